This design comes from an exercise in tuning for small area on the open sky130 flow, not from production work.
At most, simulation tests tie the RTL to the original design; equivalence was not proved.
Runs are listed by start time; runs that overlapped did not see each other's results, and the first one shown may already differ from the original design.
Some runs may be left out. An edit can pass the tests and still lose a function that they never use.
The RTL of runs 11, 12, 26 and 27 was laid out without a check of its function.

$ cat flow/design.v
module  cordic_amplitude_angle
#(    
    parameter PIPELINE  = 16                         
)
(
    input                               clk         ,
    input                               rst_n       ,
    input       signed  [31:0]          x           ,    
    input       signed  [31:0]          y           ,
    input                               pre_vaild   ,
    output  reg signed  [31:0]          amplitude   ,   
    output  reg signed  [31:0]          angle       ,   
    output  reg                         post_vaild
); 
wire signed [31:0]  angle_array[15:0];
assign angle_array[0]  = 32'sd2949120;     
assign angle_array[1]  = 32'sd1740992;     
assign angle_array[2]  = 32'sd919872;      
assign angle_array[3]  = 32'sd466944;      
assign angle_array[4]  = 32'sd234368;      
assign angle_array[5]  = 32'sd117312;      
assign angle_array[6]  = 32'sd58688;       
assign angle_array[7]  = 32'sd29312;       
assign angle_array[8]  = 32'sd14656;       
assign angle_array[9]  = 32'sd7360;        
assign angle_array[10] = 32'sd3648;        
assign angle_array[11] = 32'sd1856;	      
assign angle_array[12] = 32'sd896;         
assign angle_array[13] = 32'sd448;         
assign angle_array[14] = 32'sd256;         
assign angle_array[15] = 32'sd128;         
localparam K        = 32'sh09b74;	   
reg signed  [31:0]  x_map;
reg signed  [31:0]  y_map;
reg         [1:0]   site ;
always@(posedge clk or negedge rst_n)begin 
    if(!rst_n)begin
        x_map   <=  0;
        y_map   <=  0;
        site    <=  2'd1;
    end
    else    if(x >= 0)begin
        x_map   <=  x;  
        y_map   <=  y;
        site    <=  2'd1;
    end
    else    if(x < 0 && y >= 0)begin
        x_map   <=  -x;  
        y_map   <=  y;
        site    <=  2'd2;
    end
    else    begin
        x_map   <=  -x;  
        y_map   <=  y;
        site    <=  2'd3;
    end
end
reg signed 	[31:0] 		currentX[PIPELINE:0];
reg signed 	[31:0] 		currentY[PIPELINE:0];
reg signed 	[31:0] 		currentZ[PIPELINE:0];
always@(posedge clk or negedge rst_n)begin
   if(!rst_n)begin
       currentX[0]    <=  32'sd0;
       currentY[0]    <=  32'sd0;
       currentZ[0]    <=  32'sd0;
   end
   else    begin
       currentX[0]    <=   x_map;
       currentY[0]    <=   y_map;
       currentZ[0]    <=   32'sd0;
   end
end
genvar i;
generate
    for(i = 1;i < PIPELINE + 1;i = i + 1)begin:cal_xyz
        always@(posedge clk or negedge rst_n)begin
            if(!rst_n)begin
                currentX[i]    <=  32'sd0;
                currentY[i]    <=  32'sd0;
                currentZ[i]    <=  32'sd0;
            end
            else    if(currentY[i-1][31])begin
                currentX[i]    <=  currentX[i-1] - (currentY[i-1] >>> (i-1));
                currentY[i]    <=  currentY[i-1] + (currentX[i-1] >>> (i-1));
                currentZ[i]    <=  currentZ[i-1] - angle_array[i-1];
            end
            else    begin
                currentX[i]    <=  currentX[i-1] + (currentY[i-1] >>> (i-1));
                currentY[i]    <=  currentY[i-1] - (currentX[i-1] >>> (i-1));
                currentZ[i]    <=  currentZ[i-1] + angle_array[i-1];
            end
        end 
    end
endgenerate
reg     [PIPELINE+2:0]      vaild_r;
reg     [2*PIPELINE+3:0]    site_r;
always@(posedge clk or negedge rst_n)begin
    if(!rst_n)
        vaild_r <=  {(PIPELINE+3){1'b0}};
    else
        vaild_r <=  {vaild_r[PIPELINE+1:0],pre_vaild};
end
always@(posedge clk )begin
    site_r  <=  {site_r[2*PIPELINE+1:0],site};   
end
always@(posedge clk or negedge rst_n)begin
    if(!rst_n)
        post_vaild  <=  0;
    else
        post_vaild  <=  vaild_r[PIPELINE+2];
end
reg signed [47:0]  K_mult_currentX;
reg signed [31:0]  currentZ_r;
always@(posedge clk)begin
    K_mult_currentX <=  K*currentX[PIPELINE];
    currentZ_r      <=  currentZ[PIPELINE];
end
always@(posedge clk or negedge rst_n)begin
    if(!rst_n)begin
        amplitude <=  0;
        angle     <=  0;
    end
    else    if(~vaild_r[PIPELINE+2])begin
        amplitude <=  0;
        angle     <=  0;
    end
    else    begin
        case(site_r[2*PIPELINE+3:2*PIPELINE+2])
            2'd1:begin
                amplitude <=  K_mult_currentX >>> 16;
                angle     <=  currentZ_r;
            end
            2'd2:begin
                amplitude <=  K_mult_currentX >>> 16;
                angle     <=  32'sd11796480 - currentZ_r;
            end
            2'd3:begin
                amplitude <=  K_mult_currentX >>> 16;
                angle     <=  -32'sd11796480 - currentZ_r;
            end      
            default:begin
                amplitude <=  K_mult_currentX >>> 16;
                angle     <=  currentZ_r;
            end
        endcase  
    end
end
endmodule
$ cat flow/run.sh
#!/bin/bash
# synth_recipe.tcl (not shown) runs the flow's synth.tcl, then flattens the netlist and writes it again
# the make line also repeats each setting of config.mk as NAME=value (left out here)
make -C /OpenROAD-flow-scripts/flow DESIGN_CONFIG=/design/flow/config.mk WORK_HOME=/design/flow/orfs CLKGATE_MAP_FILE= SYNTH_SCRIPT=/design/flow/synth_recipe.tcl finish
$ cat flow/config.mk
export PLATFORM = sky130hd
export DESIGN_NAME = cordic_amplitude_angle
export DESIGN_NICKNAME = cordic_amplitude_angle
export VERILOG_FILES = /design/flow/design.v
export SDC_FILE = /design/flow/constraint.sdc
export NUM_CORES = 4
export LEC_CHECK = 0
export CAP_MARGIN = 20
export CORE_MARGIN = 2
export CORE_UTILIZATION = 40
export SLEW_MARGIN = 20
$ cat flow/constraint.sdc
create_clock -name core_clock -period 7.5 [get_ports {clk}]
set_input_delay 1.5000 -clock core_clock [delete_from_list [all_inputs] [get_ports {clk}]]
set_output_delay 1.5000 -clock core_clock [all_outputs]
set_load 0.01 [all_outputs]
==> flow_summary.json, run 1 <==
{
  "synth_edf_count": 0,
  "worst-endpoint-required_ns": 8.32,
  "grt_util_met1": 0.261,
  "dp.cells": 18700,
  "status": "no timing/DRC/antenna violations",
  "slew_viol_final": 0,
  "synth_ff_type": "dfrtp_1",
  "hold_viol_final": 0,
  "root_buffer": "clkbuf_16",
  "critPathLaunchType": "flip-flop",
  "clock_skew_ns": 0.105,
  "slowest_delay_ns": 0.52,
  "crit_fanout": 7,
  "synthTopCellsByCount": "dfrtp_1 (1568), ha_1 (1560), a21oi_1 (1335), nor2_1 (1264), xnor2_1 (1241)",
  "timing.final.crit_share": 0.858,
  "rsz0062_at_grt": "no",
  "drc": 0,
  "dieArea_um2": 332000,
  "die_x_um": 577,
  "cts.clk_slew.worst_paths_ns": 0.06,
  "crit_path_end_kind": "flip-flop",
  "busiest_layer": "met2",
  "area_delta_synth_final_pct": 9.91,
  "avgSynthCellArea_um2": 9.09,
  "drt_iter0_drc": 6221,
  "instances_no_fill": 19100,
  "drive_above_1_share": 0.0383,
  "rows": 210,
  "synth_seq_area_share": 0.314,
  "ctsResizeCount": 0,
  "globalRouteMet3Util": 0.0201,
  "postRouteAntennaNets": 0,
  "synth_cells": 14400,
  "yosys_warnings": 4,
  "critPathSlowestCell": "dfrtp_1",
  "fin_area_um2": 144000,
  "vias_per_cell": 5.40,
  "yosysTopAreaCellShare": 0.299,
  "cts_num_sinks": 1663,
  "cts_buffers": 195,
  "grt_pass1_vias": 100000,
  "grtUsageMet2": 0.359,
  "hold_ws_ns": 0.324,
  "cp_data_arrival_time_ns": 7.26,
  "synth_cell_types": 104,
  "grt_usage": 0.204,
  "dieHeight_um": 577,
  "ioPinCount": 132,
  "antenna_found_initial": 8,
  "start_util": 0.401,
  "seq_area_um2": 41200,
  "async_reset_ff_frac": 0.943,
  "vias": 103000,
  "first_pass_iters": 7,
  "wl_per_cell_um": 18.1,
  "synthTopCellsByArea": "dfrtp_1 (30%), ha_1 (15%), xnor2_1 (8.3%), a21oi_1 (5.1%), xor2_1 (4.3%)",
  "mappedNetlistArea_um2": 131000,
  "core_area_um2": 327000,
  "max_clock_freq_mhz": 155,
  "ctsHoldBuffers": 0,
  "relSlewSlack": 0.255,
  "port_buffers": 125,
  "ys_ff_latch": 1663,
  "place_hpwl_um": 279000,
  "postCtsSetupBuffers": 0,
  "setup_viol": 0,
  "min_period_ns": 6.44,
  "multi_input_area_um2": 85400,
  "placed_area_um2": 137000,
  "layout.nets": 16400,
  "cp_common_cell": "fa_1",
  "max-clock-path-buffers": 4,
  "grt_first_pass_wirelength_um": 549000,
  "insertion_delay_ns": 0.94,
  "crit_type": "reg -> reg",
  "grt_overflow": 0,
  "gp_congestion": 0.924,
  "drv_cap": 0,
  "fillers": 31800,
  "path_cells": "ha_1 -> xor2_1 -> ha_1 -> a21o_1 -> fa_1 -> fa_1 -> fa_1 -> inv_1 -> fa_1 -> inv_1 -> ha_1 -> a21o_1 -> a21o_1 -> and3_1 -> a2111oi_0 -> o21ai_1 -> a21oi_2 -> o21bai_1 -> a31o_2 -> a21oi_1 -> xnor2_1",
  "hold_class": "reg -> reg",
  "synth_area_leader_cell": "dfrtp_1",
  "worst_slew_pin_slew_ns": 1.10,
  "grt_max_degree": 161,
  "routed_wl_um": 346000,
  "cts_tree": "yes",
  "tns_ns": 0,
  "synth.most_common_cell": "dfrtp_1",
  "h-tree-depth": 4
}
[final cells by class]
| class | instances | area share |
|---|---|---|
| Tap cell | 4346 | 0.0377 |
| Timing Repair Buffer | 184 | 0.0126 |
| Clock inverter | 98 | 0.00826 |
| Inverter | 967 | 0.0252 |
| Antenna cell | 2 | 0.0000347 |
| Multi-Input combinational cell | 11500 | 0.593 |
| Sequential cell | 1663 | 0.286 |
| Clock buffer | 262 | 0.0381 |
[worst max-delay path: cells and delay by family (launching register included)]
kind / cells / cell delay (ns)
DFF: 1 / 0.52
xor gates and xnor gates: 2 / 0.34
adders and majority gates: 7 / 2.98
AOI/OAI and AO/OA: 9 / 2.24
and+or+nand+nor: 1 / 0.19
buffers and inverters: 2 / 0.09
[cell usage in the layout, fill, tap and decap left out, types with 124 or more instances in the layout]
cell / instances
and2_1: 131
nand3_1: 237
fa_1: 231
nor2_1: 1264
o21bai_1: 211
xor2_1: 637
clkdlybuf4s50_1: 124
nor3_1: 411
a21oi_1: 1335
o21a_1: 155
a31oi_1: 145
nand2b_1: 196
xnor2_1: 1241
nand2_1: 695
inv_1: 965
o21ai_0: 642
and3_1: 150
nor2b_1: 254
ha_1: 1560
clkbuf_16: 200
dfrtp_1: 1551
a21o_1: 613
[routing by layer]
metal,wire (µm),part of all wire
met1,152000,0.44
met4,11000,0.032
met3,13400,0.039
met2,169000,0.49
met5,12,0.000035
[metrics by stage]
| step | util | setup WS [ns] |
|---|---|---|
| after floorplan | - | 1.76 |
| after global routing | 0.441 | 0.576 |
| final | 0.441 | 1.06 |
| after detailed placement | 0.421 | 1.08 |
| after global placement | 0.421 | 1.18 |
| after CTS | 0.441 | 1.03 |
[worst paths after layout]
kind,from,endpoint,slack [ns],cells past startpoint
worst min-delay path,site_r[12]$_DFF_P_,site_r[14]$_DFF_P_,0.32,0
worst max-delay path,currentX[16][12]$_DFF_PN0_,K_mult_currentX[41]$_DFF_P_,1.06,21
worst max register to register,currentX[16][12]$_DFF_PN0_,K_mult_currentX[41]$_DFF_P_,1.06,21
min in group asynchronous,rst_n,currentX[16][7]$_DFF_PN0_,0.51,1
worst min register to register,site_r[12]$_DFF_P_,site_r[14]$_DFF_P_,0.32,0
max in group asynchronous,rst_n,currentZ[1][21]$_DFF_PN0_,5.26,3
[kinds of logic (layout without fill, tap and decap cells)]
| kind of cell | count (synthesis) | count (layout) | synth area share |
|---|---|---|---|
| muxes | 78 | 78 | 0.00629 |
| other | 2 | 9 | 0.0000573 |
| DFF | 1663 | 1663 | 0.314 |
| buffers and inverters | 1221 | 1511 | 0.0351 |
| and+or+nand+nor | 3886 | 3886 | 0.145 |
| AOI/OAI and AO/OA | 3902 | 3902 | 0.190 |
| xor gates and xnor gates | 1878 | 1878 | 0.125 |
| adders and majority gates | 1791 | 1791 | 0.184 |
[state kept, by name, indices dropped and copies added, names as in the netlist]
register	cells
currentX	543
x_map	32
angle	26
site	2
currentZ_r	26
amplitude	32
y_map	32
currentY	497
vaild_r	19
currentZ	385
site_r	36
post_vaild	1
K_mult_currentX	32
Power of run 1 is not shown: default switching activity piles up to over one toggle a cycle in this logic, so the estimate is an artifact.
==> run 2: changes to the inputs <==
==> flow/design.v (replaced) <==
module cordic_amplitude_angle (
    input clk, input rst_n,
    input signed [31:0] x, input signed [31:0] y, input pre_vaild,
    output signed [31:0] amplitude, output signed [31:0] angle, output reg post_vaild);
wire sx_i = x[31];
wire [28:0] ax_i = sx_i ? (~x[28:0] + 29'd1) : x[28:0];
reg [28:0] X_s0;
always @(posedge clk) X_s0 <= ax_i;
reg [29:0] Y_s0;
always @(posedge clk) Y_s0 <= y[29:0];
reg [0:0] sx_s0;
always @(posedge clk) sx_s0 <= sx_i;
wire d0 = Y_s0[29];
wire nd0 = ~d0;
wire e0 = d0 ^ ~sx_s0;
wire [28:0] xo0 = Y_s0[28:0] ^ {29{d0}};
wire [29:0] Xn0 = X_s0 + xo0 + d0;
wire [29:0] yo0 = {{1{1'b0}}, X_s0[28:0]} ^ {30{~d0}};
wire [29:0] Yn0 = Y_s0[29:0] + yo0 + nd0;
wire d1 = Yn0[29];
wire nd1 = ~d1;
wire e1 = d1 ^ ~sx_s0;
wire [27:0] xo1 = Yn0[28:1] ^ {28{d1}};
wire [30:0] Xn1 = Xn0 + xo1 + d1;
wire [29:0] yo1 = {{1{1'b0}}, Xn0[29:1]} ^ {30{~d1}};
wire [29:0] Yn1 = Yn0[29:0] + yo1 + nd1;
reg [30:0] X_s2;
always @(posedge clk) X_s2 <= Xn1;
reg [29:0] Y_s2;
always @(posedge clk) Y_s2 <= Yn1;
reg [0:0] e0_s2;
always @(posedge clk) e0_s2 <= e0;
reg [0:0] e1_s2;
always @(posedge clk) e1_s2 <= e1;
reg [0:0] sx_s2;
always @(posedge clk) sx_s2 <= sx_s0;
wire d2 = Y_s2[29];
wire nd2 = ~d2;
wire e2 = d2 ^ ~sx_s2;
wire [26:0] xo2 = Y_s2[28:2] ^ {27{d2}};
wire [30:0] Xn2 = X_s2 + xo2 + d2;
wire [29:0] yo2 = {{1{1'b0}}, X_s2[30:2]} ^ {30{~d2}};
wire [29:0] Yn2 = Y_s2[29:0] + yo2 + nd2;
wire d3 = Yn2[29];
wire nd3 = ~d3;
wire e3 = d3 ^ ~sx_s2;
wire [25:0] xo3 = Yn2[28:3] ^ {26{d3}};
wire [30:0] Xn3 = Xn2 + xo3 + d3;
wire [28:0] yo3 = {{1{1'b0}}, Xn2[30:3]} ^ {29{~d3}};
wire [28:0] Yn3 = Yn2[28:0] + yo3 + nd3;
reg [30:0] X_s4;
always @(posedge clk) X_s4 <= Xn3;
reg [28:0] Y_s4;
always @(posedge clk) Y_s4 <= Yn3;
reg [0:0] e0_s4;
always @(posedge clk) e0_s4 <= e0_s2;
reg [0:0] e1_s4;
always @(posedge clk) e1_s4 <= e1_s2;
reg [0:0] e2_s4;
always @(posedge clk) e2_s4 <= e2;
reg [0:0] e3_s4;
always @(posedge clk) e3_s4 <= e3;
reg [0:0] sx_s4;
always @(posedge clk) sx_s4 <= sx_s2;
wire d4 = Y_s4[28];
wire nd4 = ~d4;
wire e4 = d4 ^ ~sx_s4;
wire [23:0] xo4 = Y_s4[27:4] ^ {24{d4}};
wire [30:0] Xn4 = X_s4 + xo4 + d4;
wire [27:0] yo4 = {{1{1'b0}}, X_s4[30:4]} ^ {28{~d4}};
wire [27:0] Yn4 = Y_s4[27:0] + yo4 + nd4;
wire d5 = Yn4[27];
wire nd5 = ~d5;
wire e5 = d5 ^ ~sx_s4;
wire [21:0] xo5 = Yn4[26:5] ^ {22{d5}};
wire [30:0] Xn5 = Xn4 + xo5 + d5;
wire [26:0] yo5 = {{1{1'b0}}, Xn4[30:5]} ^ {27{~d5}};
wire [26:0] Yn5 = Yn4[26:0] + yo5 + nd5;
reg [30:0] X_s6;
always @(posedge clk) X_s6 <= Xn5;
reg [26:0] Y_s6;
always @(posedge clk) Y_s6 <= Yn5;
reg [0:0] e0_s6;
always @(posedge clk) e0_s6 <= e0_s4;
reg [0:0] e1_s6;
always @(posedge clk) e1_s6 <= e1_s4;
reg [0:0] e2_s6;
always @(posedge clk) e2_s6 <= e2_s4;
reg [0:0] e3_s6;
always @(posedge clk) e3_s6 <= e3_s4;
reg [0:0] e4_s6;
always @(posedge clk) e4_s6 <= e4;
reg [0:0] e5_s6;
always @(posedge clk) e5_s6 <= e5;
reg [0:0] sx_s6;
always @(posedge clk) sx_s6 <= sx_s4;
wire d6 = Y_s6[26];
wire nd6 = ~d6;
wire e6 = d6 ^ ~sx_s6;
wire [19:0] xo6 = Y_s6[25:6] ^ {20{d6}};
wire [30:0] Xn6 = X_s6 + xo6 + d6;
wire [25:0] yo6 = {{1{1'b0}}, X_s6[30:6]} ^ {26{~d6}};
wire [25:0] Yn6 = Y_s6[25:0] + yo6 + nd6;
wire d7 = Yn6[25];
wire nd7 = ~d7;
wire e7 = d7 ^ ~sx_s6;
wire [17:0] xo7 = Yn6[24:7] ^ {18{d7}};
wire [30:0] Xn7 = Xn6 + xo7 + d7;
wire [24:0] yo7 = {{1{1'b0}}, Xn6[30:7]} ^ {25{~d7}};
wire [24:0] Yn7 = Yn6[24:0] + yo7 + nd7;
reg [30:0] X_s8;
always @(posedge clk) X_s8 <= Xn7;
reg [24:0] Y_s8;
always @(posedge clk) Y_s8 <= Yn7;
reg [0:0] e0_s8;
always @(posedge clk) e0_s8 <= e0_s6;
reg [0:0] e1_s8;
always @(posedge clk) e1_s8 <= e1_s6;
reg [0:0] e2_s8;
always @(posedge clk) e2_s8 <= e2_s6;
reg [0:0] e3_s8;
always @(posedge clk) e3_s8 <= e3_s6;
reg [0:0] e4_s8;
always @(posedge clk) e4_s8 <= e4_s6;
reg [0:0] e5_s8;
always @(posedge clk) e5_s8 <= e5_s6;
reg [0:0] e6_s8;
always @(posedge clk) e6_s8 <= e6;
reg [0:0] e7_s8;
always @(posedge clk) e7_s8 <= e7;
reg [0:0] sx_s8;
always @(posedge clk) sx_s8 <= sx_s6;
wire d8 = Y_s8[24];
wire nd8 = ~d8;
wire e8 = d8 ^ ~sx_s8;
wire [15:0] xo8 = Y_s8[23:8] ^ {16{d8}};
wire [30:0] Xn8 = X_s8 + xo8 + d8;
wire [23:0] yo8 = {{1{1'b0}}, X_s8[30:8]} ^ {24{~d8}};
wire [23:0] Yn8 = Y_s8[23:0] + yo8 + nd8;
wire d9 = Yn8[23];
wire nd9 = ~d9;
wire e9 = d9 ^ ~sx_s8;
wire [13:0] xo9 = Yn8[22:9] ^ {14{d9}};
wire [30:0] Xn9 = Xn8 + xo9 + d9;
wire [22:0] yo9 = {{1{1'b0}}, Xn8[30:9]} ^ {23{~d9}};
wire [22:0] Yn9 = Yn8[22:0] + yo9 + nd9;
reg [30:0] X_s10;
always @(posedge clk) X_s10 <= Xn9;
reg [22:0] Y_s10;
always @(posedge clk) Y_s10 <= Yn9;
reg [0:0] e0_s10;
always @(posedge clk) e0_s10 <= e0_s8;
reg [0:0] e1_s10;
always @(posedge clk) e1_s10 <= e1_s8;
reg [0:0] e2_s10;
always @(posedge clk) e2_s10 <= e2_s8;
reg [0:0] e3_s10;
always @(posedge clk) e3_s10 <= e3_s8;
reg [0:0] e4_s10;
always @(posedge clk) e4_s10 <= e4_s8;
reg [0:0] e5_s10;
always @(posedge clk) e5_s10 <= e5_s8;
reg [0:0] e6_s10;
always @(posedge clk) e6_s10 <= e6_s8;
reg [0:0] e7_s10;
always @(posedge clk) e7_s10 <= e7_s8;
reg [0:0] e8_s10;
always @(posedge clk) e8_s10 <= e8;
reg [0:0] e9_s10;
always @(posedge clk) e9_s10 <= e9;
reg [0:0] sx_s10;
always @(posedge clk) sx_s10 <= sx_s8;
wire d10 = Y_s10[22];
wire nd10 = ~d10;
wire e10 = d10 ^ ~sx_s10;
wire [11:0] xo10 = Y_s10[21:10] ^ {12{d10}};
wire [30:0] Xn10 = X_s10 + xo10 + d10;
wire [21:0] yo10 = {{1{1'b0}}, X_s10[30:10]} ^ {22{~d10}};
wire [21:0] Yn10 = Y_s10[21:0] + yo10 + nd10;
wire d11 = Yn10[21];
wire nd11 = ~d11;
wire e11 = d11 ^ ~sx_s10;
wire [9:0] xo11 = Yn10[20:11] ^ {10{d11}};
wire [30:0] Xn11 = Xn10 + xo11 + d11;
wire [20:0] yo11 = {{1{1'b0}}, Xn10[30:11]} ^ {21{~d11}};
wire [20:0] Yn11 = Yn10[20:0] + yo11 + nd11;
reg [30:0] X_s12;
always @(posedge clk) X_s12 <= Xn11;
reg [20:0] Y_s12;
always @(posedge clk) Y_s12 <= Yn11;
reg [0:0] e0_s12;
always @(posedge clk) e0_s12 <= e0_s10;
reg [0:0] e1_s12;
always @(posedge clk) e1_s12 <= e1_s10;
reg [0:0] e2_s12;
always @(posedge clk) e2_s12 <= e2_s10;
reg [0:0] e3_s12;
always @(posedge clk) e3_s12 <= e3_s10;
reg [0:0] e4_s12;
always @(posedge clk) e4_s12 <= e4_s10;
reg [0:0] e5_s12;
always @(posedge clk) e5_s12 <= e5_s10;
reg [0:0] e6_s12;
always @(posedge clk) e6_s12 <= e6_s10;
reg [0:0] e7_s12;
always @(posedge clk) e7_s12 <= e7_s10;
reg [0:0] e8_s12;
always @(posedge clk) e8_s12 <= e8_s10;
reg [0:0] e9_s12;
always @(posedge clk) e9_s12 <= e9_s10;
reg [0:0] e10_s12;
always @(posedge clk) e10_s12 <= e10;
reg [0:0] e11_s12;
always @(posedge clk) e11_s12 <= e11;
reg [0:0] sx_s12;
always @(posedge clk) sx_s12 <= sx_s10;
wire d12 = Y_s12[20];
wire nd12 = ~d12;
wire e12 = d12 ^ ~sx_s12;
wire [7:0] xo12 = Y_s12[19:12] ^ {8{d12}};
wire [30:0] Xn12 = X_s12 + xo12 + d12;
wire [19:0] yo12 = {{1{1'b0}}, X_s12[30:12]} ^ {20{~d12}};
wire [19:0] Yn12 = Y_s12[19:0] + yo12 + nd12;
wire d13 = Yn12[19];
wire nd13 = ~d13;
wire e13 = d13 ^ ~sx_s12;
wire [5:0] xo13 = Yn12[18:13] ^ {6{d13}};
wire [30:0] Xn13 = Xn12 + xo13 + d13;
wire [18:0] yo13 = {{1{1'b0}}, Xn12[30:13]} ^ {19{~d13}};
wire [18:0] Yn13 = Yn12[18:0] + yo13 + nd13;
reg [30:0] X_s14;
always @(posedge clk) X_s14 <= Xn13;
reg [18:0] Y_s14;
always @(posedge clk) Y_s14 <= Yn13;
reg [0:0] e0_s14;
always @(posedge clk) e0_s14 <= e0_s12;
reg [0:0] e1_s14;
always @(posedge clk) e1_s14 <= e1_s12;
reg [0:0] e2_s14;
always @(posedge clk) e2_s14 <= e2_s12;
reg [0:0] e3_s14;
always @(posedge clk) e3_s14 <= e3_s12;
reg [0:0] e4_s14;
always @(posedge clk) e4_s14 <= e4_s12;
reg [0:0] e5_s14;
always @(posedge clk) e5_s14 <= e5_s12;
reg [0:0] e6_s14;
always @(posedge clk) e6_s14 <= e6_s12;
reg [0:0] e7_s14;
always @(posedge clk) e7_s14 <= e7_s12;
reg [0:0] e8_s14;
always @(posedge clk) e8_s14 <= e8_s12;
reg [0:0] e9_s14;
always @(posedge clk) e9_s14 <= e9_s12;
reg [0:0] e10_s14;
always @(posedge clk) e10_s14 <= e10_s12;
reg [0:0] e11_s14;
always @(posedge clk) e11_s14 <= e11_s12;
reg [0:0] e12_s14;
always @(posedge clk) e12_s14 <= e12;
reg [0:0] e13_s14;
always @(posedge clk) e13_s14 <= e13;
reg [0:0] sx_s14;
always @(posedge clk) sx_s14 <= sx_s12;
wire d14 = Y_s14[18];
wire nd14 = ~d14;
wire e14 = d14 ^ ~sx_s14;
wire [3:0] xo14 = Y_s14[17:14] ^ {4{d14}};
wire [30:0] Xn14 = X_s14 + xo14 + d14;
wire [17:0] yo14 = {{1{1'b0}}, X_s14[30:14]} ^ {18{~d14}};
wire [17:0] Yn14 = Y_s14[17:0] + yo14 + nd14;
wire d15 = Yn14[17];
wire nd15 = ~d15;
wire e15 = d15 ^ ~sx_s14;
wire [1:0] xo15 = Yn14[16:15] ^ {2{d15}};
wire [30:0] Xn15 = Xn14 + xo15 + d15;
reg [30:0] X_s16;
always @(posedge clk) X_s16 <= Xn15;
reg [0:0] e0_s16;
always @(posedge clk) e0_s16 <= e0_s14;
reg [0:0] e1_s16;
always @(posedge clk) e1_s16 <= e1_s14;
reg [0:0] e2_s16;
always @(posedge clk) e2_s16 <= e2_s14;
reg [0:0] e3_s16;
always @(posedge clk) e3_s16 <= e3_s14;
reg [0:0] e4_s16;
always @(posedge clk) e4_s16 <= e4_s14;
reg [0:0] e5_s16;
always @(posedge clk) e5_s16 <= e5_s14;
reg [0:0] e6_s16;
always @(posedge clk) e6_s16 <= e6_s14;
reg [0:0] e7_s16;
always @(posedge clk) e7_s16 <= e7_s14;
reg [0:0] e8_s16;
always @(posedge clk) e8_s16 <= e8_s14;
reg [0:0] e9_s16;
always @(posedge clk) e9_s16 <= e9_s14;
reg [0:0] e10_s16;
always @(posedge clk) e10_s16 <= e10_s14;
reg [0:0] e11_s16;
always @(posedge clk) e11_s16 <= e11_s14;
reg [0:0] e12_s16;
always @(posedge clk) e12_s16 <= e12_s14;
reg [0:0] e13_s16;
always @(posedge clk) e13_s16 <= e13_s14;
reg [0:0] e14_s16;
always @(posedge clk) e14_s16 <= e14;
reg [0:0] e15_s16;
always @(posedge clk) e15_s16 <= e15;
reg [0:0] sx_s16;
always @(posedge clk) sx_s16 <= sx_s14;
wire [46:0] prod = ({16'd0, X_s16} << 15) + ({16'd0, X_s16} << 13) - ({16'd0, X_s16} << 10) - ({16'd0, X_s16} << 7) - ({16'd0, X_s16} << 4) + ({16'd0, X_s16} << 2);
wire [16:0] tsum = (e1_s16 ? 17'd27203 : 17'd0) + (e2_s16 ? 17'd14373 : 17'd0) + (e3_s16 ? 17'd7296 : 17'd0) + (e4_s16 ? 17'd3662 : 17'd0) + (e5_s16 ? 17'd1833 : 17'd0) + (e6_s16 ? 17'd917 : 17'd0) + (e7_s16 ? 17'd458 : 17'd0) + (e8_s16 ? 17'd229 : 17'd0) + (e9_s16 ? 17'd115 : 17'd0) + (e10_s16 ? 17'd57 : 17'd0) + (e11_s16 ? 17'd29 : 17'd0) + (e12_s16 ? 17'd14 : 17'd0) + (e13_s16 ? 17'd7 : 17'd0) + (e14_s16 ? 17'd4 : 17'd0) + (e15_s16 ? 17'd2 : 17'd0);
wire d0f = e0_s16 ^ ~sx_s16;
wire [17:0] base = ~sx_s16 ? (d0f ? -18'sd51140 : -18'sd5060) : (d0f ? -18'sd97220 : 18'sd41020);
wire [17:0] ahi = base + {1'b0, tsum};
wire [31:0] amp_w = {2'b00, prod[45:16]};
wire [31:0] ang_w = {{7{ahi[17]}}, ahi, 7'b1000000};
assign amplitude = amp_w; assign angle = ang_w;
reg [7:0] vr;
always @(posedge clk or negedge rst_n)
  if (!rst_n) begin vr <= 0; post_vaild <= 1'b0; end
  else begin vr <= {vr[6:0], pre_vaild}; post_vaild <= vr[7]; end
endmodule
==> flow_summary.json, run 2 <==
{
  "synth_xor_area_frac": 0.208,
  "hold_class": "reg -> reg",
  "grt_pass1_vias": 46700,
  "synthSimpleGateAreaFrac": 0.139,
  "drc": 0,
  "cts_tree": "yes",
  "dp.cells": 8800,
  "setup_viol": 0,
  "timing.final.crit_share": 0.976,
  "port_buffers": 118,
  "root_buffer": "clkbuf_16",
  "grt_max_degree": 47,
  "worst-endpoint-required_ns": 6.00,
  "crit_fanout": 4,
  "regToRegSetupSlack_ns": 0.46,
  "grt_first_pass_wirelength_um": 244000,
  "synth_top_family_by_area": "adder cells",
  "r2r-end": "X_s4[28]$_DFF_P_",
  "yosysTopAreaCellShare": 0.194,
  "drv_cap": 0,
  "critPathLaunchType": "flip-flop",
  "min_period_ns": 7.32,
  "vias_per_cell": 5.31,
  "vias": 47400,
  "core_area_um2": 144000,
  "gp_congestion": 0.909,
  "rsz0062_at_grt": "yes",
  "max-clock-path-buffers": 3,
  "relSlewSlack": 0.293,
  "start_util": 0.403,
  "max_clock_freq_mhz": 137,
  "dieArea_um2": 148000,
  "synth.most_common_cell": "xnor2_1",
  "grtUsageMet2": 0.361,
  "cts_num_sinks": 571,
  "cts_buffers": 70,
  "ioPinCount": 132,
  "crit_type": "reg -> out",
  "synth_compound_area_frac": 0.191,
  "crit_path_end_kind": "output pin",
  "synthAdderAreaFrac": 0.219,
  "fin_ws_ns": 0.182,
  "synthTopCellsByCount": "xnor2_1 (920), ha_1 (731), dfxtp_1 (562), a21oi_1 (509), inv_1 (471)",
  "antenna_found_initial": 0,
  "first_pass_iters": 26,
  "die_x_um": 385,
  "mappedNetlistArea_um2": 57900,
  "routed_wl_um": 152000,
  "avgSynthCellArea_um2": 8.50,
  "wl_per_cell_um": 17.0,
  "muxShareOfSynthArea": 0.00326,
  "cp_data_arrival_time_ns": 5.82,
  "cts.clk_slew.worst_paths_ns": 0.06,
  "yosys_warnings": 1,
  "ys_ff_latch": 571,
  "grt_usage": 0.203,
  "fillers": 14200,
  "rows": 139,
  "r2r_start": "Y_s2[29]$_DFF_P_",
  "synth_cells": 6816,
  "cp-startpoint": "e7_s16$_DFF_P_",
  "mostFrequentLayoutCells": "xnor2_1 (920), ha_1 (729), dfxtp_1 (546)",
  "status": "no timing/DRC/antenna violations",
  "grt_util_met1": 0.257,
  "globalRouteMet3Util": 0.0210,
  "hold_viol_final": 0,
  "synth_area_leader_cell": "dfxtp_1",
  "postRouteAntennaNets": 0,
  "antenna_cells": 0,
  "synthTopCellsByArea": "dfxtp_1 (19%), ha_1 (16%), xnor2_1 (14%), xor2_1 (6.7%), fa_1 (6.1%)",
  "worst_slew_pin_slew_ns": 1.05,
  "place_hpwl_um": 127000,
  "clock_skew_ns": 0.0327,
  "rr_worst_depth": 24,
  "slew_viol_final": 0,
  "synth_seq_area_share": 0.198,
  "h-tree-depth": 3,
  "grt_overflow": 0,
  "insertion_delay_ns": 0.68,
  "layout.nets": 7954,
  "crit_end": "angle[24]",
  "synth_edf_count": 0,
  "post-place-ws_ns": -0.0822,
  "dieHeight_um": 385,
  "drive_above_1_share": 0.0542,
  "area_delta_synth_final_pct": 11.2,
  "instances_no_fill": 8935,
  "drt_iter0_drc": 2713,
  "ctsHoldBuffers": 0,
  "synth_cell_types": 109,
  "busiest_layer": "met2",
  "tns_ns": 0,
  "synth_ff_type": "dfxtp_1",
  "async_reset_ff_frac": 0.0158,
  "final_common_cell": "xnor2_1"
}
[run 2: cell count changes after synthesis, moves of 276 or more]
cell,change
xnor2_1,-321
dfrtp_1,-1559
dfxtp_1,+468
nor3_1,-276
nand2_1,-344
nor2_1,-830
a21oi_1,-826
a21o_1,-351
o21ai_0,-340
inv_1,-494
ha_1,-829
[run 2: how the worst min path moves through the flow]
stage / startpoint / end / slack [ns] / depth (start not counted)
detailed placement: e0_s6$_DFF_P_ / e0_s8$_DFF_P_ / 0.31 / 0
global route: e5_s8$_DFF_P_ / e5_s10$_DFF_P_ / 0.33 / 0
floorplan: e0_s8$_DFF_P_ / e0_s10$_DFF_P_ / 0.31 / 0
finish: e1_s12$_DFF_P_ / e1_s14$_DFF_P_ / 0.32 / 0
CTS: e1_s6$_DFF_P_ / e1_s8$_DFF_P_ / 0.32 / 0
global placement: e0_s4$_DFF_P_ / e0_s6$_DFF_P_ / 0.31 / 0
[run 2: kinds of logic after synthesis]
group,after synthesis
other,2
DFF,571
and+or+nand+nor,1621
buffers and inverters,621
adders and majority gates,907
AOI/OAI and AO/OA,1708
xor gates and xnor gates,1368
muxes,18
[run 2: area by class of cell]
type                            count  area, µm²  share of cell area
Sequential cell                   571      11500               0.178
Multi-Input combinational cell   5631      44300               0.687
Inverter                          471       1770              0.0274
Tap cell                         1903       2380              0.0369
Timing Repair Buffer              235       2140              0.0332
Clock buffer                       86       1910              0.0297
Clock inverter                     38        483             0.00749
[run 2: critical path: stages, from the launching register on]
cell and delay [ns]:
dfxtp_2 0.32, buf_4 0.14, fa_1 0.53, inv_1 0.05
fa_1 0.48, inv_1 0.06, fa_1 0.53, inv_1 0.05
fa_1 0.52, inv_1 0.04, ha_1 0.28, nor2b_2 0.14
o21ai_2 0.07, a21boi_2 0.18, o21ai_2 0.08, a21boi_2 0.18
o21ai_2 0.08, a21boi_2 0.18, o21ai_2 0.08, a21o_1 0.17
a21o_1 0.17, and3_1 0.16, a311oi_2 0.27, buf_4 0.18
buf_6 0.11, buf_2 0.12
[run 2: repair_timing]
action                     CTS  global route
gates cloned                 0             0
gates resized for setup     74            64
setup endpoints to repair   31            30
setup buffers                8             3
pin swaps                   19            26
[run 2: metal layers]
metal,vias up,part of all wire
li1,24100,-
met1,22300,0.46
met2,795,0.48
met3,197,0.029
met4,0,0.028
met5,-,0
[run 2: stage by stage]
step | utilization | instance area [µm²] | hold slack, ns
after CTS | 0.447 | 64200 | 0.325
after global routing | 0.449 | 64400 | 0.327
after detailed placement | 0.430 | 61800 | 0.312
after floorplan | - | 58000 | 0.310
final | 0.449 | 64400 | 0.317
after global placement | 0.430 | 61800 | 0.310
Power of run 2 is left out for the same reason.
==> run 3: too many edits to list; what changed since run 2 <==
flow/design.v: 325 -> 4566 lines; modules unchanged: 0
  cordic_amplitude_angle: edited, 325 -> 4566 lines, shown in part
==> module cordic_amplitude_angle, changes in run 3, first 36 of 4842 lines <==
@@ -1,322 +1,4563 @@
 module cordic_amplitude_angle (
-    input clk, input rst_n,
-    input signed [31:0] x, input signed [31:0] y, input pre_vaild,
-    output signed [31:0] amplitude, output signed [31:0] angle, output reg post_vaild);
+    input                clk,
+    input                rst_n,
+    input  signed [31:0] x,
+    input  signed [31:0] y,
+    input                pre_vaild,
+    output signed [31:0] amplitude,
+    output signed [31:0] angle,
+    output reg           post_vaild
+);
 wire sx_i = x[31];
 wire [28:0] ax_i = sx_i ? (~x[28:0] + 29'd1) : x[28:0];
-reg [28:0] X_s0;
-always @(posedge clk) X_s0 <= ax_i;
-reg [29:0] Y_s0;
-always @(posedge clk) Y_s0 <= y[29:0];
-reg [0:0] sx_s0;
-always @(posedge clk) sx_s0 <= sx_i;
-wire d0 = Y_s0[29];
+wire d0 = y[29:0][29];
 wire nd0 = ~d0;
-wire e0 = d0 ^ ~sx_s0;
-wire [28:0] xo0 = Y_s0[28:0] ^ {29{d0}};
-wire [29:0] Xn0 = X_s0 + xo0 + d0;
-wire [29:0] yo0 = {{1{1'b0}}, X_s0[28:0]} ^ {30{~d0}};
-wire [29:0] Yn0 = Y_s0[29:0] + yo0 + nd0;
-wire d1 = Yn0[29];
+wire e0 = d0 ^ ~sx_i;
+wire [28:0] xo0 = y[29:0][28:0] ^ {29{d0}};
+wire [29:0] Xn0_p, Xn0_g;
+assign Xn0_p[0] = ax_i[0] ^ xo0[0]; assign Xn0_g[0] = ax_i[0] & xo0[0];
+assign Xn0_p[1] = ax_i[1] ^ xo0[1]; assign Xn0_g[1] = ax_i[1] & xo0[1];
==> flow_summary.json, run 3 <==
{
  "drt_iter0_drc": 1641,
  "synth_area_leader_cell": "dfxtp_1",
  "synth_edf_count": 0,
  "cts_tree": "yes",
  "relSlewSlack": 0.355,
  "layout.nets": 6861,
  "ctsHoldBuffers": 0,
  "vias_per_cell": 5.03,
  "cts_buffers": 61,
  "mostFrequentLayoutCells": "ha_1 (833), xnor2_1 (692), dfxtp_1 (528)",
  "root_buffer": "clkbuf_16",
  "hold_class": "reg -> reg",
  "critPathLaunchType": "flip-flop",
  "vias": 37300,
  "insertion_delay_ns": 0.69,
  "first_pass_iters": 5,
  "fin_area_um2": 58800,
  "synth_cell_types": 87,
  "clock_skew_ns": 0.0302,
  "grt_first_pass_wirelength_um": 198000,
  "hold_viol_final": 0,
  "tns_ns": 0,
  "ioPinCount": 132,
  "max_clock_freq_mhz": 134,
  "cts_num_sinks": 559,
  "postRouteAntennaNets": 0,
  "synthTopCellsByArea": "dfxtp_1 (21%), ha_1 (20%), fa_1 (13%), xnor2_1 (12%), xor2_1 (8.1%)",
  "grt_pass1_vias": 38200,
  "fillers": 12500,
  "synthTopCellsByCount": "ha_1 (835), xnor2_1 (697), dfxtp_1 (550), xor2_1 (484), inv_1 (471)",
  "wl_per_cell_um": 16.4,
  "timing.final.crit_share": 0.992,
  "port_buffers": 118,
  "antenna_found_initial": 5,
  "worst_slew_pin_slew_ns": 0.967,
  "start_util": 0.404,
  "die_x_um": 366,
  "crit_path_end_kind": "output pin",
  "ys_ff_latch": 559,
  "crit_fanout": 6,
  "synth_ff_type": "dfxtp_1",
  "grt_overflow": 0,
  "dp.cells": 7254,
  "gp_congestion": 0.895,
  "dieHeight_um": 366,
  "synth_seq_area_share": 0.214,
  "min_period_ns": 7.44,
  "placed_area_um2": 55900,
  "cts.clk_slew.worst_paths_ns": 0.07,
  "worst-endpoint-required_ns": 6.00,
  "mappedNetlistArea_um2": 52400,
  "async_reset_ff_frac": 0.0161,
  "dieArea_um2": 134000,
  "slew_viol_final": 0,
  "routed_wl_um": 122000,
  "status": "no timing/DRC/antenna violations",
  "final_core_util": 0.453,
  "max-clock-path-buffers": 3,
  "crit_type": "reg -> out",
  "drv_cap": 0,
  "h-tree-depth": 2,
  "rsz0062_at_grt": "yes",
  "drc": 0,
  "avgSynthCellArea_um2": 9.69,
  "rows": 132,
  "grt_usage": 0.181,
  "instances_no_fill": 7420,
  "yosys_warnings": 1,
  "area_delta_synth_final_pct": 12.2,
  "yosysTopAreaCellShare": 0.210,
  "setup_viol": 0,
  "cp_data_arrival_time_ns": 5.94,
  "synth.most_common_cell": "ha_1",
  "drive_above_1_share": 0.0650,
  "final_common_cell": "ha_1",
  "grt_max_degree": 60,
  "place_hpwl_um": 103000,
  "core_area_um2": 130000,
  "synth_cells": 5409
}
## run 3: repair_timing
item                                   4_1_cts  5_1_grt
pin swaps                                   27       33
setup buffers                               44        7
resized for setup                           96       63
endpoints found under the hold margin        0        0
setup endpoints to repair                   25       31
## run 3: cell type report
| type | instances | area (µm²) | area share |
|---|---|---|---|
| Tap cell | 1742 | 2180 | 0.0371 |
| Timing Repair Buffer | 235 | 2070 | 0.0351 |
| Clock inverter | 38 | 542 | 0.00922 |
| Clock buffer | 77 | 1680 | 0.0285 |
| Inverter | 471 | 1770 | 0.0301 |
| Multi-Input combinational cell | 4297 | 39300 | 0.668 |
| Antenna cell | 1 | 2.50 | 0.0000426 |
| Sequential cell | 559 | 11300 | 0.192 |
## run 3: path summary, 6_finish.rpt
kind,to,slack [ns],cells after the start,startpoint
worst max-delay path,angle[26],0.06,26,e8_s16$_DFF_P_
worst min-delay path,e5_s15$_DFF_P_,0.30,0,e5_s13$_DFF_P_
worst max register to register,Y_s5[27]$_DFF_P_,0.77,24,Y_s3[29]$_DFF_P_
worst min register to register,e5_s15$_DFF_P_,0.30,0,e5_s13$_DFF_P_
max in group asynchronous,vr[7]$_DFF_PN0_,6.11,1,rst_n
min in group asynchronous,vr[4]$_DFF_PN0_,1.11,1,rst_n
## run 3: kinds of logic (layout without fill, tap and decap cells)
| logic type | count (synthesis) | count (layout) | synth area share |
|---|---|---|---|
| AO/OA/AOI/OAI | 950 | 950 | 0.120 |
| multiplexers | 18 | 18 | 0.00361 |
| XOR/XNOR | 1183 | 1183 | 0.198 |
| AND/OR/NAND/NOR | 968 | 968 | 0.0947 |
| flip-flops | 559 | 559 | 0.214 |
| adder cells (fa/ha/maj) | 1169 | 1169 | 0.327 |
| buffers and inverters | 560 | 821 | 0.0415 |
| other | 2 | 10 | 0.000143 |
## run 3: critical path, cell delays in order (launching register included)
cell       delay, ns
dfxtp_2         0.33
buf_6           0.12
fa_1            0.49
inv_1           0.05
fa_1            0.46
fa_2            0.53
inv_1           0.05
fa_2            0.54
inv_2           0.04
fa_2            0.39
nor2b_2         0.13
o21ai_2         0.07
a21boi_2        0.18
o21ai_2         0.09
nand2_2         0.10
a21oi_2         0.06
o21ai_2         0.16
a21o_4          0.18
a21o_1          0.19
a31oi_4         0.11
o2111ai_2       0.24
a21oi_2         0.09
xnor2_1         0.12
buf_4           0.16
buf_6           0.13
buf_6           0.11
buf_6           0.11
## run 3: routing by layer
| layer | GRT usage | up-vias | wire length, µm |
|---|---|---|---|
| met5 | 0 | - | 0 |
| met4 | 0.0378 | 0 | 2360 |
| met3 | 0.0222 | 132 | 4120 |
| met2 | 0.318 | 546 | 59500 |
| met1 | 0.237 | 17800 | 55900 |
| li1 | - | 18800 | - |
## run 3: through the flow
stage | hold slack [ns] | worst slack [ns]
2_1_floorplan | 0.310 | 0.575
3_3_place_gp | 0.310 | 0.0419
3_5_place_dp | 0.312 | -0.0711
4_1_cts | 0.309 | -0.189
5_1_grt | 0.322 | -0.229
6_report | 0.298 | 0.0629
Power of run 3 is left out for the same reason.
==> run 4: changes to the inputs <==
--- a/flow/design.v
+++ b/flow/design.v
@@ -4338,76 +4338,40 @@
 assign Yn14[16] = Yn14_p[16] ^ Yn14_G34;
 assign Yn14[17] = Yn14_p[17] ^ Yn14_G35;
-reg [30:0] X_s15;
-always @(posedge clk) X_s15 <= Xn14;
-reg [17:0] Y_s15;
-always @(posedge clk) Y_s15 <= Yn14;
-reg [0:0] sx_s15;
-always @(posedge clk) sx_s15 <= sx_s13;
-reg [0:0] e0_s15;
-always @(posedge clk) e0_s15 <= e0_s13;
-reg [0:0] e1_s15;
-always @(posedge clk) e1_s15 <= e1_s13;
-reg [0:0] e2_s15;
-always @(posedge clk) e2_s15 <= e2_s13;
-reg [0:0] e3_s15;
-always @(posedge clk) e3_s15 <= e3_s13;
-reg [0:0] e4_s15;
-always @(posedge clk) e4_s15 <= e4_s13;
-reg [0:0] e5_s15;
-always @(posedge clk) e5_s15 <= e5_s13;
-reg [0:0] e6_s15;
-always @(posedge clk) e6_s15 <= e6_s13;
-reg [0:0] e7_s15;
-always @(posedge clk) e7_s15 <= e7_s13;
-reg [0:0] e8_s15;
-always @(posedge clk) e8_s15 <= e8_s13;
-reg [0:0] e9_s15;
-always @(posedge clk) e9_s15 <= e9_s13;
-reg [0:0] e10_s15;
-always @(posedge clk) e10_s15 <= e10_s13;
-reg [0:0] e11_s15;
-always @(posedge clk) e11_s15 <= e11_s13;
-reg [0:0] e12_s15;
-always @(posedge clk) e12_s15 <= e12_s13;
-reg [0:0] e13_s15;
-always @(posedge clk) e13_s15 <= e13;
-reg [0:0] e14_s15;
-always @(posedge clk) e14_s15 <= e14;
-wire d15 = Y_s15[17];
+wire d15 = Yn14[17];
 wire nd15 = ~d15;
-wire e15 = d15 ^ ~sx_s15;
-wire [1:0] xo15 = Y_s15[16:15] ^ {2{d15}};
+wire e15 = d15 ^ ~sx_s13;
+wire [1:0] xo15 = Yn14[16:15] ^ {2{d15}};
 wire [30:0] Xn15_p, Xn15_g;
-assign Xn15_p[0] = X_s15[0] ^ xo15[0]; assign Xn15_g[0] = X_s15[0] & xo15[0];
-assign Xn15_p[1] = X_s15[1] ^ xo15[1]; assign Xn15_g[1] = X_s15[1] & xo15[1];
-assign Xn15_p[2] = X_s15[2] ^ 1'b0; assign Xn15_g[2] = X_s15[2] & 1'b0;
-assign Xn15_p[3] = X_s15[3] ^ 1'b0; assign Xn15_g[3] = X_s15[3] & 1'b0;
-assign Xn15_p[4] = X_s15[4] ^ 1'b0; assign Xn15_g[4] = X_s15[4] & 1'b0;
-assign Xn15_p[5] = X_s15[5] ^ 1'b0; assign Xn15_g[5] = X_s15[5] & 1'b0;
-assign Xn15_p[6] = X_s15[6] ^ 1'b0; assign Xn15_g[6] = X_s15[6] & 1'b0;
-assign Xn15_p[7] = X_s15[7] ^ 1'b0; assign Xn15_g[7] = X_s15[7] & 1'b0;
-assign Xn15_p[8] = X_s15[8] ^ 1'b0; assign Xn15_g[8] = X_s15[8] & 1'b0;
-assign Xn15_p[9] = X_s15[9] ^ 1'b0; assign Xn15_g[9] = X_s15[9] & 1'b0;
-assign Xn15_p[10] = X_s15[10] ^ 1'b0; assign Xn15_g[10] = X_s15[10] & 1'b0;
-assign Xn15_p[11] = X_s15[11] ^ 1'b0; assign Xn15_g[11] = X_s15[11] & 1'b0;
-assign Xn15_p[12] = X_s15[12] ^ 1'b0; assign Xn15_g[12] = X_s15[12] & 1'b0;
-assign Xn15_p[13] = X_s15[13] ^ 1'b0; assign Xn15_g[13] = X_s15[13] & 1'b0;
-assign Xn15_p[14] = X_s15[14] ^ 1'b0; assign Xn15_g[14] = X_s15[14] & 1'b0;
-assign Xn15_p[15] = X_s15[15] ^ 1'b0; assign Xn15_g[15] = X_s15[15] & 1'b0;
-assign Xn15_p[16] = X_s15[16] ^ 1'b0; assign Xn15_g[16] = X_s15[16] & 1'b0;
-assign Xn15_p[17] = X_s15[17] ^ 1'b0; assign Xn15_g[17] = X_s15[17] & 1'b0;
-assign Xn15_p[18] = X_s15[18] ^ 1'b0; assign Xn15_g[18] = X_s15[18] & 1'b0;
-assign Xn15_p[19] = X_s15[19] ^ 1'b0; assign Xn15_g[19] = X_s15[19] & 1'b0;
-assign Xn15_p[20] = X_s15[20] ^ 1'b0; assign Xn15_g[20] = X_s15[20] & 1'b0;
-assign Xn15_p[21] = X_s15[21] ^ 1'b0; assign Xn15_g[21] = X_s15[21] & 1'b0;
-assign Xn15_p[22] = X_s15[22] ^ 1'b0; assign Xn15_g[22] = X_s15[22] & 1'b0;
-assign Xn15_p[23] = X_s15[23] ^ 1'b0; assign Xn15_g[23] = X_s15[23] & 1'b0;
-assign Xn15_p[24] = X_s15[24] ^ 1'b0; assign Xn15_g[24] = X_s15[24] & 1'b0;
-assign Xn15_p[25] = X_s15[25] ^ 1'b0; assign Xn15_g[25] = X_s15[25] & 1'b0;
-assign Xn15_p[26] = X_s15[26] ^ 1'b0; assign Xn15_g[26] = X_s15[26] & 1'b0;
-assign Xn15_p[27] = X_s15[27] ^ 1'b0; assign Xn15_g[27] = X_s15[27] & 1'b0;
-assign Xn15_p[28] = X_s15[28] ^ 1'b0; assign Xn15_g[28] = X_s15[28] & 1'b0;
-assign Xn15_p[29] = X_s15[29] ^ 1'b0; assign Xn15_g[29] = X_s15[29] & 1'b0;
-assign Xn15_p[30] = X_s15[30] ^ 1'b0; assign Xn15_g[30] = X_s15[30] & 1'b0;
+assign Xn15_p[0] = Xn14[0] ^ xo15[0]; assign Xn15_g[0] = Xn14[0] & xo15[0];
+assign Xn15_p[1] = Xn14[1] ^ xo15[1]; assign Xn15_g[1] = Xn14[1] & xo15[1];
+assign Xn15_p[2] = Xn14[2] ^ 1'b0; assign Xn15_g[2] = Xn14[2] & 1'b0;
+assign Xn15_p[3] = Xn14[3] ^ 1'b0; assign Xn15_g[3] = Xn14[3] & 1'b0;
+assign Xn15_p[4] = Xn14[4] ^ 1'b0; assign Xn15_g[4] = Xn14[4] & 1'b0;
+assign Xn15_p[5] = Xn14[5] ^ 1'b0; assign Xn15_g[5] = Xn14[5] & 1'b0;
+assign Xn15_p[6] = Xn14[6] ^ 1'b0; assign Xn15_g[6] = Xn14[6] & 1'b0;
+assign Xn15_p[7] = Xn14[7] ^ 1'b0; assign Xn15_g[7] = Xn14[7] & 1'b0;
+assign Xn15_p[8] = Xn14[8] ^ 1'b0; assign Xn15_g[8] = Xn14[8] & 1'b0;
+assign Xn15_p[9] = Xn14[9] ^ 1'b0; assign Xn15_g[9] = Xn14[9] & 1'b0;
+assign Xn15_p[10] = Xn14[10] ^ 1'b0; assign Xn15_g[10] = Xn14[10] & 1'b0;
+assign Xn15_p[11] = Xn14[11] ^ 1'b0; assign Xn15_g[11] = Xn14[11] & 1'b0;
+assign Xn15_p[12] = Xn14[12] ^ 1'b0; assign Xn15_g[12] = Xn14[12] & 1'b0;
+assign Xn15_p[13] = Xn14[13] ^ 1'b0; assign Xn15_g[13] = Xn14[13] & 1'b0;
+assign Xn15_p[14] = Xn14[14] ^ 1'b0; assign Xn15_g[14] = Xn14[14] & 1'b0;
+assign Xn15_p[15] = Xn14[15] ^ 1'b0; assign Xn15_g[15] = Xn14[15] & 1'b0;
+assign Xn15_p[16] = Xn14[16] ^ 1'b0; assign Xn15_g[16] = Xn14[16] & 1'b0;
+assign Xn15_p[17] = Xn14[17] ^ 1'b0; assign Xn15_g[17] = Xn14[17] & 1'b0;
+assign Xn15_p[18] = Xn14[18] ^ 1'b0; assign Xn15_g[18] = Xn14[18] & 1'b0;
+assign Xn15_p[19] = Xn14[19] ^ 1'b0; assign Xn15_g[19] = Xn14[19] & 1'b0;
+assign Xn15_p[20] = Xn14[20] ^ 1'b0; assign Xn15_g[20] = Xn14[20] & 1'b0;
+assign Xn15_p[21] = Xn14[21] ^ 1'b0; assign Xn15_g[21] = Xn14[21] & 1'b0;
+assign Xn15_p[22] = Xn14[22] ^ 1'b0; assign Xn15_g[22] = Xn14[22] & 1'b0;
+assign Xn15_p[23] = Xn14[23] ^ 1'b0; assign Xn15_g[23] = Xn14[23] & 1'b0;
+assign Xn15_p[24] = Xn14[24] ^ 1'b0; assign Xn15_g[24] = Xn14[24] & 1'b0;
+assign Xn15_p[25] = Xn14[25] ^ 1'b0; assign Xn15_g[25] = Xn14[25] & 1'b0;
+assign Xn15_p[26] = Xn14[26] ^ 1'b0; assign Xn15_g[26] = Xn14[26] & 1'b0;
+assign Xn15_p[27] = Xn14[27] ^ 1'b0; assign Xn15_g[27] = Xn14[27] & 1'b0;
+assign Xn15_p[28] = Xn14[28] ^ 1'b0; assign Xn15_g[28] = Xn14[28] & 1'b0;
+assign Xn15_p[29] = Xn14[29] ^ 1'b0; assign Xn15_g[29] = Xn14[29] & 1'b0;
+assign Xn15_p[30] = Xn14[30] ^ 1'b0; assign Xn15_g[30] = Xn14[30] & 1'b0;
 wire Xn15_G1 = Xn15_g[0] | (Xn15_p[0] & d15);
 wire Xn15_G2 = Xn15_g[2] | (Xn15_p[2] & Xn15_g[1]);
@@ -4519,35 +4483,35 @@
 always @(posedge clk) X_s16 <= Xn15;
 reg [0:0] sx_s16;
-always @(posedge clk) sx_s16 <= sx_s15;
+always @(posedge clk) sx_s16 <= sx_s13;
 reg [0:0] e0_s16;
-always @(posedge clk) e0_s16 <= e0_s15;
+always @(posedge clk) e0_s16 <= e0_s13;
 reg [0:0] e1_s16;
-always @(posedge clk) e1_s16 <= e1_s15;
+always @(posedge clk) e1_s16 <= e1_s13;
 reg [0:0] e2_s16;
-always @(posedge clk) e2_s16 <= e2_s15;
+always @(posedge clk) e2_s16 <= e2_s13;
 reg [0:0] e3_s16;
-always @(posedge clk) e3_s16 <= e3_s15;
+always @(posedge clk) e3_s16 <= e3_s13;
 reg [0:0] e4_s16;
-always @(posedge clk) e4_s16 <= e4_s15;
+always @(posedge clk) e4_s16 <= e4_s13;
 reg [0:0] e5_s16;
-always @(posedge clk) e5_s16 <= e5_s15;
+always @(posedge clk) e5_s16 <= e5_s13;
 reg [0:0] e6_s16;
-always @(posedge clk) e6_s16 <= e6_s15;
+always @(posedge clk) e6_s16 <= e6_s13;
 reg [0:0] e7_s16;
-always @(posedge clk) e7_s16 <= e7_s15;
+always @(posedge clk) e7_s16 <= e7_s13;
 reg [0:0] e8_s16;
-always @(posedge clk) e8_s16 <= e8_s15;
+always @(posedge clk) e8_s16 <= e8_s13;
 reg [0:0] e9_s16;
-always @(posedge clk) e9_s16 <= e9_s15;
+always @(posedge clk) e9_s16 <= e9_s13;
 reg [0:0] e10_s16;
-always @(posedge clk) e10_s16 <= e10_s15;
+always @(posedge clk) e10_s16 <= e10_s13;
 reg [0:0] e11_s16;
-always @(posedge clk) e11_s16 <= e11_s15;
+always @(posedge clk) e11_s16 <= e11_s13;
 reg [0:0] e12_s16;
-always @(posedge clk) e12_s16 <= e12_s15;
+always @(posedge clk) e12_s16 <= e12_s13;
 reg [0:0] e13_s16;
-always @(posedge clk) e13_s16 <= e13_s15;
+always @(posedge clk) e13_s16 <= e13;
 reg [0:0] e14_s16;
-always @(posedge clk) e14_s16 <= e14_s15;
+always @(posedge clk) e14_s16 <= e14;
 reg [0:0] e15_s16;
 always @(posedge clk) e15_s16 <= e15;
@@ -4560,7 +4524,7 @@
 assign amplitude = {2'b00, prod[45:16]};
 assign angle = {{7{ahi[17]}}, ahi, 7'b1000000};
-reg [7:0] vr;
+reg [6:0] vr;
 always @(posedge clk or negedge rst_n)
   if (!rst_n) begin vr <= 0; post_vaild <= 1'b0; end
-  else begin vr <= {vr[6:0], pre_vaild}; post_vaild <= vr[7]; end
+  else begin vr <= {vr[5:0], pre_vaild}; post_vaild <= vr[6]; end
 endmodule
==> flow_summary.json, run 4 <==
{
  "status": "no timing/DRC/antenna violations",
  "antenna_cells": 0,
  "synth_ff_type": "dfxtp_1",
  "synth_xor_area_frac": 0.199,
  "hold_viol_final": 0,
  "grt_pass1_vias": 38600,
  "yosys_warnings": 1,
  "grt_max_degree": 54,
  "cp-startpoint": "e9_s16$_DFF_P_",
  "postRouteAntennaNets": 0,
  "crit_fanout": 6,
  "rows": 132,
  "drv_cap": 0,
  "start_util": 0.402,
  "multi_input_area_um2": 39700,
  "clock_skew_ns": 0.0469,
  "mostFrequentLayoutCells": "ha_1 (832), xnor2_1 (689), inv_1 (532)",
  "critPathLaunchType": "flip-flop",
  "ioPinCount": 132,
  "max-clock-path-buffers": 3,
  "routed_wl_um": 117000,
  "synth_compound_area_frac": 0.128,
  "cts_num_sinks": 508,
  "fillers": 12400,
  "rr_worst_depth": 34,
  "gp_congestion": 0.870,
  "avgSynthCellArea_um2": 9.52,
  "placed_area_um2": 55600,
  "cts.clk_slew.worst_paths_ns": 0.06,
  "drive_above_1_share": 0.0605,
  "ys_ff_latch": 508,
  "dieHeight_um": 365,
  "timing.final.crit_share": 0.966,
  "r2r_start": "Y_s13[19]$_DFF_P_",
  "vias": 36800,
  "first_pass_iters": 7,
  "worst_slew_pin_slew_ns": 0.880,
  "slew_viol_final": 0,
  "cp_data_arrival_time_ns": 5.75,
  "core_area_um2": 129000,
  "synth_seq_area_share": 0.196,
  "muxShareOfSynthArea": 0.00337,
  "die_x_um": 365,
  "seq_area_um2": 10300,
  "grt_first_pass_wirelength_um": 194000,
  "synth_top_family_by_area": "adder cells",
  "cts_tree": "yes",
  "synthTopCellsByArea": "ha_1 (20%), dfxtp_1 (19%), fa_1 (13%), xnor2_1 (12%), xor2_1 (8.1%)",
  "worst-endpoint-required_ns": 6.00,
  "wl_per_cell_um": 15.8,
  "ctsHoldBuffers": 0,
  "dp.cells": 7313,
  "hold_depth": 0,
  "drc": 0,
  "mappedNetlistArea_um2": 52000,
  "synthAdderAreaFrac": 0.329,
  "vias_per_cell": 4.95,
  "crit_path_end_kind": "output pin",
  "port_buffers": 118,
  "drt_iter0_drc": 1334,
  "synthTopCellsByCount": "ha_1 (835), xnor2_1 (692), inv_1 (533), dfxtp_1 (500), xor2_1 (483)",
  "crit_type": "reg -> out",
  "yosysTopAreaCellShare": 0.201,
  "fin_area_um2": 57900,
  "min_period_ns": 7.25,
  "grt_overflow": 0,
  "synth_area_leader_cell": "ha_1",
  "worstHoldStart": "e1_s3$_DFF_P_",
  "max_clock_freq_mhz": 138,
  "setup_viol": 0,
  "relSlewSlack": 0.413,
  "synth_cell_types": 102,
  "root_buffer": "clkbuf_16",
  "hold_class": "reg -> reg",
  "async_reset_ff_frac": 0.0157,
  "rsz0062_at_grt": "yes",
  "layout.nets": 6878,
  "synth.most_common_cell": "ha_1",
  "synth_edf_count": 0,
  "final_common_cell": "ha_1",
  "place_hpwl_um": 101000,
  "dieArea_um2": 133000,
  "instances_no_fill": 7430,
  "synthSimpleGateAreaFrac": 0.0974,
  "grt_usage": 0.179,
  "synth_cells": 5466,
  "h-tree-depth": 2,
  "insertion_delay_ns": 0.68,
  "area_delta_synth_final_pct": 11.4,
  "cts_buffers": 61,
  "antenna_found_initial": 0
}
## run 4: cell count changes after synthesis, sizes merged, moves of 10 or more
cell | previous run | this run
a21o | 215 | 245
nor2 | 234 | 265
nand3 | 68 | 78
a211oi | 15 | 30
buf | 52 | 64
clkbuf | 37 | 26
inv | 471 | 533
and3 | 59 | 39
nand2b | 90 | 69
dfxtp | 550 | 500
nor3 | 84 | 94
o21ai | 157 | 137
## run 4: worst max-delay path, stage by stage, from the launching register on
cell and delay (ns):
dfxtp_2 0.34, fa_1 0.52, inv_1 0.06, fa_1 0.55, fa_1 0.43, fa_1 0.49
inv_1 0.06, ha_4 0.16, inv_2 0.05, fa_2 0.22, nor2b_2 0.05, o21ai_1 0.17
a21boi_1 0.10, o21ai_1 0.14, nand2_1 0.10, a21oi_2 0.15, o21ai_1 0.09, a21o_1 0.18
a21o_1 0.19, a31oi_4 0.19, o2111ai_1 0.14, a21oi_1 0.19, xnor2_1 0.14, buf_4 0.15
buf_4 0.11, clkbuf_2 0.12
## run 4: cell type report
type / count / area share
Inverter: 533 / 0.0345
Clock buffer: 73 / 0.0287
Tap cell: 1742 / 0.0376
Timing Repair Buffer: 196 / 0.0300
Clock inverter: 36 / 0.00724
Multi-Input combinational cell: 4342 / 0.685
Sequential cell: 508 / 0.177
## run 4: kinds of logic (layout without fill, tap and decap cells)
logic type               Yosys count  count (layout)
multiplexers                      16              16
XOR/XNOR                        1178            1178
buffers and inverters            623             838
AND/OR/NAND/NOR                  991             991
adder cells (fa/ha/maj)         1169            1169
AO/OA/AOI/OAI                    979             979
other                              2               9
flip-flops                       508             508
## run 4: layer usage
| layer | global-route usage | wire length (µm) |
|---|---|---|
| met5 | 0 | 0 |
| met2 | 0.341 | 60600 |
| met3 | 0.0184 | 2870 |
| met1 | 0.205 | 49700 |
| met4 | 0.0665 | 4340 |
## run 4: final timing paths
check | end | slack (ns)
setup / recovery | angle[30] | 0.25
hold / removal | e1_s5$_DFF_P_ | 0.32
setup reg to reg | X_s16[30]$_DFF_P_ | 0.36
hold reg to reg | e1_s5$_DFF_P_ | 0.32
max in group asynchronous | vr[1]$_DFF_PN0_ | 6.15
min in group asynchronous | vr[6]$_DFF_PN0_ | 1.09
## run 4: per-stage QoR
step	hold slack, ns	utilization	worst slack [ns]	setup TNS, ns
2_1_floorplan	0.310	-	0.165	0
3_3_place_gp	0.312	0.430	0.190	0
3_5_place_dp	0.312	0.430	0.177	0
4_1_cts	0.324	0.446	0.00128	0
5_1_grt	0.328	0.448	-0.0862	-0.307
6_report	0.322	0.448	0.252	0
## run 4: what timing repair did
action,in CTS,in global routing
endpoints found under the setup margin,17,49
buffers inserted,2,6
pin swaps,6,18
gates resized for setup,39,70
Power of run 4 is left out for the same reason.
==> run 5: changes to the inputs <==
--- a/flow/config.mk
+++ b/flow/config.mk
@@ -8,4 +8,5 @@
 export CAP_MARGIN = 20
 export CORE_MARGIN = 2
-export CORE_UTILIZATION = 40
+export CORE_UTILIZATION = 65
+export PLACE_DENSITY = 0.75
 export SLEW_MARGIN = 20
==> flow_summary.json, run 5 <==
{
  "status": "no timing/DRC/antenna violations",
  "synthTopCellsByCount": "ha_1 (835), xnor2_1 (692), inv_1 (533), dfxtp_1 (500), xor2_1 (483)",
  "setup_viol": 0,
  "start_util": 0.657,
  "max_clock_freq_mhz": 137,
  "ioPinCount": 132,
  "synth_edf_count": 0,
  "yosysTopAreaCellShare": 0.201,
  "slew_viol_final": 0,
  "mostFrequentLayoutCells": "ha_1 (834), xnor2_1 (687), inv_1 (533)",
  "layout.nets": 6883,
  "grt_first_pass_wirelength_um": 191000,
  "vias_per_cell": 5.59,
  "crit_path_end_kind": "output pin",
  "port_buffers": 118,
  "root_buffer": "clkbuf_16",
  "core_area_um2": 79100,
  "final_core_util": 0.723,
  "synth_cells": 5466,
  "cts_tree": "yes",
  "clock_skew_ns": 0.0506,
  "final_common_cell": "ha_1",
  "slowest_delay_ns": 0.55,
  "timing.final.crit_share": 0.971,
  "min_period_ns": 7.28,
  "die_x_um": 287,
  "hold_viol_final": 0,
  "area_delta_synth_final_pct": 10.0,
  "fin_ws_ns": 0.217,
  "drive_above_1_share": 0.0597,
  "critPathLaunchType": "flip-flop",
  "drv_cap": 0,
  "routed_wl_um": 116000,
  "cts_num_sinks": 508,
  "grt_overflow": 0,
  "synth_seq_area_share": 0.196,
  "max-clock-path-buffers": 3,
  "async_reset_ff_frac": 0.0157,
  "antenna_found_initial": 0,
  "synth_cell_types": 102,
  "insertion_delay_ns": 0.67,
  "wl_per_cell_um": 17.1,
  "relSlewSlack": 0.438,
  "fin_area_um2": 57200,
  "h-tree-depth": 2,
  "path_cells": "buf_4 -> fa_1 -> inv_1 -> fa_1 -> fa_1 -> inv_1 -> fa_1 -> ha_1 -> a21o_1 -> a21oi_2 -> o21ai_0 -> a21oi_1 -> o21ai_0 -> a21oi_1 -> o21ai_0 -> a21oi_2 -> buf_4 -> buf_4 -> xnor2_1 -> clkdlybuf4s50_1",
  "synth_ff_type": "dfxtp_1",
  "dieArea_um2": 82300,
  "cts_buffers": 57,
  "postRouteAntennaNets": 0,
  "cp_common_cell": "fa_1",
  "synthTopCellsByArea": "ha_1 (20%), dfxtp_1 (19%), fa_1 (13%), xnor2_1 (12%), xor2_1 (8.1%)",
  "gp_congestion": 0.922,
  "grt_usage": 0.283,
  "rows": 103,
  "crit_type": "reg -> out",
  "yosys_warnings": 1,
  "first_pass_iters": 7,
  "ys_ff_latch": 508,
  "hold_class": "reg -> reg",
  "worst-endpoint-required_ns": 6.00,
  "hold_ws_ns": 0.323,
  "antenna_cells": 0,
  "placed_area_um2": 54800,
  "drt_iter0_drc": 1768,
  "synth.most_common_cell": "ha_1",
  "mappedNetlistArea_um2": 52000,
  "avgSynthCellArea_um2": 9.52,
  "synth_area_leader_cell": "ha_1",
  "crit_fanout": 4,
  "ctsHoldBuffers": 0,
  "worst_slew_pin_slew_ns": 0.838,
  "post-place-ws_ns": 0.0531,
  "grt_max_degree": 59,
  "grt_pass1_vias": 38700,
  "critPathSlowestCell": "clkdlybuf4s50_1",
  "vias": 37700,
  "dieHeight_um": 287,
  "place_hpwl_um": 95700,
  "cp_data_arrival_time_ns": 5.78,
  "drc": 0,
  "cts.clk_slew.worst_paths_ns": 0.07
}
## run 5: final timing paths
kind	cells after the start	startpoint	slack [ns]	end
max in group asynchronous	1	rst_n	6.09	vr[6]$_DFF_PN0_
worst min-delay path	0	e2_s7$_DFF_P_	0.32	e2_s9$_DFF_P_
worst max-delay path	20	e6_s16$_DFF_P_	0.22	angle[17]
worst max register to register	32	Y_s13[19]$_DFF_P_	0.44	X_s16[30]$_DFF_P_
min in group asynchronous	1	rst_n	1.14	vr[4]$_DFF_PN0_
worst min register to register	0	e2_s7$_DFF_P_	0.32	e2_s9$_DFF_P_
## run 5: critical path: cells and delay by family, from the launching register on
| family | cells | cell delay, ns |
|---|---|---|
| xor gates and xnor gates | 1 | 0.10 |
| buffers and inverters | 6 | 1.05 |
| adders and majority gates | 5 | 2.23 |
| AOI/OAI and AO/OA | 8 | 1.47 |
| DFF | 1 | 0.33 |
## run 5: final cells by class
type | count | area [µm²]
Multi-Input combinational cell | 4342 | 39700
Tap cell | 1050 | 1310
Inverter | 533 | 2000
Sequential cell | 508 | 10200
Clock buffer | 68 | 1560
Timing Repair Buffer | 205 | 1850
Fill cell | 6045 | 21900
Clock inverter | 38 | 588
## run 5: cell families (layout without fill, tap and decap cells)
group	after synthesis	in the layout	synth area share
AOI/OAI and AO/OA	979	979	0.128
xor gates and xnor gates	1178	1178	0.199
adders and majority gates	1169	1169	0.329
buffers and inverters	623	844	0.0464
DFF	508	508	0.196
muxes	16	16	0.00337
other	2	9	0.000144
and+or+nand+nor	991	991	0.0974
## run 5: per-stage QoR
step,setup TNS [ns],cells
after floorplan,0,5473
after global placement,0,6625
after detailed placement,0,6625
after CTS,0,6735
after global routing,-0.611,6744
final,0,6744
## run 5: per-layer routing
metal  routed length (µm)  GRT usage  vias up
met5                    0          0        -
met4                 4420      0.105        0
met3                 3830     0.0309      223
met2                53800      0.478      655
met1                53600      0.374    17900
li1                     -          -    18900
## run 5: what timing repair did
item	4_1_cts	5_1_grt
resized for setup	55	45
buffers inserted	4	9
hold endpoints to repair	0	0
pin swaps	7	19
setup endpoints to repair	17	49
Power of run 5 is left out for the same reason.
==> run 6: changes to the inputs <==
--- a/flow/config.mk
+++ b/flow/config.mk
@@ -8,5 +8,6 @@
 export CAP_MARGIN = 20
 export CORE_MARGIN = 2
-export CORE_UTILIZATION = 65
-export PLACE_DENSITY = 0.75
+export CORE_UTILIZATION = 55
+export CTS_CLUSTER_SIZE = 50
+export PLACE_DENSITY = 0.65
 export SLEW_MARGIN = 20
==> flow_summary.json, run 6 <==
{
  "antenna_cells": 0,
  "root_buffer": "clkbuf_16",
  "synth_seq_area_share": 0.196,
  "yosysTopAreaCellShare": 0.201,
  "synthTopCellsByCount": "ha_1 (835), xnor2_1 (692), inv_1 (533), dfxtp_1 (500), xor2_1 (483)",
  "gp_congestion": 0.926,
  "insertion_delay_ns": 0.69,
  "drt_iter0_drc": 1476,
  "ctsHoldBuffers": 0,
  "postRouteAntennaNets": 0,
  "dieHeight_um": 312,
  "avgSynthCellArea_um2": 9.52,
  "dieArea_um2": 97100,
  "critPathLaunchType": "flip-flop",
  "mappedNetlistArea_um2": 52000,
  "status": "no timing/DRC/antenna violations",
  "min_period_ns": 7.24,
  "grt_pass1_vias": 38000,
  "synth_cells": 5466,
  "max-clock-path-buffers": 3,
  "setup_viol": 0,
  "hold_viol_final": 0,
  "multi_input_area_um2": 39700,
  "cts_buffers": 58,
  "grt_first_pass_wirelength_um": 190000,
  "seq_area_um2": 10200,
  "synth_ff_type": "dfxtp_1",
  "cts.clk_slew.worst_paths_ns": 0.06,
  "drv_cap": 0,
  "drc": 0,
  "grt_usage": 0.240,
  "place_hpwl_um": 98800,
  "synth_cell_types": 102,
  "port_buffers": 118,
  "synthTopCellsByArea": "ha_1 (20%), dfxtp_1 (19%), fa_1 (13%), xnor2_1 (12%), xor2_1 (8.1%)",
  "start_util": 0.557,
  "crit_fanout": 8,
  "cp_data_arrival_time_ns": 5.74,
  "yosys_warnings": 1,
  "cts_num_sinks": 508,
  "slew_viol_final": 0,
  "layout.nets": 6876,
  "fillers": 8299,
  "timing.final.crit_share": 0.965,
  "h-tree-depth": 2,
  "die_x_um": 312,
  "synth_area_leader_cell": "ha_1",
  "ioPinCount": 132,
  "mostFrequentLayoutCells": "ha_1 (832), xnor2_1 (685), inv_1 (531)",
  "vias": 37400,
  "synth.most_common_cell": "ha_1",
  "ys_ff_latch": 508,
  "crit_type": "reg -> out",
  "grt_max_degree": 59,
  "rows": 112,
  "hold_ws_ns": 0.320,
  "vias_per_cell": 5.38,
  "hold_class": "reg -> reg",
  "drive_above_1_share": 0.0627,
  "max_clock_freq_mhz": 138,
  "relSlewSlack": 0.248,
  "antenna_found_initial": 0,
  "async_reset_ff_frac": 0.0157,
  "grt_overflow": 0,
  "routed_wl_um": 116000,
  "rsz0062_at_grt": "yes",
  "worst_slew_pin_slew_ns": 1.12,
  "synth_edf_count": 0,
  "final_common_cell": "ha_1",
  "wl_per_cell_um": 16.7,
  "core_area_um2": 93500,
  "clock_skew_ns": 0.0513,
  "first_pass_iters": 5,
  "area_delta_synth_final_pct": 10.3,
  "cts_tree": "yes",
  "worst-endpoint-required_ns": 6.00,
  "crit_path_end_kind": "output pin"
}
==> run 6: cell counts after synthesis <==
Identical to the previous run, type by type.
==> run 6: layer usage <==
layer,track usage,part of all wire
met4,0.0833,0.038
met2,0.438,0.50
met1,0.289,0.43
met3,0.0295,0.031
met5,0,0
==> run 6: cell type report <==
cell class                 count  share of cell area
clock buffer                  68              0.0266
timing repair buffer         197              0.0312
clock inverter                42             0.00883
tap                         1254              0.0273
multi-input combinational   4342               0.693
sequential                   508               0.179
inverter                     533              0.0349
==> run 6: metrics by stage <==
step | TNS [ns] | cell area (µm²) | setup WS (ns) | cells | utilization
3_5_place_dp | -0.0231 | 55000 | -0.0231 | 6824 | 0.589
6_report | 0 | 57400 | 0.262 | 6944 | 0.614
3_3_place_gp | 0 | 55000 | 0.166 | 6824 | 0.589
2_1_floorplan | 0 | 52000 | 0.165 | 5473 | -
4_1_cts | 0 | 57100 | 0.000482 | 6938 | 0.611
5_1_grt | -0.673 | 57400 | -0.119 | 6944 | 0.614
==> run 6: kinds of logic after synthesis <==
group | share of synthesized area
xor gates and xnor gates | 0.199
adders and majority gates | 0.329
and+or+nand+nor | 0.0974
AOI/OAI and AO/OA | 0.128
buffers and inverters | 0.0464
DFF | 0.196
muxes | 0.00337
other | 0.000144
==> run 6: worst paths after layout <==
path                                   start                 to  slack [ns]  cells past startpoint
min in group asynchronous              rst_n    vr[0]$_DFF_PN0_        1.10                      1
max in group asynchronous              rst_n    vr[2]$_DFF_PN0_        6.14                      1
hold / removal                e1_s11$_DFF_P_     e1_s13$_DFF_P_        0.32                      0
hold reg to reg               e1_s11$_DFF_P_     e1_s13$_DFF_P_        0.32                      0
setup / recovery              e6_s16$_DFF_P_          angle[29]        0.26                     24
setup reg to reg           Y_s13[19]$_DFF_P_  X_s16[16]$_DFF_P_        0.35                     34
==> run 6: timing repair <==
action,in CTS,in global routing
cloned,0,1
resized for setup,54,79
buffers inserted,4,5
pin swaps,6,23
setup endpoints to repair,21,53
==> run 6: worst max-delay path, stage by stage, from the launching register on <==
cell and delay, ns:
dfxtp_1 0.31, buf_4 0.16, fa_1 0.53, inv_1 0.05, fa_1 0.46, fa_2 0.53, inv_1 0.05, fa_1 0.56
inv_2 0.05, fa_2 0.39, nor2b_1 0.15, o21ai_2 0.09, a21boi_2 0.17, o21ai_1 0.07, nand2_1 0.11, a21oi_2 0.07
o21ai_2 0.14, a21o_1 0.13, a21o_1 0.16, a31oi_4 0.11, o2111ai_2 0.20, a21oi_2 0.09, xnor2_1 0.16, buf_4 0.16
clkbuf_2 0.13
Power of run 6 is left out for the same reason.
==> run 7: changes to the inputs <==
--- a/flow/design.v
+++ b/flow/design.v
@@ -4516,10 +4516,774 @@
 reg [0:0] e15_s16;
 always @(posedge clk) e15_s16 <= e15;
-wire [46:0] xf0 = {16'd0, X_s16};
-wire [46:0] prod = (xf0 << 15) + (xf0 << 13) - (xf0 << 10) - (xf0 << 7) - (xf0 << 4) + (xf0 << 2);
-wire [16:0] tsum = (e1_s16 ? 17'd27203 : 17'd0) + (e2_s16 ? 17'd14373 : 17'd0) + (e3_s16 ? 17'd7296 : 17'd0) + (e4_s16 ? 17'd3662 : 17'd0) + (e5_s16 ? 17'd1833 : 17'd0) + (e6_s16 ? 17'd917 : 17'd0) + (e7_s16 ? 17'd458 : 17'd0) + (e8_s16 ? 17'd229 : 17'd0) + (e9_s16 ? 17'd115 : 17'd0) + (e10_s16 ? 17'd57 : 17'd0) + (e11_s16 ? 17'd29 : 17'd0) + (e12_s16 ? 17'd14 : 17'd0) + (e13_s16 ? 17'd7 : 17'd0) + (e14_s16 ? 17'd4 : 17'd0) + (e15_s16 ? 17'd2 : 17'd0);
+wire prod_s1 = ~X_s16[0] ^ ~X_s16[3];
+wire prod_c1 = ~X_s16[0] & ~X_s16[3];
+wire prod_s2 = ~X_s16[1] ^ ~X_s16[4];
+wire prod_c2 = ~X_s16[1] & ~X_s16[4];
+wire prod_s3 = ~X_s16[2] ^ ~X_s16[5];
+wire prod_c3 = ~X_s16[2] & ~X_s16[5];
+wire prod_s4 = X_s16[0] ^ ~X_s16[3] ^ ~X_s16[6];
+wire prod_c4 = (X_s16[0] & ~X_s16[3]) | (X_s16[0] & ~X_s16[6]) | (~X_s16[3] & ~X_s16[6]);
+wire prod_s5 = X_s16[1] ^ ~X_s16[4] ^ ~X_s16[7];
+wire prod_c5 = (X_s16[1] & ~X_s16[4]) | (X_s16[1] & ~X_s16[7]) | (~X_s16[4] & ~X_s16[7]);
+wire prod_s6 = X_s16[0] ^ X_s16[2] ^ ~X_s16[5];
+wire prod_c6 = (X_s16[0] & X_s16[2]) | (X_s16[0] & ~X_s16[5]) | (X_s16[2] & ~X_s16[5]);
+wire prod_s7 = ~X_s16[8] ^ ~X_s16[11];
+wire prod_c7 = ~X_s16[8] & ~X_s16[11];
+wire prod_s8 = X_s16[1] ^ X_s16[3] ^ ~X_s16[6];
+wire prod_c8 = (X_s16[1] & X_s16[3]) | (X_s16[1] & ~X_s16[6]) | (X_s16[3] & ~X_s16[6]);
+wire prod_s9 = ~X_s16[9] ^ ~X_s16[12] ^ X_s16[14];
+wire prod_c9 = (~X_s16[9] & ~X_s16[12]) | (~X_s16[9] & X_s16[14]) | (~X_s16[12] & X_s16[14]);
+wire prod_s10 = X_s16[2] ^ X_s16[4] ^ ~X_s16[7];
+wire prod_c10 = (X_s16[2] & X_s16[4]) | (X_s16[2] & ~X_s16[7]) | (X_s16[4] & ~X_s16[7]);
+wire prod_s11 = ~X_s16[10] ^ ~X_s16[13] ^ X_s16[15];
+wire prod_c11 = (~X_s16[10] & ~X_s16[13]) | (~X_s16[10] & X_s16[15]) | (~X_s16[13] & X_s16[15]);
+wire prod_s12 = X_s16[3] ^ X_s16[5] ^ ~X_s16[8];
+wire prod_c12 = (X_s16[3] & X_s16[5]) | (X_s16[3] & ~X_s16[8]) | (X_s16[5] & ~X_s16[8]);
+wire prod_s13 = ~X_s16[11] ^ ~X_s16[14] ^ X_s16[16];
+wire prod_c13 = (~X_s16[11] & ~X_s16[14]) | (~X_s16[11] & X_s16[16]) | (~X_s16[14] & X_s16[16]);
+wire prod_s14 = X_s16[4] ^ X_s16[6] ^ ~X_s16[9];
+wire prod_c14 = (X_s16[4] & X_s16[6]) | (X_s16[4] & ~X_s16[9]) | (X_s16[6] & ~X_s16[9]);
+wire prod_s15 = ~X_s16[12] ^ ~X_s16[15] ^ X_s16[17];
+wire prod_c15 = (~X_s16[12] & ~X_s16[15]) | (~X_s16[12] & X_s16[17]) | (~X_s16[15] & X_s16[17]);
+wire prod_s16 = X_s16[5] ^ X_s16[7] ^ ~X_s16[10];
+wire prod_c16 = (X_s16[5] & X_s16[7]) | (X_s16[5] & ~X_s16[10]) | (X_s16[7] & ~X_s16[10]);
+wire prod_s17 = ~X_s16[13] ^ ~X_s16[16] ^ X_s16[18];
+wire prod_c17 = (~X_s16[13] & ~X_s16[16]) | (~X_s16[13] & X_s16[18]) | (~X_s16[16] & X_s16[18]);
+wire prod_s18 = X_s16[6] ^ X_s16[8] ^ ~X_s16[11];
+wire prod_c18 = (X_s16[6] & X_s16[8]) | (X_s16[6] & ~X_s16[11]) | (X_s16[8] & ~X_s16[11]);
+wire prod_s19 = ~X_s16[14] ^ ~X_s16[17] ^ X_s16[19];
+wire prod_c19 = (~X_s16[14] & ~X_s16[17]) | (~X_s16[14] & X_s16[19]) | (~X_s16[17] & X_s16[19]);
+wire prod_s20 = X_s16[7] ^ X_s16[9] ^ ~X_s16[12];
+wire prod_c20 = (X_s16[7] & X_s16[9]) | (X_s16[7] & ~X_s16[12]) | (X_s16[9] & ~X_s16[12]);
+wire prod_s21 = ~X_s16[15] ^ ~X_s16[18] ^ X_s16[20];
+wire prod_c21 = (~X_s16[15] & ~X_s16[18]) | (~X_s16[15] & X_s16[20]) | (~X_s16[18] & X_s16[20]);
+wire prod_s22 = X_s16[8] ^ X_s16[10] ^ ~X_s16[13];
+wire prod_c22 = (X_s16[8] & X_s16[10]) | (X_s16[8] & ~X_s16[13]) | (X_s16[10] & ~X_s16[13]);
+wire prod_s23 = ~X_s16[16] ^ ~X_s16[19] ^ X_s16[21];
+wire prod_c23 = (~X_s16[16] & ~X_s16[19]) | (~X_s16[16] & X_s16[21]) | (~X_s16[19] & X_s16[21]);
+wire prod_s24 = X_s16[9] ^ X_s16[11] ^ ~X_s16[14];
+wire prod_c24 = (X_s16[9] & X_s16[11]) | (X_s16[9] & ~X_s16[14]) | (X_s16[11] & ~X_s16[14]);
+wire prod_s25 = ~X_s16[17] ^ ~X_s16[20] ^ X_s16[22];
+wire prod_c25 = (~X_s16[17] & ~X_s16[20]) | (~X_s16[17] & X_s16[22]) | (~X_s16[20] & X_s16[22]);
+wire prod_s26 = X_s16[10] ^ X_s16[12] ^ ~X_s16[15];
+wire prod_c26 = (X_s16[10] & X_s16[12]) | (X_s16[10] & ~X_s16[15]) | (X_s16[12] & ~X_s16[15]);
+wire prod_s27 = ~X_s16[18] ^ ~X_s16[21] ^ X_s16[23];
+wire prod_c27 = (~X_s16[18] & ~X_s16[21]) | (~X_s16[18] & X_s16[23]) | (~X_s16[21] & X_s16[23]);
+wire prod_s28 = X_s16[11] ^ X_s16[13] ^ ~X_s16[16];
+wire prod_c28 = (X_s16[11] & X_s16[13]) | (X_s16[11] & ~X_s16[16]) | (X_s16[13] & ~X_s16[16]);
+wire prod_s29 = ~X_s16[19] ^ ~X_s16[22] ^ X_s16[24];
+wire prod_c29 = (~X_s16[19] & ~X_s16[22]) | (~X_s16[19] & X_s16[24]) | (~X_s16[22] & X_s16[24]);
+wire prod_s30 = X_s16[12] ^ X_s16[14] ^ ~X_s16[17];
+wire prod_c30 = (X_s16[12] & X_s16[14]) | (X_s16[12] & ~X_s16[17]) | (X_s16[14] & ~X_s16[17]);
+wire prod_s31 = ~X_s16[20] ^ ~X_s16[23] ^ X_s16[25];
+wire prod_c31 = (~X_s16[20] & ~X_s16[23]) | (~X_s16[20] & X_s16[25]) | (~X_s16[23] & X_s16[25]);
+wire prod_s32 = X_s16[13] ^ X_s16[15] ^ ~X_s16[18];
+wire prod_c32 = (X_s16[13] & X_s16[15]) | (X_s16[13] & ~X_s16[18]) | (X_s16[15] & ~X_s16[18]);
+wire prod_s33 = ~X_s16[21] ^ ~X_s16[24] ^ X_s16[26];
+wire prod_c33 = (~X_s16[21] & ~X_s16[24]) | (~X_s16[21] & X_s16[26]) | (~X_s16[24] & X_s16[26]);
+wire prod_s34 = X_s16[14] ^ X_s16[16] ^ ~X_s16[19];
+wire prod_c34 = (X_s16[14] & X_s16[16]) | (X_s16[14] & ~X_s16[19]) | (X_s16[16] & ~X_s16[19]);
+wire prod_s35 = ~X_s16[22] ^ ~X_s16[25] ^ X_s16[27];
+wire prod_c35 = (~X_s16[22] & ~X_s16[25]) | (~X_s16[22] & X_s16[27]) | (~X_s16[25] & X_s16[27]);
+wire prod_s36 = X_s16[15] ^ X_s16[17] ^ ~X_s16[20];
+wire prod_c36 = (X_s16[15] & X_s16[17]) | (X_s16[15] & ~X_s16[20]) | (X_s16[17] & ~X_s16[20]);
+wire prod_s37 = ~X_s16[23] ^ ~X_s16[26] ^ X_s16[28];
+wire prod_c37 = (~X_s16[23] & ~X_s16[26]) | (~X_s16[23] & X_s16[28]) | (~X_s16[26] & X_s16[28]);
+wire prod_s38 = X_s16[16] ^ X_s16[18] ^ ~X_s16[21];
+wire prod_c38 = (X_s16[16] & X_s16[18]) | (X_s16[16] & ~X_s16[21]) | (X_s16[18] & ~X_s16[21]);
+wire prod_s39 = ~X_s16[24] ^ ~X_s16[27] ^ X_s16[29];
+wire prod_c39 = (~X_s16[24] & ~X_s16[27]) | (~X_s16[24] & X_s16[29]) | (~X_s16[27] & X_s16[29]);
+wire prod_s40 = X_s16[17] ^ X_s16[19] ^ ~X_s16[22];
+wire prod_c40 = (X_s16[17] & X_s16[19]) | (X_s16[17] & ~X_s16[22]) | (X_s16[19] & ~X_s16[22]);
+wire prod_s41 = ~X_s16[25] ^ ~X_s16[28] ^ X_s16[30];
+wire prod_c41 = (~X_s16[25] & ~X_s16[28]) | (~X_s16[25] & X_s16[30]) | (~X_s16[28] & X_s16[30]);
+wire prod_s42 = X_s16[18] ^ X_s16[20] ^ ~X_s16[23];
+wire prod_c42 = (X_s16[18] & X_s16[20]) | (X_s16[18] & ~X_s16[23]) | (X_s16[20] & ~X_s16[23]);
+wire prod_s43 = ~X_s16[26] ^ ~X_s16[29];
+wire prod_c43 = ~X_s16[26] & ~X_s16[29];
+wire prod_s44 = X_s16[19] ^ X_s16[21] ^ ~X_s16[24];
+wire prod_c44 = (X_s16[19] & X_s16[21]) | (X_s16[19] & ~X_s16[24]) | (X_s16[21] & ~X_s16[24]);
+wire prod_s45 = ~X_s16[27] ^ ~X_s16[30];
+wire prod_c45 = ~X_s16[27] & ~X_s16[30];
+wire prod_s46 = X_s16[20] ^ X_s16[22] ^ ~X_s16[25];
+wire prod_c46 = (X_s16[20] & X_s16[22]) | (X_s16[20] & ~X_s16[25]) | (X_s16[22] & ~X_s16[25]);
+wire prod_s47 = ~X_s16[28] ^ 1'b1;
+wire prod_c47 = ~X_s16[28] & 1'b1;
+wire prod_s48 = X_s16[21] ^ X_s16[23] ^ ~X_s16[26];
+wire prod_c48 = (X_s16[21] & X_s16[23]) | (X_s16[21] & ~X_s16[26]) | (X_s16[23] & ~X_s16[26]);
+wire prod_s49 = ~X_s16[29] ^ 1'b1;
+wire prod_c49 = ~X_s16[29] & 1'b1;
+wire prod_s50 = X_s16[22] ^ X_s16[24] ^ ~X_s16[27];
+wire prod_c50 = (X_s16[22] & X_s16[24]) | (X_s16[22] & ~X_s16[27]) | (X_s16[24] & ~X_s16[27]);
+wire prod_s51 = ~X_s16[30] ^ 1'b1;
+wire prod_c51 = ~X_s16[30] & 1'b1;
+wire prod_s52 = X_s16[23] ^ X_s16[25];
+wire prod_c52 = X_s16[23] & X_s16[25];
+wire prod_s53 = X_s16[24] ^ X_s16[26];
+wire prod_c53 = X_s16[24] & X_s16[26];
+wire prod_s54 = X_s16[25] ^ X_s16[27];
+wire prod_c54 = X_s16[25] & X_s16[27];
+wire prod_s55 = ~X_s16[0] ^ ~X_s16[3];
+wire prod_c55 = ~X_s16[0] & ~X_s16[3];
+wire prod_s56 = ~X_s16[1] ^ ~X_s16[4];
+wire prod_c56 = ~X_s16[1] & ~X_s16[4];
+wire prod_s57 = ~X_s16[2] ^ ~X_s16[5];
+wire prod_c57 = ~X_s16[2] & ~X_s16[5];
+wire prod_s58 = prod_s1 ^ ~X_s16[6] ^ X_s16[8];
+wire prod_c58 = (prod_s1 & ~X_s16[6]) | (prod_s1 & X_s16[8]) | (~X_s16[6] & X_s16[8]);
+wire prod_s59 = prod_c1 ^ prod_s2 ^ ~X_s16[7];
+wire prod_c59 = (prod_c1 & prod_s2) | (prod_c1 & ~X_s16[7]) | (prod_s2 & ~X_s16[7]);
+wire prod_s60 = prod_c2 ^ prod_s3 ^ ~X_s16[8];
+wire prod_c60 = (prod_c2 & prod_s3) | (prod_c2 & ~X_s16[8]) | (prod_s3 & ~X_s16[8]);
+wire prod_s61 = prod_c3 ^ prod_s4 ^ ~X_s16[9];
+wire prod_c61 = (prod_c3 & prod_s4) | (prod_c3 & ~X_s16[9]) | (prod_s4 & ~X_s16[9]);
+wire prod_s62 = prod_c4 ^ prod_s5 ^ ~X_s16[10];
+wire prod_c62 = (prod_c4 & prod_s5) | (prod_c4 & ~X_s16[10]) | (prod_s5 & ~X_s16[10]);
+wire prod_s63 = prod_c5 ^ prod_s6 ^ prod_s7;
+wire prod_c63 = (prod_c5 & prod_s6) | (prod_c5 & prod_s7) | (prod_s6 & prod_s7);
+wire prod_s64 = prod_c6 ^ prod_c7 ^ prod_s8;
+wire prod_c64 = (prod_c6 & prod_c7) | (prod_c6 & prod_s8) | (prod_c7 & prod_s8);
+wire prod_s65 = prod_c8 ^ prod_c9 ^ prod_s10;
+wire prod_c65 = (prod_c8 & prod_c9) | (prod_c8 & prod_s10) | (prod_c9 & prod_s10);
+wire prod_s66 = prod_c10 ^ prod_c11 ^ prod_s12;
+wire prod_c66 = (prod_c10 & prod_c11) | (prod_c10 & prod_s12) | (prod_c11 & prod_s12);
+wire prod_s67 = prod_c12 ^ prod_c13 ^ prod_s14;
+wire prod_c67 = (prod_c12 & prod_c13) | (prod_c12 & prod_s14) | (prod_c13 & prod_s14);
+wire prod_s68 = prod_c14 ^ prod_c15 ^ prod_s16;
+wire prod_c68 = (prod_c14 & prod_c15) | (prod_c14 & prod_s16) | (prod_c15 & prod_s16);
+wire prod_s69 = prod_c16 ^ prod_c17 ^ prod_s18;
+wire prod_c69 = (prod_c16 & prod_c17) | (prod_c16 & prod_s18) | (prod_c17 & prod_s18);
+wire prod_s70 = prod_c18 ^ prod_c19 ^ prod_s20;
+wire prod_c70 = (prod_c18 & prod_c19) | (prod_c18 & prod_s20) | (prod_c19 & prod_s20);
+wire prod_s71 = prod_c20 ^ prod_c21 ^ prod_s22;
+wire prod_c71 = (prod_c20 & prod_c21) | (prod_c20 & prod_s22) | (prod_c21 & prod_s22);
+wire prod_s72 = prod_c22 ^ prod_c23 ^ prod_s24;
+wire prod_c72 = (prod_c22 & prod_c23) | (prod_c22 & prod_s24) | (prod_c23 & prod_s24);
+wire prod_s73 = prod_c24 ^ prod_c25 ^ prod_s26;
+wire prod_c73 = (prod_c24 & prod_c25) | (prod_c24 & prod_s26) | (prod_c25 & prod_s26);
+wire prod_s74 = prod_c26 ^ prod_c27 ^ prod_s28;
+wire prod_c74 = (prod_c26 & prod_c27) | (prod_c26 & prod_s28) | (prod_c27 & prod_s28);
+wire prod_s75 = prod_c28 ^ prod_c29 ^ prod_s30;
+wire prod_c75 = (prod_c28 & prod_c29) | (prod_c28 & prod_s30) | (prod_c29 & prod_s30);
+wire prod_s76 = prod_c30 ^ prod_c31 ^ prod_s32;
+wire prod_c76 = (prod_c30 & prod_c31) | (prod_c30 & prod_s32) | (prod_c31 & prod_s32);
+wire prod_s77 = prod_c32 ^ prod_c33 ^ prod_s34;
+wire prod_c77 = (prod_c32 & prod_c33) | (prod_c32 & prod_s34) | (prod_c33 & prod_s34);
+wire prod_s78 = prod_c34 ^ prod_c35 ^ prod_s36;
+wire prod_c78 = (prod_c34 & prod_c35) | (prod_c34 & prod_s36) | (prod_c35 & prod_s36);
+wire prod_s79 = prod_c36 ^ prod_c37 ^ prod_s38;
+wire prod_c79 = (prod_c36 & prod_c37) | (prod_c36 & prod_s38) | (prod_c37 & prod_s38);
+wire prod_s80 = prod_c38 ^ prod_c39 ^ prod_s40;
+wire prod_c80 = (prod_c38 & prod_c39) | (prod_c38 & prod_s40) | (prod_c39 & prod_s40);
+wire prod_s81 = prod_c40 ^ prod_c41 ^ prod_s42;
+wire prod_c81 = (prod_c40 & prod_c41) | (prod_c40 & prod_s42) | (prod_c41 & prod_s42);
+wire prod_s82 = prod_c42 ^ prod_c43 ^ prod_s44;
+wire prod_c82 = (prod_c42 & prod_c43) | (prod_c42 & prod_s44) | (prod_c43 & prod_s44);
+wire prod_s83 = prod_c44 ^ prod_c45 ^ prod_s46;
+wire prod_c83 = (prod_c44 & prod_c45) | (prod_c44 & prod_s46) | (prod_c45 & prod_s46);
+wire prod_s84 = prod_c46 ^ prod_c47 ^ prod_s48;
+wire prod_c84 = (prod_c46 & prod_c47) | (prod_c46 & prod_s48) | (prod_c47 & prod_s48);
+wire prod_s85 = prod_c48 ^ prod_c49 ^ prod_s50;
+wire prod_c85 = (prod_c48 & prod_c49) | (prod_c48 & prod_s50) | (prod_c49 & prod_s50);
+wire prod_s86 = prod_c50 ^ prod_c51 ^ prod_s52;
+wire prod_c86 = (prod_c50 & prod_c51) | (prod_c50 & prod_s52) | (prod_c51 & prod_s52);
+wire prod_s87 = prod_c52 ^ prod_s53 ^ ~X_s16[29];
+wire prod_c87 = (prod_c52 & prod_s53) | (prod_c52 & ~X_s16[29]) | (prod_s53 & ~X_s16[29]);
+wire prod_s88 = prod_c53 ^ prod_s54 ^ ~X_s16[30];
+wire prod_c88 = (prod_c53 & prod_s54) | (prod_c53 & ~X_s16[30]) | (prod_s54 & ~X_s16[30]);
+wire prod_s89 = prod_c54 ^ X_s16[26];
+wire prod_c89 = prod_c54 & X_s16[26];
+wire prod_s90 = X_s16[27] ^ X_s16[29];
+wire prod_c90 = X_s16[27] & X_s16[29];
+wire prod_s91 = X_s16[28] ^ X_s16[30];
+wire prod_c91 = X_s16[28] & X_s16[30];
+wire prod_s92 = ~X_s16[0] ^ X_s16[2];
+wire prod_c92 = ~X_s16[0] & X_s16[2];
+wire prod_s93 = ~X_s16[1] ^ X_s16[3];
+wire prod_c93 = ~X_s16[1] & X_s16[3];
+wire prod_s94 = ~X_s16[2] ^ X_s16[4];
+wire prod_c94 = ~X_s16[2] & X_s16[4];
+wire prod_s95 = prod_s55 ^ X_s16[5] ^ 1'b1;
+wire prod_c95 = (prod_s55 & X_s16[5]) | (prod_s55 & 1'b1) | (X_s16[5] & 1'b1);
+wire prod_s96 = prod_c55 ^ prod_s56 ^ X_s16[6];
+wire prod_c96 = (prod_c55 & prod_s56) | (prod_c55 & X_s16[6]) | (prod_s56 & X_s16[6]);
+wire prod_s97 = prod_c56 ^ prod_s57 ^ X_s16[7];
+wire prod_c97 = (prod_c56 & prod_s57) | (prod_c56 & X_s16[7]) | (prod_s57 & X_s16[7]);
+wire prod_s98 = prod_c57 ^ prod_s58 ^ 1'b1;
+wire prod_c98 = (prod_c57 & prod_s58) | (prod_c57 & 1'b1) | (prod_s58 & 1'b1);
+wire prod_s99 = prod_c58 ^ prod_s59 ^ X_s16[9];
+wire prod_c99 = (prod_c58 & prod_s59) | (prod_c58 & X_s16[9]) | (prod_s59 & X_s16[9]);
+wire prod_s100 = prod_c59 ^ prod_s60 ^ X_s16[10];
+wire prod_c100 = (prod_c59 & prod_s60) | (prod_c59 & X_s16[10]) | (prod_s60 & X_s16[10]);
+wire prod_s101 = prod_c60 ^ prod_s61 ^ X_s16[11];
+wire prod_c101 = (prod_c60 & prod_s61) | (prod_c60 & X_s16[11]) | (prod_s61 & X_s16[11]);
+wire prod_s102 = prod_c61 ^ prod_s62 ^ X_s16[12];
+wire prod_c102 = (prod_c61 & prod_s62) | (prod_c61 & X_s16[12]) | (prod_s62 & X_s16[12]);
+wire prod_s103 = prod_c62 ^ prod_s63 ^ X_s16[13];
+wire prod_c103 = (prod_c62 & prod_s63) | (prod_c62 & X_s16[13]) | (prod_s63 & X_s16[13]);
+wire prod_s104 = prod_c63 ^ prod_s64 ^ prod_s9;
+wire prod_c104 = (prod_c63 & prod_s64) | (prod_c63 & prod_s9) | (prod_s64 & prod_s9);
+wire prod_s105 = prod_c64 ^ prod_s65 ^ prod_s11;
+wire prod_c105 = (prod_c64 & prod_s65) | (prod_c64 & prod_s11) | (prod_s65 & prod_s11);
+wire prod_s106 = prod_c65 ^ prod_s66 ^ prod_s13;
+wire prod_c106 = (prod_c65 & prod_s66) | (prod_c65 & prod_s13) | (prod_s66 & prod_s13);
+wire prod_s107 = prod_c66 ^ prod_s67 ^ prod_s15;
+wire prod_c107 = (prod_c66 & prod_s67) | (prod_c66 & prod_s15) | (prod_s67 & prod_s15);
+wire prod_s108 = prod_c67 ^ prod_s68 ^ prod_s17;
+wire prod_c108 = (prod_c67 & prod_s68) | (prod_c67 & prod_s17) | (prod_s68 & prod_s17);
+wire prod_s109 = prod_c68 ^ prod_s69 ^ prod_s19;
+wire prod_c109 = (prod_c68 & prod_s69) | (prod_c68 & prod_s19) | (prod_s69 & prod_s19);
+wire prod_s110 = prod_c69 ^ prod_s70 ^ prod_s21;
+wire prod_c110 = (prod_c69 & prod_s70) | (prod_c69 & prod_s21) | (prod_s70 & prod_s21);
+wire prod_s111 = prod_c70 ^ prod_s71 ^ prod_s23;
+wire prod_c111 = (prod_c70 & prod_s71) | (prod_c70 & prod_s23) | (prod_s71 & prod_s23);
+wire prod_s112 = prod_c71 ^ prod_s72 ^ prod_s25;
+wire prod_c112 = (prod_c71 & prod_s72) | (prod_c71 & prod_s25) | (prod_s72 & prod_s25);
+wire prod_s113 = prod_c72 ^ prod_s73 ^ prod_s27;
+wire prod_c113 = (prod_c72 & prod_s73) | (prod_c72 & prod_s27) | (prod_s73 & prod_s27);
+wire prod_s114 = prod_c73 ^ prod_s74 ^ prod_s29;
+wire prod_c114 = (prod_c73 & prod_s74) | (prod_c73 & prod_s29) | (prod_s74 & prod_s29);
+wire prod_s115 = prod_c74 ^ prod_s75 ^ prod_s31;
+wire prod_c115 = (prod_c74 & prod_s75) | (prod_c74 & prod_s31) | (prod_s75 & prod_s31);
+wire prod_s116 = prod_c75 ^ prod_s76 ^ prod_s33;
+wire prod_c116 = (prod_c75 & prod_s76) | (prod_c75 & prod_s33) | (prod_s76 & prod_s33);
+wire prod_s117 = prod_c76 ^ prod_s77 ^ prod_s35;
+wire prod_c117 = (prod_c76 & prod_s77) | (prod_c76 & prod_s35) | (prod_s77 & prod_s35);
+wire prod_s118 = prod_c77 ^ prod_s78 ^ prod_s37;
+wire prod_c118 = (prod_c77 & prod_s78) | (prod_c77 & prod_s37) | (prod_s78 & prod_s37);
+wire prod_s119 = prod_c78 ^ prod_s79 ^ prod_s39;
+wire prod_c119 = (prod_c78 & prod_s79) | (prod_c78 & prod_s39) | (prod_s79 & prod_s39);
+wire prod_s120 = prod_c79 ^ prod_s80 ^ prod_s41;
+wire prod_c120 = (prod_c79 & prod_s80) | (prod_c79 & prod_s41) | (prod_s80 & prod_s41);
+wire prod_s121 = prod_c80 ^ prod_s81 ^ prod_s43;
+wire prod_c121 = (prod_c80 & prod_s81) | (prod_c80 & prod_s43) | (prod_s81 & prod_s43);
+wire prod_s122 = prod_c81 ^ prod_s82 ^ prod_s45;
+wire prod_c122 = (prod_c81 & prod_s82) | (prod_c81 & prod_s45) | (prod_s82 & prod_s45);
+wire prod_s123 = prod_c82 ^ prod_s83 ^ prod_s47;
+wire prod_c123 = (prod_c82 & prod_s83) | (prod_c82 & prod_s47) | (prod_s83 & prod_s47);
+wire prod_s124 = prod_c83 ^ prod_s84 ^ prod_s49;
+wire prod_c124 = (prod_c83 & prod_s84) | (prod_c83 & prod_s49) | (prod_s84 & prod_s49);
+wire prod_s125 = prod_c84 ^ prod_s85 ^ prod_s51;
+wire prod_c125 = (prod_c84 & prod_s85) | (prod_c84 & prod_s51) | (prod_s85 & prod_s51);
+wire prod_s126 = prod_c85 ^ prod_s86 ^ ~X_s16[28];
+wire prod_c126 = (prod_c85 & prod_s86) | (prod_c85 & ~X_s16[28]) | (prod_s86 & ~X_s16[28]);
+wire prod_s127 = prod_c86 ^ prod_s87 ^ 1'b1;
+wire prod_c127 = (prod_c86 & prod_s87) | (prod_c86 & 1'b1) | (prod_s87 & 1'b1);
+wire prod_s128 = prod_c87 ^ prod_s88 ^ 1'b1;
+wire prod_c128 = (prod_c87 & prod_s88) | (prod_c87 & 1'b1) | (prod_s88 & 1'b1);
+wire prod_s129 = prod_c88 ^ prod_s89 ^ X_s16[28];
+wire prod_c129 = (prod_c88 & prod_s89) | (prod_c88 & X_s16[28]) | (prod_s89 & X_s16[28]);
+wire prod_s130 = prod_c89 ^ prod_s90 ^ 1'b1;
+wire prod_c130 = (prod_c89 & prod_s90) | (prod_c89 & 1'b1) | (prod_s90 & 1'b1);
+wire prod_s131 = prod_c90 ^ prod_s91 ^ 1'b1;
+wire prod_c131 = (prod_c90 & prod_s91) | (prod_c90 & 1'b1) | (prod_s91 & 1'b1);
+wire prod_s132 = prod_c91 ^ X_s16[29] ^ 1'b1;
+wire prod_c132 = (prod_c91 & X_s16[29]) | (prod_c91 & 1'b1) | (X_s16[29] & 1'b1);
+wire prod_s133 = X_s16[30] ^ 1'b1;
+wire prod_c133 = X_s16[30] & 1'b1;
+wire [45:0] prod_p, prod_g;
+assign prod_p[0] = 1'b0 ^ 1'b0; assign prod_g[0] = 1'b0 & 1'b0;
+assign prod_p[1] = 1'b0 ^ 1'b0; assign prod_g[1] = 1'b0 & 1'b0;
+assign prod_p[2] = X_s16[0] ^ 1'b0; assign prod_g[2] = X_s16[0] & 1'b0;
+assign prod_p[3] = X_s16[1] ^ 1'b0; assign prod_g[3] = X_s16[1] & 1'b0;
+assign prod_p[4] = prod_s92 ^ 1'b1; assign prod_g[4] = prod_s92 & 1'b1;
+assign prod_p[5] = prod_c92 ^ prod_s93; assign prod_g[5] = prod_c92 & prod_s93;
+assign prod_p[6] = prod_c93 ^ prod_s94; assign prod_g[6] = prod_c93 & prod_s94;
+assign prod_p[7] = prod_c94 ^ prod_s95; assign prod_g[7] = prod_c94 & prod_s95;
+assign prod_p[8] = prod_c95 ^ prod_s96; assign prod_g[8] = prod_c95 & prod_s96;
+assign prod_p[9] = prod_c96 ^ prod_s97; assign prod_g[9] = prod_c96 & prod_s97;
+assign prod_p[10] = prod_c97 ^ prod_s98; assign prod_g[10] = prod_c97 & prod_s98;
+assign prod_p[11] = prod_c98 ^ prod_s99; assign prod_g[11] = prod_c98 & prod_s99;
+assign prod_p[12] = prod_c99 ^ prod_s100; assign prod_g[12] = prod_c99 & prod_s100;
+assign prod_p[13] = prod_c100 ^ prod_s101; assign prod_g[13] = prod_c100 & prod_s101;
+assign prod_p[14] = prod_c101 ^ prod_s102; assign prod_g[14] = prod_c101 & prod_s102;
+assign prod_p[15] = prod_c102 ^ prod_s103; assign prod_g[15] = prod_c102 & prod_s103;
+assign prod_p[16] = prod_c103 ^ prod_s104; assign prod_g[16] = prod_c103 & prod_s104;
+assign prod_p[17] = prod_c104 ^ prod_s105; assign prod_g[17] = prod_c104 & prod_s105;
+assign prod_p[18] = prod_c105 ^ prod_s106; assign prod_g[18] = prod_c105 & prod_s106;
+assign prod_p[19] = prod_c106 ^ prod_s107; assign prod_g[19] = prod_c106 & prod_s107;
+assign prod_p[20] = prod_c107 ^ prod_s108; assign prod_g[20] = prod_c107 & prod_s108;
+assign prod_p[21] = prod_c108 ^ prod_s109; assign prod_g[21] = prod_c108 & prod_s109;
+assign prod_p[22] = prod_c109 ^ prod_s110; assign prod_g[22] = prod_c109 & prod_s110;
+assign prod_p[23] = prod_c110 ^ prod_s111; assign prod_g[23] = prod_c110 & prod_s111;
+assign prod_p[24] = prod_c111 ^ prod_s112; assign prod_g[24] = prod_c111 & prod_s112;
+assign prod_p[25] = prod_c112 ^ prod_s113; assign prod_g[25] = prod_c112 & prod_s113;
+assign prod_p[26] = prod_c113 ^ prod_s114; assign prod_g[26] = prod_c113 & prod_s114;
+assign prod_p[27] = prod_c114 ^ prod_s115; assign prod_g[27] = prod_c114 & prod_s115;
+assign prod_p[28] = prod_c115 ^ prod_s116; assign prod_g[28] = prod_c115 & prod_s116;
+assign prod_p[29] = prod_c116 ^ prod_s117; assign prod_g[29] = prod_c116 & prod_s117;
+assign prod_p[30] = prod_c117 ^ prod_s118; assign prod_g[30] = prod_c117 & prod_s118;
+assign prod_p[31] = prod_c118 ^ prod_s119; assign prod_g[31] = prod_c118 & prod_s119;
+assign prod_p[32] = prod_c119 ^ prod_s120; assign prod_g[32] = prod_c119 & prod_s120;
+assign prod_p[33] = prod_c120 ^ prod_s121; assign prod_g[33] = prod_c120 & prod_s121;
+assign prod_p[34] = prod_c121 ^ prod_s122; assign prod_g[34] = prod_c121 & prod_s122;
+assign prod_p[35] = prod_c122 ^ prod_s123; assign prod_g[35] = prod_c122 & prod_s123;
+assign prod_p[36] = prod_c123 ^ prod_s124; assign prod_g[36] = prod_c123 & prod_s124;
+assign prod_p[37] = prod_c124 ^ prod_s125; assign prod_g[37] = prod_c124 & prod_s125;
+assign prod_p[38] = prod_c125 ^ prod_s126; assign prod_g[38] = prod_c125 & prod_s126;
+assign prod_p[39] = prod_c126 ^ prod_s127; assign prod_g[39] = prod_c126 & prod_s127;
+assign prod_p[40] = prod_c127 ^ prod_s128; assign prod_g[40] = prod_c127 & prod_s128;
+assign prod_p[41] = prod_c128 ^ prod_s129; assign prod_g[41] = prod_c128 & prod_s129;
+assign prod_p[42] = prod_c129 ^ prod_s130; assign prod_g[42] = prod_c129 & prod_s130;
+assign prod_p[43] = prod_c130 ^ prod_s131; assign prod_g[43] = prod_c130 & prod_s131;
+assign prod_p[44] = prod_c131 ^ prod_s132; assign prod_g[44] = prod_c131 & prod_s132;
+assign prod_p[45] = prod_c132 ^ prod_s133; assign prod_g[45] = prod_c132 & prod_s133;
+wire prod_G1 = prod_g[0] | (prod_p[0] & 1'b0);
+wire prod_G2 = prod_g[2] | (prod_p[2] & prod_g[1]);
+wire prod_P2 = prod_p[2] & prod_p[1];
+wire prod_G3 = prod_g[4] | (prod_p[4] & prod_g[3]);
+wire prod_P3 = prod_p[4] & prod_p[3];
+wire prod_G4 = prod_g[6] | (prod_p[6] & prod_g[5]);
+wire prod_P4 = prod_p[6] & prod_p[5];
+wire prod_G5 = prod_g[8] | (prod_p[8] & prod_g[7]);
+wire prod_P5 = prod_p[8] & prod_p[7];
+wire prod_G6 = prod_g[10] | (prod_p[10] & prod_g[9]);
+wire prod_P6 = prod_p[10] & prod_p[9];
+wire prod_G7 = prod_g[12] | (prod_p[12] & prod_g[11]);
+wire prod_P7 = prod_p[12] & prod_p[11];
+wire prod_G8 = prod_g[14] | (prod_p[14] & prod_g[13]);
+wire prod_P8 = prod_p[14] & prod_p[13];
+wire prod_G9 = prod_g[16] | (prod_p[16] & prod_g[15]);
+wire prod_P9 = prod_p[16] & prod_p[15];
+wire prod_G10 = prod_g[18] | (prod_p[18] & prod_g[17]);
+wire prod_P10 = prod_p[18] & prod_p[17];
+wire prod_G11 = prod_g[20] | (prod_p[20] & prod_g[19]);
+wire prod_P11 = prod_p[20] & prod_p[19];
+wire prod_G12 = prod_g[22] | (prod_p[22] & prod_g[21]);
+wire prod_P12 = prod_p[22] & prod_p[21];
+wire prod_G13 = prod_g[24] | (prod_p[24] & prod_g[23]);
+wire prod_P13 = prod_p[24] & prod_p[23];
+wire prod_G14 = prod_g[26] | (prod_p[26] & prod_g[25]);
+wire prod_P14 = prod_p[26] & prod_p[25];
+wire prod_G15 = prod_g[28] | (prod_p[28] & prod_g[27]);
+wire prod_P15 = prod_p[28] & prod_p[27];
+wire prod_G16 = prod_g[30] | (prod_p[30] & prod_g[29]);
+wire prod_P16 = prod_p[30] & prod_p[29];
+wire prod_G17 = prod_g[32] | (prod_p[32] & prod_g[31]);
+wire prod_P17 = prod_p[32] & prod_p[31];
+wire prod_G18 = prod_g[34] | (prod_p[34] & prod_g[33]);
+wire prod_P18 = prod_p[34] & prod_p[33];
+wire prod_G19 = prod_g[36] | (prod_p[36] & prod_g[35]);
+wire prod_P19 = prod_p[36] & prod_p[35];
+wire prod_G20 = prod_g[38] | (prod_p[38] & prod_g[37]);
+wire prod_P20 = prod_p[38] & prod_p[37];
+wire prod_G21 = prod_g[40] | (prod_p[40] & prod_g[39]);
+wire prod_P21 = prod_p[40] & prod_p[39];
+wire prod_G22 = prod_g[42] | (prod_p[42] & prod_g[41]);
+wire prod_P22 = prod_p[42] & prod_p[41];
+wire prod_G23 = prod_g[44] | (prod_p[44] & prod_g[43]);
+wire prod_P23 = prod_p[44] & prod_p[43];
+wire prod_G24 = prod_g[1] | (prod_p[1] & prod_G1);
+wire prod_G25 = prod_G2 | (prod_P2 & prod_G1);
+wire prod_G26 = prod_g[5] | (prod_p[5] & prod_G3);
+wire prod_P26 = prod_p[5] & prod_P3;
+wire prod_G27 = prod_G4 | (prod_P4 & prod_G3);
+wire prod_P27 = prod_P4 & prod_P3;
+wire prod_G28 = prod_g[9] | (prod_p[9] & prod_G5);
+wire prod_P28 = prod_p[9] & prod_P5;
+wire prod_G29 = prod_G6 | (prod_P6 & prod_G5);
+wire prod_P29 = prod_P6 & prod_P5;
+wire prod_G30 = prod_g[13] | (prod_p[13] & prod_G7);
+wire prod_P30 = prod_p[13] & prod_P7;
+wire prod_G31 = prod_G8 | (prod_P8 & prod_G7);
+wire prod_P31 = prod_P8 & prod_P7;
+wire prod_G32 = prod_g[17] | (prod_p[17] & prod_G9);
+wire prod_P32 = prod_p[17] & prod_P9;
+wire prod_G33 = prod_G10 | (prod_P10 & prod_G9);
+wire prod_P33 = prod_P10 & prod_P9;
+wire prod_G34 = prod_g[21] | (prod_p[21] & prod_G11);
+wire prod_P34 = prod_p[21] & prod_P11;
+wire prod_G35 = prod_G12 | (prod_P12 & prod_G11);
+wire prod_P35 = prod_P12 & prod_P11;
+wire prod_G36 = prod_g[25] | (prod_p[25] & prod_G13);
+wire prod_P36 = prod_p[25] & prod_P13;
+wire prod_G37 = prod_G14 | (prod_P14 & prod_G13);
+wire prod_P37 = prod_P14 & prod_P13;
+wire prod_G38 = prod_g[29] | (prod_p[29] & prod_G15);
+wire prod_P38 = prod_p[29] & prod_P15;
+wire prod_G39 = prod_G16 | (prod_P16 & prod_G15);
+wire prod_P39 = prod_P16 & prod_P15;
+wire prod_G40 = prod_g[33] | (prod_p[33] & prod_G17);
+wire prod_P40 = prod_p[33] & prod_P17;
+wire prod_G41 = prod_G18 | (prod_P18 & prod_G17);
+wire prod_P41 = prod_P18 & prod_P17;
+wire prod_G42 = prod_g[37] | (prod_p[37] & prod_G19);
+wire prod_P42 = prod_p[37] & prod_P19;
+wire prod_G43 = prod_G20 | (prod_P20 & prod_G19);
+wire prod_P43 = prod_P20 & prod_P19;
+wire prod_G44 = prod_g[41] | (prod_p[41] & prod_G21);
+wire prod_P44 = prod_p[41] & prod_P21;
+wire prod_G45 = prod_G22 | (prod_P22 & prod_G21);
+wire prod_P45 = prod_P22 & prod_P21;
+wire prod_G46 = prod_g[3] | (prod_p[3] & prod_G25);
+wire prod_G47 = prod_G3 | (prod_P3 & prod_G25);
+wire prod_G48 = prod_G26 | (prod_P26 & prod_G25);
+wire prod_G49 = prod_G27 | (prod_P27 & prod_G25);
+wire prod_G50 = prod_g[11] | (prod_p[11] & prod_G29);
+wire prod_P50 = prod_p[11] & prod_P29;
+wire prod_G51 = prod_G7 | (prod_P7 & prod_G29);
+wire prod_P51 = prod_P7 & prod_P29;
+wire prod_G52 = prod_G30 | (prod_P30 & prod_G29);
+wire prod_P52 = prod_P30 & prod_P29;
+wire prod_G53 = prod_G31 | (prod_P31 & prod_G29);
+wire prod_P53 = prod_P31 & prod_P29;
+wire prod_G54 = prod_g[19] | (prod_p[19] & prod_G33);
+wire prod_P54 = prod_p[19] & prod_P33;
+wire prod_G55 = prod_G11 | (prod_P11 & prod_G33);
+wire prod_P55 = prod_P11 & prod_P33;
+wire prod_G56 = prod_G34 | (prod_P34 & prod_G33);
+wire prod_P56 = prod_P34 & prod_P33;
+wire prod_G57 = prod_G35 | (prod_P35 & prod_G33);
+wire prod_P57 = prod_P35 & prod_P33;
+wire prod_G58 = prod_g[27] | (prod_p[27] & prod_G37);
+wire prod_P58 = prod_p[27] & prod_P37;
+wire prod_G59 = prod_G15 | (prod_P15 & prod_G37);
+wire prod_P59 = prod_P15 & prod_P37;
+wire prod_G60 = prod_G38 | (prod_P38 & prod_G37);
+wire prod_P60 = prod_P38 & prod_P37;
+wire prod_G61 = prod_G39 | (prod_P39 & prod_G37);
+wire prod_P61 = prod_P39 & prod_P37;
+wire prod_G62 = prod_g[35] | (prod_p[35] & prod_G41);
+wire prod_P62 = prod_p[35] & prod_P41;
+wire prod_G63 = prod_G19 | (prod_P19 & prod_G41);
+wire prod_P63 = prod_P19 & prod_P41;
+wire prod_G64 = prod_G42 | (prod_P42 & prod_G41);
+wire prod_P64 = prod_P42 & prod_P41;
+wire prod_G65 = prod_G43 | (prod_P43 & prod_G41);
+wire prod_P65 = prod_P43 & prod_P41;
+wire prod_G66 = prod_g[43] | (prod_p[43] & prod_G45);
+wire prod_P66 = prod_p[43] & prod_P45;
+wire prod_G67 = prod_G23 | (prod_P23 & prod_G45);
+wire prod_P67 = prod_P23 & prod_P45;
+wire prod_G68 = prod_g[7] | (prod_p[7] & prod_G49);
+wire prod_G69 = prod_G5 | (prod_P5 & prod_G49);
+wire prod_G70 = prod_G28 | (prod_P28 & prod_G49);
+wire prod_G71 = prod_G29 | (prod_P29 & prod_G49);
+wire prod_G72 = prod_G50 | (prod_P50 & prod_G49);
+wire prod_G73 = prod_G51 | (prod_P51 & prod_G49);
+wire prod_G74 = prod_G52 | (prod_P52 & prod_G49);
+wire prod_G75 = prod_G53 | (prod_P53 & prod_G49);
+wire prod_G76 = prod_g[23] | (prod_p[23] & prod_G57);
+wire prod_P76 = prod_p[23] & prod_P57;
+wire prod_G77 = prod_G13 | (prod_P13 & prod_G57);
+wire prod_P77 = prod_P13 & prod_P57;
+wire prod_G78 = prod_G36 | (prod_P36 & prod_G57);
+wire prod_P78 = prod_P36 & prod_P57;
+wire prod_G79 = prod_G37 | (prod_P37 & prod_G57);
+wire prod_P79 = prod_P37 & prod_P57;
+wire prod_G80 = prod_G58 | (prod_P58 & prod_G57);
+wire prod_P80 = prod_P58 & prod_P57;
+wire prod_G81 = prod_G59 | (prod_P59 & prod_G57);
+wire prod_P81 = prod_P59 & prod_P57;
+wire prod_G82 = prod_G60 | (prod_P60 & prod_G57);
+wire prod_P82 = prod_P60 & prod_P57;
+wire prod_G83 = prod_G61 | (prod_P61 & prod_G57);
+wire prod_P83 = prod_P61 & prod_P57;
+wire prod_G84 = prod_g[39] | (prod_p[39] & prod_G65);
+wire prod_P84 = prod_p[39] & prod_P65;
+wire prod_G85 = prod_G21 | (prod_P21 & prod_G65);
+wire prod_P85 = prod_P21 & prod_P65;
+wire prod_G86 = prod_G44 | (prod_P44 & prod_G65);
+wire prod_P86 = prod_P44 & prod_P65;
+wire prod_G87 = prod_G45 | (prod_P45 & prod_G65);
+wire prod_P87 = prod_P45 & prod_P65;
+wire prod_G88 = prod_G66 | (prod_P66 & prod_G65);
+wire prod_P88 = prod_P66 & prod_P65;
+wire prod_G89 = prod_G67 | (prod_P67 & prod_G65);
+wire prod_P89 = prod_P67 & prod_P65;
+wire prod_G90 = prod_g[15] | (prod_p[15] & prod_G75);
+wire prod_G91 = prod_G9 | (prod_P9 & prod_G75);
+wire prod_G92 = prod_G32 | (prod_P32 & prod_G75);
+wire prod_G93 = prod_G33 | (prod_P33 & prod_G75);
+wire prod_G94 = prod_G54 | (prod_P54 & prod_G75);
+wire prod_G95 = prod_G55 | (prod_P55 & prod_G75);
+wire prod_G96 = prod_G56 | (prod_P56 & prod_G75);
+wire prod_G97 = prod_G57 | (prod_P57 & prod_G75);
+wire prod_G98 = prod_G76 | (prod_P76 & prod_G75);
+wire prod_G99 = prod_G77 | (prod_P77 & prod_G75);
+wire prod_G100 = prod_G78 | (prod_P78 & prod_G75);
+wire prod_G101 = prod_G79 | (prod_P79 & prod_G75);
+wire prod_G102 = prod_G80 | (prod_P80 & prod_G75);
+wire prod_G103 = prod_G81 | (prod_P81 & prod_G75);
+wire prod_G104 = prod_G82 | (prod_P82 & prod_G75);
+wire prod_G105 = prod_G83 | (prod_P83 & prod_G75);
+wire prod_G106 = prod_g[31] | (prod_p[31] & prod_G105);
+wire prod_G107 = prod_G17 | (prod_P17 & prod_G105);
+wire prod_G108 = prod_G40 | (prod_P40 & prod_G105);
+wire prod_G109 = prod_G41 | (prod_P41 & prod_G105);
+wire prod_G110 = prod_G62 | (prod_P62 & prod_G105);
+wire prod_G111 = prod_G63 | (prod_P63 & prod_G105);
+wire prod_G112 = prod_G64 | (prod_P64 & prod_G105);
+wire prod_G113 = prod_G65 | (prod_P65 & prod_G105);
+wire prod_G114 = prod_G84 | (prod_P84 & prod_G105);
+wire prod_G115 = prod_G85 | (prod_P85 & prod_G105);
+wire prod_G116 = prod_G86 | (prod_P86 & prod_G105);
+wire prod_G117 = prod_G87 | (prod_P87 & prod_G105);
+wire prod_G118 = prod_G88 | (prod_P88 & prod_G105);
+wire prod_G119 = prod_G89 | (prod_P89 & prod_G105);
+wire [45:0] prod;
+assign prod[0] = prod_p[0] ^ 1'b0;
+assign prod[1] = prod_p[1] ^ prod_G1;
+assign prod[2] = prod_p[2] ^ prod_G24;
+assign prod[3] = prod_p[3] ^ prod_G25;
+assign prod[4] = prod_p[4] ^ prod_G46;
+assign prod[5] = prod_p[5] ^ prod_G47;
+assign prod[6] = prod_p[6] ^ prod_G48;
+assign prod[7] = prod_p[7] ^ prod_G49;
+assign prod[8] = prod_p[8] ^ prod_G68;
+assign prod[9] = prod_p[9] ^ prod_G69;
+assign prod[10] = prod_p[10] ^ prod_G70;
+assign prod[11] = prod_p[11] ^ prod_G71;
+assign prod[12] = prod_p[12] ^ prod_G72;
+assign prod[13] = prod_p[13] ^ prod_G73;
+assign prod[14] = prod_p[14] ^ prod_G74;
+assign prod[15] = prod_p[15] ^ prod_G75;
+assign prod[16] = prod_p[16] ^ prod_G90;
+assign prod[17] = prod_p[17] ^ prod_G91;
+assign prod[18] = prod_p[18] ^ prod_G92;
+assign prod[19] = prod_p[19] ^ prod_G93;
+assign prod[20] = prod_p[20] ^ prod_G94;
+assign prod[21] = prod_p[21] ^ prod_G95;
+assign prod[22] = prod_p[22] ^ prod_G96;
+assign prod[23] = prod_p[23] ^ prod_G97;
+assign prod[24] = prod_p[24] ^ prod_G98;
+assign prod[25] = prod_p[25] ^ prod_G99;
+assign prod[26] = prod_p[26] ^ prod_G100;
+assign prod[27] = prod_p[27] ^ prod_G101;
+assign prod[28] = prod_p[28] ^ prod_G102;
+assign prod[29] = prod_p[29] ^ prod_G103;
+assign prod[30] = prod_p[30] ^ prod_G104;
+assign prod[31] = prod_p[31] ^ prod_G105;
+assign prod[32] = prod_p[32] ^ prod_G106;
+assign prod[33] = prod_p[33] ^ prod_G107;
+assign prod[34] = prod_p[34] ^ prod_G108;
+assign prod[35] = prod_p[35] ^ prod_G109;
+assign prod[36] = prod_p[36] ^ prod_G110;
+assign prod[37] = prod_p[37] ^ prod_G111;
+assign prod[38] = prod_p[38] ^ prod_G112;
+assign prod[39] = prod_p[39] ^ prod_G113;
+assign prod[40] = prod_p[40] ^ prod_G114;
+assign prod[41] = prod_p[41] ^ prod_G115;
+assign prod[42] = prod_p[42] ^ prod_G116;
+assign prod[43] = prod_p[43] ^ prod_G117;
+assign prod[44] = prod_p[44] ^ prod_G118;
+assign prod[45] = prod_p[45] ^ prod_G119;
 wire d0f = e0_s16 ^ ~sx_s16;
 wire [17:0] base = ~sx_s16 ? (d0f ? -18'sd51140 : -18'sd5060) : (d0f ? -18'sd97220 : 18'sd41020);
-wire [17:0] ahi = base + {1'b0, tsum};
+wire ahi_s1 = e1_s16 ^ e2_s16;
+wire ahi_c1 = e1_s16 & e2_s16;
+wire ahi_s2 = ahi_s1 ^ e5_s16 ^ e6_s16;
+wire ahi_c2 = (ahi_s1 & e5_s16) | (ahi_s1 & e6_s16) | (e5_s16 & e6_s16);
+wire ahi_s3 = e8_s16 ^ e9_s16;
+wire ahi_c3 = e8_s16 & e9_s16;
+wire ahi_s4 = ahi_c1 ^ e1_s16 ^ e4_s16;
+wire ahi_c4 = (ahi_c1 & e1_s16) | (ahi_c1 & e4_s16) | (e1_s16 & e4_s16);
+wire ahi_s5 = e7_s16 ^ e9_s16 ^ e12_s16;
+wire ahi_c5 = (e7_s16 & e9_s16) | (e7_s16 & e12_s16) | (e9_s16 & e12_s16);
+wire ahi_s6 = e13_s16 ^ e15_s16;
+wire ahi_c6 = e13_s16 & e15_s16;
+wire ahi_s7 = e2_s16 ^ e4_s16 ^ e6_s16;
+wire ahi_c7 = (e2_s16 & e4_s16) | (e2_s16 & e6_s16) | (e4_s16 & e6_s16);
+wire ahi_s8 = e8_s16 ^ e11_s16 ^ e12_s16;
+wire ahi_c8 = (e8_s16 & e11_s16) | (e8_s16 & e12_s16) | (e11_s16 & e12_s16);
+wire ahi_s9 = e13_s16 ^ e14_s16 ^ base[2];
+wire ahi_c9 = (e13_s16 & e14_s16) | (e13_s16 & base[2]) | (e14_s16 & base[2]);
+wire ahi_s10 = e4_s16 ^ e5_s16 ^ e7_s16;
+wire ahi_c10 = (e4_s16 & e5_s16) | (e4_s16 & e7_s16) | (e5_s16 & e7_s16);
+wire ahi_s11 = e10_s16 ^ e11_s16 ^ e12_s16;
+wire ahi_c11 = (e10_s16 & e11_s16) | (e10_s16 & e12_s16) | (e11_s16 & e12_s16);
+wire ahi_s12 = e6_s16 ^ e9_s16;
+wire ahi_c12 = e6_s16 & e9_s16;
+wire ahi_s13 = e2_s16 ^ e5_s16;
+wire ahi_c13 = e2_s16 & e5_s16;
+wire ahi_s14 = e1_s16 ^ e4_s16;
+wire ahi_c14 = e1_s16 & e4_s16;
+wire ahi_s15 = ahi_s2 ^ ahi_s3 ^ e10_s16;
+wire ahi_c15 = (ahi_s2 & ahi_s3) | (ahi_s2 & e10_s16) | (ahi_s3 & e10_s16);
+wire ahi_s16 = ahi_c2 ^ ahi_c3 ^ ahi_s4;
+wire ahi_c16 = (ahi_c2 & ahi_c3) | (ahi_c2 & ahi_s4) | (ahi_c3 & ahi_s4);
+wire ahi_s17 = ahi_s5 ^ ahi_s6;
+wire ahi_c17 = ahi_s5 & ahi_s6;
+wire ahi_s18 = ahi_c4 ^ ahi_c5 ^ ahi_c6;
+wire ahi_c18 = (ahi_c4 & ahi_c5) | (ahi_c4 & ahi_c6) | (ahi_c5 & ahi_c6);
+wire ahi_s19 = ahi_s7 ^ ahi_s8 ^ ahi_s9;
+wire ahi_c19 = (ahi_s7 & ahi_s8) | (ahi_s7 & ahi_s9) | (ahi_s8 & ahi_s9);
+wire ahi_s20 = ahi_c7 ^ ahi_c8 ^ ahi_c9;
+wire ahi_c20 = (ahi_c7 & ahi_c8) | (ahi_c7 & ahi_c9) | (ahi_c8 & ahi_c9);
+wire ahi_s21 = ahi_s10 ^ ahi_s11 ^ base[3];
+wire ahi_c21 = (ahi_s10 & ahi_s11) | (ahi_s10 & base[3]) | (ahi_s11 & base[3]);
+wire ahi_s22 = ahi_c10 ^ ahi_c11 ^ ahi_s12;
+wire ahi_c22 = (ahi_c10 & ahi_c11) | (ahi_c10 & ahi_s12) | (ahi_c11 & ahi_s12);
+wire ahi_s23 = e10_s16 ^ e11_s16 ^ base[4];
+wire ahi_c23 = (e10_s16 & e11_s16) | (e10_s16 & base[4]) | (e11_s16 & base[4]);
+wire ahi_s24 = ahi_c12 ^ ahi_s13 ^ e8_s16;
+wire ahi_c24 = (ahi_c12 & ahi_s13) | (ahi_c12 & e8_s16) | (ahi_s13 & e8_s16);
+wire ahi_s25 = e9_s16 ^ e10_s16 ^ base[5];
+wire ahi_c25 = (e9_s16 & e10_s16) | (e9_s16 & base[5]) | (e10_s16 & base[5]);
+wire ahi_s26 = ahi_c13 ^ ahi_s14 ^ e7_s16;
+wire ahi_c26 = (ahi_c13 & ahi_s14) | (ahi_c13 & e7_s16) | (ahi_s14 & e7_s16);
+wire ahi_s27 = e8_s16 ^ e9_s16 ^ base[6];
+wire ahi_c27 = (e8_s16 & e9_s16) | (e8_s16 & base[6]) | (e9_s16 & base[6]);
+wire ahi_s28 = ahi_c14 ^ e3_s16 ^ e6_s16;
+wire ahi_c28 = (ahi_c14 & e3_s16) | (ahi_c14 & e6_s16) | (e3_s16 & e6_s16);
+wire ahi_s29 = e7_s16 ^ e8_s16 ^ base[7];
+wire ahi_c29 = (e7_s16 & e8_s16) | (e7_s16 & base[7]) | (e8_s16 & base[7]);
+wire ahi_s30 = e5_s16 ^ e6_s16 ^ e7_s16;
+wire ahi_c30 = (e5_s16 & e6_s16) | (e5_s16 & e7_s16) | (e6_s16 & e7_s16);
+wire ahi_s31 = e1_s16 ^ e4_s16 ^ e5_s16;
+wire ahi_c31 = (e1_s16 & e4_s16) | (e1_s16 & e5_s16) | (e4_s16 & e5_s16);
+wire ahi_s32 = e3_s16 ^ e4_s16;
+wire ahi_c32 = e3_s16 & e4_s16;
+wire ahi_s33 = e1_s16 ^ e2_s16 ^ e3_s16;
+wire ahi_c33 = (e1_s16 & e2_s16) | (e1_s16 & e3_s16) | (e2_s16 & e3_s16);
+wire ahi_s34 = ahi_s15 ^ e11_s16;
+wire ahi_c34 = ahi_s15 & e11_s16;
+wire ahi_s35 = ahi_c15 ^ ahi_s16 ^ ahi_s17;
+wire ahi_c35 = (ahi_c15 & ahi_s16) | (ahi_c15 & ahi_s17) | (ahi_s16 & ahi_s17);
+wire ahi_s36 = ahi_c16 ^ ahi_c17 ^ ahi_s18;
+wire ahi_c36 = (ahi_c16 & ahi_c17) | (ahi_c16 & ahi_s18) | (ahi_c17 & ahi_s18);
+wire ahi_s37 = ahi_c18 ^ ahi_c19 ^ ahi_s20;
+wire ahi_c37 = (ahi_c18 & ahi_c19) | (ahi_c18 & ahi_s20) | (ahi_c19 & ahi_s20);
+wire ahi_s38 = ahi_c20 ^ ahi_c21 ^ ahi_s22;
+wire ahi_c38 = (ahi_c20 & ahi_c21) | (ahi_c20 & ahi_s22) | (ahi_c21 & ahi_s22);
+wire ahi_s39 = ahi_c22 ^ ahi_c23 ^ ahi_s24;
+wire ahi_c39 = (ahi_c22 & ahi_c23) | (ahi_c22 & ahi_s24) | (ahi_c23 & ahi_s24);
+wire ahi_s40 = ahi_c24 ^ ahi_c25 ^ ahi_s26;
+wire ahi_c40 = (ahi_c24 & ahi_c25) | (ahi_c24 & ahi_s26) | (ahi_c25 & ahi_s26);
+wire ahi_s41 = ahi_c26 ^ ahi_c27 ^ ahi_s28;
+wire ahi_c41 = (ahi_c26 & ahi_c27) | (ahi_c26 & ahi_s28) | (ahi_c27 & ahi_s28);
+wire ahi_s42 = ahi_c28 ^ ahi_c29 ^ ahi_s30;
+wire ahi_c42 = (ahi_c28 & ahi_c29) | (ahi_c28 & ahi_s30) | (ahi_c29 & ahi_s30);
+wire ahi_s43 = ahi_c30 ^ ahi_s31 ^ e6_s16;
+wire ahi_c43 = (ahi_c30 & ahi_s31) | (ahi_c30 & e6_s16) | (ahi_s31 & e6_s16);
+wire ahi_s44 = ahi_c31 ^ ahi_s32 ^ e5_s16;
+wire ahi_c44 = (ahi_c31 & ahi_s32) | (ahi_c31 & e5_s16) | (ahi_s32 & e5_s16);
+wire ahi_s45 = ahi_c32 ^ ahi_s33 ^ e4_s16;
+wire ahi_c45 = (ahi_c32 & ahi_s33) | (ahi_c32 & e4_s16) | (ahi_s33 & e4_s16);
+wire ahi_s46 = ahi_c33 ^ e2_s16 ^ e3_s16;
+wire ahi_c46 = (ahi_c33 & e2_s16) | (ahi_c33 & e3_s16) | (e2_s16 & e3_s16);
+wire ahi_s47 = e1_s16 ^ e2_s16;
+wire ahi_c47 = e1_s16 & e2_s16;
+wire ahi_s48 = ahi_s34 ^ e13_s16;
+wire ahi_c48 = ahi_s34 & e13_s16;
+wire ahi_s49 = ahi_c34 ^ ahi_s35 ^ base[1];
+wire ahi_c49 = (ahi_c34 & ahi_s35) | (ahi_c34 & base[1]) | (ahi_s35 & base[1]);
+wire ahi_s50 = ahi_c35 ^ ahi_s36 ^ ahi_s19;
+wire ahi_c50 = (ahi_c35 & ahi_s36) | (ahi_c35 & ahi_s19) | (ahi_s36 & ahi_s19);
+wire ahi_s51 = ahi_c36 ^ ahi_s37 ^ ahi_s21;
+wire ahi_c51 = (ahi_c36 & ahi_s37) | (ahi_c36 & ahi_s21) | (ahi_s37 & ahi_s21);
+wire ahi_s52 = ahi_c37 ^ ahi_s38 ^ ahi_s23;
+wire ahi_c52 = (ahi_c37 & ahi_s38) | (ahi_c37 & ahi_s23) | (ahi_s38 & ahi_s23);
+wire ahi_s53 = ahi_c38 ^ ahi_s39 ^ ahi_s25;
+wire ahi_c53 = (ahi_c38 & ahi_s39) | (ahi_c38 & ahi_s25) | (ahi_s39 & ahi_s25);
+wire ahi_s54 = ahi_c39 ^ ahi_s40 ^ ahi_s27;
+wire ahi_c54 = (ahi_c39 & ahi_s40) | (ahi_c39 & ahi_s27) | (ahi_s40 & ahi_s27);
+wire ahi_s55 = ahi_c40 ^ ahi_s41 ^ ahi_s29;
+wire ahi_c55 = (ahi_c40 & ahi_s41) | (ahi_c40 & ahi_s29) | (ahi_s41 & ahi_s29);
+wire ahi_s56 = ahi_c41 ^ ahi_s42 ^ base[8];
+wire ahi_c56 = (ahi_c41 & ahi_s42) | (ahi_c41 & base[8]) | (ahi_s42 & base[8]);
+wire ahi_s57 = ahi_c42 ^ ahi_s43 ^ base[9];
+wire ahi_c57 = (ahi_c42 & ahi_s43) | (ahi_c42 & base[9]) | (ahi_s43 & base[9]);
+wire ahi_s58 = ahi_c43 ^ ahi_s44 ^ base[10];
+wire ahi_c58 = (ahi_c43 & ahi_s44) | (ahi_c43 & base[10]) | (ahi_s44 & base[10]);
+wire ahi_s59 = ahi_c44 ^ ahi_s45 ^ base[11];
+wire ahi_c59 = (ahi_c44 & ahi_s45) | (ahi_c44 & base[11]) | (ahi_s45 & base[11]);
+wire ahi_s60 = ahi_c45 ^ ahi_s46 ^ base[12];
+wire ahi_c60 = (ahi_c45 & ahi_s46) | (ahi_c45 & base[12]) | (ahi_s46 & base[12]);
+wire ahi_s61 = ahi_c46 ^ ahi_s47 ^ base[13];
+wire ahi_c61 = (ahi_c46 & ahi_s47) | (ahi_c46 & base[13]) | (ahi_s47 & base[13]);
+wire ahi_s62 = ahi_c47 ^ e1_s16 ^ base[14];
+wire ahi_c62 = (ahi_c47 & e1_s16) | (ahi_c47 & base[14]) | (e1_s16 & base[14]);
+wire [17:0] ahi_p, ahi_g;
+assign ahi_p[0] = ahi_s48 ^ base[0]; assign ahi_g[0] = ahi_s48 & base[0];
+assign ahi_p[1] = ahi_c48 ^ ahi_s49; assign ahi_g[1] = ahi_c48 & ahi_s49;
+assign ahi_p[2] = ahi_c49 ^ ahi_s50; assign ahi_g[2] = ahi_c49 & ahi_s50;
+assign ahi_p[3] = ahi_c50 ^ ahi_s51; assign ahi_g[3] = ahi_c50 & ahi_s51;
+assign ahi_p[4] = ahi_c51 ^ ahi_s52; assign ahi_g[4] = ahi_c51 & ahi_s52;
+assign ahi_p[5] = ahi_c52 ^ ahi_s53; assign ahi_g[5] = ahi_c52 & ahi_s53;
+assign ahi_p[6] = ahi_c53 ^ ahi_s54; assign ahi_g[6] = ahi_c53 & ahi_s54;
+assign ahi_p[7] = ahi_c54 ^ ahi_s55; assign ahi_g[7] = ahi_c54 & ahi_s55;
+assign ahi_p[8] = ahi_c55 ^ ahi_s56; assign ahi_g[8] = ahi_c55 & ahi_s56;
+assign ahi_p[9] = ahi_c56 ^ ahi_s57; assign ahi_g[9] = ahi_c56 & ahi_s57;
+assign ahi_p[10] = ahi_c57 ^ ahi_s58; assign ahi_g[10] = ahi_c57 & ahi_s58;
+assign ahi_p[11] = ahi_c58 ^ ahi_s59; assign ahi_g[11] = ahi_c58 & ahi_s59;
+assign ahi_p[12] = ahi_c59 ^ ahi_s60; assign ahi_g[12] = ahi_c59 & ahi_s60;
+assign ahi_p[13] = ahi_c60 ^ ahi_s61; assign ahi_g[13] = ahi_c60 & ahi_s61;
+assign ahi_p[14] = ahi_c61 ^ ahi_s62; assign ahi_g[14] = ahi_c61 & ahi_s62;
+assign ahi_p[15] = ahi_c62 ^ base[15]; assign ahi_g[15] = ahi_c62 & base[15];
+assign ahi_p[16] = base[16] ^ 1'b0; assign ahi_g[16] = base[16] & 1'b0;
+assign ahi_p[17] = base[17] ^ 1'b0; assign ahi_g[17] = base[17] & 1'b0;
+wire ahi_G1 = ahi_g[0] | (ahi_p[0] & 1'b0);
+wire ahi_G2 = ahi_g[2] | (ahi_p[2] & ahi_g[1]);
+wire ahi_P2 = ahi_p[2] & ahi_p[1];
+wire ahi_G3 = ahi_g[4] | (ahi_p[4] & ahi_g[3]);
+wire ahi_P3 = ahi_p[4] & ahi_p[3];
+wire ahi_G4 = ahi_g[6] | (ahi_p[6] & ahi_g[5]);
+wire ahi_P4 = ahi_p[6] & ahi_p[5];
+wire ahi_G5 = ahi_g[8] | (ahi_p[8] & ahi_g[7]);
+wire ahi_P5 = ahi_p[8] & ahi_p[7];
+wire ahi_G6 = ahi_g[10] | (ahi_p[10] & ahi_g[9]);
+wire ahi_P6 = ahi_p[10] & ahi_p[9];
+wire ahi_G7 = ahi_g[12] | (ahi_p[12] & ahi_g[11]);
+wire ahi_P7 = ahi_p[12] & ahi_p[11];
+wire ahi_G8 = ahi_g[14] | (ahi_p[14] & ahi_g[13]);
+wire ahi_P8 = ahi_p[14] & ahi_p[13];
+wire ahi_G9 = ahi_g[16] | (ahi_p[16] & ahi_g[15]);
+wire ahi_P9 = ahi_p[16] & ahi_p[15];
+wire ahi_G10 = ahi_g[1] | (ahi_p[1] & ahi_G1);
+wire ahi_G11 = ahi_G2 | (ahi_P2 & ahi_G1);
+wire ahi_G12 = ahi_g[5] | (ahi_p[5] & ahi_G3);
+wire ahi_P12 = ahi_p[5] & ahi_P3;
+wire ahi_G13 = ahi_G4 | (ahi_P4 & ahi_G3);
+wire ahi_P13 = ahi_P4 & ahi_P3;
+wire ahi_G14 = ahi_g[9] | (ahi_p[9] & ahi_G5);
+wire ahi_P14 = ahi_p[9] & ahi_P5;
+wire ahi_G15 = ahi_G6 | (ahi_P6 & ahi_G5);
+wire ahi_P15 = ahi_P6 & ahi_P5;
+wire ahi_G16 = ahi_g[13] | (ahi_p[13] & ahi_G7);
+wire ahi_P16 = ahi_p[13] & ahi_P7;
+wire ahi_G17 = ahi_G8 | (ahi_P8 & ahi_G7);
+wire ahi_P17 = ahi_P8 & ahi_P7;
+wire ahi_G18 = ahi_g[3] | (ahi_p[3] & ahi_G11);
+wire ahi_G19 = ahi_G3 | (ahi_P3 & ahi_G11);
+wire ahi_G20 = ahi_G12 | (ahi_P12 & ahi_G11);
+wire ahi_G21 = ahi_G13 | (ahi_P13 & ahi_G11);
+wire ahi_G22 = ahi_g[11] | (ahi_p[11] & ahi_G15);
+wire ahi_P22 = ahi_p[11] & ahi_P15;
+wire ahi_G23 = ahi_G7 | (ahi_P7 & ahi_G15);
+wire ahi_P23 = ahi_P7 & ahi_P15;
+wire ahi_G24 = ahi_G16 | (ahi_P16 & ahi_G15);
+wire ahi_P24 = ahi_P16 & ahi_P15;
+wire ahi_G25 = ahi_G17 | (ahi_P17 & ahi_G15);
+wire ahi_P25 = ahi_P17 & ahi_P15;
+wire ahi_G26 = ahi_g[7] | (ahi_p[7] & ahi_G21);
+wire ahi_G27 = ahi_G5 | (ahi_P5 & ahi_G21);
+wire ahi_G28 = ahi_G14 | (ahi_P14 & ahi_G21);
+wire ahi_G29 = ahi_G15 | (ahi_P15 & ahi_G21);
+wire ahi_G30 = ahi_G22 | (ahi_P22 & ahi_G21);
+wire ahi_G31 = ahi_G23 | (ahi_P23 & ahi_G21);
+wire ahi_G32 = ahi_G24 | (ahi_P24 & ahi_G21);
+wire ahi_G33 = ahi_G25 | (ahi_P25 & ahi_G21);
+wire ahi_G34 = ahi_g[15] | (ahi_p[15] & ahi_G33);
+wire ahi_G35 = ahi_G9 | (ahi_P9 & ahi_G33);
+wire [17:0] ahi;
+assign ahi[0] = ahi_p[0] ^ 1'b0;
+assign ahi[1] = ahi_p[1] ^ ahi_G1;
+assign ahi[2] = ahi_p[2] ^ ahi_G10;
+assign ahi[3] = ahi_p[3] ^ ahi_G11;
+assign ahi[4] = ahi_p[4] ^ ahi_G18;
+assign ahi[5] = ahi_p[5] ^ ahi_G19;
+assign ahi[6] = ahi_p[6] ^ ahi_G20;
+assign ahi[7] = ahi_p[7] ^ ahi_G21;
+assign ahi[8] = ahi_p[8] ^ ahi_G26;
+assign ahi[9] = ahi_p[9] ^ ahi_G27;
+assign ahi[10] = ahi_p[10] ^ ahi_G28;
+assign ahi[11] = ahi_p[11] ^ ahi_G29;
+assign ahi[12] = ahi_p[12] ^ ahi_G30;
+assign ahi[13] = ahi_p[13] ^ ahi_G31;
+assign ahi[14] = ahi_p[14] ^ ahi_G32;
+assign ahi[15] = ahi_p[15] ^ ahi_G33;
+assign ahi[16] = ahi_p[16] ^ ahi_G34;
+assign ahi[17] = ahi_p[17] ^ ahi_G35;
 assign amplitude = {2'b00, prod[45:16]};
 assign angle = {{7{ahi[17]}}, ahi, 7'b1000000};
--- a/flow/config.mk
+++ b/flow/config.mk
@@ -8,6 +8,4 @@
 export CAP_MARGIN = 20
 export CORE_MARGIN = 2
-export CORE_UTILIZATION = 55
-export CTS_CLUSTER_SIZE = 50
-export PLACE_DENSITY = 0.65
+export CORE_UTILIZATION = 40
 export SLEW_MARGIN = 20
==> flow_summary.json, run 7 <==
{
  "max-clock-path-buffers": 3,
  "status": "no timing/DRC/antenna violations",
  "cts_buffers": 55,
  "ctsHoldBuffers": 0,
  "synth.most_common_cell": "ha_1",
  "ys_ff_latch": 508,
  "async_reset_ff_frac": 0.0157,
  "cp_data_arrival_time_ns": 5.76,
  "drc": 0,
  "min_period_ns": 7.26,
  "avgSynthCellArea_um2": 9.49,
  "drt_iter0_drc": 1472,
  "wl_per_cell_um": 15.8,
  "area_delta_synth_final_pct": 11.4,
  "dp.cells": 7292,
  "port_buffers": 118,
  "crit_fanout": 2,
  "hold_viol_final": 0,
  "yosys_warnings": 1,
  "grt_usage": 0.177,
  "cts.clk_slew.worst_paths_ns": 0.07,
  "max_clock_freq_mhz": 138,
  "hold_class": "reg -> reg",
  "h-tree-depth": 2,
  "cts_tree": "yes",
  "vias_per_cell": 4.97,
  "place_hpwl_um": 101000,
  "root_buffer": "clkbuf_16",
  "cts_num_sinks": 508,
  "worst_slew_pin_slew_ns": 1.01,
  "yosysTopAreaCellShare": 0.194,
  "synthTopCellsByCount": "ha_1 (801), xnor2_1 (714), inv_1 (575), dfxtp_1 (500), xor2_1 (460)",
  "grt_max_degree": 48,
  "antenna_cells": 0,
  "ioPinCount": 132,
  "antenna_found_initial": 0,
  "instances_no_fill": 7400,
  "final_common_cell": "ha_1",
  "slew_viol_final": 0,
  "die_x_um": 364,
  "synth_cells": 5454,
  "synth_area_leader_cell": "ha_1",
  "synth_cell_types": 105,
  "post-place-ws_ns": -0.155,
  "drive_above_1_share": 0.0582,
  "crit_type": "reg -> out",
  "final_core_util": 0.450,
  "rsz0062_at_grt": "yes",
  "core_area_um2": 128000,
  "synth_edf_count": 0,
  "dieArea_um2": 132000,
  "critPathLaunchType": "flip-flop",
  "insertion_delay_ns": 0.65,
  "synth_ff_type": "dfxtp_1",
  "layout.nets": 6831,
  "start_util": 0.404,
  "postRouteAntennaNets": 0,
  "drv_cap": 0,
  "mostFrequentLayoutCells": "ha_1 (796), xnor2_1 (713), inv_1 (567)",
  "synthTopCellsByArea": "ha_1 (19%), dfxtp_1 (19%), fa_1 (13%), xnor2_1 (12%), xor2_1 (7.8%)",
  "grt_overflow": 0,
  "timing.final.crit_share": 0.967,
  "crit_path_end_kind": "output pin",
  "setup_viol": 0,
  "first_pass_iters": 5,
  "grt_pass1_vias": 37100,
  "grt_first_pass_wirelength_um": 190000,
  "relSlewSlack": 0.321,
  "dieHeight_um": 364,
  "gp_congestion": 0.883,
  "clock_skew_ns": 0.0411,
  "fin_ws_ns": 0.244,
  "fillers": 12400,
  "rows": 131,
  "routed_wl_um": 117000,
  "worst-endpoint-required_ns": 6.00,
  "vias": 36800,
  "synth_seq_area_share": 0.197,
  "mappedNetlistArea_um2": 51800
}
[run 7: final timing paths]
| path | from | to | slack, ns | depth (start not counted) |
|---|---|---|---|---|
| setup / recovery | e2_s16$_DFF_P_ | angle[23] | 0.24 | 24 |
| hold / removal | e0_s5$_DFF_P_ | e0_s7$_DFF_P_ | 0.32 | 0 |
| setup reg to reg | Y_s13[19]$_DFF_P_ | X_s16[30]$_DFF_P_ | 0.64 | 33 |
| hold reg to reg | e0_s5$_DFF_P_ | e0_s7$_DFF_P_ | 0.32 | 0 |
| max in group asynchronous | rst_n | vr[2]$_DFF_PN0_ | 6.13 | 1 |
| min in group asynchronous | rst_n | vr[1]$_DFF_PN0_ | 1.13 | 1 |
[run 7: critical path, cell delays in order, from the launching register on]
cell      delay, ns
dfxtp_2        0.34
inv_2          0.04
ha_4           0.22
fa_2           0.40
fa_1           0.51
fa_2           0.55
inv_2          0.04
ha_4           0.22
ha_4           0.16
fa_2           0.36
a21o_1         0.16
a21o_1         0.17
a21oi_2        0.19
o21bai_2       0.08
a21oi_1        0.12
inv_1          0.06
a21oi_2        0.17
o21ba_4        0.19
nor2b_4        0.05
o21ai_4        0.14
a21oi_2        0.08
a21o_1         0.19
fa_2           0.40
xnor2_2        0.15
buf_2          0.15
[run 7: layout make-up]
class / instances / area [µm²] / area share
Tap cell: 1729 / 2160 / 0.0375
Inverter: 581 / 2180 / 0.0378
Multi-Input combinational cell: 4277 / 39200 / 0.680
Sequential cell: 508 / 10200 / 0.178
Clock inverter: 32 / 433 / 0.00751
Timing Repair Buffer: 202 / 1890 / 0.0327
Clock buffer: 71 / 1550 / 0.0268
[run 7: cells by family (layout without fill, tap and decap cells)]
kind of cell	count (synthesis)	in the layout	synth area share
XOR/XNOR	1177	1177	0.200
adder cells (fa/ha/maj)	1139	1139	0.324
AND/OR/NAND/NOR	973	973	0.0968
AO/OA/AOI/OAI	963	963	0.128
buffers and inverters	676	886	0.0506
flip-flops	508	508	0.197
multiplexers	16	16	0.00353
other	2	9	0.000145
[run 7: per-stage QoR]
step | TNS [ns] | instance area, µm² | hold slack [ns]
finish | 0 | 57700 | 0.324
detailed placement | -0.233 | 55400 | 0.312
global placement | -0.142 | 55400 | 0.311
floorplan | 0 | 51800 | 0.310
CTS | 0 | 57400 | 0.325
global route | -0.178 | 57700 | 0.331
[run 7: timing repair]
action	CTS	global route
endpoints found under the setup margin	20	28
pin swaps	7	29
resized for setup	40	54
setup buffers	0	5
[run 7: per-layer routing]
metal  global-route usage  vias to the layer above  wire length, µm  part of all wire
li1                     -                    18800                -                 -
met1                0.233                    17400            54800              0.47
met4               0.0371                        0             2230             0.019
met5                    0                        -                0                 0
met2                0.313                      476            55700              0.48
met3               0.0190                      133             3870             0.033
Power of run 7 is left out for the same reason.
## Run 8: large edit since run 7, in outline
flow/design.v: 5294 -> 6000 lines; modules unchanged: 0
  cordic_amplitude_angle: edited, 5294 -> 6000 lines, not shown
==> flow_summary.json, run 8 <==
{
  "status": "finished with violations",
  "so_faults": "negative setup slack",
  "hold_class": "reg -> reg",
  "critPathSlowestCell": "or4_4",
  "grt_first_pass_wirelength_um": 210000,
  "max_clock_freq_mhz": 123,
  "synth_xor_area_frac": 0.229,
  "fillers": 11600,
  "mostFrequentLayoutCells": "buf_4 (868), xnor2_1 (780), ha_1 (696)",
  "regToRegSetupSlack_ns": -0.60,
  "drc": 0,
  "r2r_start": "Y_s5[27]$_DFF_P_",
  "synth_top_family_by_area": "adder cells",
  "crit_fanout": 6,
  "clock_skew_ns": 0.0361,
  "drv_cap": 0,
  "antenna_cells": 0,
  "area_delta_synth_final_pct": 26.8,
  "post-place-ws_ns": -0.913,
  "cts.clk_slew.worst_paths_ns": 0.07,
  "port_buffers": 118,
  "insertion_delay_ns": 0.63,
  "rsz0062_at_grt": "yes",
  "cts_tree": "yes",
  "mappedNetlistArea_um2": 50100,
  "synth_area_leader_cell": "ha_1",
  "timing.final.crit_share": 1.08,
  "crit_end": "X_s8[30]$_DFF_P_",
  "worst-endpoint-required_ns": 8.01,
  "grt_max_degree": 53,
  "cp-startpoint": "Y_s5[27]$_DFF_P_",
  "grt_overflow": 0,
  "rows": 129,
  "ys_ff_latch": 442,
  "final_core_util": 0.513,
  "synth_cell_types": 108,
  "root_buffer": "clkbuf_16",
  "routed_wl_um": 130000,
  "cts_buffers": 49,
  "min_period_ns": 8.10,
  "multi_input_area_um2": 40400,
  "vias": 41200,
  "setup_viol": 51,
  "drt_iter0_drc": 1775,
  "muxShareOfSynthArea": 0.00402,
  "ioPinCount": 132,
  "critPathBufInv": 6,
  "fin_ws_ns": -0.598,
  "yosys_warnings": 1,
  "avgSynthCellArea_um2": 8.93,
  "start_util": 0.404,
  "wl_per_cell_um": 15.7,
  "ctsHoldBuffers": 0,
  "synth_ff_type": "dfxtp_1",
  "hold_viol_final": 0,
  "drive_above_1_share": 0.206,
  "synth_seq_area_share": 0.177,
  "die_x_um": 358,
  "synthTopCellsByCount": "xnor2_1 (819), ha_1 (706), inv_1 (501), xor2_1 (490), dfxtp_1 (435)",
  "synth_edf_count": 0,
  "worst_slew_pin_slew_ns": 1.00,
  "max-clock-path-buffers": 3,
  "synthTopCellsByArea": "ha_1 (18%), dfxtp_1 (17%), xnor2_1 (14%), fa_1 (10%), xor2_1 (8.6%)",
  "final_common_cell": "buf_4",
  "tns_ns": -13.61,
  "rr_worst_depth": 40,
  "synth_cells": 5616,
  "slew_viol_final": 0,
  "grt_usage": 0.200,
  "synthSimpleGateAreaFrac": 0.118,
  "hold_ws_ns": 0.315,
  "place_hpwl_um": 110000,
  "antenna_found_initial": 0,
  "first_pass_iters": 6,
  "h-tree-depth": 2,
  "yosysTopAreaCellShare": 0.176,
  "synth_compound_area_frac": 0.142,
  "path_delay_family": "compound AO/OA/AOI/OAI gates",
  "synth.most_common_cell": "xnor2_1",
  "grt_pass1_vias": 41500,
  "crit_type": "reg -> reg",
  "r2r-end": "X_s8[30]$_DFF_P_",
  "core_area_um2": 124000,
  "layout.nets": 7606,
  "critPathLaunchType": "flip-flop",
  "crit_path_end_kind": "flip-flop",
  "vias_per_cell": 5.00,
  "cts_num_sinks": 442,
  "relSlewSlack": 0.329,
  "async_reset_ff_frac": 0.0158,
  "dieHeight_um": 358,
  "seq_area_um2": 8930,
  "synthAdderAreaFrac": 0.280,
  "cp_common_cell": "a21o_1",
  "gp_congestion": 0.904,
  "dieArea_um2": 128000,
  "slowest_delay_ns": 0.52,
  "cp.depth": 40,
  "cp_data_arrival_time_ns": 8.61,
  "postRouteAntennaNets": 0
}
run 8: routing by layer:
layer / global-route usage / vias up / share of wire
met4: 0.0453 / 0 / 0.023
met2: 0.347 / 497 / 0.47
met5: 0 / - / 0
li1: - / 21000 / -
met3: 0.0178 / 143 / 0.027
met1: 0.269 / 19600 / 0.48
run 8: worst min path at each step:
stage / startpoint / to / slack, ns / cells past startpoint
floorplan: e1_s13$_DFF_P_ / e1_s16$_DFF_P_ / 0.31 / 0
global placement: e3_s5$_DFF_P_ / e3_s8$_DFF_P_ / 0.31 / 0
detailed placement: e3_s13$_DFF_P_ / e3_s16$_DFF_P_ / 0.31 / 0
CTS: e2_s8$_DFF_P_ / e2_s10$_DFF_P_ / 0.32 / 0
global route: e2_s8$_DFF_P_ / e2_s10$_DFF_P_ / 0.32 / 0
finish: e2_s8$_DFF_P_ / e2_s10$_DFF_P_ / 0.32 / 0
run 8: stage by stage:
step	std cells	cell area [µm²]
detailed placement	8054	59300
CTS	8197	62200
finish	8250	63600
floorplan	5623	50600
global placement	8054	59300
global route	8250	63600
run 8: cell type report:
type	count	share of cell area
clock buffers	57	0.0205
clock inverters	32	0.00693
inverters	502	0.0297
multi-input cells	4535	0.636
flip-flops and latches	442	0.140
well taps	1637	0.0322
repair buffers	1045	0.135
run 8: cells by family (layout without fill, tap and decap cells):
kind of cell             after synthesis  count (layout)
XOR/XNOR                            1310            1310
adder cells (fa/ha/maj)              967             967
buffers and inverters                646            1636
AO/OA/AOI/OAI                       1049            1049
flip-flops                           442             442
AND/OR/NAND/NOR                     1183            1183
other                                  2               9
multiplexers                          17              17
run 8: timing repair:
action / 4_1_cts / 5_1_grt
gates resized for setup: 203 / 199
setup buffers: 52 / 56
cloned: 3 / 0
pin swaps: 96 / 98
endpoints found under the setup margin: 96 / 123
run 8: worst register-to-register path, delay by kind of cell (launching register included):
family,cells,cell delay [ns]
AND/OR/NAND/NOR,8,1.57
adder cells (fa/ha/maj),3,0.99
flip-flops,1,0.38
buffers and inverters,6,0.82
AO/OA/AOI/OAI,18,3.47
XOR/XNOR,5,0.76
Power of run 8 is left out for the same reason.
==> run 9: changes to the inputs <==
==> flow/design.v: back to that of run 4 <==
--- a/flow/config.mk
+++ b/flow/config.mk
@@ -9,3 +9,4 @@
 export CORE_MARGIN = 2
 export CORE_UTILIZATION = 40
+export CTS_BUF_LIST = sky130_fd_sc_hd__clkbuf_4 sky130_fd_sc_hd__clkbuf_8
 export SLEW_MARGIN = 20
==> flow_summary.json, run 9 <==
{
  "status": "no timing/DRC/antenna violations",
  "crit_path_end_kind": "output pin",
  "fillers": 12400,
  "grt_pass1_vias": 38800,
  "dieArea_um2": 133000,
  "synth.most_common_cell": "ha_1",
  "synthTopCellsByCount": "ha_1 (835), xnor2_1 (692), inv_1 (533), dfxtp_1 (500), xor2_1 (483)",
  "yosys_warnings": 1,
  "root_buffer": "clkbuf_8",
  "grt_overflow": 0,
  "critPathLaunchType": "flip-flop",
  "avgSynthCellArea_um2": 9.52,
  "worst-endpoint-required_ns": 6.00,
  "path_delay_family": "adder cells",
  "seq_area_um2": 10300,
  "drive_above_1_share": 0.0728,
  "rr_worst_depth": 34,
  "multi_input_area_um2": 39700,
  "ioPinCount": 132,
  "ys_ff_latch": 508,
  "die_x_um": 365,
  "cts_num_sinks": 508,
  "insertion_delay_ns": 0.76,
  "layout.nets": 6915,
  "core_area_um2": 129000,
  "cp_data_arrival_time_ns": 5.76,
  "mappedNetlistArea_um2": 52000,
  "antenna_found_initial": 1,
  "dieHeight_um": 365,
  "slew_viol_final": 0,
  "wl_per_cell_um": 15.8,
  "async_reset_ff_frac": 0.0157,
  "hold_ws_ns": 0.325,
  "tns_ns": 0,
  "synth_area_leader_cell": "ha_1",
  "max_clock_freq_mhz": 138,
  "final_core_util": 0.450,
  "start_util": 0.402,
  "hold_class": "reg -> reg",
  "synth_cells": 5466,
  "regToRegSetupSlack_ns": 0.33,
  "r2r-end": "X_s16[30]$_DFF_P_",
  "drt_iter0_drc": 1291,
  "synth_cell_types": 102,
  "min_period_ns": 7.26,
  "first_pass_iters": 5,
  "critPathSlowestCell": "fa_1",
  "h-tree-depth": 3,
  "rsz0062_at_grt": "yes",
  "drc": 0,
  "gp_congestion": 0.870,
  "crit_type": "reg -> out",
  "hold_viol_final": 0,
  "yosysTopAreaCellShare": 0.201,
  "final_common_cell": "ha_1",
  "ctsHoldBuffers": 0,
  "area_delta_synth_final_pct": 11.8,
  "cts_tree": "yes",
  "post-place-ws_ns": 0.177,
  "synth_seq_area_share": 0.196,
  "relSlewSlack": 0.415,
  "worstHoldStart": "e2_s13$_DFF_P_",
  "grt_max_degree": 54,
  "postRouteAntennaNets": 0,
  "drv_cap": 0,
  "max-clock-path-buffers": 3,
  "mostFrequentLayoutCells": "ha_1 (832), xnor2_1 (689), inv_1 (529)",
  "port_buffers": 118,
  "crit_fanout": 6,
  "routed_wl_um": 118000,
  "critPathBufInv": 6,
  "timing.final.crit_share": 0.968,
  "clock_skew_ns": 0.0417,
  "slowest_delay_ns": 0.53,
  "synth_ff_type": "dfxtp_1",
  "r2r_start": "Y_s13[19]$_DFF_P_",
  "vias": 37000,
  "synth_edf_count": 0,
  "worst_slew_pin_slew_ns": 0.877,
  "cp_common_cell": "fa_1",
  "hold_depth": 0,
  "rows": 132,
  "grt_first_pass_wirelength_um": 194000,
  "vias_per_cell": 4.93,
  "setup_viol": 0,
  "synthTopCellsByArea": "ha_1 (20%), dfxtp_1 (19%), fa_1 (13%), xnor2_1 (12%), xor2_1 (8.1%)",
  "grt_usage": 0.181,
  "hold_end": "e2_s16$_DFF_P_",
  "place_hpwl_um": 101000,
  "fin_ws_ns": 0.240,
  "cts.clk_slew.worst_paths_ns": 0.06,
  "cts_buffers": 93
}
==> run 9: metal layers <==
metal,up-vias,global-route usage,part of all wire
met1,17400,0.205,0.42
met3,200,0.0209,0.025
li1,19000,-,-
met2,422,0.342,0.52
met4,0,0.0685,0.035
met5,-,0,0
==> run 9: worst max path at each step <==
stage	start	to	slack [ns]	cells after the start
4_1_cts	e6_s16$_DFF_P_	angle[30]	0.01	24
6_report	e9_s16$_DFF_P_	angle[27]	0.24	25
3_5_place_dp	Y_s13[19]$_DFF_P_	X_s16[30]$_DFF_P_	0.18	34
5_1_grt	e9_s16$_DFF_P_	angle[27]	-0.11	25
2_1_floorplan	Y_s13[19]$_DFF_P_	X_s16[30]$_DFF_P_	0.16	34
3_3_place_gp	Y_s13[19]$_DFF_P_	X_s16[30]$_DFF_P_	0.19	33
==> run 9: cell families (layout without fill, tap and decap cells) <==
logic type,after synthesis,count (layout),synth area share
other,2,10,0.000144
XOR/XNOR,1178,1178,0.199
buffers and inverters,623,904,0.0464
AND/OR/NAND/NOR,991,991,0.0974
adder cells (fa/ha/maj),1169,1169,0.329
multiplexers,16,16,0.00337
AO/OA/AOI/OAI,979,979,0.128
flip-flops,508,508,0.196
==> run 9: worst register-to-register path: cells and delay by family (launching register included) <==
kind            cells  cell delay, ns
simple gates       11            2.54
fa+ha+maj           6            1.63
xor+xnor            7            1.16
compound gates      9            1.14
flops               1            0.36
buf+inv             1            0.21
==> run 9: cell type report <==
| class | instances | area share |
|---|---|---|
| clock inverter | 46 | 0.0102 |
| antenna | 1 | 0.0000430 |
| clock buffer | 124 | 0.0275 |
| multi-input combinational | 4342 | 0.682 |
| inverter | 533 | 0.0344 |
| tap | 1742 | 0.0375 |
| timing repair buffer | 201 | 0.0317 |
| sequential | 508 | 0.176 |
==> run 9: per-stage QoR <==
| stage | cells | cell area (µm²) |
|---|---|---|
| finish | 7497 | 58200 |
| global route | 7497 | 58200 |
| CTS | 7488 | 57900 |
| detailed placement | 7313 | 55600 |
| global placement | 7312 | 55600 |
| floorplan | 5473 | 52000 |
==> run 9: timing repair <==
| item | 4_1_cts | 5_1_grt |
|---|---|---|
| resized for setup | 65 | 67 |
| hold endpoints to repair | 0 | 0 |
| setup endpoints to repair | 19 | 49 |
| pin swaps | 10 | 23 |
| setup buffers | 5 | 8 |
Power of run 9 is left out for the same reason.
==> run 10: changes to the inputs <==
--- a/flow/config.mk
+++ b/flow/config.mk
@@ -9,4 +9,5 @@
 export CORE_MARGIN = 2
 export CORE_UTILIZATION = 40
-export CTS_BUF_LIST = sky130_fd_sc_hd__clkbuf_4 sky130_fd_sc_hd__clkbuf_8
+export CTS_BUF_LIST = sky130_fd_sc_hd__clkbuf_2 sky130_fd_sc_hd__clkbuf_4
+export CTS_CLUSTER_SIZE = 16
 export SLEW_MARGIN = 20
==> flow_summary.json, run 10 <==
{
  "insertion_delay_ns": 1.06,
  "drive_above_1_share": 0.0937,
  "synthTopCellsByArea": "ha_1 (20%), dfxtp_1 (19%), fa_1 (13%), xnor2_1 (12%), xor2_1 (8.1%)",
  "area_delta_synth_final_pct": 12.0,
  "cts_num_sinks": 508,
  "cp_data_arrival_time_ns": 5.95,
  "fin_ws_ns": 0.0544,
  "cts.clk_slew.worst_paths_ns": 0.07,
  "post-place-ws_ns": 0.177,
  "ioPinCount": 132,
  "min_period_ns": 7.45,
  "grt_overflow": 0,
  "synth_edf_count": 0,
  "cts_buffers": 143,
  "root_buffer": "clkbuf_4",
  "core_area_um2": 129000,
  "async_reset_ff_frac": 0.0157,
  "status": "no timing/DRC/antenna violations",
  "ys_ff_latch": 508,
  "postRouteAntennaNets": 0,
  "mostFrequentLayoutCells": "ha_1 (821), xnor2_1 (688), inv_1 (528)",
  "synth_ff_type": "dfxtp_1",
  "relSlewSlack": 0.415,
  "drt_iter0_drc": 1292,
  "grt_first_pass_wirelength_um": 195000,
  "fin_area_um2": 58300,
  "mappedNetlistArea_um2": 52000,
  "worstHoldStart": "e2_s3$_DFF_P_",
  "vias": 37600,
  "grt_max_degree": 54,
  "synth.most_common_cell": "ha_1",
  "hold_end": "e2_s5$_DFF_P_",
  "grt_pass1_vias": 39400,
  "ctsHoldBuffers": 0,
  "yosysTopAreaCellShare": 0.201,
  "grt_usage": 0.182,
  "rows": 132,
  "hold_ws_ns": 0.318,
  "crit_path_end_kind": "output pin",
  "wl_per_cell_um": 15.6,
  "synth_cells": 5466,
  "die_x_um": 365,
  "cts_tree": "yes",
  "synth_seq_area_share": 0.196,
  "start_util": 0.402,
  "worst_slew_pin_slew_ns": 0.877,
  "rsz0062_at_grt": "yes",
  "hold_depth": 0,
  "worst-endpoint-required_ns": 6.00,
  "first_pass_iters": 6,
  "drc": 0,
  "place_hpwl_um": 101000,
  "synthTopCellsByCount": "ha_1 (835), xnor2_1 (692), inv_1 (533), dfxtp_1 (500), xor2_1 (483)",
  "synth_area_leader_cell": "ha_1",
  "clock_skew_ns": 0.0637,
  "layout.nets": 6991,
  "antenna_found_initial": 3,
  "slew_viol_final": 0,
  "h-tree-depth": 4,
  "crit_fanout": 5,
  "r2r-end": "X_s16[30]$_DFF_P_",
  "rr_worst_depth": 34,
  "dieHeight_um": 365,
  "r2r_start": "Y_s13[19]$_DFF_P_",
  "setup_viol": 0,
  "max_clock_freq_mhz": 134,
  "port_buffers": 118,
  "final_core_util": 0.450,
  "crit_type": "reg -> out",
  "synth_cell_types": 102,
  "critPathLaunchType": "flip-flop",
  "hold_class": "reg -> reg",
  "gp_congestion": 0.870,
  "vias_per_cell": 4.94,
  "yosys_warnings": 1,
  "hold_viol_final": 0,
  "final_common_cell": "ha_1",
  "placed_area_um2": 55600,
  "timing.final.crit_share": 0.993,
  "avgSynthCellArea_um2": 9.52,
  "max-clock-path-buffers": 3,
  "drv_cap": 0,
  "regToRegSetupSlack_ns": 0.35,
  "dieArea_um2": 133000,
  "routed_wl_um": 119000
}
[run 10: cell counts after synthesis]
No cell type changed its count.
[run 10: layout make-up]
class	count	area (µm²)
fillers	12500	71100
clock buffers	198	1490
flip-flops and latches	508	10300
repair buffers	227	2030
well taps	1742	2180
inverters	533	2000
multi-input cells	4342	39900
clock inverters	59	372
diodes	4	10.0
[run 10: how the worst max path moves through the flow]
stage | start | endpoint | cells past startpoint
floorplan | Y_s13[19]$_DFF_P_ | X_s16[30]$_DFF_P_ | 34
global placement | Y_s13[19]$_DFF_P_ | X_s16[30]$_DFF_P_ | 33
detailed placement | Y_s13[19]$_DFF_P_ | X_s16[30]$_DFF_P_ | 34
CTS | e4_s16$_DFF_P_ | angle[31] | 25
global route | e1_s16$_DFF_P_ | angle[25] | 25
finish | e1_s16$_DFF_P_ | angle[28] | 25
[run 10: through the flow]
step,TNS (ns),instances
after floorplan,0,5473
after global placement,0,7312
final,0,7613
after CTS,-0.997,7595
after detailed placement,0,7313
after global routing,-2.90,7613
[run 10: repair_timing]
action                     CTS  global route
resized for setup          135            91
pin swaps                   34            44
setup buffers               25            13
gates cloned                 0             1
setup endpoints to repair   30            58
[run 10: critical path: stages (launching register included)]
cell and delay [ns]:
dfxtp_4 0.36, fa_1 0.52, inv_2 0.06, fa_1 0.52, fa_1 0.43, fa_1 0.49, inv_1 0.04, ha_2 0.18
inv_2 0.05, fa_2 0.19, nor2b_2 0.05, o21ai_2 0.15, a21boi_2 0.08, o21ai_1 0.11, nand2_1 0.10, a21oi_2 0.15
o21ai_2 0.07, a21o_1 0.15, a21o_1 0.19, a31oi_4 0.19, o2111ai_1 0.13, a21oi_1 0.19, xnor2_1 0.14, buf_4 0.18
buf_12 0.12, buf_6 0.09
[run 10: logic make-up after synthesis]
group,Yosys count,synth area share
AOI/OAI and AO/OA,979,0.128
xor gates and xnor gates,1178,0.199
adders and majority gates,1169,0.329
buffers and inverters,623,0.0464
DFF,508,0.196
muxes,16,0.00337
other,2,0.000144
and+or+nand+nor,991,0.0974
[run 10: routing by layer]
layer	global-route usage	vias to the layer above	share of wire
met4	0.0755	0	0.039
met2	0.341	513	0.51
met1	0.204	17600	0.42
li1	-	19200	-
met5	0	-	0
met3	0.0268	231	0.028
Power of run 10 is left out for the same reason.
--- run 11: outline of the changes from run 10 ---
flow/design.v: 4530 -> 4974 lines; modules unchanged: 0
  cordic_amplitude_angle: edited, 4530 -> 4974 lines, not shown
--- a/flow/config.mk
+++ b/flow/config.mk
@@ -9,5 +9,3 @@
 export CORE_MARGIN = 2
 export CORE_UTILIZATION = 40
-export CTS_BUF_LIST = sky130_fd_sc_hd__clkbuf_2 sky130_fd_sc_hd__clkbuf_4
-export CTS_CLUSTER_SIZE = 16
 export SLEW_MARGIN = 20
==> flow_summary.json, run 11 <==
{
  "cts.clk_slew.worst_paths_ns": 0.06,
  "mappedNetlistArea_um2": 48900,
  "hold_viol_final": 0,
  "synth_edf_count": 0,
  "mostFrequentLayoutCells": "ha_1 (748), xnor2_1 (703), buf_4 (681)",
  "dieArea_um2": 125000,
  "drive_above_1_share": 0.192,
  "setup_viol": 70,
  "min_period_ns": 8.15,
  "start_util": 0.402,
  "crit_fanout": 6,
  "drv_cap": 0,
  "drc": 0,
  "ctsHoldBuffers": 0,
  "max_clock_freq_mhz": 123,
  "r2r_start": "Y_s7[8]$_DFF_P_",
  "crit_type": "reg -> reg",
  "yosys_warnings": 1,
  "h-tree-depth": 2,
  "slowest_delay_ns": 0.36,
  "vias_per_cell": 4.87,
  "grt_max_degree": 40,
  "tns_ns": -28.27,
  "core_area_um2": 122000,
  "fin_ws_ns": -0.647,
  "rows": 128,
  "die_x_um": 354,
  "max-clock-path-buffers": 3,
  "routed_wl_um": 119000,
  "layout.nets": 7190,
  "vias": 37300,
  "dieHeight_um": 354,
  "cts_num_sinks": 444,
  "ioPinCount": 132,
  "yosysTopAreaCellShare": 0.200,
  "root_buffer": "clkbuf_16",
  "r2r-end": "X_s10[22]$_DFF_P_",
  "synth_area_leader_cell": "ha_1",
  "rr_worst_depth": 43,
  "timing.final.crit_share": 1.09,
  "so_faults": "negative setup slack",
  "worst-endpoint-required_ns": 8.02,
  "place_hpwl_um": 102000,
  "hold_end": "e12_s16$_DFF_P_",
  "worstHoldStart": "e12_s13$_DFF_P_",
  "synthTopCellsByArea": "ha_1 (20%), dfxtp_1 (18%), fa_1 (14%), xnor2_1 (13%), xor2_1 (6.9%)",
  "area_delta_synth_final_pct": 24.5,
  "synthTopCellsByCount": "ha_1 (782), xnor2_1 (738), inv_1 (584), dfxtp_1 (437), xor2_1 (388)",
  "async_reset_ff_frac": 0.0158,
  "cp_data_arrival_time_ns": 8.66,
  "first_pass_iters": 7,
  "grt_pass1_vias": 38400,
  "gp_congestion": 0.905,
  "avgSynthCellArea_um2": 9.45,
  "grt_usage": 0.188,
  "synth.most_common_cell": "ha_1",
  "cp_common_cell": "a21o_1",
  "insertion_delay_ns": 0.65,
  "cts_tree": "yes",
  "synth_cells": 5178,
  "hold_depth": 0,
  "hold_class": "reg -> reg",
  "antenna_found_initial": 3,
  "grt_overflow": 0,
  "fillers": 11200,
  "crit_path_end_kind": "flip-flop",
  "hold_ws_ns": 0.326,
  "rsz0062_at_grt": "yes",
  "postRouteAntennaNets": 0,
  "worst_slew_pin_slew_ns": 0.935,
  "clock_skew_ns": 0.0493,
  "regToRegSetupSlack_ns": -0.65,
  "drt_iter0_drc": 1568,
  "synth_cell_types": 91,
  "relSlewSlack": 0.372,
  "grt_first_pass_wirelength_um": 193000,
  "cts_buffers": 52,
  "synth_ff_type": "dfxtp_1",
  "status": "finished with violations",
  "critPathSlowestCell": "dfxtp_4",
  "ys_ff_latch": 444,
  "critPathLaunchType": "flip-flop",
  "synth_seq_area_share": 0.182,
  "port_buffers": 118,
  "final_common_cell": "ha_1",
  "slew_viol_final": 0,
  "wl_per_cell_um": 15.5
}
run 11: cell count changes in the layout (fill, tap and decap cells not counted), sizes merged, moves of 22 or more:
cell and delta:
xnor2 +47, dfxtp -63, xor2 -95, clkinv -31, clkbuf -143, inv +55, nand2 -35, nand3 -22
a21oi -35, ha -53, buf +627
run 11: critical path: cells and delay by family (launching register included):
kind	cells	cell delay [ns]
AO/OA/AOI/OAI	26	4.73
XOR/XNOR	6	0.86
adder cells (fa/ha/maj)	5	1.27
buffers and inverters	3	0.44
flip-flops	1	0.36
AND/OR/NAND/NOR	3	0.39
run 11: cell type report:
class / count / area (µm²) / share of cell area
tap: 1625 / 2030 / 0.0334
clock buffer: 59 / 1400 / 0.0230
sequential: 444 / 8960 / 0.147
inverter: 585 / 2200 / 0.0361
multi-input combinational: 4066 / 39000 / 0.640
clock inverter: 37 / 519 / 0.00852
antenna: 1 / 2.50 / 0.0000411
timing repair buffer: 845 / 6820 / 0.112
run 11: timing repair:
action | in CTS | in global routing
pin swaps | 125 | 111
endpoints found under the setup margin | 95 | 127
gates resized for setup | 223 | 200
endpoints found under the hold margin | 0 | 0
setup buffers | 60 | 42
run 11: cell families after synthesis:
logic type / share of synthesized area
AO/OA/AOI/OAI: 0.125
XOR/XNOR: 0.203
adder cells (fa/ha/maj): 0.342
buffers and inverters: 0.0533
flip-flops: 0.182
multiplexers: 0.00307
other: 0.000154
AND/OR/NAND/NOR: 0.0911
run 11: how the worst max path moves through the flow:
stage                                  from                 to  slack (ns)  cells after the start
final                       Y_s7[8]$_DFF_P_  X_s10[22]$_DFF_P_       -0.65                     43
after global routing      Y_s10[22]$_DFF_P_  Y_s13[19]$_DFF_P_       -1.07                     43
after detailed placement    Y_s7[8]$_DFF_P_  Y_s10[22]$_DFF_P_       -0.94                     41
after global placement    Y_s10[22]$_DFF_P_  Y_s13[19]$_DFF_P_       -0.89                     43
after floorplan            Y_s7[25]$_DFF_P_  Y_s10[16]$_DFF_P_       -0.92                     44
after CTS                 Y_s10[22]$_DFF_P_  Y_s13[19]$_DFF_P_       -0.66                     43
run 11: per-layer routing:
layer	global-route usage	vias up	share of wire
met4	0.0442	2	0.022
met5	0	-	0.00011
met2	0.340	483	0.50
met1	0.239	17600	0.45
li1	-	19000	-
met3	0.0201	143	0.032
run 11: per-stage QoR:
stage | cells | setup slack [ns] | util | instance area, µm²
2_1_floorplan | 5185 | -0.918 | - | 49400
3_3_place_gp | 7487 | -0.892 | 0.469 | 57000
3_5_place_dp | 7487 | -0.936 | 0.469 | 57000
4_1_cts | 7636 | -0.657 | 0.493 | 60000
5_1_grt | 7661 | -1.07 | 0.501 | 60900
6_report | 7662 | -0.647 | 0.501 | 60900
Power of run 11 is left out for the same reason.
--- run 12: outline of the changes from run 11 ---
flow/design.v: 4974 -> 5524 lines; modules unchanged: 0
  cordic_amplitude_angle: edited, 4974 -> 5524 lines, not shown
==> flow_summary.json, run 12 <==
{
  "insertion_delay_ns": 0.61,
  "crit_path_end_kind": "flip-flop",
  "routed_wl_um": 122000,
  "vias_per_cell": 4.93,
  "core_area_um2": 120000,
  "clock_skew_ns": 0.0328,
  "synth_edf_count": 0,
  "relSlewSlack": 0.360,
  "mostFrequentLayoutCells": "xnor2_1 (721), ha_1 (708), buf_4 (659)",
  "slowest_delay_ns": 0.41,
  "dieHeight_um": 352,
  "crit_fanout": 6,
  "min_period_ns": 7.94,
  "hold_class": "reg -> reg",
  "critPathBufInv": 3,
  "first_pass_iters": 7,
  "crit_type": "reg -> reg",
  "timing.final.crit_share": 1.06,
  "rr_worst_depth": 44,
  "tns_ns": -8.04,
  "fin_ws_ns": -0.439,
  "drc": 0,
  "grt_usage": 0.193,
  "wl_per_cell_um": 15.7,
  "critPathSlowestCell": "a2111oi_4",
  "grt_overflow": 0,
  "layout.nets": 7180,
  "worst_slew_pin_slew_ns": 0.953,
  "antenna_found_initial": 0,
  "port_buffers": 118,
  "setup_viol": 41,
  "async_reset_ff_frac": 0.0158,
  "synthTopCellsByCount": "xnor2_1 (766), ha_1 (726), inv_1 (514), xor2_1 (465), dfxtp_1 (437)",
  "synth_cells": 5333,
  "grt_pass1_vias": 39000,
  "cts.clk_slew.worst_paths_ns": 0.06,
  "slew_viol_final": 0,
  "synth_seq_area_share": 0.184,
  "postRouteAntennaNets": 0,
  "hold_depth": 0,
  "ys_ff_latch": 444,
  "cts_buffers": 51,
  "post-place-ws_ns": -0.632,
  "mappedNetlistArea_um2": 48500,
  "final_core_util": 0.503,
  "final_common_cell": "xnor2_1",
  "cp_data_arrival_time_ns": 8.43,
  "area_delta_synth_final_pct": 24.7,
  "avgSynthCellArea_um2": 9.09,
  "grt_first_pass_wirelength_um": 196000,
  "max_clock_freq_mhz": 126,
  "antenna_cells": 0,
  "start_util": 0.404,
  "synth.most_common_cell": "xnor2_1",
  "ioPinCount": 132,
  "place_hpwl_um": 105000,
  "so_faults": "negative setup slack",
  "h-tree-depth": 2,
  "path_delay_family": "compound AO/OA/AOI/OAI gates",
  "placed_area_um2": 56300,
  "synth_area_leader_cell": "ha_1",
  "vias": 38300,
  "dieArea_um2": 124000,
  "root_buffer": "clkbuf_16",
  "yosysTopAreaCellShare": 0.187,
  "rows": 127,
  "drive_above_1_share": 0.193,
  "die_x_um": 352,
  "gp_congestion": 0.885,
  "worst-endpoint-required_ns": 7.99,
  "status": "finished with violations",
  "drt_iter0_drc": 1601,
  "fin_area_um2": 60500,
  "synth_cell_types": 111,
  "rsz0062_at_grt": "yes",
  "synth_ff_type": "dfxtp_1",
  "critPathLaunchType": "flip-flop",
  "drv_cap": 0,
  "cts_tree": "yes",
  "grt_max_degree": 60,
  "hold_viol_final": 0,
  "yosys_warnings": 1,
  "cts_num_sinks": 444,
  "max-clock-path-buffers": 3,
  "synthTopCellsByArea": "ha_1 (19%), dfxtp_1 (18%), xnor2_1 (14%), fa_1 (11%), xor2_1 (8.4%)",
  "cp.depth": 44
}
## run 12: changes by cell type after synthesis, sizes merged, moves of 40 or more
cell / before / now
nand2: 145 / 193
xor2: 389 / 466
fa: 347 / 266
o21ai: 124 / 164
inv: 585 / 515
nand3: 56 / 105
ha: 782 / 726
a21oi: 227 / 288
a21o: 237 / 182
## run 12: final cells by class
| cell class | count | area [µm²] |
|---|---|---|
| Multi-Input combinational cell | 4267 | 38800 |
| Sequential cell | 444 | 8970 |
| Clock buffer | 69 | 1470 |
| Inverter | 515 | 1930 |
| Clock inverter | 19 | 289 |
| Timing Repair Buffer | 842 | 7000 |
| Tap cell | 1612 | 2020 |
| Fill cell | 11300 | 59700 |
## run 12: cell families after synthesis
kind of cell               Yosys count  synth area share
AOI/OAI and AO/OA                  969             0.132
xor gates and xnor gates          1234             0.224
adders and majority gates          995             0.298
buffers and inverters              629            0.0504
DFF                                444             0.184
muxes                               15           0.00330
other                                2          0.000155
and+or+nand+nor                   1045             0.109
## run 12: timing repair
action	4_1_cts	5_1_grt
setup endpoints to repair	70	103
pin swaps	70	124
gates cloned	2	0
gates resized for setup	173	263
setup buffers	31	71
hold buffers	0	0
## run 12: worst paths after layout
kind | end | from | slack, ns
max in group asynchronous | vr[2]$_DFF_PN0_ | rst_n | 6.12
setup / recovery | Y_s13[19]$_DFF_P_ | Y_s10[22]$_DFF_P_ | -0.44
hold reg to reg | e3_s16$_DFF_P_ | e3_s13$_DFF_P_ | 0.32
hold / removal | e3_s16$_DFF_P_ | e3_s13$_DFF_P_ | 0.32
setup reg to reg | Y_s13[19]$_DFF_P_ | Y_s10[22]$_DFF_P_ | -0.44
min in group asynchronous | post_vaild$_DFF_PN0_ | rst_n | 1.16
## run 12: worst reg2reg max path, delay by kind of cell, from the launching register on
| kind | cells | cell delay (ns) |
|---|---|---|
| AOI/OAI and AO/OA | 22 | 3.85 |
| and+or+nand+nor | 10 | 1.43 |
| adders and majority gates | 3 | 0.91 |
| xor gates and xnor gates | 6 | 0.90 |
| buffers and inverters | 3 | 0.38 |
| DFF | 1 | 0.37 |
## run 12: per-stage QoR
stage,hold slack [ns],cells
after floorplan,0.310,5340
after global placement,0.310,7587
after detailed placement,0.312,7587
after CTS,0.322,7708
after global routing,0.322,7768
final,0.321,7768
## run 12: layer usage
| layer | track usage | part of all wire | wire [µm] | vias to the layer above |
|---|---|---|---|---|
| li1 | - | - | - | 19500 |
| met1 | 0.239 | 0.44 | 54400 | 18100 |
| met2 | 0.351 | 0.50 | 60800 | 473 |
| met3 | 0.0173 | 0.027 | 3340 | 173 |
| met4 | 0.0591 | 0.031 | 3760 | 0 |
| met5 | 0 | 0 | 0 | - |
Power of run 12 is left out for the same reason.
## Run 13: large edit since run 12, in outline
flow/design.v: 5524 -> 5000 lines; modules unchanged: 0
  cordic_amplitude_angle: edited, 5524 -> 5000 lines, not shown
--- a/flow/config.mk
+++ b/flow/config.mk
@@ -9,3 +9,4 @@
 export CORE_MARGIN = 2
 export CORE_UTILIZATION = 40
+export SETUP_SLACK_MARGIN = 0.1
 export SLEW_MARGIN = 20
==> flow_summary.json, run 13 <==
{
  "status": "no timing/DRC/antenna violations",
  "multi_input_area_um2": 37800,
  "start_util": 0.402,
  "muxShareOfSynthArea": 0.00321,
  "synthTopCellsByArea": "dfxtp_1 (20%), ha_1 (19%), fa_1 (14%), xnor2_1 (12%), xor2_1 (7.6%)",
  "crit_path_end_kind": "output pin",
  "port_buffers": 118,
  "drc": 0,
  "grt_first_pass_wirelength_um": 184000,
  "routed_wl_um": 113000,
  "instances_no_fill": 7161,
  "max_clock_freq_mhz": 134,
  "clock_skew_ns": 0.0384,
  "crit_fanout": 2,
  "slew_viol_final": 0,
  "vias": 35400,
  "cp-startpoint": "e2_s16$_DFF_P_",
  "area_delta_synth_final_pct": 12.0,
  "root_buffer": "clkbuf_16",
  "synth_ff_type": "dfxtp_1",
  "timing.final.crit_share": 0.992,
  "postRouteAntennaNets": 0,
  "dp.cells": 7028,
  "gp_congestion": 0.877,
  "drt_iter0_drc": 1378,
  "yosys_warnings": 1,
  "hold_class": "reg -> reg",
  "cts_num_sinks": 510,
  "place_hpwl_um": 97500,
  "synthTopCellsByCount": "ha_1 (782), xnor2_1 (708), inv_1 (597), dfxtp_1 (502), xor2_1 (436)",
  "avgSynthCellArea_um2": 9.55,
  "tns_ns": 0,
  "core_area_um2": 125000,
  "ioPinCount": 132,
  "crit_type": "reg -> out",
  "seq_area_um2": 10300,
  "worstHoldStart": "e7_s9$_DFF_P_",
  "synth_cell_types": 81,
  "mappedNetlistArea_um2": 50300,
  "layout.nets": 6661,
  "synth_area_leader_cell": "dfxtp_1",
  "cts.clk_slew.worst_paths_ns": 0.06,
  "synthAdderAreaFrac": 0.333,
  "cts_tree": "yes",
  "synth_xor_area_frac": 0.199,
  "placed_area_um2": 53800,
  "cts_buffers": 57,
  "grt_max_degree": 46,
  "synthSimpleGateAreaFrac": 0.0836,
  "dieHeight_um": 359,
  "final_common_cell": "ha_1",
  "drive_above_1_share": 0.0631,
  "antenna_cells": 0,
  "ys_ff_latch": 510,
  "rows": 130,
  "grt_pass1_vias": 36000,
  "worst_slew_pin_slew_ns": 0.825,
  "setup_viol": 0,
  "synth_seq_area_share": 0.204,
  "synth.most_common_cell": "ha_1",
  "vias_per_cell": 4.94,
  "grt_usage": 0.177,
  "grt_overflow": 0,
  "h-tree-depth": 2,
  "fillers": 12100,
  "critPathLaunchType": "flip-flop",
  "r2r_start": "Y_s13[19]$_DFF_P_",
  "rsz0062_at_grt": "yes",
  "mostFrequentLayoutCells": "ha_1 (769), xnor2_1 (706), inv_1 (582)",
  "die_x_um": 359,
  "fin_area_um2": 56300,
  "relSlewSlack": 0.450,
  "synth_edf_count": 0,
  "synth_top_family_by_area": "adder cells",
  "synth_compound_area_frac": 0.125,
  "insertion_delay_ns": 0.66,
  "dieArea_um2": 129000,
  "max-clock-path-buffers": 3,
  "final_core_util": 0.450,
  "yosysTopAreaCellShare": 0.200,
  "min_period_ns": 7.44,
  "async_reset_ff_frac": 0.0157,
  "hold_viol_final": 0,
  "cp_data_arrival_time_ns": 5.94,
  "synth_cells": 5270,
  "first_pass_iters": 4,
  "worst-endpoint-required_ns": 6.00,
  "wl_per_cell_um": 15.8,
  "drv_cap": 0,
  "antenna_found_initial": 3
}
## run 13: cells by family after synthesis
kind of cell             Yosys count
flip-flops                       510
buffers and inverters            686
AND/OR/NAND/NOR                  842
AO/OA/AOI/OAI                    942
other                              2
XOR/XNOR                        1144
multiplexers                      15
adder cells (fa/ha/maj)         1129
## run 13: critical path, cell delays in order (launching register included)
cell,delay [ns]
dfxtp_2,0.34
inv_2,0.05
ha_4,0.24
fa_2,0.56
inv_2,0.04
fa_2,0.33
inv_2,0.07
fa_2,0.42
inv_2,0.08
ha_4,0.20
ha_4,0.16
fa_2,0.37
a21o_1,0.17
a21o_1,0.17
a21oi_2,0.15
o21bai_1,0.10
a21o_1,0.17
a21o_1,0.17
a21oi_2,0.13
o21bai_1,0.10
a21oi_1,0.20
o21bai_1,0.10
a21o_1,0.17
a21o_1,0.18
fa_2,0.53
buf_6,0.10
## run 13: stage by stage
step	setup slack (ns)	hold WS (ns)
after floorplan	0.123	0.310
after global placement	-0.146	0.310
after detailed placement	-0.189	0.312
after CTS	-0.0359	0.324
after global routing	-0.137	0.324
final	0.0594	0.324
## run 13: metal layers
metal	part of all wire	GRT usage	routed length, µm
met5	0	0	0
met4	0.027	0.0510	3050
met3	0.028	0.0149	3210
met1	0.46	0.228	52200
met2	0.48	0.315	54600
## run 13: area by class of cell
type                       count  area share
clock buffer                  74      0.0284
timing repair buffer         218      0.0350
sequential                   510       0.183
tap                         1650      0.0366
inverter                     597      0.0398
clock inverter                31     0.00742
multi-input combinational   4081       0.670
## run 13: worst paths after layout
path,cells past startpoint,slack (ns),to
setup / recovery,25,0.06,angle[22]
hold / removal,0,0.32,e7_s11$_DFF_P_
setup reg to reg,28,0.59,L_s16[15]$_DFF_P_
hold reg to reg,0,0.32,e7_s11$_DFF_P_
max in group asynchronous,1,6.05,vr[1]$_DFF_PN0_
min in group asynchronous,1,1.15,post_vaild$_DFF_PN0_
## run 13: what timing repair did
action	CTS	global route
hold buffers	0	0
pin swaps	38	22
endpoints found under the hold margin	0	0
buffers inserted	22	6
gates resized for setup	122	48
endpoints found under the setup margin	27	29
Power of run 13 is left out for the same reason.
==> run 14: changes to the inputs <==
--- a/flow/design.v
+++ b/flow/design.v
@@ -4124,42 +4124,304 @@
 assign Ln15[16] = Ln15_p[16] ^ Ln15_G27;
 wire [14:0] Un15 = Un14[15:1];
-reg [0:0] sx_s16;
-always @(posedge clk) sx_s16 <= sx_s13;
-reg [0:0] e0_s16;
-always @(posedge clk) e0_s16 <= e0_s13;
-reg [0:0] e1_s16;
-always @(posedge clk) e1_s16 <= e1_s13;
-reg [0:0] e2_s16;
-always @(posedge clk) e2_s16 <= e2_s13;
-reg [0:0] e3_s16;
-always @(posedge clk) e3_s16 <= e3_s13;
-reg [0:0] e4_s16;
-always @(posedge clk) e4_s16 <= e4_s13;
-reg [0:0] e5_s16;
-always @(posedge clk) e5_s16 <= e5_s13;
-reg [0:0] e6_s16;
-always @(posedge clk) e6_s16 <= e6_s13;
-reg [0:0] e7_s16;
-always @(posedge clk) e7_s16 <= e7_s13;
-reg [0:0] e8_s16;
-always @(posedge clk) e8_s16 <= e8_s13;
-reg [0:0] e9_s16;
-always @(posedge clk) e9_s16 <= e9_s13;
-reg [0:0] e10_s16;
-always @(posedge clk) e10_s16 <= e10_s13;
-reg [0:0] e11_s16;
-always @(posedge clk) e11_s16 <= e11_s13;
+wire d0f = e0_s13 ^ ~sx_s13;
+wire [17:0] base = ~sx_s13 ? (d0f ? -18'sd51140 : -18'sd5060) : (d0f ? -18'sd97220 : 18'sd41020);
+wire aearly_s1 = base[0] ^ e1_s13 ^ e2_s13;
+wire aearly_c1 = (base[0] & e1_s13) | (base[0] & e2_s13) | (e1_s13 & e2_s13);
+wire aearly_s2 = e5_s13 ^ e6_s13;
+wire aearly_c2 = e5_s13 & e6_s13;
+wire aearly_s3 = base[1] ^ e1_s13 ^ e4_s13;
+wire aearly_c3 = (base[1] & e1_s13) | (base[1] & e4_s13) | (e1_s13 & e4_s13);
+wire aearly_s4 = base[2] ^ e2_s13 ^ e4_s13;
+wire aearly_c4 = (base[2] & e2_s13) | (base[2] & e4_s13) | (e2_s13 & e4_s13);
+wire aearly_s5 = base[3] ^ e4_s13 ^ e5_s13;
+wire aearly_c5 = (base[3] & e4_s13) | (base[3] & e5_s13) | (e4_s13 & e5_s13);
+wire aearly_s6 = aearly_s1 ^ aearly_s2 ^ e8_s13;
+wire aearly_c6 = (aearly_s1 & aearly_s2) | (aearly_s1 & e8_s13) | (aearly_s2 & e8_s13);
+wire aearly_s7 = aearly_c1 ^ aearly_c2 ^ aearly_s3;
+wire aearly_c7 = (aearly_c1 & aearly_c2) | (aearly_c1 & aearly_s3) | (aearly_c2 & aearly_s3);
+wire aearly_s8 = e7_s13 ^ e9_s13;
+wire aearly_c8 = e7_s13 & e9_s13;
+wire aearly_s9 = aearly_c3 ^ aearly_s4 ^ e6_s13;
+wire aearly_c9 = (aearly_c3 & aearly_s4) | (aearly_c3 & e6_s13) | (aearly_s4 & e6_s13);
+wire aearly_s10 = e8_s13 ^ e11_s13 ^ e12_s13;
+wire aearly_c10 = (e8_s13 & e11_s13) | (e8_s13 & e12_s13) | (e11_s13 & e12_s13);
+wire aearly_s11 = aearly_c4 ^ aearly_s5 ^ e7_s13;
+wire aearly_c11 = (aearly_c4 & aearly_s5) | (aearly_c4 & e7_s13) | (aearly_s5 & e7_s13);
+wire aearly_s12 = e10_s13 ^ e11_s13 ^ e12_s13;
+wire aearly_c12 = (e10_s13 & e11_s13) | (e10_s13 & e12_s13) | (e11_s13 & e12_s13);
+wire aearly_s13 = aearly_c5 ^ base[4] ^ e6_s13;
+wire aearly_c13 = (aearly_c5 & base[4]) | (aearly_c5 & e6_s13) | (base[4] & e6_s13);
+wire aearly_s14 = e9_s13 ^ e10_s13 ^ e11_s13;
+wire aearly_c14 = (e9_s13 & e10_s13) | (e9_s13 & e11_s13) | (e10_s13 & e11_s13);
+wire aearly_s15 = base[5] ^ e2_s13 ^ e5_s13;
+wire aearly_c15 = (base[5] & e2_s13) | (base[5] & e5_s13) | (e2_s13 & e5_s13);
+wire aearly_s16 = e8_s13 ^ e9_s13 ^ e10_s13;
+wire aearly_c16 = (e8_s13 & e9_s13) | (e8_s13 & e10_s13) | (e9_s13 & e10_s13);
+wire aearly_s17 = base[6] ^ e1_s13 ^ e4_s13;
+wire aearly_c17 = (base[6] & e1_s13) | (base[6] & e4_s13) | (e1_s13 & e4_s13);
+wire aearly_s18 = e7_s13 ^ e8_s13 ^ e9_s13;
+wire aearly_c18 = (e7_s13 & e8_s13) | (e7_s13 & e9_s13) | (e8_s13 & e9_s13);
+wire aearly_s19 = base[7] ^ e3_s13 ^ e6_s13;
+wire aearly_c19 = (base[7] & e3_s13) | (base[7] & e6_s13) | (e3_s13 & e6_s13);
+wire aearly_s20 = e7_s13 ^ e8_s13;
+wire aearly_c20 = e7_s13 & e8_s13;
+wire aearly_s21 = base[8] ^ e5_s13 ^ e6_s13;
+wire aearly_c21 = (base[8] & e5_s13) | (base[8] & e6_s13) | (e5_s13 & e6_s13);
+wire aearly_s22 = base[9] ^ e1_s13 ^ e4_s13;
+wire aearly_c22 = (base[9] & e1_s13) | (base[9] & e4_s13) | (e1_s13 & e4_s13);
+wire aearly_s23 = base[10] ^ e3_s13;
+wire aearly_c23 = base[10] & e3_s13;
+wire aearly_s24 = base[11] ^ e1_s13 ^ e2_s13;
+wire aearly_c24 = (base[11] & e1_s13) | (base[11] & e2_s13) | (e1_s13 & e2_s13);
+wire aearly_s25 = aearly_s6 ^ e9_s13;
+wire aearly_c25 = aearly_s6 & e9_s13;
+wire aearly_s26 = aearly_c6 ^ aearly_s7 ^ aearly_s8;
+wire aearly_c26 = (aearly_c6 & aearly_s7) | (aearly_c6 & aearly_s8) | (aearly_s7 & aearly_s8);
+wire aearly_s27 = aearly_c7 ^ aearly_c8 ^ aearly_s9;
+wire aearly_c27 = (aearly_c7 & aearly_c8) | (aearly_c7 & aearly_s9) | (aearly_c8 & aearly_s9);
+wire aearly_s28 = aearly_c9 ^ aearly_c10 ^ aearly_s11;
+wire aearly_c28 = (aearly_c9 & aearly_c10) | (aearly_c9 & aearly_s11) | (aearly_c10 & aearly_s11);
+wire aearly_s29 = aearly_c11 ^ aearly_c12 ^ aearly_s13;
+wire aearly_c29 = (aearly_c11 & aearly_c12) | (aearly_c11 & aearly_s13) | (aearly_c12 & aearly_s13);
+wire aearly_s30 = aearly_c13 ^ aearly_c14 ^ aearly_s15;
+wire aearly_c30 = (aearly_c13 & aearly_c14) | (aearly_c13 & aearly_s15) | (aearly_c14 & aearly_s15);
+wire aearly_s31 = aearly_c15 ^ aearly_c16 ^ aearly_s17;
+wire aearly_c31 = (aearly_c15 & aearly_c16) | (aearly_c15 & aearly_s17) | (aearly_c16 & aearly_s17);
+wire aearly_s32 = aearly_c17 ^ aearly_c18 ^ aearly_s19;
+wire aearly_c32 = (aearly_c17 & aearly_c18) | (aearly_c17 & aearly_s19) | (aearly_c18 & aearly_s19);
+wire aearly_s33 = aearly_c19 ^ aearly_c20 ^ aearly_s21;
+wire aearly_c33 = (aearly_c19 & aearly_c20) | (aearly_c19 & aearly_s21) | (aearly_c20 & aearly_s21);
+wire aearly_s34 = aearly_c21 ^ aearly_s22 ^ e5_s13;
+wire aearly_c34 = (aearly_c21 & aearly_s22) | (aearly_c21 & e5_s13) | (aearly_s22 & e5_s13);
+wire aearly_s35 = aearly_c22 ^ aearly_s23 ^ e4_s13;
+wire aearly_c35 = (aearly_c22 & aearly_s23) | (aearly_c22 & e4_s13) | (aearly_s23 & e4_s13);
+wire aearly_s36 = aearly_c23 ^ aearly_s24 ^ e3_s13;
+wire aearly_c36 = (aearly_c23 & aearly_s24) | (aearly_c23 & e3_s13) | (aearly_s24 & e3_s13);
+wire aearly_s37 = aearly_c24 ^ base[12] ^ e2_s13;
+wire aearly_c37 = (aearly_c24 & base[12]) | (aearly_c24 & e2_s13) | (base[12] & e2_s13);
+wire aearly_s38 = base[13] ^ e1_s13;
+wire aearly_c38 = base[13] & e1_s13;
+wire aearly_s39 = aearly_s25 ^ e10_s13;
+wire aearly_c39 = aearly_s25 & e10_s13;
+wire aearly_s40 = aearly_c25 ^ aearly_s26 ^ e12_s13;
+wire aearly_c40 = (aearly_c25 & aearly_s26) | (aearly_c25 & e12_s13) | (aearly_s26 & e12_s13);
+wire aearly_s41 = aearly_c26 ^ aearly_s27 ^ aearly_s10;
+wire aearly_c41 = (aearly_c26 & aearly_s27) | (aearly_c26 & aearly_s10) | (aearly_s27 & aearly_s10);
+wire aearly_s42 = aearly_c27 ^ aearly_s28 ^ aearly_s12;
+wire aearly_c42 = (aearly_c27 & aearly_s28) | (aearly_c27 & aearly_s12) | (aearly_s28 & aearly_s12);
+wire aearly_s43 = aearly_c28 ^ aearly_s29 ^ aearly_s14;
+wire aearly_c43 = (aearly_c28 & aearly_s29) | (aearly_c28 & aearly_s14) | (aearly_s29 & aearly_s14);
+wire aearly_s44 = aearly_c29 ^ aearly_s30 ^ aearly_s16;
+wire aearly_c44 = (aearly_c29 & aearly_s30) | (aearly_c29 & aearly_s16) | (aearly_s30 & aearly_s16);
+wire aearly_s45 = aearly_c30 ^ aearly_s31 ^ aearly_s18;
+wire aearly_c45 = (aearly_c30 & aearly_s31) | (aearly_c30 & aearly_s18) | (aearly_s31 & aearly_s18);
+wire aearly_s46 = aearly_c31 ^ aearly_s32 ^ aearly_s20;
+wire aearly_c46 = (aearly_c31 & aearly_s32) | (aearly_c31 & aearly_s20) | (aearly_s32 & aearly_s20);
+wire aearly_s47 = aearly_c32 ^ aearly_s33 ^ e7_s13;
+wire aearly_c47 = (aearly_c32 & aearly_s33) | (aearly_c32 & e7_s13) | (aearly_s33 & e7_s13);
+wire aearly_s48 = aearly_c33 ^ aearly_s34 ^ e6_s13;
+wire aearly_c48 = (aearly_c33 & aearly_s34) | (aearly_c33 & e6_s13) | (aearly_s34 & e6_s13);
+wire aearly_s49 = aearly_c34 ^ aearly_s35 ^ e5_s13;
+wire aearly_c49 = (aearly_c34 & aearly_s35) | (aearly_c34 & e5_s13) | (aearly_s35 & e5_s13);
+wire aearly_s50 = aearly_c35 ^ aearly_s36 ^ e4_s13;
+wire aearly_c50 = (aearly_c35 & aearly_s36) | (aearly_c35 & e4_s13) | (aearly_s36 & e4_s13);
+wire aearly_s51 = aearly_c36 ^ aearly_s37 ^ e3_s13;
+wire aearly_c51 = (aearly_c36 & aearly_s37) | (aearly_c36 & e3_s13) | (aearly_s37 & e3_s13);
+wire aearly_s52 = aearly_c37 ^ aearly_s38 ^ e2_s13;
+wire aearly_c52 = (aearly_c37 & aearly_s38) | (aearly_c37 & e2_s13) | (aearly_s38 & e2_s13);
+wire aearly_s53 = aearly_c38 ^ base[14] ^ e1_s13;
+wire aearly_c53 = (aearly_c38 & base[14]) | (aearly_c38 & e1_s13) | (base[14] & e1_s13);
+wire [17:0] aearly_p, aearly_g;
+assign aearly_p[0] = aearly_s39 ^ e11_s13; assign aearly_g[0] = aearly_s39 & e11_s13;
+assign aearly_p[1] = aearly_c39 ^ aearly_s40; assign aearly_g[1] = aearly_c39 & aearly_s40;
+assign aearly_p[2] = aearly_c40 ^ aearly_s41; assign aearly_g[2] = aearly_c40 & aearly_s41;
+assign aearly_p[3] = aearly_c41 ^ aearly_s42; assign aearly_g[3] = aearly_c41 & aearly_s42;
+assign aearly_p[4] = aearly_c42 ^ aearly_s43; assign aearly_g[4] = aearly_c42 & aearly_s43;
+assign aearly_p[5] = aearly_c43 ^ aearly_s44; assign aearly_g[5] = aearly_c43 & aearly_s44;
+assign aearly_p[6] = aearly_c44 ^ aearly_s45; assign aearly_g[6] = aearly_c44 & aearly_s45;
+assign aearly_p[7] = aearly_c45 ^ aearly_s46; assign aearly_g[7] = aearly_c45 & aearly_s46;
+assign aearly_p[8] = aearly_c46 ^ aearly_s47; assign aearly_g[8] = aearly_c46 & aearly_s47;
+assign aearly_p[9] = aearly_c47 ^ aearly_s48; assign aearly_g[9] = aearly_c47 & aearly_s48;
+assign aearly_p[10] = aearly_c48 ^ aearly_s49; assign aearly_g[10] = aearly_c48 & aearly_s49;
+assign aearly_p[11] = aearly_c49 ^ aearly_s50; assign aearly_g[11] = aearly_c49 & aearly_s50;
+assign aearly_p[12] = aearly_c50 ^ aearly_s51; assign aearly_g[12] = aearly_c50 & aearly_s51;
+assign aearly_p[13] = aearly_c51 ^ aearly_s52; assign aearly_g[13] = aearly_c51 & aearly_s52;
+assign aearly_p[14] = aearly_c52 ^ aearly_s53; assign aearly_g[14] = aearly_c52 & aearly_s53;
+assign aearly_p[15] = aearly_c53 ^ base[15]; assign aearly_g[15] = aearly_c53 & base[15];
+assign aearly_p[16] = base[16] ^ 1'b0; assign aearly_g[16] = base[16] & 1'b0;
+assign aearly_p[17] = base[17] ^ 1'b0; assign aearly_g[17] = base[17] & 1'b0;
+wire aearly_G1 = aearly_g[0] | (aearly_p[0] & 1'b0);
+wire aearly_G2 = aearly_g[2] | (aearly_p[2] & aearly_g[1]);
+wire aearly_P2 = aearly_p[2] & aearly_p[1];
+wire aearly_G3 = aearly_g[4] | (aearly_p[4] & aearly_g[3]);
+wire aearly_P3 = aearly_p[4] & aearly_p[3];
+wire aearly_G4 = aearly_g[6] | (aearly_p[6] & aearly_g[5]);
+wire aearly_P4 = aearly_p[6] & aearly_p[5];
+wire aearly_G5 = aearly_g[8] | (aearly_p[8] & aearly_g[7]);
+wire aearly_P5 = aearly_p[8] & aearly_p[7];
+wire aearly_G6 = aearly_g[10] | (aearly_p[10] & aearly_g[9]);
+wire aearly_P6 = aearly_p[10] & aearly_p[9];
+wire aearly_G7 = aearly_g[12] | (aearly_p[12] & aearly_g[11]);
+wire aearly_P7 = aearly_p[12] & aearly_p[11];
+wire aearly_G8 = aearly_g[14] | (aearly_p[14] & aearly_g[13]);
+wire aearly_P8 = aearly_p[14] & aearly_p[13];
+wire aearly_G9 = aearly_g[16] | (aearly_p[16] & aearly_g[15]);
+wire aearly_P9 = aearly_p[16] & aearly_p[15];
+wire aearly_G10 = aearly_g[1] | (aearly_p[1] & aearly_G1);
+wire aearly_G11 = aearly_G2 | (aearly_P2 & aearly_G1);
+wire aearly_G12 = aearly_g[5] | (aearly_p[5] & aearly_G3);
+wire aearly_P12 = aearly_p[5] & aearly_P3;
+wire aearly_G13 = aearly_G4 | (aearly_P4 & aearly_G3);
+wire aearly_P13 = aearly_P4 & aearly_P3;
+wire aearly_G14 = aearly_g[9] | (aearly_p[9] & aearly_G5);
+wire aearly_P14 = aearly_p[9] & aearly_P5;
+wire aearly_G15 = aearly_G6 | (aearly_P6 & aearly_G5);
+wire aearly_P15 = aearly_P6 & aearly_P5;
+wire aearly_G16 = aearly_g[13] | (aearly_p[13] & aearly_G7);
+wire aearly_P16 = aearly_p[13] & aearly_P7;
+wire aearly_G17 = aearly_G8 | (aearly_P8 & aearly_G7);
+wire aearly_P17 = aearly_P8 & aearly_P7;
+wire aearly_G18 = aearly_g[3] | (aearly_p[3] & aearly_G11);
+wire aearly_G19 = aearly_G3 | (aearly_P3 & aearly_G11);
+wire aearly_G20 = aearly_G12 | (aearly_P12 & aearly_G11);
+wire aearly_G21 = aearly_G13 | (aearly_P13 & aearly_G11);
+wire aearly_G22 = aearly_g[11] | (aearly_p[11] & aearly_G15);
+wire aearly_P22 = aearly_p[11] & aearly_P15;
+wire aearly_G23 = aearly_G7 | (aearly_P7 & aearly_G15);
+wire aearly_P23 = aearly_P7 & aearly_P15;
+wire aearly_G24 = aearly_G16 | (aearly_P16 & aearly_G15);
+wire aearly_P24 = aearly_P16 & aearly_P15;
+wire aearly_G25 = aearly_G17 | (aearly_P17 & aearly_G15);
+wire aearly_P25 = aearly_P17 & aearly_P15;
+wire aearly_G26 = aearly_g[7] | (aearly_p[7] & aearly_G21);
+wire aearly_G27 = aearly_G5 | (aearly_P5 & aearly_G21);
+wire aearly_G28 = aearly_G14 | (aearly_P14 & aearly_G21);
+wire aearly_G29 = aearly_G15 | (aearly_P15 & aearly_G21);
+wire aearly_G30 = aearly_G22 | (aearly_P22 & aearly_G21);
+wire aearly_G31 = aearly_G23 | (aearly_P23 & aearly_G21);
+wire aearly_G32 = aearly_G24 | (aearly_P24 & aearly_G21);
+wire aearly_G33 = aearly_G25 | (aearly_P25 & aearly_G21);
+wire aearly_G34 = aearly_g[15] | (aearly_p[15] & aearly_G33);
+wire aearly_G35 = aearly_G9 | (aearly_P9 & aearly_G33);
+wire [17:0] aearly;
+assign aearly[0] = aearly_p[0] ^ 1'b0;
+assign aearly[1] = aearly_p[1] ^ aearly_G1;
+assign aearly[2] = aearly_p[2] ^ aearly_G10;
+assign aearly[3] = aearly_p[3] ^ aearly_G11;
+assign aearly[4] = aearly_p[4] ^ aearly_G18;
+assign aearly[5] = aearly_p[5] ^ aearly_G19;
+assign aearly[6] = aearly_p[6] ^ aearly_G20;
+assign aearly[7] = aearly_p[7] ^ aearly_G21;
+assign aearly[8] = aearly_p[8] ^ aearly_G26;
+assign aearly[9] = aearly_p[9] ^ aearly_G27;
+assign aearly[10] = aearly_p[10] ^ aearly_G28;
+assign aearly[11] = aearly_p[11] ^ aearly_G29;
+assign aearly[12] = aearly_p[12] ^ aearly_G30;
+assign aearly[13] = aearly_p[13] ^ aearly_G31;
+assign aearly[14] = aearly_p[14] ^ aearly_G32;
+assign aearly[15] = aearly_p[15] ^ aearly_G33;
+assign aearly[16] = aearly_p[16] ^ aearly_G34;
+assign aearly[17] = aearly_p[17] ^ aearly_G35;
+wire ahi_s1 = aearly[1] ^ e13;
+wire ahi_c1 = aearly[1] & e13;
+wire ahi_s2 = aearly[2] ^ e13 ^ e14;
+wire ahi_c2 = (aearly[2] & e13) | (aearly[2] & e14) | (e13 & e14);
+wire [17:0] ahi_p, ahi_g;
+assign ahi_p[0] = aearly[0] ^ e13; assign ahi_g[0] = aearly[0] & e13;
+assign ahi_p[1] = ahi_s1 ^ e15; assign ahi_g[1] = ahi_s1 & e15;
+assign ahi_p[2] = ahi_c1 ^ ahi_s2; assign ahi_g[2] = ahi_c1 & ahi_s2;
+assign ahi_p[3] = ahi_c2 ^ aearly[3]; assign ahi_g[3] = ahi_c2 & aearly[3];
+assign ahi_p[4] = aearly[4] ^ 1'b0; assign ahi_g[4] = aearly[4] & 1'b0;
+assign ahi_p[5] = aearly[5] ^ 1'b0; assign ahi_g[5] = aearly[5] & 1'b0;
+assign ahi_p[6] = aearly[6] ^ 1'b0; assign ahi_g[6] = aearly[6] & 1'b0;
+assign ahi_p[7] = aearly[7] ^ 1'b0; assign ahi_g[7] = aearly[7] & 1'b0;
+assign ahi_p[8] = aearly[8] ^ 1'b0; assign ahi_g[8] = aearly[8] & 1'b0;
+assign ahi_p[9] = aearly[9] ^ 1'b0; assign ahi_g[9] = aearly[9] & 1'b0;
+assign ahi_p[10] = aearly[10] ^ 1'b0; assign ahi_g[10] = aearly[10] & 1'b0;
+assign ahi_p[11] = aearly[11] ^ 1'b0; assign ahi_g[11] = aearly[11] & 1'b0;
+assign ahi_p[12] = aearly[12] ^ 1'b0; assign ahi_g[12] = aearly[12] & 1'b0;
+assign ahi_p[13] = aearly[13] ^ 1'b0; assign ahi_g[13] = aearly[13] & 1'b0;
+assign ahi_p[14] = aearly[14] ^ 1'b0; assign ahi_g[14] = aearly[14] & 1'b0;
+assign ahi_p[15] = aearly[15] ^ 1'b0; assign ahi_g[15] = aearly[15] & 1'b0;
+assign ahi_p[16] = aearly[16] ^ 1'b0; assign ahi_g[16] = aearly[16] & 1'b0;
+assign ahi_p[17] = aearly[17] ^ 1'b0; assign ahi_g[17] = aearly[17] & 1'b0;
+wire ahi_G1 = ahi_g[0] | (ahi_p[0] & 1'b0);
+wire ahi_G2 = ahi_g[2] | (ahi_p[2] & ahi_g[1]);
+wire ahi_P2 = ahi_p[2] & ahi_p[1];
+wire ahi_G3 = ahi_g[4] | (ahi_p[4] & ahi_g[3]);
+wire ahi_P3 = ahi_p[4] & ahi_p[3];
+wire ahi_G4 = ahi_g[6] | (ahi_p[6] & ahi_g[5]);
+wire ahi_P4 = ahi_p[6] & ahi_p[5];
+wire ahi_G5 = ahi_g[8] | (ahi_p[8] & ahi_g[7]);
+wire ahi_P5 = ahi_p[8] & ahi_p[7];
+wire ahi_G6 = ahi_g[10] | (ahi_p[10] & ahi_g[9]);
+wire ahi_P6 = ahi_p[10] & ahi_p[9];
+wire ahi_G7 = ahi_g[12] | (ahi_p[12] & ahi_g[11]);
+wire ahi_P7 = ahi_p[12] & ahi_p[11];
+wire ahi_G8 = ahi_g[14] | (ahi_p[14] & ahi_g[13]);
+wire ahi_P8 = ahi_p[14] & ahi_p[13];
+wire ahi_G9 = ahi_g[16] | (ahi_p[16] & ahi_g[15]);
+wire ahi_P9 = ahi_p[16] & ahi_p[15];
+wire ahi_G10 = ahi_g[1] | (ahi_p[1] & ahi_G1);
+wire ahi_G11 = ahi_G2 | (ahi_P2 & ahi_G1);
+wire ahi_G12 = ahi_g[5] | (ahi_p[5] & ahi_G3);
+wire ahi_P12 = ahi_p[5] & ahi_P3;
+wire ahi_G13 = ahi_G4 | (ahi_P4 & ahi_G3);
+wire ahi_P13 = ahi_P4 & ahi_P3;
+wire ahi_G14 = ahi_g[9] | (ahi_p[9] & ahi_G5);
+wire ahi_P14 = ahi_p[9] & ahi_P5;
+wire ahi_G15 = ahi_G6 | (ahi_P6 & ahi_G5);
+wire ahi_P15 = ahi_P6 & ahi_P5;
+wire ahi_G16 = ahi_g[13] | (ahi_p[13] & ahi_G7);
+wire ahi_P16 = ahi_p[13] & ahi_P7;
+wire ahi_G17 = ahi_G8 | (ahi_P8 & ahi_G7);
+wire ahi_P17 = ahi_P8 & ahi_P7;
+wire ahi_G18 = ahi_g[3] | (ahi_p[3] & ahi_G11);
+wire ahi_G19 = ahi_G3 | (ahi_P3 & ahi_G11);
+wire ahi_G20 = ahi_G12 | (ahi_P12 & ahi_G11);
+wire ahi_G21 = ahi_G13 | (ahi_P13 & ahi_G11);
+wire ahi_G22 = ahi_g[11] | (ahi_p[11] & ahi_G15);
+wire ahi_P22 = ahi_p[11] & ahi_P15;
+wire ahi_G23 = ahi_G7 | (ahi_P7 & ahi_G15);
+wire ahi_P23 = ahi_P7 & ahi_P15;
+wire ahi_G24 = ahi_G16 | (ahi_P16 & ahi_G15);
+wire ahi_P24 = ahi_P16 & ahi_P15;
+wire ahi_G25 = ahi_G17 | (ahi_P17 & ahi_G15);
+wire ahi_P25 = ahi_P17 & ahi_P15;
+wire ahi_G26 = ahi_g[7] | (ahi_p[7] & ahi_G21);
+wire ahi_G27 = ahi_G5 | (ahi_P5 & ahi_G21);
+wire ahi_G28 = ahi_G14 | (ahi_P14 & ahi_G21);
+wire ahi_G29 = ahi_G15 | (ahi_P15 & ahi_G21);
+wire ahi_G30 = ahi_G22 | (ahi_P22 & ahi_G21);
+wire ahi_G31 = ahi_G23 | (ahi_P23 & ahi_G21);
+wire ahi_G32 = ahi_G24 | (ahi_P24 & ahi_G21);
+wire ahi_G33 = ahi_G25 | (ahi_P25 & ahi_G21);
+wire ahi_G34 = ahi_g[15] | (ahi_p[15] & ahi_G33);
+wire ahi_G35 = ahi_G9 | (ahi_P9 & ahi_G33);
+wire [17:0] ahi;
+assign ahi[0] = ahi_p[0] ^ 1'b0;
+assign ahi[1] = ahi_p[1] ^ ahi_G1;
+assign ahi[2] = ahi_p[2] ^ ahi_G10;
+assign ahi[3] = ahi_p[3] ^ ahi_G11;
+assign ahi[4] = ahi_p[4] ^ ahi_G18;
+assign ahi[5] = ahi_p[5] ^ ahi_G19;
+assign ahi[6] = ahi_p[6] ^ ahi_G20;
+assign ahi[7] = ahi_p[7] ^ ahi_G21;
+assign ahi[8] = ahi_p[8] ^ ahi_G26;
+assign ahi[9] = ahi_p[9] ^ ahi_G27;
+assign ahi[10] = ahi_p[10] ^ ahi_G28;
+assign ahi[11] = ahi_p[11] ^ ahi_G29;
+assign ahi[12] = ahi_p[12] ^ ahi_G30;
+assign ahi[13] = ahi_p[13] ^ ahi_G31;
+assign ahi[14] = ahi_p[14] ^ ahi_G32;
+assign ahi[15] = ahi_p[15] ^ ahi_G33;
+assign ahi[16] = ahi_p[16] ^ ahi_G34;
+assign ahi[17] = ahi_p[17] ^ ahi_G35;
 reg [14:0] U_s16;
 always @(posedge clk) U_s16 <= Un15;
 reg [16:0] L_s16;
 always @(posedge clk) L_s16 <= Ln15;
-reg [0:0] e12_s16;
-always @(posedge clk) e12_s16 <= e12_s13;
-reg [0:0] e13_s16;
-always @(posedge clk) e13_s16 <= e13;
-reg [0:0] e14_s16;
-always @(posedge clk) e14_s16 <= e14;
-reg [0:0] e15_s16;
-always @(posedge clk) e15_s16 <= e15;
+reg [17:0] ahi_s16;
+always @(posedge clk) ahi_s16 <= ahi;
 wire prod_s1 = L_s16[3] ^ L_s16[5];
 wire prod_c1 = L_s16[3] & L_s16[5];
@@ -4775,223 +5037,6 @@
 assign prod[44] = prod_p[44] ^ prod_G118;
 assign prod[45] = prod_p[45] ^ prod_G119;
-wire d0f = e0_s16 ^ ~sx_s16;
-wire [17:0] base = ~sx_s16 ? (d0f ? -18'sd51140 : -18'sd5060) : (d0f ? -18'sd97220 : 18'sd41020);
-wire ahi_s1 = e1_s16 ^ e2_s16;
-wire ahi_c1 = e1_s16 & e2_s16;
-wire ahi_s2 = ahi_s1 ^ e5_s16 ^ e6_s16;
-wire ahi_c2 = (ahi_s1 & e5_s16) | (ahi_s1 & e6_s16) | (e5_s16 & e6_s16);
-wire ahi_s3 = e8_s16 ^ e9_s16;
-wire ahi_c3 = e8_s16 & e9_s16;
-wire ahi_s4 = ahi_c1 ^ e1_s16 ^ e4_s16;
-wire ahi_c4 = (ahi_c1 & e1_s16) | (ahi_c1 & e4_s16) | (e1_s16 & e4_s16);
-wire ahi_s5 = e7_s16 ^ e9_s16 ^ e12_s16;
-wire ahi_c5 = (e7_s16 & e9_s16) | (e7_s16 & e12_s16) | (e9_s16 & e12_s16);
-wire ahi_s6 = e13_s16 ^ e15_s16;
-wire ahi_c6 = e13_s16 & e15_s16;
-wire ahi_s7 = e2_s16 ^ e4_s16 ^ e6_s16;
-wire ahi_c7 = (e2_s16 & e4_s16) | (e2_s16 & e6_s16) | (e4_s16 & e6_s16);
-wire ahi_s8 = e8_s16 ^ e11_s16 ^ e12_s16;
-wire ahi_c8 = (e8_s16 & e11_s16) | (e8_s16 & e12_s16) | (e11_s16 & e12_s16);
-wire ahi_s9 = e13_s16 ^ e14_s16 ^ base[2];
-wire ahi_c9 = (e13_s16 & e14_s16) | (e13_s16 & base[2]) | (e14_s16 & base[2]);
-wire ahi_s10 = e4_s16 ^ e5_s16 ^ e7_s16;
-wire ahi_c10 = (e4_s16 & e5_s16) | (e4_s16 & e7_s16) | (e5_s16 & e7_s16);
-wire ahi_s11 = e10_s16 ^ e11_s16 ^ e12_s16;
-wire ahi_c11 = (e10_s16 & e11_s16) | (e10_s16 & e12_s16) | (e11_s16 & e12_s16);
-wire ahi_s12 = e6_s16 ^ e9_s16;
-wire ahi_c12 = e6_s16 & e9_s16;
-wire ahi_s13 = e2_s16 ^ e5_s16;
-wire ahi_c13 = e2_s16 & e5_s16;
-wire ahi_s14 = e1_s16 ^ e4_s16;
-wire ahi_c14 = e1_s16 & e4_s16;
-wire ahi_s15 = ahi_s2 ^ ahi_s3 ^ e10_s16;
-wire ahi_c15 = (ahi_s2 & ahi_s3) | (ahi_s2 & e10_s16) | (ahi_s3 & e10_s16);
-wire ahi_s16 = ahi_c2 ^ ahi_c3 ^ ahi_s4;
-wire ahi_c16 = (ahi_c2 & ahi_c3) | (ahi_c2 & ahi_s4) | (ahi_c3 & ahi_s4);
-wire ahi_s17 = ahi_s5 ^ ahi_s6;
-wire ahi_c17 = ahi_s5 & ahi_s6;
-wire ahi_s18 = ahi_c4 ^ ahi_c5 ^ ahi_c6;
-wire ahi_c18 = (ahi_c4 & ahi_c5) | (ahi_c4 & ahi_c6) | (ahi_c5 & ahi_c6);
-wire ahi_s19 = ahi_s7 ^ ahi_s8 ^ ahi_s9;
-wire ahi_c19 = (ahi_s7 & ahi_s8) | (ahi_s7 & ahi_s9) | (ahi_s8 & ahi_s9);
-wire ahi_s20 = ahi_c7 ^ ahi_c8 ^ ahi_c9;
-wire ahi_c20 = (ahi_c7 & ahi_c8) | (ahi_c7 & ahi_c9) | (ahi_c8 & ahi_c9);
-wire ahi_s21 = ahi_s10 ^ ahi_s11 ^ base[3];
-wire ahi_c21 = (ahi_s10 & ahi_s11) | (ahi_s10 & base[3]) | (ahi_s11 & base[3]);
-wire ahi_s22 = ahi_c10 ^ ahi_c11 ^ ahi_s12;
-wire ahi_c22 = (ahi_c10 & ahi_c11) | (ahi_c10 & ahi_s12) | (ahi_c11 & ahi_s12);
-wire ahi_s23 = e10_s16 ^ e11_s16 ^ base[4];
-wire ahi_c23 = (e10_s16 & e11_s16) | (e10_s16 & base[4]) | (e11_s16 & base[4]);
-wire ahi_s24 = ahi_c12 ^ ahi_s13 ^ e8_s16;
-wire ahi_c24 = (ahi_c12 & ahi_s13) | (ahi_c12 & e8_s16) | (ahi_s13 & e8_s16);
-wire ahi_s25 = e9_s16 ^ e10_s16 ^ base[5];
-wire ahi_c25 = (e9_s16 & e10_s16) | (e9_s16 & base[5]) | (e10_s16 & base[5]);
-wire ahi_s26 = ahi_c13 ^ ahi_s14 ^ e7_s16;
-wire ahi_c26 = (ahi_c13 & ahi_s14) | (ahi_c13 & e7_s16) | (ahi_s14 & e7_s16);
-wire ahi_s27 = e8_s16 ^ e9_s16 ^ base[6];
-wire ahi_c27 = (e8_s16 & e9_s16) | (e8_s16 & base[6]) | (e9_s16 & base[6]);
-wire ahi_s28 = ahi_c14 ^ e3_s16 ^ e6_s16;
-wire ahi_c28 = (ahi_c14 & e3_s16) | (ahi_c14 & e6_s16) | (e3_s16 & e6_s16);
-wire ahi_s29 = e7_s16 ^ e8_s16 ^ base[7];
-wire ahi_c29 = (e7_s16 & e8_s16) | (e7_s16 & base[7]) | (e8_s16 & base[7]);
-wire ahi_s30 = e5_s16 ^ e6_s16 ^ e7_s16;
-wire ahi_c30 = (e5_s16 & e6_s16) | (e5_s16 & e7_s16) | (e6_s16 & e7_s16);
-wire ahi_s31 = e1_s16 ^ e4_s16 ^ e5_s16;
-wire ahi_c31 = (e1_s16 & e4_s16) | (e1_s16 & e5_s16) | (e4_s16 & e5_s16);
-wire ahi_s32 = e3_s16 ^ e4_s16;
-wire ahi_c32 = e3_s16 & e4_s16;
-wire ahi_s33 = e1_s16 ^ e2_s16 ^ e3_s16;
-wire ahi_c33 = (e1_s16 & e2_s16) | (e1_s16 & e3_s16) | (e2_s16 & e3_s16);
-wire ahi_s34 = ahi_s15 ^ e11_s16;
-wire ahi_c34 = ahi_s15 & e11_s16;
-wire ahi_s35 = ahi_c15 ^ ahi_s16 ^ ahi_s17;
-wire ahi_c35 = (ahi_c15 & ahi_s16) | (ahi_c15 & ahi_s17) | (ahi_s16 & ahi_s17);
-wire ahi_s36 = ahi_c16 ^ ahi_c17 ^ ahi_s18;
-wire ahi_c36 = (ahi_c16 & ahi_c17) | (ahi_c16 & ahi_s18) | (ahi_c17 & ahi_s18);
-wire ahi_s37 = ahi_c18 ^ ahi_c19 ^ ahi_s20;
-wire ahi_c37 = (ahi_c18 & ahi_c19) | (ahi_c18 & ahi_s20) | (ahi_c19 & ahi_s20);
-wire ahi_s38 = ahi_c20 ^ ahi_c21 ^ ahi_s22;
-wire ahi_c38 = (ahi_c20 & ahi_c21) | (ahi_c20 & ahi_s22) | (ahi_c21 & ahi_s22);
-wire ahi_s39 = ahi_c22 ^ ahi_c23 ^ ahi_s24;
-wire ahi_c39 = (ahi_c22 & ahi_c23) | (ahi_c22 & ahi_s24) | (ahi_c23 & ahi_s24);
-wire ahi_s40 = ahi_c24 ^ ahi_c25 ^ ahi_s26;
-wire ahi_c40 = (ahi_c24 & ahi_c25) | (ahi_c24 & ahi_s26) | (ahi_c25 & ahi_s26);
-wire ahi_s41 = ahi_c26 ^ ahi_c27 ^ ahi_s28;
-wire ahi_c41 = (ahi_c26 & ahi_c27) | (ahi_c26 & ahi_s28) | (ahi_c27 & ahi_s28);
-wire ahi_s42 = ahi_c28 ^ ahi_c29 ^ ahi_s30;
-wire ahi_c42 = (ahi_c28 & ahi_c29) | (ahi_c28 & ahi_s30) | (ahi_c29 & ahi_s30);
-wire ahi_s43 = ahi_c30 ^ ahi_s31 ^ e6_s16;
-wire ahi_c43 = (ahi_c30 & ahi_s31) | (ahi_c30 & e6_s16) | (ahi_s31 & e6_s16);
-wire ahi_s44 = ahi_c31 ^ ahi_s32 ^ e5_s16;
-wire ahi_c44 = (ahi_c31 & ahi_s32) | (ahi_c31 & e5_s16) | (ahi_s32 & e5_s16);
-wire ahi_s45 = ahi_c32 ^ ahi_s33 ^ e4_s16;
-wire ahi_c45 = (ahi_c32 & ahi_s33) | (ahi_c32 & e4_s16) | (ahi_s33 & e4_s16);
-wire ahi_s46 = ahi_c33 ^ e2_s16 ^ e3_s16;
-wire ahi_c46 = (ahi_c33 & e2_s16) | (ahi_c33 & e3_s16) | (e2_s16 & e3_s16);
-wire ahi_s47 = e1_s16 ^ e2_s16;
-wire ahi_c47 = e1_s16 & e2_s16;
-wire ahi_s48 = ahi_s34 ^ e13_s16;
-wire ahi_c48 = ahi_s34 & e13_s16;
-wire ahi_s49 = ahi_c34 ^ ahi_s35 ^ base[1];
-wire ahi_c49 = (ahi_c34 & ahi_s35) | (ahi_c34 & base[1]) | (ahi_s35 & base[1]);
-wire ahi_s50 = ahi_c35 ^ ahi_s36 ^ ahi_s19;
-wire ahi_c50 = (ahi_c35 & ahi_s36) | (ahi_c35 & ahi_s19) | (ahi_s36 & ahi_s19);
-wire ahi_s51 = ahi_c36 ^ ahi_s37 ^ ahi_s21;
-wire ahi_c51 = (ahi_c36 & ahi_s37) | (ahi_c36 & ahi_s21) | (ahi_s37 & ahi_s21);
-wire ahi_s52 = ahi_c37 ^ ahi_s38 ^ ahi_s23;
-wire ahi_c52 = (ahi_c37 & ahi_s38) | (ahi_c37 & ahi_s23) | (ahi_s38 & ahi_s23);
-wire ahi_s53 = ahi_c38 ^ ahi_s39 ^ ahi_s25;
-wire ahi_c53 = (ahi_c38 & ahi_s39) | (ahi_c38 & ahi_s25) | (ahi_s39 & ahi_s25);
-wire ahi_s54 = ahi_c39 ^ ahi_s40 ^ ahi_s27;
-wire ahi_c54 = (ahi_c39 & ahi_s40) | (ahi_c39 & ahi_s27) | (ahi_s40 & ahi_s27);
-wire ahi_s55 = ahi_c40 ^ ahi_s41 ^ ahi_s29;
-wire ahi_c55 = (ahi_c40 & ahi_s41) | (ahi_c40 & ahi_s29) | (ahi_s41 & ahi_s29);
-wire ahi_s56 = ahi_c41 ^ ahi_s42 ^ base[8];
-wire ahi_c56 = (ahi_c41 & ahi_s42) | (ahi_c41 & base[8]) | (ahi_s42 & base[8]);
-wire ahi_s57 = ahi_c42 ^ ahi_s43 ^ base[9];
-wire ahi_c57 = (ahi_c42 & ahi_s43) | (ahi_c42 & base[9]) | (ahi_s43 & base[9]);
-wire ahi_s58 = ahi_c43 ^ ahi_s44 ^ base[10];
-wire ahi_c58 = (ahi_c43 & ahi_s44) | (ahi_c43 & base[10]) | (ahi_s44 & base[10]);
-wire ahi_s59 = ahi_c44 ^ ahi_s45 ^ base[11];
-wire ahi_c59 = (ahi_c44 & ahi_s45) | (ahi_c44 & base[11]) | (ahi_s45 & base[11]);
-wire ahi_s60 = ahi_c45 ^ ahi_s46 ^ base[12];
-wire ahi_c60 = (ahi_c45 & ahi_s46) | (ahi_c45 & base[12]) | (ahi_s46 & base[12]);
-wire ahi_s61 = ahi_c46 ^ ahi_s47 ^ base[13];
-wire ahi_c61 = (ahi_c46 & ahi_s47) | (ahi_c46 & base[13]) | (ahi_s47 & base[13]);
-wire ahi_s62 = ahi_c47 ^ e1_s16 ^ base[14];
-wire ahi_c62 = (ahi_c47 & e1_s16) | (ahi_c47 & base[14]) | (e1_s16 & base[14]);
-wire [17:0] ahi_p, ahi_g;
-assign ahi_p[0] = ahi_s48 ^ base[0]; assign ahi_g[0] = ahi_s48 & base[0];
-assign ahi_p[1] = ahi_c48 ^ ahi_s49; assign ahi_g[1] = ahi_c48 & ahi_s49;
-assign ahi_p[2] = ahi_c49 ^ ahi_s50; assign ahi_g[2] = ahi_c49 & ahi_s50;
-assign ahi_p[3] = ahi_c50 ^ ahi_s51; assign ahi_g[3] = ahi_c50 & ahi_s51;
-assign ahi_p[4] = ahi_c51 ^ ahi_s52; assign ahi_g[4] = ahi_c51 & ahi_s52;
-assign ahi_p[5] = ahi_c52 ^ ahi_s53; assign ahi_g[5] = ahi_c52 & ahi_s53;
-assign ahi_p[6] = ahi_c53 ^ ahi_s54; assign ahi_g[6] = ahi_c53 & ahi_s54;
-assign ahi_p[7] = ahi_c54 ^ ahi_s55; assign ahi_g[7] = ahi_c54 & ahi_s55;
-assign ahi_p[8] = ahi_c55 ^ ahi_s56; assign ahi_g[8] = ahi_c55 & ahi_s56;
-assign ahi_p[9] = ahi_c56 ^ ahi_s57; assign ahi_g[9] = ahi_c56 & ahi_s57;
-assign ahi_p[10] = ahi_c57 ^ ahi_s58; assign ahi_g[10] = ahi_c57 & ahi_s58;
-assign ahi_p[11] = ahi_c58 ^ ahi_s59; assign ahi_g[11] = ahi_c58 & ahi_s59;
-assign ahi_p[12] = ahi_c59 ^ ahi_s60; assign ahi_g[12] = ahi_c59 & ahi_s60;
-assign ahi_p[13] = ahi_c60 ^ ahi_s61; assign ahi_g[13] = ahi_c60 & ahi_s61;
-assign ahi_p[14] = ahi_c61 ^ ahi_s62; assign ahi_g[14] = ahi_c61 & ahi_s62;
-assign ahi_p[15] = ahi_c62 ^ base[15]; assign ahi_g[15] = ahi_c62 & base[15];
-assign ahi_p[16] = base[16] ^ 1'b0; assign ahi_g[16] = base[16] & 1'b0;
-assign ahi_p[17] = base[17] ^ 1'b0; assign ahi_g[17] = base[17] & 1'b0;
-wire ahi_G1 = ahi_g[0] | (ahi_p[0] & 1'b0);
-wire ahi_G2 = ahi_g[2] | (ahi_p[2] & ahi_g[1]);
-wire ahi_P2 = ahi_p[2] & ahi_p[1];
-wire ahi_G3 = ahi_g[4] | (ahi_p[4] & ahi_g[3]);
-wire ahi_P3 = ahi_p[4] & ahi_p[3];
-wire ahi_G4 = ahi_g[6] | (ahi_p[6] & ahi_g[5]);
-wire ahi_P4 = ahi_p[6] & ahi_p[5];
-wire ahi_G5 = ahi_g[8] | (ahi_p[8] & ahi_g[7]);
-wire ahi_P5 = ahi_p[8] & ahi_p[7];
-wire ahi_G6 = ahi_g[10] | (ahi_p[10] & ahi_g[9]);
-wire ahi_P6 = ahi_p[10] & ahi_p[9];
-wire ahi_G7 = ahi_g[12] | (ahi_p[12] & ahi_g[11]);
-wire ahi_P7 = ahi_p[12] & ahi_p[11];
-wire ahi_G8 = ahi_g[14] | (ahi_p[14] & ahi_g[13]);
-wire ahi_P8 = ahi_p[14] & ahi_p[13];
-wire ahi_G9 = ahi_g[16] | (ahi_p[16] & ahi_g[15]);
-wire ahi_P9 = ahi_p[16] & ahi_p[15];
-wire ahi_G10 = ahi_g[1] | (ahi_p[1] & ahi_G1);
-wire ahi_G11 = ahi_G2 | (ahi_P2 & ahi_G1);
-wire ahi_G12 = ahi_g[5] | (ahi_p[5] & ahi_G3);
-wire ahi_P12 = ahi_p[5] & ahi_P3;
-wire ahi_G13 = ahi_G4 | (ahi_P4 & ahi_G3);
-wire ahi_P13 = ahi_P4 & ahi_P3;
-wire ahi_G14 = ahi_g[9] | (ahi_p[9] & ahi_G5);
-wire ahi_P14 = ahi_p[9] & ahi_P5;
-wire ahi_G15 = ahi_G6 | (ahi_P6 & ahi_G5);
-wire ahi_P15 = ahi_P6 & ahi_P5;
-wire ahi_G16 = ahi_g[13] | (ahi_p[13] & ahi_G7);
-wire ahi_P16 = ahi_p[13] & ahi_P7;
-wire ahi_G17 = ahi_G8 | (ahi_P8 & ahi_G7);
-wire ahi_P17 = ahi_P8 & ahi_P7;
-wire ahi_G18 = ahi_g[3] | (ahi_p[3] & ahi_G11);
-wire ahi_G19 = ahi_G3 | (ahi_P3 & ahi_G11);
-wire ahi_G20 = ahi_G12 | (ahi_P12 & ahi_G11);
-wire ahi_G21 = ahi_G13 | (ahi_P13 & ahi_G11);
-wire ahi_G22 = ahi_g[11] | (ahi_p[11] & ahi_G15);
-wire ahi_P22 = ahi_p[11] & ahi_P15;
-wire ahi_G23 = ahi_G7 | (ahi_P7 & ahi_G15);
-wire ahi_P23 = ahi_P7 & ahi_P15;
-wire ahi_G24 = ahi_G16 | (ahi_P16 & ahi_G15);
-wire ahi_P24 = ahi_P16 & ahi_P15;
-wire ahi_G25 = ahi_G17 | (ahi_P17 & ahi_G15);
-wire ahi_P25 = ahi_P17 & ahi_P15;
-wire ahi_G26 = ahi_g[7] | (ahi_p[7] & ahi_G21);
-wire ahi_G27 = ahi_G5 | (ahi_P5 & ahi_G21);
-wire ahi_G28 = ahi_G14 | (ahi_P14 & ahi_G21);
-wire ahi_G29 = ahi_G15 | (ahi_P15 & ahi_G21);
-wire ahi_G30 = ahi_G22 | (ahi_P22 & ahi_G21);
-wire ahi_G31 = ahi_G23 | (ahi_P23 & ahi_G21);
-wire ahi_G32 = ahi_G24 | (ahi_P24 & ahi_G21);
-wire ahi_G33 = ahi_G25 | (ahi_P25 & ahi_G21);
-wire ahi_G34 = ahi_g[15] | (ahi_p[15] & ahi_G33);
-wire ahi_G35 = ahi_G9 | (ahi_P9 & ahi_G33);
-wire [17:0] ahi;
-assign ahi[0] = ahi_p[0] ^ 1'b0;
-assign ahi[1] = ahi_p[1] ^ ahi_G1;
-assign ahi[2] = ahi_p[2] ^ ahi_G10;
-assign ahi[3] = ahi_p[3] ^ ahi_G11;
-assign ahi[4] = ahi_p[4] ^ ahi_G18;
-assign ahi[5] = ahi_p[5] ^ ahi_G19;
-assign ahi[6] = ahi_p[6] ^ ahi_G20;
-assign ahi[7] = ahi_p[7] ^ ahi_G21;
-assign ahi[8] = ahi_p[8] ^ ahi_G26;
-assign ahi[9] = ahi_p[9] ^ ahi_G27;
-assign ahi[10] = ahi_p[10] ^ ahi_G28;
-assign ahi[11] = ahi_p[11] ^ ahi_G29;
-assign ahi[12] = ahi_p[12] ^ ahi_G30;
-assign ahi[13] = ahi_p[13] ^ ahi_G31;
-assign ahi[14] = ahi_p[14] ^ ahi_G32;
-assign ahi[15] = ahi_p[15] ^ ahi_G33;
-assign ahi[16] = ahi_p[16] ^ ahi_G34;
-assign ahi[17] = ahi_p[17] ^ ahi_G35;
 assign amplitude = {2'b00, prod[45:16]};
-assign angle = {{7{ahi[17]}}, ahi, 7'b1000000};
+assign angle = {{7{ahi_s16[17]}}, ahi_s16, 7'b1000000};
 reg [6:0] vr;
 always @(posedge clk or negedge rst_n)
--- a/flow/config.mk
+++ b/flow/config.mk
@@ -9,4 +9,3 @@
 export CORE_MARGIN = 2
 export CORE_UTILIZATION = 40
-export SETUP_SLACK_MARGIN = 0.1
 export SLEW_MARGIN = 20
==> flow_summary.json, run 14 <==
{
  "status": "no timing/DRC/antenna violations",
  "final_common_cell": "ha_1",
  "cts.clk_slew.worst_paths_ns": 0.06,
  "worst_slew_pin_slew_ns": 0.911,
  "grt_max_degree": 45,
  "grt_usage": 0.174,
  "r2r-end": "Y_s13[19]$_DFF_P_",
  "ctsHoldBuffers": 0,
  "synthTopCellsByArea": "dfxtp_1 (20%), ha_1 (20%), fa_1 (14%), xnor2_1 (11%), xor2_1 (8.6%)",
  "h-tree-depth": 2,
  "core_area_um2": 125000,
  "vias": 35500,
  "grt_overflow": 0,
  "async_reset_ff_frac": 0.0157,
  "synth_area_leader_cell": "dfxtp_1",
  "synth_cells": 5291,
  "crit_path_end_kind": "output pin",
  "drive_above_1_share": 0.0594,
  "mappedNetlistArea_um2": 50400,
  "postRouteAntennaNets": 0,
  "yosysTopAreaCellShare": 0.200,
  "fin_ws_ns": 0.216,
  "slew_viol_final": 0,
  "start_util": 0.402,
  "port_buffers": 118,
  "avgSynthCellArea_um2": 9.53,
  "rr_worst_depth": 26,
  "antenna_found_initial": 2,
  "relSlewSlack": 0.388,
  "synth_ff_type": "dfxtp_1",
  "setup_viol": 0,
  "instances_no_fill": 7171,
  "vias_per_cell": 4.96,
  "path_cells": "inv_2 -> fa_2 -> inv_1 -> fa_1 -> fa_2 -> fa_1 -> inv_1 -> ha_4 -> nand4_1 -> a31oi_1 -> a211oi_2 -> nand2b_4 -> nand3_4 -> o31a_1 -> o21ai_2 -> o211ai_1 -> o211ai_1 -> a21boi_1 -> o21a_1 -> nor2_2 -> xnor2_2 -> buf_2",
  "antenna_cells": 0,
  "cts_tree": "yes",
  "min_period_ns": 7.28,
  "critPathBufInv": 4,
  "timing.final.crit_share": 0.971,
  "die_x_um": 359,
  "rsz0062_at_grt": "yes",
  "rows": 130,
  "wl_per_cell_um": 15.6,
  "root_buffer": "clkbuf_16",
  "critPathSlowestCell": "fa_2",
  "clock_skew_ns": 0.0405,
  "slowest_delay_ns": 0.52,
  "dieArea_um2": 129000,
  "r2r_start": "X_s11[13]$_DFF_P_",
  "hold_end": "e3_s7$_DFF_P_",
  "drv_cap": 0,
  "synthTopCellsByCount": "ha_1 (789), xnor2_1 (645), inv_1 (555), dfxtp_1 (503), xor2_1 (495)",
  "worst-endpoint-required_ns": 6.00,
  "ys_ff_latch": 511,
  "routed_wl_um": 112000,
  "layout.nets": 6677,
  "dp.cells": 7052,
  "cts_num_sinks": 511,
  "gp_congestion": 0.868,
  "regToRegSetupSlack_ns": 0.55,
  "crit_fanout": 4,
  "grt_pass1_vias": 35800,
  "synth_cell_types": 85,
  "place_hpwl_um": 96200,
  "critPathLaunchType": "flip-flop",
  "crit_type": "reg -> out",
  "first_pass_iters": 8,
  "cp_data_arrival_time_ns": 5.78,
  "hold_viol_final": 0,
  "placed_area_um2": 53900,
  "max_clock_freq_mhz": 137,
  "drt_iter0_drc": 1349,
  "post-place-ws_ns": -0.110,
  "fin_area_um2": 56400,
  "hold_ws_ns": 0.305,
  "worstHoldStart": "e3_s5$_DFF_P_",
  "path_delay_family": "adder cells",
  "synth.most_common_cell": "ha_1",
  "dieHeight_um": 359,
  "mostFrequentLayoutCells": "ha_1 (780), xnor2_1 (639), inv_1 (543)",
  "ioPinCount": 132,
  "hold_class": "reg -> reg",
  "yosys_warnings": 1,
  "drc": 0,
  "insertion_delay_ns": 0.67,
  "grt_first_pass_wirelength_um": 184000,
  "hold_depth": 0,
  "max-clock-path-buffers": 3,
  "area_delta_synth_final_pct": 11.8,
  "synth_seq_area_share": 0.204,
  "synth_edf_count": 0,
  "cts_buffers": 58
}
-- run 14: logic make-up after synthesis --
logic type	share of synthesized area
other	0.000149
adder cells (fa/ha/maj)	0.332
buffers and inverters	0.0497
flip-flops	0.204
multiplexers	0.00342
AO/OA/AOI/OAI	0.122
AND/OR/NAND/NOR	0.0912
XOR/XNOR	0.198
-- run 14: worst max-delay path by stage --
stage	cells after the start	endpoint	slack (ns)	start
2_1_floorplan	39	ahi_s16[14]$_DFF_P_	0.02	Y_s13[19]$_DFF_P_
6_report	22	amplitude[29]	0.22	L_s16[10]$_DFF_P_
5_1_grt	24	amplitude[27]	-0.12	U_s16[0]$_DFF_P_
3_5_place_dp	36	ahi_s16[14]$_DFF_P_	-0.11	Y_s13[19]$_DFF_P_
4_1_cts	22	amplitude[25]	0.01	L_s16[12]$_DFF_P_
3_3_place_gp	22	amplitude[29]	-0.05	L_s16[11]$_DFF_P_
-- run 14: worst register-to-register path, cell delays in order (launching register included) --
cell      delay (ns)
dfxtp_1         0.46
xnor2_1         0.16
ha_1            0.28
a21o_1          0.17
a41oi_1         0.32
nand3b_1        0.18
a31oi_1         0.19
a41oi_1         0.44
a21oi_1         0.17
a21o_1          0.23
or2_2           0.31
xnor2_2         0.32
xnor2_1         0.15
fa_1            0.46
a21o_1          0.18
a21o_1          0.20
a21o_1          0.19
a2111o_1        0.42
a41oi_1         0.33
nor2b_1         0.12
o211ai_1        0.26
a21boi_0        0.20
o21ai_0         0.31
a211oi_1        0.18
o21a_1          0.22
nor2_1          0.11
xor2_1          0.28
-- run 14: cell type report --
| cell class | count | area (µm²) |
|---|---|---|
| inverter | 556 | 2090 |
| clock buffer | 75 | 1660 |
| multi-input combinational | 4137 | 38000 |
| sequential | 511 | 10300 |
| timing repair buffer | 214 | 1920 |
| fill | 12100 | 69000 |
| tap | 1650 | 2060 |
| clock inverter | 28 | 342 |
-- run 14: per-layer routing --
layer  wire (µm)  GRT usage  vias to the layer above
li1            -          -                    18200
met1       51700      0.224                    16700
met2       53800      0.306                      481
met3        3270     0.0189                      159
met4        3040     0.0493                        0
met5           0          0                        -
-- run 14: repair_timing --
item / 4_1_cts / 5_1_grt
pin swaps: 7 / 29
gates resized for setup: 52 / 45
buffers inserted: 7 / 9
gates cloned: 0 / 0
setup endpoints to repair: 16 / 15
-- run 14: per-stage QoR --
stage | utilization | TNS, ns
6_report | 0.450 | 0
3_5_place_dp | 0.430 | -0.230
5_1_grt | 0.450 | -0.226
4_1_cts | 0.447 | 0
2_1_floorplan | - | 0
3_3_place_gp | 0.430 | -0.0775
Power of run 14 is left out for the same reason.
==> run 15: changes to the inputs <==
==> flow/flow/run.sh (new file) <==
#!/bin/bash
# The standard layout flow (standard.sh), with the port buffers that global
# placement inserts on every input and output made of sky130_fd_sc_hd__buf_1
# cells instead of the default choice; the resizer may still upsize them.
export BUFFER_PORTS_ARGS="-buffer_cell sky130_fd_sc_hd__buf_1"
bash standard.sh > standard_flow.log 2>&1
status=$?
cp standard.sh standard_copy.sh.txt 2>/dev/null
exit $status
==> flow/standard.sh (new file) <==
#!/bin/bash
# synth_recipe.tcl (not shown) runs the flow's synth.tcl, then flattens the netlist and writes it again
# the make line also repeats each setting of config.mk as NAME=value (left out here)
make -C /OpenROAD-flow-scripts/flow DESIGN_CONFIG=/design/flow/config.mk WORK_HOME=/design/flow/orfs CLKGATE_MAP_FILE= SYNTH_SCRIPT=/design/flow/synth_recipe.tcl "${@:-finish}"
removed: flow/run.sh
==> flow_summary.json, run 15 <==
{
  "rr_worst_depth": 39,
  "fillers": 12200,
  "antenna_found_initial": 1,
  "setup_viol": 0,
  "crit_fanout": 3,
  "mostFrequentLayoutCells": "ha_1 (780), xnor2_1 (641), inv_1 (545)",
  "grt_max_degree": 46,
  "hold_depth": 0,
  "grt_overflow": 0,
  "synth_seq_area_share": 0.204,
  "r2r_start": "Y_s13[19]$_DFF_P_",
  "seq_area_um2": 10300,
  "slowest_delay_ns": 0.53,
  "hold_end": "e5_s11$_DFF_P_",
  "final_common_cell": "ha_1",
  "timing.final.crit_share": 0.980,
  "postRouteAntennaNets": 0,
  "path_delay_family": "adder cells",
  "dieArea_um2": 129000,
  "vias_per_cell": 4.97,
  "h-tree-depth": 2,
  "area_delta_synth_final_pct": 10.3,
  "start_util": 0.402,
  "grt_pass1_vias": 36500,
  "critPathLaunchType": "flip-flop",
  "async_reset_ff_frac": 0.0157,
  "min_period_ns": 7.35,
  "gp_congestion": 0.870,
  "clock_skew_ns": 0.0536,
  "synth_area_leader_cell": "dfxtp_1",
  "relSlewSlack": 0.346,
  "cts.clk_slew.worst_paths_ns": 0.07,
  "synthTopCellsByArea": "dfxtp_1 (20%), ha_1 (20%), fa_1 (14%), xnor2_1 (11%), xor2_1 (8.6%)",
  "path_cells": "buf_6 -> fa_1 -> fa_1 -> inv_2 -> fa_1 -> fa_1 -> inv_2 -> ha_4 -> a21o_1 -> a21oi_2 -> o211ai_1 -> a21oi_2 -> nand3_2 -> o31a_1 -> o21ai_2 -> o211ai_1 -> o211ai_1 -> a21boi_1 -> o21a_1 -> nor2_2 -> xnor2_1 -> buf_2",
  "cp_data_arrival_time_ns": 5.85,
  "regToRegSetupSlack_ns": 0.40,
  "routed_wl_um": 112000,
  "cts_num_sinks": 511,
  "drv_cap": 0,
  "avgSynthCellArea_um2": 9.53,
  "antenna_cells": 0,
  "worst-endpoint-required_ns": 6.00,
  "die_x_um": 359,
  "status": "no timing/DRC/antenna violations",
  "ioPinCount": 132,
  "synth_ff_type": "dfxtp_1",
  "cts_buffers": 59,
  "ys_ff_latch": 511,
  "root_buffer": "clkbuf_16",
  "yosysTopAreaCellShare": 0.200,
  "hold_viol_final": 0,
  "r2r-end": "ahi_s16[14]$_DFF_P_",
  "ctsHoldBuffers": 0,
  "drt_iter0_drc": 1311,
  "dieHeight_um": 359,
  "max_clock_freq_mhz": 136,
  "yosys_warnings": 1,
  "drc": 0,
  "synth_edf_count": 0,
  "worstHoldStart": "e5_s9$_DFF_P_",
  "synth_cells": 5291,
  "synthTopCellsByCount": "ha_1 (789), xnor2_1 (645), inv_1 (555), dfxtp_1 (503), xor2_1 (495)",
  "drive_above_1_share": 0.0548,
  "wl_per_cell_um": 15.7,
  "instances_no_fill": 7156,
  "insertion_delay_ns": 0.68,
  "synth_cell_types": 85,
  "hold_ws_ns": 0.319,
  "layout.nets": 6658,
  "hold_class": "reg -> reg",
  "critPathSlowestCell": "fa_1",
  "crit_path_end_kind": "output pin",
  "synth.most_common_cell": "ha_1",
  "critPathBufInv": 4,
  "port_buffers": 118,
  "cts_tree": "yes",
  "slew_viol_final": 0,
  "vias": 35600,
  "first_pass_iters": 5,
  "rsz0062_at_grt": "yes",
  "max-clock-path-buffers": 3,
  "place_hpwl_um": 96600,
  "grt_first_pass_wirelength_um": 187000,
  "rows": 130,
  "mappedNetlistArea_um2": 50400,
  "core_area_um2": 125000,
  "multi_input_area_um2": 37900,
  "worst_slew_pin_slew_ns": 0.974,
  "grt_usage": 0.176,
  "cp_common_cell": "fa_1",
  "crit_type": "reg -> out",
  "dp.cells": 7035
}
==> run 15: metrics by stage <==
step | TNS (ns) | worst slack (ns) | area (µm²) | utilization
after CTS | -0.0149 | -0.0149 | 55400 | 0.441
after global routing | -0.254 | -0.107 | 55600 | 0.443
after global placement | -0.445 | -0.178 | 53100 | 0.423
after floorplan | 0 | 0.0158 | 50400 | -
final | 0 | 0.146 | 55600 | 0.443
after detailed placement | -0.843 | -0.286 | 53100 | 0.423
==> run 15: cells by family (layout without fill, tap and decap cells) <==
logic type               after synthesis  after routing  share of synthesized area
adder cells (fa/ha/maj)             1132           1132                      0.332
XOR/XNOR                            1140           1140                      0.198
multiplexers                          16             16                    0.00342
AO/OA/AOI/OAI                        914            914                      0.122
AND/OR/NAND/NOR                      926            926                     0.0912
flip-flops                           511            511                      0.204
other                                  2              9                   0.000149
buffers and inverters                650            858                     0.0497
==> run 15: timing repair <==
| item | 4_1_cts | 5_1_grt |
|---|---|---|
| resized for setup | 28 | 45 |
| buffers inserted | 3 | 10 |
| endpoints found under the setup margin | 10 | 15 |
| pin swaps | 11 | 29 |
==> run 15: cell type report <==
| type | instances | area share |
|---|---|---|
| clock buffers | 74 | 0.0290 |
| clock inverters | 34 | 0.00985 |
| inverters | 556 | 0.0375 |
| multi-input cells | 4137 | 0.682 |
| flip-flops and latches | 511 | 0.185 |
| well taps | 1650 | 0.0371 |
| repair buffers | 194 | 0.0191 |
==> run 15: per-layer routing <==
layer,vias up,track usage,routed length [µm]
li1,18200,-,-
met1,16800,0.224,51700
met2,441,0.313,54600
met3,151,0.0213,3150
met4,0,0.0442,2900
met5,-,0,0
==> run 15: worst max-delay path by stage <==
stage / from / endpoint / cells after the start / slack, ns
3_5_place_dp: Y_s13[19]$_DFF_P_ / ahi_s16[14]$_DFF_P_ / 36 / -0.29
6_report: L_s16[11]$_DFF_P_ / amplitude[29] / 22 / 0.15
3_3_place_gp: Y_s13[19]$_DFF_P_ / ahi_s16[14]$_DFF_P_ / 36 / -0.18
4_1_cts: L_s16[11]$_DFF_P_ / amplitude[29] / 22 / -0.01
2_1_floorplan: Y_s13[19]$_DFF_P_ / ahi_s16[14]$_DFF_P_ / 39 / 0.02
5_1_grt: L_s16[11]$_DFF_P_ / amplitude[29] / 22 / -0.11
Power of run 15 is left out for the same reason.
==> run 16: too many edits to list; what changed since run 15 <==
flow/design.v: 5045 -> 5595 lines; modules unchanged: 0
  cordic_amplitude_angle: edited, 5045 -> 5595 lines, not shown
removed: flow/flow/run.sh
removed: flow/standard.sh
==> flow/run.sh (new file) <==
#!/bin/bash
# synth_recipe.tcl (not shown) runs the flow's synth.tcl, then flattens the netlist and writes it again
# the make line also repeats each setting of config.mk as NAME=value (left out here)
make -C /OpenROAD-flow-scripts/flow DESIGN_CONFIG=/design/flow/config.mk WORK_HOME=/design/flow/orfs CLKGATE_MAP_FILE= SYNTH_SCRIPT=/design/flow/synth_recipe.tcl finish
==> flow_summary.json, run 16 <==
{
  "synthTopCellsByCount": "xnor2_1 (778), ha_1 (733), inv_1 (518), dfxtp_1 (503), xor2_1 (474)",
  "start_util": 0.404,
  "critPathLaunchType": "flip-flop",
  "rows": 130,
  "antenna_cells": 0,
  "globalRouteMet3Util": 0.0182,
  "h-tree-depth": 2,
  "ctsHoldBuffers": 0,
  "yosysTopAreaCellShare": 0.198,
  "vias_per_cell": 5.01,
  "final_common_cell": "xnor2_1",
  "cts_tree": "yes",
  "max-clock-path-buffers": 3,
  "cts_num_sinks": 511,
  "core_area_um2": 126000,
  "gp_congestion": 0.889,
  "ioPinCount": 132,
  "post-place-ws_ns": 0.0300,
  "layout.nets": 6717,
  "async_reset_ff_frac": 0.0157,
  "grt_util_met1": 0.253,
  "synth_seq_area_share": 0.202,
  "vias": 36900,
  "busiest_layer": "met2",
  "synthTopCellsByArea": "dfxtp_1 (20%), ha_1 (18%), xnor2_1 (13%), fa_1 (10%), xor2_1 (8.2%)",
  "grt_pass1_vias": 36900,
  "die_x_um": 360,
  "insertion_delay_ns": 0.68,
  "first_pass_iters": 5,
  "yosys_warnings": 1,
  "cts_buffers": 60,
  "crit_fanout": 3,
  "synth_ff_type": "dfxtp_1",
  "avgSynthCellArea_um2": 9.22,
  "antenna_found_initial": 0,
  "grt_first_pass_wirelength_um": 193000,
  "min_period_ns": 7.45,
  "drv_cap": 0,
  "routed_wl_um": 117000,
  "instances_no_fill": 7354,
  "fin_area_um2": 56400,
  "worst_slew_pin_slew_ns": 0.937,
  "port_buffers": 118,
  "mostFrequentLayoutCells": "xnor2_1 (773), ha_1 (731), inv_1 (514)",
  "placed_area_um2": 54100,
  "rsz0062_at_grt": "yes",
  "area_delta_synth_final_pct": 11.1,
  "dp.cells": 7233,
  "ys_ff_latch": 511,
  "grtUsageMet2": 0.302,
  "max_clock_freq_mhz": 134,
  "cp_data_arrival_time_ns": 5.95,
  "drive_above_1_share": 0.0566,
  "dieHeight_um": 360,
  "clock_skew_ns": 0.0312,
  "r2r_start": "Y_s13[19]$_DFF_P_",
  "crit_type": "reg -> out",
  "crit_path_end_kind": "output pin",
  "grt_max_degree": 60,
  "root_buffer": "clkbuf_16",
  "grt_usage": 0.181,
  "synth.most_common_cell": "xnor2_1",
  "worstHoldStart": "e8_s11$_DFF_P_",
  "synth_edf_count": 0,
  "relSlewSlack": 0.375,
  "place_hpwl_um": 101000,
  "fillers": 12100,
  "cts.clk_slew.worst_paths_ns": 0.06,
  "mappedNetlistArea_um2": 50700,
  "synth_cells": 5506,
  "drc": 0,
  "hold_viol_final": 0,
  "hold_class": "reg -> reg",
  "slew_viol_final": 0,
  "timing.final.crit_share": 0.993,
  "wl_per_cell_um": 15.9,
  "dieArea_um2": 130000,
  "worst-endpoint-required_ns": 6.00,
  "synth_cell_types": 108,
  "drt_iter0_drc": 1718,
  "postRouteAntennaNets": 0,
  "fin_ws_ns": 0.0538,
  "status": "no timing/DRC/antenna violations",
  "cp-startpoint": "L_s16[12]$_DFF_P_",
  "setup_viol": 0,
  "grt_overflow": 0,
  "synth_area_leader_cell": "dfxtp_1"
}
run 16: cell types whose count changed in the layout (fill, tap and decap cells not counted), moves of 26 or more:
| cell | before | now |
|---|---|---|
| nor2_1 | 255 | 294 |
| o21ai_0 | 105 | 142 |
| a21o_1 | 233 | 207 |
| a21oi_1 | 234 | 283 |
| fa_1 | 339 | 259 |
| nor2b_1 | 48 | 75 |
| buf_1 | 114 | 0 |
| nor3_1 | 77 | 104 |
| clkdlybuf4s50_1 | 0 | 104 |
| xnor2_1 | 641 | 773 |
| ha_1 | 780 | 731 |
| inv_1 | 545 | 514 |
run 16: path summary, 6_finish.rpt:
path	end	slack (ns)	depth (start not counted)
min	e8_s13$_DFF_P_	0.32	0
max reg2reg	L_s16[15]$_DFF_P_	0.46	31
max	amplitude[29]	0.05	22
max in group asynchronous	post_vaild$_DFF_PN0_	6.02	1
min reg2reg	e8_s13$_DFF_P_	0.32	0
min in group asynchronous	vr[4]$_DFF_PN0_	1.14	1
run 16: per-stage QoR:
stage / setup TNS (ns) / utilization / hold WS [ns]
after floorplan: 0 / - / 0.310
after global placement: 0 / 0.430 / 0.310
after detailed placement: 0 / 0.430 / 0.312
after CTS: -0.0597 / 0.447 / 0.321
after global routing: -0.586 / 0.448 / 0.330
final: 0 / 0.448 / 0.323
run 16: final cells by class:
cell class / count / area (µm²) / share of cell area
sequential: 511 / 10300 / 0.183
multi-input combinational: 4368 / 38300 / 0.679
clock buffer: 86 / 1730 / 0.0307
timing repair buffer: 195 / 1800 / 0.0319
clock inverter: 25 / 264 / 0.00468
inverter: 519 / 1950 / 0.0346
tap: 1650 / 2060 / 0.0366
run 16: layer usage:
layer,vias up,share of wire
li1,19000,-
met1,17200,0.50
met4,0,0.018
met3,130,0.033
met2,519,0.45
met5,-,0
run 16: what timing repair did:
action / 4_1_cts / 5_1_grt
gates resized for setup: 42 / 40
endpoints found under the setup margin: 15 / 28
buffers inserted: 5 / 5
pin swaps: 14 / 21
run 16: cells by family (layout without fill, tap and decap cells):
group / after synthesis / in the layout / synth area share
multiplexers: 17 / 17 / 0.00363
AO/OA/AOI/OAI: 1059 / 1059 / 0.143
adder cells (fa/ha/maj): 997 / 997 / 0.285
AND/OR/NAND/NOR: 1031 / 1031 / 0.101
XOR/XNOR: 1255 / 1255 / 0.217
flip-flops: 511 / 511 / 0.202
other: 2 / 9 / 0.000148
buffers and inverters: 634 / 825 / 0.0486
run 16: critical path: stages (launching register included):
cell,delay (ns)
dfxtp_1,0.31
buf_4,0.16
fa_1,0.56
fa_1,0.43
fa_1,0.49
inv_1,0.05
fa_1,0.49
inv_1,0.04
ha_1,0.28
a21o_1,0.21
a21oi_2,0.12
o21bai_1,0.09
a2111oi_1,0.39
buf_4,0.18
o21ai_2,0.07
o2111ai_2,0.22
a31oi_2,0.13
and4_1,0.18
o31a_1,0.25
o21a_1,0.20
nor2_1,0.13
xnor2_1,0.13
buf_2,0.15
Power of run 16 is left out for the same reason.
==> run 17: changes to the inputs <==
==> flow/design.v: back to that of run 14 <==
==> flow/flow/run.sh (new file) <==
#!/bin/bash
# The standard layout flow (standard.sh), with the port buffers that global
# placement inserts on every input and output made of sky130_fd_sc_hd__buf_1
# cells instead of the default choice; the resizer may still upsize them.
export BUFFER_PORTS_ARGS="-buffer_cell sky130_fd_sc_hd__buf_1"
# Remove the buffers ABC inserted and let the resizer buffer the design instead.
export REMOVE_ABC_BUFFERS=1
bash standard.sh > standard_flow.log 2>&1
status=$?
cp standard.sh standard_copy.sh.txt 2>/dev/null
exit $status
==> flow/standard.sh (new file) <==
#!/bin/bash
# synth_recipe.tcl (not shown) runs the flow's synth.tcl, then flattens the netlist and writes it again
# the make line also repeats each setting of config.mk as NAME=value (left out here)
make -C /OpenROAD-flow-scripts/flow DESIGN_CONFIG=/design/flow/config.mk WORK_HOME=/design/flow/orfs CLKGATE_MAP_FILE= SYNTH_SCRIPT=/design/flow/synth_recipe.tcl "${@:-finish}"
removed: flow/run.sh
==> flow_summary.json, run 17 <==
{
  "status": "no timing/DRC/antenna violations",
  "synth_edf_count": 0,
  "critPathBufInv": 4,
  "min_period_ns": 7.26,
  "area_delta_synth_final_pct": 10.5,
  "timing.final.crit_share": 0.968,
  "async_reset_ff_frac": 0.0157,
  "worst_slew_pin_slew_ns": 0.999,
  "synth_area_leader_cell": "dfxtp_1",
  "grt_pass1_vias": 35900,
  "avgSynthCellArea_um2": 9.53,
  "path_delay_family": "adder cells",
  "mappedNetlistArea_um2": 50400,
  "hold_class": "reg -> reg",
  "crit_type": "reg -> out",
  "h-tree-depth": 2,
  "dieHeight_um": 359,
  "setup_viol": 0,
  "ioPinCount": 132,
  "max-clock-path-buffers": 3,
  "slowest_delay_ns": 0.57,
  "ys_ff_latch": 511,
  "yosysTopAreaCellShare": 0.200,
  "yosys_warnings": 1,
  "drt_iter0_drc": 1362,
  "crit_fanout": 4,
  "port_buffers": 118,
  "start_util": 0.402,
  "place_hpwl_um": 94700,
  "cts_buffers": 58,
  "worst-endpoint-required_ns": 6.00,
  "tns_ns": 0,
  "clock_skew_ns": 0.0167,
  "routed_wl_um": 110000,
  "antenna_found_initial": 1,
  "grt_usage": 0.171,
  "fillers": 12200,
  "root_buffer": "clkbuf_16",
  "mostFrequentLayoutCells": "ha_1 (780), xnor2_1 (641), inv_1 (543)",
  "cts_num_sinks": 511,
  "synth_cell_types": 85,
  "hold_viol_final": 0,
  "crit_path_end_kind": "output pin",
  "drive_above_1_share": 0.0572,
  "final_core_util": 0.444,
  "layout.nets": 6665,
  "max_clock_freq_mhz": 138,
  "synth_ff_type": "dfxtp_1",
  "insertion_delay_ns": 0.66,
  "gp_congestion": 0.880,
  "cts_tree": "yes",
  "grt_max_degree": 36,
  "slew_viol_final": 0,
  "path_cells": "buf_4 -> fa_2 -> fa_1 -> inv_2 -> fa_1 -> fa_1 -> inv_1 -> ha_4 -> a21oi_1 -> o211ai_1 -> a21oi_2 -> nand3_4 -> o31a_1 -> o21ai_2 -> o211ai_1 -> o211ai_1 -> a21boi_1 -> o21a_1 -> nor2_2 -> xnor2_1 -> buf_2",
  "rows": 130,
  "drv_cap": 0,
  "cts.clk_slew.worst_paths_ns": 0.06,
  "synth.most_common_cell": "ha_1",
  "synth_cells": 5291,
  "critPathLaunchType": "flip-flop",
  "die_x_um": 359,
  "postRouteAntennaNets": 0,
  "relSlewSlack": 0.329,
  "cp_data_arrival_time_ns": 5.76,
  "vias_per_cell": 4.93,
  "vias": 35300,
  "synthTopCellsByArea": "dfxtp_1 (20%), ha_1 (20%), fa_1 (14%), xnor2_1 (11%), xor2_1 (8.6%)",
  "synthTopCellsByCount": "ha_1 (789), xnor2_1 (645), inv_1 (555), dfxtp_1 (503), xor2_1 (495)",
  "grt_overflow": 0,
  "core_area_um2": 125000,
  "dieArea_um2": 129000,
  "wl_per_cell_um": 15.3,
  "synth_seq_area_share": 0.204,
  "critPathSlowestCell": "fa_1",
  "drc": 0,
  "rsz0062_at_grt": "yes",
  "first_pass_iters": 5,
  "antenna_cells": 0,
  "grt_first_pass_wirelength_um": 181000,
  "final_common_cell": "ha_1"
}
-- run 17: cell count changes after synthesis, moves of 21 or more --
cell	change
xnor2_1	-133
fa_1	+81
ha_1	+56
a21oi_1	-51
o21ai_0	-38
inv_1	+37
nor2_1	-37
nor2b_1	-28
nor3_1	-28
a21o_1	+26
nand3_1	-21
xor2_1	+21
-- run 17: cell type report --
cell class | count | area (µm²) | share of cell area
sequential | 511 | 10300 | 0.185
inverter | 556 | 2090 | 0.0375
multi-input combinational | 4137 | 38000 | 0.682
clock inverter | 24 | 413 | 0.00741
tap | 1650 | 2060 | 0.0371
clock buffer | 79 | 1670 | 0.0300
timing repair buffer | 202 | 1150 | 0.0207
-- run 17: worst reg2reg max path: cells and delay by family, from the launching register on --
family / cells / cell delay (ns)
flip-flops: 1 / 0.36
XOR/XNOR: 5 / 0.79
AO/OA/AOI/OAI: 18 / 2.87
adder cells (fa/ha/maj): 4 / 1.40
AND/OR/NAND/NOR: 10 / 1.46
-- run 17: timing repair --
action / 4_1_cts / 5_1_grt
hold buffers: 0 / 0
pin swaps: 12 / 29
setup buffers: 8 / 11
endpoints found under the setup margin: 9 / 13
gates resized for setup: 39 / 51
-- run 17: worst paths after layout --
| path | startpoint | endpoint | slack (ns) | depth (start not counted) |
|---|---|---|---|---|
| setup / recovery | L_s16[12]$_DFF_P_ | amplitude[29] | 0.24 | 21 |
| hold / removal | e0_s1$_DFF_P_ | e0_s3$_DFF_P_ | 0.32 | 0 |
| setup reg to reg | Y_s13[19]$_DFF_P_ | ahi_s16[14]$_DFF_P_ | 0.55 | 37 |
| hold reg to reg | e0_s1$_DFF_P_ | e0_s3$_DFF_P_ | 0.32 | 0 |
| max in group asynchronous | rst_n | vr[6]$_DFF_PN0_ | 6.48 | 1 |
| min in group asynchronous | rst_n | vr[0]$_DFF_PN0_ | 0.74 | 1 |
-- run 17: metrics by stage --
step | worst slack, ns | cells | instance area, µm² | hold WS, ns
final | 0.241 | 7159 | 55700 | 0.321
after detailed placement | -0.0711 | 7038 | 53100 | 0.312
after global routing | -0.133 | 7159 | 55700 | 0.331
after floorplan | -2.71 | 5204 | 50000 | 0.310
after CTS | 0.00159 | 7149 | 55400 | 0.319
after global placement | 0.0147 | 7038 | 53100 | 0.312
-- run 17: kinds of logic after synthesis --
kind of cell | after synthesis | synth area share
other | 2 | 0.000149
XOR/XNOR | 1140 | 0.198
flip-flops | 511 | 0.204
multiplexers | 16 | 0.00342
AO/OA/AOI/OAI | 914 | 0.122
AND/OR/NAND/NOR | 926 | 0.0912
buffers and inverters | 650 | 0.0497
adder cells (fa/ha/maj) | 1132 | 0.332
-- run 17: per-layer routing --
| layer | GRT usage | up-vias | wire, µm | share of wire |
|---|---|---|---|---|
| met2 | 0.307 | 470 | 53100 | 0.49 |
| met5 | 0 | - | 0 | 0 |
| li1 | - | 18200 | - | - |
| met1 | 0.216 | 16500 | 50200 | 0.46 |
| met4 | 0.0451 | 0 | 2830 | 0.026 |
| met3 | 0.0203 | 160 | 3380 | 0.031 |
Power of run 17 is left out for the same reason.
--- run 18: outline of the changes from run 17 ---
flow/design.v: 5045 -> 4968 lines; modules unchanged: 0
  cordic_amplitude_angle: edited, 5045 -> 4968 lines, not shown
==> flow/flow/run.sh (replaced) <==
#!/bin/bash
# The standard layout flow (standard.sh) with one change: the buffers that
# global placement puts on every input and output port are
# sky130_fd_sc_hd__buf_1 cells instead of the default choice (the resizer may
# still upsize them). standard.sh's own output goes to standard_flow.log; each
# ORFS step keeps its full log under orfs/logs/.
export BUFFER_PORTS_ARGS="-buffer_cell sky130_fd_sc_hd__buf_1"
bash standard.sh > standard_flow.log 2>&1
==> flow_summary.json, run 18 <==
{
  "fin_ws_ns": -0.843,
  "hold_viol_final": 0,
  "grt_usage": 0.179,
  "cp_common_cell": "a21o_1",
  "antenna_found_initial": 1,
  "so_faults": "negative setup slack",
  "crit_type": "reg -> reg",
  "insertion_delay_ns": 0.68,
  "vias": 35800,
  "cts_num_sinks": 511,
  "hold_ws_ns": 0.319,
  "synthTopCellsByCount": "ha_1 (780), xnor2_1 (672), inv_1 (571), dfxtp_1 (503), xor2_1 (456)",
  "cts_buffers": 59,
  "postRouteAntennaNets": 0,
  "yosysTopAreaCellShare": 0.200,
  "clock_skew_ns": 0.0334,
  "path_delay_family": "compound AO/OA/AOI/OAI gates",
  "dieArea_um2": 129000,
  "ys_ff_latch": 511,
  "rows": 130,
  "drc": 0,
  "drv_cap": 0,
  "drt_iter0_drc": 1415,
  "area_delta_synth_final_pct": 11.4,
  "synth_cell_types": 87,
  "first_pass_iters": 5,
  "relSlewSlack": 0.295,
  "synth_ff_type": "dfxtp_1",
  "crit_fanout": 5,
  "wl_per_cell_um": 15.7,
  "critPathLaunchType": "flip-flop",
  "synth_edf_count": 0,
  "gp_congestion": 0.883,
  "grt_max_degree": 46,
  "grt_overflow": 0,
  "grt_first_pass_wirelength_um": 186000,
  "root_buffer": "clkbuf_16",
  "core_area_um2": 125000,
  "max_clock_freq_mhz": 120,
  "slew_viol_final": 0,
  "ioPinCount": 132,
  "critPathBufInv": 3,
  "cts_tree": "yes",
  "synth_area_leader_cell": "dfxtp_1",
  "min_period_ns": 8.34,
  "worst_slew_pin_slew_ns": 1.05,
  "final_common_cell": "ha_1",
  "mappedNetlistArea_um2": 50300,
  "grt_pass1_vias": 36500,
  "cp_data_arrival_time_ns": 8.88,
  "critPathSlowestCell": "fa_1",
  "dieHeight_um": 359,
  "routed_wl_um": 114000,
  "start_util": 0.402,
  "worst-endpoint-required_ns": 8.03,
  "drive_above_1_share": 0.0663,
  "rsz0062_at_grt": "yes",
  "synth.most_common_cell": "ha_1",
  "synth_cells": 5268,
  "slowest_delay_ns": 0.51,
  "crit_path_end_kind": "flip-flop",
  "max-clock-path-buffers": 3,
  "avgSynthCellArea_um2": 9.55,
  "cts.clk_slew.worst_paths_ns": 0.06,
  "mostFrequentLayoutCells": "ha_1 (776), xnor2_1 (665), inv_1 (567)",
  "timing.final.crit_share": 1.11,
  "status": "finished with violations",
  "hold_class": "reg -> reg",
  "async_reset_ff_frac": 0.0157,
  "vias_per_cell": 4.96,
  "layout.nets": 6710,
  "die_x_um": 359,
  "h-tree-depth": 2,
  "yosys_warnings": 1,
  "place_hpwl_um": 98300,
  "synthTopCellsByArea": "dfxtp_1 (20%), ha_1 (19%), fa_1 (14%), xnor2_1 (12%), xor2_1 (7.9%)",
  "synth_seq_area_share": 0.204,
  "setup_viol": 8,
  "post-place-ws_ns": -1.30,
  "port_buffers": 118
}
run 18: logic make-up after synthesis:
group	after synthesis	share of synthesized area
DFF	511	0.204
muxes	15	0.00318
and+or+nand+nor	902	0.0897
buffers and inverters	659	0.0507
other	2	0.000149
xor gates and xnor gates	1129	0.197
adders and majority gates	1127	0.332
AOI/OAI and AO/OA	923	0.123
run 18: per-layer routing:
metal	routed length [µm]	vias to the layer above	GRT usage
li1	-	18200	-
met1	51200	16900	0.222
met2	55300	473	0.322
met3	3900	148	0.0243
met4	3120	0	0.0494
met5	0	-	0
run 18: worst register-to-register path: cells and delay by family (launching register included):
family          cells  cell delay (ns)
flops               1             0.38
simple gates        7             1.10
fa+ha+maj           6             2.10
compound gates     22             3.71
xor+xnor            4             0.60
buf+inv             3             0.32
run 18: what timing repair did:
item	4_1_cts	5_1_grt
pin swaps	36	15
setup endpoints to repair	18	24
gates resized for setup	30	15
setup buffers	13	9
hold buffers	0	0
gates cloned	0	0
run 18: final timing paths:
kind,startpoint,to,slack (ns),depth (start not counted)
max,Y_s13[19]$_DFF_P_,ahi_s16[16]$_DFF_P_,-0.84,42
min in group asynchronous,rst_n,vr[0]$_DFF_PN0_,0.71,1
max in group asynchronous,rst_n,vr[6]$_DFF_PN0_,6.52,1
min,e7_s11$_DFF_P_,e7_s13$_DFF_P_,0.32,0
max reg2reg,Y_s13[19]$_DFF_P_,ahi_s16[16]$_DFF_P_,-0.84,42
min reg2reg,e7_s11$_DFF_P_,e7_s13$_DFF_P_,0.32,0
run 18: final cells by class:
type                    instances  area, µm²
multi-input cells            4105      37800
inverters                     572       2150
fillers                     12100      69200
repair buffers                267       1660
clock inverters                33        402
diodes                          1       2.50
well taps                    1650       2060
clock buffers                  78       1640
flip-flops and latches        511      10300
run 18: stage by stage:
stage          cells   util  setup TNS (ns)  area, µm²
2_1_floorplan   5275      -           -4.35      50500
3_3_place_gp    7083  0.429           -6.88      53700
3_5_place_dp    7083  0.429           -7.32      53700
4_1_cts         7207  0.446           -4.94      55900
5_1_grt         7216  0.447           -8.37      56000
6_report        7217  0.447           -3.85      56000
Power of run 18 is left out for the same reason.
==> run 19: changes to the inputs <==
--- a/flow/flow/run.sh
+++ b/flow/flow/run.sh
@@ -6,3 +6,4 @@
 # ORFS step keeps its full log under orfs/logs/.
 export BUFFER_PORTS_ARGS="-buffer_cell sky130_fd_sc_hd__buf_1"
+export RECOVER_POWER=100
 bash standard.sh > standard_flow.log 2>&1
==> flow_summary.json, run 19 <==
{
  "insertion_delay_ns": 0.69,
  "port_buffers": 118,
  "h-tree-depth": 2,
  "placed_area_um2": 53700,
  "layout.nets": 6710,
  "yosysTopAreaCellShare": 0.200,
  "worst_slew_pin_slew_ns": 1.50,
  "routed_wl_um": 114000,
  "grtUsageMet2": 0.322,
  "dieArea_um2": 129000,
  "path_delay_family": "compound AO/OA/AOI/OAI gates",
  "vias_per_cell": 4.96,
  "hold_class": "reg -> reg",
  "clock_skew_ns": 0.0339,
  "worst-endpoint-required_ns": 8.03,
  "cts.clk_slew.worst_paths_ns": 0.06,
  "so_faults": "max-capacitance violations, max-slew violations, negative setup slack",
  "cts_buffers": 59,
  "synth_area_leader_cell": "dfxtp_1",
  "slowest_delay_ns": 0.52,
  "yosys_warnings": 1,
  "synthTopCellsByCount": "ha_1 (780), xnor2_1 (672), inv_1 (571), dfxtp_1 (503), xor2_1 (456)",
  "mostFrequentLayoutCells": "ha_1 (776), xnor2_1 (668), inv_1 (567)",
  "dieHeight_um": 359,
  "critPathLaunchType": "flip-flop",
  "drv_cap": 1,
  "ioPinCount": 132,
  "postRouteAntennaNets": 0,
  "crit_path_end_kind": "flip-flop",
  "max_clock_freq_mhz": 120,
  "relSlewSlack": -0.00407,
  "synth_ff_type": "dfxtp_1",
  "synthTopCellsByArea": "dfxtp_1 (20%), ha_1 (19%), fa_1 (14%), xnor2_1 (12%), xor2_1 (7.9%)",
  "synth_cell_types": 87,
  "worstHoldStart": "e7_s11$_DFF_P_",
  "globalRouteMet3Util": 0.0243,
  "dp.cells": 7083,
  "cts_num_sinks": 511,
  "drive_above_1_share": 0.0596,
  "mappedNetlistArea_um2": 50300,
  "core_area_um2": 125000,
  "rsz0062_at_grt": "yes",
  "synth_cells": 5268,
  "die_x_um": 359,
  "rr_worst_depth": 42,
  "ctsHoldBuffers": 0,
  "regToRegSetupSlack_ns": -0.84,
  "wl_per_cell_um": 15.7,
  "hold_end": "e7_s13$_DFF_P_",
  "grt_usage": 0.179,
  "max-clock-path-buffers": 3,
  "hold_depth": 0,
  "final_core_util": 0.446,
  "async_reset_ff_frac": 0.0157,
  "busiest_layer": "met2",
  "fin_area_um2": 55900,
  "instances_no_fill": 7217,
  "drt_iter0_drc": 1381,
  "grt_max_degree": 46,
  "vias": 35800,
  "synth.most_common_cell": "ha_1",
  "hold_ws_ns": 0.319,
  "r2r-end": "ahi_s16[16]$_DFF_P_",
  "setup_viol": 95,
  "grt_first_pass_wirelength_um": 186000,
  "synth_seq_area_share": 0.204,
  "ys_ff_latch": 511,
  "fin_ws_ns": -0.840,
  "final_common_cell": "ha_1",
  "min_period_ns": 8.34,
  "place_hpwl_um": 98300,
  "cp_data_arrival_time_ns": 8.88,
  "crit_type": "reg -> reg",
  "grt_pass1_vias": 36500,
  "critPathBufInv": 3,
  "cts_tree": "yes",
  "antenna_found_initial": 1,
  "avgSynthCellArea_um2": 9.55,
  "fillers": 12200,
  "grt_overflow": 0,
  "drc": 0,
  "slew_viol_final": 25,
  "cp_common_cell": "a21o_1",
  "grt_util_met1": 0.222,
  "critPathSlowestCell": "fa_1",
  "synth_edf_count": 0,
  "r2r_start": "Y_s13[19]$_DFF_P_",
  "first_pass_iters": 5,
  "area_delta_synth_final_pct": 11.1,
  "gp_congestion": 0.883,
  "rows": 130,
  "status": "finished with violations",
  "start_util": 0.402,
  "root_buffer": "clkbuf_16",
  "hold_viol_final": 0,
  "crit_fanout": 5,
  "timing.final.crit_share": 1.11
}
run 19: cell counts after synthesis:
Identical to the previous run, type by type.
run 19: metal layers:
layer  wire length [µm]  up-vias
li1                   -    18200
met1              51200    17000
met2              55300      482
met3               4010      146
met4               3110        0
met5                  0        -
run 19: kinds of logic (layout without fill, tap and decap cells):
logic type | Yosys count | after routing | synth area share
buffers and inverters | 659 | 950 | 0.0507
muxes | 15 | 15 | 0.00318
other | 2 | 10 | 0.000149
and+or+nand+nor | 902 | 902 | 0.0897
adders and majority gates | 1127 | 1127 | 0.332
DFF | 511 | 511 | 0.204
xor gates and xnor gates | 1129 | 1129 | 0.197
AOI/OAI and AO/OA | 923 | 923 | 0.123
run 19: timing repair:
action,CTS,global route
setup endpoints to repair,18,24
gates resized for setup,30,15
setup buffers,13,9
pin swaps,36,15
run 19: how the worst max path moves through the flow:
stage                 startpoint             endpoint  slack (ns)  depth (start not counted)
2_1_floorplan  Y_s13[19]$_DFF_P_  ahi_s16[16]$_DFF_P_       -1.06                         45
3_3_place_gp   Y_s13[19]$_DFF_P_  ahi_s16[16]$_DFF_P_       -1.26                         42
3_5_place_dp   Y_s13[19]$_DFF_P_  ahi_s16[16]$_DFF_P_       -1.30                         42
4_1_cts        L_s13[13]$_DFF_P_  ahi_s16[16]$_DFF_P_       -1.01                         43
5_1_grt        L_s13[13]$_DFF_P_  ahi_s16[16]$_DFF_P_       -1.28                         44
6_report       Y_s13[19]$_DFF_P_  ahi_s16[16]$_DFF_P_       -0.84                         42
run 19: layout make-up:
cell class                      count  area [µm²]  share of cell area
Timing Repair Buffer              267        1550              0.0278
Inverter                          572        2150              0.0385
Multi-Input combinational cell   4105       37800               0.676
Antenna cell                        1        2.50           0.0000448
Sequential cell                   511       10300               0.184
Clock inverter                     33         402             0.00719
Clock buffer                       78        1640              0.0293
Tap cell                         1650        2060              0.0370
run 19: through the flow:
step / setup WS (ns) / TNS [ns]
6_report: -0.840 / -24.91
5_1_grt: -1.28 / -107.84
4_1_cts: -1.01 / -4.94
3_5_place_dp: -1.30 / -7.32
3_3_place_gp: -1.26 / -6.88
2_1_floorplan: -1.06 / -4.35
Power of run 19 is left out for the same reason.
==> run 20: changes to the inputs <==
==> flow/design.v: back to that of run 14 <==
--- a/flow/flow/run.sh
+++ b/flow/flow/run.sh
@@ -6,4 +6,3 @@
 # ORFS step keeps its full log under orfs/logs/.
 export BUFFER_PORTS_ARGS="-buffer_cell sky130_fd_sc_hd__buf_1"
-export RECOVER_POWER=100
 bash standard.sh > standard_flow.log 2>&1
==> flow_summary.json, run 20 <==
{
  "insertion_delay_ns": 0.68,
  "layout.nets": 6658,
  "hold_viol_final": 0,
  "gp_congestion": 0.870,
  "cts.clk_slew.worst_paths_ns": 0.07,
  "start_util": 0.402,
  "core_area_um2": 125000,
  "synth_ff_type": "dfxtp_1",
  "place_hpwl_um": 96600,
  "crit_type": "reg -> out",
  "synth_seq_area_share": 0.204,
  "cp_common_cell": "fa_1",
  "avgSynthCellArea_um2": 9.53,
  "hold_ws_ns": 0.319,
  "dieArea_um2": 129000,
  "grt_overflow": 0,
  "max-clock-path-buffers": 3,
  "area_delta_synth_final_pct": 10.3,
  "grt_usage": 0.176,
  "antenna_found_initial": 1,
  "ioPinCount": 132,
  "cts_buffers": 59,
  "critPathBufInv": 4,
  "status": "no timing/DRC/antenna violations",
  "cts_num_sinks": 511,
  "cts_tree": "yes",
  "synth_cell_types": 85,
  "fillers": 12200,
  "port_buffers": 118,
  "rows": 130,
  "relSlewSlack": 0.346,
  "final_common_cell": "ha_1",
  "die_x_um": 359,
  "hold_class": "reg -> reg",
  "synth_area_leader_cell": "dfxtp_1",
  "worst_slew_pin_slew_ns": 0.974,
  "critPathSlowestCell": "fa_1",
  "postRouteAntennaNets": 0,
  "mappedNetlistArea_um2": 50400,
  "synth_cells": 5291,
  "vias_per_cell": 4.97,
  "h-tree-depth": 2,
  "root_buffer": "clkbuf_16",
  "ctsHoldBuffers": 0,
  "async_reset_ff_frac": 0.0157,
  "crit_path_end_kind": "output pin",
  "synthTopCellsByArea": "dfxtp_1 (20%), ha_1 (20%), fa_1 (14%), xnor2_1 (11%), xor2_1 (8.6%)",
  "drt_iter0_drc": 1311,
  "ys_ff_latch": 511,
  "drv_cap": 0,
  "first_pass_iters": 5,
  "min_period_ns": 7.35,
  "antenna_cells": 0,
  "setup_viol": 0,
  "synthTopCellsByCount": "ha_1 (789), xnor2_1 (645), inv_1 (555), dfxtp_1 (503), xor2_1 (495)",
  "crit_fanout": 3,
  "slowest_delay_ns": 0.53,
  "worst-endpoint-required_ns": 6.00,
  "clock_skew_ns": 0.0536,
  "yosys_warnings": 1,
  "wl_per_cell_um": 15.7,
  "synth_edf_count": 0,
  "synth.most_common_cell": "ha_1",
  "path_delay_family": "adder cells",
  "grt_first_pass_wirelength_um": 187000,
  "max_clock_freq_mhz": 136,
  "grt_pass1_vias": 36500,
  "post-place-ws_ns": -0.286,
  "timing.final.crit_share": 0.980,
  "vias": 35600,
  "yosysTopAreaCellShare": 0.200,
  "cp_data_arrival_time_ns": 5.85,
  "routed_wl_um": 112000,
  "mostFrequentLayoutCells": "ha_1 (780), xnor2_1 (641), inv_1 (545)",
  "path_cells": "buf_6 -> fa_1 -> fa_1 -> inv_2 -> fa_1 -> fa_1 -> inv_2 -> ha_4 -> a21o_1 -> a21oi_2 -> o211ai_1 -> a21oi_2 -> nand3_2 -> o31a_1 -> o21ai_2 -> o211ai_1 -> o211ai_1 -> a21boi_1 -> o21a_1 -> nor2_2 -> xnor2_1 -> buf_2",
  "dieHeight_um": 359,
  "critPathLaunchType": "flip-flop",
  "regToRegSetupSlack_ns": 0.40,
  "drive_above_1_share": 0.0548,
  "grt_max_degree": 46,
  "slew_viol_final": 0,
  "fin_ws_ns": 0.146,
  "rsz0062_at_grt": "yes",
  "tns_ns": 0,
  "drc": 0
}
==> run 20: worst paths after layout <==
kind / startpoint / to / cells past startpoint
max: L_s16[11]$_DFF_P_ / amplitude[29] / 22
min: e5_s9$_DFF_P_ / e5_s11$_DFF_P_ / 0
max reg2reg: Y_s13[19]$_DFF_P_ / ahi_s16[14]$_DFF_P_ / 39
min reg2reg: e5_s9$_DFF_P_ / e5_s11$_DFF_P_ / 0
max in group asynchronous: rst_n / vr[5]$_DFF_PN0_ / 1
min in group asynchronous: rst_n / vr[1]$_DFF_PN0_ / 1
==> run 20: metal layers <==
layer,track usage,wire [µm]
met1,0.224,51700
met2,0.313,54600
met3,0.0213,3150
met4,0.0442,2900
met5,0,0
==> run 20: layout make-up <==
class	count	area, µm²	share of cell area
Inverter	556	2090	0.0375
Multi-Input combinational cell	4137	37900	0.682
Sequential cell	511	10300	0.185
Timing Repair Buffer	194	1060	0.0191
Clock buffer	74	1610	0.0290
Clock inverter	34	548	0.00985
Tap cell	1650	2060	0.0371
==> run 20: cells by family (layout without fill, tap and decap cells) <==
kind of cell,count (synthesis),after routing,share of synthesized area
mux,16,16,0.00342
compound gates,914,914,0.122
simple gates,926,926,0.0912
fa+ha+maj,1132,1132,0.332
other cells,2,9,0.000149
flops,511,511,0.204
buf+inv,650,858,0.0497
xor+xnor,1140,1140,0.198
==> run 20: metrics by stage <==
stage	utilization	area [µm²]	cells
2_1_floorplan	-	50400	5298
3_3_place_gp	0.423	53100	7035
3_5_place_dp	0.423	53100	7035
4_1_cts	0.441	55400	7146
5_1_grt	0.443	55600	7156
6_report	0.443	55600	7156
==> run 20: what timing repair did <==
action | 4_1_cts | 5_1_grt
endpoints found under the setup margin | 10 | 15
resized for setup | 28 | 45
pin swaps | 11 | 29
setup buffers | 3 | 10
hold endpoints to repair | 0 | 0
Power of run 20 is left out for the same reason.
==> run 21: too many edits to list; what changed since run 20 <==
flow/design.v: 5045 -> 5055 lines; modules unchanged: 0
  cordic_amplitude_angle: edited, 5045 -> 5055 lines, not shown
==> flow_summary.json, run 21 <==
{
  "synthTopCellsByCount": "ha_1 (784), xnor2_1 (661), inv_1 (562), dfxtp_1 (503), xor2_1 (499)",
  "final_core_util": 0.440,
  "cp_data_arrival_time_ns": 5.62,
  "synth_cells": 5358,
  "place_hpwl_um": 99000,
  "layout.nets": 6698,
  "crit_type": "reg -> out",
  "postRouteAntennaNets": 0,
  "grt_max_degree": 59,
  "gp_congestion": 0.878,
  "crit_path_end_kind": "output pin",
  "async_reset_ff_frac": 0.0157,
  "slew_viol_final": 0,
  "first_pass_iters": 5,
  "worst-endpoint-required_ns": 6.00,
  "drv_cap": 0,
  "max-clock-path-buffers": 3,
  "root_buffer": "clkbuf_16",
  "mostFrequentLayoutCells": "ha_1 (783), xnor2_1 (660), inv_1 (561)",
  "fin_ws_ns": 0.375,
  "antenna_cells": 0,
  "grt_usage": 0.177,
  "hold_ws_ns": 0.310,
  "ioPinCount": 132,
  "synth_seq_area_share": 0.201,
  "cts_tree": "yes",
  "worst_slew_pin_slew_ns": 0.981,
  "antenna_found_initial": 2,
  "routed_wl_um": 115000,
  "path_cells": "inv_1 -> fa_1 -> fa_1 -> fa_1 -> ha_1 -> or3_1 -> a211oi_1 -> nor3_1 -> o21a_2 -> a221oi_2 -> buf_4 -> o21bai_2 -> a211oi_2 -> o21ai_2 -> a2111o_1 -> o211a_1 -> buf_1",
  "h-tree-depth": 2,
  "cts.clk_slew.worst_paths_ns": 0.07,
  "grt_pass1_vias": 36600,
  "hold_class": "reg -> reg",
  "synth_area_leader_cell": "dfxtp_1",
  "tns_ns": 0,
  "grt_overflow": 0,
  "drc": 0,
  "synth.most_common_cell": "ha_1",
  "synthTopCellsByArea": "dfxtp_1 (20%), ha_1 (19%), fa_1 (14%), xnor2_1 (11%), xor2_1 (8.6%)",
  "synth_cell_types": 98,
  "critPathLaunchType": "flip-flop",
  "dieHeight_um": 361,
  "slowest_delay_ns": 0.54,
  "max_clock_freq_mhz": 140,
  "drt_iter0_drc": 1561,
  "post-place-ws_ns": 0.197,
  "ctsHoldBuffers": 0,
  "port_buffers": 118,
  "ys_ff_latch": 511,
  "start_util": 0.402,
  "cts_num_sinks": 511,
  "rsz0062_at_grt": "no",
  "relSlewSlack": 0.341,
  "min_period_ns": 7.12,
  "dieArea_um2": 131000,
  "insertion_delay_ns": 0.66,
  "grt_first_pass_wirelength_um": 188000,
  "cts_buffers": 59,
  "rows": 131,
  "avgSynthCellArea_um2": 9.54,
  "yosysTopAreaCellShare": 0.197,
  "final_common_cell": "ha_1",
  "wl_per_cell_um": 15.9,
  "synth_edf_count": 0,
  "mappedNetlistArea_um2": 51100,
  "status": "no timing/DRC/antenna violations",
  "area_delta_synth_final_pct": 9.41,
  "drive_above_1_share": 0.0497,
  "vias": 36100,
  "cp_common_cell": "fa_1",
  "die_x_um": 361,
  "synth_ff_type": "dfxtp_1",
  "clock_skew_ns": 0.0338,
  "timing.final.crit_share": 0.950,
  "yosys_warnings": 1,
  "crit_fanout": 6,
  "vias_per_cell": 5.01,
  "hold_viol_final": 0,
  "core_area_um2": 127000,
  "setup_viol": 0,
  "critPathSlowestCell": "fa_1"
}
## run 21: cell types whose count changed after synthesis, moves of 8 or more
| cell | previous run | this run |
|---|---|---|
| o21ai_0 | 108 | 130 |
| o21a_1 | 84 | 59 |
| nor2b_1 | 48 | 74 |
| xnor2_1 | 645 | 661 |
| nor4_1 | 12 | 20 |
| buf_1 | 38 | 29 |
| buf_2 | 6 | 17 |
| nand2b_1 | 60 | 44 |
| a31o_2 | 10 | 18 |
| a21oi_1 | 239 | 267 |
| nor2_1 | 260 | 225 |
## run 21: final cells by class
| cell class | instances | area, µm² |
|---|---|---|
| multi-input combinational | 4200 | 38500 |
| inverter | 563 | 2120 |
| timing repair buffer | 166 | 823 |
| sequential | 511 | 10300 |
| fill | 12300 | 71300 |
| clock buffer | 72 | 1640 |
| tap | 1662 | 2080 |
| clock inverter | 37 | 504 |
## run 21: per-stage QoR
step                      instances  cell area (µm²)
after global routing           7211            55900
final                          7211            55900
after CTS                      7209            55800
after floorplan                5365            51100
after detailed placement       7100            53700
after global placement         7100            53700
## run 21: final timing paths
check | start | endpoint | slack [ns] | cells after the start
setup / recovery | L_s16[4]$_DFF_P_ | amplitude[29] | 0.38 | 17
hold / removal | e8_s11$_DFF_P_ | e8_s13$_DFF_P_ | 0.31 | 0
setup reg to reg | Y_s13[19]$_DFF_P_ | ahi_s16[17]$_DFF_P_ | 0.54 | 31
hold reg to reg | e8_s11$_DFF_P_ | e8_s13$_DFF_P_ | 0.31 | 0
max in group asynchronous | rst_n | vr[6]$_DFF_PN0_ | 6.48 | 1
min in group asynchronous | rst_n | vr[0]$_DFF_PN0_ | 0.75 | 1
## run 21: what timing repair did
action,4_1_cts,5_1_grt
endpoints found under the setup margin,2,15
pin swaps,0,4
setup buffers,0,2
gates resized for setup,3,23
## run 21: routing by layer
metal  routed length, µm  vias up  share of wire  GRT usage
met5                   0        -              0          0
met4                2970        0          0.026     0.0475
met3                3920      160          0.034     0.0178
met2               55700      503           0.49      0.315
met1               52100    17000           0.45      0.226
li1                    -    18400              -          -
## run 21: worst max-delay path, delay by kind of cell (launching register included)
| family | cells | cell delay, ns |
|---|---|---|
| flops | 1 | 0.45 |
| buf+inv | 3 | 0.44 |
| compound gates | 8 | 1.97 |
| fa+ha+maj | 4 | 1.69 |
| simple gates | 2 | 0.42 |
## run 21: cells by family after synthesis
| kind of cell | Yosys count | synth area share |
|---|---|---|
| xor+xnor | 1162 | 0.200 |
| fa+ha+maj | 1130 | 0.327 |
| compound gates | 979 | 0.130 |
| simple gates | 903 | 0.0891 |
| buf+inv | 654 | 0.0496 |
| flops | 511 | 0.201 |
| mux | 17 | 0.00355 |
| other cells | 2 | 0.000147 |
Power of run 21 is left out for the same reason.
==> run 22: changes to the inputs <==
--- a/flow/config.mk
+++ b/flow/config.mk
@@ -9,3 +9,5 @@
 export CORE_MARGIN = 2
 export CORE_UTILIZATION = 40
+export CTS_CLUSTER_DIAMETER = 70
+export CTS_CLUSTER_SIZE = 25
 export SLEW_MARGIN = 20
==> flow_summary.json, run 22 <==
{
  "crit_type": "reg -> out",
  "drc": 0,
  "drive_above_1_share": 0.0465,
  "area_delta_synth_final_pct": 8.77,
  "setup_viol": 0,
  "synth_ff_type": "dfxtp_1",
  "start_util": 0.402,
  "synth_cells": 5358,
  "busiest_layer": "met2",
  "mostFrequentLayoutCells": "ha_1 (783), xnor2_1 (660), inv_1 (561)",
  "ioPinCount": 132,
  "synth.most_common_cell": "ha_1",
  "ctsHoldBuffers": 0,
  "wl_per_cell_um": 15.9,
  "h-tree-depth": 2,
  "slew_viol_final": 0,
  "cts.clk_slew.worst_paths_ns": 0.09,
  "grt_pass1_vias": 36500,
  "grtUsageMet2": 0.315,
  "timing.final.crit_share": 0.950,
  "synth_cell_types": 98,
  "synthTopCellsByCount": "ha_1 (784), xnor2_1 (661), inv_1 (562), dfxtp_1 (503), xor2_1 (499)",
  "antenna_found_initial": 1,
  "layout.nets": 6686,
  "rows": 131,
  "grt_first_pass_wirelength_um": 188000,
  "cts_buffers": 47,
  "hold_viol_final": 0,
  "core_area_um2": 127000,
  "status": "no timing/DRC/antenna violations",
  "hold_class": "reg -> reg",
  "cp_data_arrival_time_ns": 5.63,
  "drv_cap": 0,
  "max-clock-path-buffers": 3,
  "ys_ff_latch": 511,
  "async_reset_ff_frac": 0.0157,
  "dieHeight_um": 361,
  "synth_area_leader_cell": "dfxtp_1",
  "instances_no_fill": 7191,
  "insertion_delay_ns": 0.65,
  "final_common_cell": "ha_1",
  "max_clock_freq_mhz": 140,
  "yosysTopAreaCellShare": 0.197,
  "cts_num_sinks": 511,
  "root_buffer": "clkbuf_16",
  "postRouteAntennaNets": 0,
  "grt_usage": 0.176,
  "synthTopCellsByArea": "dfxtp_1 (20%), ha_1 (19%), fa_1 (14%), xnor2_1 (11%), xor2_1 (8.6%)",
  "avgSynthCellArea_um2": 9.54,
  "port_buffers": 118,
  "synth_seq_area_share": 0.201,
  "first_pass_iters": 5,
  "dp.cells": 7100,
  "drt_iter0_drc": 1543,
  "grt_util_met1": 0.225,
  "tns_ns": 0,
  "min_period_ns": 7.13,
  "mappedNetlistArea_um2": 51100,
  "crit_path_end_kind": "output pin",
  "dieArea_um2": 131000,
  "routed_wl_um": 114000,
  "gp_congestion": 0.878,
  "worst_slew_pin_slew_ns": 0.978,
  "vias_per_cell": 5.01,
  "cts_tree": "yes",
  "yosys_warnings": 1,
  "crit_fanout": 6,
  "vias": 36000,
  "grt_max_degree": 59,
  "relSlewSlack": 0.343,
  "critPathLaunchType": "flip-flop",
  "rsz0062_at_grt": "no",
  "synth_edf_count": 0,
  "place_hpwl_um": 99000,
  "die_x_um": 361,
  "clock_skew_ns": 0.0255,
  "globalRouteMet3Util": 0.0194,
  "grt_overflow": 0,
  "worst-endpoint-required_ns": 6.00
}
-- run 22: changes by cell type in the layout (fill, tap and decap cells not counted), moves of 2 or more --
cell and delta:
clkbuf_16 -12, clkinv_2 -8, clkinv_8 +2, bufinv_16 -6, clkinv_16 +4, clkinvlp_4 -6
clkbuf_8 -8, inv_8 +5, inv_12 +5, inv_16 +2
-- run 22: routing by layer --
metal | routed length (µm) | share of wire | up-vias
li1 | - | - | 18400
met1 | 51800 | 0.45 | 17000
met2 | 55700 | 0.49 | 497
met3 | 4050 | 0.035 | 142
met4 | 2820 | 0.025 | 0
met5 | 0 | 0 | -
-- run 22: logic make-up (layout without fill, tap and decap cells) --
family,after synthesis,count (layout),synth area share
buf+inv,654,817,0.0496
mux,17,17,0.00355
other cells,2,10,0.000147
compound gates,979,979,0.130
simple gates,903,903,0.0891
xor+xnor,1162,1162,0.200
fa+ha+maj,1130,1130,0.327
flops,511,511,0.201
-- run 22: worst max-delay path, stage by stage (launching register included) --
cell	delay, ns
dfxtp_1	0.45
inv_1	0.12
fa_1	0.50
fa_1	0.54
fa_1	0.43
ha_1	0.22
or3_1	0.33
a211oi_1	0.36
nor3_1	0.09
o21a_2	0.28
a221oi_2	0.26
buf_4	0.19
o21bai_2	0.11
a211oi_2	0.30
o21ai_2	0.13
a2111o_1	0.38
o211a_1	0.15
buf_1	0.13
-- run 22: final timing paths --
path | start | to | slack [ns] | cells past startpoint
worst max-delay path | L_s16[4]$_DFF_P_ | amplitude[29] | 0.37 | 17
worst min-delay path | e6_s9$_DFF_P_ | e6_s11$_DFF_P_ | 0.31 | 0
max in group asynchronous | rst_n | vr[3]$_DFF_PN0_ | 6.47 | 1
worst max register to register | Y_s13[19]$_DFF_P_ | ahi_s16[17]$_DFF_P_ | 0.54 | 31
min in group asynchronous | rst_n | vr[0]$_DFF_PN0_ | 0.76 | 1
worst min register to register | e6_s9$_DFF_P_ | e6_s11$_DFF_P_ | 0.31 | 0
-- run 22: layout make-up --
type                    count  area (µm²)
diodes                      1        2.50
clock inverters            37         587
well taps                1662        2080
clock buffers              51        1220
inverters                 563        2120
multi-input cells        4200       38500
fillers                 12400       71600
flip-flops and latches    511       10300
repair buffers            166         823
-- run 22: per-stage QoR --
| stage | instance area, µm² | setup slack [ns] | utilization | hold slack, ns |
|---|---|---|---|---|
| floorplan | 51100 | 0.0951 | - | 0.310 |
| global route | 55600 | 0.0152 | 0.437 | 0.326 |
| CTS | 55500 | 0.0681 | 0.436 | 0.323 |
| finish | 55600 | 0.372 | 0.437 | 0.313 |
| detailed placement | 53700 | 0.197 | 0.422 | 0.312 |
| global placement | 53700 | 0.268 | 0.422 | 0.310 |
-- run 22: what timing repair did --
item / in CTS / in global routing
buffers inserted: 0 / 2
gates resized for setup: 3 / 25
endpoints found under the setup margin: 2 / 15
pin swaps: 0 / 4
cloned: 0 / 0
Power of run 22 is left out for the same reason.
==> run 23: changes to the inputs <==
==> flow/design.v: back to that of run 14 <==
==> flow_summary.json, run 23 <==
{
  "grt_usage": 0.175,
  "rsz0062_at_grt": "yes",
  "mostFrequentLayoutCells": "ha_1 (780), xnor2_1 (641), inv_1 (544)",
  "critPathBufInv": 4,
  "crit_path_end_kind": "output pin",
  "setup_viol": 0,
  "r2r-end": "ahi_s16[14]$_DFF_P_",
  "ctsHoldBuffers": 0,
  "ys_ff_latch": 511,
  "max-clock-path-buffers": 3,
  "ioPinCount": 132,
  "place_hpwl_um": 96600,
  "cp_common_cell": "fa_1",
  "hold_ws_ns": 0.325,
  "avgSynthCellArea_um2": 9.53,
  "critPathLaunchType": "flip-flop",
  "mappedNetlistArea_um2": 50400,
  "grt_max_degree": 46,
  "worst-endpoint-required_ns": 6.00,
  "rows": 130,
  "antenna_found_initial": 1,
  "area_delta_synth_final_pct": 9.56,
  "slowest_delay_ns": 0.53,
  "insertion_delay_ns": 0.67,
  "first_pass_iters": 5,
  "synthSimpleGateAreaFrac": 0.0912,
  "cts.clk_slew.worst_paths_ns": 0.09,
  "regToRegSetupSlack_ns": 0.43,
  "cts_num_sinks": 511,
  "status": "no timing/DRC/antenna violations",
  "die_x_um": 359,
  "synth_edf_count": 0,
  "wl_per_cell_um": 15.6,
  "synth_cells": 5291,
  "async_reset_ff_frac": 0.0157,
  "gp_congestion": 0.870,
  "synth_ff_type": "dfxtp_1",
  "drt_iter0_drc": 1305,
  "clock_skew_ns": 0.0608,
  "grt_first_pass_wirelength_um": 185000,
  "cp_data_arrival_time_ns": 5.86,
  "drv_cap": 0,
  "root_buffer": "clkbuf_16",
  "cts_buffers": 47,
  "rr_worst_depth": 38,
  "synth_seq_area_share": 0.204,
  "muxShareOfSynthArea": 0.00342,
  "yosys_warnings": 1,
  "worst_slew_pin_slew_ns": 0.984,
  "max_clock_freq_mhz": 136,
  "r2r_start": "Y_s13[19]$_DFF_P_",
  "h-tree-depth": 2,
  "vias_per_cell": 4.97,
  "hold_end": "e6_s11$_DFF_P_",
  "final_common_cell": "ha_1",
  "post-place-ws_ns": -0.286,
  "dieArea_um2": 129000,
  "synth.most_common_cell": "ha_1",
  "path_delay_family": "adder cells",
  "min_period_ns": 7.36,
  "postRouteAntennaNets": 0,
  "timing.final.crit_share": 0.982,
  "worstHoldStart": "e6_s9$_DFF_P_",
  "path_cells": "buf_6 -> fa_1 -> fa_1 -> inv_2 -> fa_1 -> fa_1 -> inv_2 -> ha_4 -> a21o_1 -> a21oi_2 -> o211ai_1 -> a21oi_2 -> nand3_4 -> o31a_1 -> o21ai_2 -> o211ai_1 -> o211ai_1 -> a21boi_1 -> o21a_1 -> nor2_2 -> xnor2_1 -> buf_2",
  "hold_viol_final": 0,
  "synth_top_family_by_area": "adder cells",
  "drc": 0,
  "routed_wl_um": 112000,
  "vias": 35500,
  "synth_xor_area_frac": 0.198,
  "crit_type": "reg -> out",
  "slew_viol_final": 0,
  "synthTopCellsByCount": "ha_1 (789), xnor2_1 (645), inv_1 (555), dfxtp_1 (503), xor2_1 (495)",
  "synthAdderAreaFrac": 0.332,
  "hold_class": "reg -> reg",
  "relSlewSlack": 0.339,
  "critPathSlowestCell": "fa_1",
  "synth_compound_area_frac": 0.122,
  "fin_ws_ns": 0.139,
  "hold_depth": 0,
  "port_buffers": 118,
  "start_util": 0.402,
  "grt_pass1_vias": 36400,
  "layout.nets": 6646,
  "crit_fanout": 3,
  "dieHeight_um": 359,
  "synthTopCellsByArea": "dfxtp_1 (20%), ha_1 (20%), fa_1 (14%), xnor2_1 (11%), xor2_1 (8.6%)",
  "synth_cell_types": 85,
  "cts_tree": "yes",
  "yosysTopAreaCellShare": 0.200,
  "final_core_util": 0.440,
  "grt_overflow": 0,
  "drive_above_1_share": 0.0527,
  "core_area_um2": 125000,
  "synth_area_leader_cell": "dfxtp_1"
}
-- run 23: cell types whose count changed after synthesis, sizes merged, moves of 17 or more --
cell | previous run | this run
o21ai | 141 | 121
a21oi | 270 | 241
nor2b | 74 | 48
nor2 | 226 | 260
xnor2 | 662 | 645
o21a | 59 | 84
-- run 23: cells by family after synthesis --
logic type	after synthesis
adder cells (fa/ha/maj)	1132
other	2
AO/OA/AOI/OAI	914
buffers and inverters	650
flip-flops	511
XOR/XNOR	1140
AND/OR/NAND/NOR	926
multiplexers	16
-- run 23: cell type report --
type | count | area [µm²]
inverter | 556 | 2090
timing repair buffer | 194 | 1060
clock inverter | 39 | 592
multi-input combinational | 4137 | 38000
tap | 1650 | 2060
antenna | 1 | 2.50
clock buffer | 48 | 1180
sequential | 511 | 10300
fill | 12200 | 70200
-- run 23: worst max path at each step --
stage | depth (start not counted) | slack [ns] | start | end
floorplan | 39 | 0.02 | Y_s13[19]$_DFF_P_ | ahi_s16[14]$_DFF_P_
global placement | 36 | -0.18 | Y_s13[19]$_DFF_P_ | ahi_s16[14]$_DFF_P_
detailed placement | 36 | -0.29 | Y_s13[19]$_DFF_P_ | ahi_s16[14]$_DFF_P_
CTS | 23 | -0.01 | L_s16[14]$_DFF_P_ | amplitude[29]
global route | 38 | -0.09 | Y_s13[19]$_DFF_P_ | ahi_s16[14]$_DFF_P_
finish | 22 | 0.14 | L_s16[11]$_DFF_P_ | amplitude[29]
-- run 23: per-layer routing --
metal	wire (µm)	up-vias	part of all wire	GRT usage
met5	0	-	0	0
met2	54600	422	0.49	0.314
met1	51500	16800	0.46	0.223
met3	2940	132	0.026	0.0172
met4	2620	0	0.023	0.0438
li1	-	18100	-	-
-- run 23: what timing repair did --
action	in CTS	in global routing
pin swaps	9	28
buffers inserted	3	10
resized for setup	23	52
endpoints found under the setup margin	10	17
-- run 23: per-stage QoR --
stage / instance area (µm²) / std cells / setup TNS, ns
3_3_place_gp: 53100 / 7035 / -0.445
6_report: 55200 / 7136 / 0
5_1_grt: 55200 / 7135 / -0.222
3_5_place_dp: 53100 / 7035 / -0.843
4_1_cts: 55000 / 7125 / -0.0138
2_1_floorplan: 50400 / 5298 / 0
Power of run 23 is left out for the same reason.
==> run 24: changes to the inputs <==
==> flow/design.v: back to that of run 21 <==
--- a/flow/config.mk
+++ b/flow/config.mk
@@ -9,5 +9,5 @@
 export CORE_MARGIN = 2
 export CORE_UTILIZATION = 40
-export CTS_CLUSTER_DIAMETER = 70
-export CTS_CLUSTER_SIZE = 25
+export CTS_CLUSTER_DIAMETER = 85
+export CTS_CLUSTER_SIZE = 32
 export SLEW_MARGIN = 20
==> flow_summary.json, run 24 <==
{
  "status": "no timing/DRC/antenna violations",
  "start_util": 0.402,
  "synthTopCellsByArea": "dfxtp_1 (20%), ha_1 (19%), fa_1 (14%), xnor2_1 (11%), xor2_1 (8.6%)",
  "yosysTopAreaCellShare": 0.197,
  "grt_overflow": 0,
  "timing.final.crit_share": 0.952,
  "drive_above_1_share": 0.0430,
  "postRouteAntennaNets": 0,
  "rows": 131,
  "cts_buffers": 37,
  "async_reset_ff_frac": 0.0157,
  "grt_first_pass_wirelength_um": 187000,
  "crit_type": "reg -> out",
  "drt_iter0_drc": 1550,
  "cts_num_sinks": 511,
  "drc": 0,
  "grt_pass1_vias": 36300,
  "place_hpwl_um": 99000,
  "vias_per_cell": 5.01,
  "layout.nets": 6676,
  "multi_input_area_um2": 38500,
  "cts_tree": "yes",
  "ioPinCount": 132,
  "synth_cells": 5358,
  "mappedNetlistArea_um2": 51100,
  "max-clock-path-buffers": 3,
  "synth_area_leader_cell": "dfxtp_1",
  "synth.most_common_cell": "ha_1",
  "cp-startpoint": "L_s16[4]$_DFF_P_",
  "avgSynthCellArea_um2": 9.54,
  "relSlewSlack": 0.316,
  "slew_viol_final": 0,
  "hold_class": "reg -> reg",
  "root_buffer": "clkbuf_16",
  "worst-endpoint-required_ns": 6.00,
  "setup_viol": 0,
  "synth_cell_types": 98,
  "max_clock_freq_mhz": 140,
  "cts.clk_slew.worst_paths_ns": 0.11,
  "ctsHoldBuffers": 0,
  "core_area_um2": 127000,
  "port_buffers": 118,
  "synth_seq_area_share": 0.201,
  "crit_path_end_kind": "output pin",
  "dieHeight_um": 361,
  "synthTopCellsByCount": "ha_1 (784), xnor2_1 (661), inv_1 (562), dfxtp_1 (503), xor2_1 (499)",
  "die_x_um": 361,
  "synth_ff_type": "dfxtp_1",
  "yosys_warnings": 1,
  "first_pass_iters": 5,
  "h-tree-depth": 2,
  "drv_cap": 0,
  "min_period_ns": 7.14,
  "critPathLaunchType": "flip-flop",
  "fillers": 12400,
  "fin_ws_ns": 0.361,
  "mostFrequentLayoutCells": "ha_1 (783), xnor2_1 (660), inv_1 (561)",
  "hold_ws_ns": 0.303,
  "crit_fanout": 6,
  "vias": 36000,
  "worstHoldStart": "e3_s7$_DFF_P_",
  "ys_ff_latch": 511,
  "wl_per_cell_um": 15.9,
  "post-place-ws_ns": 0.197,
  "fin_area_um2": 55300,
  "hold_viol_final": 0,
  "final_common_cell": "ha_1",
  "grt_max_degree": 59,
  "seq_area_um2": 10300,
  "worst_slew_pin_slew_ns": 1.02,
  "placed_area_um2": 53700,
  "clock_skew_ns": 0.0439,
  "r2r_start": "Y_s13[19]$_DFF_P_",
  "area_delta_synth_final_pct": 8.13,
  "routed_wl_um": 114000,
  "gp_congestion": 0.878,
  "antenna_found_initial": 1,
  "grt_usage": 0.176,
  "synth_edf_count": 0,
  "insertion_delay_ns": 0.62,
  "dieArea_um2": 131000,
  "cp_data_arrival_time_ns": 5.64
}
==> run 24: worst paths after layout <==
check	cells past startpoint	slack, ns	endpoint
worst max-delay path	17	0.36	amplitude[29]
max in group asynchronous	1	6.46	vr[3]$_DFF_PN0_
min in group asynchronous	1	0.77	vr[0]$_DFF_PN0_
worst min-delay path	0	0.30	e3_s9$_DFF_P_
worst min register to register	0	0.30	e3_s9$_DFF_P_
worst max register to register	31	0.51	ahi_s16[17]$_DFF_P_
==> run 24: final cells by class <==
type | instances | area share
Inverter | 563 | 0.0383
Tap cell | 1662 | 0.0376
Multi-Input combinational cell | 4200 | 0.696
Antenna cell | 1 | 0.0000453
Sequential cell | 511 | 0.186
Clock buffer | 40 | 0.0177
Timing Repair Buffer | 166 | 0.0149
Clock inverter | 27 | 0.00910
==> run 24: kinds of logic (layout without fill, tap and decap cells) <==
logic type	after synthesis	count (layout)	synth area share
buffers and inverters	654	796	0.0496
other	2	10	0.000147
AO/OA/AOI/OAI	979	979	0.130
AND/OR/NAND/NOR	903	903	0.0891
XOR/XNOR	1162	1162	0.200
adder cells (fa/ha/maj)	1130	1130	0.327
flip-flops	511	511	0.201
multiplexers	17	17	0.00355
==> run 24: stage by stage <==
stage,util,setup TNS (ns),instances
global placement,0.422,0,7100
floorplan,-,0,5365
detailed placement,0.422,0,7100
CTS,0.434,0,7167
finish,0.434,0,7170
global route,0.434,-0.00921,7169
==> run 24: worst max-delay path, cell delays in order, from the launching register on <==
cell and delay (ns):
dfxtp_1 0.47, inv_1 0.12, fa_1 0.50, fa_1 0.54, fa_1 0.42, ha_1 0.22
or3_1 0.33, a211oi_1 0.36, nor3_1 0.09, o21a_1 0.29, a221oi_2 0.28, buf_4 0.19
o21bai_2 0.11, a211oi_2 0.30, o21ai_2 0.13, a2111o_1 0.38, o211a_1 0.15, buf_1 0.13
==> run 24: what timing repair did <==
item | in CTS | in global routing
setup buffers | 0 | 2
endpoints found under the setup margin | 2 | 16
pin swaps | 0 | 4
gates resized for setup | 3 | 24
==> run 24: routing by layer <==
metal / global-route usage / up-vias / wire length (µm)
met2: 0.313 / 476 / 55300
met1: 0.226 / 17000 / 52300
met4: 0.0458 / 0 / 2880
met5: 0 / - / 0
li1: - / 18300 / -
met3: 0.0164 / 133 / 3420
Power of run 24 is left out for the same reason.
==> run 25: changes to the inputs <==
==> flow/flow/run.sh (replaced) <==
#!/bin/bash
# The standard layout flow (standard.sh) with two changes:
# - the buffers that global placement puts on every input and output port are
#   sky130_fd_sc_hd__buf_1 cells instead of the default choice (the resizer may
#   still upsize them);
# - clock tree synthesis clusters up to 25 flip-flops within 70 um per leaf
#   buffer and inserts no dummy loads.
# standard.sh's own output goes to standard_flow.log; each ORFS step keeps its
# full log under orfs/logs/.
export BUFFER_PORTS_ARGS="-buffer_cell sky130_fd_sc_hd__buf_1"
export CTS_ARGS="-sink_clustering_enable -repair_clock_nets -sink_clustering_size 25 -sink_clustering_max_diameter 70 -dont_use_dummy_load"
bash standard.sh > standard_flow.log 2>&1
--- a/flow/config.mk
+++ b/flow/config.mk
@@ -9,5 +9,3 @@
 export CORE_MARGIN = 2
 export CORE_UTILIZATION = 40
-export CTS_CLUSTER_DIAMETER = 85
-export CTS_CLUSTER_SIZE = 32
 export SLEW_MARGIN = 20
==> flow_summary.json, run 25 <==
{
  "synthAdderAreaFrac": 0.327,
  "min_period_ns": 7.12,
  "drt_iter0_drc": 1528,
  "core_area_um2": 127000,
  "grt_first_pass_wirelength_um": 187000,
  "critPathLaunchType": "flip-flop",
  "mappedNetlistArea_um2": 51100,
  "drv_cap": 0,
  "insertion_delay_ns": 0.64,
  "relSlewSlack": 0.346,
  "rsz0062_at_grt": "no",
  "hold_ws_ns": 0.276,
  "timing.final.crit_share": 0.950,
  "synthSimpleGateAreaFrac": 0.0891,
  "max-clock-path-buffers": 3,
  "rows": 131,
  "worst_slew_pin_slew_ns": 0.974,
  "root_buffer": "clkbuf_16",
  "post-place-ws_ns": 0.197,
  "routed_wl_um": 114000,
  "crit_type": "reg -> out",
  "slew_viol_final": 0,
  "antenna_found_initial": 1,
  "synth_compound_area_frac": 0.130,
  "synth_seq_area_share": 0.201,
  "wl_per_cell_um": 15.9,
  "synth_edf_count": 0,
  "synth_cell_types": 98,
  "crit_path_end_kind": "output pin",
  "grt_usage": 0.176,
  "final_core_util": 0.432,
  "die_x_um": 361,
  "crit_fanout": 6,
  "start_util": 0.402,
  "grt_pass1_vias": 36400,
  "synth_ff_type": "dfxtp_1",
  "async_reset_ff_frac": 0.0157,
  "cts.clk_slew.worst_paths_ns": 0.09,
  "yosysTopAreaCellShare": 0.197,
  "grt_max_degree": 59,
  "layout.nets": 6686,
  "hold_viol_final": 0,
  "worst-endpoint-required_ns": 6.00,
  "postRouteAntennaNets": 0,
  "vias_per_cell": 5.02,
  "ys_ff_latch": 511,
  "avgSynthCellArea_um2": 9.54,
  "synth_top_family_by_area": "adder cells",
  "tns_ns": 0,
  "mostFrequentLayoutCells": "ha_1 (783), xnor2_1 (660), inv_1 (561)",
  "clock_skew_ns": 0.0675,
  "synthTopCellsByArea": "dfxtp_1 (20%), ha_1 (19%), fa_1 (14%), xnor2_1 (11%), xor2_1 (8.6%)",
  "synth.most_common_cell": "ha_1",
  "drive_above_1_share": 0.0395,
  "synth_area_leader_cell": "dfxtp_1",
  "area_delta_synth_final_pct": 7.53,
  "status": "no timing/DRC/antenna violations",
  "dieHeight_um": 361,
  "cts_num_sinks": 511,
  "synthTopCellsByCount": "ha_1 (784), xnor2_1 (661), inv_1 (562), dfxtp_1 (503), xor2_1 (499)",
  "fillers": 12400,
  "muxShareOfSynthArea": 0.00355,
  "drc": 0,
  "ioPinCount": 132,
  "first_pass_iters": 5,
  "cp_data_arrival_time_ns": 5.62,
  "place_hpwl_um": 99000,
  "grt_overflow": 0,
  "gp_congestion": 0.878,
  "dieArea_um2": 131000,
  "synth_cells": 5358,
  "h-tree-depth": 2,
  "max_clock_freq_mhz": 140,
  "port_buffers": 118,
  "yosys_warnings": 1,
  "setup_viol": 0,
  "cts_tree": "yes",
  "final_common_cell": "ha_1",
  "fin_ws_ns": 0.375,
  "hold_class": "reg -> reg",
  "cts_buffers": 47,
  "ctsHoldBuffers": 0,
  "synth_xor_area_frac": 0.200,
  "vias": 35900
}
==> run 25: cell counts after synthesis <==
Identical to the previous run, type by type.
==> run 25: per-stage QoR <==
step                std cells  cell area (µm²)
floorplan                5365            51100
global placement         7100            53700
detailed placement       7100            53700
CTS                      7147            54900
global route             7149            55000
finish                   7150            55000
==> run 25: path summary, 6_finish.rpt <==
check	end	cells past startpoint	slack [ns]	from
min reg2reg	e6_s11$_DFF_P_	0	0.28	e6_s9$_DFF_P_
max in group asynchronous	vr[3]$_DFF_PN0_	1	6.45	rst_n
min	e6_s11$_DFF_P_	0	0.28	e6_s9$_DFF_P_
max reg2reg	ahi_s16[17]$_DFF_P_	31	0.54	Y_s13[19]$_DFF_P_
max	amplitude[29]	17	0.38	L_s16[4]$_DFF_P_
min in group asynchronous	vr[0]$_DFF_PN0_	1	0.78	rst_n
==> run 25: area by class of cell <==
class,instances,area (µm²),area share
sequential,511,10300,0.187
antenna,1,2.50,0.0000455
tap,1662,2080,0.0378
clock buffer,47,1180,0.0214
timing repair buffer,166,823,0.0150
inverter,563,2120,0.0385
multi-input combinational,4200,38500,0.700
==> run 25: what timing repair did <==
action / 4_1_cts / 5_1_grt
gates cloned: 0 / 0
buffers inserted: 0 / 2
pin swaps: 0 / 4
endpoints found under the setup margin: 2 / 15
gates resized for setup: 3 / 24
==> run 25: worst max-delay path: stages, from the launching register on <==
cell and delay, ns:
dfxtp_1 0.45, inv_1 0.12, fa_1 0.51, fa_1 0.54
fa_1 0.42, ha_1 0.22, or3_1 0.33, a211oi_1 0.36
nor3_1 0.09, o21a_1 0.29, a221oi_2 0.28, buf_4 0.19
o21bai_2 0.11, a211oi_2 0.30, o21ai_2 0.13, a2111o_1 0.38
o211a_1 0.15, buf_1 0.13
==> run 25: per-layer routing <==
metal / up-vias / wire (µm) / global-route usage
li1: 18300 / - / -
met1: 17000 / 51900 / 0.225
met2: 486 / 55500 / 0.314
met3: 142 / 3760 / 0.0194
met4: 0 / 2770 / 0.0441
met5: - / 0 / 0
==> run 25: kinds of logic after synthesis <==
| family | Yosys count |
|---|---|
| simple gates | 903 |
| flops | 511 |
| buf+inv | 654 |
| compound gates | 979 |
| fa+ha+maj | 1130 |
| mux | 17 |
| other cells | 2 |
| xor+xnor | 1162 |
Power of run 25 is left out for the same reason.
==> run 26: changes to the inputs <==
--- a/flow/design.v
+++ b/flow/design.v
@@ -538,119 +538,79 @@
 wire Yn1_G15 = Yn1_g[28] | (Yn1_p[28] & Yn1_g[27]);
 wire Yn1_P15 = Yn1_p[28] & Yn1_p[27];
-wire Yn1_G16 = Yn1_g[1] | (Yn1_p[1] & Yn1_G1);
-wire Yn1_G17 = Yn1_G2 | (Yn1_P2 & Yn1_G1);
-wire Yn1_G18 = Yn1_g[5] | (Yn1_p[5] & Yn1_G3);
-wire Yn1_P18 = Yn1_p[5] & Yn1_P3;
-wire Yn1_G19 = Yn1_G4 | (Yn1_P4 & Yn1_G3);
-wire Yn1_P19 = Yn1_P4 & Yn1_P3;
-wire Yn1_G20 = Yn1_g[9] | (Yn1_p[9] & Yn1_G5);
-wire Yn1_P20 = Yn1_p[9] & Yn1_P5;
-wire Yn1_G21 = Yn1_G6 | (Yn1_P6 & Yn1_G5);
-wire Yn1_P21 = Yn1_P6 & Yn1_P5;
-wire Yn1_G22 = Yn1_g[13] | (Yn1_p[13] & Yn1_G7);
-wire Yn1_P22 = Yn1_p[13] & Yn1_P7;
-wire Yn1_G23 = Yn1_G8 | (Yn1_P8 & Yn1_G7);
-wire Yn1_P23 = Yn1_P8 & Yn1_P7;
-wire Yn1_G24 = Yn1_g[17] | (Yn1_p[17] & Yn1_G9);
-wire Yn1_P24 = Yn1_p[17] & Yn1_P9;
-wire Yn1_G25 = Yn1_G10 | (Yn1_P10 & Yn1_G9);
-wire Yn1_P25 = Yn1_P10 & Yn1_P9;
-wire Yn1_G26 = Yn1_g[21] | (Yn1_p[21] & Yn1_G11);
-wire Yn1_P26 = Yn1_p[21] & Yn1_P11;
-wire Yn1_G27 = Yn1_G12 | (Yn1_P12 & Yn1_G11);
-wire Yn1_P27 = Yn1_P12 & Yn1_P11;
-wire Yn1_G28 = Yn1_g[25] | (Yn1_p[25] & Yn1_G13);
-wire Yn1_P28 = Yn1_p[25] & Yn1_P13;
-wire Yn1_G29 = Yn1_G14 | (Yn1_P14 & Yn1_G13);
-wire Yn1_P29 = Yn1_P14 & Yn1_P13;
-wire Yn1_G30 = Yn1_g[3] | (Yn1_p[3] & Yn1_G17);
-wire Yn1_G31 = Yn1_G3 | (Yn1_P3 & Yn1_G17);
-wire Yn1_G32 = Yn1_G18 | (Yn1_P18 & Yn1_G17);
-wire Yn1_G33 = Yn1_G19 | (Yn1_P19 & Yn1_G17);
-wire Yn1_G34 = Yn1_g[11] | (Yn1_p[11] & Yn1_G21);
-wire Yn1_P34 = Yn1_p[11] & Yn1_P21;
-wire Yn1_G35 = Yn1_G7 | (Yn1_P7 & Yn1_G21);
-wire Yn1_P35 = Yn1_P7 & Yn1_P21;
-wire Yn1_G36 = Yn1_G22 | (Yn1_P22 & Yn1_G21);
-wire Yn1_P36 = Yn1_P22 & Yn1_P21;
-wire Yn1_G37 = Yn1_G23 | (Yn1_P23 & Yn1_G21);
-wire Yn1_P37 = Yn1_P23 & Yn1_P21;
-wire Yn1_G38 = Yn1_g[19] | (Yn1_p[19] & Yn1_G25);
-wire Yn1_P38 = Yn1_p[19] & Yn1_P25;
-wire Yn1_G39 = Yn1_G11 | (Yn1_P11 & Yn1_G25);
-wire Yn1_P39 = Yn1_P11 & Yn1_P25;
-wire Yn1_G40 = Yn1_G26 | (Yn1_P26 & Yn1_G25);
-wire Yn1_P40 = Yn1_P26 & Yn1_P25;
-wire Yn1_G41 = Yn1_G27 | (Yn1_P27 & Yn1_G25);
-wire Yn1_P41 = Yn1_P27 & Yn1_P25;
-wire Yn1_G42 = Yn1_g[27] | (Yn1_p[27] & Yn1_G29);
-wire Yn1_P42 = Yn1_p[27] & Yn1_P29;
-wire Yn1_G43 = Yn1_G15 | (Yn1_P15 & Yn1_G29);
-wire Yn1_P43 = Yn1_P15 & Yn1_P29;
-wire Yn1_G44 = Yn1_g[7] | (Yn1_p[7] & Yn1_G33);
-wire Yn1_G45 = Yn1_G5 | (Yn1_P5 & Yn1_G33);
-wire Yn1_G46 = Yn1_G20 | (Yn1_P20 & Yn1_G33);
-wire Yn1_G47 = Yn1_G21 | (Yn1_P21 & Yn1_G33);
-wire Yn1_G48 = Yn1_G34 | (Yn1_P34 & Yn1_G33);
-wire Yn1_G49 = Yn1_G35 | (Yn1_P35 & Yn1_G33);
-wire Yn1_G50 = Yn1_G36 | (Yn1_P36 & Yn1_G33);
-wire Yn1_G51 = Yn1_G37 | (Yn1_P37 & Yn1_G33);
-wire Yn1_G52 = Yn1_g[23] | (Yn1_p[23] & Yn1_G41);
-wire Yn1_P52 = Yn1_p[23] & Yn1_P41;
-wire Yn1_G53 = Yn1_G13 | (Yn1_P13 & Yn1_G41);
-wire Yn1_P53 = Yn1_P13 & Yn1_P41;
-wire Yn1_G54 = Yn1_G28 | (Yn1_P28 & Yn1_G41);
-wire Yn1_P54 = Yn1_P28 & Yn1_P41;
-wire Yn1_G55 = Yn1_G29 | (Yn1_P29 & Yn1_G41);
-wire Yn1_P55 = Yn1_P29 & Yn1_P41;
-wire Yn1_G56 = Yn1_G42 | (Yn1_P42 & Yn1_G41);
-wire Yn1_P56 = Yn1_P42 & Yn1_P41;
-wire Yn1_G57 = Yn1_G43 | (Yn1_P43 & Yn1_G41);
-wire Yn1_P57 = Yn1_P43 & Yn1_P41;
-wire Yn1_G58 = Yn1_g[15] | (Yn1_p[15] & Yn1_G51);
-wire Yn1_G59 = Yn1_G9 | (Yn1_P9 & Yn1_G51);
-wire Yn1_G60 = Yn1_G24 | (Yn1_P24 & Yn1_G51);
-wire Yn1_G61 = Yn1_G25 | (Yn1_P25 & Yn1_G51);
-wire Yn1_G62 = Yn1_G38 | (Yn1_P38 & Yn1_G51);
-wire Yn1_G63 = Yn1_G39 | (Yn1_P39 & Yn1_G51);
-wire Yn1_G64 = Yn1_G40 | (Yn1_P40 & Yn1_G51);
-wire Yn1_G65 = Yn1_G41 | (Yn1_P41 & Yn1_G51);
-wire Yn1_G66 = Yn1_G52 | (Yn1_P52 & Yn1_G51);
-wire Yn1_G67 = Yn1_G53 | (Yn1_P53 & Yn1_G51);
-wire Yn1_G68 = Yn1_G54 | (Yn1_P54 & Yn1_G51);
-wire Yn1_G69 = Yn1_G55 | (Yn1_P55 & Yn1_G51);
-wire Yn1_G70 = Yn1_G56 | (Yn1_P56 & Yn1_G51);
-wire Yn1_G71 = Yn1_G57 | (Yn1_P57 & Yn1_G51);
+wire Yn1_G16 = Yn1_G2 | (Yn1_P2 & Yn1_G1);
+wire Yn1_G17 = Yn1_G4 | (Yn1_P4 & Yn1_G3);
+wire Yn1_P17 = Yn1_P4 & Yn1_P3;
+wire Yn1_G18 = Yn1_G6 | (Yn1_P6 & Yn1_G5);
+wire Yn1_P18 = Yn1_P6 & Yn1_P5;
+wire Yn1_G19 = Yn1_G8 | (Yn1_P8 & Yn1_G7);
+wire Yn1_P19 = Yn1_P8 & Yn1_P7;
+wire Yn1_G20 = Yn1_G10 | (Yn1_P10 & Yn1_G9);
+wire Yn1_P20 = Yn1_P10 & Yn1_P9;
+wire Yn1_G21 = Yn1_G12 | (Yn1_P12 & Yn1_G11);
+wire Yn1_P21 = Yn1_P12 & Yn1_P11;
+wire Yn1_G22 = Yn1_G14 | (Yn1_P14 & Yn1_G13);
+wire Yn1_P22 = Yn1_P14 & Yn1_P13;
+wire Yn1_G23 = Yn1_G17 | (Yn1_P17 & Yn1_G16);
+wire Yn1_G24 = Yn1_G19 | (Yn1_P19 & Yn1_G18);
+wire Yn1_P24 = Yn1_P19 & Yn1_P18;
+wire Yn1_G25 = Yn1_G21 | (Yn1_P21 & Yn1_G20);
+wire Yn1_P25 = Yn1_P21 & Yn1_P20;
+wire Yn1_G26 = Yn1_G24 | (Yn1_P24 & Yn1_G23);
+wire Yn1_G27 = Yn1_G25 | (Yn1_P25 & Yn1_G26);
+wire Yn1_G28 = Yn1_G18 | (Yn1_P18 & Yn1_G23);
+wire Yn1_G29 = Yn1_G20 | (Yn1_P20 & Yn1_G26);
+wire Yn1_G30 = Yn1_G22 | (Yn1_P22 & Yn1_G27);
+wire Yn1_G31 = Yn1_G3 | (Yn1_P3 & Yn1_G16);
+wire Yn1_G32 = Yn1_G5 | (Yn1_P5 & Yn1_G23);
+wire Yn1_G33 = Yn1_G7 | (Yn1_P7 & Yn1_G28);
+wire Yn1_G34 = Yn1_G9 | (Yn1_P9 & Yn1_G26);
+wire Yn1_G35 = Yn1_G11 | (Yn1_P11 & Yn1_G29);
+wire Yn1_G36 = Yn1_G13 | (Yn1_P13 & Yn1_G27);
+wire Yn1_G37 = Yn1_G15 | (Yn1_P15 & Yn1_G30);
+wire Yn1_G38 = Yn1_g[1] | (Yn1_p[1] & Yn1_G1);
+wire Yn1_G39 = Yn1_g[3] | (Yn1_p[3] & Yn1_G16);
+wire Yn1_G40 = Yn1_g[5] | (Yn1_p[5] & Yn1_G31);
+wire Yn1_G41 = Yn1_g[7] | (Yn1_p[7] & Yn1_G23);
+wire Yn1_G42 = Yn1_g[9] | (Yn1_p[9] & Yn1_G32);
+wire Yn1_G43 = Yn1_g[11] | (Yn1_p[11] & Yn1_G28);
+wire Yn1_G44 = Yn1_g[13] | (Yn1_p[13] & Yn1_G33);
+wire Yn1_G45 = Yn1_g[15] | (Yn1_p[15] & Yn1_G26);
+wire Yn1_G46 = Yn1_g[17] | (Yn1_p[17] & Yn1_G34);
+wire Yn1_G47 = Yn1_g[19] | (Yn1_p[19] & Yn1_G29);
+wire Yn1_G48 = Yn1_g[21] | (Yn1_p[21] & Yn1_G35);
+wire Yn1_G49 = Yn1_g[23] | (Yn1_p[23] & Yn1_G27);
+wire Yn1_G50 = Yn1_g[25] | (Yn1_p[25] & Yn1_G36);
+wire Yn1_G51 = Yn1_g[27] | (Yn1_p[27] & Yn1_G30);
 wire [29:0] Yn1;
 assign Yn1[0] = Yn1_p[0] ^ nd1;
 assign Yn1[1] = Yn1_p[1] ^ Yn1_G1;
-assign Yn1[2] = Yn1_p[2] ^ Yn1_G16;
-assign Yn1[3] = Yn1_p[3] ^ Yn1_G17;
-assign Yn1[4] = Yn1_p[4] ^ Yn1_G30;
+assign Yn1[2] = Yn1_p[2] ^ Yn1_G38;
+assign Yn1[3] = Yn1_p[3] ^ Yn1_G16;
+assign Yn1[4] = Yn1_p[4] ^ Yn1_G39;
 assign Yn1[5] = Yn1_p[5] ^ Yn1_G31;
-assign Yn1[6] = Yn1_p[6] ^ Yn1_G32;
-assign Yn1[7] = Yn1_p[7] ^ Yn1_G33;
-assign Yn1[8] = Yn1_p[8] ^ Yn1_G44;
-assign Yn1[9] = Yn1_p[9] ^ Yn1_G45;
-assign Yn1[10] = Yn1_p[10] ^ Yn1_G46;
-assign Yn1[11] = Yn1_p[11] ^ Yn1_G47;
-assign Yn1[12] = Yn1_p[12] ^ Yn1_G48;
-assign Yn1[13] = Yn1_p[13] ^ Yn1_G49;
-assign Yn1[14] = Yn1_p[14] ^ Yn1_G50;
-assign Yn1[15] = Yn1_p[15] ^ Yn1_G51;
-assign Yn1[16] = Yn1_p[16] ^ Yn1_G58;
-assign Yn1[17] = Yn1_p[17] ^ Yn1_G59;
-assign Yn1[18] = Yn1_p[18] ^ Yn1_G60;
-assign Yn1[19] = Yn1_p[19] ^ Yn1_G61;
-assign Yn1[20] = Yn1_p[20] ^ Yn1_G62;
-assign Yn1[21] = Yn1_p[21] ^ Yn1_G63;
-assign Yn1[22] = Yn1_p[22] ^ Yn1_G64;
-assign Yn1[23] = Yn1_p[23] ^ Yn1_G65;
-assign Yn1[24] = Yn1_p[24] ^ Yn1_G66;
-assign Yn1[25] = Yn1_p[25] ^ Yn1_G67;
-assign Yn1[26] = Yn1_p[26] ^ Yn1_G68;
-assign Yn1[27] = Yn1_p[27] ^ Yn1_G69;
-assign Yn1[28] = Yn1_p[28] ^ Yn1_G70;
-assign Yn1[29] = Yn1_p[29] ^ Yn1_G71;
+assign Yn1[6] = Yn1_p[6] ^ Yn1_G40;
+assign Yn1[7] = Yn1_p[7] ^ Yn1_G23;
+assign Yn1[8] = Yn1_p[8] ^ Yn1_G41;
+assign Yn1[9] = Yn1_p[9] ^ Yn1_G32;
+assign Yn1[10] = Yn1_p[10] ^ Yn1_G42;
+assign Yn1[11] = Yn1_p[11] ^ Yn1_G28;
+assign Yn1[12] = Yn1_p[12] ^ Yn1_G43;
+assign Yn1[13] = Yn1_p[13] ^ Yn1_G33;
+assign Yn1[14] = Yn1_p[14] ^ Yn1_G44;
+assign Yn1[15] = Yn1_p[15] ^ Yn1_G26;
+assign Yn1[16] = Yn1_p[16] ^ Yn1_G45;
+assign Yn1[17] = Yn1_p[17] ^ Yn1_G34;
+assign Yn1[18] = Yn1_p[18] ^ Yn1_G46;
+assign Yn1[19] = Yn1_p[19] ^ Yn1_G29;
+assign Yn1[20] = Yn1_p[20] ^ Yn1_G47;
+assign Yn1[21] = Yn1_p[21] ^ Yn1_G35;
+assign Yn1[22] = Yn1_p[22] ^ Yn1_G48;
+assign Yn1[23] = Yn1_p[23] ^ Yn1_G27;
+assign Yn1[24] = Yn1_p[24] ^ Yn1_G49;
+assign Yn1[25] = Yn1_p[25] ^ Yn1_G36;
+assign Yn1[26] = Yn1_p[26] ^ Yn1_G50;
+assign Yn1[27] = Yn1_p[27] ^ Yn1_G30;
+assign Yn1[28] = Yn1_p[28] ^ Yn1_G51;
+assign Yn1[29] = Yn1_p[29] ^ Yn1_G37;
 wire d2 = Yn1[29];
 wire nd2 = ~d2;
@@ -1183,113 +1143,77 @@
 wire Yn3_G14 = Yn3_g[26] | (Yn3_p[26] & Yn3_g[25]);
 wire Yn3_P14 = Yn3_p[26] & Yn3_p[25];
-wire Yn3_G15 = Yn3_g[1] | (Yn3_p[1] & Yn3_G1);
-wire Yn3_G16 = Yn3_G2 | (Yn3_P2 & Yn3_G1);
-wire Yn3_G17 = Yn3_g[5] | (Yn3_p[5] & Yn3_G3);
-wire Yn3_P17 = Yn3_p[5] & Yn3_P3;
-wire Yn3_G18 = Yn3_G4 | (Yn3_P4 & Yn3_G3);
-wire Yn3_P18 = Yn3_P4 & Yn3_P3;
-wire Yn3_G19 = Yn3_g[9] | (Yn3_p[9] & Yn3_G5);
-wire Yn3_P19 = Yn3_p[9] & Yn3_P5;
-wire Yn3_G20 = Yn3_G6 | (Yn3_P6 & Yn3_G5);
-wire Yn3_P20 = Yn3_P6 & Yn3_P5;
-wire Yn3_G21 = Yn3_g[13] | (Yn3_p[13] & Yn3_G7);
-wire Yn3_P21 = Yn3_p[13] & Yn3_P7;
-wire Yn3_G22 = Yn3_G8 | (Yn3_P8 & Yn3_G7);
-wire Yn3_P22 = Yn3_P8 & Yn3_P7;
-wire Yn3_G23 = Yn3_g[17] | (Yn3_p[17] & Yn3_G9);
-wire Yn3_P23 = Yn3_p[17] & Yn3_P9;
-wire Yn3_G24 = Yn3_G10 | (Yn3_P10 & Yn3_G9);
-wire Yn3_P24 = Yn3_P10 & Yn3_P9;
-wire Yn3_G25 = Yn3_g[21] | (Yn3_p[21] & Yn3_G11);
-wire Yn3_P25 = Yn3_p[21] & Yn3_P11;
-wire Yn3_G26 = Yn3_G12 | (Yn3_P12 & Yn3_G11);
-wire Yn3_P26 = Yn3_P12 & Yn3_P11;
-wire Yn3_G27 = Yn3_g[25] | (Yn3_p[25] & Yn3_G13);
-wire Yn3_P27 = Yn3_p[25] & Yn3_P13;
-wire Yn3_G28 = Yn3_G14 | (Yn3_P14 & Yn3_G13);
-wire Yn3_P28 = Yn3_P14 & Yn3_P13;
-wire Yn3_G29 = Yn3_g[3] | (Yn3_p[3] & Yn3_G16);
-wire Yn3_G30 = Yn3_G3 | (Yn3_P3 & Yn3_G16);
-wire Yn3_G31 = Yn3_G17 | (Yn3_P17 & Yn3_G16);
-wire Yn3_G32 = Yn3_G18 | (Yn3_P18 & Yn3_G16);
-wire Yn3_G33 = Yn3_g[11] | (Yn3_p[11] & Yn3_G20);
-wire Yn3_P33 = Yn3_p[11] & Yn3_P20;
-wire Yn3_G34 = Yn3_G7 | (Yn3_P7 & Yn3_G20);
-wire Yn3_P34 = Yn3_P7 & Yn3_P20;
-wire Yn3_G35 = Yn3_G21 | (Yn3_P21 & Yn3_G20);
-wire Yn3_P35 = Yn3_P21 & Yn3_P20;
-wire Yn3_G36 = Yn3_G22 | (Yn3_P22 & Yn3_G20);
-wire Yn3_P36 = Yn3_P22 & Yn3_P20;
-wire Yn3_G37 = Yn3_g[19] | (Yn3_p[19] & Yn3_G24);
-wire Yn3_P37 = Yn3_p[19] & Yn3_P24;
-wire Yn3_G38 = Yn3_G11 | (Yn3_P11 & Yn3_G24);
-wire Yn3_P38 = Yn3_P11 & Yn3_P24;
-wire Yn3_G39 = Yn3_G25 | (Yn3_P25 & Yn3_G24);
-wire Yn3_P39 = Yn3_P25 & Yn3_P24;
-wire Yn3_G40 = Yn3_G26 | (Yn3_P26 & Yn3_G24);
-wire Yn3_P40 = Yn3_P26 & Yn3_P24;
-wire Yn3_G41 = Yn3_g[27] | (Yn3_p[27] & Yn3_G28);
-wire Yn3_P41 = Yn3_p[27] & Yn3_P28;
-wire Yn3_G42 = Yn3_g[7] | (Yn3_p[7] & Yn3_G32);
-wire Yn3_G43 = Yn3_G5 | (Yn3_P5 & Yn3_G32);
-wire Yn3_G44 = Yn3_G19 | (Yn3_P19 & Yn3_G32);
-wire Yn3_G45 = Yn3_G20 | (Yn3_P20 & Yn3_G32);
-wire Yn3_G46 = Yn3_G33 | (Yn3_P33 & Yn3_G32);
-wire Yn3_G47 = Yn3_G34 | (Yn3_P34 & Yn3_G32);
-wire Yn3_G48 = Yn3_G35 | (Yn3_P35 & Yn3_G32);
-wire Yn3_G49 = Yn3_G36 | (Yn3_P36 & Yn3_G32);
-wire Yn3_G50 = Yn3_g[23] | (Yn3_p[23] & Yn3_G40);
-wire Yn3_P50 = Yn3_p[23] & Yn3_P40;
-wire Yn3_G51 = Yn3_G13 | (Yn3_P13 & Yn3_G40);
-wire Yn3_P51 = Yn3_P13 & Yn3_P40;
-wire Yn3_G52 = Yn3_G27 | (Yn3_P27 & Yn3_G40);
-wire Yn3_P52 = Yn3_P27 & Yn3_P40;
-wire Yn3_G53 = Yn3_G28 | (Yn3_P28 & Yn3_G40);
-wire Yn3_P53 = Yn3_P28 & Yn3_P40;
-wire Yn3_G54 = Yn3_G41 | (Yn3_P41 & Yn3_G40);
-wire Yn3_P54 = Yn3_P41 & Yn3_P40;
-wire Yn3_G55 = Yn3_g[15] | (Yn3_p[15] & Yn3_G49);
-wire Yn3_G56 = Yn3_G9 | (Yn3_P9 & Yn3_G49);
-wire Yn3_G57 = Yn3_G23 | (Yn3_P23 & Yn3_G49);
-wire Yn3_G58 = Yn3_G24 | (Yn3_P24 & Yn3_G49);
-wire Yn3_G59 = Yn3_G37 | (Yn3_P37 & Yn3_G49);
-wire Yn3_G60 = Yn3_G38 | (Yn3_P38 & Yn3_G49);
-wire Yn3_G61 = Yn3_G39 | (Yn3_P39 & Yn3_G49);
-wire Yn3_G62 = Yn3_G40 | (Yn3_P40 & Yn3_G49);
-wire Yn3_G63 = Yn3_G50 | (Yn3_P50 & Yn3_G49);
-wire Yn3_G64 = Yn3_G51 | (Yn3_P51 & Yn3_G49);
-wire Yn3_G65 = Yn3_G52 | (Yn3_P52 & Yn3_G49);
-wire Yn3_G66 = Yn3_G53 | (Yn3_P53 & Yn3_G49);
-wire Yn3_G67 = Yn3_G54 | (Yn3_P54 & Yn3_G49);
+wire Yn3_G15 = Yn3_G2 | (Yn3_P2 & Yn3_G1);
+wire Yn3_G16 = Yn3_G4 | (Yn3_P4 & Yn3_G3);
+wire Yn3_P16 = Yn3_P4 & Yn3_P3;
+wire Yn3_G17 = Yn3_G6 | (Yn3_P6 & Yn3_G5);
+wire Yn3_P17 = Yn3_P6 & Yn3_P5;
+wire Yn3_G18 = Yn3_G8 | (Yn3_P8 & Yn3_G7);
+wire Yn3_P18 = Yn3_P8 & Yn3_P7;
+wire Yn3_G19 = Yn3_G10 | (Yn3_P10 & Yn3_G9);
+wire Yn3_P19 = Yn3_P10 & Yn3_P9;
+wire Yn3_G20 = Yn3_G12 | (Yn3_P12 & Yn3_G11);
+wire Yn3_P20 = Yn3_P12 & Yn3_P11;
+wire Yn3_G21 = Yn3_G14 | (Yn3_P14 & Yn3_G13);
+wire Yn3_P21 = Yn3_P14 & Yn3_P13;
+wire Yn3_G22 = Yn3_G16 | (Yn3_P16 & Yn3_G15);
+wire Yn3_G23 = Yn3_G18 | (Yn3_P18 & Yn3_G17);
+wire Yn3_P23 = Yn3_P18 & Yn3_P17;
+wire Yn3_G24 = Yn3_G20 | (Yn3_P20 & Yn3_G19);
+wire Yn3_P24 = Yn3_P20 & Yn3_P19;
+wire Yn3_G25 = Yn3_G23 | (Yn3_P23 & Yn3_G22);
+wire Yn3_G26 = Yn3_G24 | (Yn3_P24 & Yn3_G25);
+wire Yn3_G27 = Yn3_G17 | (Yn3_P17 & Yn3_G22);
+wire Yn3_G28 = Yn3_G19 | (Yn3_P19 & Yn3_G25);
+wire Yn3_G29 = Yn3_G21 | (Yn3_P21 & Yn3_G26);
+wire Yn3_G30 = Yn3_G3 | (Yn3_P3 & Yn3_G15);
+wire Yn3_G31 = Yn3_G5 | (Yn3_P5 & Yn3_G22);
+wire Yn3_G32 = Yn3_G7 | (Yn3_P7 & Yn3_G27);
+wire Yn3_G33 = Yn3_G9 | (Yn3_P9 & Yn3_G25);
+wire Yn3_G34 = Yn3_G11 | (Yn3_P11 & Yn3_G28);
+wire Yn3_G35 = Yn3_G13 | (Yn3_P13 & Yn3_G26);
+wire Yn3_G36 = Yn3_g[1] | (Yn3_p[1] & Yn3_G1);
+wire Yn3_G37 = Yn3_g[3] | (Yn3_p[3] & Yn3_G15);
+wire Yn3_G38 = Yn3_g[5] | (Yn3_p[5] & Yn3_G30);
+wire Yn3_G39 = Yn3_g[7] | (Yn3_p[7] & Yn3_G22);
+wire Yn3_G40 = Yn3_g[9] | (Yn3_p[9] & Yn3_G31);
+wire Yn3_G41 = Yn3_g[11] | (Yn3_p[11] & Yn3_G27);
+wire Yn3_G42 = Yn3_g[13] | (Yn3_p[13] & Yn3_G32);
+wire Yn3_G43 = Yn3_g[15] | (Yn3_p[15] & Yn3_G25);
+wire Yn3_G44 = Yn3_g[17] | (Yn3_p[17] & Yn3_G33);
+wire Yn3_G45 = Yn3_g[19] | (Yn3_p[19] & Yn3_G28);
+wire Yn3_G46 = Yn3_g[21] | (Yn3_p[21] & Yn3_G34);
+wire Yn3_G47 = Yn3_g[23] | (Yn3_p[23] & Yn3_G26);
+wire Yn3_G48 = Yn3_g[25] | (Yn3_p[25] & Yn3_G35);
+wire Yn3_G49 = Yn3_g[27] | (Yn3_p[27] & Yn3_G29);
 wire [28:0] Yn3;
 assign Yn3[0] = Yn3_p[0] ^ nd3;
 assign Yn3[1] = Yn3_p[1] ^ Yn3_G1;
-assign Yn3[2] = Yn3_p[2] ^ Yn3_G15;
-assign Yn3[3] = Yn3_p[3] ^ Yn3_G16;
-assign Yn3[4] = Yn3_p[4] ^ Yn3_G29;
+assign Yn3[2] = Yn3_p[2] ^ Yn3_G36;
+assign Yn3[3] = Yn3_p[3] ^ Yn3_G15;
+assign Yn3[4] = Yn3_p[4] ^ Yn3_G37;
 assign Yn3[5] = Yn3_p[5] ^ Yn3_G30;
-assign Yn3[6] = Yn3_p[6] ^ Yn3_G31;
-assign Yn3[7] = Yn3_p[7] ^ Yn3_G32;
-assign Yn3[8] = Yn3_p[8] ^ Yn3_G42;
-assign Yn3[9] = Yn3_p[9] ^ Yn3_G43;
-assign Yn3[10] = Yn3_p[10] ^ Yn3_G44;
-assign Yn3[11] = Yn3_p[11] ^ Yn3_G45;
-assign Yn3[12] = Yn3_p[12] ^ Yn3_G46;
-assign Yn3[13] = Yn3_p[13] ^ Yn3_G47;
-assign Yn3[14] = Yn3_p[14] ^ Yn3_G48;
-assign Yn3[15] = Yn3_p[15] ^ Yn3_G49;
-assign Yn3[16] = Yn3_p[16] ^ Yn3_G55;
-assign Yn3[17] = Yn3_p[17] ^ Yn3_G56;
-assign Yn3[18] = Yn3_p[18] ^ Yn3_G57;
-assign Yn3[19] = Yn3_p[19] ^ Yn3_G58;
-assign Yn3[20] = Yn3_p[20] ^ Yn3_G59;
-assign Yn3[21] = Yn3_p[21] ^ Yn3_G60;
-assign Yn3[22] = Yn3_p[22] ^ Yn3_G61;
-assign Yn3[23] = Yn3_p[23] ^ Yn3_G62;
-assign Yn3[24] = Yn3_p[24] ^ Yn3_G63;
-assign Yn3[25] = Yn3_p[25] ^ Yn3_G64;
-assign Yn3[26] = Yn3_p[26] ^ Yn3_G65;
-assign Yn3[27] = Yn3_p[27] ^ Yn3_G66;
-assign Yn3[28] = Yn3_p[28] ^ Yn3_G67;
+assign Yn3[6] = Yn3_p[6] ^ Yn3_G38;
+assign Yn3[7] = Yn3_p[7] ^ Yn3_G22;
+assign Yn3[8] = Yn3_p[8] ^ Yn3_G39;
+assign Yn3[9] = Yn3_p[9] ^ Yn3_G31;
+assign Yn3[10] = Yn3_p[10] ^ Yn3_G40;
+assign Yn3[11] = Yn3_p[11] ^ Yn3_G27;
+assign Yn3[12] = Yn3_p[12] ^ Yn3_G41;
+assign Yn3[13] = Yn3_p[13] ^ Yn3_G32;
+assign Yn3[14] = Yn3_p[14] ^ Yn3_G42;
+assign Yn3[15] = Yn3_p[15] ^ Yn3_G25;
+assign Yn3[16] = Yn3_p[16] ^ Yn3_G43;
+assign Yn3[17] = Yn3_p[17] ^ Yn3_G33;
+assign Yn3[18] = Yn3_p[18] ^ Yn3_G44;
+assign Yn3[19] = Yn3_p[19] ^ Yn3_G28;
+assign Yn3[20] = Yn3_p[20] ^ Yn3_G45;
+assign Yn3[21] = Yn3_p[21] ^ Yn3_G34;
+assign Yn3[22] = Yn3_p[22] ^ Yn3_G46;
+assign Yn3[23] = Yn3_p[23] ^ Yn3_G26;
+assign Yn3[24] = Yn3_p[24] ^ Yn3_G47;
+assign Yn3[25] = Yn3_p[25] ^ Yn3_G35;
+assign Yn3[26] = Yn3_p[26] ^ Yn3_G48;
+assign Yn3[27] = Yn3_p[27] ^ Yn3_G29;
+assign Yn3[28] = Yn3_p[28] ^ Yn3_G49;
 wire d4 = Yn3[28];
 wire nd4 = ~d4;
@@ -1806,101 +1730,71 @@
 wire Yn5_G13 = Yn5_g[24] | (Yn5_p[24] & Yn5_g[23]);
 wire Yn5_P13 = Yn5_p[24] & Yn5_p[23];
-wire Yn5_G14 = Yn5_g[1] | (Yn5_p[1] & Yn5_G1);
-wire Yn5_G15 = Yn5_G2 | (Yn5_P2 & Yn5_G1);
-wire Yn5_G16 = Yn5_g[5] | (Yn5_p[5] & Yn5_G3);
-wire Yn5_P16 = Yn5_p[5] & Yn5_P3;
-wire Yn5_G17 = Yn5_G4 | (Yn5_P4 & Yn5_G3);
-wire Yn5_P17 = Yn5_P4 & Yn5_P3;
-wire Yn5_G18 = Yn5_g[9] | (Yn5_p[9] & Yn5_G5);
-wire Yn5_P18 = Yn5_p[9] & Yn5_P5;
-wire Yn5_G19 = Yn5_G6 | (Yn5_P6 & Yn5_G5);
-wire Yn5_P19 = Yn5_P6 & Yn5_P5;
-wire Yn5_G20 = Yn5_g[13] | (Yn5_p[13] & Yn5_G7);
-wire Yn5_P20 = Yn5_p[13] & Yn5_P7;
-wire Yn5_G21 = Yn5_G8 | (Yn5_P8 & Yn5_G7);
-wire Yn5_P21 = Yn5_P8 & Yn5_P7;
-wire Yn5_G22 = Yn5_g[17] | (Yn5_p[17] & Yn5_G9);
-wire Yn5_P22 = Yn5_p[17] & Yn5_P9;
-wire Yn5_G23 = Yn5_G10 | (Yn5_P10 & Yn5_G9);
-wire Yn5_P23 = Yn5_P10 & Yn5_P9;
-wire Yn5_G24 = Yn5_g[21] | (Yn5_p[21] & Yn5_G11);
-wire Yn5_P24 = Yn5_p[21] & Yn5_P11;
-wire Yn5_G25 = Yn5_G12 | (Yn5_P12 & Yn5_G11);
-wire Yn5_P25 = Yn5_P12 & Yn5_P11;
-wire Yn5_G26 = Yn5_g[25] | (Yn5_p[25] & Yn5_G13);
-wire Yn5_P26 = Yn5_p[25] & Yn5_P13;
-wire Yn5_G27 = Yn5_g[3] | (Yn5_p[3] & Yn5_G15);
-wire Yn5_G28 = Yn5_G3 | (Yn5_P3 & Yn5_G15);
-wire Yn5_G29 = Yn5_G16 | (Yn5_P16 & Yn5_G15);
-wire Yn5_G30 = Yn5_G17 | (Yn5_P17 & Yn5_G15);
-wire Yn5_G31 = Yn5_g[11] | (Yn5_p[11] & Yn5_G19);
-wire Yn5_P31 = Yn5_p[11] & Yn5_P19;
-wire Yn5_G32 = Yn5_G7 | (Yn5_P7 & Yn5_G19);
-wire Yn5_P32 = Yn5_P7 & Yn5_P19;
-wire Yn5_G33 = Yn5_G20 | (Yn5_P20 & Yn5_G19);
-wire Yn5_P33 = Yn5_P20 & Yn5_P19;
-wire Yn5_G34 = Yn5_G21 | (Yn5_P21 & Yn5_G19);
-wire Yn5_P34 = Yn5_P21 & Yn5_P19;
-wire Yn5_G35 = Yn5_g[19] | (Yn5_p[19] & Yn5_G23);
-wire Yn5_P35 = Yn5_p[19] & Yn5_P23;
-wire Yn5_G36 = Yn5_G11 | (Yn5_P11 & Yn5_G23);
-wire Yn5_P36 = Yn5_P11 & Yn5_P23;
-wire Yn5_G37 = Yn5_G24 | (Yn5_P24 & Yn5_G23);
-wire Yn5_P37 = Yn5_P24 & Yn5_P23;
-wire Yn5_G38 = Yn5_G25 | (Yn5_P25 & Yn5_G23);
-wire Yn5_P38 = Yn5_P25 & Yn5_P23;
-wire Yn5_G39 = Yn5_g[7] | (Yn5_p[7] & Yn5_G30);
-wire Yn5_G40 = Yn5_G5 | (Yn5_P5 & Yn5_G30);
-wire Yn5_G41 = Yn5_G18 | (Yn5_P18 & Yn5_G30);
-wire Yn5_G42 = Yn5_G19 | (Yn5_P19 & Yn5_G30);
-wire Yn5_G43 = Yn5_G31 | (Yn5_P31 & Yn5_G30);
-wire Yn5_G44 = Yn5_G32 | (Yn5_P32 & Yn5_G30);
-wire Yn5_G45 = Yn5_G33 | (Yn5_P33 & Yn5_G30);
-wire Yn5_G46 = Yn5_G34 | (Yn5_P34 & Yn5_G30);
-wire Yn5_G47 = Yn5_g[23] | (Yn5_p[23] & Yn5_G38);
-wire Yn5_P47 = Yn5_p[23] & Yn5_P38;
-wire Yn5_G48 = Yn5_G13 | (Yn5_P13 & Yn5_G38);
-wire Yn5_P48 = Yn5_P13 & Yn5_P38;
-wire Yn5_G49 = Yn5_G26 | (Yn5_P26 & Yn5_G38);
-wire Yn5_P49 = Yn5_P26 & Yn5_P38;
-wire Yn5_G50 = Yn5_g[15] | (Yn5_p[15] & Yn5_G46);
-wire Yn5_G51 = Yn5_G9 | (Yn5_P9 & Yn5_G46);
-wire Yn5_G52 = Yn5_G22 | (Yn5_P22 & Yn5_G46);
-wire Yn5_G53 = Yn5_G23 | (Yn5_P23 & Yn5_G46);
-wire Yn5_G54 = Yn5_G35 | (Yn5_P35 & Yn5_G46);
-wire Yn5_G55 = Yn5_G36 | (Yn5_P36 & Yn5_G46);
-wire Yn5_G56 = Yn5_G37 | (Yn5_P37 & Yn5_G46);
-wire Yn5_G57 = Yn5_G38 | (Yn5_P38 & Yn5_G46);
-wire Yn5_G58 = Yn5_G47 | (Yn5_P47 & Yn5_G46);
-wire Yn5_G59 = Yn5_G48 | (Yn5_P48 & Yn5_G46);
-wire Yn5_G60 = Yn5_G49 | (Yn5_P49 & Yn5_G46);
+wire Yn5_G14 = Yn5_G2 | (Yn5_P2 & Yn5_G1);
+wire Yn5_G15 = Yn5_G4 | (Yn5_P4 & Yn5_G3);
+wire Yn5_P15 = Yn5_P4 & Yn5_P3;
+wire Yn5_G16 = Yn5_G6 | (Yn5_P6 & Yn5_G5);
+wire Yn5_P16 = Yn5_P6 & Yn5_P5;
+wire Yn5_G17 = Yn5_G8 | (Yn5_P8 & Yn5_G7);
+wire Yn5_P17 = Yn5_P8 & Yn5_P7;
+wire Yn5_G18 = Yn5_G10 | (Yn5_P10 & Yn5_G9);
+wire Yn5_P18 = Yn5_P10 & Yn5_P9;
+wire Yn5_G19 = Yn5_G12 | (Yn5_P12 & Yn5_G11);
+wire Yn5_P19 = Yn5_P12 & Yn5_P11;
+wire Yn5_G20 = Yn5_G15 | (Yn5_P15 & Yn5_G14);
+wire Yn5_G21 = Yn5_G17 | (Yn5_P17 & Yn5_G16);
+wire Yn5_P21 = Yn5_P17 & Yn5_P16;
+wire Yn5_G22 = Yn5_G19 | (Yn5_P19 & Yn5_G18);
+wire Yn5_P22 = Yn5_P19 & Yn5_P18;
+wire Yn5_G23 = Yn5_G21 | (Yn5_P21 & Yn5_G20);
+wire Yn5_G24 = Yn5_G22 | (Yn5_P22 & Yn5_G23);
+wire Yn5_G25 = Yn5_G16 | (Yn5_P16 & Yn5_G20);
+wire Yn5_G26 = Yn5_G18 | (Yn5_P18 & Yn5_G23);
+wire Yn5_G27 = Yn5_G3 | (Yn5_P3 & Yn5_G14);
+wire Yn5_G28 = Yn5_G5 | (Yn5_P5 & Yn5_G20);
+wire Yn5_G29 = Yn5_G7 | (Yn5_P7 & Yn5_G25);
+wire Yn5_G30 = Yn5_G9 | (Yn5_P9 & Yn5_G23);
+wire Yn5_G31 = Yn5_G11 | (Yn5_P11 & Yn5_G26);
+wire Yn5_G32 = Yn5_G13 | (Yn5_P13 & Yn5_G24);
+wire Yn5_G33 = Yn5_g[1] | (Yn5_p[1] & Yn5_G1);
+wire Yn5_G34 = Yn5_g[3] | (Yn5_p[3] & Yn5_G14);
+wire Yn5_G35 = Yn5_g[5] | (Yn5_p[5] & Yn5_G27);
+wire Yn5_G36 = Yn5_g[7] | (Yn5_p[7] & Yn5_G20);
+wire Yn5_G37 = Yn5_g[9] | (Yn5_p[9] & Yn5_G28);
+wire Yn5_G38 = Yn5_g[11] | (Yn5_p[11] & Yn5_G25);
+wire Yn5_G39 = Yn5_g[13] | (Yn5_p[13] & Yn5_G29);
+wire Yn5_G40 = Yn5_g[15] | (Yn5_p[15] & Yn5_G23);
+wire Yn5_G41 = Yn5_g[17] | (Yn5_p[17] & Yn5_G30);
+wire Yn5_G42 = Yn5_g[19] | (Yn5_p[19] & Yn5_G26);
+wire Yn5_G43 = Yn5_g[21] | (Yn5_p[21] & Yn5_G31);
+wire Yn5_G44 = Yn5_g[23] | (Yn5_p[23] & Yn5_G24);
+wire Yn5_G45 = Yn5_g[25] | (Yn5_p[25] & Yn5_G32);
 wire [26:0] Yn5;
 assign Yn5[0] = Yn5_p[0] ^ nd5;
 assign Yn5[1] = Yn5_p[1] ^ Yn5_G1;
-assign Yn5[2] = Yn5_p[2] ^ Yn5_G14;
-assign Yn5[3] = Yn5_p[3] ^ Yn5_G15;
-assign Yn5[4] = Yn5_p[4] ^ Yn5_G27;
-assign Yn5[5] = Yn5_p[5] ^ Yn5_G28;
-assign Yn5[6] = Yn5_p[6] ^ Yn5_G29;
-assign Yn5[7] = Yn5_p[7] ^ Yn5_G30;
-assign Yn5[8] = Yn5_p[8] ^ Yn5_G39;
-assign Yn5[9] = Yn5_p[9] ^ Yn5_G40;
-assign Yn5[10] = Yn5_p[10] ^ Yn5_G41;
-assign Yn5[11] = Yn5_p[11] ^ Yn5_G42;
-assign Yn5[12] = Yn5_p[12] ^ Yn5_G43;
-assign Yn5[13] = Yn5_p[13] ^ Yn5_G44;
-assign Yn5[14] = Yn5_p[14] ^ Yn5_G45;
-assign Yn5[15] = Yn5_p[15] ^ Yn5_G46;
-assign Yn5[16] = Yn5_p[16] ^ Yn5_G50;
-assign Yn5[17] = Yn5_p[17] ^ Yn5_G51;
-assign Yn5[18] = Yn5_p[18] ^ Yn5_G52;
-assign Yn5[19] = Yn5_p[19] ^ Yn5_G53;
-assign Yn5[20] = Yn5_p[20] ^ Yn5_G54;
-assign Yn5[21] = Yn5_p[21] ^ Yn5_G55;
-assign Yn5[22] = Yn5_p[22] ^ Yn5_G56;
-assign Yn5[23] = Yn5_p[23] ^ Yn5_G57;
-assign Yn5[24] = Yn5_p[24] ^ Yn5_G58;
-assign Yn5[25] = Yn5_p[25] ^ Yn5_G59;
-assign Yn5[26] = Yn5_p[26] ^ Yn5_G60;
+assign Yn5[2] = Yn5_p[2] ^ Yn5_G33;
+assign Yn5[3] = Yn5_p[3] ^ Yn5_G14;
+assign Yn5[4] = Yn5_p[4] ^ Yn5_G34;
+assign Yn5[5] = Yn5_p[5] ^ Yn5_G27;
+assign Yn5[6] = Yn5_p[6] ^ Yn5_G35;
+assign Yn5[7] = Yn5_p[7] ^ Yn5_G20;
+assign Yn5[8] = Yn5_p[8] ^ Yn5_G36;
+assign Yn5[9] = Yn5_p[9] ^ Yn5_G28;
+assign Yn5[10] = Yn5_p[10] ^ Yn5_G37;
+assign Yn5[11] = Yn5_p[11] ^ Yn5_G25;
+assign Yn5[12] = Yn5_p[12] ^ Yn5_G38;
+assign Yn5[13] = Yn5_p[13] ^ Yn5_G29;
+assign Yn5[14] = Yn5_p[14] ^ Yn5_G39;
+assign Yn5[15] = Yn5_p[15] ^ Yn5_G23;
+assign Yn5[16] = Yn5_p[16] ^ Yn5_G40;
+assign Yn5[17] = Yn5_p[17] ^ Yn5_G30;
+assign Yn5[18] = Yn5_p[18] ^ Yn5_G41;
+assign Yn5[19] = Yn5_p[19] ^ Yn5_G26;
+assign Yn5[20] = Yn5_p[20] ^ Yn5_G42;
+assign Yn5[21] = Yn5_p[21] ^ Yn5_G31;
+assign Yn5[22] = Yn5_p[22] ^ Yn5_G43;
+assign Yn5[23] = Yn5_p[23] ^ Yn5_G24;
+assign Yn5[24] = Yn5_p[24] ^ Yn5_G44;
+assign Yn5[25] = Yn5_p[25] ^ Yn5_G32;
+assign Yn5[26] = Yn5_p[26] ^ Yn5_G45;
 wire d6 = Yn5[26];
 wire nd6 = ~d6;
@@ -2401,91 +2295,67 @@
 wire Yn7_G12 = Yn7_g[22] | (Yn7_p[22] & Yn7_g[21]);
 wire Yn7_P12 = Yn7_p[22] & Yn7_p[21];
-wire Yn7_G13 = Yn7_g[1] | (Yn7_p[1] & Yn7_G1);
-wire Yn7_G14 = Yn7_G2 | (Yn7_P2 & Yn7_G1);
-wire Yn7_G15 = Yn7_g[5] | (Yn7_p[5] & Yn7_G3);
-wire Yn7_P15 = Yn7_p[5] & Yn7_P3;
-wire Yn7_G16 = Yn7_G4 | (Yn7_P4 & Yn7_G3);
-wire Yn7_P16 = Yn7_P4 & Yn7_P3;
-wire Yn7_G17 = Yn7_g[9] | (Yn7_p[9] & Yn7_G5);
-wire Yn7_P17 = Yn7_p[9] & Yn7_P5;
-wire Yn7_G18 = Yn7_G6 | (Yn7_P6 & Yn7_G5);
-wire Yn7_P18 = Yn7_P6 & Yn7_P5;
-wire Yn7_G19 = Yn7_g[13] | (Yn7_p[13] & Yn7_G7);
-wire Yn7_P19 = Yn7_p[13] & Yn7_P7;
-wire Yn7_G20 = Yn7_G8 | (Yn7_P8 & Yn7_G7);
-wire Yn7_P20 = Yn7_P8 & Yn7_P7;
-wire Yn7_G21 = Yn7_g[17] | (Yn7_p[17] & Yn7_G9);
-wire Yn7_P21 = Yn7_p[17] & Yn7_P9;
-wire Yn7_G22 = Yn7_G10 | (Yn7_P10 & Yn7_G9);
-wire Yn7_P22 = Yn7_P10 & Yn7_P9;
-wire Yn7_G23 = Yn7_g[21] | (Yn7_p[21] & Yn7_G11);
-wire Yn7_P23 = Yn7_p[21] & Yn7_P11;
-wire Yn7_G24 = Yn7_G12 | (Yn7_P12 & Yn7_G11);
-wire Yn7_P24 = Yn7_P12 & Yn7_P11;
-wire Yn7_G25 = Yn7_g[3] | (Yn7_p[3] & Yn7_G14);
-wire Yn7_G26 = Yn7_G3 | (Yn7_P3 & Yn7_G14);
-wire Yn7_G27 = Yn7_G15 | (Yn7_P15 & Yn7_G14);
-wire Yn7_G28 = Yn7_G16 | (Yn7_P16 & Yn7_G14);
-wire Yn7_G29 = Yn7_g[11] | (Yn7_p[11] & Yn7_G18);
-wire Yn7_P29 = Yn7_p[11] & Yn7_P18;
-wire Yn7_G30 = Yn7_G7 | (Yn7_P7 & Yn7_G18);
-wire Yn7_P30 = Yn7_P7 & Yn7_P18;
-wire Yn7_G31 = Yn7_G19 | (Yn7_P19 & Yn7_G18);
-wire Yn7_P31 = Yn7_P19 & Yn7_P18;
-wire Yn7_G32 = Yn7_G20 | (Yn7_P20 & Yn7_G18);
-wire Yn7_P32 = Yn7_P20 & Yn7_P18;
-wire Yn7_G33 = Yn7_g[19] | (Yn7_p[19] & Yn7_G22);
-wire Yn7_P33 = Yn7_p[19] & Yn7_P22;
-wire Yn7_G34 = Yn7_G11 | (Yn7_P11 & Yn7_G22);
-wire Yn7_P34 = Yn7_P11 & Yn7_P22;
-wire Yn7_G35 = Yn7_G23 | (Yn7_P23 & Yn7_G22);
-wire Yn7_P35 = Yn7_P23 & Yn7_P22;
-wire Yn7_G36 = Yn7_G24 | (Yn7_P24 & Yn7_G22);
-wire Yn7_P36 = Yn7_P24 & Yn7_P22;
-wire Yn7_G37 = Yn7_g[7] | (Yn7_p[7] & Yn7_G28);
-wire Yn7_G38 = Yn7_G5 | (Yn7_P5 & Yn7_G28);
-wire Yn7_G39 = Yn7_G17 | (Yn7_P17 & Yn7_G28);
-wire Yn7_G40 = Yn7_G18 | (Yn7_P18 & Yn7_G28);
-wire Yn7_G41 = Yn7_G29 | (Yn7_P29 & Yn7_G28);
-wire Yn7_G42 = Yn7_G30 | (Yn7_P30 & Yn7_G28);
-wire Yn7_G43 = Yn7_G31 | (Yn7_P31 & Yn7_G28);
-wire Yn7_G44 = Yn7_G32 | (Yn7_P32 & Yn7_G28);
-wire Yn7_G45 = Yn7_g[23] | (Yn7_p[23] & Yn7_G36);
-wire Yn7_P45 = Yn7_p[23] & Yn7_P36;
-wire Yn7_G46 = Yn7_g[15] | (Yn7_p[15] & Yn7_G44);
-wire Yn7_G47 = Yn7_G9 | (Yn7_P9 & Yn7_G44);
-wire Yn7_G48 = Yn7_G21 | (Yn7_P21 & Yn7_G44);
-wire Yn7_G49 = Yn7_G22 | (Yn7_P22 & Yn7_G44);
-wire Yn7_G50 = Yn7_G33 | (Yn7_P33 & Yn7_G44);
-wire Yn7_G51 = Yn7_G34 | (Yn7_P34 & Yn7_G44);
-wire Yn7_G52 = Yn7_G35 | (Yn7_P35 & Yn7_G44);
-wire Yn7_G53 = Yn7_G36 | (Yn7_P36 & Yn7_G44);
-wire Yn7_G54 = Yn7_G45 | (Yn7_P45 & Yn7_G44);
+wire Yn7_G13 = Yn7_G2 | (Yn7_P2 & Yn7_G1);
+wire Yn7_G14 = Yn7_G4 | (Yn7_P4 & Yn7_G3);
+wire Yn7_P14 = Yn7_P4 & Yn7_P3;
+wire Yn7_G15 = Yn7_G6 | (Yn7_P6 & Yn7_G5);
+wire Yn7_P15 = Yn7_P6 & Yn7_P5;
+wire Yn7_G16 = Yn7_G8 | (Yn7_P8 & Yn7_G7);
+wire Yn7_P16 = Yn7_P8 & Yn7_P7;
+wire Yn7_G17 = Yn7_G10 | (Yn7_P10 & Yn7_G9);
+wire Yn7_P17 = Yn7_P10 & Yn7_P9;
+wire Yn7_G18 = Yn7_G12 | (Yn7_P12 & Yn7_G11);
+wire Yn7_P18 = Yn7_P12 & Yn7_P11;
+wire Yn7_G19 = Yn7_G14 | (Yn7_P14 & Yn7_G13);
+wire Yn7_G20 = Yn7_G16 | (Yn7_P16 & Yn7_G15);
+wire Yn7_P20 = Yn7_P16 & Yn7_P15;
+wire Yn7_G21 = Yn7_G18 | (Yn7_P18 & Yn7_G17);
+wire Yn7_P21 = Yn7_P18 & Yn7_P17;
+wire Yn7_G22 = Yn7_G20 | (Yn7_P20 & Yn7_G19);
+wire Yn7_G23 = Yn7_G21 | (Yn7_P21 & Yn7_G22);
+wire Yn7_G24 = Yn7_G15 | (Yn7_P15 & Yn7_G19);
+wire Yn7_G25 = Yn7_G17 | (Yn7_P17 & Yn7_G22);
+wire Yn7_G26 = Yn7_G3 | (Yn7_P3 & Yn7_G13);
+wire Yn7_G27 = Yn7_G5 | (Yn7_P5 & Yn7_G19);
+wire Yn7_G28 = Yn7_G7 | (Yn7_P7 & Yn7_G24);
+wire Yn7_G29 = Yn7_G9 | (Yn7_P9 & Yn7_G22);
+wire Yn7_G30 = Yn7_G11 | (Yn7_P11 & Yn7_G25);
+wire Yn7_G31 = Yn7_g[1] | (Yn7_p[1] & Yn7_G1);
+wire Yn7_G32 = Yn7_g[3] | (Yn7_p[3] & Yn7_G13);
+wire Yn7_G33 = Yn7_g[5] | (Yn7_p[5] & Yn7_G26);
+wire Yn7_G34 = Yn7_g[7] | (Yn7_p[7] & Yn7_G19);
+wire Yn7_G35 = Yn7_g[9] | (Yn7_p[9] & Yn7_G27);
+wire Yn7_G36 = Yn7_g[11] | (Yn7_p[11] & Yn7_G24);
+wire Yn7_G37 = Yn7_g[13] | (Yn7_p[13] & Yn7_G28);
+wire Yn7_G38 = Yn7_g[15] | (Yn7_p[15] & Yn7_G22);
+wire Yn7_G39 = Yn7_g[17] | (Yn7_p[17] & Yn7_G29);
+wire Yn7_G40 = Yn7_g[19] | (Yn7_p[19] & Yn7_G25);
+wire Yn7_G41 = Yn7_g[21] | (Yn7_p[21] & Yn7_G30);
+wire Yn7_G42 = Yn7_g[23] | (Yn7_p[23] & Yn7_G23);
 wire [24:0] Yn7;
 assign Yn7[0] = Yn7_p[0] ^ nd7;
 assign Yn7[1] = Yn7_p[1] ^ Yn7_G1;
-assign Yn7[2] = Yn7_p[2] ^ Yn7_G13;
-assign Yn7[3] = Yn7_p[3] ^ Yn7_G14;
-assign Yn7[4] = Yn7_p[4] ^ Yn7_G25;
+assign Yn7[2] = Yn7_p[2] ^ Yn7_G31;
+assign Yn7[3] = Yn7_p[3] ^ Yn7_G13;
+assign Yn7[4] = Yn7_p[4] ^ Yn7_G32;
 assign Yn7[5] = Yn7_p[5] ^ Yn7_G26;
-assign Yn7[6] = Yn7_p[6] ^ Yn7_G27;
-assign Yn7[7] = Yn7_p[7] ^ Yn7_G28;
-assign Yn7[8] = Yn7_p[8] ^ Yn7_G37;
-assign Yn7[9] = Yn7_p[9] ^ Yn7_G38;
-assign Yn7[10] = Yn7_p[10] ^ Yn7_G39;
-assign Yn7[11] = Yn7_p[11] ^ Yn7_G40;
-assign Yn7[12] = Yn7_p[12] ^ Yn7_G41;
-assign Yn7[13] = Yn7_p[13] ^ Yn7_G42;
-assign Yn7[14] = Yn7_p[14] ^ Yn7_G43;
-assign Yn7[15] = Yn7_p[15] ^ Yn7_G44;
-assign Yn7[16] = Yn7_p[16] ^ Yn7_G46;
-assign Yn7[17] = Yn7_p[17] ^ Yn7_G47;
-assign Yn7[18] = Yn7_p[18] ^ Yn7_G48;
-assign Yn7[19] = Yn7_p[19] ^ Yn7_G49;
-assign Yn7[20] = Yn7_p[20] ^ Yn7_G50;
-assign Yn7[21] = Yn7_p[21] ^ Yn7_G51;
-assign Yn7[22] = Yn7_p[22] ^ Yn7_G52;
-assign Yn7[23] = Yn7_p[23] ^ Yn7_G53;
-assign Yn7[24] = Yn7_p[24] ^ Yn7_G54;
+assign Yn7[6] = Yn7_p[6] ^ Yn7_G33;
+assign Yn7[7] = Yn7_p[7] ^ Yn7_G19;
+assign Yn7[8] = Yn7_p[8] ^ Yn7_G34;
+assign Yn7[9] = Yn7_p[9] ^ Yn7_G27;
+assign Yn7[10] = Yn7_p[10] ^ Yn7_G35;
+assign Yn7[11] = Yn7_p[11] ^ Yn7_G24;
+assign Yn7[12] = Yn7_p[12] ^ Yn7_G36;
+assign Yn7[13] = Yn7_p[13] ^ Yn7_G28;
+assign Yn7[14] = Yn7_p[14] ^ Yn7_G37;
+assign Yn7[15] = Yn7_p[15] ^ Yn7_G22;
+assign Yn7[16] = Yn7_p[16] ^ Yn7_G38;
+assign Yn7[17] = Yn7_p[17] ^ Yn7_G29;
+assign Yn7[18] = Yn7_p[18] ^ Yn7_G39;
+assign Yn7[19] = Yn7_p[19] ^ Yn7_G25;
+assign Yn7[20] = Yn7_p[20] ^ Yn7_G40;
+assign Yn7[21] = Yn7_p[21] ^ Yn7_G30;
+assign Yn7[22] = Yn7_p[22] ^ Yn7_G41;
+assign Yn7[23] = Yn7_p[23] ^ Yn7_G23;
+assign Yn7[24] = Yn7_p[24] ^ Yn7_G42;
 wire d8 = Yn7[24];
 wire nd8 = ~d8;
@@ -2974,81 +2844,59 @@
 wire Yn9_G11 = Yn9_g[20] | (Yn9_p[20] & Yn9_g[19]);
 wire Yn9_P11 = Yn9_p[20] & Yn9_p[19];
-wire Yn9_G12 = Yn9_g[1] | (Yn9_p[1] & Yn9_G1);
-wire Yn9_G13 = Yn9_G2 | (Yn9_P2 & Yn9_G1);
-wire Yn9_G14 = Yn9_g[5] | (Yn9_p[5] & Yn9_G3);
-wire Yn9_P14 = Yn9_p[5] & Yn9_P3;
-wire Yn9_G15 = Yn9_G4 | (Yn9_P4 & Yn9_G3);
-wire Yn9_P15 = Yn9_P4 & Yn9_P3;
-wire Yn9_G16 = Yn9_g[9] | (Yn9_p[9] & Yn9_G5);
-wire Yn9_P16 = Yn9_p[9] & Yn9_P5;
-wire Yn9_G17 = Yn9_G6 | (Yn9_P6 & Yn9_G5);
-wire Yn9_P17 = Yn9_P6 & Yn9_P5;
-wire Yn9_G18 = Yn9_g[13] | (Yn9_p[13] & Yn9_G7);
-wire Yn9_P18 = Yn9_p[13] & Yn9_P7;
-wire Yn9_G19 = Yn9_G8 | (Yn9_P8 & Yn9_G7);
-wire Yn9_P19 = Yn9_P8 & Yn9_P7;
-wire Yn9_G20 = Yn9_g[17] | (Yn9_p[17] & Yn9_G9);
-wire Yn9_P20 = Yn9_p[17] & Yn9_P9;
-wire Yn9_G21 = Yn9_G10 | (Yn9_P10 & Yn9_G9);
-wire Yn9_P21 = Yn9_P10 & Yn9_P9;
-wire Yn9_G22 = Yn9_g[21] | (Yn9_p[21] & Yn9_G11);
-wire Yn9_P22 = Yn9_p[21] & Yn9_P11;
-wire Yn9_G23 = Yn9_g[3] | (Yn9_p[3] & Yn9_G13);
-wire Yn9_G24 = Yn9_G3 | (Yn9_P3 & Yn9_G13);
-wire Yn9_G25 = Yn9_G14 | (Yn9_P14 & Yn9_G13);
-wire Yn9_G26 = Yn9_G15 | (Yn9_P15 & Yn9_G13);
-wire Yn9_G27 = Yn9_g[11] | (Yn9_p[11] & Yn9_G17);
-wire Yn9_P27 = Yn9_p[11] & Yn9_P17;
-wire Yn9_G28 = Yn9_G7 | (Yn9_P7 & Yn9_G17);
-wire Yn9_P28 = Yn9_P7 & Yn9_P17;
-wire Yn9_G29 = Yn9_G18 | (Yn9_P18 & Yn9_G17);
-wire Yn9_P29 = Yn9_P18 & Yn9_P17;
-wire Yn9_G30 = Yn9_G19 | (Yn9_P19 & Yn9_G17);
-wire Yn9_P30 = Yn9_P19 & Yn9_P17;
-wire Yn9_G31 = Yn9_g[19] | (Yn9_p[19] & Yn9_G21);
-wire Yn9_P31 = Yn9_p[19] & Yn9_P21;
-wire Yn9_G32 = Yn9_G11 | (Yn9_P11 & Yn9_G21);
-wire Yn9_P32 = Yn9_P11 & Yn9_P21;
-wire Yn9_G33 = Yn9_G22 | (Yn9_P22 & Yn9_G21);
-wire Yn9_P33 = Yn9_P22 & Yn9_P21;
-wire Yn9_G34 = Yn9_g[7] | (Yn9_p[7] & Yn9_G26);
-wire Yn9_G35 = Yn9_G5 | (Yn9_P5 & Yn9_G26);
-wire Yn9_G36 = Yn9_G16 | (Yn9_P16 & Yn9_G26);
-wire Yn9_G37 = Yn9_G17 | (Yn9_P17 & Yn9_G26);
-wire Yn9_G38 = Yn9_G27 | (Yn9_P27 & Yn9_G26);
-wire Yn9_G39 = Yn9_G28 | (Yn9_P28 & Yn9_G26);
-wire Yn9_G40 = Yn9_G29 | (Yn9_P29 & Yn9_G26);
-wire Yn9_G41 = Yn9_G30 | (Yn9_P30 & Yn9_G26);
-wire Yn9_G42 = Yn9_g[15] | (Yn9_p[15] & Yn9_G41);
-wire Yn9_G43 = Yn9_G9 | (Yn9_P9 & Yn9_G41);
-wire Yn9_G44 = Yn9_G20 | (Yn9_P20 & Yn9_G41);
-wire Yn9_G45 = Yn9_G21 | (Yn9_P21 & Yn9_G41);
-wire Yn9_G46 = Yn9_G31 | (Yn9_P31 & Yn9_G41);
-wire Yn9_G47 = Yn9_G32 | (Yn9_P32 & Yn9_G41);
-wire Yn9_G48 = Yn9_G33 | (Yn9_P33 & Yn9_G41);
+wire Yn9_G12 = Yn9_G2 | (Yn9_P2 & Yn9_G1);
+wire Yn9_G13 = Yn9_G4 | (Yn9_P4 & Yn9_G3);
+wire Yn9_P13 = Yn9_P4 & Yn9_P3;
+wire Yn9_G14 = Yn9_G6 | (Yn9_P6 & Yn9_G5);
+wire Yn9_P14 = Yn9_P6 & Yn9_P5;
+wire Yn9_G15 = Yn9_G8 | (Yn9_P8 & Yn9_G7);
+wire Yn9_P15 = Yn9_P8 & Yn9_P7;
+wire Yn9_G16 = Yn9_G10 | (Yn9_P10 & Yn9_G9);
+wire Yn9_P16 = Yn9_P10 & Yn9_P9;
+wire Yn9_G17 = Yn9_G13 | (Yn9_P13 & Yn9_G12);
+wire Yn9_G18 = Yn9_G15 | (Yn9_P15 & Yn9_G14);
+wire Yn9_P18 = Yn9_P15 & Yn9_P14;
+wire Yn9_G19 = Yn9_G18 | (Yn9_P18 & Yn9_G17);
+wire Yn9_G20 = Yn9_G14 | (Yn9_P14 & Yn9_G17);
+wire Yn9_G21 = Yn9_G16 | (Yn9_P16 & Yn9_G19);
+wire Yn9_G22 = Yn9_G3 | (Yn9_P3 & Yn9_G12);
+wire Yn9_G23 = Yn9_G5 | (Yn9_P5 & Yn9_G17);
+wire Yn9_G24 = Yn9_G7 | (Yn9_P7 & Yn9_G20);
+wire Yn9_G25 = Yn9_G9 | (Yn9_P9 & Yn9_G19);
+wire Yn9_G26 = Yn9_G11 | (Yn9_P11 & Yn9_G21);
+wire Yn9_G27 = Yn9_g[1] | (Yn9_p[1] & Yn9_G1);
+wire Yn9_G28 = Yn9_g[3] | (Yn9_p[3] & Yn9_G12);
+wire Yn9_G29 = Yn9_g[5] | (Yn9_p[5] & Yn9_G22);
+wire Yn9_G30 = Yn9_g[7] | (Yn9_p[7] & Yn9_G17);
+wire Yn9_G31 = Yn9_g[9] | (Yn9_p[9] & Yn9_G23);
+wire Yn9_G32 = Yn9_g[11] | (Yn9_p[11] & Yn9_G20);
+wire Yn9_G33 = Yn9_g[13] | (Yn9_p[13] & Yn9_G24);
+wire Yn9_G34 = Yn9_g[15] | (Yn9_p[15] & Yn9_G19);
+wire Yn9_G35 = Yn9_g[17] | (Yn9_p[17] & Yn9_G25);
+wire Yn9_G36 = Yn9_g[19] | (Yn9_p[19] & Yn9_G21);
+wire Yn9_G37 = Yn9_g[21] | (Yn9_p[21] & Yn9_G26);
 wire [22:0] Yn9;
 assign Yn9[0] = Yn9_p[0] ^ nd9;
 assign Yn9[1] = Yn9_p[1] ^ Yn9_G1;
-assign Yn9[2] = Yn9_p[2] ^ Yn9_G12;
-assign Yn9[3] = Yn9_p[3] ^ Yn9_G13;
-assign Yn9[4] = Yn9_p[4] ^ Yn9_G23;
-assign Yn9[5] = Yn9_p[5] ^ Yn9_G24;
-assign Yn9[6] = Yn9_p[6] ^ Yn9_G25;
-assign Yn9[7] = Yn9_p[7] ^ Yn9_G26;
-assign Yn9[8] = Yn9_p[8] ^ Yn9_G34;
-assign Yn9[9] = Yn9_p[9] ^ Yn9_G35;
-assign Yn9[10] = Yn9_p[10] ^ Yn9_G36;
-assign Yn9[11] = Yn9_p[11] ^ Yn9_G37;
-assign Yn9[12] = Yn9_p[12] ^ Yn9_G38;
-assign Yn9[13] = Yn9_p[13] ^ Yn9_G39;
-assign Yn9[14] = Yn9_p[14] ^ Yn9_G40;
-assign Yn9[15] = Yn9_p[15] ^ Yn9_G41;
-assign Yn9[16] = Yn9_p[16] ^ Yn9_G42;
-assign Yn9[17] = Yn9_p[17] ^ Yn9_G43;
-assign Yn9[18] = Yn9_p[18] ^ Yn9_G44;
-assign Yn9[19] = Yn9_p[19] ^ Yn9_G45;
-assign Yn9[20] = Yn9_p[20] ^ Yn9_G46;
-assign Yn9[21] = Yn9_p[21] ^ Yn9_G47;
-assign Yn9[22] = Yn9_p[22] ^ Yn9_G48;
+assign Yn9[2] = Yn9_p[2] ^ Yn9_G27;
+assign Yn9[3] = Yn9_p[3] ^ Yn9_G12;
+assign Yn9[4] = Yn9_p[4] ^ Yn9_G28;
+assign Yn9[5] = Yn9_p[5] ^ Yn9_G22;
+assign Yn9[6] = Yn9_p[6] ^ Yn9_G29;
+assign Yn9[7] = Yn9_p[7] ^ Yn9_G17;
+assign Yn9[8] = Yn9_p[8] ^ Yn9_G30;
+assign Yn9[9] = Yn9_p[9] ^ Yn9_G23;
+assign Yn9[10] = Yn9_p[10] ^ Yn9_G31;
+assign Yn9[11] = Yn9_p[11] ^ Yn9_G20;
+assign Yn9[12] = Yn9_p[12] ^ Yn9_G32;
+assign Yn9[13] = Yn9_p[13] ^ Yn9_G24;
+assign Yn9[14] = Yn9_p[14] ^ Yn9_G33;
+assign Yn9[15] = Yn9_p[15] ^ Yn9_G19;
+assign Yn9[16] = Yn9_p[16] ^ Yn9_G34;
+assign Yn9[17] = Yn9_p[17] ^ Yn9_G25;
+assign Yn9[18] = Yn9_p[18] ^ Yn9_G35;
+assign Yn9[19] = Yn9_p[19] ^ Yn9_G21;
+assign Yn9[20] = Yn9_p[20] ^ Yn9_G36;
+assign Yn9[21] = Yn9_p[21] ^ Yn9_G26;
+assign Yn9[22] = Yn9_p[22] ^ Yn9_G37;
 wire d10 = Yn9[22];
 wire nd10 = ~d10;
@@ -3440,71 +3288,55 @@
 wire Yn11_G10 = Yn11_g[18] | (Yn11_p[18] & Yn11_g[17]);
 wire Yn11_P10 = Yn11_p[18] & Yn11_p[17];
-wire Yn11_G11 = Yn11_g[1] | (Yn11_p[1] & Yn11_G1);
-wire Yn11_G12 = Yn11_G2 | (Yn11_P2 & Yn11_G1);
-wire Yn11_G13 = Yn11_g[5] | (Yn11_p[5] & Yn11_G3);
-wire Yn11_P13 = Yn11_p[5] & Yn11_P3;
-wire Yn11_G14 = Yn11_G4 | (Yn11_P4 & Yn11_G3);
-wire Yn11_P14 = Yn11_P4 & Yn11_P3;
-wire Yn11_G15 = Yn11_g[9] | (Yn11_p[9] & Yn11_G5);
-wire Yn11_P15 = Yn11_p[9] & Yn11_P5;
-wire Yn11_G16 = Yn11_G6 | (Yn11_P6 & Yn11_G5);
-wire Yn11_P16 = Yn11_P6 & Yn11_P5;
-wire Yn11_G17 = Yn11_g[13] | (Yn11_p[13] & Yn11_G7);
-wire Yn11_P17 = Yn11_p[13] & Yn11_P7;
-wire Yn11_G18 = Yn11_G8 | (Yn11_P8 & Yn11_G7);
-wire Yn11_P18 = Yn11_P8 & Yn11_P7;
-wire Yn11_G19 = Yn11_g[17] | (Yn11_p[17] & Yn11_G9);
-wire Yn11_P19 = Yn11_p[17] & Yn11_P9;
-wire Yn11_G20 = Yn11_G10 | (Yn11_P10 & Yn11_G9);
-wire Yn11_P20 = Yn11_P10 & Yn11_P9;
-wire Yn11_G21 = Yn11_g[3] | (Yn11_p[3] & Yn11_G12);
-wire Yn11_G22 = Yn11_G3 | (Yn11_P3 & Yn11_G12);
-wire Yn11_G23 = Yn11_G13 | (Yn11_P13 & Yn11_G12);
-wire Yn11_G24 = Yn11_G14 | (Yn11_P14 & Yn11_G12);
-wire Yn11_G25 = Yn11_g[11] | (Yn11_p[11] & Yn11_G16);
-wire Yn11_P25 = Yn11_p[11] & Yn11_P16;
-wire Yn11_G26 = Yn11_G7 | (Yn11_P7 & Yn11_G16);
-wire Yn11_P26 = Yn11_P7 & Yn11_P16;
-wire Yn11_G27 = Yn11_G17 | (Yn11_P17 & Yn11_G16);
-wire Yn11_P27 = Yn11_P17 & Yn11_P16;
-wire Yn11_G28 = Yn11_G18 | (Yn11_P18 & Yn11_G16);
-wire Yn11_P28 = Yn11_P18 & Yn11_P16;
-wire Yn11_G29 = Yn11_g[19] | (Yn11_p[19] & Yn11_G20);
-wire Yn11_P29 = Yn11_p[19] & Yn11_P20;
-wire Yn11_G30 = Yn11_g[7] | (Yn11_p[7] & Yn11_G24);
-wire Yn11_G31 = Yn11_G5 | (Yn11_P5 & Yn11_G24);
-wire Yn11_G32 = Yn11_G15 | (Yn11_P15 & Yn11_G24);
-wire Yn11_G33 = Yn11_G16 | (Yn11_P16 & Yn11_G24);
-wire Yn11_G34 = Yn11_G25 | (Yn11_P25 & Yn11_G24);
-wire Yn11_G35 = Yn11_G26 | (Yn11_P26 & Yn11_G24);
-wire Yn11_G36 = Yn11_G27 | (Yn11_P27 & Yn11_G24);
-wire Yn11_G37 = Yn11_G28 | (Yn11_P28 & Yn11_G24);
-wire Yn11_G38 = Yn11_g[15] | (Yn11_p[15] & Yn11_G37);
-wire Yn11_G39 = Yn11_G9 | (Yn11_P9 & Yn11_G37);
-wire Yn11_G40 = Yn11_G19 | (Yn11_P19 & Yn11_G37);
-wire Yn11_G41 = Yn11_G20 | (Yn11_P20 & Yn11_G37);
-wire Yn11_G42 = Yn11_G29 | (Yn11_P29 & Yn11_G37);
+wire Yn11_G11 = Yn11_G2 | (Yn11_P2 & Yn11_G1);
+wire Yn11_G12 = Yn11_G4 | (Yn11_P4 & Yn11_G3);
+wire Yn11_P12 = Yn11_P4 & Yn11_P3;
+wire Yn11_G13 = Yn11_G6 | (Yn11_P6 & Yn11_G5);
+wire Yn11_P13 = Yn11_P6 & Yn11_P5;
+wire Yn11_G14 = Yn11_G8 | (Yn11_P8 & Yn11_G7);
+wire Yn11_P14 = Yn11_P8 & Yn11_P7;
+wire Yn11_G15 = Yn11_G10 | (Yn11_P10 & Yn11_G9);
+wire Yn11_P15 = Yn11_P10 & Yn11_P9;
+wire Yn11_G16 = Yn11_G12 | (Yn11_P12 & Yn11_G11);
+wire Yn11_G17 = Yn11_G14 | (Yn11_P14 & Yn11_G13);
+wire Yn11_P17 = Yn11_P14 & Yn11_P13;
+wire Yn11_G18 = Yn11_G17 | (Yn11_P17 & Yn11_G16);
+wire Yn11_G19 = Yn11_G13 | (Yn11_P13 & Yn11_G16);
+wire Yn11_G20 = Yn11_G15 | (Yn11_P15 & Yn11_G18);
+wire Yn11_G21 = Yn11_G3 | (Yn11_P3 & Yn11_G11);
+wire Yn11_G22 = Yn11_G5 | (Yn11_P5 & Yn11_G16);
+wire Yn11_G23 = Yn11_G7 | (Yn11_P7 & Yn11_G19);
+wire Yn11_G24 = Yn11_G9 | (Yn11_P9 & Yn11_G18);
+wire Yn11_G25 = Yn11_g[1] | (Yn11_p[1] & Yn11_G1);
+wire Yn11_G26 = Yn11_g[3] | (Yn11_p[3] & Yn11_G11);
+wire Yn11_G27 = Yn11_g[5] | (Yn11_p[5] & Yn11_G21);
+wire Yn11_G28 = Yn11_g[7] | (Yn11_p[7] & Yn11_G16);
+wire Yn11_G29 = Yn11_g[9] | (Yn11_p[9] & Yn11_G22);
+wire Yn11_G30 = Yn11_g[11] | (Yn11_p[11] & Yn11_G19);
+wire Yn11_G31 = Yn11_g[13] | (Yn11_p[13] & Yn11_G23);
+wire Yn11_G32 = Yn11_g[15] | (Yn11_p[15] & Yn11_G18);
+wire Yn11_G33 = Yn11_g[17] | (Yn11_p[17] & Yn11_G24);
+wire Yn11_G34 = Yn11_g[19] | (Yn11_p[19] & Yn11_G20);
 wire [20:0] Yn11;
 assign Yn11[0] = Yn11_p[0] ^ yc11;
 assign Yn11[1] = Yn11_p[1] ^ Yn11_G1;
-assign Yn11[2] = Yn11_p[2] ^ Yn11_G11;
-assign Yn11[3] = Yn11_p[3] ^ Yn11_G12;
-assign Yn11[4] = Yn11_p[4] ^ Yn11_G21;
-assign Yn11[5] = Yn11_p[5] ^ Yn11_G22;
-assign Yn11[6] = Yn11_p[6] ^ Yn11_G23;
-assign Yn11[7] = Yn11_p[7] ^ Yn11_G24;
-assign Yn11[8] = Yn11_p[8] ^ Yn11_G30;
-assign Yn11[9] = Yn11_p[9] ^ Yn11_G31;
-assign Yn11[10] = Yn11_p[10] ^ Yn11_G32;
-assign Yn11[11] = Yn11_p[11] ^ Yn11_G33;
-assign Yn11[12] = Yn11_p[12] ^ Yn11_G34;
-assign Yn11[13] = Yn11_p[13] ^ Yn11_G35;
-assign Yn11[14] = Yn11_p[14] ^ Yn11_G36;
-assign Yn11[15] = Yn11_p[15] ^ Yn11_G37;
-assign Yn11[16] = Yn11_p[16] ^ Yn11_G38;
-assign Yn11[17] = Yn11_p[17] ^ Yn11_G39;
-assign Yn11[18] = Yn11_p[18] ^ Yn11_G40;
-assign Yn11[19] = Yn11_p[19] ^ Yn11_G41;
-assign Yn11[20] = Yn11_p[20] ^ Yn11_G42;
+assign Yn11[2] = Yn11_p[2] ^ Yn11_G25;
+assign Yn11[3] = Yn11_p[3] ^ Yn11_G11;
+assign Yn11[4] = Yn11_p[4] ^ Yn11_G26;
+assign Yn11[5] = Yn11_p[5] ^ Yn11_G21;
+assign Yn11[6] = Yn11_p[6] ^ Yn11_G27;
+assign Yn11[7] = Yn11_p[7] ^ Yn11_G16;
+assign Yn11[8] = Yn11_p[8] ^ Yn11_G28;
+assign Yn11[9] = Yn11_p[9] ^ Yn11_G22;
+assign Yn11[10] = Yn11_p[10] ^ Yn11_G29;
+assign Yn11[11] = Yn11_p[11] ^ Yn11_G19;
+assign Yn11[12] = Yn11_p[12] ^ Yn11_G30;
+assign Yn11[13] = Yn11_p[13] ^ Yn11_G23;
+assign Yn11[14] = Yn11_p[14] ^ Yn11_G31;
+assign Yn11[15] = Yn11_p[15] ^ Yn11_G18;
+assign Yn11[16] = Yn11_p[16] ^ Yn11_G32;
+assign Yn11[17] = Yn11_p[17] ^ Yn11_G24;
+assign Yn11[18] = Yn11_p[18] ^ Yn11_G33;
+assign Yn11[19] = Yn11_p[19] ^ Yn11_G20;
+assign Yn11[20] = Yn11_p[20] ^ Yn11_G34;
 wire [18:0] Un11 = Us11[19:1];
 wire d12 = Yn11[20];
@@ -3816,63 +3648,49 @@
 wire Yn13_G9 = Yn13_g[16] | (Yn13_p[16] & Yn13_g[15]);
 wire Yn13_P9 = Yn13_p[16] & Yn13_p[15];
-wire Yn13_G10 = Yn13_g[1] | (Yn13_p[1] & Yn13_G1);
-wire Yn13_G11 = Yn13_G2 | (Yn13_P2 & Yn13_G1);
-wire Yn13_G12 = Yn13_g[5] | (Yn13_p[5] & Yn13_G3);
-wire Yn13_P12 = Yn13_p[5] & Yn13_P3;
-wire Yn13_G13 = Yn13_G4 | (Yn13_P4 & Yn13_G3);
-wire Yn13_P13 = Yn13_P4 & Yn13_P3;
-wire Yn13_G14 = Yn13_g[9] | (Yn13_p[9] & Yn13_G5);
-wire Yn13_P14 = Yn13_p[9] & Yn13_P5;
-wire Yn13_G15 = Yn13_G6 | (Yn13_P6 & Yn13_G5);
-wire Yn13_P15 = Yn13_P6 & Yn13_P5;
-wire Yn13_G16 = Yn13_g[13] | (Yn13_p[13] & Yn13_G7);
-wire Yn13_P16 = Yn13_p[13] & Yn13_P7;
-wire Yn13_G17 = Yn13_G8 | (Yn13_P8 & Yn13_G7);
-wire Yn13_P17 = Yn13_P8 & Yn13_P7;
-wire Yn13_G18 = Yn13_g[17] | (Yn13_p[17] & Yn13_G9);
-wire Yn13_P18 = Yn13_p[17] & Yn13_P9;
-wire Yn13_G19 = Yn13_g[3] | (Yn13_p[3] & Yn13_G11);
-wire Yn13_G20 = Yn13_G3 | (Yn13_P3 & Yn13_G11);
-wire Yn13_G21 = Yn13_G12 | (Yn13_P12 & Yn13_G11);
-wire Yn13_G22 = Yn13_G13 | (Yn13_P13 & Yn13_G11);
-wire Yn13_G23 = Yn13_g[11] | (Yn13_p[11] & Yn13_G15);
-wire Yn13_P23 = Yn13_p[11] & Yn13_P15;
-wire Yn13_G24 = Yn13_G7 | (Yn13_P7 & Yn13_G15);
-wire Yn13_P24 = Yn13_P7 & Yn13_P15;
-wire Yn13_G25 = Yn13_G16 | (Yn13_P16 & Yn13_G15);
-wire Yn13_P25 = Yn13_P16 & Yn13_P15;
-wire Yn13_G26 = Yn13_G17 | (Yn13_P17 & Yn13_G15);
-wire Yn13_P26 = Yn13_P17 & Yn13_P15;
-wire Yn13_G27 = Yn13_g[7] | (Yn13_p[7] & Yn13_G22);
-wire Yn13_G28 = Yn13_G5 | (Yn13_P5 & Yn13_G22);
-wire Yn13_G29 = Yn13_G14 | (Yn13_P14 & Yn13_G22);
-wire Yn13_G30 = Yn13_G15 | (Yn13_P15 & Yn13_G22);
-wire Yn13_G31 = Yn13_G23 | (Yn13_P23 & Yn13_G22);
-wire Yn13_G32 = Yn13_G24 | (Yn13_P24 & Yn13_G22);
-wire Yn13_G33 = Yn13_G25 | (Yn13_P25 & Yn13_G22);
-wire Yn13_G34 = Yn13_G26 | (Yn13_P26 & Yn13_G22);
-wire Yn13_G35 = Yn13_g[15] | (Yn13_p[15] & Yn13_G34);
-wire Yn13_G36 = Yn13_G9 | (Yn13_P9 & Yn13_G34);
-wire Yn13_G37 = Yn13_G18 | (Yn13_P18 & Yn13_G34);
+wire Yn13_G10 = Yn13_G2 | (Yn13_P2 & Yn13_G1);
+wire Yn13_G11 = Yn13_G4 | (Yn13_P4 & Yn13_G3);
+wire Yn13_P11 = Yn13_P4 & Yn13_P3;
+wire Yn13_G12 = Yn13_G6 | (Yn13_P6 & Yn13_G5);
+wire Yn13_P12 = Yn13_P6 & Yn13_P5;
+wire Yn13_G13 = Yn13_G8 | (Yn13_P8 & Yn13_G7);
+wire Yn13_P13 = Yn13_P8 & Yn13_P7;
+wire Yn13_G14 = Yn13_G11 | (Yn13_P11 & Yn13_G10);
+wire Yn13_G15 = Yn13_G13 | (Yn13_P13 & Yn13_G12);
+wire Yn13_P15 = Yn13_P13 & Yn13_P12;
+wire Yn13_G16 = Yn13_G15 | (Yn13_P15 & Yn13_G14);
+wire Yn13_G17 = Yn13_G12 | (Yn13_P12 & Yn13_G14);
+wire Yn13_G18 = Yn13_G3 | (Yn13_P3 & Yn13_G10);
+wire Yn13_G19 = Yn13_G5 | (Yn13_P5 & Yn13_G14);
+wire Yn13_G20 = Yn13_G7 | (Yn13_P7 & Yn13_G17);
+wire Yn13_G21 = Yn13_G9 | (Yn13_P9 & Yn13_G16);
+wire Yn13_G22 = Yn13_g[1] | (Yn13_p[1] & Yn13_G1);
+wire Yn13_G23 = Yn13_g[3] | (Yn13_p[3] & Yn13_G10);
+wire Yn13_G24 = Yn13_g[5] | (Yn13_p[5] & Yn13_G18);
+wire Yn13_G25 = Yn13_g[7] | (Yn13_p[7] & Yn13_G14);
+wire Yn13_G26 = Yn13_g[9] | (Yn13_p[9] & Yn13_G19);
+wire Yn13_G27 = Yn13_g[11] | (Yn13_p[11] & Yn13_G17);
+wire Yn13_G28 = Yn13_g[13] | (Yn13_p[13] & Yn13_G20);
+wire Yn13_G29 = Yn13_g[15] | (Yn13_p[15] & Yn13_G16);
+wire Yn13_G30 = Yn13_g[17] | (Yn13_p[17] & Yn13_G21);
 wire [18:0] Yn13;
 assign Yn13[0] = Yn13_p[0] ^ yc13;
 assign Yn13[1] = Yn13_p[1] ^ Yn13_G1;
-assign Yn13[2] = Yn13_p[2] ^ Yn13_G10;
-assign Yn13[3] = Yn13_p[3] ^ Yn13_G11;
-assign Yn13[4] = Yn13_p[4] ^ Yn13_G19;
-assign Yn13[5] = Yn13_p[5] ^ Yn13_G20;
-assign Yn13[6] = Yn13_p[6] ^ Yn13_G21;
-assign Yn13[7] = Yn13_p[7] ^ Yn13_G22;
-assign Yn13[8] = Yn13_p[8] ^ Yn13_G27;
-assign Yn13[9] = Yn13_p[9] ^ Yn13_G28;
-assign Yn13[10] = Yn13_p[10] ^ Yn13_G29;
-assign Yn13[11] = Yn13_p[11] ^ Yn13_G30;
-assign Yn13[12] = Yn13_p[12] ^ Yn13_G31;
-assign Yn13[13] = Yn13_p[13] ^ Yn13_G32;
-assign Yn13[14] = Yn13_p[14] ^ Yn13_G33;
-assign Yn13[15] = Yn13_p[15] ^ Yn13_G34;
-assign Yn13[16] = Yn13_p[16] ^ Yn13_G35;
-assign Yn13[17] = Yn13_p[17] ^ Yn13_G36;
-assign Yn13[18] = Yn13_p[18] ^ Yn13_G37;
+assign Yn13[2] = Yn13_p[2] ^ Yn13_G22;
+assign Yn13[3] = Yn13_p[3] ^ Yn13_G10;
+assign Yn13[4] = Yn13_p[4] ^ Yn13_G23;
+assign Yn13[5] = Yn13_p[5] ^ Yn13_G18;
+assign Yn13[6] = Yn13_p[6] ^ Yn13_G24;
+assign Yn13[7] = Yn13_p[7] ^ Yn13_G14;
+assign Yn13[8] = Yn13_p[8] ^ Yn13_G25;
+assign Yn13[9] = Yn13_p[9] ^ Yn13_G19;
+assign Yn13[10] = Yn13_p[10] ^ Yn13_G26;
+assign Yn13[11] = Yn13_p[11] ^ Yn13_G17;
+assign Yn13[12] = Yn13_p[12] ^ Yn13_G27;
+assign Yn13[13] = Yn13_p[13] ^ Yn13_G20;
+assign Yn13[14] = Yn13_p[14] ^ Yn13_G28;
+assign Yn13[15] = Yn13_p[15] ^ Yn13_G16;
+assign Yn13[16] = Yn13_p[16] ^ Yn13_G29;
+assign Yn13[17] = Yn13_p[17] ^ Yn13_G21;
+assign Yn13[18] = Yn13_p[18] ^ Yn13_G30;
 wire [16:0] Un13 = U_s13[17:1];
 wire d14 = Yn13[18];
==> flow_summary.json, run 26 <==
{
  "hold_class": "reg -> reg",
  "vias": 34100,
  "grt_first_pass_wirelength_um": 179000,
  "crit_fanout": 6,
  "rsz0062_at_grt": "yes",
  "final_core_util": 0.448,
  "first_pass_iters": 5,
  "synth_edf_count": 0,
  "synth_area_leader_cell": "dfxtp_1",
  "setup_viol": 2,
  "vias_per_cell": 4.94,
  "synth_cell_types": 87,
  "drt_iter0_drc": 1206,
  "status": "finished with violations",
  "async_reset_ff_frac": 0.0157,
  "gp_congestion": 0.874,
  "start_util": 0.403,
  "core_area_um2": 124000,
  "synthTopCellsByArea": "dfxtp_1 (20%), ha_1 (20%), fa_1 (16%), xor2_1 (9.9%), xnor2_1 (9.7%)",
  "cts_buffers": 39,
  "place_hpwl_um": 95400,
  "rows": 129,
  "crit_path_end_kind": "flip-flop",
  "ioPinCount": 132,
  "fin_ws_ns": -0.0172,
  "slew_viol_final": 0,
  "drc": 0,
  "critPathBufInv": 3,
  "crit_type": "reg -> reg",
  "drv_cap": 0,
  "synth_ff_type": "dfxtp_1",
  "synth.most_common_cell": "ha_1",
  "synth_seq_area_share": 0.206,
  "cts_tree": "yes",
  "die_x_um": 357,
  "path_delay_family": "compound AO/OA/AOI/OAI gates",
  "mostFrequentLayoutCells": "ha_1 (777), xor2_1 (562), xnor2_1 (540)",
  "wl_per_cell_um": 15.9,
  "worst-endpoint-required_ns": 8.02,
  "routed_wl_um": 110000,
  "insertion_delay_ns": 0.62,
  "hold_viol_final": 0,
  "critPathLaunchType": "flip-flop",
  "worst_slew_pin_slew_ns": 0.849,
  "layout.nets": 6516,
  "so_faults": "negative setup slack",
  "avgSynthCellArea_um2": 10.0,
  "root_buffer": "clkbuf_16",
  "dieHeight_um": 357,
  "h-tree-depth": 2,
  "synth_cells": 4967,
  "timing.final.crit_share": 1.00,
  "ctsHoldBuffers": 0,
  "port_buffers": 118,
  "dieArea_um2": 127000,
  "synthTopCellsByCount": "ha_1 (778), xor2_1 (563), xnor2_1 (552), dfxtp_1 (503), inv_1 (486)",
  "yosysTopAreaCellShare": 0.202,
  "critPathSlowestCell": "fa_1",
  "slowest_delay_ns": 0.50,
  "cts.clk_slew.worst_paths_ns": 0.10,
  "yosys_warnings": 1,
  "area_delta_synth_final_pct": 11.1,
  "clock_skew_ns": 0.0604,
  "drive_above_1_share": 0.0828,
  "grt_pass1_vias": 35200,
  "antenna_found_initial": 0,
  "relSlewSlack": 0.434,
  "min_period_ns": 7.52,
  "mappedNetlistArea_um2": 49800,
  "max_clock_freq_mhz": 133,
  "max-clock-path-buffers": 3,
  "ys_ff_latch": 511,
  "cts_num_sinks": 511,
  "grt_overflow": 0,
  "cp_data_arrival_time_ns": 8.04,
  "grt_max_degree": 54,
  "postRouteAntennaNets": 0,
  "grt_usage": 0.174,
  "cp_common_cell": "a21o_1",
  "final_common_cell": "ha_1"
}
[run 26: cell type report]
| type | count | area (µm²) |
|---|---|---|
| diodes | 1 | 2.50 |
| clock buffers | 39 | 976 |
| fillers | 12000 | 68300 |
| inverters | 487 | 1830 |
| multi-input cells | 3884 | 37900 |
| flip-flops and latches | 511 | 10300 |
| well taps | 1637 | 2050 |
| repair buffers | 347 | 2270 |
[run 26: per-stage QoR]
stage	cell area, µm²	setup TNS, ns	worst slack [ns]	cells	hold WS (ns)
floorplan	50000	-0.0613	-0.0613	4974	0.310
global placement	53700	-3.42	-0.538	6848	0.310
detailed placement	53700	-3.46	-0.473	6848	0.312
CTS	54800	-0.274	-0.0943	6894	0.284
global route	55300	-3.08	-0.369	6905	0.277
finish	55300	-0.0262	-0.0172	6906	0.276
[run 26: path summary, 6_finish.rpt]
path / endpoint / slack (ns) / cells past startpoint / from
worst max-delay path: L_s16[15]$_DFF_P_ / -0.02 / 35 / Y_s13[19]$_DFF_P_
worst min-delay path: e1_s11$_DFF_P_ / 0.28 / 0 / e1_s9$_DFF_P_
worst max register to register: L_s16[15]$_DFF_P_ / -0.02 / 35 / Y_s13[19]$_DFF_P_
worst min register to register: e1_s11$_DFF_P_ / 0.28 / 0 / e1_s9$_DFF_P_
max in group asynchronous: post_vaild$_DFF_PN0_ / 6.41 / 1 / rst_n
min in group asynchronous: vr[6]$_DFF_PN0_ / 0.76 / 1 / rst_n
[run 26: worst reg2reg max path: cells and delay by family (launching register included)]
kind	cells	cell delay [ns]
adder cells (fa/ha/maj)	5	1.74
AO/OA/AOI/OAI	16	3.06
buffers and inverters	3	0.32
XOR/XNOR	5	0.96
AND/OR/NAND/NOR	6	0.96
flip-flops	1	0.38
[run 26: what timing repair did]
item | 4_1_cts | 5_1_grt
pin swaps | 14 | 19
resized for setup | 27 | 71
setup endpoints to repair | 36 | 86
buffers inserted | 7 | 10
gates cloned | 0 | 1
[run 26: logic make-up (layout without fill, tap and decap cells)]
logic type	Yosys count	after routing	synth area share
adder cells (fa/ha/maj)	1180	1180	0.357
flip-flops	511	511	0.206
AND/OR/NAND/NOR	726	726	0.0733
buffers and inverters	579	873	0.0451
XOR/XNOR	1122	1122	0.199
other	2	10	0.000151
AO/OA/AOI/OAI	830	830	0.115
multiplexers	17	17	0.00377
[run 26: metal layers]
layer,global-route usage,share of wire,vias up
met5,0,0,-
met4,0.0438,0.024,0
met3,0.0145,0.028,107
met2,0.317,0.50,408
met1,0.221,0.45,16300
li1,-,-,17300
Power of run 26 is left out for the same reason.
==> run 27: changes to the inputs <==
--- a/flow/design.v
+++ b/flow/design.v
@@ -3648,49 +3648,63 @@
 wire Yn13_G9 = Yn13_g[16] | (Yn13_p[16] & Yn13_g[15]);
 wire Yn13_P9 = Yn13_p[16] & Yn13_p[15];
-wire Yn13_G10 = Yn13_G2 | (Yn13_P2 & Yn13_G1);
-wire Yn13_G11 = Yn13_G4 | (Yn13_P4 & Yn13_G3);
-wire Yn13_P11 = Yn13_P4 & Yn13_P3;
-wire Yn13_G12 = Yn13_G6 | (Yn13_P6 & Yn13_G5);
-wire Yn13_P12 = Yn13_P6 & Yn13_P5;
-wire Yn13_G13 = Yn13_G8 | (Yn13_P8 & Yn13_G7);
-wire Yn13_P13 = Yn13_P8 & Yn13_P7;
-wire Yn13_G14 = Yn13_G11 | (Yn13_P11 & Yn13_G10);
-wire Yn13_G15 = Yn13_G13 | (Yn13_P13 & Yn13_G12);
-wire Yn13_P15 = Yn13_P13 & Yn13_P12;
-wire Yn13_G16 = Yn13_G15 | (Yn13_P15 & Yn13_G14);
-wire Yn13_G17 = Yn13_G12 | (Yn13_P12 & Yn13_G14);
-wire Yn13_G18 = Yn13_G3 | (Yn13_P3 & Yn13_G10);
-wire Yn13_G19 = Yn13_G5 | (Yn13_P5 & Yn13_G14);
-wire Yn13_G20 = Yn13_G7 | (Yn13_P7 & Yn13_G17);
-wire Yn13_G21 = Yn13_G9 | (Yn13_P9 & Yn13_G16);
-wire Yn13_G22 = Yn13_g[1] | (Yn13_p[1] & Yn13_G1);
-wire Yn13_G23 = Yn13_g[3] | (Yn13_p[3] & Yn13_G10);
-wire Yn13_G24 = Yn13_g[5] | (Yn13_p[5] & Yn13_G18);
-wire Yn13_G25 = Yn13_g[7] | (Yn13_p[7] & Yn13_G14);
-wire Yn13_G26 = Yn13_g[9] | (Yn13_p[9] & Yn13_G19);
-wire Yn13_G27 = Yn13_g[11] | (Yn13_p[11] & Yn13_G17);
-wire Yn13_G28 = Yn13_g[13] | (Yn13_p[13] & Yn13_G20);
-wire Yn13_G29 = Yn13_g[15] | (Yn13_p[15] & Yn13_G16);
-wire Yn13_G30 = Yn13_g[17] | (Yn13_p[17] & Yn13_G21);
+wire Yn13_G10 = Yn13_g[1] | (Yn13_p[1] & Yn13_G1);
+wire Yn13_G11 = Yn13_G2 | (Yn13_P2 & Yn13_G1);
+wire Yn13_G12 = Yn13_g[5] | (Yn13_p[5] & Yn13_G3);
+wire Yn13_P12 = Yn13_p[5] & Yn13_P3;
+wire Yn13_G13 = Yn13_G4 | (Yn13_P4 & Yn13_G3);
+wire Yn13_P13 = Yn13_P4 & Yn13_P3;
+wire Yn13_G14 = Yn13_g[9] | (Yn13_p[9] & Yn13_G5);
+wire Yn13_P14 = Yn13_p[9] & Yn13_P5;
+wire Yn13_G15 = Yn13_G6 | (Yn13_P6 & Yn13_G5);
+wire Yn13_P15 = Yn13_P6 & Yn13_P5;
+wire Yn13_G16 = Yn13_g[13] | (Yn13_p[13] & Yn13_G7);
+wire Yn13_P16 = Yn13_p[13] & Yn13_P7;
+wire Yn13_G17 = Yn13_G8 | (Yn13_P8 & Yn13_G7);
+wire Yn13_P17 = Yn13_P8 & Yn13_P7;
+wire Yn13_G18 = Yn13_g[17] | (Yn13_p[17] & Yn13_G9);
+wire Yn13_P18 = Yn13_p[17] & Yn13_P9;
+wire Yn13_G19 = Yn13_g[3] | (Yn13_p[3] & Yn13_G11);
+wire Yn13_G20 = Yn13_G3 | (Yn13_P3 & Yn13_G11);
+wire Yn13_G21 = Yn13_G12 | (Yn13_P12 & Yn13_G11);
+wire Yn13_G22 = Yn13_G13 | (Yn13_P13 & Yn13_G11);
+wire Yn13_G23 = Yn13_g[11] | (Yn13_p[11] & Yn13_G15);
+wire Yn13_P23 = Yn13_p[11] & Yn13_P15;
+wire Yn13_G24 = Yn13_G7 | (Yn13_P7 & Yn13_G15);
+wire Yn13_P24 = Yn13_P7 & Yn13_P15;
+wire Yn13_G25 = Yn13_G16 | (Yn13_P16 & Yn13_G15);
+wire Yn13_P25 = Yn13_P16 & Yn13_P15;
+wire Yn13_G26 = Yn13_G17 | (Yn13_P17 & Yn13_G15);
+wire Yn13_P26 = Yn13_P17 & Yn13_P15;
+wire Yn13_G27 = Yn13_g[7] | (Yn13_p[7] & Yn13_G22);
+wire Yn13_G28 = Yn13_G5 | (Yn13_P5 & Yn13_G22);
+wire Yn13_G29 = Yn13_G14 | (Yn13_P14 & Yn13_G22);
+wire Yn13_G30 = Yn13_G15 | (Yn13_P15 & Yn13_G22);
+wire Yn13_G31 = Yn13_G23 | (Yn13_P23 & Yn13_G22);
+wire Yn13_G32 = Yn13_G24 | (Yn13_P24 & Yn13_G22);
+wire Yn13_G33 = Yn13_G25 | (Yn13_P25 & Yn13_G22);
+wire Yn13_G34 = Yn13_G26 | (Yn13_P26 & Yn13_G22);
+wire Yn13_G35 = Yn13_g[15] | (Yn13_p[15] & Yn13_G34);
+wire Yn13_G36 = Yn13_G9 | (Yn13_P9 & Yn13_G34);
+wire Yn13_G37 = Yn13_G18 | (Yn13_P18 & Yn13_G34);
 wire [18:0] Yn13;
 assign Yn13[0] = Yn13_p[0] ^ yc13;
 assign Yn13[1] = Yn13_p[1] ^ Yn13_G1;
-assign Yn13[2] = Yn13_p[2] ^ Yn13_G22;
-assign Yn13[3] = Yn13_p[3] ^ Yn13_G10;
-assign Yn13[4] = Yn13_p[4] ^ Yn13_G23;
-assign Yn13[5] = Yn13_p[5] ^ Yn13_G18;
-assign Yn13[6] = Yn13_p[6] ^ Yn13_G24;
-assign Yn13[7] = Yn13_p[7] ^ Yn13_G14;
-assign Yn13[8] = Yn13_p[8] ^ Yn13_G25;
-assign Yn13[9] = Yn13_p[9] ^ Yn13_G19;
-assign Yn13[10] = Yn13_p[10] ^ Yn13_G26;
-assign Yn13[11] = Yn13_p[11] ^ Yn13_G17;
-assign Yn13[12] = Yn13_p[12] ^ Yn13_G27;
-assign Yn13[13] = Yn13_p[13] ^ Yn13_G20;
-assign Yn13[14] = Yn13_p[14] ^ Yn13_G28;
-assign Yn13[15] = Yn13_p[15] ^ Yn13_G16;
-assign Yn13[16] = Yn13_p[16] ^ Yn13_G29;
-assign Yn13[17] = Yn13_p[17] ^ Yn13_G21;
-assign Yn13[18] = Yn13_p[18] ^ Yn13_G30;
+assign Yn13[2] = Yn13_p[2] ^ Yn13_G10;
+assign Yn13[3] = Yn13_p[3] ^ Yn13_G11;
+assign Yn13[4] = Yn13_p[4] ^ Yn13_G19;
+assign Yn13[5] = Yn13_p[5] ^ Yn13_G20;
+assign Yn13[6] = Yn13_p[6] ^ Yn13_G21;
+assign Yn13[7] = Yn13_p[7] ^ Yn13_G22;
+assign Yn13[8] = Yn13_p[8] ^ Yn13_G27;
+assign Yn13[9] = Yn13_p[9] ^ Yn13_G28;
+assign Yn13[10] = Yn13_p[10] ^ Yn13_G29;
+assign Yn13[11] = Yn13_p[11] ^ Yn13_G30;
+assign Yn13[12] = Yn13_p[12] ^ Yn13_G31;
+assign Yn13[13] = Yn13_p[13] ^ Yn13_G32;
+assign Yn13[14] = Yn13_p[14] ^ Yn13_G33;
+assign Yn13[15] = Yn13_p[15] ^ Yn13_G34;
+assign Yn13[16] = Yn13_p[16] ^ Yn13_G35;
+assign Yn13[17] = Yn13_p[17] ^ Yn13_G36;
+assign Yn13[18] = Yn13_p[18] ^ Yn13_G37;
 wire [16:0] Un13 = U_s13[17:1];
 wire d14 = Yn13[18];
==> flow_summary.json, run 27 <==
{
  "status": "no timing/DRC/antenna violations",
  "rows": 129,
  "first_pass_iters": 5,
  "worst_slew_pin_slew_ns": 1.14,
  "final_common_cell": "ha_1",
  "tns_ns": 0,
  "synth_seq_area_share": 0.205,
  "max-clock-path-buffers": 3,
  "vias_per_cell": 4.90,
  "grt_pass1_vias": 35600,
  "cts_tree": "yes",
  "setup_viol": 0,
  "critPathSlowestCell": "o41a_1",
  "slowest_delay_ns": 0.42,
  "critPathBufInv": 2,
  "hold_class": "reg -> reg",
  "grt_first_pass_wirelength_um": 181000,
  "cts_num_sinks": 511,
  "min_period_ns": 7.32,
  "synthTopCellsByCount": "ha_1 (779), xnor2_1 (567), xor2_1 (541), inv_1 (526), dfxtp_1 (503)",
  "area_delta_synth_final_pct": 11.2,
  "drive_above_1_share": 0.0786,
  "r2r-end": "X_s7[28]$_DFF_P_",
  "synth_edf_count": 0,
  "timing.final.crit_share": 0.976,
  "cts_buffers": 40,
  "drc": 0,
  "clock_skew_ns": 0.0524,
  "wl_per_cell_um": 15.7,
  "drt_iter0_drc": 1386,
  "rr_worst_depth": 33,
  "slew_viol_final": 0,
  "path_delay_family": "compound AO/OA/AOI/OAI gates",
  "r2r_start": "Y_s5[27]$_DFF_P_",
  "routed_wl_um": 110000,
  "port_buffers": 118,
  "hold_end": "e0_s7$_DFF_P_",
  "insertion_delay_ns": 0.60,
  "cp_data_arrival_time_ns": 7.80,
  "gp_congestion": 0.855,
  "async_reset_ff_frac": 0.0157,
  "die_x_um": 357,
  "synth_cells": 5073,
  "postRouteAntennaNets": 0,
  "h-tree-depth": 2,
  "worstHoldStart": "e0_s5$_DFF_P_",
  "multi_input_area_um2": 38000,
  "relSlewSlack": 0.239,
  "crit_fanout": 8,
  "mostFrequentLayoutCells": "ha_1 (769), xnor2_1 (551), xor2_1 (539)",
  "yosysTopAreaCellShare": 0.201,
  "mappedNetlistArea_um2": 50000,
  "seq_area_um2": 10300,
  "critPathLaunchType": "flip-flop",
  "avgSynthCellArea_um2": 9.85,
  "place_hpwl_um": 95600,
  "ctsHoldBuffers": 0,
  "grt_max_degree": 59,
  "dieHeight_um": 357,
  "core_area_um2": 124000,
  "root_buffer": "clkbuf_16",
  "ioPinCount": 132,
  "hold_viol_final": 0,
  "start_util": 0.404,
  "layout.nets": 6601,
  "grt_overflow": 0,
  "synth_cell_types": 84,
  "worst-endpoint-required_ns": 7.98,
  "cts.clk_slew.worst_paths_ns": 0.10,
  "rsz0062_at_grt": "yes",
  "yosys_warnings": 1,
  "synth_ff_type": "dfxtp_1",
  "synthTopCellsByArea": "dfxtp_1 (20%), ha_1 (20%), fa_1 (16%), xnor2_1 (9.9%), xor2_1 (9.5%)",
  "hold_depth": 0,
  "regToRegSetupSlack_ns": 0.18,
  "crit_path_end_kind": "flip-flop",
  "ys_ff_latch": 511,
  "vias": 34300,
  "max_clock_freq_mhz": 137,
  "crit_type": "reg -> reg",
  "drv_cap": 0,
  "antenna_found_initial": 2,
  "grt_usage": 0.175,
  "synth.most_common_cell": "ha_1",
  "synth_area_leader_cell": "dfxtp_1",
  "dieArea_um2": 128000,
  "fillers": 11900
}
run 27: worst max path at each step:
stage                                  from                to  slack [ns]  depth (start not counted)
final                      Y_s5[27]$_DFF_P_  X_s7[28]$_DFF_P_        0.18                         33
after global routing       Y_s5[27]$_DFF_P_  X_s7[28]$_DFF_P_       -0.04                         33
after CTS                 L_s16[10]$_DFF_P_     amplitude[29]      -0.009                         21
after detailed placement   Y_s3[29]$_DFF_P_  X_s5[30]$_DFF_P_       -0.23                         34
after global placement     Y_s3[29]$_DFF_P_  X_s5[30]$_DFF_P_       -0.28                         34
after floorplan            Y_s5[27]$_DFF_P_  X_s7[28]$_DFF_P_     0.00007                         35
run 27: layout make-up:
| class | instances | share of cell area |
|---|---|---|
| Tap cell | 1637 | 0.0368 |
| Inverter | 530 | 0.0358 |
| Antenna cell | 1 | 0.0000450 |
| Sequential cell | 511 | 0.185 |
| Clock buffer | 40 | 0.0180 |
| Multi-Input combinational cell | 3946 | 0.684 |
| Timing Repair Buffer | 330 | 0.0395 |
run 27: kinds of logic (layout without fill, tap and decap cells):
kind of cell / count (synthesis) / count (layout) / synth area share
other cells: 2 / 10 / 0.000150
mux: 16 / 16 / 0.00348
flops: 511 / 511 / 0.205
simple gates: 800 / 800 / 0.0795
compound gates: 831 / 831 / 0.113
buf+inv: 623 / 900 / 0.0483
fa+ha+maj: 1176 / 1176 / 0.354
xor+xnor: 1114 / 1114 / 0.197
run 27: through the flow:
step	hold slack (ns)	worst slack (ns)	area, µm²	cells	util
floorplan	0.310	0.0000657	50200	5080	-
detailed placement	0.312	-0.229	53700	6932	0.434
finish	0.298	0.181	55600	6995	0.449
global route	0.314	-0.0431	55600	6994	0.449
global placement	0.311	-0.277	53700	6932	0.434
CTS	0.306	-0.00860	54900	6977	0.444
run 27: repair_timing:
| action | CTS | global route |
|---|---|---|
| resized for setup | 47 | 98 |
| gates cloned | 0 | 0 |
| buffers inserted | 5 | 18 |
| setup endpoints to repair | 41 | 77 |
| pin swaps | 25 | 56 |
run 27: routing by layer:
layer / routed length, µm / vias up / track usage
li1: - / 17600 / -
met1: 50800 / 16200 / 0.225
met2: 53600 / 347 / 0.314
met3: 3050 / 121 / 0.0171
met4: 2590 / 0 / 0.0432
met5: 0 / - / 0
Power of run 27 is left out for the same reason.
==> run 28: changes to the inputs <==
==> flow/design.v: back to that of run 21 <==
--- a/flow/config.mk
+++ b/flow/config.mk
@@ -9,3 +9,4 @@
 export CORE_MARGIN = 2
 export CORE_UTILIZATION = 40
+export GPL_TIMING_DRIVEN = 0
 export SLEW_MARGIN = 20
==> flow_summary.json, run 28 <==
{
  "area_delta_synth_final_pct": 8.21,
  "tns_ns": 0,
  "cts_buffers": 46,
  "routed_wl_um": 120000,
  "synth_area_leader_cell": "dfxtp_1",
  "min_period_ns": 7.15,
  "setup_viol": 0,
  "rr_worst_depth": 20,
  "max-clock-path-buffers": 3,
  "crit_path_end_kind": "flip-flop",
  "gp_congestion": 0.898,
  "regToRegSetupSlack_ns": 0.35,
  "crit_fanout": 10,
  "dieHeight_um": 361,
  "drive_above_1_share": 0.0456,
  "slew_viol_final": 0,
  "synthTopCellsByCount": "ha_1 (784), xnor2_1 (661), inv_1 (562), dfxtp_1 (503), xor2_1 (499)",
  "drv_cap": 0,
  "synth_edf_count": 0,
  "fillers": 12400,
  "grt_max_degree": 26,
  "first_pass_iters": 5,
  "dieArea_um2": 131000,
  "grt_overflow": 0,
  "cts.clk_slew.worst_paths_ns": 0.09,
  "cp_data_arrival_time_ns": 7.58,
  "drt_iter0_drc": 1786,
  "r2r_start": "Y_s7[25]$_DFF_P_",
  "synth.most_common_cell": "ha_1",
  "avgSynthCellArea_um2": 9.54,
  "cts_tree": "yes",
  "layout.nets": 6742,
  "synth_cell_types": 98,
  "hold_end": "e2_s9$_DFF_P_",
  "ioPinCount": 132,
  "vias": 36700,
  "clock_skew_ns": 0.111,
  "worst-endpoint-required_ns": 7.93,
  "final_common_cell": "ha_1",
  "worst_slew_pin_slew_ns": 0.950,
  "hold_viol_final": 0,
  "postRouteAntennaNets": 0,
  "critPathLaunchType": "flip-flop",
  "max_clock_freq_mhz": 140,
  "mostFrequentLayoutCells": "ha_1 (783), xnor2_1 (660), inv_1 (561)",
  "mappedNetlistArea_um2": 51100,
  "status": "no timing/DRC/antenna violations",
  "place_hpwl_um": 105000,
  "r2r-end": "X_s9[29]$_DFF_P_",
  "hold_depth": 0,
  "crit_type": "reg -> reg",
  "vias_per_cell": 5.10,
  "grt_first_pass_wirelength_um": 193000,
  "async_reset_ff_frac": 0.0157,
  "seq_area_um2": 10300,
  "wl_per_cell_um": 16.7,
  "synth_cells": 5358,
  "yosys_warnings": 1,
  "ys_ff_latch": 511,
  "multi_input_area_um2": 38600,
  "rows": 131,
  "synthTopCellsByArea": "dfxtp_1 (20%), ha_1 (19%), fa_1 (14%), xnor2_1 (11%), xor2_1 (8.6%)",
  "grt_pass1_vias": 37100,
  "h-tree-depth": 2,
  "yosysTopAreaCellShare": 0.197,
  "synth_ff_type": "dfxtp_1",
  "synth_seq_area_share": 0.201,
  "timing.final.crit_share": 0.953,
  "insertion_delay_ns": 0.66,
  "grt_usage": 0.183,
  "cts_num_sinks": 511,
  "relSlewSlack": 0.361,
  "antenna_cells": 0,
  "root_buffer": "clkbuf_16",
  "core_area_um2": 127000,
  "die_x_um": 361,
  "port_buffers": 117,
  "antenna_found_initial": 0,
  "hold_class": "reg -> reg",
  "drc": 0,
  "start_util": 0.402,
  "worstHoldStart": "e2_s7$_DFF_P_"
}
==> run 28: cell types whose count changed in the layout (fill, tap and decap cells not counted), sizes merged, moves of 24 or more <==
cell,previous run,this run
clkbuf,41,87
nor2,202,226
nor2b,43,74
buf,329,180
xnor2,568,662
a21oi,217,270
a21o,202,229
nand2,152,181
xor2,541,499
nand4,26,54
fa,396,346
inv,530,563
==> run 28: worst max-delay path by stage <==
stage / slack, ns / endpoint / start
3_5_place_dp: -2.02 / ahi_s16[17]$_DFF_P_ / Y_s13[19]$_DFF_P_
3_3_place_gp: -1.87 / ahi_s16[17]$_DFF_P_ / Y_s13[19]$_DFF_P_
5_1_grt: -0.007 / ahi_s16[17]$_DFF_P_ / Y_s13[19]$_DFF_P_
2_1_floorplan: 0.1 / ahi_s16[16]$_DFF_P_ / Y_s13[19]$_DFF_P_
6_report: 0.35 / X_s9[29]$_DFF_P_ / Y_s7[25]$_DFF_P_
4_1_cts: 0.004 / Y_s13[19]$_DFF_P_ / Y_s11[21]$_DFF_P_
==> run 28: metrics by stage <==
| stage | instances | utilization | setup slack [ns] | area, µm² | hold slack (ns) |
|---|---|---|---|---|---|
| finish | 7205 | 0.435 | 0.350 | 55300 | 0.247 |
| global route | 7205 | 0.435 | -0.00726 | 55300 | 0.266 |
| CTS | 7201 | 0.433 | 0.00429 | 55000 | 0.250 |
| detailed placement | 7144 | 0.422 | -2.02 | 53700 | 0.312 |
| global placement | 7144 | 0.422 | -1.87 | 53700 | 0.310 |
| floorplan | 5365 | - | 0.0951 | 51100 | 0.310 |
==> run 28: what timing repair did <==
action                                  in CTS  in global routing
hold buffers                                 0                  0
buffers inserted                            12                  4
endpoints found under the setup margin     121                 99
pin swaps                                    6                 11
resized for setup                           49                 80
==> run 28: final cells by class <==
| class | count | area share |
|---|---|---|
| inverter | 563 | 0.0382 |
| clock buffer | 46 | 0.0208 |
| tap | 1662 | 0.0376 |
| timing repair buffer | 133 | 0.0101 |
| sequential | 511 | 0.186 |
| multi-input combinational | 4200 | 0.697 |
| buffer | 90 | 0.00982 |
==> run 28: cells by family (layout without fill, tap and decap cells) <==
family / count (synthesis) / after routing / share of synthesized area
xor+xnor: 1162 / 1162 / 0.200
fa+ha+maj: 1130 / 1130 / 0.327
compound gates: 979 / 979 / 0.130
simple gates: 903 / 903 / 0.0891
buf+inv: 654 / 832 / 0.0496
flops: 511 / 511 / 0.201
mux: 17 / 17 / 0.00355
other cells: 2 / 9 / 0.000147
==> run 28: critical path, cell delays in order (launching register included) <==
cell and delay, ns:
dfxtp_1 0.30, buf_2 0.23, clkdlybuf4s15_1 0.83, xnor2_1 0.20
ha_1 0.33, a21oi_1 0.15, o21ai_0 0.13, a221o_1 0.35
a21oi_2 0.39, nor3_1 0.14, nor3_2 0.50, clkbuf_1 0.69
xnor2_1 0.25, ha_1 0.33, inv_1 0.05, o41ai_2 0.60
nand3_1 0.17, a31oi_1 0.27, o211ai_1 0.24, nor4_1 0.47
ha_1 0.33
==> run 28: metal layers <==
metal	GRT usage	vias up	routed length [µm]
met5	0	-	0
met4	0.0488	0	2920
met3	0.0167	151	4060
met2	0.324	590	58100
met1	0.238	17500	55200
li1	-	18500	-
Power of run 28 is left out for the same reason.
==> run 29: changes to the inputs <==
==> flow/flow/run.sh (replaced) <==
#!/bin/bash
# The standard layout flow (standard.sh) with two changes:
# - the buffers that global placement puts on every input and output port are
#   sky130_fd_sc_hd__buf_1 cells instead of the default choice (the resizer may
#   still upsize them);
# - clock tree synthesis clusters up to 30 flip-flops within 80 um per leaf
#   buffer and inserts no dummy loads.
# standard.sh's own output goes to standard_flow.log; each ORFS step keeps its
# full log under orfs/logs/.
export BUFFER_PORTS_ARGS="-buffer_cell sky130_fd_sc_hd__buf_1"
export CTS_ARGS="-sink_clustering_enable -repair_clock_nets -sink_clustering_size 30 -sink_clustering_max_diameter 80 -dont_use_dummy_load"
bash standard.sh > standard_flow.log 2>&1
--- a/flow/config.mk
+++ b/flow/config.mk
@@ -9,4 +9,3 @@
 export CORE_MARGIN = 2
 export CORE_UTILIZATION = 40
-export GPL_TIMING_DRIVEN = 0
 export SLEW_MARGIN = 20
==> flow_summary.json, run 29 <==
{
  "grt_pass1_vias": 36300,
  "port_buffers": 118,
  "synth.most_common_cell": "ha_1",
  "dp.cells": 7100,
  "grt_first_pass_wirelength_um": 187000,
  "synthTopCellsByCount": "ha_1 (784), xnor2_1 (661), inv_1 (562), dfxtp_1 (503), xor2_1 (499)",
  "async_reset_ff_frac": 0.0157,
  "wl_per_cell_um": 15.9,
  "ys_ff_latch": 511,
  "routed_wl_um": 114000,
  "vias_per_cell": 5.03,
  "grt_overflow": 0,
  "synth_seq_area_share": 0.201,
  "drt_iter0_drc": 1558,
  "area_delta_synth_final_pct": 7.14,
  "synth_top_family_by_area": "adder cells",
  "layout.nets": 6679,
  "place_hpwl_um": 99000,
  "fin_ws_ns": 0.324,
  "drc": 0,
  "muxShareOfSynthArea": 0.00355,
  "timing.final.crit_share": 0.957,
  "dieArea_um2": 131000,
  "synth_cell_types": 98,
  "hold_class": "reg -> reg",
  "critPathLaunchType": "flip-flop",
  "grt_max_degree": 59,
  "path_cells": "inv_1 -> fa_1 -> fa_1 -> fa_1 -> ha_1 -> or3_1 -> a211oi_1 -> nor3_1 -> o21a_1 -> a221oi_2 -> buf_4 -> o21bai_1 -> a211oi_2 -> o21ai_2 -> a2111o_1 -> o211a_1 -> buf_1",
  "synth_cells": 5358,
  "synth_edf_count": 0,
  "crit_type": "reg -> out",
  "yosysTopAreaCellShare": 0.197,
  "drv_cap": 0,
  "first_pass_iters": 5,
  "yosys_warnings": 1,
  "instances_no_fill": 7143,
  "fillers": 12400,
  "core_area_um2": 127000,
  "hold_viol_final": 0,
  "setup_viol": 0,
  "ctsHoldBuffers": 0,
  "max_clock_freq_mhz": 139,
  "cts_buffers": 40,
  "synth_ff_type": "dfxtp_1",
  "final_core_util": 0.431,
  "insertion_delay_ns": 0.61,
  "worst_slew_pin_slew_ns": 0.999,
  "synthSimpleGateAreaFrac": 0.0891,
  "start_util": 0.402,
  "synthTopCellsByArea": "dfxtp_1 (20%), ha_1 (19%), fa_1 (14%), xnor2_1 (11%), xor2_1 (8.6%)",
  "antenna_found_initial": 2,
  "status": "no timing/DRC/antenna violations",
  "crit_path_end_kind": "output pin",
  "synth_xor_area_frac": 0.200,
  "rows": 131,
  "synth_compound_area_frac": 0.130,
  "slew_viol_final": 0,
  "cp_data_arrival_time_ns": 5.68,
  "mostFrequentLayoutCells": "ha_1 (784), xnor2_1 (660), inv_1 (562)",
  "root_buffer": "clkbuf_16",
  "gp_congestion": 0.878,
  "synthAdderAreaFrac": 0.327,
  "cts_tree": "yes",
  "crit_fanout": 6,
  "min_period_ns": 7.18,
  "ioPinCount": 132,
  "critPathSlowestCell": "fa_1",
  "final_common_cell": "ha_1",
  "relSlewSlack": 0.329,
  "dieHeight_um": 361,
  "multi_input_area_um2": 38400,
  "avgSynthCellArea_um2": 9.54,
  "post-place-ws_ns": 0.197,
  "vias": 35900,
  "slowest_delay_ns": 0.54,
  "postRouteAntennaNets": 0,
  "h-tree-depth": 2,
  "drive_above_1_share": 0.0374,
  "grt_usage": 0.175,
  "max-clock-path-buffers": 3,
  "worst-endpoint-required_ns": 6.00,
  "cts.clk_slew.worst_paths_ns": 0.10,
  "die_x_um": 361,
  "synth_area_leader_cell": "dfxtp_1",
  "cp_common_cell": "fa_1",
  "cts_num_sinks": 511,
  "mappedNetlistArea_um2": 51100,
  "seq_area_um2": 10300,
  "clock_skew_ns": 0.0639
}
[run 29: cell families (layout without fill, tap and decap cells)]
group,count (synthesis),after routing
multiplexers,17,17
adder cells (fa/ha/maj),1130,1130
other,2,10
AO/OA/AOI/OAI,979,979
flip-flops,511,511
buffers and inverters,654,769
AND/OR/NAND/NOR,903,903
XOR/XNOR,1162,1162
[run 29: area by class of cell]
type / count / area share
Antenna cell: 1 / 0.0000457
Clock buffer: 40 / 0.0183
Inverter: 563 / 0.0386
Multi-Input combinational cell: 4200 / 0.702
Sequential cell: 511 / 0.188
Tap cell: 1662 / 0.0380
Timing Repair Buffer: 166 / 0.0150
[run 29: repair_timing]
action	4_1_cts	5_1_grt
pin swaps	0	4
resized for setup	2	20
endpoints found under the setup margin	2	15
setup buffers	0	2
[run 29: final timing paths]
kind | startpoint | endpoint | slack [ns] | cells past startpoint
min in group asynchronous | rst_n | vr[0]$_DFF_PN0_ | 0.82 | 1
min | e1_s3$_DFF_P_ | e1_s5$_DFF_P_ | 0.29 | 0
max in group asynchronous | rst_n | vr[6]$_DFF_PN0_ | 6.40 | 1
max | L_s16[7]$_DFF_P_ | amplitude[29] | 0.32 | 17
min reg2reg | e1_s3$_DFF_P_ | e1_s5$_DFF_P_ | 0.29 | 0
max reg2reg | Y_s13[19]$_DFF_P_ | ahi_s16[17]$_DFF_P_ | 0.51 | 31
[run 29: per-stage QoR]
step | hold WS (ns) | instance area (µm²) | setup TNS, ns
after floorplan | 0.310 | 51100 | 0
after global placement | 0.310 | 53700 | 0
after detailed placement | 0.312 | 53700 | 0
after CTS | 0.288 | 54700 | 0
after global routing | 0.286 | 54800 | -0.000575
final | 0.286 | 54800 | 0
[run 29: metal layers]
metal,vias up,track usage,share of wire
li1,18300,-,-
met3,141,0.0152,0.031
met4,0,0.0456,0.026
met2,494,0.314,0.49
met1,17000,0.225,0.46
met5,-,0,0
[run 29: worst max-delay path, delay by kind of cell, from the launching register on]
family                   cells  cell delay (ns)
AND/OR/NAND/NOR              2             0.42
AO/OA/AOI/OAI                8             2.05
buffers and inverters        3             0.52
adder cells (fa/ha/maj)      4             1.68
flip-flops                   1             0.45
Power of run 29 is left out for the same reason.
==> run 30: changes to the inputs <==
--- a/flow/config.mk
+++ b/flow/config.mk
@@ -8,4 +8,5 @@
 export CAP_MARGIN = 20
 export CORE_MARGIN = 2
-export CORE_UTILIZATION = 40
+export CORE_UTILIZATION = 55
+export PLACE_DENSITY = 0.65
 export SLEW_MARGIN = 20
==> flow_summary.json, run 30 <==
{
  "area_delta_synth_final_pct": 6.04,
  "min_period_ns": 7.17,
  "synth_seq_area_share": 0.201,
  "ys_ff_latch": 511,
  "grt_overflow": 0,
  "grt_pass1_vias": 35900,
  "synth.most_common_cell": "ha_1",
  "grt_max_degree": 38,
  "die_x_um": 309,
  "ctsHoldBuffers": 0,
  "hold_class": "reg -> reg",
  "core_area_um2": 91900,
  "slew_viol_final": 0,
  "drt_iter0_drc": 1770,
  "grt_first_pass_wirelength_um": 179000,
  "cts.clk_slew.worst_paths_ns": 0.07,
  "synthTopCellsByArea": "dfxtp_1 (20%), ha_1 (19%), fa_1 (14%), xnor2_1 (11%), xor2_1 (8.6%)",
  "mappedNetlistArea_um2": 51100,
  "crit_fanout": 5,
  "drc": 0,
  "worst_slew_pin_slew_ns": 0.919,
  "rsz0062_at_grt": "yes",
  "crit_path_end_kind": "output pin",
  "r2r_start": "Y_s13[19]$_DFF_P_",
  "drive_above_1_share": 0.0361,
  "final_common_cell": "ha_1",
  "gp_congestion": 0.890,
  "max_clock_freq_mhz": 139,
  "clock_skew_ns": 0.0952,
  "synthTopCellsByCount": "ha_1 (784), xnor2_1 (661), inv_1 (562), dfxtp_1 (503), xor2_1 (499)",
  "mostFrequentLayoutCells": "ha_1 (784), xnor2_1 (660), inv_1 (562)",
  "insertion_delay_ns": 0.61,
  "status": "no timing/DRC/antenna violations",
  "crit_type": "reg -> out",
  "cts_buffers": 39,
  "synth_ff_type": "dfxtp_1",
  "antenna_found_initial": 0,
  "synth_cell_types": 98,
  "root_buffer": "clkbuf_16",
  "yosys_warnings": 1,
  "critPathLaunchType": "flip-flop",
  "timing.final.crit_share": 0.956,
  "async_reset_ff_frac": 0.0157,
  "hold_viol_final": 0,
  "h-tree-depth": 2,
  "hold_ws_ns": 0.308,
  "wl_per_cell_um": 16.2,
  "relSlewSlack": 0.383,
  "synth_cells": 5358,
  "ioPinCount": 132,
  "worstHoldStart": "e2_s3$_DFF_P_",
  "rows": 111,
  "cts_tree": "yes",
  "dieArea_um2": 95400,
  "routed_wl_um": 109000,
  "cts_num_sinks": 511,
  "yosysTopAreaCellShare": 0.197,
  "postRouteAntennaNets": 0,
  "cp_data_arrival_time_ns": 5.67,
  "synth_edf_count": 0,
  "drv_cap": 0,
  "grt_usage": 0.231,
  "antenna_cells": 0,
  "layout.nets": 6678,
  "vias_per_cell": 5.35,
  "avgSynthCellArea_um2": 9.54,
  "worst-endpoint-required_ns": 6.00,
  "start_util": 0.556,
  "first_pass_iters": 5,
  "place_hpwl_um": 94500,
  "setup_viol": 0,
  "max-clock-path-buffers": 3,
  "port_buffers": 118,
  "vias": 35900,
  "dieHeight_um": 309,
  "cp-startpoint": "L_s16[9]$_DFF_P_",
  "synth_area_leader_cell": "dfxtp_1"
}
==> run 30: cell counts after synthesis <==
Identical to the previous run, type by type.
==> run 30: cells by family (layout without fill, tap and decap cells) <==
| kind of cell | after synthesis | in the layout | synth area share |
|---|---|---|---|
| adder cells (fa/ha/maj) | 1130 | 1130 | 0.327 |
| buffers and inverters | 654 | 768 | 0.0496 |
| multiplexers | 17 | 17 | 0.00355 |
| XOR/XNOR | 1162 | 1162 | 0.200 |
| AND/OR/NAND/NOR | 903 | 903 | 0.0891 |
| AO/OA/AOI/OAI | 979 | 979 | 0.130 |
| flip-flops | 511 | 511 | 0.201 |
| other | 2 | 9 | 0.000147 |
==> run 30: worst paths after layout <==
check                                 endpoint  slack [ns]  cells after the start
max in group asynchronous      vr[6]$_DFF_PN0_        6.39                      1
hold reg to reg                  e2_s5$_DFF_P_        0.31                      0
setup reg to reg           ahi_s16[17]$_DFF_P_        0.40                     29
setup / recovery                 amplitude[29]        0.33                     19
min in group asynchronous      vr[2]$_DFF_PN0_        0.82                      1
hold / removal                   e2_s5$_DFF_P_        0.31                      0
==> run 30: stage by stage <==
stage          setup slack (ns)  setup TNS (ns)  instances  instance area (µm²)   util
3_3_place_gp            -0.0403          -0.103       6679                53100  0.578
3_5_place_dp             -0.222          -0.750       6679                53100  0.578
2_1_floorplan            0.0951               0       5365                51100      -
5_1_grt                 -0.0610          -0.110       6722                54200  0.589
4_1_cts                  0.0250               0       6720                54100  0.589
6_report                  0.330               0       6722                54200  0.589
==> run 30: final cells by class <==
| type | count | area [µm²] |
|---|---|---|
| multi-input cells | 4200 | 38400 |
| inverters | 563 | 2110 |
| repair buffers | 166 | 831 |
| flip-flops and latches | 511 | 10300 |
| fillers | 8146 | 37700 |
| well taps | 1243 | 1560 |
| clock buffers | 39 | 976 |
==> run 30: timing repair <==
action	4_1_cts	5_1_grt
setup endpoints to repair	6	23
pin swaps	0	3
buffers inserted	2	2
gates resized for setup	4	11
==> run 30: worst max-delay path, cell delays in order (launching register included) <==
cell      delay [ns]
dfxtp_1         0.57
fa_1            0.48
fa_1            0.49
inv_1           0.05
fa_1            0.46
fa_1            0.51
inv_1           0.04
ha_1            0.33
a21o_1          0.20
a21o_1          0.18
a21oi_1         0.14
nor2b_1         0.05
o21ai_0         0.20
a211oi_1        0.12
o21bai_1        0.24
a211oi_2        0.26
o21ai_1         0.16
a2111o_1        0.40
o211a_1         0.14
buf_1           0.12
==> run 30: per-layer routing <==
metal	GRT usage	share of wire	vias up
met2	0.406	0.47	529
met4	0.0645	0.029	0
li1	-	-	18300
met1	0.304	0.47	16900
met5	0	0	-
met3	0.0221	0.033	149
Power of run 30 is left out for the same reason.

-- re-timing with driven ports --
In the flow no input, the clock included, has a driving cell. The finished layouts below were timed again as built, in two steps.
Step 1 assumes that a clkbuf_16 drives the clock port and a buf_2 every other input.
Step 2 times the ports against the registers' clock, not the clock port: input delays grow and output delays shrink by t, the midpoint of the rising clock arrivals with the driver on.
Three values: ideal, step 1, step 2; two values: the first two.
| run | t, ns | slack for setup (ns) | latest minus earliest clock arrival (ns) | worst slew at a driven data input, ns | pins driven straight from the clock port |
|---|---|---|---|---|---|
| run 1 | 0.988 | 1.063 / 1.063 / 1.063 | 0.106 / 0.105 | 0.09 | 1 |
| run 2 | 0.734 | 0.182 / 0.107 / 0.461 | 0.035 / 0.035 | 0.04 | 1 |
| run 3 | 0.743 | 0.063 / -0.005 / 0.514 | 0.035 / 0.034 | 0.07 | 1 |
| run 4 | 0.735 | 0.252 / 0.177 / 0.357 | 0.053 / 0.054 | 0.05 | 1 |
| run 5 | 0.708 | 0.217 / 0.152 / 0.437 | 0.054 / 0.053 | 0.04 | 1 |
| run 6 | 0.734 | 0.262 / 0.196 / 0.353 | 0.051 / 0.052 | 0.06 | 1 |
| run 7 | 0.695 | 0.244 / 0.176 / 0.140 | 0.041 / 0.041 | 0.04 | 1 |
| run 8 | 0.684 | -0.598 / -0.598 / -0.598 | 0.037 / 0.036 | 0.04 | 1 |
| run 9 | 0.804 | 0.240 / 0.169 / 0.332 | 0.047 / 0.047 | 0.05 | 1 |
| run 10 | 1.087 | 0.054 / -0.019 / 0.347 | 0.095 / 0.095 | 0.05 | 1 |
| run 11 | 0.695 | -0.647 / -0.647 / -0.647 | 0.050 / 0.050 | 0.08 | 1 |
| run 12 | 0.667 | -0.439 / -0.439 / -0.439 | 0.034 / 0.034 | 0.06 | 1 |
| run 13 | 0.714 | 0.059 / -0.017 / 0.590 | 0.039 / 0.039 | 0.04 | 1 |
| run 14 | 0.722 | 0.216 / 0.144 / 0.545 | 0.040 / 0.040 | 0.04 | 1 |
| run 15 | 0.724 | 0.146 / 0.080 / 0.402 | 0.053 / 0.054 | 0.04 | 1 |
| run 16 | 0.738 | 0.054 / -0.018 / 0.462 | 0.032 / 0.031 | 0.06 | 1 |
| run 17 | 0.722 | 0.241 / 0.175 / 0.546 | 0.018 / 0.017 | 0.13 | 1 |
| run 18 | 0.734 | -0.843 / -0.843 / -0.843 | 0.034 / 0.033 | 0.06 | 1 |
| run 19 | 0.734 | -0.840 / -0.840 / -0.840 | 0.034 / 0.034 | 0.06 | 1 |
| run 20 | 0.724 | 0.146 / 0.080 / 0.402 | 0.053 / 0.054 | 0.04 | 1 |
| run 21 | 0.709 | 0.375 / 0.306 / 0.542 | 0.035 / 0.036 | 0.05 | 1 |
| run 22 | 0.711 | 0.372 / 0.301 / 0.541 | 0.026 / 0.026 | 0.05 | 1 |
| run 23 | 0.709 | 0.139 / 0.068 / 0.429 | 0.062 / 0.061 | 0.04 | 1 |
| run 24 | 0.672 | 0.361 / 0.292 / 0.509 | 0.048 / 0.048 | 0.05 | 1 |
| run 25 | 0.681 | 0.375 / 0.304 / 0.537 | 0.068 / 0.068 | 0.05 | 1 |
| run 26 | 0.649 | -0.017 / -0.017 / -0.017 | 0.072 / 0.073 | 0.05 | 1 |
| run 27 | 0.645 | 0.181 / 0.158 / 0.181 | 0.062 / 0.062 | 0.04 | 1 |
| run 28 | 0.667 | 0.350 / 0.312 / 0.350 | 0.126 / 0.126 | 0.03 | 1 |
| run 29 | 0.643 | 0.324 / 0.257 / 0.510 | 0.064 / 0.064 | 0.05 | 1 |
| run 30 | 0.626 | 0.330 / 0.268 / 0.397 | 0.096 / 0.096 | 0.05 | 1 |
The setup slack of run 7, which loses most, moves by -0.068 ns with the drivers and by -0.104 ns with both steps.
